This design comes from an exercise in tuning for small area, a short achievable clock period and few clock cycles per item on the open sky130 flow, not from production work. Where RTL was checked, it was by simulation tests only, not by an equivalence proof against the original. Order is by start time. A run may have started before the one above it ended, and the first run may already hold edits. Some runs may be left out. An edit can pass the tests and still lose a function that they never use. Function not checked in runs 5, 8, 10, 11, 14, 15 and 17: the RTL went through the layout flow alone.

==> flow/design.v <==
module modulo(clk, rst, ld, A, B, O, Done);
input clk, rst, ld;
input [63:0] A;
input [63:0] B;
output reg [63:0] O;	 
output reg Done;
reg busy;
reg [6:0] cnt;
reg [63:0] a;	 
reg [63:0] b;	 
wire [64:0] t   = {O, a[63]};
wire [65:0] sub = {1'b0, t} - {2'b00, b};
always @(posedge clk or posedge rst)
begin
	if (rst)
	begin
		busy <= 1'b0;
		Done <= 1'b0;
		cnt  <= 7'd0;
	end
	else
	begin
		Done <= 1'b0;
		if (ld)
		begin
			a    <= A;
			b    <= B;
			O    <= 64'd0;
			cnt  <= 7'd64;
			busy <= 1'b1;
		end
		else if (busy)
		begin
			if (!sub[65]) O <= sub[63:0];
			else          O <= t[63:0];
			a   <= {a[62:0], 1'b0};
			cnt <= cnt - 7'd1;
			if (cnt == 7'd1)
			begin
				busy <= 1'b0;
				Done <= 1'b1;
			end
		end
	end
end
endmodule
module modmul(clk, rst, ld, X, Y, N, O, Done);
input clk, rst, ld;
input [63:0] X;
input [63:0] Y;
input [63:0] N;
output reg [63:0] O;	 
output reg Done;
reg busy;
reg [6:0] cnt;
reg [63:0] x;
reg [63:0] y;
reg [63:0] n;
wire [65:0] t  = {1'b0, O, 1'b0} + (y[63] ? {2'b00, x} : 66'd0);
wire [65:0] t1 = t - {2'b00, n};
wire [65:0] t2 = t - {1'b0, n, 1'b0};
always @(posedge clk or posedge rst)
begin
	if (rst)
	begin
		busy <= 1'b0;
		Done <= 1'b0;
		cnt  <= 7'd0;
	end
	else
	begin
		Done <= 1'b0;
		if (ld)
		begin
			x    <= X;
			y    <= Y;
			n    <= N;
			O    <= 64'd0;
			cnt  <= 7'd64;
			busy <= 1'b1;
		end
		else if (busy)
		begin
			if (!t2[65])      O <= t2[63:0];
			else if (!t1[65]) O <= t1[63:0];
			else              O <= t[63:0];
			y   <= {y[62:0], 1'b0};
			cnt <= cnt - 7'd1;
			if (cnt == 7'd1)
			begin
				busy <= 1'b0;
				Done <= 1'b1;
			end
		end
	end
end
endmodule
module exponent(clk, rst, ld, A, B, N, O, Done);
input clk, rst, ld;
input [63:0] A;	 
input [63:0] B;	 
input [63:0] N;	 
output reg [63:0] O;	 
output reg Done;
reg [2:0] select;
reg [6:0] C;		 
reg [63:0] a;		 
reg [63:0] b;		 
reg [63:0] n;
reg mm_ld;
reg [63:0] mm_x;
reg [63:0] mm_y;
wire [63:0] mm_o;
wire mm_done;
modmul mult(
	.clk	(clk),
	.rst	(rst),
	.ld		(mm_ld),
	.X		(mm_x),
	.Y		(mm_y),
	.N		(n),
	.O		(mm_o),
	.Done	(mm_done)
);
always @(posedge clk or posedge rst)
begin
if (rst)
 begin
	select <= 3'd0;
	Done   <= 1'b0;
	mm_ld  <= 1'b0;
 end
else
 begin
	Done  <= 1'b0;
	mm_ld <= 1'b0;
	case (select)
	0:begin	 
		if (ld)
		begin
			a      <= A;
			b      <= B;
			n      <= N;
			O      <= (N == 64'd1) ? 64'd0 : 64'd1;
			C      <= 7'd64;
			select <= 3'd1;
		end
	  end
	1:begin	 
		mm_x   <= O;
		mm_y   <= O;
		mm_ld  <= 1'b1;
		select <= 3'd2;
	  end
	2:begin	 
		if (mm_done)
		begin
			O <= mm_o;
			if (b[63]) select <= 3'd3;
			else       select <= 3'd5;
		end
	  end
	3:begin	 
		mm_x   <= a;
		mm_y   <= O;
		mm_ld  <= 1'b1;
		select <= 3'd4;
	  end
	4:begin	 
		if (mm_done)
		begin
			O      <= mm_o;
			select <= 3'd5;
		end
	  end
	5:begin	 
		b <= {b[62:0], 1'b0};
		C <= C - 7'd1;
		if (C == 7'd1)
		begin
			Done   <= 1'b1;
			select <= 3'd0;
		end
		else
			select <= 3'd1;
	  end
	default: select <= 3'd0;
	endcase
 end
end
endmodule
module RSA_Encryptor(private_key, public_key, message_val, clk, start, rst, cal_done, cal_val);
	input 	[63:0] 	private_key;	 
	input 	[63:0] 	public_key;		 
	input 	[63:0] 	message_val;	 
	input 			clk;			 
	input 			start;			 
	input 			rst;			 
	output	reg		cal_done;		 
	output	reg [63:0]	cal_val;	 
	reg 	[1:0] 	state;			 
	reg 	[63:0]	loc_msg_val;	 
	reg		[63:0] 	loc_pri_key;	 
	reg		[63:0]	loc_pub_key;	 
	reg load_exp;
	wire [63:0] exp_output;
	wire exp_done;
	reg load_mod;
	wire [63:0] mod_out;
	wire mod_done;
	modulo my_mod(
	.clk	(clk),
	.rst	(rst),
	.ld		(load_mod),
	.A		(loc_msg_val),
	.B		(loc_pub_key),
	.O		(mod_out),
	.Done	(mod_done)
	);
	exponent my_exp(
	.clk	(clk),
	.rst	(rst),
	.ld		(load_exp),
	.A		(mod_out),
	.B		(loc_pri_key),
	.N		(loc_pub_key),
	.O		(exp_output),
	.Done	(exp_done)
	);
	parameter  Capture_state	= 	2'b00;	 
	parameter  Mod_state		= 	2'b01;	 
	parameter  Exp_state		= 	2'b10;	 
	always @(posedge clk or posedge rst)
	begin
		if(rst)
		begin
			state		<=	Capture_state;
			cal_done	<=	1'b0;
			load_mod	<=	1'b0;
			load_exp	<=	1'b0;
		end
		else
		begin
			cal_done	<=	1'b0;
			load_mod	<=	1'b0;
			load_exp	<=	1'b0;
			case(state)
			Capture_state:begin
				if (start)
				begin
					loc_msg_val	<=	message_val;
					loc_pri_key	<=	private_key;
					loc_pub_key	<=	public_key;
					load_mod	<=	1'b1;
					state		<=	Mod_state;
				end
			end
			Mod_state:begin
				if (mod_done)
				begin
					load_exp	<=	1'b1;
					state		<=	Exp_state;
				end
			end
			Exp_state:begin
				if (exp_done)
				begin
					cal_val		<=	exp_output;
					cal_done	<=	1'b1;
					state		<=	Capture_state;
				end
			end
			default: state <= Capture_state;
			endcase
		end
	end
endmodule
==> flow/run.sh <==
#!/bin/bash
# synth_recipe.tcl (not shown) runs the flow's synth.tcl, then flattens the netlist and writes it again
# the make line also repeats each setting of config.mk as NAME=value (left out here)
make -C /OpenROAD-flow-scripts/flow DESIGN_CONFIG=/design/flow/config.mk WORK_HOME=/design/flow/orfs CLKGATE_MAP_FILE= SYNTH_SCRIPT=/design/flow/synth_recipe.tcl finish
==> flow/config.mk <==
export PLATFORM = sky130hd
export DESIGN_NAME = RSA_Encryptor
export DESIGN_NICKNAME = RSA_Encryptor
export VERILOG_FILES = /design/flow/design.v
export SDC_FILE = /design/flow/constraint.sdc
export NUM_CORES = 4
export LEC_CHECK = 0
export CAP_MARGIN = 20
export CORE_MARGIN = 2
export CORE_UTILIZATION = 40
export SLEW_MARGIN = 20
==> flow/constraint.sdc <==
create_clock -name core_clock -period 10.0 [get_ports {clk}]
set_input_delay 2.0000 -clock core_clock [delete_from_list [all_inputs] [get_ports {clk}]]
set_output_delay 2.0000 -clock core_clock [all_outputs]
set_load 0.01 [all_outputs]
==> run notes, run 1 <==
- Status: complete, no violations
- Top cell type's share of synthesized area: 0.5856
- Die area: 143400 um^2
- CP startpoint kind: register
- Worst-Margin Slew: 1.049 ns
- Final net count: 5102
- Worst-Skew Late Latency: 0.77 ns
- Req. time, crit path: 10.53 ns
- Final Setup Violations: 0
- Ys flop type: edfxtp_1
- Critical path class: reg2reg
- H-tree depth: 3
- Vias in the first global route: 34.96k
- Initial antenna violation count: 33
- Post CTS Setup Buffer Count: 0
- Drt drc: 0
- Root Buffer: clkbuf_16
- Die Ht: 378.7 um
- Fraction of layout cells with a size suffix above 1: 0.1105
- Number of port buffers: 259
- Global-route wire length before repair: 215000 um
- DR iter-0 viols: 2846
- HPWL after detailed placement: 106100 um
- Fill count: 12.50k
- Met3 Use GR: 0.03557
- Post-Synthesis Cell Area: 56150 um^2
- Yosys cell types: 97
- CTS sink count: 1123
- Crit end category: register
- Met1 Usage GRT: 0.3020
- Clk buf depth: 3
- Core area: 139400 um^2
- DR pass1 iterations: 5
- Total grt overflow: 0
- Post-synth EDFFs: 1095
- Post-DRT Antenna Nets: 0
- M2 GR Usage: 0.2834
- Num rows: 137
- Fin. Hold Viols: 0
- Cts repair resizes: 0
- Setup_tns: 0 ns
- Reg clk slew, reported paths: 0.06 ns
- Sequential area share after synthesis: 0.5981
- Die X: 378.7 um
- DR vias: 35.52k
- Layout Area Growth over Synthesis: 15.06%
- RSZ-0062 raised after global routing: no
- Max_cap viols: 0
- Max-slew headroom: 0.2957
- Worst Skew: 0.07170 ns
- GR peak layer: met1
- Most area-consuming cells after synthesis: edfxtp_1 59%, ha_1 5.8%, mux2_2 5.1%
- Post-synth top area cell: edfxtp_1
- CTS tree: built
- Max Clk Rate: 122.4 MHz
- Hold Path Class: reg2reg
- Synthesized instance count: 4412
- CTS buffer count: 117
- Synth cell count leaders: 1095 x edfxtp_1, 315 x nor2_1, 293 x a21oi_1
- Tot GR Track Use: 0.1966
- Routed len/inst: 21.40 um
- Max Slew Vio Count: 0
- Period utilization: 0.8167
- #FFs+latches synth: 1123
- Worst-path fanout max: 53
- Synthesized area per cell: 12.73 um^2
- Synthesis Warnings: 4
- Effective utilization at floorplan: 0.4029
- Crit path time final: 8.167 ns
- Post-synth ARST share: 0.02493
- Hold buffers post-CTS: 0
- IO Count: 260
- Routability cong.: 0.9258
- Routed WL: 141800 um
- Syn Nets: 4872
- Most common cell in the netlist: edfxtp_1
- CP arrival: 8.69 ns
- Largest net degree at the start of global routing: 146
- Drt via density: 5.361
==> critical path: stages (launching register included) <==
cell and delay, ns:
edfxtp_1 0.55, buf_8 0.24, and2_1 0.17, ha_1 0.31, a211oi_2 0.19, nor2_1 0.13
o31ai_1 0.33, a21oi_1 0.18, o41ai_1 0.54, a221oi_1 0.18, buf_4 0.21, a221oi_1 0.26
buf_4 0.19, o21ai_0 0.22, a41oi_1 0.35, xnor2_1 0.27, ha_1 0.39, a21o_1 0.19
a21o_1 0.17, a21oi_1 0.33, nand2_1 0.10, a211oi_1 0.27, o21bai_1 0.25, nor4_4 0.91
nor2_8 0.40, mux2i_1 0.22, a211oi_1 0.32
==> final timing paths <==
kind                                             endpoint  depth (start not counted)                         from  slack [ns]
setup / recovery           my_exp.mult.O[7]$_SDFFCE_PP0P_                         26  my_exp.mult.y[63]$_DFFE_PP_        1.83
min in group asynchronous       my_mod.cnt[6]$_DFFE_PP0N_                          2                          rst        2.31
hold / removal                my_exp.mult.x[36]$_DFFE_PP_                          0    my_exp.mm_x[36]$_DFFE_PP_        0.41
hold reg to reg               my_exp.mult.x[36]$_DFFE_PP_                          0    my_exp.mm_x[36]$_DFFE_PP_        0.41
setup reg to reg           my_exp.mult.O[7]$_SDFFCE_PP0P_                         26  my_exp.mult.y[63]$_DFFE_PP_        1.83
max in group asynchronous          my_exp.mm_ld$_DFF_PP0_                          3                          rst        7.00
==> cell usage in the layout, fill, tap and decap left out, types with 58 or more instances in the layout <==
| master | n |
|---|---|
| nand3_1 | 66 |
| xnor2_1 | 156 |
| mux2i_1 | 87 |
| nand4_1 | 58 |
| a21oi_1 | 293 |
| nor3_1 | 59 |
| mux2_2 | 254 |
| ha_1 | 261 |
| xor2_1 | 95 |
| nor2_1 | 313 |
| clkdlybuf4s50_1 | 259 |
| inv_1 | 195 |
| o21ai_0 | 156 |
| nand2_1 | 230 |
| a211oi_1 | 89 |
| edfxtp_1 | 1095 |
| and2_1 | 143 |
| a21o_1 | 142 |
| clkbuf_16 | 118 |
==> final cells by class <==
type,count,area [um^2],area share
flip-flops and latches,1123,33590,0.5199
multi-input cells,2909,21180,0.3278
clock buffers,137,3024,0.04681
repair buffers,296,2928,0.04532
well taps,1876,2347,0.03633
clock inverters,82,789.5,0.01222
inverters,195,732.0,0.01133
diodes,7,17.52,0.0002711
==> layer usage <==
metal	wire (um)	vias up
met4	3078	32
met1	70350	17230
li1	-	17080
met5	207	-
met2	58790	990
met3	9359	193
==> cell families after synthesis <==
logic type | count (synthesis) | share of synthesized area
AOI/OAI and AO/OA | 990 | 0.1163
muxes | 341 | 0.06645
adders and majority gates | 265 | 0.05958
xor gates and xnor gates | 253 | 0.03980
DFF | 1123 | 0.5981
buffers and inverters | 380 | 0.02681
and+or+nand+nor | 1060 | 0.09299
==> metrics by stage <==
stage	setup slack, ns	hold slack (ns)	util	instances	instance area (um^2)
after floorplan	1.101	0.4003	-	4412	56180
after CTS	1.421	0.4141	0.4634	6617	64570
after global routing	1.323	0.4201	0.4635	6622	64600
after detailed placement	1.493	0.4045	0.4360	6398	60760
after global placement	1.244	0.4002	0.4360	6398	60750
final	1.833	0.4141	0.4636	6625	64610
Testbench counts, summed over its fixed seeds: cycles 208,772, items 32.
Power of run 1 is not shown: the default activity estimate is doubtful for this run.
==> run 2, diff against run 1 <==
==> flow/design.v (replaced) <==
module cpa66(a, b, ci, s);
input  [65:0] a;
input  [65:0] b;
input         ci;
output [65:0] s;
assign s = a + b + {65'd0, ci};
endmodule
module mont_step(S, C, k, a, B, N, So, Co, ko);
input  [65:0] S;
input  [65:0] C;
input         k;
input  [1:0]  a;
input  [64:0] B;
input  [63:0] N;
output [65:0] So;
output [65:0] Co;
output        ko;
wire       q0 = S[0] ^ C[0] ^ k ^ (a[0] & B[0]);
wire [2:0] v  = {1'b0, S[1:0]} + {1'b0, C[1:0]} + {2'b0, k}
              + (a[0] ? {1'b0, B[1:0]} : 3'd0)
              + (q0   ? {1'b0, N[1:0]} : 3'd0)
              + {1'b0, a[1] & B[0], 1'b0};
wire       q1 = v[1];
wire [67:0] p0 = a[0] ? {3'b0, B} : 68'd0;
wire [67:0] p1 = {(a[1] ? {2'b0, B} : 67'd0), k};
wire [67:0] r0 = q0 ? {4'b0, N} : 68'd0;
wire [67:0] r1 = {(q1 ? {3'b0, N} : 67'd0), 1'b0};
wire [67:0] s1 = S ^ C ^ p0;
wire [67:0] c1 = {((S & C) | (S & p0) | (C & p0)), 1'b0};
wire [67:0] s2 = s1 ^ c1 ^ p1;
wire [67:0] c2 = {((s1 & c1) | (s1 & p1) | (c1 & p1)), 1'b0};
wire [67:0] s3 = s2 ^ c2 ^ r0;
wire [67:0] c3 = {((s2 & c2) | (s2 & r0) | (c2 & r0)), 1'b0};
wire [67:0] s4 = s3 ^ c3 ^ r1;
wire [67:0] c4 = {((s3 & c3) | (s3 & r1) | (c3 & r1)), 1'b0};
assign So = s4[67:2];
assign Co = c4[67:2];
assign ko = s4[1] | s4[0] | c4[1];
endmodule
module RSA_Encryptor(private_key, public_key, message_val, clk, start, rst, cal_done, cal_val);
	input 	[63:0] 	private_key;	 
	input 	[63:0] 	public_key;		 
	input 	[63:0] 	message_val;	 
	input 			clk;
	input 			start;
	input 			rst;
	output	reg		cal_done;
	output	[63:0]	cal_val;
	localparam IDLE  = 3'd0;
	localparam SETUP = 3'd1;	 
	localparam DIV   = 3'd2;	 
	localparam MUL   = 3'd3;	 
	localparam CPA   = 3'd4;	 
	localparam FIX   = 3'd5;	 
	localparam M_SQ  = 2'd0;	 
	localparam M_MX  = 2'd1;	 
	localparam M_FIN = 2'd2;	 
	reg [2:0]  state;
	reg [1:0]  mode;
	reg        first;		 
	reg [7:0]  cnt;
	reg [6:0]  ecnt;		 
	reg [63:0] N;
	reg [63:0] E;
	reg [64:0] X;			 
	reg [64:0] A;			 
	reg [65:0] S;			 
	reg [65:0] C;
	reg        k;			 
	reg [1:0]  ad;			 
	assign cal_val = A[63:0];
	wire [65:0] cpa;
	cpa66 u_cpa(.a(S), .b(C), .ci(k), .s(cpa));
	wire [65:0] Sn, Cn;
	wire        kn;
	mont_step u_step(.S(S), .C(C), .k(k), .a(ad), .B(A), .N(N), .So(Sn), .Co(Cn), .ko(kn));
	wire        ok  = ~cpa[65];
	wire [64:0] rem = ok ? cpa[64:0] : S[64:0];
	wire        ez  = ~|E;
	wire        divbit = ez ? (cnt == 8'd63) : X[63];
	wire [67:0] dsrc = (mode == M_MX) ? {3'b0, X} : {3'b0, A};
	wire [1:0]  dnext = (mode == M_FIN) ? 2'b00 : dsrc[2*cnt[5:0]+2 +: 2];
	wire eshift = (state == SETUP || state == DIV) && !E[63] && ecnt != 7'd0;
	always @(posedge clk or posedge rst)
	begin
		if (rst)
		begin
			state    <= IDLE;
			cal_done <= 1'b0;
		end
		else
		begin
			cal_done <= 1'b0;
			case (state)
			IDLE:  if (start) state <= SETUP;
			SETUP: state <= DIV;
			DIV:   if (cnt == 8'd129) state <= CPA;
			MUL:   if (cnt == 8'd32) state <= CPA;
			CPA:   if (mode == M_FIN && !first) state <= FIX;
			       else state <= MUL;
			FIX:   begin
				cal_done <= 1'b1;
				state    <= IDLE;
			end
			default: state <= IDLE;
			endcase
		end
	end
	always @(posedge clk)
	begin
		case (state)
		MUL:     begin S <= Sn; C <= Cn; k <= kn; end
		DIV:     begin
			S <= {rem, divbit};
			if (cnt == 8'd129) begin C <= 66'd0; k <= 1'b0; end
			else begin C <= {2'b11, ~N}; k <= 1'b1; end
		end
		SETUP:   begin S <= 66'd0; C <= {2'b11, ~N}; k <= 1'b1; end
		default: begin S <= 66'd0; C <= 66'd0; k <= 1'b0; end
		endcase
		if (state == IDLE && start)
		begin
			E    <= private_key;
			ecnt <= 7'd64;
		end
		else if (eshift)
		begin
			E    <= {E[62:0], 1'b0};
			ecnt <= ecnt - 7'd1;
		end
		else if (state == CPA && !(mode == M_FIN && !first) &&
		         !(mode == M_SQ && E[63] && !first) && ecnt > 7'd1)
		begin
			E    <= {E[62:0], 1'b0};
			ecnt <= ecnt - 7'd1;
		end
		if (state == IDLE && start) N <= public_key;
		if (state == IDLE && start) X <= {1'b0, message_val};
		else if (state == DIV)      X <= {X[63:0], 1'b0};
		else if (state == CPA && first) X <= cpa[64:0];
		if (state == CPA)      A <= cpa[64:0];
		else if (state == FIX) A <= (A == {1'b0, N}) ? 65'd0 : A;
		case (state)
		SETUP: cnt <= 8'd0;
		DIV:   cnt <= cnt + 8'd1;
		MUL:   cnt <= cnt + 8'd1;
		default: cnt <= 8'd0;
		endcase
		if (state == DIV) first <= 1'b1;
		else if (state == CPA) first <= 1'b0;
		if (state == MUL) ad <= dnext;
		else if (state == CPA)
		begin
			if (mode == M_SQ && E[63] && !first)
			begin
				mode <= M_MX;
				ad   <= X[1:0];
			end
			else if (ecnt <= 7'd1)
			begin
				mode <= M_FIN;
				ad   <= 2'b01;
			end
			else
			begin
				mode <= M_SQ;
				ad   <= cpa[1:0];
			end
		end
	end
endmodule
==> run 2 against run 1 <==
Compared with the run above:
- flip-flop and latch count shrank 708
- critical path type unchanged
- final cell count shrank 36%
- critical endpoint is now S[27]$_DFF_P_
- synthesized cell count shrank 30%
- still clean on timing, DRC and antenna
- first-iteration DRC count shrank 23%
- count of clock-buffer cells in the layout shrank 76
- via count shrank 33%
- critical path depth shrank 14
- synthesized area shrank 46%
- fmax grew 77%
==> run notes, run 2 <==
- IO Count: 260 (unchanged)
- Worst Skew: 0.02519 ns (-0.04651 ns)
- Num rows: 100 (-27%)
- Post-Synthesis Cell Area: 30110 um^2 (-46%)
- Post CTS Setup Buffer Count: 0 (unchanged)
- Max Slew Vio Count: 0 (unchanged)
- Period utilization: 0.4602 (-0.3566)
- Final net count: 3737 (-27%)
- Fill count: 6980 (-44%)
- CTS sink count: 415 (-63%)
- H-tree depth: 2 (-1)
- Final Setup Violations: 0 (unchanged)
- Critical path class: reg2reg
- Syn Nets: 3629 (-26%)
- Status: complete, no violations
- Crit path time final: 4.602 ns (-3.566 ns)
- HPWL after detailed placement: 74270 um (-30%)
- CP startpoint kind: register
- Vias in the first global route: 23.47k (-33%)
- Synthesized instance count: 3096 (-30%)
- Sequential area share after synthesis: 0.3633 (-0.2347)
- Reg clk slew, reported paths: 0.06 ns (about the same)
- DR iter-0 viols: 2187 (-23%)
- Fraction of layout cells with a size suffix above 1: 0.05484 (-0.05567)
- Max Clk Rate: 217.3 MHz (+77%)
- Post-synth top area cell: edfxtp_1
- Crit-path cells: fa_1 > a21oi_1 > nand4b_1 > a21o_1 > a211o_1 > a21oi_1 > o31a_1 > nor2_4 > xor2_4 > buf_4 > mux2_2 > o22ai_1
- Post-synth EDFFs: 261 (-76%)
- DR vias: 23.76k (-33%)
- Cell mode on critical path: a21oi_1
- Most area-consuming cells after synthesis: edfxtp_1 26%, fa_1 17%, dfxtp_1 10%
- Routed len/inst: 23.92 um (+12%)
- DR pass1 iterations: 6 (+1)
- Total grt overflow: 0 (unchanged)
- Number of port buffers: 259 (unchanged)
- Global-route wire length before repair: 151400 um (-30%)
- CTS tree: built
- Hold buffers post-CTS: 0 (unchanged)
- Worst-Skew Late Latency: 0.63 ns (-0.14 ns)
- Routability cong.: 0.9970 (+7.7%)
- Die X: 278.4 um (-26%)
- Area of the multi-input gates: 17180 um^2 (-19%)
- Crit-path slowest cell: buf_4
- Largest regs: C: 66 flops, S: 66 flops
- Area after DPL: 33060 um^2 (-46%)
- DP Cell Count: 4120 (-36%)
- CP arrival: 5.12 ns (-3.57 ns)
- Req. time, crit path: 10.52 ns (about the same)
- CTS buffer count: 50 (-57%)
- Synthesized area per cell: 9.726 um^2 (-24%)
- Largest net degree at the start of global routing: 99 (-32%)
- Die area: 77490 um^2 (-46%)
- Routed WL: 100900 um (-29%)
- Worst-Margin Slew: 1.124 ns (+0.07582 ns)
- Crit end category: register
- Post-DRT Antenna Nets: 0 (unchanged)
- Clk buf depth: 3 (unchanged)
- Initial antenna violation count: 3 (-91%)
- #FFs+latches synth: 415 (-63%)
- Drt drc: 0 (unchanged)
- Most common cell in the netlist: nand2_1
- Synth cell count leaders: 580 x nand2_1, 261 x edfxtp_1, 260 x fa_1
- Effective utilization at floorplan: 0.4045 (+0.001564)
- Hold Path Class: reg2reg
- Final Instance Count excl. Fillers: 4217 (-36%)
- Ys flop type: edfxtp_1
- Synthesis Warnings: 1 (-3)
- Top cell type's share of synthesized area: 0.2603 (-0.3253)
- Final Cell Area: 34840 um^2 (-46%)
- Drt via density: 5.633 (+5.1%)
- Max-slew headroom: 0.2435 (-0.05221)
- RSZ-0062 raised after global routing: no
- Tot GR Track Use: 0.2594 (+0.06282)
- Root Buffer: clkbuf_16
- Fin. Hold Viols: 0 (unchanged)
- FF+latch area: 10940 um^2 (-67%)
- Layout Area Growth over Synthesis: 15.71%
- FF-to-FF setup slack: 5.40 ns (+3.57 ns)
- Buffer and inverter count on the worst path: 1 (-2)
- Yosys cell types: 78 (-20%)
- Core area: 74450 um^2 (-47%)
- Cts repair resizes: 0 (unchanged)
- Setup_tns: 0 ns (unchanged)
- Most common cell after layout, fill and taps aside: nand2_1
- Commonest cells after routing, fill and taps aside: 577 x nand2_1, 261 x edfxtp_1, 260 x fa_1
- Post-synth ARST share: 0.009639 (-0.01529)
- Crit-path leading delay family: compound AO/OA/AOI/OAI gates
- Worst-path fanout max: 36 (-32%)
- Max_cap viols: 0 (unchanged)
- Largest stage delay on the critical path: 0.65 ns (-0.26 ns)
- Die Ht: 278.4 um (-26%)
[run 2: metal layers]
layer,routed length [um],global-route usage,part of all wire
met3,8721,0.05356,0.086
met2,44700,0.3983,0.44
met5,0,0,0
met4,3541,0.08773,0.035
met1,43920,0.3651,0.44
[run 2: final cells by class]
type,count,area share
timing repair buffer,281,0.07972
inverter,259,0.02805
clock buffer,61,0.03767
sequential,415,0.3141
clock inverter,33,0.01253
multi-input combinational,2197,0.4930
tap,969,0.03480
antenna,2,0.0001436
[run 2: logic make-up after synthesis]
family	share of synthesized area
and+or+nand+nor	0.1654
buffers and inverters	0.06918
muxes	0.04695
DFF	0.3633
adders and majority gates	0.2053
AOI/OAI and AO/OA	0.1130
xor gates and xnor gates	0.03690
[run 2: per-stage QoR]
stage	util	hold WS, ns	setup slack [ns]
after floorplan	-	0.4576	3.264
after global placement	0.4441	0.4835	5.070
after detailed placement	0.4441	0.5023	5.001
after CTS	0.4676	0.5127	5.511
after global routing	0.4680	0.5344	5.272
final	0.4680	0.5167	5.398
[run 2: final timing paths]
check                                  endpoint  cells past startpoint                 start
max                               S[27]$_DFF_P_                     12          S[0]$_DFF_P_
min in group asynchronous  state[2]$_DFFE_PP0P_                      2                   rst
min                        ecnt[6]$_SDFFE_PP1P_                      2  ecnt[6]$_SDFFE_PP1P_
max reg2reg                       S[27]$_DFF_P_                     12          S[0]$_DFF_P_
min reg2reg                ecnt[6]$_SDFFE_PP1P_                      2  ecnt[6]$_SDFFE_PP1P_
max in group asynchronous  state[0]$_DFFE_PP0P_                      2                   rst
[run 2: tightest hold or removal path: stages, from the launching register on]
cell	delay [ns]
dfxtp_1	0.33
inv_1	0.07
o21ai_0	0.07
Testbench counts for the RTL of run 2, summed over its fixed seeds: cycles 105,980, items 32.
Power of run 2 is not shown: the default activity estimate is doubtful for this run.
==> run 3, diff against run 2 <==
==> flow/design.v (replaced) <==
module cpa66(a, b, ci, s);
input  [65:0] a;
input  [65:0] b;
input         ci;
output [65:0] s;
wire [65:0] p = a ^ b;
wire [65:0] g = a & b;
wire [65:0] G0 = {g[65:1], g[0] | (p[0] & ci)};
wire [65:0] P0 = p;
wire [65:0] G1 = {G0[65:1] | (P0[65:1] & G0[64:0]), G0[0:0]};
wire [65:0] P1 = {P0[65:1] & P0[64:0], P0[0:0]};
wire [65:0] G2 = {G1[65:2] | (P1[65:2] & G1[63:0]), G1[1:0]};
wire [65:0] P2 = {P1[65:2] & P1[63:0], P1[1:0]};
wire [65:0] G3 = {G2[65:4] | (P2[65:4] & G2[61:0]), G2[3:0]};
wire [65:0] P3 = {P2[65:4] & P2[61:0], P2[3:0]};
wire [65:0] G4 = {G3[65:8] | (P3[65:8] & G3[57:0]), G3[7:0]};
wire [65:0] P4 = {P3[65:8] & P3[57:0], P3[7:0]};
wire [65:0] G5 = {G4[65:16] | (P4[65:16] & G4[49:0]), G4[15:0]};
wire [65:0] P5 = {P4[65:16] & P4[49:0], P4[15:0]};
wire [65:0] G6 = {G5[65:32] | (P5[65:32] & G5[33:0]), G5[31:0]};
wire [65:0] P6 = {P5[65:32] & P5[33:0], P5[31:0]};
wire [65:0] G7 = {G6[65:64] | (P6[65:64] & G6[1:0]), G6[63:0]};
wire [65:0] P7 = {P6[65:64] & P6[1:0], P6[63:0]};
assign s = p ^ {G7[64:0], ci};
endmodule
module mont_step(S, C, k, a, ab, B, N, So, Co, ko);
input  [65:0] S;
input  [65:0] C;
input         k;
input  [2:0]  a;
input  [2:0]  ab;
input  [64:0] B;
input  [63:0] N;
output [65:0] So;
output [65:0] Co;
output        ko;
wire [2:0] u = S[2:0] + C[2:0] + {2'b0, k} + ab;
wire [2:0] q = (3'd0 - u) * N[2:0];
wire [68:0] p0 = a[0] ? {4'b0, B} : 69'd0;
wire [68:0] p1 = {(a[1] ? {3'b0, B} : 68'd0), k};
wire [68:0] p2 = {(a[2] ? {2'b0, B} : 67'd0), 2'b0};
wire [68:0] r0 = q[0] ? {5'b0, N} : 69'd0;
wire [68:0] r1 = {(q[1] ? {4'b0, N} : 68'd0), 1'b0};
wire [68:0] r2 = {(q[2] ? {3'b0, N} : 67'd0), 2'b0};
wire [68:0] s0 = {3'b0, S};
wire [68:0] c0 = {3'b0, C};
wire [68:0] s1 = s0 ^ c0 ^ p0;
wire [68:0] c1 = {((s0 & c0) | (s0 & p0) | (c0 & p0)), 1'b0};
wire [68:0] s2 = s1 ^ c1 ^ p1;
wire [68:0] c2 = {((s1 & c1) | (s1 & p1) | (c1 & p1)), 1'b0};
wire [68:0] s3 = s2 ^ c2 ^ p2;
wire [68:0] c3 = {((s2 & c2) | (s2 & p2) | (c2 & p2)), 1'b0};
wire [68:0] s4 = r0 ^ r1 ^ r2;
wire [68:0] c4 = {((r0 & r1) | (r0 & r2) | (r1 & r2)), 1'b0};
wire [68:0] s5 = s3 ^ c3 ^ s4;
wire [68:0] c5 = {((s3 & c3) | (s3 & s4) | (c3 & s4)), 1'b0};
wire [68:0] s6 = s5 ^ c5 ^ c4;
wire [68:0] c6 = {((s5 & c5) | (s5 & c4) | (c5 & c4)), 1'b0};
assign So = s6[68:3];
assign Co = c6[68:3];
assign ko = |{s6[2:0], c6[2:1]};
endmodule
module RSA_Encryptor(private_key, public_key, message_val, clk, start, rst, cal_done, cal_val);
	input 	[63:0] 	private_key;	 
	input 	[63:0] 	public_key;		 
	input 	[63:0] 	message_val;	 
	input 			clk;
	input 			start;
	input 			rst;
	output	reg		cal_done;
	output	[63:0]	cal_val;
	localparam IDLE  = 3'd0;
	localparam SETUP = 3'd1;	 
	localparam DIV   = 3'd2;	 
	localparam MUL   = 3'd3;	 
	localparam CPA   = 3'd4;	 
	localparam FIX   = 3'd5;	 
	localparam M_SQ  = 2'd0;	 
	localparam M_MX  = 2'd1;	 
	localparam M_FIN = 2'd2;	 
	reg [2:0]  state;
	reg [1:0]  mode;
	reg        first;		 
	reg [7:0]  cnt;
	reg [6:0]  ecnt;		 
	reg [63:0] N;
	reg [63:0] E;
	reg [64:0] X;			 
	reg [64:0] A;			 
	reg [65:0] S;			 
	reg [65:0] C;
	reg        k;			 
	reg [2:0]  ad;			 
	reg [2:0]  abr;			 
	reg        idle;
	assign cal_val = A[63:0];
	wire [65:0] cpa;
	cpa66 u_cpa(.a(S), .b(C), .ci(k), .s(cpa));
	wire [65:0] Sn, Cn;
	wire        kn;
	wire [2:0]  dnext;
	mont_step u_step(.S(S), .C(C), .k(k), .a(ad), .ab(abr), .B(A), .N(N),
	                 .So(Sn), .Co(Cn), .ko(kn));
	wire        ok  = ~cpa[65];
	wire [64:0] rem = ok ? cpa[64:0] : S[64:0];
	wire        ez  = ~|E;
	wire        divbit = ez ? (cnt == 8'd63) : X[63];
	wire [68:0] dsrc = (mode == M_MX) ? {4'b0, X} : {4'b0, A};
	assign      dnext = (mode == M_FIN) ? 3'd0 : dsrc[3*cnt[4:0]+3 +: 3];
	wire        nmx  = mode == M_SQ && E[63] && !first;
	wire        nfin = !nmx && ecnt <= 7'd1;
	wire [2:0]  d0   = nmx ? X[2:0] : (nfin ? 3'd1 : cpa[2:0]);
	wire eshift = (state == SETUP || state == DIV) && !E[63] && ecnt != 7'd0;
	always @(posedge clk or posedge rst)
	begin
		if (rst)
		begin
			state    <= IDLE;
			idle     <= 1'b1;
			cal_done <= 1'b0;
		end
		else
		begin
			cal_done <= 1'b0;
			idle     <= 1'b0;
			case (state)
			IDLE:  if (start) state <= SETUP;
			       else idle <= 1'b1;
			SETUP: state <= DIV;
			DIV:   if (cnt == 8'd129) state <= CPA;
			MUL:   if (cnt == 8'd21) state <= CPA;
			CPA:   if (mode == M_FIN && !first) state <= FIX;
			       else state <= MUL;
			FIX:   begin
				cal_done <= 1'b1;
				idle     <= 1'b1;
				state    <= IDLE;
			end
			default: state <= IDLE;
			endcase
		end
	end
	always @(posedge clk)
	begin
		case (state)
		MUL:     begin S <= Sn; C <= Cn; k <= kn; end
		DIV:     begin
			S <= {rem, divbit};
			if (cnt == 8'd129) begin C <= 66'd0; k <= 1'b0; end
			else begin C <= {2'b11, ~N}; k <= 1'b1; end
		end
		SETUP:   begin S <= 66'd0; C <= {2'b11, ~N}; k <= 1'b1; end
		default: begin S <= 66'd0; C <= 66'd0; k <= 1'b0; end
		endcase
		if (idle)
		begin
			E    <= private_key;
			ecnt <= 7'd64;
		end
		else if (eshift)
		begin
			E    <= {E[62:0], 1'b0};
			ecnt <= ecnt - 7'd1;
		end
		else if (state == CPA && !(mode == M_FIN && !first) && !nmx && !nfin)
		begin
			E    <= {E[62:0], 1'b0};
			ecnt <= ecnt - 7'd1;
		end
		if (idle) N <= public_key;
		if (idle) X <= {1'b0, message_val};
		else if (state == DIV)      X <= {X[63:0], 1'b0};
		else if (state == CPA && first) X <= cpa[64:0];
		if (state == CPA)      A <= cpa[64:0];
		else if (state == FIX) A <= (A == {1'b0, N}) ? 65'd0 : A;
		case (state)
		SETUP: cnt <= 8'd0;
		DIV:   cnt <= cnt + 8'd1;
		MUL:   cnt <= cnt + 8'd1;
		default: cnt <= 8'd0;
		endcase
		if (state == DIV) first <= 1'b1;
		else if (state == CPA) first <= 1'b0;
		if (state == MUL)
		begin
			ad  <= dnext;
			abr <= dnext * A[2:0];
		end
		else if (state == CPA)
		begin
			ad   <= d0;
			abr  <= d0 * cpa[2:0];
			mode <= nmx ? M_MX : (nfin ? M_FIN : M_SQ);
		end
	end
endmodule
==> run 3 against run 2 <==
Compared with the run above:
- synthesized cell count is 9.4% higher
- still clean
- largest cell class unchanged
- global-route usage rose by 1.2 points
- fmax down 16%
==> run notes, run 3 <==
- Routability cong.: 0.9198 (-7.7%)
- Yosys cell types: 85 (+9.0%)
- Tot GR Track Use: 0.2711 (+0.01167)
- Ys flop type: edfxtp_1
- Global-route wire length before repair: 175100 um (+16%)
- Req. time, crit path: 10.52 ns (about the same)
- Fill count: 8125 (+16%)
- CTS buffer count: 54 (+8.0%)
- Critical path class: reg2reg
- Most area-consuming cells after synthesis: edfxtp_1 23%, fa_1 23%, dfxtp_1 8.8%
- Synthesis Warnings: 1 (unchanged)
- Reg-to-Reg Start: C[0]$_DFF_P_
- Setup crit end: S[9]$_DFF_P_
- Worst-path fanout max: 34 (-5.6%)
- Max Slew Vio Count: 0 (unchanged)
- CTS tree: built
- Post-synth EDFFs: 265 (+1.5%)
- Initial antenna violation count: 1 (-2)
- Worst-Skew Late Latency: 0.66 ns (+0.03 ns)
- Max Clk Rate: 183.5 MHz (-16%)
- Die Ht: 295.8 um (+6.3%)
- Synthesized instance count: 3388 (+9.4%)
- Post-DRT Antenna Nets: 0 (unchanged)
- Most common cell after layout, fill and taps aside: nand2_1
- FF-to-FF setup slack: 4.55 ns (-0.85 ns)
- CP arrival: 5.96 ns (+0.84 ns)
- IO Count: 260 (unchanged)
- HPWL after detailed placement: 90220 um (+21%)
- Sequential area share after synthesis: 0.3255 (-0.03783)
- RSZ-0062 raised after global routing: no
- DR iter-0 viols: 2052 (-6.2%)
- Routed len/inst: 25.14 um (+5.1%)
- Setup ws final: 4.552 ns (-0.8464 ns)
- Worst Skew: 0.05292 ns (+0.02773 ns)
- R2R cell count: 15 (+3)
- Max-slew headroom: 0.2671 (+0.02364)
- DR pass1 iterations: 5 (-1)
- Setup_tns: 0 ns (unchanged)
- Reg2reg end: S[9]$_DFF_P_
- Largest net degree at the start of global routing: 94 (-5.1%)
- Worst-Margin Slew: 1.099 ns (-0.02509 ns)
- Final Setup Violations: 0 (unchanged)
- Worst Hold Margin: 0.5223 ns (+0.005668 ns)
- DP Worst Slack: 4.641 ns (-0.3606 ns)
- Post-Synthesis Cell Area: 34060 um^2 (+13%)
- Drt via density: 5.585 (-0.86%)
- Drt drc: 0 (unchanged)
- Final net count: 4159 (+11%)
- Number of port buffers: 259 (unchanged)
- Hold Path Class: reg2reg
- #FFs+latches synth: 420 (+1.2%)
- Effective utilization at floorplan: 0.4019 (-0.002544)
- Synth cell count leaders: 450 x nand2_1, 389 x fa_1, 369 x inv_1
- DR vias: 26.14k (+10%)
- Crit end category: register
- Vias in the first global route: 27.13k (+16%)
- Post CTS Setup Buffer Count: 0 (unchanged)
- Routed WL: 117700 um (+17%)
- Die area: 87510 um^2 (+13%)
- Fraction of layout cells with a size suffix above 1: 0.07270 (+0.01786)
- Period utilization: 0.5448 (+0.08464)
- Cts repair resizes: 0 (unchanged)
- Core area: 84750 um^2 (+14%)
- CTS sink count: 420 (+1.2%)
- Most common cell in the netlist: nand2_1
- Hold Startpoint: ecnt[1]$_SDFFE_PP0P_
- Die X: 295.8 um (+6.3%)
- CP startpoint kind: register
- Fin. Hold Viols: 0 (unchanged)
- Syn Nets: 4056 (+12%)
- Hold buffers post-CTS: 0 (unchanged)
- Crit path time final: 5.448 ns (+0.8464 ns)
- Top cell type's share of synthesized area: 0.2336 (-0.02666)
- Num rows: 107 (+7.0%)
- Post-synth ARST share: 0.01190 (+0.002266)
- Layout Area Growth over Synthesis: 14.51%
- Root Buffer: clkbuf_16
- Largest regs: C: 66 flops, S: 66 flops
- Status: complete, no violations
- Clk buf depth: 3 (unchanged)
- Post-synth top area cell: edfxtp_1
- Max_cap viols: 0 (unchanged)
- Commonest cells after routing, fill and taps aside: 447 x nand2_1, 389 x fa_1, 369 x inv_1
- Total grt overflow: 0 (unchanged)
- Reg clk slew, reported paths: 0.07 ns (about the same)
- Synthesized area per cell: 10.05 um^2 (+3.4%)
- H-tree depth: 2 (unchanged)
- Critical Path Start: C[0]$_DFF_P_
==> run 3: worst min path at each step <==
stage | depth (start not counted) | slack (ns) | to
finish | 2 | 0.52 | ecnt[1]$_SDFFE_PP0P_
global route | 2 | 0.55 | S[30]$_DFF_P_
CTS | 2 | 0.51 | S[65]$_DFF_P_
detailed placement | 2 | 0.50 | S[65]$_DFF_P_
global placement | 2 | 0.49 | S[65]$_DFF_P_
floorplan | 2 | 0.45 | S[65]$_DFF_P_
==> run 3: stage by stage <==
stage,cell area (um^2),instances,utilization
floorplan,34060,3388,-
global placement,37190,4579,0.4388
detailed placement,37190,4579,0.4388
CTS,39000,4679,0.4602
global route,39000,4680,0.4602
finish,39000,4681,0.4603
==> run 3: cell families after synthesis <==
family | after synthesis | share of synthesized area
buffers and inverters | 613 | 0.07615
AOI/OAI and AO/OA | 575 | 0.1076
and+or+nand+nor | 1055 | 0.1449
DFF | 420 | 0.3255
muxes | 134 | 0.05532
adders and majority gates | 473 | 0.2595
xor gates and xnor gates | 118 | 0.03111
==> run 3: area by class of cell <==
class / count / area, um^2 / area share
flip-flops and latches: 420 / 11100 / 0.2845
multi-input cells: 2355 / 20440 / 0.5241
clock inverters: 28 / 364.1 / 0.009335
well taps: 1144 / 1431 / 0.03670
diodes: 2 / 5.005 / 0.0001283
repair buffers: 291 / 2833 / 0.07262
clock buffers: 72 / 1449 / 0.03715
inverters: 369 / 1385 / 0.03551
==> run 3: routing by layer <==
metal / track usage / part of all wire
met1: 0.3310 / 0.38
met2: 0.4720 / 0.51
met3: 0.02938 / 0.051
met4: 0.1432 / 0.060
met5: 0 / 0
==> run 3: worst max-delay path: stages (launching register included) <==
cell and delay (ns):
dfxtp_1 0.36, fa_1 0.43, inv_1 0.09, fa_1 0.43, ha_1 0.30, and2_1 0.15
ha_2 0.80, buf_4 0.52, nand2_1 0.14, fa_1 0.53, inv_1 0.06, fa_1 0.55
inv_1 0.06, fa_1 0.43, or3_1 0.36, o311ai_1 0.08
Testbench counts for the RTL of run 3, summed over its fixed seeds: cycles 73,090, items 32.
Power of run 3 is not shown: the default activity estimate is doubtful for this run.
==> run 4, diff against run 3 <==
--- a/flow/design.v
+++ b/flow/design.v
@@ -24,8 +24,9 @@
 assign s = p ^ {G7[64:0], ci};
 endmodule
-module mont_step(S, C, k, a, ab, B, N, So, Co, ko);
+module mont_step(S, C, k, u, a, ab, B, N, So, Co, ko, uo);
 input  [65:0] S;
 input  [65:0] C;
 input         k;
+input  [2:0]  u;
 input  [2:0]  a;
 input  [2:0]  ab;
@@ -35,6 +36,6 @@
 output [65:0] Co;
 output        ko;
-wire [2:0] u = S[2:0] + C[2:0] + {2'b0, k} + ab;
-wire [2:0] q = (3'd0 - u) * N[2:0];
+output [2:0]  uo;
+wire [2:0] q = (3'd0 - (u + ab)) * N[2:0];
 wire [68:0] p0 = a[0] ? {4'b0, B} : 69'd0;
 wire [68:0] p1 = {(a[1] ? {3'b0, B} : 68'd0), k};
@@ -60,4 +61,5 @@
 assign Co = c6[68:3];
 assign ko = |{s6[2:0], c6[2:1]};
+assign uo = s6[5:3] + c6[5:3] + {2'b0, ko};
 endmodule
 module RSA_Encryptor(private_key, public_key, message_val, clk, start, rst, cal_done, cal_val);
@@ -91,4 +93,5 @@
 	reg [65:0] C;
 	reg        k;			 
+	reg [2:0]  u;			 
 	reg [2:0]  ad;			 
 	reg [2:0]  abr;			 
@@ -99,7 +102,8 @@
 	wire [65:0] Sn, Cn;
 	wire        kn;
+	wire [2:0]  un;
 	wire [2:0]  dnext;
-	mont_step u_step(.S(S), .C(C), .k(k), .a(ad), .ab(abr), .B(A), .N(N),
-	                 .So(Sn), .Co(Cn), .ko(kn));
+	mont_step u_step(.S(S), .C(C), .k(k), .u(u), .a(ad), .ab(abr), .B(A), .N(N),
+	                 .So(Sn), .Co(Cn), .ko(kn), .uo(un));
 	wire        ok  = ~cpa[65];
 	wire [64:0] rem = ok ? cpa[64:0] : S[64:0];
@@ -144,5 +148,5 @@
 	begin
 		case (state)
-		MUL:     begin S <= Sn; C <= Cn; k <= kn; end
+		MUL:     begin S <= Sn; C <= Cn; k <= kn; u <= un; end
 		DIV:     begin
 			S <= {rem, divbit};
@@ -151,5 +155,5 @@
 		end
 		SETUP:   begin S <= 66'd0; C <= {2'b11, ~N}; k <= 1'b1; end
-		default: begin S <= 66'd0; C <= 66'd0; k <= 1'b0; end
+		default: begin S <= 66'd0; C <= 66'd0; k <= 1'b0; u <= 3'd0; end
 		endcase
 		if (idle)
==> run 4 against run 3 <==
Compared with the run above:
- final cell count rose by 6.6%
- critical path depth increased by 1
- die area increased by 5.2%
- global-route usage grew 0.75 points
- design area is 4.4% higher
- flip-flop and latch count up 3
- register-to-register slack got worse by 0.48 ns
- first-iteration DRC count increased by 44%
- count of clock-buffer cells in the layout down 1
- worst setup slack got worse by 0.48 ns
- via count up 11%
- sequential share of layout area decreased by 0.99 points
- largest cell class unchanged
==> run notes, run 4 <==
- Status: complete, no violations
- Die Ht: 303.4 um (+2.6%)
- #FFs+latches synth: 423 (+0.71%)
- Max Slew Vio Count: 0 (unchanged)
- Clk buf depth: 3 (unchanged)
- CTS sink count: 423 (+0.71%)
- Hold buffers post-CTS: 0 (unchanged)
- Most common cell in the netlist: nand2_1
- Final net count: 4446 (+6.9%)
- Post-DRT Antenna Nets: 0 (unchanged)
- Synth cell count leaders: 482 x nand2_1, 410 x inv_1, 389 x fa_1
- Fin. Hold Viols: 0 (unchanged)
- Worst-Margin Slew: 1.256 ns (+0.1565 ns)
- Top cell type's share of synthesized area: 0.2245 (-0.009138)
- CP arrival: 6.31 ns (+0.35 ns)
- DR pass1 iterations: 6 (+1)
- Req. time, crit path: 10.38 ns (-0.14 ns)
- Worst Skew: 0.04579 ns (-0.007131 ns)
- Layout Area Growth over Synthesis: 13.59%
- Post-Synthesis Cell Area: 35850 um^2 (+5.2%)
- FF+latch area: 11180 um^2 (+0.78%)
- Worst-Skew Late Latency: 0.66 ns (about the same)
- IO Count: 260 (unchanged)
- Total grt overflow: 0 (unchanged)
- Setup_tns: 0 ns (unchanged)
- HPWL after detailed placement: 96220 um (+6.7%)
- RSZ-0062 raised after global routing: no
- Post CTS Setup Buffer Count: 0 (unchanged)
- Routed WL: 127700 um (+8.5%)
- Fraction of layout cells with a size suffix above 1: 0.07378 (+0.001082)
- Critical path class: reg2reg
- CTS buffer count: 53 (-1.9%)
- Worst-path fanout max: 64 (+88%)
- Effective utilization at floorplan: 0.4044 (+0.002475)
- Core area: 88650 um^2 (+4.6%)
- Largest net degree at the start of global routing: 89 (-5.3%)
- Vias in the first global route: 28.43k (+4.8%)
- CTS tree: built
- Die X: 303.4 um (+2.6%)
- Syn Nets: 4372 (+7.8%)
- Routability cong.: 0.9754 (+6.0%)
- Initial antenna violation count: 6 (+5)
- Post-synth EDFFs: 268 (+1.1%)
- Post-synth ARST share: 0.01182 (-0.00008443)
- Tot GR Track Use: 0.2786 (+0.007536)
- Routed len/inst: 25.61 um (+1.9%)
- Drt drc: 0 (unchanged)
- Reg-to-Reg Start: abr[1]$_DFFE_PP_
- Fill count: 8460 (+4.1%)
- DR vias: 29.02k (+11%)
- Period utilization: 0.5931 (+0.04830)
- Most common cell after layout, fill and taps aside: nand2_1
- Max-slew headroom: 0.1628 (-0.1043)
- Area of the multi-input gates: 21850 um^2 (+6.9%)
- Reg clk slew, reported paths: 0.06 ns (about the same)
- Drt via density: 5.817 (+4.2%)
- Commonest cells after routing, fill and taps aside: 478 x nand2_1, 410 x inv_1, 389 x fa_1
- Number of port buffers: 259 (unchanged)
- Largest regs: C: 66 flops, S: 66 flops
- Yosys cell types: 95 (+12%)
- Final Setup Violations: 0 (unchanged)
- Max Clk Rate: 168.6 MHz (-8.1%)
- Global-route wire length before repair: 189500 um (+8.2%)
- Crit path time final: 5.931 ns (+0.4830 ns)
- Max_cap viols: 0 (unchanged)
- Root Buffer: clkbuf_16
- Synthesized area per cell: 9.682 um^2 (-3.7%)
- Hold Startpoint: ecnt[1]$_SDFFE_PP0P_
- DR iter-0 viols: 2953 (+44%)
- Num rows: 109 (+1.9%)
- Most area-consuming cells after synthesis: edfxtp_1 22%, fa_1 22%, dfxtp_1 8.4%
- Hold Path Class: reg2reg
- Synthesis Warnings: 1 (unchanged)
- Critical Path Start: abr[1]$_DFFE_PP_
- CP startpoint kind: register
- Die area: 92040 um^2 (+5.2%)
- FF-to-FF setup slack: 4.07 ns (-0.48 ns)
- Sequential area share after synthesis: 0.3118 (-0.01372)
- Ys flop type: edfxtp_1
- Cts repair resizes: 0 (unchanged)
- Crit end category: register
- Synthesized instance count: 3703 (+9.3%)
- Post-synth top area cell: edfxtp_1
- H-tree depth: 2 (unchanged)
[run 4: cell types whose count changed after synthesis, sizes merged, moves of 32 or more]
cell     before  now
nand3        51  119
and3         32   68
nand2       450  483
or3          11   58
and2        170  123
nor3         17  112
nor2        209  170
o31a         38    3
inv         369  411
o2111ai       4   36
[run 4: cell families after synthesis]
group / synth area share
and+or+nand+nor: 0.1685
DFF: 0.3118
buffers and inverters: 0.08146
AOI/OAI and AO/OA: 0.1090
adders and majority gates: 0.2469
muxes: 0.05357
xor gates and xnor gates: 0.02883
[run 4: cell type report]
cell class | instances | share of cell area
antenna | 1 | 0.00006145
clock buffer | 71 | 0.03496
clock inverter | 29 | 0.009064
inverter | 411 | 0.03788
multi-input combinational | 2589 | 0.5366
sequential | 423 | 0.2746
tap | 1165 | 0.03579
timing repair buffer | 299 | 0.07104
[run 4: stage by stage]
stage                     instances  setup slack, ns  instance area, um^2  utilization  hold slack, ns
after floorplan                3703            4.554                35850            -          0.4760
after global placement         4887            4.021                38910       0.4390          0.4945
after detailed placement       4887            4.042                38910       0.4390          0.5029
after CTS                      4987            4.035                40710       0.4592          0.5164
after global routing           4987            3.825                40720       0.4594          0.5480
final                          4988            4.069                40720       0.4594          0.5107
[run 4: worst max-delay path: stages (launching register included)]
cell and delay (ns):
edfxtp_1 0.37, ha_1 0.28, inv_1 0.04, ha_1 0.27, and2_1 0.16, ha_2 0.30
buf_4 0.69, and2_1 0.26, fa_1 0.46, fa_1 0.54, inv_1 0.05, fa_1 0.47
or4b_2 0.63, fa_1 0.47, fa_1 0.44, xnor2_1 0.16, nor2_1 0.05
[run 4: metal layers]
metal  global-route usage  routed length (um)  vias to the layer above  share of wire
met5                    0                  58                        -        0.00045
met4               0.1005                5007                        8          0.039
met3              0.07789               15100                      238           0.12
met2               0.4019               53570                     1517           0.42
met1               0.3993               54000                    14540           0.42
li1                     -                   -                    12710              -
[run 4: path summary, 6_finish.rpt]
kind,to,depth (start not counted)
setup / recovery,u[2]$_SDFFCE_PN0N_,16
max in group asynchronous,idle$_DFF_PP1_,2
hold reg to reg,ecnt[1]$_SDFFE_PP0P_,2
min in group asynchronous,cal_done$_DFF_PP0_,2
hold / removal,ecnt[1]$_SDFFE_PP0P_,2
setup reg to reg,u[2]$_SDFFCE_PN0N_,16
Testbench counts for the RTL of run 4, summed over its fixed seeds: cycles 73,090, items 32.
Power of run 4 is not shown: the default activity estimate is doubtful for this run.
==> run 5, diff against run 4 <==
--- a/flow/design.v
+++ b/flow/design.v
@@ -24,11 +24,12 @@
 assign s = p ^ {G7[64:0], ci};
 endmodule
-module mont_step(S, C, k, u, a, ab, B, N, So, Co, ko, uo);
+module mont_step(S, C, k, a, q, ab, abn, B, N, So, Co, ko, qo);
 input  [65:0] S;
 input  [65:0] C;
 input         k;
-input  [2:0]  u;
 input  [2:0]  a;
-input  [2:0]  ab;
+input  [2:0]  q;
+input  [5:0]  ab;
+input  [2:0]  abn;
 input  [64:0] B;
 input  [63:0] N;
@@ -36,6 +37,5 @@
 output [65:0] Co;
 output        ko;
-output [2:0]  uo;
-wire [2:0] q = (3'd0 - (u + ab)) * N[2:0];
+output [2:0]  qo;
 wire [68:0] p0 = a[0] ? {4'b0, B} : 69'd0;
 wire [68:0] p1 = {(a[1] ? {3'b0, B} : 68'd0), k};
@@ -48,10 +48,10 @@
 wire [68:0] s1 = s0 ^ c0 ^ p0;
 wire [68:0] c1 = {((s0 & c0) | (s0 & p0) | (c0 & p0)), 1'b0};
-wire [68:0] s2 = s1 ^ c1 ^ p1;
-wire [68:0] c2 = {((s1 & c1) | (s1 & p1) | (c1 & p1)), 1'b0};
-wire [68:0] s3 = s2 ^ c2 ^ p2;
-wire [68:0] c3 = {((s2 & c2) | (s2 & p2) | (c2 & p2)), 1'b0};
-wire [68:0] s4 = r0 ^ r1 ^ r2;
-wire [68:0] c4 = {((r0 & r1) | (r0 & r2) | (r1 & r2)), 1'b0};
+wire [68:0] s2 = p1 ^ p2 ^ r0;
+wire [68:0] c2 = {((p1 & p2) | (p1 & r0) | (p2 & r0)), 1'b0};
+wire [68:0] s3 = s1 ^ c1 ^ s2;
+wire [68:0] c3 = {((s1 & c1) | (s1 & s2) | (c1 & s2)), 1'b0};
+wire [68:0] s4 = c2 ^ r1 ^ r2;
+wire [68:0] c4 = {((c2 & r1) | (c2 & r2) | (r1 & r2)), 1'b0};
 wire [68:0] s5 = s3 ^ c3 ^ s4;
 wire [68:0] c5 = {((s3 & c3) | (s3 & s4) | (c3 & s4)), 1'b0};
@@ -61,5 +61,293 @@
 assign Co = c6[68:3];
 assign ko = |{s6[2:0], c6[2:1]};
-assign uo = s6[5:3] + c6[5:3] + {2'b0, ko};
+wire [5:0] x  = S[5:0] ^ C[5:0] ^ ab;
+wire [5:0] y  = {(S[4:0] & C[4:0]) | (S[4:0] & ab[4:0]) | (C[4:0] & ab[4:0]), k};
+wire [5:0] g  = x & y;
+wire [5:0] p  = x ^ y;
+wire [5:0] cy;
+assign cy[0] = 1'b0;
+assign cy[1] = g[0];
+assign cy[2] = g[1] | (p[1] & g[0]);
+assign cy[3] = g[2] | (p[2] & g[1]) | (p[2] & p[1] & g[0]);
+wire       g43 = g[4] | (p[4] & g[3]);
+wire       p43 = p[4] & p[3];
+assign cy[4] = g[3] | (p[3] & cy[3]);
+assign cy[5] = g43 | (p43 & cy[3]);
+wire [5:0] w  = p ^ cy;
+reg  [2:0] h;
+always @(*)
+begin
+	case ({N[5:1], w[2:0]})
+	8'b00000_000: h = 3'd0;
+	8'b00000_001: h = 3'd1;
+	8'b00000_010: h = 3'd1;
+	8'b00000_011: h = 3'd1;
+	8'b00000_100: h = 3'd1;
+	8'b00000_101: h = 3'd1;
+	8'b00000_110: h = 3'd1;
+	8'b00000_111: h = 3'd1;
+	8'b00001_000: h = 3'd0;
+	8'b00001_001: h = 3'd2;
+	8'b00001_010: h = 3'd1;
+	8'b00001_011: h = 3'd3;
+	8'b00001_100: h = 3'd2;
+	8'b00001_101: h = 3'd1;
+	8'b00001_110: h = 3'd3;
+	8'b00001_111: h = 3'd2;
+	8'b00010_000: h = 3'd0;
+	8'b00010_001: h = 3'd2;
+	8'b00010_010: h = 3'd4;
+	8'b00010_011: h = 3'd1;
+	8'b00010_100: h = 3'd3;
+	8'b00010_101: h = 3'd5;
+	8'b00010_110: h = 3'd2;
+	8'b00010_111: h = 3'd4;
+	8'b00011_000: h = 3'd0;
+	8'b00011_001: h = 3'd1;
+	8'b00011_010: h = 3'd2;
+	8'b00011_011: h = 3'd3;
+	8'b00011_100: h = 3'd4;
+	8'b00011_101: h = 3'd5;
+	8'b00011_110: h = 3'd6;
+	8'b00011_111: h = 3'd7;
+	8'b00100_000: h = 3'd0;
+	8'b00100_001: h = 3'd0;
+	8'b00100_010: h = 3'd7;
+	8'b00100_011: h = 3'd6;
+	8'b00100_100: h = 3'd5;
+	8'b00100_101: h = 3'd4;
+	8'b00100_110: h = 3'd3;
+	8'b00100_111: h = 3'd2;
+	8'b00101_000: h = 3'd0;
+	8'b00101_001: h = 3'd7;
+	8'b00101_010: h = 3'd3;
+	8'b00101_011: h = 3'd2;
+	8'b00101_100: h = 3'd6;
+	8'b00101_101: h = 3'd2;
+	8'b00101_110: h = 3'd1;
+	8'b00101_111: h = 3'd5;
+	8'b00110_000: h = 3'd0;
+	8'b00110_001: h = 3'd5;
+	8'b00110_010: h = 3'd2;
+	8'b00110_011: h = 3'd2;
+	8'b00110_100: h = 3'd7;
+	8'b00110_101: h = 3'd4;
+	8'b00110_110: h = 3'd4;
+	8'b00110_111: h = 3'd1;
+	8'b00111_000: h = 3'd0;
+	8'b00111_001: h = 3'd2;
+	8'b00111_010: h = 3'd4;
+	8'b00111_011: h = 3'd6;
+	8'b00111_100: h = 3'd0;
+	8'b00111_101: h = 3'd2;
+	8'b00111_110: h = 3'd4;
+	8'b00111_111: h = 3'd6;
+	8'b01000_000: h = 3'd0;
+	8'b01000_001: h = 3'd7;
+	8'b01000_010: h = 3'd5;
+	8'b01000_011: h = 3'd3;
+	8'b01000_100: h = 3'd1;
+	8'b01000_101: h = 3'd7;
+	8'b01000_110: h = 3'd5;
+	8'b01000_111: h = 3'd3;
+	8'b01001_000: h = 3'd0;
+	8'b01001_001: h = 3'd4;
+	8'b01001_010: h = 3'd5;
+	8'b01001_011: h = 3'd1;
+	8'b01001_100: h = 3'd2;
+	8'b01001_101: h = 3'd3;
+	8'b01001_110: h = 3'd7;
+	8'b01001_111: h = 3'd0;
+	8'b01010_000: h = 3'd0;
+	8'b01010_001: h = 3'd0;
+	8'b01010_010: h = 3'd0;
+	8'b01010_011: h = 3'd3;
+	8'b01010_100: h = 3'd3;
+	8'b01010_101: h = 3'd3;
+	8'b01010_110: h = 3'd6;
+	8'b01010_111: h = 3'd6;
+	8'b01011_000: h = 3'd0;
+	8'b01011_001: h = 3'd3;
+	8'b01011_010: h = 3'd6;
+	8'b01011_011: h = 3'd1;
+	8'b01011_100: h = 3'd4;
+	8'b01011_101: h = 3'd7;
+	8'b01011_110: h = 3'd2;
+	8'b01011_111: h = 3'd5;
+	8'b01100_000: h = 3'd0;
+	8'b01100_001: h = 3'd6;
+	8'b01100_010: h = 3'd3;
+	8'b01100_011: h = 3'd0;
+	8'b01100_100: h = 3'd5;
+	8'b01100_101: h = 3'd2;
+	8'b01100_110: h = 3'd7;
+	8'b01100_111: h = 3'd4;
+	8'b01101_000: h = 3'd0;
+	8'b01101_001: h = 3'd1;
+	8'b01101_010: h = 3'd7;
+	8'b01101_011: h = 3'd0;
+	8'b01101_100: h = 3'd6;
+	8'b01101_101: h = 3'd4;
+	8'b01101_110: h = 3'd5;
+	8'b01101_111: h = 3'd3;
+	8'b01110_000: h = 3'd0;
+	8'b01110_001: h = 3'd3;
+	8'b01110_010: h = 3'd6;
+	8'b01110_011: h = 3'd4;
+	8'b01110_100: h = 3'd7;
+	8'b01110_101: h = 3'd2;
+	8'b01110_110: h = 3'd0;
+	8'b01110_111: h = 3'd3;
+	8'b01111_000: h = 3'd0;
+	8'b01111_001: h = 3'd4;
+	8'b01111_010: h = 3'd0;
+	8'b01111_011: h = 3'd4;
+	8'b01111_100: h = 3'd0;
+	8'b01111_101: h = 3'd4;
+	8'b01111_110: h = 3'd0;
+	8'b01111_111: h = 3'd4;
+	8'b10000_000: h = 3'd0;
+	8'b10000_001: h = 3'd5;
+	8'b10000_010: h = 3'd1;
+	8'b10000_011: h = 3'd5;
+	8'b10000_100: h = 3'd1;
+	8'b10000_101: h = 3'd5;
+	8'b10000_110: h = 3'd1;
+	8'b10000_111: h = 3'd5;
+	8'b10001_000: h = 3'd0;
+	8'b10001_001: h = 3'd6;
+	8'b10001_010: h = 3'd1;
+	8'b10001_011: h = 3'd7;
+	8'b10001_100: h = 3'd2;
+	8'b10001_101: h = 3'd5;
+	8'b10001_110: h = 3'd3;
+	8'b10001_111: h = 3'd6;
+	8'b10010_000: h = 3'd0;
+	8'b10010_001: h = 3'd6;
+	8'b10010_010: h = 3'd4;
+	8'b10010_011: h = 3'd5;
+	8'b10010_100: h = 3'd3;
+	8'b10010_101: h = 3'd1;
+	8'b10010_110: h = 3'd2;
+	8'b10010_111: h = 3'd0;
+	8'b10011_000: h = 3'd0;
+	8'b10011_001: h = 3'd5;
+	8'b10011_010: h = 3'd2;
+	8'b10011_011: h = 3'd7;
+	8'b10011_100: h = 3'd4;
+	8'b10011_101: h = 3'd1;
+	8'b10011_110: h = 3'd6;
+	8'b10011_111: h = 3'd3;
+	8'b10100_000: h = 3'd0;
+	8'b10100_001: h = 3'd4;
+	8'b10100_010: h = 3'd7;
+	8'b10100_011: h = 3'd2;
+	8'b10100_100: h = 3'd5;
+	8'b10100_101: h = 3'd0;
+	8'b10100_110: h = 3'd3;
+	8'b10100_111: h = 3'd6;
+	8'b10101_000: h = 3'd0;
+	8'b10101_001: h = 3'd3;
+	8'b10101_010: h = 3'd3;
+	8'b10101_011: h = 3'd6;
+	8'b10101_100: h = 3'd6;
+	8'b10101_101: h = 3'd6;
+	8'b10101_110: h = 3'd1;
+	8'b10101_111: h = 3'd1;
+	8'b10110_000: h = 3'd0;
+	8'b10110_001: h = 3'd1;
+	8'b10110_010: h = 3'd2;
+	8'b10110_011: h = 3'd6;
+	8'b10110_100: h = 3'd7;
+	8'b10110_101: h = 3'd0;
+	8'b10110_110: h = 3'd4;
+	8'b10110_111: h = 3'd5;
+	8'b10111_000: h = 3'd0;
+	8'b10111_001: h = 3'd6;
+	8'b10111_010: h = 3'd4;
+	8'b10111_011: h = 3'd2;
+	8'b10111_100: h = 3'd0;
+	8'b10111_101: h = 3'd6;
+	8'b10111_110: h = 3'd4;
+	8'b10111_111: h = 3'd2;
+	8'b11000_000: h = 3'd0;
+	8'b11000_001: h = 3'd3;
+	8'b11000_010: h = 3'd5;
+	8'b11000_011: h = 3'd7;
+	8'b11000_100: h = 3'd1;
+	8'b11000_101: h = 3'd3;
+	8'b11000_110: h = 3'd5;
+	8'b11000_111: h = 3'd7;
+	8'b11001_000: h = 3'd0;
+	8'b11001_001: h = 3'd0;
+	8'b11001_010: h = 3'd5;
+	8'b11001_011: h = 3'd5;
+	8'b11001_100: h = 3'd2;
+	8'b11001_101: h = 3'd7;
+	8'b11001_110: h = 3'd7;
+	8'b11001_111: h = 3'd4;
+	8'b11010_000: h = 3'd0;
+	8'b11010_001: h = 3'd4;
+	8'b11010_010: h = 3'd0;
+	8'b11010_011: h = 3'd7;
+	8'b11010_100: h = 3'd3;
+	8'b11010_101: h = 3'd7;
+	8'b11010_110: h = 3'd6;
+	8'b11010_111: h = 3'd2;
+	8'b11011_000: h = 3'd0;
+	8'b11011_001: h = 3'd7;
+	8'b11011_010: h = 3'd6;
+	8'b11011_011: h = 3'd5;
+	8'b11011_100: h = 3'd4;
+	8'b11011_101: h = 3'd3;
+	8'b11011_110: h = 3'd2;
+	8'b11011_111: h = 3'd1;
+	8'b11100_000: h = 3'd0;
+	8'b11100_001: h = 3'd2;
+	8'b11100_010: h = 3'd3;
+	8'b11100_011: h = 3'd4;
+	8'b11100_100: h = 3'd5;
+	8'b11100_101: h = 3'd6;
+	8'b11100_110: h = 3'd7;
+	8'b11100_111: h = 3'd0;
+	8'b11101_000: h = 3'd0;
+	8'b11101_001: h = 3'd5;
+	8'b11101_010: h = 3'd7;
+	8'b11101_011: h = 3'd4;
+	8'b11101_100: h = 3'd6;
+	8'b11101_101: h = 3'd0;
+	8'b11101_110: h = 3'd5;
+	8'b11101_111: h = 3'd7;
+	8'b11110_000: h = 3'd0;
+	8'b11110_001: h = 3'd7;
+	8'b11110_010: h = 3'd6;
+	8'b11110_011: h = 3'd0;
+	8'b11110_100: h = 3'd7;
+	8'b11110_101: h = 3'd6;
+	8'b11110_110: h = 3'd0;
+	8'b11110_111: h = 3'd7;
+	8'b11111_000: h = 3'd0;
+	8'b11111_001: h = 3'd0;
+	8'b11111_010: h = 3'd0;
+	8'b11111_011: h = 3'd0;
+	8'b11111_100: h = 3'd0;
+	8'b11111_101: h = 3'd0;
+	8'b11111_110: h = 3'd0;
+	8'b11111_111: h = 3'd0;
+	default: h = 3'd0;
+	endcase
+end
+wire [2:0] u;
+assign u[0] = w[3] ^ h[0];
+assign u[1] = w[4] ^ h[1] ^ (w[3] & h[0]);
+assign u[2] = w[5] ^ h[2] ^ ((w[4] & h[1]) | ((w[4] ^ h[1]) & w[3] & h[0]));
+wire [2:0] v;
+assign v[0] = u[0] ^ abn[0];
+assign v[1] = u[1] ^ abn[1] ^ (u[0] & abn[0]);
+assign v[2] = u[2] ^ abn[2] ^ ((u[1] & abn[1]) | ((u[1] ^ abn[1]) & u[0] & abn[0]));
+wire [2:0] mn = {~N[2], ~N[1], 1'b1};
+assign qo[0] = v[0];
+assign qo[1] = v[1] ^ (mn[1] & v[0]);
+assign qo[2] = v[2] ^ (mn[1] & v[1]) ^ (mn[2] & v[0]) ^ (v[1] & mn[1] & v[0]);
 endmodule
 module RSA_Encryptor(private_key, public_key, message_val, clk, start, rst, cal_done, cal_val);
@@ -71,5 +359,5 @@
 	input 			rst;
 	output	reg		cal_done;
-	output	[63:0]	cal_val;
+	output	reg [63:0]	cal_val;
 	localparam IDLE  = 3'd0;
 	localparam SETUP = 3'd1;	 
@@ -84,4 +372,6 @@
 	reg [1:0]  mode;
 	reg        first;		 
+	reg        ph;			 
+	reg        sg;			 
 	reg [7:0]  cnt;
 	reg [6:0]  ecnt;		 
@@ -93,19 +383,25 @@
 	reg [65:0] C;
 	reg        k;			 
-	reg [2:0]  u;			 
+	reg [2:0]  q;			 
 	reg [2:0]  ad;			 
-	reg [2:0]  abr;			 
+	reg [5:0]  abr;			 
 	reg        idle;
-	assign cal_val = A[63:0];
 	wire [65:0] cpa;
 	cpa66 u_cpa(.a(S), .b(C), .ci(k), .s(cpa));
 	wire [65:0] Sn, Cn;
 	wire        kn;
-	wire [2:0]  un;
+	wire [2:0]  qn;
 	wire [2:0]  dnext;
-	mont_step u_step(.S(S), .C(C), .k(k), .u(u), .a(ad), .ab(abr), .B(A), .N(N),
-	                 .So(Sn), .Co(Cn), .ko(kn), .uo(un));
-	wire        ok  = ~cpa[65];
-	wire [64:0] rem = ok ? cpa[64:0] : S[64:0];
+	wire [5:0]  abnext = dnext * A[5:0];
+	wire [2:0]  abn;
+	assign abn[0] = dnext[0] & A[0];
+	assign abn[1] = (dnext[0] & A[1]) ^ (dnext[1] & A[0]);
+	assign abn[2] = (dnext[0] & A[2]) ^ (dnext[1] & A[1]) ^ (dnext[2] & A[0])
+	              ^ (dnext[0] & A[1] & dnext[1] & A[0]);
+	mont_step u_step(.S(S), .C(C), .k(k), .a(ad), .q(q), .ab(abr), .abn(abn), .B(A), .N(N),
+	                 .So(Sn), .Co(Cn), .ko(kn), .qo(qn));
+	wire        fast  = N[63] && S[65:63] == 3'd0;
+	wire        dstep = state == DIV && (fast || ph);
+	wire [64:0] rem   = (fast || sg) ? S[64:0] : A[64:0];
 	wire        ez  = ~|E;
 	wire        divbit = ez ? (cnt == 8'd63) : X[63];
@@ -115,4 +411,6 @@
 	wire        nfin = !nmx && ecnt <= 7'd1;
 	wire [2:0]  d0   = nmx ? X[2:0] : (nfin ? 3'd1 : cpa[2:0]);
+	wire [5:0]  ab0  = d0 * cpa[5:0];
+	wire [2:0]  q0   = (3'd0 - ab0[2:0]) * N[2:0];
 	wire eshift = (state == SETUP || state == DIV) && !E[63] && ecnt != 7'd0;
 	always @(posedge clk or posedge rst)
@@ -132,5 +430,5 @@
 			       else idle <= 1'b1;
 			SETUP: state <= DIV;
-			DIV:   if (cnt == 8'd129) state <= CPA;
+			DIV:   if (dstep && cnt == 8'd129) state <= CPA;
 			MUL:   if (cnt == 8'd21) state <= CPA;
 			CPA:   if (mode == M_FIN && !first) state <= FIX;
@@ -148,12 +446,12 @@
 	begin
 		case (state)
-		MUL:     begin S <= Sn; C <= Cn; k <= kn; u <= un; end
-		DIV:     begin
+		MUL:     begin S <= Sn; C <= Cn; k <= kn; end
+		DIV:     if (dstep)
+		begin
 			S <= {rem, divbit};
 			if (cnt == 8'd129) begin C <= 66'd0; k <= 1'b0; end
-			else begin C <= {2'b11, ~N}; k <= 1'b1; end
 		end
 		SETUP:   begin S <= 66'd0; C <= {2'b11, ~N}; k <= 1'b1; end
-		default: begin S <= 66'd0; C <= 66'd0; k <= 1'b0; u <= 3'd0; end
+		default: begin S <= 66'd0; C <= 66'd0; k <= 1'b0; end
 		endcase
 		if (idle)
@@ -174,11 +472,13 @@
 		if (idle) N <= public_key;
 		if (idle) X <= {1'b0, message_val};
-		else if (state == DIV)      X <= {X[63:0], 1'b0};
+		else if (dstep)             X <= {X[63:0], 1'b0};
 		else if (state == CPA && first) X <= cpa[64:0];
-		if (state == CPA)      A <= cpa[64:0];
-		else if (state == FIX) A <= (A == {1'b0, N}) ? 65'd0 : A;
+		if (state == CPA || (state == DIV && !dstep)) A <= cpa[64:0];
+		sg <= cpa[65];
+		ph <= state == DIV && !dstep;
+		cal_val <= (A == {1'b0, N}) ? 64'd0 : A[63:0];
 		case (state)
 		SETUP: cnt <= 8'd0;
-		DIV:   cnt <= cnt + 8'd1;
+		DIV:   if (dstep) cnt <= cnt + 8'd1;
 		MUL:   cnt <= cnt + 8'd1;
 		default: cnt <= 8'd0;
@@ -189,10 +489,12 @@
 		begin
 			ad  <= dnext;
-			abr <= dnext * A[2:0];
+			abr <= abnext;
+			q   <= qn;
 		end
 		else if (state == CPA)
 		begin
 			ad   <= d0;
-			abr  <= d0 * cpa[2:0];
+			abr  <= ab0;
+			q    <= q0;
 			mode <= nmx ? M_MX : (nfin ? M_FIN : M_SQ);
 		end
==> flow/flow/run.sh (new file) <==
#!/bin/bash
# Layout flow: the standard layout (standard.sh, unchanged synthesis),
# with two repair settings changed:
#  - the input and output ports are buffered with buf_2 cells instead of the
#    default pick, a slow delay buffer;
#  - repair_timing aims for SETUP_SLACK_MARGIN ns of extra setup slack.
# The clock period and all constraints are the standard flow's.
set -euo pipefail
MARGIN=6.5
bash standard.sh "BUFFER_PORTS_ARGS=-buffer_cell sky130_fd_sc_hd__buf_2" \
	"SETUP_SLACK_MARGIN=${MARGIN}" finish > standard.log 2>&1
==> flow/standard.sh (new file) <==
#!/bin/bash
# synth_recipe.tcl (not shown) runs the flow's synth.tcl, then flattens the netlist and writes it again
# the make line also repeats each setting of config.mk as NAME=value (left out here)
make -C /OpenROAD-flow-scripts/flow DESIGN_CONFIG=/design/flow/config.mk WORK_HOME=/design/flow/orfs CLKGATE_MAP_FILE= SYNTH_SCRIPT=/design/flow/synth_recipe.tcl "${@:-finish}"
removed: flow/run.sh
==> run 5 against run 4 <==
Compared with the run above:
- critical path type unchanged
- count of clock-buffer cells in the layout up 26
- synthesized cell count up 1.9%
- global-route usage down 1.5 points
- largest cell class unchanged
- flip-flop and latch count up 69
- core utilization up 3.3 points
- sequential share of layout area up 1.5 points
- synthesized area up 10%
- clock skew up 0.0055 ns
==> run notes, run 5 <==
- Status: complete, no violations
- Setup_tns: 0 ns (unchanged)
- R2R cell count: 22 (+6)
- Largest net degree at the start of global routing: 73 (-18%)
- Worst Skew: 0.05133 ns (+0.005543 ns)
- Total grt overflow: 0 (unchanged)
- Max-slew headroom: 0.1992 (+0.03637)
- Post-Synthesis Cell Area: 39540 um^2 (+10%)
- Hold Crit Depth: 2 (unchanged)
- FF-to-FF setup slack: 4.92 ns (+0.85 ns)
- Synthesized instance count: 3774 (+1.9%)
- Fill count: 8956 (+5.9%)
- CP arrival: 5.55 ns (-0.76 ns)
- Num rows: 115 (+5.5%)
- Layout Area Growth over Synthesis: 22.18%
- Critical path class: reg2reg
- Global-route wire length before repair: 200900 um (+6.0%)
- Yosys cell types: 98 (+3.2%)
- CTS buffer count: 68 (+28%)
- Clk buf depth: 3 (unchanged)
- Vias in the first global route: 31.11k (+9.4%)
- Most common cell in the netlist: inv_1
- Max_cap viols: 0 (unchanged)
- Worst-Margin Slew: 1.201 ns (-0.05456 ns)
- Post-synth ARST share: 0.01016 (-0.001658)
- Final Setup Violations: 0 (unchanged)
- Routability cong.: 0.9495 (-2.7%)
- Die X: 318.4 um (+5.0%)
- RSZ-0062 raised after global routing: yes
- Most area-consuming cells after synthesis: edfxtp_1 31%, fa_1 20%, inv_1 5.8%
- Die Ht: 318.4 um (+5.0%)
- Post-DRT Antenna Nets: 0 (unchanged)
- Req. time, crit path: 10.47 ns (+0.09 ns)
- CTS sink count: 492 (+16%)
- Syn Nets: 4478 (+2.4%)
- Crit path time final: 5.084 ns (-0.8476 ns)
- Worst-path fanout max: 3 (-95%)
- Root Buffer: clkbuf_16
- Crit end category: register
- Final net count: 4823 (+8.5%)
- Routed WL: 134700 um (+5.5%)
- Routed len/inst: 24.65 um (-3.7%)
- Drt drc: 0 (unchanged)
- Top cell type's share of synthesized area: 0.3129 (+0.08843)
- Most common cell after layout, fill and taps aside: inv_1
- Die area: 101400 um^2 (+10%)
- DR pass1 iterations: 5 (-1)
- Sequential area share after synthesis: 0.3541 (+0.04232)
- IO Count: 260 (unchanged)
- Worst-Skew Late Latency: 0.66 ns (about the same)
- Synthesis Warnings: 2 (+1)
- DR vias: 30.45k (+4.9%)
- H-tree depth: 3 (+1)
- Hold Path Class: reg2reg
- Fin. Hold Viols: 0 (unchanged)
- #FFs+latches synth: 492 (+16%)
- Area of the multi-input gates: 24310 um^2 (+11%)
- HPWL after detailed placement: 92500 um (-3.9%)
- FF+latch area: 14010 um^2 (+25%)
- Max Slew Vio Count: 0 (unchanged)
- Synth cell count leaders: 613 x inv_1, 412 x edfxtp_1, 402 x fa_1
- Largest regs: C: 66 flops, S: 66 flops
- Effective utilization at floorplan: 0.4029 (-0.001511)
- Synthesized area per cell: 10.48 um^2 (+8.2%)
- Reg clk slew, reported paths: 0.06 ns (about the same)
- Period utilization: 0.5084 (-0.08476)
- Number of port buffers: 259 (unchanged)
- DR iter-0 viols: 2591 (-12%)
- Core area: 98130 um^2 (+11%)
- Tot GR Track Use: 0.2639 (-0.01476)
- Initial antenna violation count: 26 (+20)
- CTS tree: built
- Fraction of layout cells with a size suffix above 1: 0.2679 (+0.1941)
- Commonest cells after routing, fill and taps aside: 521 x inv_1, 412 x edfxtp_1, 350 x fa_1
- Max Clk Rate: 196.7 MHz (+17%)
- Drt via density: 5.572 (-4.2%)
- Ys flop type: edfxtp_1
- Post-synth top area cell: edfxtp_1
- CP startpoint kind: register
- Post-synth EDFFs: 412 (+54%)
-- run 5: changes by cell type after synthesis, moves of 52 or more --
cell / delta
edfxtp_1: +144
nor2b_1: +53
inv_1: +203
and3_1: -52
nand3_1: -95
and2_1: +185
dfxtp_1: -75
a211oi_1: +59
buf_4: -67
nor2_1: -70
mux2i_1: +85
nor3_1: -96
nand2_1: -121
-- run 5: repair_timing --
item | CTS | global route
setup buffers | 102 | 48
endpoints found under the setup margin | 255 | 220
resized for setup | 314 | 266
pin swaps | 255 | 250
hold buffers | 0 | 0
cloned | 15 | 2
-- run 5: path summary, 6_finish.rpt --
path / from / to
setup / recovery: S[1]$_DFFE_PN_ / q[2]$_DFFE_PP_
hold / removal: ecnt[6]$_SDFFE_PP1P_ / ecnt[6]$_SDFFE_PP1P_
setup reg to reg: S[1]$_DFFE_PN_ / q[2]$_DFFE_PP_
hold reg to reg: ecnt[6]$_SDFFE_PP1P_ / ecnt[6]$_SDFFE_PP1P_
max in group asynchronous: rst / idle$_DFF_PP1_
min in group asynchronous: rst / cal_done$_DFF_PP0_
-- run 5: cell families (layout without fill, tap and decap cells) --
family | count (synthesis) | in the layout | synth area share
and+or+nand+nor | 1007 | 1007 | 0.1303
AOI/OAI and AO/OA | 593 | 593 | 0.1024
adders and majority gates | 509 | 509 | 0.2374
xor gates and xnor gates | 152 | 152 | 0.03402
buffers and inverters | 807 | 1206 | 0.07763
DFF | 492 | 492 | 0.3541
muxes | 214 | 214 | 0.06411
other | 0 | 5 | 0
-- run 5: worst max-delay path, stage by stage (launching register included) --
cell	delay, ns
edfxtp_1	0.42
fa_1	0.53
ha_4	0.34
xor2_4	0.23
buf_6	0.14
ha_4	0.19
mux2_4	0.27
a211oi_2	0.19
a31oi_1	0.07
a211oi_2	0.19
a21oi_1	0.07
o31a_1	0.26
a22o_1	0.22
ha_2	0.18
xor2_1	0.14
ha_1	0.34
xor2_2	0.19
a22oi_2	0.08
xnor2_1	0.20
xnor2_1	0.15
xnor2_1	0.16
xnor3_1	0.24
o21ai_1	0.12
-- run 5: area by class of cell --
type / instances / share of cell area
Timing Repair inverter: 1 / 0.0001036
Antenna cell: 5 / 0.0002590
Multi-Input combinational cell: 2475 / 0.5033
Inverter: 616 / 0.04804
Tap cell: 1287 / 0.03333
Timing Repair Buffer: 465 / 0.07685
Clock inverter: 27 / 0.005931
Clock buffer: 97 / 0.04222
Sequential cell: 492 / 0.2900
-- run 5: metal layers --
layer	vias to the layer above	GRT usage	wire length, um
met4	34	0.1032	6105
met5	-	0	219
met2	1375	0.4044	59800
li1	13290	-	-
met1	15450	0.3550	55030
met3	301	0.07301	13560
-- run 5: through the flow --
| stage | setup WS, ns | instances | instance area (um^2) | util | hold slack [ns] |
|---|---|---|---|---|---|
| 2_1_floorplan | 4.835 | 3774 | 39690 | - | 0.4616 |
| 3_3_place_gp | 4.085 | 5168 | 42140 | 0.4294 | 0.4840 |
| 3_5_place_dp | 4.181 | 5168 | 42140 | 0.4294 | 0.4891 |
| 4_1_cts | 4.800 | 5409 | 46800 | 0.4769 | 0.5086 |
| 5_1_grt | 4.701 | 5463 | 48300 | 0.4922 | 0.5526 |
| 6_report | 4.916 | 5465 | 48310 | 0.4923 | 0.5143 |
Power of run 5 is not shown: default switching activity piles up to over one toggle a cycle in this logic, so the estimate is an artifact.
==> run 6, diff against run 5 <==
==> flow/design.v (replaced) <==
module cpa66(a, b, ci, s);
input  [65:0] a;
input  [65:0] b;
input         ci;
output [65:0] s;
wire [65:0] p = a ^ b;
wire [65:0] g = a & b;
wire [65:0] G0 = {g[65:1], g[0] | (p[0] & ci)};
wire [65:0] P0 = p;
wire [65:0] G1 = {G0[65:1] | (P0[65:1] & G0[64:0]), G0[0:0]};
wire [65:0] P1 = {P0[65:1] & P0[64:0], P0[0:0]};
wire [65:0] G2 = {G1[65:2] | (P1[65:2] & G1[63:0]), G1[1:0]};
wire [65:0] P2 = {P1[65:2] & P1[63:0], P1[1:0]};
wire [65:0] G3 = {G2[65:4] | (P2[65:4] & G2[61:0]), G2[3:0]};
wire [65:0] P3 = {P2[65:4] & P2[61:0], P2[3:0]};
wire [65:0] G4 = {G3[65:8] | (P3[65:8] & G3[57:0]), G3[7:0]};
wire [65:0] P4 = {P3[65:8] & P3[57:0], P3[7:0]};
wire [65:0] G5 = {G4[65:16] | (P4[65:16] & G4[49:0]), G4[15:0]};
wire [65:0] P5 = {P4[65:16] & P4[49:0], P4[15:0]};
wire [65:0] G6 = {G5[65:32] | (P5[65:32] & G5[33:0]), G5[31:0]};
wire [65:0] P6 = {P5[65:32] & P5[33:0], P5[31:0]};
wire [65:0] G7 = {G6[65:64] | (P6[65:64] & G6[1:0]), G6[63:0]};
wire [65:0] P7 = {P6[65:64] & P6[1:0], P6[63:0]};
assign s = p ^ {G7[64:0], ci};
endmodule
module mont_step(S, C, v, k, a, abn, B, N, So, Co, ko, vo);
input  [65:0] S;
input  [65:0] C;
input  [2:0]  v;
input         k;
input  [2:0]  a;
input  [2:0]  abn;
input  [64:0] B;
input  [63:0] N;
output [65:0] So;
output [65:0] Co;
output        ko;
output [2:0]  vo;
wire [2:0] fs = S[2:0] ^ C[2:0] ^ v;
wire [2:0] fc = (S[2:0] & C[2:0]) | (S[2:0] & v) | (C[2:0] & v);
wire [2:0] u;
assign u[0] = fs[0];
assign u[1] = fs[1] ^ fc[0];
assign u[2] = fs[2] ^ fc[1] ^ (fs[1] & fc[0]);
wire [2:0] mn = {~N[2], ~N[1], 1'b1};	 
wire [2:0] q;
assign q[0] = u[0];
assign q[1] = u[1] ^ (mn[1] & u[0]);
assign q[2] = u[2] ^ (mn[1] & u[1]) ^ (mn[2] & u[0]) ^ (u[1] & mn[1] & u[0]);
wire [68:0] p0 = a[0] ? {4'b0, B} : 69'd0;
wire [68:0] p1 = {(a[1] ? {3'b0, B} : 68'd0), k};
wire [68:0] p2 = {(a[2] ? {2'b0, B} : 67'd0), 2'b0};
wire [68:0] r0 = q[0] ? {5'b0, N} : 69'd0;
wire [68:0] r1 = {(q[1] ? {4'b0, N} : 68'd0), 1'b0};
wire [68:0] r2 = {(q[2] ? {3'b0, N} : 67'd0), 2'b0};
wire [68:0] s0 = {3'b0, S};
wire [68:0] c0 = {3'b0, C};
wire [68:0] s1 = s0 ^ c0 ^ p0;
wire [68:0] c1 = {((s0 & c0) | (s0 & p0) | (c0 & p0)), 1'b0};
wire [68:0] s2 = s1 ^ c1 ^ p1;
wire [68:0] c2 = {((s1 & c1) | (s1 & p1) | (c1 & p1)), 1'b0};
wire [68:0] s3 = s2 ^ c2 ^ p2;
wire [68:0] c3 = {((s2 & c2) | (s2 & p2) | (c2 & p2)), 1'b0};
wire [68:0] s4 = r0 ^ r1 ^ r2;
wire [68:0] c4 = {((r0 & r1) | (r0 & r2) | (r1 & r2)), 1'b0};
wire [68:0] s5 = s3 ^ c3 ^ s4;
wire [68:0] c5 = {((s3 & c3) | (s3 & s4) | (c3 & s4)), 1'b0};
wire [68:0] s6 = s5 ^ c5 ^ c4;
wire [68:0] c6 = {((s5 & c5) | (s5 & c4) | (c5 & c4)), 1'b0};
assign So = s6[68:3];
assign Co = c6[68:3];
assign ko = |{s6[2:0], c6[2:1]};
assign vo[0] = abn[0] ^ ko;
assign vo[1] = abn[1] ^ (abn[0] & ko);
assign vo[2] = abn[2] ^ (abn[1] & abn[0] & ko);
endmodule
module RSA_Encryptor(private_key, public_key, message_val, clk, start, rst, cal_done, cal_val);
	input 	[63:0] 	private_key;	 
	input 	[63:0] 	public_key;		 
	input 	[63:0] 	message_val;	 
	input 			clk;
	input 			start;
	input 			rst;
	output	reg		cal_done;
	output	reg [63:0]	cal_val;
	localparam IDLE  = 3'd0;
	localparam SETUP = 3'd1;	 
	localparam DIV   = 3'd2;	 
	localparam MUL   = 3'd3;	 
	localparam CPA   = 3'd4;	 
	localparam FIX   = 3'd5;	 
	localparam M_SQ  = 2'd0;	 
	localparam M_MX  = 2'd1;	 
	localparam M_FIN = 2'd2;	 
	reg [2:0]  state;
	reg [1:0]  mode;
	reg        first;		 
	reg        ph;			 
	reg        sg;			 
	reg [7:0]  cnt;
	reg [6:0]  ecnt;		 
	reg [63:0] N;
	reg [63:0] E;
	reg [64:0] X;			 
	reg [64:0] A;			 
	reg [65:0] S;			 
	reg [65:0] C;
	reg        k;			 
	reg [2:0]  v;			 
	reg [2:0]  ad;			 
	reg        idle;
	wire [65:0] cpa;
	cpa66 u_cpa(.a(S), .b(C), .ci(k), .s(cpa));
	wire [65:0] Sn, Cn;
	wire        kn;
	wire [2:0]  vn;
	wire [2:0]  dnext;
	wire [2:0]  abn = dnext * A[2:0];
	mont_step u_step(.S(S), .C(C), .v(v), .k(k), .a(ad), .abn(abn), .B(A), .N(N),
	                 .So(Sn), .Co(Cn), .ko(kn), .vo(vn));
	wire        fast  = N[63] && S[65:63] == 3'd0;
	wire        dstep = state == DIV && (fast || ph);
	wire [64:0] rem   = (fast || sg) ? S[64:0] : A[64:0];
	wire        ez  = ~|E;
	wire        divbit = ez ? (cnt == 8'd63) : X[63];
	wire [68:0] dsrc = (mode == M_MX) ? {4'b0, X} : {4'b0, A};
	assign      dnext = (mode == M_FIN) ? 3'd0 : dsrc[3*cnt[4:0]+3 +: 3];
	wire        nmx  = mode == M_SQ && E[63] && !first;
	wire        nfin = !nmx && ecnt <= 7'd1;
	wire [2:0]  d0   = nmx ? X[2:0] : (nfin ? 3'd1 : cpa[2:0]);
	wire [2:0]  ab0  = d0 * cpa[2:0];
	wire eshift = (state == SETUP || state == DIV) && !E[63] && ecnt != 7'd0;
	always @(posedge clk or posedge rst)
	begin
		if (rst)
		begin
			state    <= IDLE;
			idle     <= 1'b1;
			cal_done <= 1'b0;
		end
		else
		begin
			cal_done <= 1'b0;
			idle     <= 1'b0;
			case (state)
			IDLE:  if (start) state <= SETUP;
			       else idle <= 1'b1;
			SETUP: state <= DIV;
			DIV:   if (dstep && cnt == 8'd129) state <= CPA;
			MUL:   if (cnt == 8'd21) state <= CPA;
			CPA:   if (mode == M_FIN && !first) state <= FIX;
			       else state <= MUL;
			FIX:   begin
				cal_done <= 1'b1;
				idle     <= 1'b1;
				state    <= IDLE;
			end
			default: state <= IDLE;
			endcase
		end
	end
	always @(posedge clk)
	begin
		case (state)
		MUL:     begin S <= Sn; C <= Cn; k <= kn; end
		DIV:     if (dstep)
		begin
			S <= {rem, divbit};
			if (cnt == 8'd129) begin C <= 66'd0; k <= 1'b0; end
		end
		SETUP:   begin S <= 66'd0; C <= {2'b11, ~N}; k <= 1'b1; end
		default: begin S <= 66'd0; C <= 66'd0; k <= 1'b0; end
		endcase
		if (idle)
		begin
			E    <= private_key;
			ecnt <= 7'd64;
		end
		else if (eshift)
		begin
			E    <= {E[62:0], 1'b0};
			ecnt <= ecnt - 7'd1;
		end
		else if (state == CPA && !(mode == M_FIN && !first) && !nmx && !nfin)
		begin
			E    <= {E[62:0], 1'b0};
			ecnt <= ecnt - 7'd1;
		end
		if (idle) N <= public_key;
		if (idle) X <= {1'b0, message_val};
		else if (dstep)             X <= {X[63:0], 1'b0};
		else if (state == CPA && first) X <= cpa[64:0];
		if (state == CPA || (state == DIV && !dstep)) A <= cpa[64:0];
		sg <= cpa[65];
		ph <= state == DIV && !dstep;
		cal_val <= (A == {1'b0, N}) ? 64'd0 : A[63:0];
		case (state)
		SETUP: cnt <= 8'd0;
		DIV:   if (dstep) cnt <= cnt + 8'd1;
		MUL:   cnt <= cnt + 8'd1;
		default: cnt <= 8'd0;
		endcase
		if (state == DIV) first <= 1'b1;
		else if (state == CPA) first <= 1'b0;
		if (state == MUL)
		begin
			ad  <= dnext;
			v   <= vn;
		end
		else if (state == CPA)
		begin
			ad   <= d0;
			v    <= ab0;
			mode <= nmx ? M_MX : (nfin ? M_FIN : M_SQ);
		end
	end
endmodule
==> flow/run.sh (new file) <==
#!/bin/bash
# synth_recipe.tcl (not shown) runs the flow's synth.tcl, then flattens the netlist and writes it again
# the make line also repeats each setting of config.mk as NAME=value (left out here)
make -C /OpenROAD-flow-scripts/flow DESIGN_CONFIG=/design/flow/config.mk WORK_HOME=/design/flow/orfs CLKGATE_MAP_FILE= SYNTH_SCRIPT=/design/flow/synth_recipe.tcl finish
removed: flow/flow/run.sh
removed: flow/standard.sh
==> run 6 against run 5 <==
Compared with the run above:
- still clean
- synthesized cell count shrank 13%
- design area shrank 13%
- core utilization fell by 2.3 points
- routed wire length decreased by 15%
- hold slack gained 0.0033 ns
- final cell count fell by 14%
- count of clock-buffer cells in the layout is 16 lower
- via count shrank 13%
- highest routed layer unchanged
==> run notes, run 6 <==
- CP startpoint kind: register
- Routability cong.: 0.9228 (-2.8%)
- Largest net degree at the start of global routing: 88 (+21%)
- Max-slew headroom: 0.2201 (+0.02088)
- Worst-Skew Late Latency: 0.67 ns (about the same)
- Die Ht: 304.9 um (-4.2%)
- Max Clk Rate: 189.1 MHz (-3.9%)
- Ys flop type: edfxtp_1
- Max_cap viols: 0 (unchanged)
- Most common cell in the netlist: nand2_1
- Largest regs: C: 66 flops, S: 66 flops
- Most area-consuming cells after synthesis: edfxtp_1 34%, fa_1 22%, nand2_1 4.3%
- Crit-path cells: inv_1 > fa_1 > inv_1 > ha_1 > a21oi_1 > xnor2_2 > nand2_1 > fa_1 > inv_1 > fa_1 > inv_1 > fa_1 > nor4b_1 > nor2b_1 > and3_1 > o21ai_0 > nand4_1 > xnor2_1 > a21oi_1
- DR pass1 iterations: 5 (unchanged)
- Buffer and inverter count on the worst path: 4 (+3)
- Tot GR Track Use: 0.2466 (-0.01730)
- Crit path time final: 5.289 ns (+0.2053 ns)
- Cts repair resizes: 0 (-100%)
- Crit end category: register
- Core area: 89870 um^2 (-8.4%)
- DR iter-0 viols: 2289 (-12%)
- Fin. Hold Viols: 0 (unchanged)
- Hold Path Class: reg2reg
- Syn Nets: 3951 (-12%)
- Clk buf depth: 3 (unchanged)
- Global-route wire length before repair: 174000 um (-13%)
- Routed WL: 114500 um (-15%)
- CTS tree: built
- Effective utilization at floorplan: 0.4029 (about the same)
- Period utilization: 0.5289 (+0.02053)
- Post-DRT Antenna Nets: 0 (unchanged)
- Post-synth ARST share: 0.01029 (+0.0001255)
- CP arrival: 5.70 ns (+0.15 ns)
- Status: complete, no violations
- Worst-path fanout max: 4 (+1)
- Critical Path Start: C[1]$_DFFE_PP_
- Synthesis Warnings: 1 (-1)
- DR vias: 26.35k (-13%)
- Total grt overflow: 0 (unchanged)
- Util after Layout: 0.4693 (-0.02301)
- Fraction of layout cells with a size suffix above 1: 0.07330 (-0.1946)
- Synthesized area per cell: 11.03 um^2 (+5.3%)
- Post-synth top area cell: edfxtp_1
- Reg clk slew, reported paths: 0.06 ns (about the same)
- Largest stage delay on the critical path: 0.55 ns (+0.02 ns)
- Crit-path slowest cell: fa_1
- Most common cell after layout, fill and taps aside: nand2_1
- Final Instance Count excl. Fillers: 4697 (-14%)
- Yosys cell types: 75 (-23%)
- Req. time, crit path: 10.41 ns (-0.06 ns)
- H-tree depth: 2 (-1)
- Layout Area Growth over Synthesis: 16.47%
- Initial antenna violation count: 11 (-58%)
- Crit-path leading delay family: adder cells
- Worst-Margin Slew: 1.170 ns (-0.03132 ns)
- #FFs+latches synth: 486 (-1.2%)
- Final Setup Violations: 0 (unchanged)
- Drt drc: 0 (unchanged)
- Hold Startpoint: ecnt[1]$_SDFFE_PP0P_
- RSZ-0062 raised after global routing: no
- Synth cell count leaders: 415 x nand2_1, 406 x edfxtp_1, 389 x fa_1
- Hold buffers post-CTS: 0 (unchanged)
- Post-synth EDFFs: 406 (-1.5%)
- Num rows: 110 (-4.3%)
- Commonest cells after routing, fill and taps aside: 412 x nand2_1, 406 x edfxtp_1, 388 x fa_1
- Final net count: 4134 (-14%)
- Worst Skew: 0.01748 ns (-0.03385 ns)
- Drt via density: 5.610 (+0.69%)
- HPWL after detailed placement: 82790 um (-10%)
- CTS sink count: 486 (-1.2%)
- Synthesized instance count: 3284 (-13%)
- Fill count: 8294 (-7.4%)
- CTS buffer count: 61 (-10%)
- Number of port buffers: 259 (unchanged)
- Post-Synthesis Cell Area: 36210 um^2 (-8.4%)
- Critical path class: reg2reg
- Top cell type's share of synthesized area: 0.3367 (+0.02376)
- Max Slew Vio Count: 0 (unchanged)
- Vias in the first global route: 27.01k (-13%)
- Root Buffer: clkbuf_16
- Post CTS Setup Buffer Count: 0 (-100%)
- Reg-to-Reg Start: C[1]$_DFFE_PP_
- IO Count: 260 (unchanged)
- Setup_tns: 0 ns (unchanged)
- Routed len/inst: 24.38 um (-1.1%)
- DP Cell Count: 4580 (-11%)
- Die X: 304.9 um (-4.2%)
- Die area: 92950 um^2 (-8.3%)
- Sequential area share after synthesis: 0.3816 (+0.02754)
-- run 6: cell count changes after synthesis, sizes merged, moves of 10 or more --
cell,change
mux2i,-40
xnor2,-16
ha,-24
a2bb2oi,-17
a21o,-19
a211oi,+44
and2,-108
nor3,+10
fa,-13
nand2,+54
o21ai,+15
inv,-284
-- run 6: final cells by class --
type                    count  area [um^2]  area share
multi-input cells        2295        20560      0.4876
flip-flops and latches    486        13830      0.3278
repair buffers            293         2848     0.06752
clock buffers              81         1737     0.04118
well taps                1176         1471     0.03489
inverters                 330         1239     0.02937
clock inverters            35        488.0     0.01157
diodes                      1        2.502  0.00005933
-- run 6: path summary, 6_finish.rpt --
check | end | slack (ns) | cells past startpoint
worst min register to register | ecnt[1]$_SDFFE_PP0P_ | 0.52 | 2
min in group asynchronous | cal_done$_DFF_PP0_ | 1.53 | 2
worst max register to register | v[2]$_DFFE_PP_ | 4.71 | 19
worst max-delay path | v[2]$_DFFE_PP_ | 4.71 | 19
worst min-delay path | ecnt[1]$_SDFFE_PP0P_ | 0.52 | 2
max in group asynchronous | idle$_DFF_PP1_ | 8.23 | 2
-- run 6: per-layer routing --
metal  track usage  vias up  part of all wire
li1              -    11630                 -
met1        0.3424    13440              0.43
met2        0.3807     1085              0.45
met3       0.06390      182             0.091
met4       0.07103       16             0.030
met5             0        -           0.00091
-- run 6: cell families (layout without fill, tap and decap cells) --
logic type,count (synthesis),after routing,share of synthesized area
compound gates,543,543,0.09758
xor+xnor,141,141,0.03410
fa+ha+maj,472,472,0.2437
buf+inv,503,739,0.05314
flops,486,486,0.3816
mux,172,172,0.05853
other cells,0,1,0
simple gates,967,967,0.1313
-- run 6: through the flow --
stage / setup slack [ns] / hold slack, ns / instance area (um^2)
detailed placement: 4.735 / 0.5094 / 39940
global route: 4.285 / 0.5423 / 42170
CTS: 4.708 / 0.5235 / 42160
finish: 4.711 / 0.5176 / 42180
global placement: 4.896 / 0.4937 / 39930
floorplan: 2.996 / 0.4760 / 36210
-- run 6: worst min-delay path, delay by kind of cell, from the launching register on --
kind,cells,cell delay (ns)
DFF,1,0.35
AOI/OAI and AO/OA,1,0.07
and+or+nand+nor,1,0.07
Testbench counts for the RTL of run 6, summed over its fixed seeds: cycles 74,483, items 32.
Power of run 6 is left out for the same reason.
==> run 7, diff against run 6 <==
==> flow/flow/run.sh (new file) <==
#!/bin/bash
# Layout flow: the standard layout (standard.sh, unchanged synthesis),
# with two repair settings changed:
#  - the input and output ports are buffered with buf_2 cells instead of the
#    default pick, a slow delay buffer;
#  - repair_timing aims for SETUP_SLACK_MARGIN ns of extra setup slack.
# The clock period and all constraints are the standard flow's.
set -euo pipefail
MARGIN=6.5
bash standard.sh "BUFFER_PORTS_ARGS=-buffer_cell sky130_fd_sc_hd__buf_2" \
	"SETUP_SLACK_MARGIN=${MARGIN}" finish > standard.log 2>&1
==> flow/standard.sh (new file) <==
#!/bin/bash
# synth_recipe.tcl (not shown) runs the flow's synth.tcl, then flattens the netlist and writes it again
# the make line also repeats each setting of config.mk as NAME=value (left out here)
make -C /OpenROAD-flow-scripts/flow DESIGN_CONFIG=/design/flow/config.mk WORK_HOME=/design/flow/orfs CLKGATE_MAP_FILE= SYNTH_SCRIPT=/design/flow/synth_recipe.tcl "${@:-finish}"
removed: flow/run.sh
==> run 7 against run 6 <==
Compared with the run above:
- still clean on timing, DRC and antenna
- register-to-register slack improved by 0.67 ns
- design area grew 6.4%
- via count grew 3.6%
- highest routed layer unchanged
==> run notes, run 7 <==
- Status: complete, no violations
- Fill count: 7955 (-4.1%)
- Synthesized instance count: 3284 (unchanged)
- FF-to-FF setup slack: 5.38 ns (+0.67 ns)
- Max Clk Rate: 216.4 MHz (+14%)
- Largest stage delay on the critical path: 0.55 ns (about the same)
- DR pass1 iterations: 7 (+2)
- Post-DRT Antenna Nets: 0 (unchanged)
- Hold buffers post-CTS: 0 (unchanged)
- Worst-path fanout max: 6 (+2)
- Routed WL: 122200 um (+6.7%)
- Post-synthesis mux area share: 0.05853 (unchanged)
- Syn Nets: 3951 (unchanged)
- Root Buffer: clkbuf_16
- Effective utilization at floorplan: 0.4029 (unchanged)
- Crit path time final: 4.621 ns (-0.6682 ns)
- Yosys cell types: 75 (unchanged)
- Die Ht: 304.9 um (unchanged)
- Worst-Margin Slew: 1.340 ns (+0.1705 ns)
- Most area-consuming cells after synthesis: edfxtp_1 34%, fa_1 22%, nand2_1 4.3%
- Largest net degree at the start of global routing: 170 (+93%)
- H-tree depth: 2 (unchanged)
- Initial antenna violation count: 20 (+9)
- Num rows: 110 (unchanged)
- Period utilization: 0.4621 (-0.06682)
- Max_cap viols: 0 (unchanged)
- Die X: 304.9 um (unchanged)
- Cell mode on critical path: fa_1
- CTS sink count: 486 (unchanged)
- Synth Area in Adders: 0.2437 (unchanged)
- Final net count: 4278 (+3.5%)
- Tot GR Track Use: 0.2591 (+0.01251)
- Reg2reg end: v[2]$_DFFE_PP_
- Number of port buffers: 259 (unchanged)
- Critical path class: reg2reg
- Reg clk slew, reported paths: 0.06 ns (about the same)
- Reg-to-Reg Start: ad[0]$_DFFE_PP_
- CTS tree: built
- HPWL after detailed placement: 81630 um (-1.4%)
- Crit end category: register
- Routability cong.: 0.9171 (-0.62%)
- Hold Path Class: reg2reg
- Post-synth top area cell: edfxtp_1
- Worst-Skew Late Latency: 0.66 ns (about the same)
- Post-synth ARST share: 0.01029 (unchanged)
- Req. time, crit path: 10.39 ns (-0.02 ns)
- Worst Skew: 0.02541 ns (+0.007927 ns)
- Largest regs: C: 66 flops, S: 66 flops
- Setup_tns: 0 ns (unchanged)
- DR vias: 27.31k (+3.6%)
- Die area: 92950 um^2 (unchanged)
- Crit-path cells: and2_1 > fa_1 > inv_1 > fa_1 > inv_1 > fa_1 > fa_1 > inv_1 > fa_1 > nor4b_4 > nor2b_2 > and3_1 > o21ai_1 > nand4_1 > xnor2_1 > a21oi_1
- Post-Synth Simple-Gate Area: 0.1313 (unchanged)
- CP arrival: 5.01 ns (-0.69 ns)
- Final Instance Count excl. Fillers: 4839 (+3.0%)
- DP Cell Count: 4574 (-0.13%)
- Post-synth EDFFs: 406 (unchanged)
- Setup crit end: v[2]$_DFFE_PP_
- Synth cell count leaders: 415 x nand2_1, 406 x edfxtp_1, 389 x fa_1
- CTS buffer count: 59 (-3.3%)
- Crit-path slowest cell: fa_1
- Area of the multi-input gates: 22660 um^2 (+10%)
- Global-route wire length before repair: 180500 um (+3.7%)
- Final Setup Violations: 0 (unchanged)
- Fin. Hold Viols: 0 (unchanged)
- Main combinational cell family by area after synthesis: adder cells
- IO Count: 260 (unchanged)
- Sequential area share after synthesis: 0.3816 (unchanged)
- DR iter-0 viols: 2711 (+18%)
- Fraction of layout cells with a size suffix above 1: 0.2927 (+0.2194)
- Total grt overflow: 0 (unchanged)
- Critical Path Start: ad[0]$_DFFE_PP_
- Layout Area Growth over Synthesis: 23.92%
- Post-Synthesis Cell Area: 36210 um^2 (unchanged)
- R2R cell count: 16 (-3)
- Top cell type's share of synthesized area: 0.3367 (unchanged)
- #FFs+latches synth: 486 (unchanged)
- FF+latch area: 13830 um^2 (unchanged)
- Most common cell after layout, fill and taps aside: edfxtp_1
- Clk buf depth: 3 (unchanged)
- Commonest cells after routing, fill and taps aside: 406 x edfxtp_1, 348 x nand2_1, 306 x fa_1
- Core area: 89870 um^2 (unchanged)
- Synthesized area per cell: 11.03 um^2 (unchanged)
- Vias in the first global route: 27.65k (+2.4%)
- Util after Layout: 0.4993 (+0.03002)
- Max-slew headroom: 0.1064 (-0.1136)
- Routed len/inst: 25.26 um (+3.6%)
- Drt via density: 5.643 (+0.58%)
- Most common cell in the netlist: nand2_1
- Drt drc: 0 (unchanged)
- Max Slew Vio Count: 0 (unchanged)
- Post-Synth XOR/XNOR Area: 0.03410 (unchanged)
- CP startpoint kind: register
- Ys flop type: edfxtp_1
- Synthesis Warnings: 1 (unchanged)
- Post-synthesis compound-gate area fraction: 0.09757 (unchanged)
- Worst Hold Margin: 0.5110 ns (-0.006632 ns)
- RSZ-0062 raised after global routing: yes
run 7: cell counts after synthesis:
Identical to the previous run, type by type.
run 7: area by class of cell:
type / count / share of cell area
clock buffers: 80 / 0.03761
inverters: 330 / 0.02780
well taps: 1176 / 0.03279
flip-flops and latches: 486 / 0.3081
multi-input cells: 2295 / 0.5049
diodes: 1 / 0.00005577
clock inverters: 32 / 0.009648
repair buffers: 439 / 0.07902
run 7: logic make-up after synthesis:
family          count (synthesis)
buf+inv                       503
fa+ha+maj                     472
mux                           172
compound gates                543
simple gates                  967
flops                         486
xor+xnor                      141
run 7: metrics by stage:
stage	setup WS, ns	instance area [um^2]
2_1_floorplan	5.269	36330
3_3_place_gp	4.527	38690
3_5_place_dp	4.487	38700
4_1_cts	5.399	42850
5_1_grt	5.134	44870
6_report	5.379	44870
run 7: critical path: cells and delay by family (launching register included):
kind	cells	cell delay [ns]
buf+inv	3	0.16
simple gates	5	0.85
compound gates	2	0.20
fa+ha+maj	5	2.47
flops	1	0.52
xor+xnor	1	0.15
run 7: how the worst min path moves through the flow:
stage                                    start  cells past startpoint                    to  slack [ns]
after CTS                 ecnt[5]$_SDFFE_PP0P_                      2  ecnt[5]$_SDFFE_PP0P_        0.52
after global placement    ecnt[5]$_SDFFE_PP0P_                      2  ecnt[5]$_SDFFE_PP0P_        0.50
after global routing      ecnt[5]$_SDFFE_PP0P_                      2  ecnt[5]$_SDFFE_PP0P_        0.54
after detailed placement  ecnt[5]$_SDFFE_PP0P_                      2  ecnt[5]$_SDFFE_PP0P_        0.50
final                     ecnt[5]$_SDFFE_PP0P_                      2  ecnt[5]$_SDFFE_PP0P_        0.51
after floorplan           ecnt[5]$_SDFFE_PP0P_                      2  ecnt[5]$_SDFFE_PP0P_        0.48
run 7: routing by layer:
layer  routed length, um  up-vias  GRT usage
met5                 230        -          0
met4                4934       36    0.08934
met3               12510      246    0.07712
met2               54900     1295     0.3986
met1               49670    13820     0.3487
li1                    -    11910          -
run 7: timing repair:
item | 4_1_cts | 5_1_grt
pin swaps | 178 | 237
gates resized for setup | 277 | 364
buffers inserted | 71 | 68
cloned | 12 | 0
setup endpoints to repair | 472 | 246
Power of run 7 is left out for the same reason.
==> run 8, diff against run 7 <==
--- a/flow/design.v
+++ b/flow/design.v
@@ -27,8 +27,8 @@
 input  [65:0] S;
 input  [65:0] C;
-input  [2:0]  v;
+input  [3:0]  v;
 input         k;
-input  [2:0]  a;
-input  [2:0]  abn;
+input  [3:0]  a;
+input  [3:0]  abn;
 input  [64:0] B;
 input  [63:0] N;
@@ -36,42 +36,195 @@
 output [65:0] Co;
 output        ko;
-output [2:0]  vo;
-wire [2:0] fs = S[2:0] ^ C[2:0] ^ v;
-wire [2:0] fc = (S[2:0] & C[2:0]) | (S[2:0] & v) | (C[2:0] & v);
-wire [2:0] u;
+output [3:0]  vo;
+wire [3:0] fs = S[3:0] ^ C[3:0] ^ v;
+wire [3:0] fc = (S[3:0] & C[3:0]) | (S[3:0] & v) | (C[3:0] & v);
+wire [3:0] u;
 assign u[0] = fs[0];
 assign u[1] = fs[1] ^ fc[0];
 assign u[2] = fs[2] ^ fc[1] ^ (fs[1] & fc[0]);
-wire [2:0] mn = {~N[2], ~N[1], 1'b1};	 
-wire [2:0] q;
-assign q[0] = u[0];
-assign q[1] = u[1] ^ (mn[1] & u[0]);
-assign q[2] = u[2] ^ (mn[1] & u[1]) ^ (mn[2] & u[0]) ^ (u[1] & mn[1] & u[0]);
-wire [68:0] p0 = a[0] ? {4'b0, B} : 69'd0;
-wire [68:0] p1 = {(a[1] ? {3'b0, B} : 68'd0), k};
-wire [68:0] p2 = {(a[2] ? {2'b0, B} : 67'd0), 2'b0};
-wire [68:0] r0 = q[0] ? {5'b0, N} : 69'd0;
-wire [68:0] r1 = {(q[1] ? {4'b0, N} : 68'd0), 1'b0};
-wire [68:0] r2 = {(q[2] ? {3'b0, N} : 67'd0), 2'b0};
-wire [68:0] s0 = {3'b0, S};
-wire [68:0] c0 = {3'b0, C};
-wire [68:0] s1 = s0 ^ c0 ^ p0;
-wire [68:0] c1 = {((s0 & c0) | (s0 & p0) | (c0 & p0)), 1'b0};
-wire [68:0] s2 = s1 ^ c1 ^ p1;
-wire [68:0] c2 = {((s1 & c1) | (s1 & p1) | (c1 & p1)), 1'b0};
-wire [68:0] s3 = s2 ^ c2 ^ p2;
-wire [68:0] c3 = {((s2 & c2) | (s2 & p2) | (c2 & p2)), 1'b0};
-wire [68:0] s4 = r0 ^ r1 ^ r2;
-wire [68:0] c4 = {((r0 & r1) | (r0 & r2) | (r1 & r2)), 1'b0};
-wire [68:0] s5 = s3 ^ c3 ^ s4;
-wire [68:0] c5 = {((s3 & c3) | (s3 & s4) | (c3 & s4)), 1'b0};
-wire [68:0] s6 = s5 ^ c5 ^ c4;
-wire [68:0] c6 = {((s5 & c5) | (s5 & c4) | (c5 & c4)), 1'b0};
-assign So = s6[68:3];
-assign Co = c6[68:3];
-assign ko = |{s6[2:0], c6[2:1]};
+assign u[3] = fs[3] ^ fc[2] ^ ((fs[2] & fc[1]) | ((fs[2] ^ fc[1]) & fs[1] & fc[0]));
+reg [3:0] mn;
+always @(*)
+begin
+	case (N[3:1])
+	3'b000: mn = 4'd15;
+	3'b001: mn = 4'd5;
+	3'b010: mn = 4'd3;
+	3'b011: mn = 4'd9;
+	3'b100: mn = 4'd7;
+	3'b101: mn = 4'd13;
+	3'b110: mn = 4'd11;
+	3'b111: mn = 4'd1;
+	default: mn = 4'd0;
+	endcase
+end
+reg [3:0] q;
+always @(*)
+begin
+	case ({mn[3:1], u})
+	7'b000_0000: q = 4'd0;
+	7'b000_0001: q = 4'd1;
+	7'b000_0010: q = 4'd2;
+	7'b000_0011: q = 4'd3;
+	7'b000_0100: q = 4'd4;
+	7'b000_0101: q = 4'd5;
+	7'b000_0110: q = 4'd6;
+	7'b000_0111: q = 4'd7;
+	7'b000_1000: q = 4'd8;
+	7'b000_1001: q = 4'd9;
+	7'b000_1010: q = 4'd10;
+	7'b000_1011: q = 4'd11;
+	7'b000_1100: q = 4'd12;
+	7'b000_1101: q = 4'd13;
+	7'b000_1110: q = 4'd14;
+	7'b000_1111: q = 4'd15;
+	7'b001_0000: q = 4'd0;
+	7'b001_0001: q = 4'd3;
+	7'b001_0010: q = 4'd6;
+	7'b001_0011: q = 4'd9;
+	7'b001_0100: q = 4'd12;
+	7'b001_0101: q = 4'd15;
+	7'b001_0110: q = 4'd2;
+	7'b001_0111: q = 4'd5;
+	7'b001_1000: q = 4'd8;
+	7'b001_1001: q = 4'd11;
+	7'b001_1010: q = 4'd14;
+	7'b001_1011: q = 4'd1;
+	7'b001_1100: q = 4'd4;
+	7'b001_1101: q = 4'd7;
+	7'b001_1110: q = 4'd10;
+	7'b001_1111: q = 4'd13;
+	7'b010_0000: q = 4'd0;
+	7'b010_0001: q = 4'd5;
+	7'b010_0010: q = 4'd10;
+	7'b010_0011: q = 4'd15;
+	7'b010_0100: q = 4'd4;
+	7'b010_0101: q = 4'd9;
+	7'b010_0110: q = 4'd14;
+	7'b010_0111: q = 4'd3;
+	7'b010_1000: q = 4'd8;
+	7'b010_1001: q = 4'd13;
+	7'b010_1010: q = 4'd2;
+	7'b010_1011: q = 4'd7;
+	7'b010_1100: q = 4'd12;
+	7'b010_1101: q = 4'd1;
+	7'b010_1110: q = 4'd6;
+	7'b010_1111: q = 4'd11;
+	7'b011_0000: q = 4'd0;
+	7'b011_0001: q = 4'd7;
+	7'b011_0010: q = 4'd14;
+	7'b011_0011: q = 4'd5;
+	7'b011_0100: q = 4'd12;
+	7'b011_0101: q = 4'd3;
+	7'b011_0110: q = 4'd10;
+	7'b011_0111: q = 4'd1;
+	7'b011_1000: q = 4'd8;
+	7'b011_1001: q = 4'd15;
+	7'b011_1010: q = 4'd6;
+	7'b011_1011: q = 4'd13;
+	7'b011_1100: q = 4'd4;
+	7'b011_1101: q = 4'd11;
+	7'b011_1110: q = 4'd2;
+	7'b011_1111: q = 4'd9;
+	7'b100_0000: q = 4'd0;
+	7'b100_0001: q = 4'd9;
+	7'b100_0010: q = 4'd2;
+	7'b100_0011: q = 4'd11;
+	7'b100_0100: q = 4'd4;
+	7'b100_0101: q = 4'd13;
+	7'b100_0110: q = 4'd6;
+	7'b100_0111: q = 4'd15;
+	7'b100_1000: q = 4'd8;
+	7'b100_1001: q = 4'd1;
+	7'b100_1010: q = 4'd10;
+	7'b100_1011: q = 4'd3;
+	7'b100_1100: q = 4'd12;
+	7'b100_1101: q = 4'd5;
+	7'b100_1110: q = 4'd14;
+	7'b100_1111: q = 4'd7;
+	7'b101_0000: q = 4'd0;
+	7'b101_0001: q = 4'd11;
+	7'b101_0010: q = 4'd6;
+	7'b101_0011: q = 4'd1;
+	7'b101_0100: q = 4'd12;
+	7'b101_0101: q = 4'd7;
+	7'b101_0110: q = 4'd2;
+	7'b101_0111: q = 4'd13;
+	7'b101_1000: q = 4'd8;
+	7'b101_1001: q = 4'd3;
+	7'b101_1010: q = 4'd14;
+	7'b101_1011: q = 4'd9;
+	7'b101_1100: q = 4'd4;
+	7'b101_1101: q = 4'd15;
+	7'b101_1110: q = 4'd10;
+	7'b101_1111: q = 4'd5;
+	7'b110_0000: q = 4'd0;
+	7'b110_0001: q = 4'd13;
+	7'b110_0010: q = 4'd10;
+	7'b110_0011: q = 4'd7;
+	7'b110_0100: q = 4'd4;
+	7'b110_0101: q = 4'd1;
+	7'b110_0110: q = 4'd14;
+	7'b110_0111: q = 4'd11;
+	7'b110_1000: q = 4'd8;
+	7'b110_1001: q = 4'd5;
+	7'b110_1010: q = 4'd2;
+	7'b110_1011: q = 4'd15;
+	7'b110_1100: q = 4'd12;
+	7'b110_1101: q = 4'd9;
+	7'b110_1110: q = 4'd6;
+	7'b110_1111: q = 4'd3;
+	7'b111_0000: q = 4'd0;
+	7'b111_0001: q = 4'd15;
+	7'b111_0010: q = 4'd14;
+	7'b111_0011: q = 4'd13;
+	7'b111_0100: q = 4'd12;
+	7'b111_0101: q = 4'd11;
+	7'b111_0110: q = 4'd10;
+	7'b111_0111: q = 4'd9;
+	7'b111_1000: q = 4'd8;
+	7'b111_1001: q = 4'd7;
+	7'b111_1010: q = 4'd6;
+	7'b111_1011: q = 4'd5;
+	7'b111_1100: q = 4'd4;
+	7'b111_1101: q = 4'd3;
+	7'b111_1110: q = 4'd2;
+	7'b111_1111: q = 4'd1;
+	default: q = 4'd0;
+	endcase
+end
+wire [70:0] p0 = a[0] ? {6'b0, B} : 71'd0;
+wire [70:0] p1 = {(a[1] ? {5'b0, B} : 70'd0), k};
+wire [70:0] p2 = {(a[2] ? {4'b0, B} : 69'd0), 2'b0};
+wire [70:0] p3 = {(a[3] ? {3'b0, B} : 68'd0), 3'b0};
+wire [70:0] r0 = q[0] ? {7'b0, N} : 71'd0;
+wire [70:0] r1 = {(q[1] ? {6'b0, N} : 70'd0), 1'b0};
+wire [70:0] r2 = {(q[2] ? {5'b0, N} : 69'd0), 2'b0};
+wire [70:0] r3 = {(q[3] ? {4'b0, N} : 68'd0), 3'b0};
+wire [70:0] s0 = {5'b0, S};
+wire [70:0] c0 = {5'b0, C};
+wire [70:0] s1 = s0 ^ c0 ^ p0;
+wire [70:0] c1 = {((s0 & c0) | (s0 & p0) | (c0 & p0)), 1'b0};
+wire [70:0] s2 = p1 ^ p2 ^ p3;
+wire [70:0] c2 = {((p1 & p2) | (p1 & p3) | (p2 & p3)), 1'b0};
+wire [70:0] s3 = s1 ^ c1 ^ s2;
+wire [70:0] c3 = {((s1 & c1) | (s1 & s2) | (c1 & s2)), 1'b0};
+wire [70:0] s4 = s3 ^ c3 ^ c2;
+wire [70:0] c4 = {((s3 & c3) | (s3 & c2) | (c3 & c2)), 1'b0};
+wire [70:0] s5 = s4 ^ c4 ^ r0;
+wire [70:0] c5 = {((s4 & c4) | (s4 & r0) | (c4 & r0)), 1'b0};
+wire [70:0] s6 = r1 ^ r2 ^ r3;
+wire [70:0] c6 = {((r1 & r2) | (r1 & r3) | (r2 & r3)), 1'b0};
+wire [70:0] s7 = s5 ^ c5 ^ s6;
+wire [70:0] c7 = {((s5 & c5) | (s5 & s6) | (c5 & s6)), 1'b0};
+wire [70:0] s8 = s7 ^ c7 ^ c6;
+wire [70:0] c8 = {((s7 & c7) | (s7 & c6) | (c7 & c6)), 1'b0};
+assign So = s8[69:4];
+assign Co = c8[69:4];
+assign ko = |{s8[3:0], c8[3:1]};
 assign vo[0] = abn[0] ^ ko;
 assign vo[1] = abn[1] ^ (abn[0] & ko);
 assign vo[2] = abn[2] ^ (abn[1] & abn[0] & ko);
+assign vo[3] = abn[3] ^ (abn[2] & abn[1] & abn[0] & ko);
 endmodule
 module RSA_Encryptor(private_key, public_key, message_val, clk, start, rst, cal_done, cal_val);
@@ -83,5 +236,5 @@
 	input 			rst;
 	output	reg		cal_done;
-	output	reg [63:0]	cal_val;
+	output	[63:0]	cal_val;
 	localparam IDLE  = 3'd0;
 	localparam SETUP = 3'd1;	 
@@ -107,6 +260,7 @@
 	reg [65:0] C;
 	reg        k;			 
-	reg [2:0]  v;			 
-	reg [2:0]  ad;			 
+	reg [3:0]  v;			 
+	assign cal_val = A[63:0];
+	reg [3:0]  ad;			 
 	reg        idle;
 	wire [65:0] cpa;
@@ -114,7 +268,7 @@
 	wire [65:0] Sn, Cn;
 	wire        kn;
-	wire [2:0]  vn;
-	wire [2:0]  dnext;
-	wire [2:0]  abn = dnext * A[2:0];
+	wire [3:0]  vn;
+	wire [3:0]  dnext;
+	wire [3:0]  abn = dnext * A[3:0];
 	mont_step u_step(.S(S), .C(C), .v(v), .k(k), .a(ad), .abn(abn), .B(A), .N(N),
 	                 .So(Sn), .Co(Cn), .ko(kn), .vo(vn));
@@ -124,10 +278,10 @@
 	wire        ez  = ~|E;
 	wire        divbit = ez ? (cnt == 8'd63) : X[63];
-	wire [68:0] dsrc = (mode == M_MX) ? {4'b0, X} : {4'b0, A};
-	assign      dnext = (mode == M_FIN) ? 3'd0 : dsrc[3*cnt[4:0]+3 +: 3];
+	wire [71:0] dsrc = (mode == M_MX) ? {7'b0, X} : {7'b0, A};
+	assign      dnext = (mode == M_FIN) ? 4'd0 : dsrc[4*cnt[4:0]+4 +: 4];
 	wire        nmx  = mode == M_SQ && E[63] && !first;
 	wire        nfin = !nmx && ecnt <= 7'd1;
-	wire [2:0]  d0   = nmx ? X[2:0] : (nfin ? 3'd1 : cpa[2:0]);
-	wire [2:0]  ab0  = d0 * cpa[2:0];
+	wire [3:0]  d0   = nmx ? X[3:0] : (nfin ? 4'd1 : cpa[3:0]);
+	wire [3:0]  ab0  = d0 * cpa[3:0];
 	wire eshift = (state == SETUP || state == DIV) && !E[63] && ecnt != 7'd0;
 	always @(posedge clk or posedge rst)
@@ -147,6 +301,6 @@
 			       else idle <= 1'b1;
 			SETUP: state <= DIV;
-			DIV:   if (dstep && cnt == 8'd129) state <= CPA;
-			MUL:   if (cnt == 8'd21) state <= CPA;
+			DIV:   if (dstep && cnt == 8'd131) state <= CPA;
+			MUL:   if (cnt == 8'd16) state <= CPA;
 			CPA:   if (mode == M_FIN && !first) state <= FIX;
 			       else state <= MUL;
@@ -167,5 +321,5 @@
 		begin
 			S <= {rem, divbit};
-			if (cnt == 8'd129) begin C <= 66'd0; k <= 1'b0; end
+			if (cnt == 8'd131) begin C <= 66'd0; k <= 1'b0; end
 		end
 		SETUP:   begin S <= 66'd0; C <= {2'b11, ~N}; k <= 1'b1; end
@@ -192,7 +346,7 @@
 		else if (state == CPA && first) X <= cpa[64:0];
 		if (state == CPA || (state == DIV && !dstep)) A <= cpa[64:0];
+		else if (state == FIX) A <= (A == {1'b0, N}) ? 65'd0 : A;
 		sg <= cpa[65];
 		ph <= state == DIV && !dstep;
-		cal_val <= (A == {1'b0, N}) ? 64'd0 : A[63:0];
 		case (state)
 		SETUP: cnt <= 8'd0;
==> run 8 against run 7 <==
Compared with the run above:
- first-iteration DRC count is 4.2% higher
- worst setup slack lost 0.87 ns
- register-to-register slack got worse by 0.87 ns
- clock skew up 0.026 ns
- via count is 15% higher
- sequential share of layout area decreased by 4.8 points
- critical path type unchanged
- critical endpoint unchanged
==> run notes, run 8 <==
- Status: complete, no violations
- Crit end category: register
- Most common cell after layout, fill and taps aside: inv_1
- Max Slew Vio Count: 0 (unchanged)
- IO Count: 260 (unchanged)
- DR pass1 iterations: 5 (-2)
- CP startpoint kind: register
- Largest regs: C: 66 flops, S: 66 flops
- Most area-consuming cells after synthesis: edfxtp_1 30%, fa_1 26%, inv_1 5.0%
- Final Setup Violations: 0 (unchanged)
- HPWL after detailed placement: 100400 um (+23%)
- Period utilization: 0.5491 (+0.08705)
- Setup_tns: 0 ns (unchanged)
- Critical path class: reg2reg
- DR iter-0 viols: 2826 (+4.2%)
- Layout Area Growth over Synthesis: 20.74%
- Drt via density: 5.652 (+0.15%)
- Root Buffer: clkbuf_16
- Post-synth ARST share: 0.01171 (+0.001422)
- Routability cong.: 0.9486 (+3.4%)
- CP arrival: 5.83 ns (+0.82 ns)
- Worst-Margin Slew: 1.273 ns (-0.06696 ns)
- Die Ht: 321.8 um (+5.5%)
- H-tree depth: 2 (unchanged)
- Worst Skew: 0.05142 ns (+0.02601 ns)
- Req. time, crit path: 10.34 ns (-0.05 ns)
- #FFs+latches synth: 427 (-12%)
- Effective utilization at floorplan: 0.4033 (about the same)
- Synth cell count leaders: 535 x inv_1, 517 x fa_1, 427 x nand2_1
- Post-synth EDFFs: 408 (+0.49%)
- Top cell type's share of synthesized area: 0.3034 (-0.03331)
- Hold Path Class: reg2reg
- Total grt overflow: 0 (unchanged)
- Fraction of layout cells with a size suffix above 1: 0.2572 (-0.03557)
- Initial antenna violation count: 6 (-70%)
- Most common cell in the netlist: inv_1
- Number of port buffers: 259 (unchanged)
- Max Clk Rate: 182.1 MHz (-16%)
- Drt drc: 0 (unchanged)
- CTS tree: built
- Largest net degree at the start of global routing: 94 (-45%)
- Synthesized area per cell: 10.44 um^2 (-5.3%)
- Vias in the first global route: 32.38k (+17%)
- Worst-Skew Late Latency: 0.67 ns (about the same)
- Max-slew headroom: 0.1511 (+0.04464)
- Global-route wire length before repair: 215800 um (+20%)
- Post-DRT Antenna Nets: 0 (unchanged)
- Clk buf depth: 3 (unchanged)
- Fin. Hold Viols: 0 (unchanged)
- Routed len/inst: 26.57 um (+5.2%)
- Sequential area share after synthesis: 0.3134 (-0.06819)
- DR vias: 31.40k (+15%)
- Worst-path fanout max: 65 (+59)
- Ys flop type: edfxtp_1
- Die X: 321.8 um (+5.5%)
- CTS sink count: 427 (-12%)
- Reg clk slew, reported paths: 0.07 ns (about the same)
- Routed WL: 147600 um (+21%)
- Synthesized instance count: 3868 (+18%)
- Post-Synthesis Cell Area: 40390 um^2 (+12%)
- Crit path time final: 5.491 ns (+0.8705 ns)
- Post-synth top area cell: edfxtp_1
- Yosys cell types: 92 (+23%)
- Final net count: 5028 (+18%)
- Max_cap viols: 0 (unchanged)
- Synthesis Warnings: 2 (+1)
- Commonest cells after routing, fill and taps aside: 529 x inv_1, 433 x fa_1, 408 x edfxtp_1
- Core area: 100100 um^2 (+11%)
- Util after Layout: 0.4869 (-0.01236)
- Num rows: 116 (+5.5%)
- Syn Nets: 4686 (+19%)
- Die area: 103500 um^2 (+11%)
- Tot GR Track Use: 0.2847 (+0.02564)
- CTS buffer count: 52 (-12%)
- RSZ-0062 raised after global routing: yes
-- run 8: changes by cell type in the layout (fill, tap and decap cells not counted), sizes merged, moves of 61 or more --
cell	before	now
inv	331	537
nor2	102	196
buf	437	536
a211oi	117	48
and2	199	279
fa	389	517
dfxtp	75	14
-- run 8: final timing paths --
kind,startpoint,end,slack [ns],cells past startpoint
min in group asynchronous,rst,cal_done$_DFF_PP0_,1.25,2
hold / removal,ecnt[6]$_SDFFE_PP1P_,ecnt[6]$_SDFFE_PP1P_,0.47,2
max in group asynchronous,rst,idle$_DFF_PP1_,8.49,2
hold reg to reg,ecnt[6]$_SDFFE_PP1P_,ecnt[6]$_SDFFE_PP1P_,0.47,2
setup reg to reg,ad[1]$_DFFE_PP_,v[2]$_DFFE_PP_,4.51,21
setup / recovery,ad[1]$_DFFE_PP_,v[2]$_DFFE_PP_,4.51,21
-- run 8: metal layers --
metal  global-route usage  part of all wire  up-vias
met5                    0           0.00029        -
met4               0.1518             0.062        6
met3              0.05420             0.079      387
met2               0.4873              0.50     1451
met1               0.3390              0.36    16090
li1                     -                 -    13460
-- run 8: timing repair --
| item | 4_1_cts | 5_1_grt |
|---|---|---|
| buffers inserted | 186 | 42 |
| gates resized for setup | 391 | 136 |
| setup endpoints to repair | 412 | 388 |
| hold buffers | 0 | 0 |
| gates cloned | 13 | 0 |
| pin swaps | 116 | 76 |
-- run 8: final cells by class --
type,instances,area [um^2]
multi-input cells,2653,26410
clock inverters,32,372.9
diodes,3,7.507
well taps,1298,1624
inverters,538,2026
clock buffers,66,1426
flip-flops and latches,427,12670
fillers,9231,51380
repair buffers,538,4230
-- run 8: through the flow --
step | area [um^2] | setup WS [ns] | hold slack, ns | cells
after floorplan | 40710 | 4.579 | 0.4364 | 3868
after global placement | 42690 | 3.910 | 0.4555 | 5212
after detailed placement | 42690 | 3.730 | 0.4622 | 5212
after CTS | 47850 | 4.454 | 0.4706 | 5509
after global routing | 48760 | 4.223 | 0.5129 | 5555
final | 48760 | 4.509 | 0.4729 | 5555
-- run 8: logic make-up after synthesis --
family,after synthesis,share of synthesized area
DFF,427,0.3134
muxes,197,0.06156
AOI/OAI and AO/OA,554,0.08811
xor gates and xnor gates,132,0.02881
buffers and inverters,790,0.07993
and+or+nand+nor,1145,0.1390
adders and majority gates,623,0.2891
-- run 8: critical path, stage by stage (launching register included) --
cell	delay [ns]
edfxtp_1	0.34
buf_6	0.49
and2_1	0.25
fa_1	0.44
inv_1	0.10
fa_1	0.41
fa_1	0.51
inv_1	0.06
fa_1	0.49
inv_1	0.06
fa_1	0.54
inv_1	0.05
fa_1	0.46
nor2_2	0.13
nand2_2	0.08
buf_4	0.15
buf_6	0.10
buf_4	0.13
nand3_1	0.07
nor2_1	0.05
xnor2_1	0.16
o21ai_1	0.08
Power of run 8 is left out for the same reason.
==> run 9, diff against run 8 <==
==> flow/design.v: back to that of run 3 <==
==> run 9 against run 8 <==
Compared with the run above:
- still clean
- core utilization is essentially flat
- routed wire length shrank 15%
- sequential share of layout area grew 0.99 points
- clock skew shrank 0.028 ns
- first-iteration DRC count shrank 9.9%
- non-clock buffer count shrank 81
- final cell count shrank 13%
- via count shrank 13%
- count of clock-buffer cells in the layout grew 9
==> run notes, run 9 <==
- Hold buffers post-CTS: 0 (unchanged)
- Yosys cell types: 85 (-7.6%)
- Util after Layout: 0.4868 (about the same)
- Setup_tns: 0 ns (unchanged)
- Root Buffer: clkbuf_16
- Clk buf depth: 3 (unchanged)
- Most common cell in the netlist: nand2_1
- Initial antenna violation count: 2 (-4)
- Period utilization: 0.4831 (-0.06599)
- Largest net degree at the start of global routing: 193 (+110%)
- Critical path class: reg2reg
- Core area: 84750 um^2 (-15%)
- Max-slew headroom: 0.1738 (+0.02271)
- Drt drc: 0 (unchanged)
- RSZ-0062 raised after global routing: yes
- Synthesis Warnings: 1 (-1)
- Worst-Skew Late Latency: 0.64 ns (-0.03 ns)
- Crit end category: register
- Max Slew Vio Count: 0 (unchanged)
- Routability cong.: 0.9622 (+1.4%)
- Post-synth top area cell: edfxtp_1
- Effective utilization at floorplan: 0.4019 (-0.001330)
- Crit path time final: 4.831 ns (-0.6599 ns)
- FF+latch area: 11120 um^2 (-12%)
- Hold Path Class: reg2reg
- Commonest cells after routing, fill and taps aside: 399 x nand2_1, 340 x inv_1, 334 x fa_1
- H-tree depth: 2 (unchanged)
- Most area-consuming cells after synthesis: edfxtp_1 23%, fa_1 23%, dfxtp_1 8.8%
- Routed WL: 125800 um (-15%)
- Synthesized area per cell: 10.05 um^2 (-3.7%)
- Post-Synthesis Cell Area: 34060 um^2 (-16%)
- Area after DPL: 36050 um^2 (-16%)
- Final Cell Area: 41250 um^2 (-15%)
- Ys flop type: edfxtp_1
- Global-route wire length before repair: 181900 um (-16%)
- Worst-path fanout max: 6 (-91%)
- Num rows: 107 (-7.8%)
- Layout Area Growth over Synthesis: 21.10%
- Reg clk slew, reported paths: 0.06 ns (about the same)
- IO Count: 260 (unchanged)
- Worst Hold Margin: 0.5145 ns (+0.04163 ns)
- Die X: 295.8 um (-8.1%)
- Fraction of layout cells with a size suffix above 1: 0.2710 (+0.01379)
- Die area: 87510 um^2 (-15%)
- Synth cell count leaders: 450 x nand2_1, 389 x fa_1, 369 x inv_1
- Sequential area share after synthesis: 0.3255 (+0.01205)
- Worst Skew: 0.02316 ns (-0.02827 ns)
- Most common cell after layout, fill and taps aside: nand2_1
- CP startpoint kind: register
- Vias in the first global route: 27.80k (-14%)
- DR iter-0 viols: 2545 (-9.9%)
- Post-synth EDFFs: 265 (-35%)
- Post-synth ARST share: 0.01190 (+0.0001952)
- Worst-Margin Slew: 1.239 ns (-0.03407 ns)
- Max_cap viols: 0 (unchanged)
- CTS buffer count: 51 (-1.9%)
- Synthesized instance count: 3388 (-12%)
- HPWL after detailed placement: 89580 um (-11%)
- CTS sink count: 420 (-1.6%)
- Die Ht: 295.8 um (-8.1%)
- Tot GR Track Use: 0.2829 (-0.001819)
- Area of the multi-input gates: 22220 um^2 (-16%)
- Syn Nets: 4056 (-13%)
- Drt via density: 5.659 (+0.13%)
- Req. time, crit path: 10.51 ns (+0.17 ns)
- Total grt overflow: 0 (unchanged)
- Fin. Hold Viols: 0 (unchanged)
- DR vias: 27.41k (-13%)
- Post-DRT Antenna Nets: 0 (unchanged)
- Max Clk Rate: 207.0 MHz (+14%)
- Largest regs: C: 66 flops, S: 66 flops
- Routed len/inst: 25.97 um (-2.3%)
- Fill count: 7859 (-15%)
- DR pass1 iterations: 6 (+1)
- CP arrival: 5.34 ns (-0.49 ns)
- CTS tree: built
- Number of port buffers: 259 (unchanged)
- #FFs+latches synth: 420 (-1.6%)
- Final Setup Violations: 0 (unchanged)
- Top cell type's share of synthesized area: 0.2336 (-0.06975)
- Final net count: 4323 (-14%)
- Status: complete, no violations
## run 9: cell count changes in the layout (fill, tap and decap cells not counted), moves of 32 or more
cell,change
inv_1,-189
edfxtp_1,-143
and2_1,-136
dfxtp_1,+122
fa_1,-99
mux2i_1,-70
buf_6,-56
nor2b_1,-48
buf_4,-41
nand2_1,+38
o31a_1,+36
a211oi_2,-35
o22ai_2,+32
## run 9: final timing paths
| kind | slack (ns) | startpoint | depth (start not counted) | end |
|---|---|---|---|---|
| min in group asynchronous | 1.31 | rst | 2 | cal_done$_DFF_PP0_ |
| worst max register to register | 5.17 | abr[0]$_DFFE_PP_ | 17 | S[35]$_DFF_P_ |
| worst max-delay path | 5.17 | abr[0]$_DFFE_PP_ | 17 | S[35]$_DFF_P_ |
| worst min-delay path | 0.51 | S[64]$_DFF_P_ | 2 | S[65]$_DFF_P_ |
| worst min register to register | 0.51 | S[64]$_DFF_P_ | 2 | S[65]$_DFF_P_ |
| max in group asynchronous | 8.41 | rst | 2 | idle$_DFF_PP1_ |
## run 9: critical path, stage by stage, from the launching register on
cell       delay, ns
edfxtp_1        0.41
fa_2            0.42
inv_2           0.07
fa_1            0.45
ha_4            0.28
and2_4          0.15
ha_4            0.17
xnor2_4         0.21
xnor2_4         0.15
buf_12          0.17
buf_12          0.15
clkbuf_16       0.19
nand2_4         0.06
fa_1            0.60
fa_2            0.48
fa_1            0.55
a21oi_2         0.06
o31a_1          0.14
## run 9: cells by family (layout without fill, tap and decap cells)
logic type                 after synthesis  after routing  share of synthesized area
and+or+nand+nor                       1055           1055                     0.1449
buffers and inverters                  613            922                    0.07615
AOI/OAI and AO/OA                      575            575                     0.1076
adders and majority gates              473            473                     0.2595
DFF                                    420            420                     0.3255
muxes                                  134            134                    0.05532
xor gates and xnor gates               118            119                    0.03111
other                                    0              2                          0
## run 9: stage by stage
step	cells	worst slack, ns
after global placement	4580	4.347
after CTS	4795	5.278
after global routing	4843	5.110
after floorplan	3388	5.445
final	4844	5.169
after detailed placement	4581	4.173
## run 9: cell type report
class,instances,area share
inverter,369,0.03373
clock inverter,21,0.004792
tap,1144,0.03470
timing repair buffer,457,0.08238
multi-input combinational,2356,0.5386
antenna,2,0.0001213
clock buffer,75,0.03603
sequential,420,0.2696
## run 9: timing repair
item                                    CTS  global route
buffers inserted                        110            45
gates cloned                              8             2
resized for setup                       171           295
pin swaps                                81           196
endpoints found under the setup margin  418           339
## run 9: per-layer routing
layer	vias to the layer above	share of wire	wire [um]	track usage
li1	11880	-	-	-
met1	13980	0.37	46120	0.3396
met2	1201	0.49	61970	0.4828
met3	354	0.073	9157	0.04287
met4	2	0.068	8525	0.1655
met5	-	0.00010	13	0
Testbench counts for the RTL of run 9, summed over its fixed seeds: cycles 73,090, items 32.
Power of run 9 is not shown: the default activity estimate is doubtful for this run.
==> run 10, diff against run 9 <==
--- a/flow/design.v
+++ b/flow/design.v
@@ -24,10 +24,11 @@
 assign s = p ^ {G7[64:0], ci};
 endmodule
-module mont_step(S, C, k, a, ab, B, N, So, Co, ko);
+module mont_step(S, C, u, k, a, abn, B, N, So, Co, ko, uo);
 input  [65:0] S;
 input  [65:0] C;
+input  [3:0]  u;
 input         k;
-input  [2:0]  a;
-input  [2:0]  ab;
+input  [3:0]  a;
+input  [3:0]  abn;
 input  [64:0] B;
 input  [63:0] N;
@@ -35,29 +36,192 @@
 output [65:0] Co;
 output        ko;
-wire [2:0] u = S[2:0] + C[2:0] + {2'b0, k} + ab;
-wire [2:0] q = (3'd0 - u) * N[2:0];
-wire [68:0] p0 = a[0] ? {4'b0, B} : 69'd0;
-wire [68:0] p1 = {(a[1] ? {3'b0, B} : 68'd0), k};
-wire [68:0] p2 = {(a[2] ? {2'b0, B} : 67'd0), 2'b0};
-wire [68:0] r0 = q[0] ? {5'b0, N} : 69'd0;
-wire [68:0] r1 = {(q[1] ? {4'b0, N} : 68'd0), 1'b0};
-wire [68:0] r2 = {(q[2] ? {3'b0, N} : 67'd0), 2'b0};
-wire [68:0] s0 = {3'b0, S};
-wire [68:0] c0 = {3'b0, C};
-wire [68:0] s1 = s0 ^ c0 ^ p0;
-wire [68:0] c1 = {((s0 & c0) | (s0 & p0) | (c0 & p0)), 1'b0};
-wire [68:0] s2 = s1 ^ c1 ^ p1;
-wire [68:0] c2 = {((s1 & c1) | (s1 & p1) | (c1 & p1)), 1'b0};
-wire [68:0] s3 = s2 ^ c2 ^ p2;
-wire [68:0] c3 = {((s2 & c2) | (s2 & p2) | (c2 & p2)), 1'b0};
-wire [68:0] s4 = r0 ^ r1 ^ r2;
-wire [68:0] c4 = {((r0 & r1) | (r0 & r2) | (r1 & r2)), 1'b0};
-wire [68:0] s5 = s3 ^ c3 ^ s4;
-wire [68:0] c5 = {((s3 & c3) | (s3 & s4) | (c3 & s4)), 1'b0};
-wire [68:0] s6 = s5 ^ c5 ^ c4;
-wire [68:0] c6 = {((s5 & c5) | (s5 & c4) | (c5 & c4)), 1'b0};
-assign So = s6[68:3];
-assign Co = c6[68:3];
-assign ko = |{s6[2:0], c6[2:1]};
+output [3:0]  uo;
+reg [3:0] mn;
+always @(*)
+begin
+	case (N[3:1])
+	3'b000: mn = 4'd15;
+	3'b001: mn = 4'd5;
+	3'b010: mn = 4'd3;
+	3'b011: mn = 4'd9;
+	3'b100: mn = 4'd7;
+	3'b101: mn = 4'd13;
+	3'b110: mn = 4'd11;
+	3'b111: mn = 4'd1;
+	default: mn = 4'd0;
+	endcase
+end
+reg [3:0] q;
+always @(*)
+begin
+	case ({mn[3:1], u})
+	7'b000_0000: q = 4'd0;
+	7'b000_0001: q = 4'd1;
+	7'b000_0010: q = 4'd2;
+	7'b000_0011: q = 4'd3;
+	7'b000_0100: q = 4'd4;
+	7'b000_0101: q = 4'd5;
+	7'b000_0110: q = 4'd6;
+	7'b000_0111: q = 4'd7;
+	7'b000_1000: q = 4'd8;
+	7'b000_1001: q = 4'd9;
+	7'b000_1010: q = 4'd10;
+	7'b000_1011: q = 4'd11;
+	7'b000_1100: q = 4'd12;
+	7'b000_1101: q = 4'd13;
+	7'b000_1110: q = 4'd14;
+	7'b000_1111: q = 4'd15;
+	7'b001_0000: q = 4'd0;
+	7'b001_0001: q = 4'd3;
+	7'b001_0010: q = 4'd6;
+	7'b001_0011: q = 4'd9;
+	7'b001_0100: q = 4'd12;
+	7'b001_0101: q = 4'd15;
+	7'b001_0110: q = 4'd2;
+	7'b001_0111: q = 4'd5;
+	7'b001_1000: q = 4'd8;
+	7'b001_1001: q = 4'd11;
+	7'b001_1010: q = 4'd14;
+	7'b001_1011: q = 4'd1;
+	7'b001_1100: q = 4'd4;
+	7'b001_1101: q = 4'd7;
+	7'b001_1110: q = 4'd10;
+	7'b001_1111: q = 4'd13;
+	7'b010_0000: q = 4'd0;
+	7'b010_0001: q = 4'd5;
+	7'b010_0010: q = 4'd10;
+	7'b010_0011: q = 4'd15;
+	7'b010_0100: q = 4'd4;
+	7'b010_0101: q = 4'd9;
+	7'b010_0110: q = 4'd14;
+	7'b010_0111: q = 4'd3;
+	7'b010_1000: q = 4'd8;
+	7'b010_1001: q = 4'd13;
+	7'b010_1010: q = 4'd2;
+	7'b010_1011: q = 4'd7;
+	7'b010_1100: q = 4'd12;
+	7'b010_1101: q = 4'd1;
+	7'b010_1110: q = 4'd6;
+	7'b010_1111: q = 4'd11;
+	7'b011_0000: q = 4'd0;
+	7'b011_0001: q = 4'd7;
+	7'b011_0010: q = 4'd14;
+	7'b011_0011: q = 4'd5;
+	7'b011_0100: q = 4'd12;
+	7'b011_0101: q = 4'd3;
+	7'b011_0110: q = 4'd10;
+	7'b011_0111: q = 4'd1;
+	7'b011_1000: q = 4'd8;
+	7'b011_1001: q = 4'd15;
+	7'b011_1010: q = 4'd6;
+	7'b011_1011: q = 4'd13;
+	7'b011_1100: q = 4'd4;
+	7'b011_1101: q = 4'd11;
+	7'b011_1110: q = 4'd2;
+	7'b011_1111: q = 4'd9;
+	7'b100_0000: q = 4'd0;
+	7'b100_0001: q = 4'd9;
+	7'b100_0010: q = 4'd2;
+	7'b100_0011: q = 4'd11;
+	7'b100_0100: q = 4'd4;
+	7'b100_0101: q = 4'd13;
+	7'b100_0110: q = 4'd6;
+	7'b100_0111: q = 4'd15;
+	7'b100_1000: q = 4'd8;
+	7'b100_1001: q = 4'd1;
+	7'b100_1010: q = 4'd10;
+	7'b100_1011: q = 4'd3;
+	7'b100_1100: q = 4'd12;
+	7'b100_1101: q = 4'd5;
+	7'b100_1110: q = 4'd14;
+	7'b100_1111: q = 4'd7;
+	7'b101_0000: q = 4'd0;
+	7'b101_0001: q = 4'd11;
+	7'b101_0010: q = 4'd6;
+	7'b101_0011: q = 4'd1;
+	7'b101_0100: q = 4'd12;
+	7'b101_0101: q = 4'd7;
+	7'b101_0110: q = 4'd2;
+	7'b101_0111: q = 4'd13;
+	7'b101_1000: q = 4'd8;
+	7'b101_1001: q = 4'd3;
+	7'b101_1010: q = 4'd14;
+	7'b101_1011: q = 4'd9;
+	7'b101_1100: q = 4'd4;
+	7'b101_1101: q = 4'd15;
+	7'b101_1110: q = 4'd10;
+	7'b101_1111: q = 4'd5;
+	7'b110_0000: q = 4'd0;
+	7'b110_0001: q = 4'd13;
+	7'b110_0010: q = 4'd10;
+	7'b110_0011: q = 4'd7;
+	7'b110_0100: q = 4'd4;
+	7'b110_0101: q = 4'd1;
+	7'b110_0110: q = 4'd14;
+	7'b110_0111: q = 4'd11;
+	7'b110_1000: q = 4'd8;
+	7'b110_1001: q = 4'd5;
+	7'b110_1010: q = 4'd2;
+	7'b110_1011: q = 4'd15;
+	7'b110_1100: q = 4'd12;
+	7'b110_1101: q = 4'd9;
+	7'b110_1110: q = 4'd6;
+	7'b110_1111: q = 4'd3;
+	7'b111_0000: q = 4'd0;
+	7'b111_0001: q = 4'd15;
+	7'b111_0010: q = 4'd14;
+	7'b111_0011: q = 4'd13;
+	7'b111_0100: q = 4'd12;
+	7'b111_0101: q = 4'd11;
+	7'b111_0110: q = 4'd10;
+	7'b111_0111: q = 4'd9;
+	7'b111_1000: q = 4'd8;
+	7'b111_1001: q = 4'd7;
+	7'b111_1010: q = 4'd6;
+	7'b111_1011: q = 4'd5;
+	7'b111_1100: q = 4'd4;
+	7'b111_1101: q = 4'd3;
+	7'b111_1110: q = 4'd2;
+	7'b111_1111: q = 4'd1;
+	default: q = 4'd0;
+	endcase
+end
+wire [70:0] p0 = a[0] ? {6'b0, B} : 71'd0;
+wire [70:0] p1 = {(a[1] ? {5'b0, B} : 70'd0), k};
+wire [70:0] p2 = {(a[2] ? {4'b0, B} : 69'd0), 2'b0};
+wire [70:0] p3 = {(a[3] ? {3'b0, B} : 68'd0), 3'b0};
+wire [70:0] r0 = q[0] ? {7'b0, N} : 71'd0;
+wire [70:0] r1 = {(q[1] ? {6'b0, N} : 70'd0), 1'b0};
+wire [70:0] r2 = {(q[2] ? {5'b0, N} : 69'd0), 2'b0};
+wire [70:0] r3 = {(q[3] ? {4'b0, N} : 68'd0), 3'b0};
+wire [70:0] s0 = {5'b0, S};
+wire [70:0] c0 = {5'b0, C};
+wire [70:0] s1 = s0 ^ c0 ^ p0;
+wire [70:0] c1 = {((s0 & c0) | (s0 & p0) | (c0 & p0)), 1'b0};
+wire [70:0] s2 = p1 ^ p2 ^ p3;
+wire [70:0] c2 = {((p1 & p2) | (p1 & p3) | (p2 & p3)), 1'b0};
+wire [70:0] s3 = s1 ^ c1 ^ s2;
+wire [70:0] c3 = {((s1 & c1) | (s1 & s2) | (c1 & s2)), 1'b0};
+wire [70:0] s4 = s3 ^ c3 ^ c2;
+wire [70:0] c4 = {((s3 & c3) | (s3 & c2) | (c3 & c2)), 1'b0};
+wire [70:0] s5 = s4 ^ c4 ^ r0;
+wire [70:0] c5 = {((s4 & c4) | (s4 & r0) | (c4 & r0)), 1'b0};
+wire [70:0] s6 = r1 ^ r2 ^ r3;
+wire [70:0] c6 = {((r1 & r2) | (r1 & r3) | (r2 & r3)), 1'b0};
+wire [70:0] s7 = s5 ^ c5 ^ s6;
+wire [70:0] c7 = {((s5 & c5) | (s5 & s6) | (c5 & s6)), 1'b0};
+wire [70:0] s8 = s7 ^ c7 ^ c6;
+wire [70:0] c8 = {((s7 & c7) | (s7 & c6) | (c7 & c6)), 1'b0};
+assign So = s8[69:4];
+assign Co = c8[69:4];
+assign ko = |{s8[3:0], c8[3:1]};
+wire [3:0] ux = s8[7:4] ^ c8[7:4] ^ abn;
+wire [3:0] uy = (s8[7:4] & c8[7:4]) | (s8[7:4] & abn) | (c8[7:4] & abn);
+wire [3:0] uc;
+assign uc[0] = ko;
+assign uc[1] = ux[0] & ko;
+assign uc[2] = (ux[1] & uy[0]) | ((ux[1] ^ uy[0]) & uc[1]);
+assign uc[3] = (ux[2] & uy[1]) | ((ux[2] ^ uy[1]) & uc[2]);
+assign uo = ux ^ {uy[2:0], 1'b0} ^ uc;
 endmodule
 module RSA_Encryptor(private_key, public_key, message_val, clk, start, rst, cal_done, cal_val);
@@ -91,24 +255,27 @@
 	reg [65:0] C;
 	reg        k;			 
-	reg [2:0]  ad;			 
-	reg [2:0]  abr;			 
+	reg [3:0]  u;			 
+	assign cal_val = A[63:0];
+	reg [3:0]  ad;			 
 	reg        idle;
-	assign cal_val = A[63:0];
 	wire [65:0] cpa;
 	cpa66 u_cpa(.a(S), .b(C), .ci(k), .s(cpa));
 	wire [65:0] Sn, Cn;
 	wire        kn;
-	wire [2:0]  dnext;
-	mont_step u_step(.S(S), .C(C), .k(k), .a(ad), .ab(abr), .B(A), .N(N),
-	                 .So(Sn), .Co(Cn), .ko(kn));
+	wire [3:0]  un;
+	wire [3:0]  dnext;
+	wire [3:0]  abn = dnext * A[3:0];
+	mont_step u_step(.S(S), .C(C), .u(u), .k(k), .a(ad), .abn(abn), .B(A), .N(N),
+	                 .So(Sn), .Co(Cn), .ko(kn), .uo(un));
 	wire        ok  = ~cpa[65];
 	wire [64:0] rem = ok ? cpa[64:0] : S[64:0];
 	wire        ez  = ~|E;
-	wire        divbit = ez ? (cnt == 8'd63) : X[63];
-	wire [68:0] dsrc = (mode == M_MX) ? {4'b0, X} : {4'b0, A};
-	assign      dnext = (mode == M_FIN) ? 3'd0 : dsrc[3*cnt[4:0]+3 +: 3];
+	wire        divbit = ez ? (cnt == 8'd63) : (cnt[7:6] == 2'b00 && X[~cnt[5:0]]);
+	wire [71:0] dsrc = (mode == M_MX) ? {7'b0, X} : {7'b0, A};
+	assign      dnext = (mode == M_FIN) ? 4'd0 : dsrc[4*cnt[4:0]+4 +: 4];
 	wire        nmx  = mode == M_SQ && E[63] && !first;
 	wire        nfin = !nmx && ecnt <= 7'd1;
-	wire [2:0]  d0   = nmx ? X[2:0] : (nfin ? 3'd1 : cpa[2:0]);
+	wire [3:0]  d0   = nmx ? X[3:0] : (nfin ? 4'd1 : cpa[3:0]);
+	wire [3:0]  ab0  = d0 * cpa[3:0];
 	wire eshift = (state == SETUP || state == DIV) && !E[63] && ecnt != 7'd0;
 	always @(posedge clk or posedge rst)
@@ -128,6 +295,6 @@
 			       else idle <= 1'b1;
 			SETUP: state <= DIV;
-			DIV:   if (cnt == 8'd129) state <= CPA;
-			MUL:   if (cnt == 8'd21) state <= CPA;
+			DIV:   if (cnt == 8'd131) state <= CPA;
+			MUL:   if (cnt == 8'd16) state <= CPA;
 			CPA:   if (mode == M_FIN && !first) state <= FIX;
 			       else state <= MUL;
@@ -147,8 +314,8 @@
 		DIV:     begin
 			S <= {rem, divbit};
-			if (cnt == 8'd129) begin C <= 66'd0; k <= 1'b0; end
+			if (cnt == 8'd131) begin C <= 66'd0; k <= 1'b0; end
 			else begin C <= {2'b11, ~N}; k <= 1'b1; end
 		end
-		SETUP:   begin S <= 66'd0; C <= {2'b11, ~N}; k <= 1'b1; end
+		SETUP:   begin S <= (N[63] && !ez) ? {3'b0, X[63:1]} : 66'd0; C <= {2'b11, ~N}; k <= 1'b1; end
 		default: begin S <= 66'd0; C <= 66'd0; k <= 1'b0; end
 		endcase
@@ -170,10 +337,9 @@
 		if (idle) N <= public_key;
 		if (idle) X <= {1'b0, message_val};
-		else if (state == DIV)      X <= {X[63:0], 1'b0};
 		else if (state == CPA && first) X <= cpa[64:0];
-		if (state == CPA)      A <= cpa[64:0];
+		if (state == CPA) A <= cpa[64:0];
 		else if (state == FIX) A <= (A == {1'b0, N}) ? 65'd0 : A;
 		case (state)
-		SETUP: cnt <= 8'd0;
+		SETUP: cnt <= N[63] ? 8'd63 : 8'd0;
 		DIV:   cnt <= cnt + 8'd1;
 		MUL:   cnt <= cnt + 8'd1;
@@ -185,10 +351,10 @@
 		begin
 			ad  <= dnext;
-			abr <= dnext * A[2:0];
+			u   <= un;
 		end
 		else if (state == CPA)
 		begin
 			ad   <= d0;
-			abr  <= d0 * cpa[2:0];
+			u    <= ab0;
 			mode <= nmx ? M_MX : (nfin ? M_FIN : M_SQ);
 		end
--- a/flow/flow/run.sh
+++ b/flow/flow/run.sh
@@ -7,5 +7,5 @@
 # The clock period and all constraints are the standard flow's.
 set -euo pipefail
-MARGIN=6.5
+MARGIN=5.5
 bash standard.sh "BUFFER_PORTS_ARGS=-buffer_cell sky130_fd_sc_hd__buf_2" \
 	"SETUP_SLACK_MARGIN=${MARGIN}" finish > standard.log 2>&1
==> run 10 against run 9 <==
Compared with the run above:
- count of clock-buffer cells in the layout decreased by 13
- synthesized cell count is 14% higher
- clock skew grew 0.013 ns
- critical endpoint is now u[3]$_DFFE_PP_
- synthesized area rose by 15%
- largest cell class unchanged
- register-to-register slack got worse by 1.6 ns
- critical path type unchanged
- die area increased by 15%
- sequential share of layout area fell by 2.0 points
- first-iteration DRC count rose by 16%
==> run notes, run 10 <==
- Post-Synthesis Cell Area: 39170 um^2 (+15%)
- Die area: 100400 um^2 (+15%)
- Max_cap viols: 0 (unchanged)
- Hold EP: first$_SDFFE_PP1N_
- Final Setup Violations: 0 (unchanged)
- Reg2reg end: u[3]$_DFFE_PP_
- Period utilization: 0.6478 (+0.1647)
- Post-synth EDFFs: 267 (+0.75%)
- Syn Nets: 4693 (+16%)
- Fill count: 9052 (+15%)
- DR vias: 30.41k (+11%)
- Tot GR Track Use: 0.2731 (-0.009822)
- Worst Skew: 0.03585 ns (+0.01269 ns)
- H-tree depth: 2 (unchanged)
- Commonest cells after routing, fill and taps aside: 554 x inv_1, 404 x fa_1, 334 x nand2_1
- Worst Hold Margin: 0.5023 ns (-0.01222 ns)
- Synth cell count leaders: 636 x inv_1, 518 x fa_1, 339 x nand2_1
- Number of port buffers: 259 (unchanged)
- Most area-consuming cells after synthesis: fa_1 26%, edfxtp_1 20%, dfxtp_1 7.8%
- Largest net degree at the start of global routing: 89 (-54%)
- #FFs+latches synth: 425 (+1.2%)
- Worst-Skew Late Latency: 0.66 ns (+0.02 ns)
- Die X: 316.9 um (+7.1%)
- Initial antenna violation count: 6 (+4)
- Status: complete, no violations
- Clk buf depth: 3 (unchanged)
- Fraction of layout cells with a size suffix above 1: 0.2242 (-0.04673)
- Final net count: 4876 (+13%)
- RSZ-0062 raised after global routing: yes
- CTS tree: built
- Worst-path fanout max: 4 (-2)
- Core area: 96850 um^2 (+14%)
- Vias in the first global route: 30.96k (+11%)
- Routed WL: 136700 um (+8.7%)
- Ys flop type: edfxtp_1
- Reg clk slew, reported paths: 0.06 ns (about the same)
- DR pass1 iterations: 6 (unchanged)
- Worst-Margin Slew: 1.187 ns (-0.05280 ns)
- Post-synth top area cell: fa_1
- Crit end category: register
- Global-route wire length before repair: 202100 um (+11%)
- Drt via density: 5.651 (-0.14%)
- Hold Crit Depth: 2 (unchanged)
- Fin. Hold Viols: 0 (unchanged)
- Synthesized instance count: 3876 (+14%)
- Most common cell after layout, fill and taps aside: inv_1
- IO Count: 260 (unchanged)
- Max Clk Rate: 154.4 MHz (-25%)
- Most common cell in the netlist: inv_1
- CP arrival: 6.83 ns (+1.49 ns)
- Hold Startpoint: first$_SDFFE_PP1N_
- Num rows: 114 (+6.5%)
- Effective utilization at floorplan: 0.4045 (+0.002509)
- Max-slew headroom: 0.2065 (+0.03275)
- Post-synth ARST share: 0.01176 (-0.0001401)
- Req. time, crit path: 10.35 ns (-0.16 ns)
- CTS sink count: 425 (+1.2%)
- Synthesis Warnings: 2 (+1)
- Top cell type's share of synthesized area: 0.2647 (+0.03112)
- Yosys cell types: 78 (-8.2%)
- Drt drc: 0 (unchanged)
- Die Ht: 316.9 um (+7.1%)
- Synthesized area per cell: 10.11 um^2 (+0.52%)
- Total grt overflow: 0 (unchanged)
- Reg-to-Reg Start: ad[2]$_DFFE_PP_
- Crit path time final: 6.478 ns (+1.647 ns)
- CTS buffer count: 53 (+3.9%)
- Max Slew Vio Count: 0 (unchanged)
- Layout Area Growth over Synthesis: 14.64%
- Routability cong.: 0.9196 (-4.4%)
- Post-DRT Antenna Nets: 0 (unchanged)
- FF-to-FF setup slack: 3.52 ns (-1.65 ns)
- DR iter-0 viols: 2957 (+16%)
- Hold buffers post-CTS: 0 (unchanged)
- R2R cell count: 24 (+7)
- Routed len/inst: 25.41 um (-2.1%)
- Setup_tns: 0 ns (unchanged)
- Largest regs: C: 66 flops, S: 66 flops
- Sequential area share after synthesis: 0.2861 (-0.03938)
- HPWL after detailed placement: 100700 um (+12%)
- Critical path class: reg2reg
- Root Buffer: clkbuf_16
- Hold Path Class: reg2reg
- CP startpoint kind: register
run 10: cells by family after synthesis:
group,share of synthesized area
AND/OR/NAND/NOR,0.1410
buffers and inverters,0.09193
adder cells (fa/ha/maj),0.2982
AO/OA/AOI/OAI,0.09362
flip-flops,0.2861
multiplexers,0.05756
XOR/XNOR,0.03156
run 10: worst max-delay path by stage:
stage | from | endpoint | cells past startpoint
CTS | ad[2]$_DFFE_PP_ | u[3]$_DFFE_PP_ | 22
global placement | ad[2]$_DFFE_PP_ | u[3]$_DFFE_PP_ | 21
floorplan | ad[3]$_DFFE_PP_ | u[3]$_DFFE_PP_ | 25
detailed placement | ad[2]$_DFFE_PP_ | u[3]$_DFFE_PP_ | 21
global route | u[0]$_DFFE_PP_ | u[3]$_DFFE_PP_ | 25
finish | ad[2]$_DFFE_PP_ | u[3]$_DFFE_PP_ | 24
run 10: final cells by class:
type                    count  area [um^2]  share of cell area
diodes                      1        2.502          0.00005573
clock buffers              62         1370             0.03051
clock inverters            37        399.1            0.008888
inverters                 639         2401             0.05347
multi-input cells        2571        25240              0.5621
flip-flops and latches    425        11210              0.2497
well taps                1276         1597             0.03555
repair buffers            369         2680             0.05968
run 10: what timing repair did:
action,CTS,global route
endpoints found under the setup margin,135,136
gates resized for setup,224,171
pin swaps,172,186
gates cloned,13,0
setup buffers,48,16
run 10: per-layer routing:
metal,up-vias,GRT usage,part of all wire
li1,13020,-,-
met3,303,0.05608,0.090
met1,15620,0.3667,0.40
met5,-,0,0.00045
met2,1457,0.4330,0.46
met4,10,0.1101,0.045
run 10: metrics by stage:
stage	instances	cell area, um^2	utilization	setup slack, ns
after detailed placement	5203	41210	0.4255	2.701
after global routing	5379	44900	0.4636	3.283
final	5380	44910	0.4637	3.522
after CTS	5363	44330	0.4577	3.529
after global placement	5203	41210	0.4255	2.857
after floorplan	3876	39230	-	3.734
run 10: critical path, cell delays in order (launching register included):
cell	delay, ns
edfxtp_1	0.44
buf_8	0.16
and2_4	0.13
fa_1	0.49
inv_1	0.05
fa_1	0.47
fa_1	0.50
inv_1	0.05
fa_1	0.48
inv_1	0.05
fa_1	0.49
inv_1	0.05
fa_1	0.50
inv_1	0.06
fa_1	0.47
inv_1	0.05
fa_2	0.33
fa_2	0.34
xnor2_1	0.14
xnor2_1	0.18
xnor2_1	0.16
xnor2_1	0.11
xnor2_1	0.24
xnor2_1	0.15
o21ai_1	0.07
Power of run 10 is not shown: the default activity estimate is doubtful for this run.
==> run 11, diff against run 10 <==
--- a/flow/design.v
+++ b/flow/design.v
@@ -24,8 +24,9 @@
 assign s = p ^ {G7[64:0], ci};
 endmodule
-module mont_step(S, C, u, k, a, abn, B, N, So, Co, ko, uo);
+module mont_step(S, C, ux, uy, k, a, abn, B, N, So, Co, ko, uxo, uyo);
 input  [65:0] S;
 input  [65:0] C;
-input  [3:0]  u;
+input  [3:0]  ux;
+input  [2:0]  uy;
 input         k;
 input  [3:0]  a;
@@ -36,5 +37,14 @@
 output [65:0] Co;
 output        ko;
-output [3:0]  uo;
+output [3:0]  uxo;
+output [2:0]  uyo;
+wire [3:0] u;
+wire       u1c = ux[0] & k;
+wire       u2c = (ux[1] & uy[0]) | ((ux[1] ^ uy[0]) & u1c);
+wire       u3c = (ux[2] & uy[1]) | ((ux[2] ^ uy[1]) & u2c);
+assign u[0] = ux[0] ^ k;
+assign u[1] = ux[1] ^ uy[0] ^ u1c;
+assign u[2] = ux[2] ^ uy[1] ^ u2c;
+assign u[3] = ux[3] ^ uy[2] ^ u3c;
 reg [3:0] mn;
 always @(*)
@@ -197,31 +207,26 @@
 wire [70:0] s0 = {5'b0, S};
 wire [70:0] c0 = {5'b0, C};
-wire [70:0] s1 = s0 ^ c0 ^ p0;
-wire [70:0] c1 = {((s0 & c0) | (s0 & p0) | (c0 & p0)), 1'b0};
-wire [70:0] s2 = p1 ^ p2 ^ p3;
-wire [70:0] c2 = {((p1 & p2) | (p1 & p3) | (p2 & p3)), 1'b0};
-wire [70:0] s3 = s1 ^ c1 ^ s2;
-wire [70:0] c3 = {((s1 & c1) | (s1 & s2) | (c1 & s2)), 1'b0};
-wire [70:0] s4 = s3 ^ c3 ^ c2;
-wire [70:0] c4 = {((s3 & c3) | (s3 & c2) | (c3 & c2)), 1'b0};
-wire [70:0] s5 = s4 ^ c4 ^ r0;
-wire [70:0] c5 = {((s4 & c4) | (s4 & r0) | (c4 & r0)), 1'b0};
-wire [70:0] s6 = r1 ^ r2 ^ r3;
-wire [70:0] c6 = {((r1 & r2) | (r1 & r3) | (r2 & r3)), 1'b0};
-wire [70:0] s7 = s5 ^ c5 ^ s6;
-wire [70:0] c7 = {((s5 & c5) | (s5 & s6) | (c5 & s6)), 1'b0};
-wire [70:0] s8 = s7 ^ c7 ^ c6;
-wire [70:0] c8 = {((s7 & c7) | (s7 & c6) | (c7 & c6)), 1'b0};
+wire [70:0] a1s = s0 ^ c0 ^ p0;
+wire [70:0] a1c = {((s0 & c0) | (s0 & p0) | (c0 & p0)), 1'b0};
+wire [70:0] a2s = p1 ^ p2 ^ p3;
+wire [70:0] a2c = {((p1 & p2) | (p1 & p3) | (p2 & p3)), 1'b0};
+wire [70:0] b1s = a1s ^ a1c ^ a2s;
+wire [70:0] b1c = {((a1s & a1c) | (a1s & a2s) | (a1c & a2s)), 1'b0};
+wire [70:0] b2s = a2c ^ r0 ^ r1;
+wire [70:0] b2c = {((a2c & r0) | (a2c & r1) | (r0 & r1)), 1'b0};
+wire [70:0] c1s = b1s ^ b1c ^ r2;
+wire [70:0] c1c = {((b1s & b1c) | (b1s & r2) | (b1c & r2)), 1'b0};
+wire [70:0] c2s = b2s ^ b2c ^ r3;
+wire [70:0] c2c = {((b2s & b2c) | (b2s & r3) | (b2c & r3)), 1'b0};
+wire [70:0] d1s = c1s ^ c1c ^ c2s;
+wire [70:0] d1c = {((c1s & c1c) | (c1s & c2s) | (c1c & c2s)), 1'b0};
+wire [70:0] s8  = d1s ^ d1c ^ c2c;
+wire [70:0] c8  = {((d1s & d1c) | (d1s & c2c) | (d1c & c2c)), 1'b0};
 assign So = s8[69:4];
 assign Co = c8[69:4];
 assign ko = |{s8[3:0], c8[3:1]};
-wire [3:0] ux = s8[7:4] ^ c8[7:4] ^ abn;
-wire [3:0] uy = (s8[7:4] & c8[7:4]) | (s8[7:4] & abn) | (c8[7:4] & abn);
-wire [3:0] uc;
-assign uc[0] = ko;
-assign uc[1] = ux[0] & ko;
-assign uc[2] = (ux[1] & uy[0]) | ((ux[1] ^ uy[0]) & uc[1]);
-assign uc[3] = (ux[2] & uy[1]) | ((ux[2] ^ uy[1]) & uc[2]);
-assign uo = ux ^ {uy[2:0], 1'b0} ^ uc;
+assign uxo = s8[7:4] ^ c8[7:4] ^ abn;
+wire [3:0] uyw = (s8[7:4] & c8[7:4]) | (s8[7:4] & abn) | (c8[7:4] & abn);
+assign uyo = uyw[2:0];
 endmodule
 module RSA_Encryptor(private_key, public_key, message_val, clk, start, rst, cal_done, cal_val);
@@ -255,5 +260,6 @@
 	reg [65:0] C;
 	reg        k;			 
-	reg [3:0]  u;			 
+	reg [3:0]  ux;			 
+	reg [2:0]  uy;
 	assign cal_val = A[63:0];
 	reg [3:0]  ad;			 
@@ -263,9 +269,10 @@
 	wire [65:0] Sn, Cn;
 	wire        kn;
-	wire [3:0]  un;
+	wire [3:0]  uxn;
+	wire [2:0]  uyn;
 	wire [3:0]  dnext;
 	wire [3:0]  abn = dnext * A[3:0];
-	mont_step u_step(.S(S), .C(C), .u(u), .k(k), .a(ad), .abn(abn), .B(A), .N(N),
-	                 .So(Sn), .Co(Cn), .ko(kn), .uo(un));
+	mont_step u_step(.S(S), .C(C), .ux(ux), .uy(uy), .k(k), .a(ad), .abn(abn), .B(A), .N(N),
+	                 .So(Sn), .Co(Cn), .ko(kn), .uxo(uxn), .uyo(uyn));
 	wire        ok  = ~cpa[65];
 	wire [64:0] rem = ok ? cpa[64:0] : S[64:0];
@@ -351,10 +358,12 @@
 		begin
 			ad  <= dnext;
-			u   <= un;
+			ux  <= uxn;
+			uy  <= uyn;
 		end
 		else if (state == CPA)
 		begin
 			ad   <= d0;
-			u    <= ab0;
+			ux   <= ab0;
+			uy   <= 3'd0;
 			mode <= nmx ? M_MX : (nfin ? M_FIN : M_SQ);
 		end
--- a/flow/flow/run.sh
+++ b/flow/flow/run.sh
@@ -7,5 +7,5 @@
 # The clock period and all constraints are the standard flow's.
 set -euo pipefail
-MARGIN=5.5
+MARGIN=6.5
 bash standard.sh "BUFFER_PORTS_ARGS=-buffer_cell sky130_fd_sc_hd__buf_2" \
 	"SETUP_SLACK_MARGIN=${MARGIN}" finish > standard.log 2>&1
==> run 11 against run 10 <==
Compared with the run above:
- still clean on timing, DRC and antenna
- final cell count is the same
- critical path depth shrank 4
- die area shrank 1.6%
- hold slack gained 0.00052 ns
- worst setup slack gained 0.80 ns
- flip-flop and latch count grew 3
- sequential share of layout area shrank 0.052 points
- first-iteration DRC count grew 9.7%
- core utilization grew 1.3 points
- largest cell class unchanged
==> run notes, run 11 <==
- IO Count: 260 (unchanged)
- Post-synth ARST share: 0.01168 (-0.00008246)
- Commonest cells after routing, fill and taps aside: 533 x inv_1, 521 x nand2_1, 475 x fa_1
- Final Setup Violations: 0 (unchanged)
- Clk buf depth: 3 (unchanged)
- Number of port buffers: 259 (unchanged)
- Largest net degree at the start of global routing: 75 (-16%)
- FF+latch area: 11310 um^2 (+0.86%)
- Total grt overflow: 0 (unchanged)
- Synthesized instance count: 3787 (-2.3%)
- Post-Synthesis Cell Area: 38530 um^2 (-1.6%)
- CTS sink count: 428 (+0.71%)
- Max Slew Vio Count: 0 (unchanged)
- Routed len/inst: 25.61 um (+0.76%)
- Tot GR Track Use: 0.2771 (+0.004029)
- Root Buffer: clkbuf_16
- Vias in the first global route: 30.88k (-0.25%)
- Synthesis Warnings: 2 (unchanged)
- Post-synth EDFFs: 270 (+1.1%)
- Setup_tns: 0 ns (unchanged)
- Area of the multi-input gates: 25260 um^2 (about the same)
- Worst-Skew Late Latency: 0.68 ns (+0.02 ns)
- Die X: 314.4 um (-0.81%)
- Most area-consuming cells after synthesis: fa_1 27%, edfxtp_1 21%, dfxtp_1 7.9%
- Crit-path slowest cell: ha_1
- Drt via density: 5.649 (about the same)
- Drt drc: 0 (unchanged)
- #FFs+latches synth: 428 (+0.71%)
- Num rows: 113 (-0.88%)
- Top cell type's share of synthesized area: 0.2697 (+0.004930)
- Worst Skew: 0.05079 ns (+0.01494 ns)
- Syn Nets: 4604 (-1.9%)
- Fill count: 8980 (-0.80%)
- Fin. Hold Viols: 0 (unchanged)
- Global-route wire length before repair: 202600 um (+0.22%)
- DR vias: 30.39k (-0.046%)
- Reg clk slew, reported paths: 0.07 ns (about the same)
- Crit path time final: 5.677 ns (-0.8009 ns)
- Post-DRT Antenna Nets: 0 (unchanged)
- Max_cap viols: 0 (unchanged)
- Effective utilization at floorplan: 0.4043 (about the same)
- CTS tree: built
- Most common cell after layout, fill and taps aside: inv_1
- Routed WL: 137800 um (+0.76%)
- Most common cell in the netlist: inv_1
- Synth cell count leaders: 544 x inv_1, 541 x nand2_1, 519 x fa_1
- CP arrival: 6.04 ns (-0.79 ns)
- Sequential area share after synthesis: 0.2932 (+0.007104)
- Max-slew headroom: 0.2006 (-0.005875)
- CP startpoint kind: register
- Ys flop type: edfxtp_1
- Cell mode on critical path: xnor2_1
- Die Ht: 314.4 um (-0.81%)
- Period utilization: 0.5677 (-0.08009)
- RSZ-0062 raised after global routing: yes
- CTS buffer count: 54 (+1.9%)
- Core area: 95290 um^2 (-1.6%)
- Status: complete, no violations
- Routability cong.: 0.9813 (+6.7%)
- DR iter-0 viols: 3244 (+9.7%)
- Synthesized area per cell: 10.17 um^2 (+0.67%)
- Hold Path Class: reg2reg
- Die area: 98820 um^2 (-1.6%)
- Req. time, crit path: 10.36 ns (about the same)
- Crit-path cells: ha_2 > fa_2 > ha_1 > mux2i_1 > xnor2_1 > mux4_2 > nand2_2 > o21ai_4 > buf_12 > nand2_4 > fa_1 > fa_1 > fa_1 > xnor2_1 > xnor2_1 > xnor2_1 > xnor2_1 > xnor2_1 > xnor2_1 > mux2i_1
- Yosys cell types: 82 (+5.1%)
- DR pass1 iterations: 8 (+2)
- HPWL after detailed placement: 98680 um (-2.0%)
- Crit end category: register
- Final net count: 4886 (+0.21%)
- Fraction of layout cells with a size suffix above 1: 0.2210 (-0.003273)
- Largest stage delay on the critical path: 0.65 ns (+0.15 ns)
- Worst-Margin Slew: 1.188 ns (+0.001534 ns)
- Buffer and inverter count on the worst path: 1 (-6)
- Initial antenna violation count: 4 (-2)
- Worst-path fanout max: 8 (+4)
- Critical path class: reg2reg
- Largest regs: C: 66 flops, S: 66 flops
- Crit-path leading delay family: adder cells
- Max Clk Rate: 176.2 MHz (+14%)
- Post-synth top area cell: fa_1
- Layout Area Growth over Synthesis: 17.80%
- H-tree depth: 2 (unchanged)
[run 11: cell count changes in the layout (fill, tap and decap cells not counted), moves of 52 or more]
cell and delta:
fa_2 -70, inv_2 -70, buf_4 +52, fa_1 +71, nand2_1 +187, nor2b_1 -101
and2_4 -55
[run 11: final cells by class]
class                      instances  share of cell area
multi-input combinational       2586              0.5565
clock buffer                      64             0.03195
sequential                       428              0.2492
timing repair buffer             453             0.07300
clock inverter                    37            0.009235
antenna                            1          0.00005514
tap                             1265             0.03487
inverter                         546             0.04516
[run 11: repair_timing]
item | 4_1_cts | 5_1_grt
setup buffers | 100 | 48
endpoints found under the setup margin | 406 | 382
hold buffers | 0 | 0
pin swaps | 73 | 74
cloned | 8 | 4
gates resized for setup | 206 | 144
[run 11: metal layers]
| metal | GRT usage | up-vias | wire [um] |
|---|---|---|---|
| met4 | 0.1053 | 0 | 5369 |
| met2 | 0.4335 | 1517 | 62890 |
| li1 | - | 13040 | - |
| met1 | 0.3776 | 15570 | 56070 |
| met5 | 0 | - | 0 |
| met3 | 0.06054 | 264 | 13430 |
[run 11: worst register-to-register path, delay by kind of cell, from the launching register on]
family          cells  cell delay (ns)
xor+xnor            7             1.10
mux                 3             0.73
fa+ha+maj           6             2.85
buf+inv             1             0.13
compound gates      1             0.07
simple gates        2             0.15
flops               1             0.38
[run 11: worst paths after layout]
check | depth (start not counted) | to | startpoint | slack, ns
max | 20 | ux[3]$_DFFE_PP_ | ux[0]$_DFFE_PP_ | 4.32
min reg2reg | 2 | X[64]$_SDFFE_PP0P_ | X[64]$_SDFFE_PP0P_ | 0.50
max in group asynchronous | 2 | idle$_DFF_PP1_ | rst | 8.51
min in group asynchronous | 2 | state[1]$_DFFE_PP0P_ | rst | 1.25
max reg2reg | 20 | ux[3]$_DFFE_PP_ | ux[0]$_DFFE_PP_ | 4.32
min | 2 | X[64]$_SDFFE_PP0P_ | X[64]$_SDFFE_PP0P_ | 0.50
[run 11: stage by stage]
stage | util | hold slack (ns) | instances | cell area (um^2) | setup WS (ns)
detailed placement | 0.4272 | 0.4860 | 5118 | 40710 | 3.899
floorplan | - | 0.4549 | 3787 | 38630 | 4.544
global route | 0.4762 | 0.5375 | 5379 | 45380 | 4.146
CTS | 0.4650 | 0.5022 | 5327 | 44310 | 4.378
finish | 0.4763 | 0.5028 | 5380 | 45390 | 4.323
global placement | 0.4272 | 0.4703 | 5118 | 40710 | 3.924
[run 11: kinds of logic after synthesis]
kind of cell / after synthesis / share of synthesized area
xor+xnor: 133 / 0.03023
compound gates: 549 / 0.09301
fa+ha+maj: 622 / 0.3031
simple gates: 1112 / 0.1345
flops: 428 / 0.2932
mux: 167 / 0.06303
buf+inv: 776 / 0.08287
Power of run 11 is not shown: the default activity estimate is doubtful for this run.
==> run 12, diff against run 11 <==
==> flow/design.v (replaced) <==
module cpa66(a, b, ci, s);
input  [65:0] a;
input  [65:0] b;
input         ci;
output [65:0] s;
wire [65:0] p = a ^ b;
wire [65:0] g = a & b;
wire [65:0] G0 = {g[65:1], g[0] | (p[0] & ci)};
wire [65:0] P0 = p;
wire [65:0] G1 = {G0[65:1] | (P0[65:1] & G0[64:0]), G0[0:0]};
wire [65:0] P1 = {P0[65:1] & P0[64:0], P0[0:0]};
wire [65:0] G2 = {G1[65:2] | (P1[65:2] & G1[63:0]), G1[1:0]};
wire [65:0] P2 = {P1[65:2] & P1[63:0], P1[1:0]};
wire [65:0] G3 = {G2[65:4] | (P2[65:4] & G2[61:0]), G2[3:0]};
wire [65:0] P3 = {P2[65:4] & P2[61:0], P2[3:0]};
wire [65:0] G4 = {G3[65:8] | (P3[65:8] & G3[57:0]), G3[7:0]};
wire [65:0] P4 = {P3[65:8] & P3[57:0], P3[7:0]};
wire [65:0] G5 = {G4[65:16] | (P4[65:16] & G4[49:0]), G4[15:0]};
wire [65:0] P5 = {P4[65:16] & P4[49:0], P4[15:0]};
wire [65:0] G6 = {G5[65:32] | (P5[65:32] & G5[33:0]), G5[31:0]};
wire [65:0] P6 = {P5[65:32] & P5[33:0], P5[31:0]};
wire [65:0] G7 = {G6[65:64] | (P6[65:64] & G6[1:0]), G6[63:0]};
wire [65:0] P7 = {P6[65:64] & P6[1:0], P6[63:0]};
assign s = p ^ {G7[64:0], ci};
endmodule
module mont_step(S, C, v, k, a, abn, B, N, So, Co, ko, vo);
input  [65:0] S;
input  [65:0] C;
input  [2:0]  v;
input         k;
input  [2:0]  a;
input  [2:0]  abn;
input  [64:0] B;
input  [63:0] N;
output [65:0] So;
output [65:0] Co;
output        ko;
output [2:0]  vo;
wire [2:0] fs = S[2:0] ^ C[2:0] ^ v;
wire [2:0] fc = (S[2:0] & C[2:0]) | (S[2:0] & v) | (C[2:0] & v);
wire [2:0] u;
assign u[0] = fs[0];
assign u[1] = fs[1] ^ fc[0];
assign u[2] = fs[2] ^ fc[1] ^ (fs[1] & fc[0]);
wire [2:0] mn = {~N[2], ~N[1], 1'b1};	 
wire [2:0] q;
assign q[0] = u[0];
assign q[1] = u[1] ^ (mn[1] & u[0]);
assign q[2] = u[2] ^ (mn[1] & u[1]) ^ (mn[2] & u[0]) ^ (u[1] & mn[1] & u[0]);
wire [68:0] p0 = a[0] ? {4'b0, B} : 69'd0;
wire [68:0] p1 = {(a[1] ? {3'b0, B} : 68'd0), k};
wire [68:0] p2 = {(a[2] ? {2'b0, B} : 67'd0), 2'b0};
wire [68:0] r0 = q[0] ? {5'b0, N} : 69'd0;
wire [68:0] r1 = {(q[1] ? {4'b0, N} : 68'd0), 1'b0};
wire [68:0] r2 = {(q[2] ? {3'b0, N} : 67'd0), 2'b0};
wire [68:0] s0 = {3'b0, S};
wire [68:0] c0 = {3'b0, C};
wire [68:0] s1 = s0 ^ c0 ^ p0;
wire [68:0] c1 = {((s0 & c0) | (s0 & p0) | (c0 & p0)), 1'b0};
wire [68:0] s2 = s1 ^ c1 ^ p1;
wire [68:0] c2 = {((s1 & c1) | (s1 & p1) | (c1 & p1)), 1'b0};
wire [68:0] s3 = s2 ^ c2 ^ p2;
wire [68:0] c3 = {((s2 & c2) | (s2 & p2) | (c2 & p2)), 1'b0};
wire [68:0] s4 = r0 ^ r1 ^ r2;
wire [68:0] c4 = {((r0 & r1) | (r0 & r2) | (r1 & r2)), 1'b0};
wire [68:0] s5 = s3 ^ c3 ^ s4;
wire [68:0] c5 = {((s3 & c3) | (s3 & s4) | (c3 & s4)), 1'b0};
wire [68:0] s6 = s5 ^ c5 ^ c4;
wire [68:0] c6 = {((s5 & c5) | (s5 & c4) | (c5 & c4)), 1'b0};
assign So = s6[68:3];
assign Co = c6[68:3];
assign ko = |{s6[2:0], c6[2:1]};
assign vo[0] = abn[0] ^ ko;
assign vo[1] = abn[1] ^ (abn[0] & ko);
assign vo[2] = abn[2] ^ (abn[1] & abn[0] & ko);
endmodule
module RSA_Encryptor(private_key, public_key, message_val, clk, start, rst, cal_done, cal_val);
	input 	[63:0] 	private_key;	 
	input 	[63:0] 	public_key;		 
	input 	[63:0] 	message_val;	 
	input 			clk;
	input 			start;
	input 			rst;
	output	reg		cal_done;
	output	[63:0]	cal_val;
	localparam IDLE  = 3'd0;
	localparam SETUP = 3'd1;	 
	localparam DIV   = 3'd2;	 
	localparam MUL   = 3'd3;	 
	localparam CPA   = 3'd4;	 
	localparam FIX   = 3'd5;	 
	localparam M_SQ  = 2'd0;	 
	localparam M_MX  = 2'd1;	 
	localparam M_FIN = 2'd2;	 
	reg [2:0]  state;
	reg [1:0]  mode;
	reg        first;		 
	reg [7:0]  cnt;
	reg [6:0]  ecnt;		 
	reg [63:0] N;
	reg [63:0] E;
	reg [64:0] X;			 
	reg [64:0] A;			 
	reg [65:0] S;			 
	reg [65:0] C;
	reg        k;			 
	reg [2:0]  v;			 
	assign cal_val = A[63:0];
	reg [2:0]  ad;			 
	reg        idle;
	wire [65:0] cpa;
	cpa66 u_cpa(.a(S), .b(C), .ci(k), .s(cpa));
	wire [65:0] Sn, Cn;
	wire        kn;
	wire [2:0]  vn;
	wire [2:0]  dnext;
	wire [2:0]  abn = dnext * A[2:0];
	mont_step u_step(.S(S), .C(C), .v(v), .k(k), .a(ad), .abn(abn), .B(A), .N(N),
	                 .So(Sn), .Co(Cn), .ko(kn), .vo(vn));
	wire        ok  = ~cpa[65];
	wire [64:0] rem = ok ? cpa[64:0] : S[64:0];
	wire        ez  = ~|E;
	wire        divbit = ez ? (cnt == 8'd63) : (cnt[7:6] == 2'b00 && X[~cnt[5:0]]);
	wire [68:0] dsrc = (mode == M_MX) ? {4'b0, X} : {4'b0, A};
	assign      dnext = (mode == M_FIN) ? 3'd0 : dsrc[3*cnt[4:0]+3 +: 3];
	wire        nmx  = mode == M_SQ && E[63] && !first;
	wire        nfin = !nmx && ecnt <= 7'd1;
	wire [2:0]  d0   = nmx ? X[2:0] : (nfin ? 3'd1 : cpa[2:0]);
	wire [2:0]  ab0  = d0 * cpa[2:0];
	wire eshift = (state == SETUP || state == DIV) && !E[63] && ecnt != 7'd0;
	always @(posedge clk or posedge rst)
	begin
		if (rst)
		begin
			state    <= IDLE;
			idle     <= 1'b1;
			cal_done <= 1'b0;
		end
		else
		begin
			cal_done <= 1'b0;
			idle     <= 1'b0;
			case (state)
			IDLE:  if (start) state <= SETUP;
			       else idle <= 1'b1;
			SETUP: state <= DIV;
			DIV:   if (cnt == 8'd129) state <= CPA;
			MUL:   if (cnt == 8'd21) state <= CPA;
			CPA:   if (mode == M_FIN && !first) state <= FIX;
			       else state <= MUL;
			FIX:   begin
				cal_done <= 1'b1;
				idle     <= 1'b1;
				state    <= IDLE;
			end
			default: state <= IDLE;
			endcase
		end
	end
	always @(posedge clk)
	begin
		case (state)
		MUL:     begin S <= Sn; C <= Cn; k <= kn; end
		DIV:     begin
			S <= {rem, divbit};
			if (cnt == 8'd129) begin C <= 66'd0; k <= 1'b0; end
			else begin C <= {2'b11, ~N}; k <= 1'b1; end
		end
		SETUP:   begin S <= (N[63] && !ez) ? {3'b0, X[63:1]} : 66'd0; C <= {2'b11, ~N}; k <= 1'b1; end
		default: begin S <= 66'd0; C <= 66'd0; k <= 1'b0; end
		endcase
		if (idle)
		begin
			E    <= private_key;
			ecnt <= 7'd64;
		end
		else if (eshift)
		begin
			E    <= {E[62:0], 1'b0};
			ecnt <= ecnt - 7'd1;
		end
		else if (state == CPA && !(mode == M_FIN && !first) && !nmx && !nfin)
		begin
			E    <= {E[62:0], 1'b0};
			ecnt <= ecnt - 7'd1;
		end
		if (idle) N <= public_key;
		if (idle) X <= {1'b0, message_val};
		else if (state == CPA && first) X <= cpa[64:0];
		if (state == CPA) A <= cpa[64:0];
		else if (state == FIX) A <= (A == {1'b0, N}) ? 65'd0 : A;
		case (state)
		SETUP: cnt <= N[63] ? 8'd63 : 8'd0;
		DIV:   cnt <= cnt + 8'd1;
		MUL:   cnt <= cnt + 8'd1;
		default: cnt <= 8'd0;
		endcase
		if (state == DIV) first <= 1'b1;
		else if (state == CPA) first <= 1'b0;
		if (state == MUL)
		begin
			ad  <= dnext;
			v   <= vn;
		end
		else if (state == CPA)
		begin
			ad   <= d0;
			v    <= ab0;
			mode <= nmx ? M_MX : (nfin ? M_FIN : M_SQ);
		end
	end
endmodule
==> run 12 against run 11 <==
Compared with the run above:
- synthesized cell count decreased by 13%
- final cell count down 13%
- worst setup slack better by 0.97 ns
- synthesized area decreased by 12%
- critical path depth is 2 higher
- count of clock-buffer cells in the layout grew 1
- sequential share of layout area rose by 2.3 points
- routed wire length decreased by 12%
- via count down 11%
- flip-flop and latch count shrank 8
- hold slack barely moved
- critical endpoint is now v[2]$_DFFE_PP_
- highest routed layer is now met5
==> run notes, run 12 <==
- Number of port buffers: 259 (unchanged)
- #FFs+latches synth: 420 (-1.9%)
- Largest regs: C: 66 flops, S: 66 flops
- Post-synth EDFFs: 265 (-1.9%)
- Max Clk Rate: 212.4 MHz (+21%)
- Reg clk slew, reported paths: 0.07 ns (about the same)
- Syn Nets: 3962 (-14%)
- Tot GR Track Use: 0.2804 (+0.003227)
- Worst-Margin Slew: 0.9603 ns (-0.2278 ns)
- Most common cell after layout, fill and taps aside: nand2_1
- Core area: 83560 um^2 (-12%)
- Routed WL: 121600 um (-12%)
- Worst Skew: 0.03631 ns (-0.01448 ns)
- Final Setup Violations: 0 (unchanged)
- Setup_tns: 0 ns (unchanged)
- Root Buffer: clkbuf_16
- IO Count: 260 (unchanged)
- Initial antenna violation count: 4 (unchanged)
- Post-DRT Antenna Nets: 0 (unchanged)
- Die area: 86660 um^2 (-12%)
- Max_cap viols: 0 (unchanged)
- Die X: 294.4 um (-6.4%)
- Final net count: 4233 (-13%)
- Ys flop type: edfxtp_1
- Sequential area share after synthesis: 0.3287 (+0.03551)
- Most area-consuming cells after synthesis: edfxtp_1 24%, fa_1 23%, dfxtp_1 8.9%
- Yosys cell types: 84 (+2.4%)
- Top cell type's share of synthesized area: 0.2359 (-0.03372)
- CP startpoint kind: register
- Synthesized area per cell: 10.23 um^2 (+0.58%)
- Global-route wire length before repair: 180400 um (-11%)
- CTS tree: built
- Req. time, crit path: 10.34 ns (-0.02 ns)
- DR iter-0 viols: 2816 (-13%)
- Fraction of layout cells with a size suffix above 1: 0.2647 (+0.04372)
- Largest net degree at the start of global routing: 76 (+1.3%)
- Critical path class: reg2reg
- Crit path time final: 4.709 ns (-0.9680 ns)
- Worst-Skew Late Latency: 0.64 ns (-0.04 ns)
- Fin. Hold Viols: 0 (unchanged)
- H-tree depth: 2 (unchanged)
- Layout Area Growth over Synthesis: 21.04%
- Die Ht: 294.4 um (-6.4%)
- Drt drc: 0 (unchanged)
- Max-slew headroom: 0.3539 (+0.1532)
- Hold Path Class: reg2reg
- HPWL after detailed placement: 85330 um (-14%)
- Effective utilization at floorplan: 0.4037 (-0.0006686)
- Routability cong.: 0.9394 (-4.3%)
- Synth cell count leaders: 490 x nand2_1, 435 x inv_1, 389 x fa_1
- Hold buffers post-CTS: 0 (unchanged)
- Commonest cells after routing, fill and taps aside: 437 x nand2_1, 407 x inv_1, 324 x fa_1
- Clk buf depth: 3 (unchanged)
- DR vias: 27.15k (-11%)
- Crit end category: register
- Num rows: 106 (-6.2%)
- DR pass1 iterations: 8 (unchanged)
- CTS sink count: 420 (-1.9%)
- Status: complete, no violations
- CP arrival: 5.05 ns (-0.99 ns)
- Worst-path fanout max: 3 (-5)
- Max Slew Vio Count: 0 (unchanged)
- CTS buffer count: 53 (-1.9%)
- Total grt overflow: 0 (unchanged)
- Post-synth top area cell: edfxtp_1
- Period utilization: 0.4709 (-0.09680)
- Routed len/inst: 25.89 um (+1.1%)
- Setup ws final: 5.291 ns (+0.9680 ns)
- Worst Hold Margin: 0.5025 ns (-0.0002800 ns)
- DP Worst Slack: 4.302 ns (+0.4024 ns)
- RSZ-0062 raised after global routing: yes
- Vias in the first global route: 27.68k (-10%)
- Post-synth ARST share: 0.01190 (+0.0002225)
- Drt via density: 5.782 (+2.4%)
- Most common cell in the netlist: nand2_1
- Synthesized instance count: 3296 (-13%)
- Synthesis Warnings: 1 (-1)
- Post-Synthesis Cell Area: 33730 um^2 (-12%)
-- run 12: final cells by class --
type | instances | area (um^2)
repair buffers | 437 | 3386
clock inverters | 35 | 464.2
multi-input cells | 2219 | 21440
inverters | 436 | 1638
diodes | 4 | 10.01
flip-flops and latches | 420 | 11100
clock buffers | 65 | 1434
fillers | 7687 | 42730
well taps | 1080 | 1351
-- run 12: path summary, 6_finish.rpt --
kind	from	end	slack, ns	cells past startpoint
max	C[1]$_DFF_P_	v[2]$_DFFE_PP_	5.29	22
min	X[64]$_SDFFE_PP0P_	X[64]$_SDFFE_PP0P_	0.50	2
max reg2reg	C[1]$_DFF_P_	v[2]$_DFFE_PP_	5.29	22
min reg2reg	X[64]$_SDFFE_PP0P_	X[64]$_SDFFE_PP0P_	0.50	2
max in group asynchronous	rst	idle$_DFF_PP1_	8.45	2
min in group asynchronous	rst	state[2]$_DFFE_PP0P_	1.29	2
-- run 12: per-layer routing --
layer,vias up,part of all wire,GRT usage
met1,13780,0.41,0.3804
met3,342,0.094,0.05746
met4,4,0.051,0.1251
met5,-,0.00019,0
li1,11590,-,-
met2,1438,0.45,0.4336
-- run 12: kinds of logic after synthesis --
kind of cell / Yosys count / synth area share
fa+ha+maj: 471 / 0.2613
flops: 420 / 0.3287
xor+xnor: 125 / 0.03302
compound gates: 522 / 0.1005
mux: 139 / 0.06351
buf+inv: 660 / 0.08187
simple gates: 959 / 0.1311
-- run 12: what timing repair did --
action	4_1_cts	5_1_grt
buffers inserted	89	43
cloned	16	0
resized for setup	360	88
pin swaps	200	108
setup endpoints to repair	352	388
-- run 12: critical path, cell delays in order (launching register included) --
cell	delay, ns
dfxtp_4	0.35
inv_2	0.04
fa_1	0.54
inv_2	0.05
ha_4	0.17
xnor2_4	0.19
xnor2_4	0.16
buf_12	0.14
xnor2_4	0.11
buf_6	0.13
nand2_4	0.04
fa_1	0.48
inv_1	0.05
fa_1	0.50
inv_2	0.05
fa_1	0.51
nor4b_4	0.28
nor3b_2	0.09
xor2_1	0.17
nand2_1	0.09
xnor2_1	0.14
nor2_1	0.08
a21oi_1	0.05
-- run 12: per-stage QoR --
stage	cell area, um^2	utilization	std cells
CTS	40220	0.4814	4649
global placement	35670	0.4269	4444
floorplan	33840	-	3296
global route	40820	0.4885	4693
detailed placement	35670	0.4269	4444
finish	40820	0.4886	4696
Testbench counts for the RTL of run 12, summed over its fixed seeds: cycles 71,074, items 32.
Power of run 12 is not shown: the default activity estimate is doubtful for this run.
==> run 13, diff against run 12 <==
--- a/flow/design.v
+++ b/flow/design.v
@@ -71,7 +71,6 @@
 assign Co = c6[68:3];
 assign ko = |{s6[2:0], c6[2:1]};
-assign vo[0] = abn[0] ^ ko;
-assign vo[1] = abn[1] ^ (abn[0] & ko);
-assign vo[2] = abn[2] ^ (abn[1] & abn[0] & ko);
+wire [2:0] abn1 = abn + 3'd1;
+assign vo = ko ? abn1 : abn;
 endmodule
 module RSA_Encryptor(private_key, public_key, message_val, clk, start, rst, cal_done, cal_val);
==> run 13 against run 12 <==
Compared with the run above:
- final cell count down 1.4%
- first-iteration DRC count is 20% lower
- still clean on timing, DRC and antenna
- hold slack better by 0.014 ns
- flip-flop and latch count is the same
- clock skew shrank 0.022 ns
- synthesized cell count is 2.0% lower
==> run notes, run 13 <==
- Status: complete, no violations
- Post-DRT Antenna Nets: 0 (unchanged)
- Final net count: 4118 (-2.7%)
- Clk buf depth: 3 (unchanged)
- Reg clk slew, reported paths: 0.06 ns (about the same)
- Max_cap viols: 0 (unchanged)
- Synthesized area per cell: 10.49 um^2 (+2.5%)
- Worst-path fanout max: 6 (+3)
- Core area: 83820 um^2 (+0.32%)
- Sequential area share after synthesis: 0.3272 (-0.001529)
- Post-synth ARST share: 0.01190 (unchanged)
- Routed len/inst: 25.11 um (-3.0%)
- Fill count: 7768 (+1.1%)
- DR pass1 iterations: 6 (-2)
- Commonest cells after routing, fill and taps aside: 416 x nand2_1, 351 x inv_1, 302 x fa_1
- Critical path class: reg2reg
- Area of the multi-input gates: 21910 um^2 (+2.2%)
- Cell mode on critical path: buf_6
- Layout Area Growth over Synthesis: 19.66%
- Largest stage delay on the critical path: 0.54 ns (about the same)
- CP arrival: 5.10 ns (+0.05 ns)
- Worst Hold Margin: 0.5161 ns (+0.01355 ns)
- RSZ-0062 raised after global routing: yes
- Routed WL: 116300 um (-4.3%)
- Die Ht: 295.1 um (+0.23%)
- Vias in the first global route: 26.70k (-3.5%)
- Total grt overflow: 0 (unchanged)
- Max Slew Vio Count: 0 (unchanged)
- Crit-path leading delay family: adder cells
- Synth cell count leaders: 477 x nand2_1, 389 x fa_1, 378 x inv_1
- Largest regs: C: 66 flops, S: 66 flops
- CTS sink count: 420 (unchanged)
- Hold buffers post-CTS: 0 (unchanged)
- Post-synth EDFFs: 265 (unchanged)
- DR iter-0 viols: 2241 (-20%)
- Yosys cell types: 83 (-1.2%)
- Root Buffer: clkbuf_16
- Worst-Margin Slew: 1.197 ns (+0.2370 ns)
- Setup_tns: 0 ns (unchanged)
- #FFs+latches synth: 420 (unchanged)
- Hold Path Class: reg2reg
- Number of port buffers: 259 (unchanged)
- Most area-consuming cells after synthesis: edfxtp_1 23%, fa_1 23%, dfxtp_1 8.9%
- Die area: 87060 um^2 (+0.46%)
- Routability cong.: 0.9507 (+1.2%)
- Crit path time final: 4.591 ns (-0.1182 ns)
- Crit-path cells: inv_2 > fa_1 > inv_2 > ha_4 > nor3b_4 > a21oi_4 > xnor2_4 > buf_6 > buf_6 > buf_6 > buf_12 > buf_6 > buf_12 > buf_16 > buf_6 > nand2_2 > fa_1 > fa_2 > fa_2 > nor2_1 > a21oi_1 > o211ai_2
- H-tree depth: 2 (unchanged)
- Syn Nets: 3896 (-1.7%)
- CTS buffer count: 52 (-1.9%)
- Worst-Skew Late Latency: 0.63 ns (about the same)
- Initial antenna violation count: 4 (unchanged)
- Buffer and inverter count on the worst path: 10 (+4)
- Fraction of layout cells with a size suffix above 1: 0.2840 (+0.01937)
- CTS tree: built
- IO Count: 260 (unchanged)
- Top cell type's share of synthesized area: 0.2348 (-0.001098)
- Final Setup Violations: 0 (unchanged)
- Die X: 295.1 um (+0.23%)
- Synthesized instance count: 3230 (-2.0%)
- Global-route wire length before repair: 171800 um (-4.8%)
- Crit end category: register
- CP startpoint kind: register
- FF+latch area: 11130 um^2 (+0.25%)
- Effective utilization at floorplan: 0.4043 (+0.0006034)
- Crit-path slowest cell: fa_1
- Drt drc: 0 (unchanged)
- Most common cell in the netlist: nand2_1
- Ys flop type: edfxtp_1
- Largest net degree at the start of global routing: 155 (+100%)
- Req. time, crit path: 10.51 ns (+0.17 ns)
- Post-synth top area cell: edfxtp_1
- Max-slew headroom: 0.2018 (-0.1521)
- Drt via density: 5.596 (-3.2%)
- Fin. Hold Viols: 0 (unchanged)
- Tot GR Track Use: 0.2662 (-0.01417)
- HPWL after detailed placement: 81360 um (-4.7%)
- Num rows: 106 (unchanged)
- Synthesis Warnings: 1 (unchanged)
- Worst Skew: 0.01411 ns (-0.02221 ns)
- DR vias: 25.92k (-4.6%)
- Max Clk Rate: 217.8 MHz (+2.6%)
- Most common cell after layout, fill and taps aside: nand2_1
- Period utilization: 0.4591 (-0.01182)
- Post-Synthesis Cell Area: 33880 um^2 (+0.47%)
==> run 13: layout make-up <==
cell class	count	area share
timing repair buffer	388	0.07002
clock inverter	29	0.009689
multi-input combinational	2210	0.5404
tap	1134	0.03499
clock buffer	69	0.03515
sequential	420	0.2745
inverter	380	0.03518
antenna	1	0.00006172
==> run 13: kinds of logic (layout without fill, tap and decap cells) <==
| kind of cell | after synthesis | count (layout) | synth area share |
|---|---|---|---|
| other | 0 | 1 | 0 |
| xor gates and xnor gates | 145 | 145 | 0.03811 |
| buffers and inverters | 600 | 866 | 0.07607 |
| and+or+nand+nor | 914 | 914 | 0.1224 |
| DFF | 420 | 420 | 0.3272 |
| AOI/OAI and AO/OA | 500 | 500 | 0.09933 |
| muxes | 180 | 180 | 0.07684 |
| adders and majority gates | 471 | 471 | 0.2601 |
==> run 13: tightest hold or removal path: cells and delay by family (launching register included) <==
family,cells,cell delay (ns)
compound gates,1,0.05
flops,1,0.32
simple gates,1,0.10
==> run 13: repair_timing <==
item / in CTS / in global routing
pin swaps: 149 / 240
setup buffers: 55 / 38
endpoints found under the setup margin: 253 / 248
resized for setup: 170 / 295
gates cloned: 8 / 1
==> run 13: path summary, 6_finish.rpt <==
kind                                        end                  from  slack, ns  cells past startpoint
min                        ecnt[1]$_SDFFE_PP0P_  ecnt[1]$_SDFFE_PP0P_       0.52                      2
min reg2reg                ecnt[1]$_SDFFE_PP0P_  ecnt[1]$_SDFFE_PP0P_       0.52                      2
max reg2reg                       S[52]$_DFF_P_          C[1]$_DFF_P_       5.41                     22
max                               S[52]$_DFF_P_          C[1]$_DFF_P_       5.41                     22
min in group asynchronous  state[1]$_DFFE_PP0P_                   rst       1.27                      2
max in group asynchronous        idle$_DFF_PP1_                   rst       8.47                      2
==> run 13: routing by layer <==
metal | routed length, um | global-route usage
met5 | 67 | 0
met4 | 5059 | 0.09385
met3 | 10010 | 0.04894
met2 | 54950 | 0.4403
met1 | 46210 | 0.3510
==> run 13: metrics by stage <==
stage / setup WS (ns) / cells / cell area [um^2] / utilization
2_1_floorplan: 5.328 / 3230 / 34000 / -
3_3_place_gp: 5.068 / 4430 / 35850 / 0.4277
3_5_place_dp: 4.963 / 4430 / 35850 / 0.4277
4_1_cts: 5.518 / 4591 / 39120 / 0.4667
5_1_grt: 5.316 / 4631 / 40550 / 0.4837
6_report: 5.409 / 4631 / 40550 / 0.4837
Testbench counts for the RTL of run 13, summed over its fixed seeds: cycles 71,074, items 32.
Power of run 13 is not shown: the default activity estimate is doubtful for this run.
==> run 14, diff against run 13 <==
--- a/flow/design.v
+++ b/flow/design.v
@@ -8,18 +8,32 @@
 wire [65:0] G0 = {g[65:1], g[0] | (p[0] & ci)};
 wire [65:0] P0 = p;
-wire [65:0] G1 = {G0[65:1] | (P0[65:1] & G0[64:0]), G0[0:0]};
-wire [65:0] P1 = {P0[65:1] & P0[64:0], P0[0:0]};
-wire [65:0] G2 = {G1[65:2] | (P1[65:2] & G1[63:0]), G1[1:0]};
-wire [65:0] P2 = {P1[65:2] & P1[63:0], P1[1:0]};
-wire [65:0] G3 = {G2[65:4] | (P2[65:4] & G2[61:0]), G2[3:0]};
-wire [65:0] P3 = {P2[65:4] & P2[61:0], P2[3:0]};
-wire [65:0] G4 = {G3[65:8] | (P3[65:8] & G3[57:0]), G3[7:0]};
-wire [65:0] P4 = {P3[65:8] & P3[57:0], P3[7:0]};
-wire [65:0] G5 = {G4[65:16] | (P4[65:16] & G4[49:0]), G4[15:0]};
-wire [65:0] P5 = {P4[65:16] & P4[49:0], P4[15:0]};
-wire [65:0] G6 = {G5[65:32] | (P5[65:32] & G5[33:0]), G5[31:0]};
-wire [65:0] P6 = {P5[65:32] & P5[33:0], P5[31:0]};
-wire [65:0] G7 = {G6[65:64] | (P6[65:64] & G6[1:0]), G6[63:0]};
-wire [65:0] P7 = {P6[65:64] & P6[1:0], P6[63:0]};
+wire [65:0] G1s = {G0[64], 1'b0, G0[62], 1'b0, G0[60], 1'b0, G0[58], 1'b0, G0[56], 1'b0, G0[54], 1'b0, G0[52], 1'b0, G0[50], 1'b0, G0[48], 1'b0, G0[46], 1'b0, G0[44], 1'b0, G0[42], 1'b0, G0[40], 1'b0, G0[38], 1'b0, G0[36], 1'b0, G0[34], 1'b0, G0[32], 1'b0, G0[30], 1'b0, G0[28], 1'b0, G0[26], 1'b0, G0[24], 1'b0, G0[22], 1'b0, G0[20], 1'b0, G0[18], 1'b0, G0[16], 1'b0, G0[14], 1'b0, G0[12], 1'b0, G0[10], 1'b0, G0[8], 1'b0, G0[6], 1'b0, G0[4], 1'b0, G0[2], 1'b0, G0[0], 1'b0};
+wire [65:0] P1s = {P0[64], 1'b1, P0[62], 1'b1, P0[60], 1'b1, P0[58], 1'b1, P0[56], 1'b1, P0[54], 1'b1, P0[52], 1'b1, P0[50], 1'b1, P0[48], 1'b1, P0[46], 1'b1, P0[44], 1'b1, P0[42], 1'b1, P0[40], 1'b1, P0[38], 1'b1, P0[36], 1'b1, P0[34], 1'b1, P0[32], 1'b1, P0[30], 1'b1, P0[28], 1'b1, P0[26], 1'b1, P0[24], 1'b1, P0[22], 1'b1, P0[20], 1'b1, P0[18], 1'b1, P0[16], 1'b1, P0[14], 1'b1, P0[12], 1'b1, P0[10], 1'b1, P0[8], 1'b1, P0[6], 1'b1, P0[4], 1'b1, P0[2], 1'b1, P0[0], 1'b1};
+wire [65:0] G1 = G0 | (P0 & G1s);
+wire [65:0] P1 = P0 & P1s;
+wire [65:0] G2s = {1'b0, 1'b0, G1[61], G1[61], 1'b0, 1'b0, G1[57], G1[57], 1'b0, 1'b0, G1[53], G1[53], 1'b0, 1'b0, G1[49], G1[49], 1'b0, 1'b0, G1[45], G1[45], 1'b0, 1'b0, G1[41], G1[41], 1'b0, 1'b0, G1[37], G1[37], 1'b0, 1'b0, G1[33], G1[33], 1'b0, 1'b0, G1[29], G1[29], 1'b0, 1'b0, G1[25], G1[25], 1'b0, 1'b0, G1[21], G1[21], 1'b0, 1'b0, G1[17], G1[17], 1'b0, 1'b0, G1[13], G1[13], 1'b0, 1'b0, G1[9], G1[9], 1'b0, 1'b0, G1[5], G1[5], 1'b0, 1'b0, G1[1], G1[1], 1'b0, 1'b0};
+wire [65:0] P2s = {1'b1, 1'b1, P1[61], P1[61], 1'b1, 1'b1, P1[57], P1[57], 1'b1, 1'b1, P1[53], P1[53], 1'b1, 1'b1, P1[49], P1[49], 1'b1, 1'b1, P1[45], P1[45], 1'b1, 1'b1, P1[41], P1[41], 1'b1, 1'b1, P1[37], P1[37], 1'b1, 1'b1, P1[33], P1[33], 1'b1, 1'b1, P1[29], P1[29], 1'b1, 1'b1, P1[25], P1[25], 1'b1, 1'b1, P1[21], P1[21], 1'b1, 1'b1, P1[17], P1[17], 1'b1, 1'b1, P1[13], P1[13], 1'b1, 1'b1, P1[9], P1[9], 1'b1, 1'b1, P1[5], P1[5], 1'b1, 1'b1, P1[1], P1[1], 1'b1, 1'b1};
+wire [65:0] G2 = G1 | (P1 & G2s);
+wire [65:0] P2 = P1 & P2s;
+wire [65:0] G3s = {1'b0, 1'b0, G2[59], G2[59], G2[59], G2[59], 1'b0, 1'b0, 1'b0, 1'b0, G2[51], G2[51], G2[51], G2[51], 1'b0, 1'b0, 1'b0, 1'b0, G2[43], G2[43], G2[43], G2[43], 1'b0, 1'b0, 1'b0, 1'b0, G2[35], G2[35], G2[35], G2[35], 1'b0, 1'b0, 1'b0, 1'b0, G2[27], G2[27], G2[27], G2[27], 1'b0, 1'b0, 1'b0, 1'b0, G2[19], G2[19], G2[19], G2[19], 1'b0, 1'b0, 1'b0, 1'b0, G2[11], G2[11], G2[11], G2[11], 1'b0, 1'b0, 1'b0, 1'b0, G2[3], G2[3], G2[3], G2[3], 1'b0, 1'b0, 1'b0, 1'b0};
+wire [65:0] P3s = {1'b1, 1'b1, P2[59], P2[59], P2[59], P2[59], 1'b1, 1'b1, 1'b1, 1'b1, P2[51], P2[51], P2[51], P2[51], 1'b1, 1'b1, 1'b1, 1'b1, P2[43], P2[43], P2[43], P2[43], 1'b1, 1'b1, 1'b1, 1'b1, P2[35], P2[35], P2[35], P2[35], 1'b1, 1'b1, 1'b1, 1'b1, P2[27], P2[27], P2[27], P2[27], 1'b1, 1'b1, 1'b1, 1'b1, P2[19], P2[19], P2[19], P2[19], 1'b1, 1'b1, 1'b1, 1'b1, P2[11], P2[11], P2[11], P2[11], 1'b1, 1'b1, 1'b1, 1'b1, P2[3], P2[3], P2[3], P2[3], 1'b1, 1'b1, 1'b1, 1'b1};
+wire [65:0] G3 = G2 | (P2 & G3s);
+wire [65:0] P3 = P2 & P3s;
+wire [65:0] G4s = {1'b0, 1'b0, G3[55], G3[55], G3[55], G3[55], G3[55], G3[55], G3[55], G3[55], 1'b0, 1'b0, 1'b0, 1'b0, 1'b0, 1'b0, 1'b0, 1'b0, G3[39], G3[39], G3[39], G3[39], G3[39], G3[39], G3[39], G3[39], 1'b0, 1'b0, 1'b0, 1'b0, 1'b0, 1'b0, 1'b0, 1'b0, G3[23], G3[23], G3[23], G3[23], G3[23], G3[23], G3[23], G3[23], 1'b0, 1'b0, 1'b0, 1'b0, 1'b0, 1'b0, 1'b0, 1'b0, G3[7], G3[7], G3[7], G3[7], G3[7], G3[7], G3[7], G3[7], 1'b0, 1'b0, 1'b0, 1'b0, 1'b0, 1'b0, 1'b0, 1'b0};
+wire [65:0] P4s = {1'b1, 1'b1, P3[55], P3[55], P3[55], P3[55], P3[55], P3[55], P3[55], P3[55], 1'b1, 1'b1, 1'b1, 1'b1, 1'b1, 1'b1, 1'b1, 1'b1, P3[39], P3[39], P3[39], P3[39], P3[39], P3[39], P3[39], P3[39], 1'b1, 1'b1, 1'b1, 1'b1, 1'b1, 1'b1, 1'b1, 1'b1, P3[23], P3[23], P3[23], P3[23], P3[23], P3[23], P3[23], P3[23], 1'b1, 1'b1, 1'b1, 1'b1, 1'b1, 1'b1, 1'b1, 1'b1, P3[7], P3[7], P3[7], P3[7], P3[7], P3[7], P3[7], P3[7], 1'b1, 1'b1, 1'b1, 1'b1, 1'b1, 1'b1, 1'b1, 1'b1};
+wire [65:0] G4 = G3 | (P3 & G4s);
+wire [65:0] P4 = P3 & P4s;
+wire [65:0] G5s = {1'b0, 1'b0, G4[47], G4[47], G4[47], G4[47], G4[47], G4[47], G4[47], G4[47], G4[47], G4[47], G4[47], G4[47], G4[47], G4[47], G4[47], G4[47], 1'b0, 1'b0, 1'b0, 1'b0, 1'b0, 1'b0, 1'b0, 1'b0, 1'b0, 1'b0, 1'b0, 1'b0, 1'b0, 1'b0, 1'b0, 1'b0, G4[15], G4[15], G4[15], G4[15], G4[15], G4[15], G4[15], G4[15], G4[15], G4[15], G4[15], G4[15], G4[15], G4[15], G4[15], G4[15], 1'b0, 1'b0, 1'b0, 1'b0, 1'b0, 1'b0, 1'b0, 1'b0, 1'b0, 1'b0, 1'b0, 1'b0, 1'b0, 1'b0, 1'b0, 1'b0};
+wire [65:0] P5s = {1'b1, 1'b1, P4[47], P4[47], P4[47], P4[47], P4[47], P4[47], P4[47], P4[47], P4[47], P4[47], P4[47], P4[47], P4[47], P4[47], P4[47], P4[47], 1'b1, 1'b1, 1'b1, 1'b1, 1'b1, 1'b1, 1'b1, 1'b1, 1'b1, 1'b1, 1'b1, 1'b1, 1'b1, 1'b1, 1'b1, 1'b1, P4[15], P4[15], P4[15], P4[15], P4[15], P4[15], P4[15], P4[15], P4[15], P4[15], P4[15], P4[15], P4[15], P4[15], P4[15], P4[15], 1'b1, 1'b1, 1'b1, 1'b1, 1'b1, 1'b1, 1'b1, 1'b1, 1'b1, 1'b1, 1'b1, 1'b1, 1'b1, 1'b1, 1'b1, 1'b1};
+wire [65:0] G5 = G4 | (P4 & G5s);
+wire [65:0] P5 = P4 & P5s;
+wire [65:0] G6s = {1'b0, 1'b0, G5[31], G5[31], G5[31], G5[31], G5[31], G5[31], G5[31], G5[31], G5[31], G5[31], G5[31], G5[31], G5[31], G5[31], G5[31], G5[31], G5[31], G5[31], G5[31], G5[31], G5[31], G5[31], G5[31], G5[31], G5[31], G5[31], G5[31], G5[31], G5[31], G5[31], G5[31], G5[31], 1'b0, 1'b0, 1'b0, 1'b0, 1'b0, 1'b0, 1'b0, 1'b0, 1'b0, 1'b0, 1'b0, 1'b0, 1'b0, 1'b0, 1'b0, 1'b0, 1'b0, 1'b0, 1'b0, 1'b0, 1'b0, 1'b0, 1'b0, 1'b0, 1'b0, 1'b0, 1'b0, 1'b0, 1'b0, 1'b0, 1'b0, 1'b0};
+wire [65:0] P6s = {1'b1, 1'b1, P5[31], P5[31], P5[31], P5[31], P5[31], P5[31], P5[31], P5[31], P5[31], P5[31], P5[31], P5[31], P5[31], P5[31], P5[31], P5[31], P5[31], P5[31], P5[31], P5[31], P5[31], P5[31], P5[31], P5[31], P5[31], P5[31], P5[31], P5[31], P5[31], P5[31], P5[31], P5[31], 1'b1, 1'b1, 1'b1, 1'b1, 1'b1, 1'b1, 1'b1, 1'b1, 1'b1, 1'b1, 1'b1, 1'b1, 1'b1, 1'b1, 1'b1, 1'b1, 1'b1, 1'b1, 1'b1, 1'b1, 1'b1, 1'b1, 1'b1, 1'b1, 1'b1, 1'b1, 1'b1, 1'b1, 1'b1, 1'b1, 1'b1, 1'b1};
+wire [65:0] G6 = G5 | (P5 & G6s);
+wire [65:0] P6 = P5 & P6s;
+wire [65:0] G7s = {G6[63], G6[63], 1'b0, 1'b0, 1'b0, 1'b0, 1'b0, 1'b0, 1'b0, 1'b0, 1'b0, 1'b0, 1'b0, 1'b0, 1'b0, 1'b0, 1'b0, 1'b0, 1'b0, 1'b0, 1'b0, 1'b0, 1'b0, 1'b0, 1'b0, 1'b0, 1'b0, 1'b0, 1'b0, 1'b0, 1'b0, 1'b0, 1'b0, 1'b0, 1'b0, 1'b0, 1'b0, 1'b0, 1'b0, 1'b0, 1'b0, 1'b0, 1'b0, 1'b0, 1'b0, 1'b0, 1'b0, 1'b0, 1'b0, 1'b0, 1'b0, 1'b0, 1'b0, 1'b0, 1'b0, 1'b0, 1'b0, 1'b0, 1'b0, 1'b0, 1'b0, 1'b0, 1'b0, 1'b0, 1'b0, 1'b0};
+wire [65:0] P7s = {P6[63], P6[63], 1'b1, 1'b1, 1'b1, 1'b1, 1'b1, 1'b1, 1'b1, 1'b1, 1'b1, 1'b1, 1'b1, 1'b1, 1'b1, 1'b1, 1'b1, 1'b1, 1'b1, 1'b1, 1'b1, 1'b1, 1'b1, 1'b1, 1'b1, 1'b1, 1'b1, 1'b1, 1'b1, 1'b1, 1'b1, 1'b1, 1'b1, 1'b1, 1'b1, 1'b1, 1'b1, 1'b1, 1'b1, 1'b1, 1'b1, 1'b1, 1'b1, 1'b1, 1'b1, 1'b1, 1'b1, 1'b1, 1'b1, 1'b1, 1'b1, 1'b1, 1'b1, 1'b1, 1'b1, 1'b1, 1'b1, 1'b1, 1'b1, 1'b1, 1'b1, 1'b1, 1'b1, 1'b1, 1'b1, 1'b1};
+wire [65:0] G7 = G6 | (P6 & G7s);
+wire [65:0] P7 = P6 & P7s;
 assign s = p ^ {G7[64:0], ci};
 endmodule
==> run 14 against run 13 <==
Compared with the run above:
- still clean on timing, DRC and antenna
- clock skew increased by 0.023 ns
- design area up 1.8%
- hold slack worse by 0.0091 ns
- critical path depth is 4 lower
- count of clock-buffer cells in the layout grew 2
- register-to-register slack improved by 0.07 ns
- final cell count increased by 0.41%
- global-route usage grew 1.2 points
- non-clock buffer count rose by 58
- core utilization grew 1.1 points
- critical path type unchanged
- critical endpoint is now v[2]$_DFFE_PP_
==> run notes, run 14 <==
- Fin. Hold Viols: 0 (unchanged)
- Max Slew Vio Count: 0 (unchanged)
- Layout Area Growth over Synthesis: 22.81%
- Final Setup Violations: 0 (unchanged)
- Setup crit end: v[2]$_DFFE_PP_
- Syn Nets: 3893 (-0.077%)
- Status: complete, no violations
- Number of port buffers: 259 (unchanged)
- Synthesized instance count: 3223 (-0.22%)
- Synthesized area per cell: 10.43 um^2 (-0.55%)
- Routability cong.: 0.9303 (-2.1%)
- Drt via density: 5.662 (+1.2%)
- Core area: 83420 um^2 (-0.47%)
- Global-route wire length before repair: 177200 um (+3.2%)
- Die area: 86400 um^2 (-0.76%)
- Top cell type's share of synthesized area: 0.2367 (+0.001818)
- Clk buf depth: 3 (unchanged)
- Max_cap viols: 0 (unchanged)
- Period utilization: 0.4521 (-0.007015)
- DR iter-0 viols: 2423 (+8.1%)
- Drt drc: 0 (unchanged)
- Largest net degree at the start of global routing: 88 (-43%)
- IO Count: 260 (unchanged)
- Yosys cell types: 70 (-16%)
- Post-synth ARST share: 0.01190 (unchanged)
- R2R cell count: 18 (-18%)
- Max-slew headroom: 0.1593 (-0.04251)
- Met1 Usage GRT: 0.3725 (+0.02149)
- CP arrival: 5.02 ns (-0.08 ns)
- Critical path class: reg2reg
- Commonest cells after routing, fill and taps aside: 465 x inv_1, 326 x fa_1, 265 x edfxtp_1
- GR peak layer: met2
- Ys flop type: edfxtp_1
- Hold Path Class: reg2reg
- Post-synthesis mux area share: 0.06627 (-0.01057)
- Buffer and inverter count on the worst path: 3 (-7)
- Crit-path cells: inv_2 > fa_1 > inv_2 > ha_4 > nor3b_4 > a21oi_4 > xnor2_4 > nor2_2 > fa_1 > fa_1 > inv_2 > fa_1 > nor4b_4 > nand2b_4 > xnor2_2 > xnor2_1 > xnor3_1 > a21oi_2
- Most common cell in the netlist: inv_1
- Synthesis Warnings: 1 (unchanged)
- Crit path time final: 4.521 ns (-0.07015 ns)
- Routed WL: 120500 um (+3.6%)
- Worst-Skew Late Latency: 0.65 ns (+0.02 ns)
- Tot GR Track Use: 0.2784 (+0.01219)
- Post-synth top area cell: edfxtp_1
- Die Ht: 293.9 um (-0.38%)
- Synth Area in Adders: 0.2649 (+0.004841)
- FF+latch area: 11120 um^2 (-0.10%)
- HPWL after detailed placement: 80870 um (-0.60%)
- CTS sink count: 420 (unchanged)
- Root Buffer: clkbuf_16
- Worst path depth: 18 (-18%)
- Post-Synth Simple-Gate Area: 0.1323 (+0.009952)
- Cell mode on critical path: fa_1
- Post-Synth XOR/XNOR Area: 0.02906 (-0.009045)
- Reg2reg end: v[2]$_DFFE_PP_
- Worst-Margin Slew: 1.261 ns (+0.06377 ns)
- DR vias: 26.33k (+1.6%)
- Crit-path slowest cell: fa_1
- Setup_tns: 0 ns (unchanged)
- Req. time, crit path: 10.50 ns (about the same)
- Total grt overflow: 0 (unchanged)
- Reg-to-Reg Start: S[1]$_DFF_P_
- Die X: 293.9 um (-0.38%)
- Sequential area share after synthesis: 0.3297 (+0.002532)
- Most area-consuming cells after synthesis: edfxtp_1 24%, fa_1 24%, dfxtp_1 8.9%
- FF-to-FF setup slack: 5.48 ns (+0.07 ns)
- RSZ-0062 raised after global routing: yes
- Hold buffers post-CTS: 0 (unchanged)
- Crit-path leading delay family: adder cells
- CTS tree: built
- H-tree depth: 2 (unchanged)
- Crit end category: register
- Synth cell count leaders: 488 x inv_1, 395 x fa_1, 265 x edfxtp_1
- DR pass1 iterations: 6 (unchanged)
- Met3 Use GR: 0.06760 (+0.01866)
- M2 GR Usage: 0.4281 (-0.01225)
- Post-DRT Antenna Nets: 0 (unchanged)
- Routed len/inst: 25.91 um (+3.2%)
- Worst Skew: 0.03704 ns (+0.02293 ns)
- Area of the multi-input gates: 21450 um^2 (-2.1%)
- Main combinational cell family by area after synthesis: adder cells
- Initial antenna violation count: 5 (+1)
- Reg clk slew, reported paths: 0.06 ns (about the same)
- Post-Synthesis Cell Area: 33620 um^2 (-0.77%)
- Post-synth EDFFs: 265 (unchanged)
- Num rows: 106 (unchanged)
- Fill count: 7580 (-2.4%)
- Most common cell after layout, fill and taps aside: inv_1
- Largest regs: C: 66 flops, S: 66 flops
- CTS buffer count: 54 (+3.8%)
- Fraction of layout cells with a size suffix above 1: 0.2786 (-0.005451)
- Worst-path fanout max: 2 (-4)
- Effective utilization at floorplan: 0.4031 (-0.001192)
- Post-synthesis compound-gate area fraction: 0.09210 (-0.007232)
- Vias in the first global route: 26.72k (+0.10%)
- Max Clk Rate: 221.2 MHz (+1.6%)
- CP startpoint kind: register
- Largest stage delay on the critical path: 0.55 ns (about the same)
- #FFs+latches synth: 420 (unchanged)
- Critical Path Start: S[1]$_DFF_P_
- Final net count: 4193 (+1.8%)
==> run 14: changes by cell type after synthesis, moves of 16 or more <==
cell,delta
a221oi_1,+34
xnor2_1,-35
nand4_1,-16
nor2_1,+44
a21o_1,-33
o21ai_1,-23
o22ai_1,+19
o221ai_1,-20
inv_1,+110
nand2_1,-248
o21ai_0,+32
and2_1,+76
nor2b_1,+110
mux2_4,-16
==> run 14: final cells by class <==
class,count,share of cell area
antenna,2,0.0001212
inverter,491,0.04472
timing repair buffer,446,0.09180
clock buffer,71,0.03451
clock inverter,30,0.007363
multi-input combinational,2110,0.5195
tap,1080,0.03272
sequential,420,0.2693
==> run 14: layer usage <==
metal	wire [um]	share of wire
met5	36	0.00030
met4	6100	0.051
met3	12550	0.10
met2	54300	0.45
met1	47500	0.39
==> run 14: worst min path at each step <==
stage,endpoint,start,depth (start not counted)
2_1_floorplan,C[12]$_DFF_P_,N[12]$_DFFE_PP_,1
3_3_place_gp,S[18]$_DFF_P_,X[19]$_DFFE_PP_,2
3_5_place_dp,C[11]$_DFF_P_,N[11]$_DFFE_PP_,1
4_1_cts,C[54]$_DFF_P_,N[54]$_DFFE_PP_,1
5_1_grt,C[54]$_DFF_P_,N[54]$_DFFE_PP_,1
6_report,C[54]$_DFF_P_,N[54]$_DFFE_PP_,1
==> run 14: repair_timing <==
item / CTS / global route
gates cloned: 21 / 1
endpoints found under the hold margin: 0 / 0
setup buffers: 99 / 38
setup endpoints to repair: 366 / 233
gates resized for setup: 354 / 180
pin swaps: 192 / 134
==> run 14: cell families after synthesis <==
group,Yosys count
AND/OR/NAND/NOR,885
AO/OA/AOI/OAI,487
buffers and inverters,696
multiplexers,150
flip-flops,420
XOR/XNOR,110
adder cells (fa/ha/maj),475
==> run 14: per-stage QoR <==
step	cell area, um^2	hold WS (ns)	std cells	util	setup WS (ns)
6_report	41300	0.5070	4650	0.4950	5.479
5_1_grt	41300	0.5257	4650	0.4950	5.368
4_1_cts	40210	0.5145	4609	0.4820	5.471
3_5_place_dp	35720	0.5043	4388	0.4281	4.287
3_3_place_gp	35720	0.4977	4388	0.4281	4.433
2_1_floorplan	33880	0.4444	3223	-	5.408
==> run 14: worst register-to-register path, cell delays in order, from the launching register on <==
cell and delay (ns):
dfxtp_2 0.33, inv_2 0.05, fa_1 0.55, inv_2 0.05, ha_4 0.25, nor3b_4 0.22, a21oi_4 0.07, xnor2_4 0.22
nor2_2 0.08, fa_1 0.45, fa_1 0.52, inv_2 0.04, fa_1 0.47, nor4b_4 0.26, nand2b_4 0.20, xnor2_2 0.11
xnor2_1 0.14, xnor3_1 0.24, a21oi_2 0.11
Power of run 14 is not shown: the default activity estimate is doubtful for this run.
==> run 15, diff against run 14 <==
--- a/flow/design.v
+++ b/flow/design.v
@@ -76,10 +76,10 @@
 wire [68:0] s3 = s2 ^ c2 ^ p2;
 wire [68:0] c3 = {((s2 & c2) | (s2 & p2) | (c2 & p2)), 1'b0};
-wire [68:0] s4 = r0 ^ r1 ^ r2;
-wire [68:0] c4 = {((r0 & r1) | (r0 & r2) | (r1 & r2)), 1'b0};
-wire [68:0] s5 = s3 ^ c3 ^ s4;
-wire [68:0] c5 = {((s3 & c3) | (s3 & s4) | (c3 & s4)), 1'b0};
-wire [68:0] s6 = s5 ^ c5 ^ c4;
-wire [68:0] c6 = {((s5 & c5) | (s5 & c4) | (c5 & c4)), 1'b0};
+wire [68:0] s4 = s3 ^ c3 ^ r0;
+wire [68:0] c4 = {((s3 & c3) | (s3 & r0) | (c3 & r0)), 1'b0};
+wire [68:0] s5 = s4 ^ c4 ^ r1;
+wire [68:0] c5 = {((s4 & c4) | (s4 & r1) | (c4 & r1)), 1'b0};
+wire [68:0] s6 = s5 ^ c5 ^ r2;
+wire [68:0] c6 = {((s5 & c5) | (s5 & r2) | (c5 & r2)), 1'b0};
 assign So = s6[68:3];
 assign Co = c6[68:3];
==> flow/flow/run.sh (replaced) <==
#!/bin/bash
# Layout flow: the standard layout (standard.sh, unchanged synthesis),
# with two repair settings changed:
#  - the input and output ports are buffered with buf_2 cells instead of the
#    default pick, a slow delay buffer;
set -euo pipefail
bash standard.sh "BUFFER_PORTS_ARGS=-buffer_cell sky130_fd_sc_hd__buf_2" \
	"SETUP_SLACK_MARGIN=6.5" \
	finish > standard.log 2>&1
--- a/flow/config.mk
+++ b/flow/config.mk
@@ -8,4 +8,5 @@
 export CAP_MARGIN = 20
 export CORE_MARGIN = 2
-export CORE_UTILIZATION = 40
+export CORE_UTILIZATION = 60
 export SLEW_MARGIN = 20
+export TNS_END_PERCENT = 10
==> run 15 against run 14 <==
Compared with the run above:
- still clean
- flip-flop and latch count unchanged
- hold slack gained 0.0029 ns
- routed wire length is 12% lower
- register-to-register slack worse by 0.49 ns
- final cell count down 13%
- clock skew grew 0.0043 ns
==> run notes, run 15 <==
- Status: complete, no violations
- Die Ht: 238.6 um (-19%)
- Met3 Use GR: 0.08291 (+0.01531)
- Crit path time final: 5.007 ns (+0.4867 ns)
- Fin. Hold Viols: 0 (unchanged)
- Req. time, crit path: 10.47 ns (-0.03 ns)
- Effective utilization at floorplan: 0.6102 (+0.2072)
- IO Count: 260 (unchanged)
- Number of port buffers: 259 (unchanged)
- Routed len/inst: 26.13 um (+0.84%)
- Post-synthesis mux area share: 0.06363 (-0.002638)
- Critical path class: reg2reg
- Synthesized area per cell: 10.58 um^2 (+1.4%)
- Met1 Usage GRT: 0.5168 (+0.1443)
- Cell mode on critical path: fa_2
- Synthesized instance count: 3123 (-3.1%)
- Critical Path Start: ad[0]$_DFFE_PP_
- Worst-path fanout max: 8 (+6)
- Core area: 54130 um^2 (-35%)
- GR peak layer: met2
- Max-slew headroom: 0.2349 (+0.07560)
- Worst-Skew Late Latency: 0.64 ns (about the same)
- Largest net degree at the start of global routing: 199 (+130%)
- Crit-path slowest cell: fa_2
- M2 GR Usage: 0.5839 (+0.1558)
- CTS sink count: 420 (unchanged)
- Crit-path cells: buf_4 > buf_6 > buf_6 > buf_12 > buf_12 > buf_4 > buf_16 > and2_1 > fa_2 > inv_1 > fa_2 > fa_2 > fa_1 > inv_1 > fa_2 > inv_1 > fa_1 > o221ai_1
- Root Buffer: clkbuf_16
- H-tree depth: 2 (unchanged)
- Layout Area Growth over Synthesis: 11.63%
- Commonest cells after routing, fill and taps aside: 402 x inv_1, 357 x nand2_1, 344 x fa_1
- DR pass1 iterations: 7 (+1)
- Total grt overflow: 0 (unchanged)
- CP startpoint kind: register
- Post-Synthesis Cell Area: 33030 um^2 (-1.8%)
- Post-synthesis compound-gate area fraction: 0.09216 (about the same)
- Synth cell count leaders: 417 x inv_1, 395 x fa_1, 361 x nand2_1
- Most common cell after layout, fill and taps aside: inv_1
- DR vias: 25.30k (-3.9%)
- Initial antenna violation count: 6 (+1)
- Util after Layout: 0.6812 (+0.1862)
- CTS tree: built
- Max Slew Vio Count: 0 (unchanged)
- Post-Synth Simple-Gate Area: 0.1280 (-0.004334)
- Sequential area share after synthesis: 0.3356 (+0.005907)
- Reg clk slew, reported paths: 0.07 ns (about the same)
- Top cell type's share of synthesized area: 0.2409 (+0.004240)
- Period utilization: 0.5007 (+0.04867)
- Hold Startpoint: X[11]$_DFFE_PP_
- Fill count: 4271 (-44%)
- Syn Nets: 3796 (-2.5%)
- Largest regs: C: 66 flops, S: 66 flops
- Die area: 56950 um^2 (-34%)
- Post-synth top area cell: edfxtp_1
- Hold Crit Depth: 2 (+1)
- Routed WL: 105400 um (-12%)
- Fraction of layout cells with a size suffix above 1: 0.1945 (-0.08411)
- Synth Area in Adders: 0.2708 (+0.005883)
- Most area-consuming cells after synthesis: edfxtp_1 24%, fa_1 24%, dfxtp_1 9.1%
- Crit end category: register
- Routability cong.: 0.9272 (-0.33%)
- Drt drc: 0 (unchanged)
- Reg-to-Reg Start: ad[0]$_DFFE_PP_
- Post-DRT Antenna Nets: 0 (unchanged)
- Synthesis Warnings: 1 (unchanged)
- Final net count: 3964 (-5.5%)
- Area after DPL: 34550 um^2 (-3.3%)
- Worst-Margin Slew: 1.145 ns (-0.1161 ns)
- Die X: 238.6 um (-19%)
- Area of the multi-input gates: 19740 um^2 (-8.0%)
- Max Clk Rate: 199.7 MHz (-9.7%)
- FF-to-FF setup slack: 4.99 ns (-0.49 ns)
- Ys flop type: edfxtp_1
- Clk buf depth: 3 (unchanged)
- DR iter-0 viols: 2351 (-3.0%)
- FF+latch area: 11100 um^2 (-0.21%)
- Max_cap viols: 0 (unchanged)
- Final Cell Area: 36880 um^2 (-11%)
- #FFs+latches synth: 420 (unchanged)
- Hold EP: S[10]$_DFF_P_
- Setup_tns: 0 ns (unchanged)
- Worst Skew: 0.04138 ns (+0.004336 ns)
- CTS buffer count: 50 (-7.4%)
- Drt via density: 6.267 (+11%)
- Post-synth ARST share: 0.01190 (unchanged)
- Main combinational cell family by area after synthesis: adder cells
- Hold Path Class: reg2reg
- HPWL after detailed placement: 75830 um (-6.2%)
- Reg2reg end: S[18]$_DFF_P_
- Tot GR Track Use: 0.3789 (+0.1005)
- Vias in the first global route: 26.18k (-2.0%)
- RSZ-0062 raised after global routing: yes
- Largest stage delay on the critical path: 0.54 ns (about the same)
- Yosys cell types: 82 (+17%)
- R2R cell count: 18 (unchanged)
- CP arrival: 5.48 ns (+0.46 ns)
- Num rows: 85 (-20%)
- Post-Synth XOR/XNOR Area: 0.03129 (+0.002225)
- Post-synth EDFFs: 265 (unchanged)
- Final Setup Violations: 0 (unchanged)
- Global-route wire length before repair: 159700 um (-9.9%)
- Most common cell in the netlist: inv_1
==> run 15: changes by cell type after synthesis, moves of 11 or more <==
cell,delta
nor2_1,-45
nor2b_1,-60
inv_1,-71
a21oi_1,-25
and2_1,-28
a222oi_1,+21
nand2_1,+132
o22ai_1,-42
o21ai_0,+32
a221oi_1,-11
==> run 15: cells by family (layout without fill, tap and decap cells) <==
logic type / after synthesis / count (layout)
and+or+nand+nor: 881 / 882
buffers and inverters: 620 / 828
adders and majority gates: 478 / 478
AOI/OAI and AO/OA: 466 / 466
DFF: 420 / 420
muxes: 140 / 140
xor gates and xnor gates: 118 / 118
other: 0 / 8
==> run 15: worst max path at each step <==
stage / slack [ns] / cells after the start / to
global route: 4.86 / 18 / v[2]$_DFFE_PP_
finish: 4.99 / 18 / S[18]$_DFF_P_
global placement: 4.27 / 19 / S[32]$_DFF_P_
CTS: 5.04 / 18 / v[2]$_DFFE_PP_
floorplan: 5.24 / 18 / v[2]$_DFFE_PP_
detailed placement: 4.16 / 19 / S[32]$_DFF_P_
==> run 15: area by class of cell <==
class | count | share of cell area
multi-input cells | 2084 | 0.5354
inverters | 419 | 0.04265
flip-flops and latches | 420 | 0.3009
repair buffers | 316 | 0.05202
diodes | 8 | 0.0005429
clock buffers | 60 | 0.03746
clock inverters | 33 | 0.007397
well taps | 696 | 0.02362
==> run 15: stage by stage <==
step                      instances  hold slack [ns]  worst slack [ns]
after floorplan                3123           0.4554             5.237
after global placement         3912           0.4989             4.273
after detailed placement       3912           0.4980             4.161
after CTS                      4023           0.5087             5.036
after global routing           4033           0.5492             4.859
final                          4036           0.5099             4.993
==> run 15: per-layer routing <==
metal	up-vias	routed length [um]
met3	303	10700
li1	10780	-
met4	0	5664
met5	-	0
met1	12850	41390
met2	1367	47690
==> run 15: timing repair <==
action / in CTS / in global routing
gates resized for setup: 93 / 66
hold buffers: 0 / 0
buffers inserted: 11 / 5
setup endpoints to repair: 405 / 398
pin swaps: 40 / 41
gates cloned: 7 / 0
==> run 15: worst max-delay path, delay by kind of cell, from the launching register on <==
kind | cells | cell delay [ns]
fa+ha+maj | 6 | 3.01
buf+inv | 10 | 1.12
compound gates | 1 | 0.13
flops | 1 | 0.44
simple gates | 1 | 0.15
Power of run 15 is not shown: the default activity estimate is doubtful for this run.
==> run 16, diff against run 15 <==
==> flow/design.v: back to that of run 13 <==
--- a/flow/config.mk
+++ b/flow/config.mk
@@ -8,5 +8,5 @@
 export CAP_MARGIN = 20
 export CORE_MARGIN = 2
-export CORE_UTILIZATION = 60
+export CORE_UTILIZATION = 55
 export SLEW_MARGIN = 20
 export TNS_END_PERCENT = 10
==> run 16 against run 15 <==
Compared with the run above:
- still clean on timing, DRC and antenna
- synthesized cell count increased by 3.4%
- critical path depth is 1 higher
- die area grew 12%
- worst setup slack improved by 0.40 ns
- core utilization down 4.3 points
- flip-flop and latch count is the same
- design area up 4.8%
- sequential share of layout area down 1.3 points
- count of clock-buffer cells in the layout rose by 14
- final cell count increased by 5.3%
- clock skew is 0.024 ns lower
- non-clock buffer count grew 41
==> run notes, run 16 <==
- Status: complete, no violations
- Fin. Hold Viols: 0 (unchanged)
- CP arrival: 4.94 ns (-0.54 ns)
- CTS sink count: 420 (unchanged)
- R2R cell count: 19 (+1)
- Area after DPL: 35390 um^2 (+2.4%)
- Synth cell count leaders: 477 x nand2_1, 389 x fa_1, 378 x inv_1
- CTS tree: built
- H-tree depth: 2 (unchanged)
- HPWL after detailed placement: 79160 um (+4.4%)
- Worst Skew: 0.01703 ns (-0.02435 ns)
- IO Count: 260 (unchanged)
- Worst-Skew Late Latency: 0.63 ns (about the same)
- Post-synth top area cell: edfxtp_1
- Post-Synthesis Cell Area: 33880 um^2 (+2.6%)
- Hold Path Class: reg2reg
- Hold buffers post-CTS: 0 (unchanged)
- DR pass1 iterations: 6 (-1)
- #FFs+latches synth: 420 (unchanged)
- Post-DRT Antenna Nets: 0 (unchanged)
- Req. time, crit path: 10.34 ns (-0.13 ns)
- Hold EP: S[30]$_DFF_P_
- Largest net degree at the start of global routing: 94 (-53%)
- Final Cell Area: 38630 um^2 (+4.8%)
- Hold Startpoint: X[31]$_DFFE_PP_
- Max_cap viols: 0 (unchanged)
- Period utilization: 0.4604 (-0.04034)
- Die Ht: 252.2 um (+5.7%)
- Num rows: 90 (+5.9%)
- Commonest cells after routing, fill and taps aside: 446 x nand2_1, 372 x fa_1, 364 x inv_1
- Crit-path leading delay family: adder cells
- Largest regs: C: 66 flops, S: 66 flops
- Most area-consuming cells after synthesis: edfxtp_1 23%, fa_1 23%, dfxtp_1 8.9%
- Number of port buffers: 259 (unchanged)
- Root Buffer: clkbuf_16
- Post-synth ARST share: 0.01190 (unchanged)
- RSZ-0062 raised after global routing: yes
- Effective utilization at floorplan: 0.5593 (-0.05090)
- Most common cell after layout, fill and taps aside: nand2_1
- Synthesized instance count: 3230 (+3.4%)
- Max Slew Vio Count: 0 (unchanged)
- Reg clk slew, reported paths: 0.06 ns (about the same)
- Max Clk Rate: 217.2 MHz (+8.8%)
- Util after Layout: 0.6377 (-0.04349)
- Total grt overflow: 0 (unchanged)
- Crit end category: register
- Yosys cell types: 83 (+1.2%)
- Cell mode on critical path: fa_1
- CP startpoint kind: register
- Hold Crit Depth: 2 (unchanged)
- Die area: 63610 um^2 (+12%)
- FF-to-FF setup slack: 5.40 ns (+0.40 ns)
- Most common cell in the netlist: nand2_1
- Drt via density: 6.173 (-1.5%)
- Worst-path fanout max: 2 (-6)
- Routed len/inst: 27.19 um (+4.1%)
- Synthesized area per cell: 10.49 um^2 (-0.82%)
- Syn Nets: 3896 (+2.6%)
- Critical path class: reg2reg
- DR vias: 26.22k (+3.7%)
- Crit-path cells: inv_2 > fa_1 > inv_2 > ha_4 > nor3b_4 > a21oi_4 > xnor2_4 > nand2_4 > fa_1 > inv_1 > fa_1 > inv_2 > fa_1 > nor4b_4 > nand2b_4 > xnor2_2 > xnor3_1 > nor2_1 > a21oi_1
- Clk buf depth: 3 (unchanged)
- Global-route wire length before repair: 172700 um (+8.2%)
- Reg2reg end: v[2]$_DFFE_PP_
- Reg-to-Reg Start: C[1]$_DFF_P_
- Vias in the first global route: 27.13k (+3.6%)
- Core area: 60580 um^2 (+12%)
- Synthesis Warnings: 1 (unchanged)
- Crit path time final: 4.604 ns (-0.4034 ns)
- Worst-Margin Slew: 1.131 ns (-0.01411 ns)
- Crit-path slowest cell: fa_1
- Fraction of layout cells with a size suffix above 1: 0.2108 (+0.01632)
- Layout Area Growth over Synthesis: 14.02%
- DR iter-0 viols: 2632 (+12%)
- Final net count: 4086 (+3.1%)
- Post-synth EDFFs: 265 (unchanged)
- Die X: 252.2 um (+5.7%)
- Sequential area share after synthesis: 0.3272 (-0.008440)
- Setup_tns: 0 ns (unchanged)
- Tot GR Track Use: 0.3682 (-0.01071)
- Routed WL: 115500 um (+9.5%)
- CTS buffer count: 51 (+2.0%)
- Initial antenna violation count: 5 (-1)
- Largest stage delay on the critical path: 0.55 ns (about the same)
- Ys flop type: edfxtp_1
- Final Setup Violations: 0 (unchanged)
- Buffer and inverter count on the worst path: 4 (-6)
- Top cell type's share of synthesized area: 0.2348 (-0.006058)
- Drt drc: 0 (unchanged)
- Routability cong.: 0.9282 (+0.11%)
- Max-slew headroom: 0.2461 (+0.01122)
==> run 16: cell types whose count changed after synthesis, moves of 23 or more <==
| cell | change |
|---|---|
| mux2i_1 | +25 |
| a21o_1 | +29 |
| nand2_1 | +116 |
| inv_1 | -39 |
| nor2b_1 | -50 |
| o21ai_0 | -64 |
| xnor2_1 | +25 |
| a221oi_1 | -23 |
| o22ai_1 | +23 |
| o21ai_1 | +25 |
| and2_1 | -48 |
| a21oi_1 | +32 |
==> run 16: layout make-up <==
| class | count | area (um^2) |
|---|---|---|
| antenna | 3 | 7.507 |
| clock buffer | 74 | 1525 |
| clock inverter | 22 | 225.2 |
| fill | 5045 | 21950 |
| inverter | 380 | 1426 |
| multi-input combinational | 2210 | 20810 |
| sequential | 420 | 11110 |
| tap | 782 | 978.4 |
| timing repair buffer | 357 | 2560 |
==> run 16: how the worst max path moves through the flow <==
stage                         start              to  slack (ns)  cells past startpoint
floorplan              S[1]$_DFF_P_  v[2]$_DFFE_PP_        5.33                     20
global placement    ad[0]$_DFFE_PP_  v[2]$_DFFE_PP_        4.68                     16
detailed placement     C[0]$_DFF_P_  v[2]$_DFFE_PP_        4.54                     15
CTS                    C[1]$_DFF_P_  v[2]$_DFFE_PP_        5.41                     19
global route        ad[0]$_DFFE_PP_  v[2]$_DFFE_PP_        5.25                     16
finish                 C[1]$_DFF_P_  v[2]$_DFFE_PP_        5.40                     19
==> run 16: what timing repair did <==
item                                    CTS  global route
setup buffers                            39            20
pin swaps                               101            82
gates resized for setup                  93            63
endpoints found under the setup margin  252           358
cloned                                   11             0
==> run 16: through the flow <==
stage          hold slack, ns  setup slack [ns]  std cells
4_1_cts                0.5093             5.415       4225
6_report               0.5153             5.396       4248
3_3_place_gp           0.4951             4.677       4079
2_1_floorplan          0.4558             5.328       3230
5_1_grt                0.5287             5.254       4246
3_5_place_dp           0.5037             4.539       4079
==> run 16: routing by layer <==
metal / vias to the layer above / track usage / share of wire
li1: 11230 / - / -
met1: 13260 / 0.4836 / 0.39
met2: 1411 / 0.5815 / 0.46
met3: 317 / 0.08527 / 0.098
met4: 2 / 0.1736 / 0.054
met5: - / 0 / 0.00011
==> run 16: cell families after synthesis <==
family	after synthesis	synth area share
xor gates and xnor gates	145	0.03811
DFF	420	0.3272
muxes	180	0.07684
adders and majority gates	471	0.2601
AOI/OAI and AO/OA	500	0.09933
and+or+nand+nor	914	0.1224
buffers and inverters	600	0.07607
==> run 16: tightest hold or removal path: cells and delay by family (launching register included) <==
family	cells	cell delay (ns)
compound gates	1	0.06
simple gates	1	0.06
flops	1	0.37
Testbench counts for the RTL of run 16, summed over its fixed seeds: cycles 71,074, items 32.
Power of run 16 is not shown: the default activity estimate is doubtful for this run.
==> run 17, diff against run 16 <==
--- a/flow/design.v
+++ b/flow/design.v
@@ -27,8 +27,8 @@
 input  [65:0] S;
 input  [65:0] C;
-input  [2:0]  v;
+input  [3:0]  v;
 input         k;
-input  [2:0]  a;
-input  [2:0]  abn;
+input  [3:0]  a;
+input  [3:0]  abn;
 input  [64:0] B;
 input  [63:0] N;
@@ -36,40 +36,192 @@
 output [65:0] Co;
 output        ko;
-output [2:0]  vo;
-wire [2:0] fs = S[2:0] ^ C[2:0] ^ v;
-wire [2:0] fc = (S[2:0] & C[2:0]) | (S[2:0] & v) | (C[2:0] & v);
-wire [2:0] u;
+output [3:0]  vo;
+wire [3:0] fs = S[3:0] ^ C[3:0] ^ v;
+wire [3:0] fc = (S[3:0] & C[3:0]) | (S[3:0] & v) | (C[3:0] & v);
+wire [3:0] u;
 assign u[0] = fs[0];
 assign u[1] = fs[1] ^ fc[0];
 assign u[2] = fs[2] ^ fc[1] ^ (fs[1] & fc[0]);
-wire [2:0] mn = {~N[2], ~N[1], 1'b1};	 
-wire [2:0] q;
-assign q[0] = u[0];
-assign q[1] = u[1] ^ (mn[1] & u[0]);
-assign q[2] = u[2] ^ (mn[1] & u[1]) ^ (mn[2] & u[0]) ^ (u[1] & mn[1] & u[0]);
-wire [68:0] p0 = a[0] ? {4'b0, B} : 69'd0;
-wire [68:0] p1 = {(a[1] ? {3'b0, B} : 68'd0), k};
-wire [68:0] p2 = {(a[2] ? {2'b0, B} : 67'd0), 2'b0};
-wire [68:0] r0 = q[0] ? {5'b0, N} : 69'd0;
-wire [68:0] r1 = {(q[1] ? {4'b0, N} : 68'd0), 1'b0};
-wire [68:0] r2 = {(q[2] ? {3'b0, N} : 67'd0), 2'b0};
-wire [68:0] s0 = {3'b0, S};
-wire [68:0] c0 = {3'b0, C};
-wire [68:0] s1 = s0 ^ c0 ^ p0;
-wire [68:0] c1 = {((s0 & c0) | (s0 & p0) | (c0 & p0)), 1'b0};
-wire [68:0] s2 = s1 ^ c1 ^ p1;
-wire [68:0] c2 = {((s1 & c1) | (s1 & p1) | (c1 & p1)), 1'b0};
-wire [68:0] s3 = s2 ^ c2 ^ p2;
-wire [68:0] c3 = {((s2 & c2) | (s2 & p2) | (c2 & p2)), 1'b0};
-wire [68:0] s4 = r0 ^ r1 ^ r2;
-wire [68:0] c4 = {((r0 & r1) | (r0 & r2) | (r1 & r2)), 1'b0};
-wire [68:0] s5 = s3 ^ c3 ^ s4;
-wire [68:0] c5 = {((s3 & c3) | (s3 & s4) | (c3 & s4)), 1'b0};
-wire [68:0] s6 = s5 ^ c5 ^ c4;
-wire [68:0] c6 = {((s5 & c5) | (s5 & c4) | (c5 & c4)), 1'b0};
-assign So = s6[68:3];
-assign Co = c6[68:3];
-assign ko = |{s6[2:0], c6[2:1]};
-wire [2:0] abn1 = abn + 3'd1;
+assign u[3] = fs[3] ^ fc[2] ^ ((fs[2] & fc[1]) | ((fs[2] ^ fc[1]) & fs[1] & fc[0]));
+reg [3:0] mn;
+always @(*)
+begin
+	case (N[3:1])
+	3'b000: mn = 4'd15;
+	3'b001: mn = 4'd5;
+	3'b010: mn = 4'd3;
+	3'b011: mn = 4'd9;
+	3'b100: mn = 4'd7;
+	3'b101: mn = 4'd13;
+	3'b110: mn = 4'd11;
+	3'b111: mn = 4'd1;
+	default: mn = 4'd0;
+	endcase
+end
+reg [3:0] q;
+always @(*)
+begin
+	case ({mn[3:1], u})
+	7'b000_0000: q = 4'd0;
+	7'b000_0001: q = 4'd1;
+	7'b000_0010: q = 4'd2;
+	7'b000_0011: q = 4'd3;
+	7'b000_0100: q = 4'd4;
+	7'b000_0101: q = 4'd5;
+	7'b000_0110: q = 4'd6;
+	7'b000_0111: q = 4'd7;
+	7'b000_1000: q = 4'd8;
+	7'b000_1001: q = 4'd9;
+	7'b000_1010: q = 4'd10;
+	7'b000_1011: q = 4'd11;
+	7'b000_1100: q = 4'd12;
+	7'b000_1101: q = 4'd13;
+	7'b000_1110: q = 4'd14;
+	7'b000_1111: q = 4'd15;
+	7'b001_0000: q = 4'd0;
+	7'b001_0001: q = 4'd3;
+	7'b001_0010: q = 4'd6;
+	7'b001_0011: q = 4'd9;
+	7'b001_0100: q = 4'd12;
+	7'b001_0101: q = 4'd15;
+	7'b001_0110: q = 4'd2;
+	7'b001_0111: q = 4'd5;
+	7'b001_1000: q = 4'd8;
+	7'b001_1001: q = 4'd11;
+	7'b001_1010: q = 4'd14;
+	7'b001_1011: q = 4'd1;
+	7'b001_1100: q = 4'd4;
+	7'b001_1101: q = 4'd7;
+	7'b001_1110: q = 4'd10;
+	7'b001_1111: q = 4'd13;
+	7'b010_0000: q = 4'd0;
+	7'b010_0001: q = 4'd5;
+	7'b010_0010: q = 4'd10;
+	7'b010_0011: q = 4'd15;
+	7'b010_0100: q = 4'd4;
+	7'b010_0101: q = 4'd9;
+	7'b010_0110: q = 4'd14;
+	7'b010_0111: q = 4'd3;
+	7'b010_1000: q = 4'd8;
+	7'b010_1001: q = 4'd13;
+	7'b010_1010: q = 4'd2;
+	7'b010_1011: q = 4'd7;
+	7'b010_1100: q = 4'd12;
+	7'b010_1101: q = 4'd1;
+	7'b010_1110: q = 4'd6;
+	7'b010_1111: q = 4'd11;
+	7'b011_0000: q = 4'd0;
+	7'b011_0001: q = 4'd7;
+	7'b011_0010: q = 4'd14;
+	7'b011_0011: q = 4'd5;
+	7'b011_0100: q = 4'd12;
+	7'b011_0101: q = 4'd3;
+	7'b011_0110: q = 4'd10;
+	7'b011_0111: q = 4'd1;
+	7'b011_1000: q = 4'd8;
+	7'b011_1001: q = 4'd15;
+	7'b011_1010: q = 4'd6;
+	7'b011_1011: q = 4'd13;
+	7'b011_1100: q = 4'd4;
+	7'b011_1101: q = 4'd11;
+	7'b011_1110: q = 4'd2;
+	7'b011_1111: q = 4'd9;
+	7'b100_0000: q = 4'd0;
+	7'b100_0001: q = 4'd9;
+	7'b100_0010: q = 4'd2;
+	7'b100_0011: q = 4'd11;
+	7'b100_0100: q = 4'd4;
+	7'b100_0101: q = 4'd13;
+	7'b100_0110: q = 4'd6;
+	7'b100_0111: q = 4'd15;
+	7'b100_1000: q = 4'd8;
+	7'b100_1001: q = 4'd1;
+	7'b100_1010: q = 4'd10;
+	7'b100_1011: q = 4'd3;
+	7'b100_1100: q = 4'd12;
+	7'b100_1101: q = 4'd5;
+	7'b100_1110: q = 4'd14;
+	7'b100_1111: q = 4'd7;
+	7'b101_0000: q = 4'd0;
+	7'b101_0001: q = 4'd11;
+	7'b101_0010: q = 4'd6;
+	7'b101_0011: q = 4'd1;
+	7'b101_0100: q = 4'd12;
+	7'b101_0101: q = 4'd7;
+	7'b101_0110: q = 4'd2;
+	7'b101_0111: q = 4'd13;
+	7'b101_1000: q = 4'd8;
+	7'b101_1001: q = 4'd3;
+	7'b101_1010: q = 4'd14;
+	7'b101_1011: q = 4'd9;
+	7'b101_1100: q = 4'd4;
+	7'b101_1101: q = 4'd15;
+	7'b101_1110: q = 4'd10;
+	7'b101_1111: q = 4'd5;
+	7'b110_0000: q = 4'd0;
+	7'b110_0001: q = 4'd13;
+	7'b110_0010: q = 4'd10;
+	7'b110_0011: q = 4'd7;
+	7'b110_0100: q = 4'd4;
+	7'b110_0101: q = 4'd1;
+	7'b110_0110: q = 4'd14;
+	7'b110_0111: q = 4'd11;
+	7'b110_1000: q = 4'd8;
+	7'b110_1001: q = 4'd5;
+	7'b110_1010: q = 4'd2;
+	7'b110_1011: q = 4'd15;
+	7'b110_1100: q = 4'd12;
+	7'b110_1101: q = 4'd9;
+	7'b110_1110: q = 4'd6;
+	7'b110_1111: q = 4'd3;
+	7'b111_0000: q = 4'd0;
+	7'b111_0001: q = 4'd15;
+	7'b111_0010: q = 4'd14;
+	7'b111_0011: q = 4'd13;
+	7'b111_0100: q = 4'd12;
+	7'b111_0101: q = 4'd11;
+	7'b111_0110: q = 4'd10;
+	7'b111_0111: q = 4'd9;
+	7'b111_1000: q = 4'd8;
+	7'b111_1001: q = 4'd7;
+	7'b111_1010: q = 4'd6;
+	7'b111_1011: q = 4'd5;
+	7'b111_1100: q = 4'd4;
+	7'b111_1101: q = 4'd3;
+	7'b111_1110: q = 4'd2;
+	7'b111_1111: q = 4'd1;
+	default: q = 4'd0;
+	endcase
+end
+wire [70:0] p0 = a[0] ? {6'b0, B} : 71'd0;
+wire [70:0] p1 = {(a[1] ? {5'b0, B} : 70'd0), k};
+wire [70:0] p2 = {(a[2] ? {4'b0, B} : 69'd0), 2'b0};
+wire [70:0] p3 = {(a[3] ? {3'b0, B} : 68'd0), 3'b0};
+wire [70:0] r0 = q[0] ? {7'b0, N} : 71'd0;
+wire [70:0] r1 = {(q[1] ? {6'b0, N} : 70'd0), 1'b0};
+wire [70:0] r2 = {(q[2] ? {5'b0, N} : 69'd0), 2'b0};
+wire [70:0] r3 = {(q[3] ? {4'b0, N} : 68'd0), 3'b0};
+wire [70:0] s0 = {5'b0, S};
+wire [70:0] c0 = {5'b0, C};
+wire [70:0] s1 = s0 ^ c0 ^ p0;
+wire [70:0] c1 = {((s0 & c0) | (s0 & p0) | (c0 & p0)), 1'b0};
+wire [70:0] s2 = p1 ^ p2 ^ p3;
+wire [70:0] c2 = {((p1 & p2) | (p1 & p3) | (p2 & p3)), 1'b0};
+wire [70:0] s3 = s1 ^ c1 ^ s2;
+wire [70:0] c3 = {((s1 & c1) | (s1 & s2) | (c1 & s2)), 1'b0};
+wire [70:0] s4 = s3 ^ c3 ^ c2;
+wire [70:0] c4 = {((s3 & c3) | (s3 & c2) | (c3 & c2)), 1'b0};
+wire [70:0] s5 = s4 ^ c4 ^ r0;
+wire [70:0] c5 = {((s4 & c4) | (s4 & r0) | (c4 & r0)), 1'b0};
+wire [70:0] s6 = r1 ^ r2 ^ r3;
+wire [70:0] c6 = {((r1 & r2) | (r1 & r3) | (r2 & r3)), 1'b0};
+wire [70:0] s7 = s5 ^ c5 ^ s6;
+wire [70:0] c7 = {((s5 & c5) | (s5 & s6) | (c5 & s6)), 1'b0};
+wire [70:0] s8 = s7 ^ c7 ^ c6;
+wire [70:0] c8 = {((s7 & c7) | (s7 & c6) | (c7 & c6)), 1'b0};
+assign So = s8[69:4];
+assign Co = c8[69:4];
+assign ko = |{s8[3:0], c8[3:1]};
+wire [3:0] abn1 = abn + 4'd1;
 assign vo = ko ? abn1 : abn;
 endmodule
@@ -104,7 +256,7 @@
 	reg [65:0] C;
 	reg        k;			 
-	reg [2:0]  v;			 
+	reg [3:0]  v;			 
 	assign cal_val = A[63:0];
-	reg [2:0]  ad;			 
+	reg [3:0]  ad;			 
 	reg        idle;
 	wire [65:0] cpa;
@@ -112,7 +264,7 @@
 	wire [65:0] Sn, Cn;
 	wire        kn;
-	wire [2:0]  vn;
-	wire [2:0]  dnext;
-	wire [2:0]  abn = dnext * A[2:0];
+	wire [3:0]  vn;
+	wire [3:0]  dnext;
+	wire [3:0]  abn = dnext * A[3:0];
 	mont_step u_step(.S(S), .C(C), .v(v), .k(k), .a(ad), .abn(abn), .B(A), .N(N),
 	                 .So(Sn), .Co(Cn), .ko(kn), .vo(vn));
@@ -121,10 +273,10 @@
 	wire        ez  = ~|E;
 	wire        divbit = ez ? (cnt == 8'd63) : (cnt[7:6] == 2'b00 && X[~cnt[5:0]]);
-	wire [68:0] dsrc = (mode == M_MX) ? {4'b0, X} : {4'b0, A};
-	assign      dnext = (mode == M_FIN) ? 3'd0 : dsrc[3*cnt[4:0]+3 +: 3];
+	wire [71:0] dsrc = (mode == M_MX) ? {7'b0, X} : {7'b0, A};
+	assign      dnext = (mode == M_FIN) ? 4'd0 : dsrc[4*cnt[4:0]+4 +: 4];
 	wire        nmx  = mode == M_SQ && E[63] && !first;
 	wire        nfin = !nmx && ecnt <= 7'd1;
-	wire [2:0]  d0   = nmx ? X[2:0] : (nfin ? 3'd1 : cpa[2:0]);
-	wire [2:0]  ab0  = d0 * cpa[2:0];
+	wire [3:0]  d0   = nmx ? X[3:0] : (nfin ? 4'd1 : cpa[3:0]);
+	wire [3:0]  ab0  = d0 * cpa[3:0];
 	wire eshift = (state == SETUP || state == DIV) && !E[63] && ecnt != 7'd0;
 	always @(posedge clk or posedge rst)
@@ -144,6 +296,6 @@
 			       else idle <= 1'b1;
 			SETUP: state <= DIV;
-			DIV:   if (cnt == 8'd129) state <= CPA;
-			MUL:   if (cnt == 8'd21) state <= CPA;
+			DIV:   if (cnt == 8'd131) state <= CPA;
+			MUL:   if (cnt == 8'd16) state <= CPA;
 			CPA:   if (mode == M_FIN && !first) state <= FIX;
 			       else state <= MUL;
@@ -163,5 +315,5 @@
 		DIV:     begin
 			S <= {rem, divbit};
-			if (cnt == 8'd129) begin C <= 66'd0; k <= 1'b0; end
+			if (cnt == 8'd131) begin C <= 66'd0; k <= 1'b0; end
 			else begin C <= {2'b11, ~N}; k <= 1'b1; end
 		end
==> run 17 against run 16 <==
Compared with the run above:
- count of clock-buffer cells in the layout shrank 2
- routed wire length grew 13%
- worst setup slack lost 0.87 ns
- global-route usage grew 0.11 points
- critical path depth grew 1
- fmax shrank 16%
- still clean on timing, DRC and antenna
- design area grew 10%
- final cell count grew 15%
==> run notes, run 17 <==
- Drt via density: 6.097 (-1.2%)
- Yosys cell types: 73 (-12%)
- Routed WL: 130000 um (+13%)
- IO Count: 260 (unchanged)
- Num rows: 96 (+6.7%)
- FF+latch area: 11220 um^2 (+1.0%)
- Most common cell in the netlist: inv_1
- Commonest cells after routing, fill and taps aside: 525 x inv_1, 504 x fa_1, 476 x nand2_1
- Largest net degree at the start of global routing: 84 (-11%)
- Worst-Skew Late Latency: 0.64 ns (about the same)
- Clk buf depth: 3 (unchanged)
- Layout Area Growth over Synthesis: 11.51%
- Fin. Hold Viols: 0 (unchanged)
- Final net count: 4713 (+15%)
- Die Ht: 267.6 um (+6.1%)
- Hold Path Class: reg2reg
- Status: complete, no violations
- Core area: 68710 um^2 (+13%)
- Crit path time final: 5.478 ns (+0.8739 ns)
- Drt drc: 0 (unchanged)
- Post-DRT Antenna Nets: 0 (unchanged)
- Hold buffers post-CTS: 0 (unchanged)
- Die area: 71620 um^2 (+13%)
- Post-synth ARST share: 0.01176 (-0.0001401)
- H-tree depth: 2 (unchanged)
- Largest regs: C: 66 flops, S: 66 flops
- Most common cell after layout, fill and taps aside: inv_1
- RSZ-0062 raised after global routing: yes
- CTS buffer count: 53 (+3.9%)
- Final Setup Violations: 0 (unchanged)
- CTS sink count: 425 (+1.2%)
- Initial antenna violation count: 4 (-1)
- Crit end category: register
- Root Buffer: clkbuf_16
- Ys flop type: edfxtp_1
- Period utilization: 0.5478 (+0.08739)
- Max-slew headroom: 0.2314 (-0.01475)
- Fill count: 5874 (+16%)
- Top cell type's share of synthesized area: 0.2708 (+0.03595)
- Hold Startpoint: ecnt[2]$_SDFFE_PP0P_
- Sequential area share after synthesis: 0.2932 (-0.03397)
- R2R cell count: 20 (+1)
- Total grt overflow: 0 (unchanged)
- Fraction of layout cells with a size suffix above 1: 0.1664 (-0.04439)
- Routed len/inst: 26.64 um (-2.0%)
- DR pass1 iterations: 6 (unchanged)
- CTS tree: built
- Routability cong.: 1.016 (+9.4%)
- Synthesis Warnings: 2 (+1)
- FF-to-FF setup slack: 4.52 ns (-0.87 ns)
- Number of port buffers: 259 (unchanged)
- Most area-consuming cells after synthesis: fa_1 27%, edfxtp_1 21%, dfxtp_1 8.0%
- Global-route wire length before repair: 195600 um (+13%)
- Critical path class: reg2reg
- Synthesized instance count: 3753 (+16%)
- Worst Skew: 0.02266 ns (+0.005635 ns)
- Hold EP: ecnt[2]$_SDFFE_PP0P_
- HPWL after detailed placement: 94940 um (+20%)
- Post-Synthesis Cell Area: 38220 um^2 (+13%)
- Post-synth EDFFs: 267 (+0.75%)
- Reg2reg end: v[3]$_DFFE_PP_
- Synth cell count leaders: 532 x inv_1, 517 x fa_1, 513 x nand2_1
- Setup_tns: 0 ns (unchanged)
- Reg clk slew, reported paths: 0.06 ns (about the same)
- CP startpoint kind: register
- DR iter-0 viols: 3208 (+22%)
- Max Slew Vio Count: 0 (unchanged)
- Vias in the first global route: 31.17k (+15%)
- Synthesized area per cell: 10.18 um^2 (-2.9%)
- #FFs+latches synth: 425 (+1.2%)
- Syn Nets: 4563 (+17%)
- DR vias: 29.75k (+13%)
- Hold Crit Depth: 2 (unchanged)
- Max_cap viols: 0 (unchanged)
- Reg-to-Reg Start: C[2]$_DFF_P_
- Tot GR Track Use: 0.3693 (+0.001100)
- Post-synth top area cell: fa_1
- Area of the multi-input gates: 24330 um^2 (+17%)
- Max Clk Rate: 182.6 MHz (-16%)
- Die X: 267.6 um (+6.1%)
- Effective utilization at floorplan: 0.5563 (-0.003024)
- Worst-Margin Slew: 1.150 ns (+0.01939 ns)
- CP arrival: 5.83 ns (+0.89 ns)
- Worst-path fanout max: 5 (+3)
- Req. time, crit path: 10.35 ns (about the same)
-- run 17: what timing repair did --
action                                  CTS  global route
buffers inserted                         17            11
cloned                                    3             0
pin swaps                                40            34
endpoints found under the setup margin  262           295
resized for setup                        72            61
-- run 17: critical path: stages, from the launching register on --
cell     delay (ns)
dfxtp_1        0.34
fa_1           0.60
ha_4           0.24
xnor2_4        0.18
buf_6          0.15
a31oi_4        0.19
a21oi_2        0.09
a221o_1        0.32
mux4_2         0.53
buf_12         0.16
nand2_4        0.05
fa_1           0.43
fa_1           0.51
fa_1           0.45
nand2_4        0.11
nand4_1        0.12
xnor2_1        0.20
nand2_1        0.11
xnor2_2        0.15
xnor2_1        0.16
o21ai_0        0.09
-- run 17: worst max path at each step --
stage | start | to | slack (ns) | depth (start not counted)
floorplan | S[1]$_DFF_P_ | v[3]$_DFFE_PP_ | 4.74 | 23
CTS | v[2]$_DFFE_PP_ | v[3]$_DFFE_PP_ | 4.63 | 20
global route | v[2]$_DFFE_PP_ | v[3]$_DFFE_PP_ | 4.37 | 21
global placement | C[0]$_DFF_P_ | v[3]$_DFFE_PP_ | 4.14 | 21
finish | C[2]$_DFF_P_ | v[3]$_DFFE_PP_ | 4.52 | 20
detailed placement | C[0]$_DFF_P_ | v[3]$_DFFE_PP_ | 3.97 | 21
-- run 17: layout make-up --
| cell class | instances | share of cell area |
|---|---|---|
| antenna | 1 | 0.00005872 |
| clock buffer | 72 | 0.03517 |
| clock inverter | 28 | 0.008807 |
| inverter | 535 | 0.04712 |
| multi-input combinational | 2565 | 0.5708 |
| sequential | 425 | 0.2633 |
| tap | 931 | 0.02733 |
| timing repair buffer | 323 | 0.04738 |
-- run 17: metrics by stage --
stage	instances	hold WS, ns	utilization	setup WS [ns]	cell area (um^2)
6_report	4880	0.4886	0.6203	4.522	42620
5_1_grt	4880	0.5069	0.6203	4.368	42620
4_1_cts	4868	0.4849	0.6154	4.633	42280
3_5_place_dp	4748	0.4758	0.5813	3.970	39940
3_3_place_gp	4748	0.4576	0.5813	4.144	39940
2_1_floorplan	3753	0.4501	-	4.743	38300
-- run 17: layer usage --
metal / up-vias / wire [um] / part of all wire / track usage
li1: 12640 / - / - / -
met1: 15210 / 52930 / 0.41 / 0.5107
met2: 1601 / 59890 / 0.46 / 0.5867
met3: 305 / 11880 / 0.091 / 0.06592
met4: 4 / 5302 / 0.041 / 0.1347
met5: - / 26 / 0.00020 / 0
-- run 17: cells by family after synthesis --
logic type,count (synthesis),synth area share
buffers and inverters,763,0.08276
muxes,174,0.06678
AOI/OAI and AO/OA,537,0.08986
adders and majority gates,615,0.3029
DFF,425,0.2932
xor gates and xnor gates,142,0.03254
and+or+nand+nor,1097,0.1320
Power of run 17 is not shown: the default activity estimate is doubtful for this run.
==> run 18, diff against run 17 <==
==> flow/design.v: back to that of run 13 <==
--- a/flow/config.mk
+++ b/flow/config.mk
@@ -8,5 +8,5 @@
 export CAP_MARGIN = 20
 export CORE_MARGIN = 2
-export CORE_UTILIZATION = 55
+export CORE_UTILIZATION = 78
 export SLEW_MARGIN = 20
-export TNS_END_PERCENT = 10
+export TNS_END_PERCENT = 2
==> run 18 against run 17 <==
Compared with the run above:
- still clean on timing, DRC and antenna
- sequential share of layout area is 3.3 points higher
- fmax is 17% higher
- worst setup slack better by 0.80 ns
- die area is 37% lower
- core utilization is 25 points higher
- synthesized cell count is 14% lower
- non-clock buffer count is 7 lower
- hold slack better by 0.027 ns
- critical path depth is 9 lower
- first-iteration DRC count is 31% higher
- clock skew is 0.011 ns higher
- largest cell class unchanged
- highest routed layer unchanged
==> run notes, run 18 <==
- Reg clk slew, reported paths: 0.06 ns (about the same)
- Area of the multi-input gates: 20530 um^2 (-16%)
- Met3 Use GR: 0.1721 (+0.1062)
- Post-Synthesis Cell Area: 33880 um^2 (-11%)
- Ys flop type: edfxtp_1
- CP startpoint kind: register
- FF+latch area: 11110 um^2 (-1.0%)
- Drt drc: 0 (unchanged)
- Max-slew headroom: 0.1399 (-0.09151)
- Root Buffer: clkbuf_16
- Die Ht: 212.4 um (-21%)
- H-tree depth: 2 (unchanged)
- Most area-consuming cells after synthesis: edfxtp_1 23%, fa_1 23%, dfxtp_1 8.9%
- Largest net degree at the start of global routing: 114 (+36%)
- Post-synth EDFFs: 265 (-0.75%)
- Synthesis Warnings: 1 (-1)
- Synthesized instance count: 3230 (-14%)
- Total grt overflow: 0 (unchanged)
- CTS sink count: 420 (-1.2%)
- DR iter-0 viols: 4188 (+31%)
- Largest stage delay on the critical path: 0.96 ns (+0.36 ns)
- Routed WL: 113100 um (-13%)
- Largest regs: C: 66 flops, S: 66 flops
- Yosys cell types: 83 (+14%)
- Vias in the first global route: 28.96k (-7.1%)
- Layout Area Growth over Synthesis: 10.68%
- Post-DRT Antenna Nets: 0 (unchanged)
- Crit path time final: 4.680 ns (-0.7977 ns)
- Worst-Margin Slew: 1.278 ns (+0.1282 ns)
- Drt via density: 7.009 (+15%)
- Crit end category: register
- Top cell type's share of synthesized area: 0.2348 (-0.03595)
- Setup_tns: 0 ns (unchanged)
- DR vias: 28.07k (-5.7%)
- M2 GR Usage: 0.7495 (+0.1628)
- Effective utilization at floorplan: 0.7884 (+0.2321)
- Critical path class: reg2reg
- Crit-path cells: ha_1 > nand3_1 > o21bai_1 > nor2_1 > o31a_1 > o31ai_2 > a21o_1 > a21oi_1 > nor4b_1 > nor4_1 > nor2_1
- Met1 Usage GRT: 0.6105 (+0.09981)
- Fraction of layout cells with a size suffix above 1: 0.1816 (+0.01519)
- Post-synth ARST share: 0.01190 (+0.0001401)
- Sequential area share after synthesis: 0.3272 (+0.03397)
- Die area: 45130 um^2 (-37%)
- Crit-path slowest cell: nor4_1
- RSZ-0062 raised after global routing: yes
- Global-route wire length before repair: 167400 um (-14%)
- CP arrival: 5.00 ns (-0.83 ns)
- Hold Crit Depth: 2 (unchanged)
- R2R cell count: 11 (-45%)
- Worst Skew: 0.03348 ns (+0.01081 ns)
- Syn Nets: 3896 (-15%)
- Status: complete, no violations
- Commonest cells after routing, fill and taps aside: 473 x nand2_1, 386 x fa_1, 374 x inv_1
- Max Slew Vio Count: 0 (unchanged)
- Max Clk Rate: 213.7 MHz (+17%)
- Number of port buffers: 259 (unchanged)
- Period utilization: 0.4680 (-0.07977)
- Cell mode on critical path: nor2_1
- Post-synth top area cell: edfxtp_1
- Worst-Skew Late Latency: 0.64 ns (about the same)
- Fin. Hold Viols: 0 (unchanged)
- Crit-path leading delay family: compound AO/OA/AOI/OAI gates
- Synth cell count leaders: 477 x nand2_1, 389 x fa_1, 378 x inv_1
- Synthesized area per cell: 10.49 um^2 (+3.0%)
- Initial antenna violation count: 8 (+4)
- HPWL after detailed placement: 73000 um (-23%)
- Worst path depth: 11 (-45%)
- Final net count: 4041 (-14%)
- Routability cong.: 1.016 (about the same)
- Most common cell in the netlist: nand2_1
- Final Setup Violations: 0 (unchanged)
- Fill count: 2094 (-64%)
- Core area: 42980 um^2 (-37%)
- Num rows: 76 (-21%)
- CTS buffer count: 47 (-11%)
- Hold Path Class: reg2reg
- IO Count: 260 (unchanged)
- Clk buf depth: 3 (unchanged)
- DR pass1 iterations: 6 (unchanged)
- Buffer and inverter count on the worst path: 0 (-2)
- Tot GR Track Use: 0.5027 (+0.1335)
- Most common cell after layout, fill and taps aside: nand2_1
- Worst-path fanout max: 6 (+1)
- Routed len/inst: 28.25 um (+6.0%)
- Max_cap viols: 0 (unchanged)
- CTS tree: built
- Req. time, crit path: 10.32 ns (-0.03 ns)
- Hold buffers post-CTS: 0 (unchanged)
- GR peak layer: met2
- #FFs+latches synth: 420 (-1.2%)
- Die X: 212.4 um (-21%)
==> run 18: cell types whose count changed after synthesis, moves of 17 or more <==
cell	previous run	this run
inv_1	532	378
fa_1	517	389
and2_1	212	107
nor2_1	202	157
o21ai_0	145	107
nand2_1	513	477
a21o_1	17	41
nor2b_1	31	12
o221ai_1	9	28
a221o_1	20	3
a221oi_1	21	4
==> run 18: kinds of logic after synthesis <==
group	share of synthesized area
multiplexers	0.07684
adder cells (fa/ha/maj)	0.2601
buffers and inverters	0.07607
XOR/XNOR	0.03811
AND/OR/NAND/NOR	0.1224
flip-flops	0.3272
AO/OA/AOI/OAI	0.09933
==> run 18: routing by layer <==
layer | routed length (um) | vias to the layer above
met5 | 38 | -
met4 | 10230 | 6
met3 | 17400 | 739
met2 | 49570 | 2723
met1 | 35900 | 13470
li1 | - | 11130
==> run 18: final cells by class <==
class | instances | area share
Timing Repair Buffer | 316 | 0.05348
Clock inverter | 24 | 0.009475
Multi-Input combinational cell | 2210 | 0.5474
Antenna cell | 6 | 0.0004003
Clock buffer | 64 | 0.03553
Inverter | 380 | 0.03803
Sequential cell | 420 | 0.2961
Tap cell | 585 | 0.01952
==> run 18: final timing paths <==
path / end / slack [ns] / startpoint
worst max-delay path: A[63]$_SDFFCE_PP0P_ / 5.32 / S[2]$_DFF_P_
worst min-delay path: ecnt[1]$_SDFFE_PP0P_ / 0.52 / ecnt[1]$_SDFFE_PP0P_
worst max register to register: A[63]$_SDFFCE_PP0P_ / 5.32 / S[2]$_DFF_P_
worst min register to register: ecnt[1]$_SDFFE_PP0P_ / 0.52 / ecnt[1]$_SDFFE_PP0P_
max in group asynchronous: idle$_DFF_PP1_ / 8.48 / rst
min in group asynchronous: state[0]$_DFFE_PP0P_ / 1.26 / rst
==> run 18: worst register-to-register path: cells and delay by family, from the launching register on <==
kind	cells	cell delay [ns]
and+or+nand+nor	5	1.60
adders and majority gates	1	0.62
DFF	1	0.36
AOI/OAI and AO/OA	5	1.79
==> run 18: repair_timing <==
| action | 4_1_cts | 5_1_grt |
|---|---|---|
| cloned | 4 | 2 |
| gates resized for setup | 18 | 36 |
| setup endpoints to repair | 291 | 307 |
| pin swaps | 8 | 15 |
| buffers inserted | 9 | 14 |
==> run 18: per-stage QoR <==
step / setup slack (ns) / hold slack [ns] / util / cells / instance area, um^2
3_3_place_gp: 5.132 / 0.4943 / 0.8171 / 3880 / 35120
4_1_cts: 5.348 / 0.5258 / 0.8634 / 3981 / 37110
6_report: 5.320 / 0.5160 / 0.8726 / 4005 / 37500
5_1_grt: 5.237 / 0.5408 / 0.8724 / 4003 / 37500
3_5_place_dp: 4.984 / 0.5085 / 0.8171 / 3880 / 35120
2_1_floorplan: 5.328 / 0.4558 / - / 3230 / 33980
Testbench counts for the RTL of run 18, summed over its fixed seeds: cycles 71,074, items 32.
Power of run 18 is not shown: the default activity estimate is doubtful for this run.
==> run 19, diff against run 18 <==
--- a/flow/config.mk
+++ b/flow/config.mk
@@ -8,5 +8,5 @@
 export CAP_MARGIN = 20
 export CORE_MARGIN = 2
-export CORE_UTILIZATION = 78
+export CORE_UTILIZATION = 70
 export SLEW_MARGIN = 20
-export TNS_END_PERCENT = 2
+export TNS_END_PERCENT = 5
==> run 19 against run 18 <==
Compared with the run above:
- hold slack got worse by 0.0029 ns
- synthesized cell count did not move
- core utilization fell by 8.8 points
- sequential share of layout area barely moved
- largest cell class unchanged
- final cell count rose by 0.97%
- still clean on timing, DRC and antenna
- non-clock buffer count rose by 10
- design area barely moved
- synthesized area did not move
- critical path type unchanged
- die area rose by 11%
- global-route usage fell by 7.2 points
==> run notes, run 19 <==
- Status: complete, no violations
- Post-synthesis compound-gate area fraction: 0.09933 (unchanged)
- DR iter-0 viols: 2990 (-29%)
- Synthesized instance count: 3230 (unchanged)
- Hold Path Class: reg2reg
- Most common cell in the netlist: nand2_1
- Root Buffer: clkbuf_16
- Met2 wire length: 47580 um (-4.0%)
- Critical path class: reg2reg
- Sequential area share after synthesis: 0.3272 (unchanged)
- Worst-path fanout max: 8 (+2)
- FF-to-FF setup slack: 5.44 ns (+0.12 ns)
- CTS sink count: 420 (unchanged)
- Commonest cells after routing, fill and taps aside: 473 x nand2_1, 386 x fa_1, 375 x inv_1
- Reg clk slew, reported paths: 0.07 ns (about the same)
- Routed len/inst: 26.30 um (-6.9%)
- Hold EP: S[65]$_DFF_P_
- Reg-to-Reg Start: C[1]$_DFF_P_
- Largest regs: C: 66 flops, S: 66 flops
- Routability cong.: 1.029 (+1.4%)
- Die Ht: 224.0 um (+5.5%)
- Largest stage delay on the critical path: 0.56 ns (-0.40 ns)
- Crit-path leading delay family: adder cells
- Crit end category: register
- Die X: 224.0 um (+5.5%)
- Synthesized area per cell: 10.49 um^2 (unchanged)
- R2R cell count: 20 (+9)
- Final Cell Area: 37480 um^2 (about the same)
- Hold Startpoint: S[64]$_DFF_P_
- Synth Area in Adders: 0.2601 (unchanged)
- Hold buffers post-CTS: 0 (unchanged)
- Initial antenna violation count: 7 (-1)
- Synth cell count leaders: 477 x nand2_1, 389 x fa_1, 378 x inv_1
- Worst-Skew Late Latency: 0.62 ns (-0.02 ns)
- Post-synth EDFFs: 265 (unchanged)
- CP startpoint kind: register
- Routed WL: 106400 um (-6.0%)
- Area after DPL: 35160 um^2 (+0.10%)
- Die area: 50180 um^2 (+11%)
- Reg2reg end: S[57]$_DFF_P_
- Drt drc: 0 (unchanged)
- Vias in the first global route: 27.72k (-4.3%)
- Main combinational cell family by area after synthesis: adder cells
- DP Cell Count: 3907 (+0.70%)
- M1 wire length: 38300 um (+6.7%)
- Max_cap viols: 0 (unchanged)
- Ys flop type: edfxtp_1
- Layout Area Growth over Synthesis: 10.60% (about the same)
- DR pass1 iterations: 6 (unchanged)
- Cell mode on critical path: fa_1
- Post-Synth Simple-Gate Area: 0.1224 (unchanged)
- Syn Nets: 3896 (unchanged)
- Crit path time final: 4.563 ns (-0.1169 ns)
- Clk buf depth: 3 (unchanged)
- CTS tree: built
- Num rows: 80 (+5.3%)
- Post-synth top area cell: edfxtp_1
- HPWL after detailed placement: 74210 um (+1.7%)
- Final Setup Violations: 0 (unchanged)
- Post-DRT Antenna Nets: 0 (unchanged)
- Core area: 47750 um^2 (+11%)
- Number of port buffers: 259 (unchanged)
- RSZ-0062 raised after global routing: yes
- Post-Synthesis Cell Area: 33880 um^2 (unchanged)
- Crit-path cells: inv_2 > fa_1 > inv_2 > ha_4 > xnor2_4 > xnor2_2 > xnor2_4 > buf_4 > buf_8 > buf_16 > buf_12 > nand2_1 > fa_1 > inv_1 > fa_1 > inv_1 > fa_1 > nor2_1 > a21oi_1 > o211ai_1
- IO Count: 260 (unchanged)
- Setup_tns: 0 ns (unchanged)
- Global-route wire length before repair: 161400 um (-3.6%)
- Worst Hold Margin: 0.5132 ns (-0.002867 ns)
- Hold Crit Depth: 2 (unchanged)
- H-tree depth: 2 (unchanged)
- Largest net degree at the start of global routing: 187 (+64%)
- Worst-Margin Slew: 1.123 ns (-0.1559 ns)
- Effective utilization at floorplan: 0.7097 (-0.07867)
- Drt via density: 6.600 (-5.8%)
- Final Instance Count excl. Fillers: 4044 (+0.97%)
- Fill count: 3077 (+47%)
- Req. time, crit path: 10.47 ns (+0.15 ns)
- Max Slew Vio Count: 0 (unchanged)
- Metal3 WL: 13630 um (-22%)
- CTS buffer count: 48 (+2.1%)
- Crit-path slowest cell: fa_1
- Post-synthesis mux area share: 0.07684 (unchanged)
- Buffer and inverter count on the worst path: 8 (+8)
- Final net count: 4052 (+0.27%)
- Most common cell after layout, fill and taps aside: nand2_1
- Most area-consuming cells after synthesis: edfxtp_1 23%, fa_1 23%, dfxtp_1 8.9%
- Total grt overflow: 0 (unchanged)
- Fin. Hold Viols: 0 (unchanged)
- Max Clk Rate: 219.1 MHz (+2.6%)
- Yosys cell types: 83 (unchanged)
- Max-slew headroom: 0.2448 (+0.1049)
- Top cell type's share of synthesized area: 0.2348 (unchanged)
- CP arrival: 5.03 ns (+0.03 ns)
- Tot GR Track Use: 0.4304 (-0.07232)
- Post-synth ARST share: 0.01190 (unchanged)
- Synthesis Warnings: 1 (unchanged)
- #FFs+latches synth: 420 (unchanged)
- Period utilization: 0.4563 (-0.01169)
- Fraction of layout cells with a size suffix above 1: 0.1856 (+0.004034)
- Post-Synth XOR/XNOR Area: 0.03811 (unchanged)
- DR vias: 26.69k (-4.9%)
- DR top layer: met5
- Worst Skew: 0.01842 ns (-0.01506 ns)
[run 19: cell counts after synthesis]
No cell type changed its count.
[run 19: kinds of logic after synthesis]
kind of cell	count (synthesis)
AND/OR/NAND/NOR	914
buffers and inverters	600
AO/OA/AOI/OAI	500
adder cells (fa/ha/maj)	471
flip-flops	420
multiplexers	180
XOR/XNOR	145
[run 19: worst max-delay path by stage]
stage | start | to | slack [ns] | depth (start not counted)
5_1_grt | C[1]$_DFF_P_ | S[57]$_DFF_P_ | 5.31 | 20
2_1_floorplan | S[1]$_DFF_P_ | v[2]$_DFFE_PP_ | 5.33 | 20
6_report | C[1]$_DFF_P_ | S[57]$_DFF_P_ | 5.44 | 20
3_5_place_dp | S[1]$_DFF_P_ | S[59]$_DFF_P_ | 4.94 | 17
3_3_place_gp | S[1]$_DFF_P_ | S[60]$_DFF_P_ | 5.05 | 17
4_1_cts | C[1]$_DFF_P_ | v[2]$_DFFE_PP_ | 5.43 | 19
[run 19: tightest hold or removal path, stage by stage, from the launching register on]
cell	delay, ns
dfxtp_1	0.35
nand3_1	0.08
o21ai_1	0.06
[run 19: per-layer routing]
metal	vias to the layer above	track usage
met3	432	0.1163
met4	6	0.2363
met2	1925	0.6548
li1	11140	-
met1	13190	0.5670
met5	-	0
[run 19: what timing repair did]
item,in CTS,in global routing
setup endpoints to repair,247,325
cloned,2,0
setup buffers,9,32
pin swaps,8,24
resized for setup,18,58
[run 19: per-stage QoR]
stage | utilization | setup slack, ns
after floorplan | - | 5.328
after global placement | 0.7362 | 5.053
after detailed placement | 0.7363 | 4.939
after CTS | 0.7726 | 5.432
after global routing | 0.7848 | 5.311
final | 0.7849 | 5.437
[run 19: layout make-up]
class | instances | area [um^2] | share of cell area
inverter | 380 | 1426 | 0.03806
sequential | 420 | 11110 | 0.2963
timing repair buffer | 326 | 1988 | 0.05305
multi-input combinational | 2210 | 20660 | 0.5512
antenna | 3 | 7.507 | 0.0002003
clock buffer | 66 | 1289 | 0.03439
tap | 615 | 769.5 | 0.02053
clock inverter | 24 | 232.7 | 0.006210
Power of run 19 is not shown: the default activity estimate is doubtful for this run.
==> run 20, diff against run 19 <==
--- a/flow/flow/run.sh
+++ b/flow/flow/run.sh
@@ -6,4 +6,4 @@
 set -euo pipefail
 bash standard.sh "BUFFER_PORTS_ARGS=-buffer_cell sky130_fd_sc_hd__buf_2" \
-	"SETUP_SLACK_MARGIN=6.5" \
+	"SETUP_SLACK_MARGIN=7" \
 	finish > standard.log 2>&1
==> run 20 against run 19 <==
Compared with the run above:
- still clean on timing, DRC and antenna
- first-iteration DRC count rose by 4.2%
- non-clock buffer count increased by 18
- critical path depth down 9
- count of clock-buffer cells in the layout unchanged
- hold slack got worse by 0.0083 ns
- core utilization up 0.79 points
- critical endpoint is now X[63]$_DFFE_PP_
==> run notes, run 20 <==
- Ys flop type: edfxtp_1
- Crit-path slowest cell: nor4_1
- Commonest cells after routing, fill and taps aside: 468 x nand2_1, 385 x fa_1, 371 x inv_1
- Top cell type's share of synthesized area: 0.2348 (unchanged)
- Post-synth ARST share: 0.01190 (unchanged)
- Hold Path Class: reg2reg
- Core area: 47750 um^2 (unchanged)
- Worst-path fanout max: 6 (-2)
- Setup_tns: 0 ns (unchanged)
- Synth cell count leaders: 477 x nand2_1, 389 x fa_1, 378 x inv_1
- Num rows: 80 (unchanged)
- Synthesized instance count: 3230 (unchanged)
- Die Ht: 224.0 um (unchanged)
- Final Setup Violations: 0 (unchanged)
- Most common cell in the netlist: nand2_1
- Req. time, crit path: 10.33 ns (-0.14 ns)
- Crit-path cells: ha_1 > nand3_1 > o21bai_1 > nor2_1 > o31a_1 > o31ai_2 > a21o_1 > a21oi_1 > nor4b_1 > nor4_1 > o21ai_1
- Post-synth top area cell: edfxtp_1
- Global-route wire length before repair: 161400 um (about the same)
- Fraction of layout cells with a size suffix above 1: 0.1986 (+0.01297)
- Drt via density: 6.627 (+0.40%)
- Final net count: 4070 (+0.44%)
- Fin. Hold Viols: 0 (unchanged)
- CP startpoint kind: register
- Buffer and inverter count on the worst path: 0 (-8)
- Post-Synthesis Cell Area: 33880 um^2 (unchanged)
- IO Count: 260 (unchanged)
- Vias in the first global route: 27.71k (-0.051%)
- Die area: 50180 um^2 (unchanged)
- Routed len/inst: 26.76 um (+1.8%)
- Number of port buffers: 259 (unchanged)
- CTS sink count: 420 (unchanged)
- #FFs+latches synth: 420 (unchanged)
- DR iter-0 viols: 3115 (+4.2%)
- DP Worst Slack: 4.939 ns (unchanged)
- CTS tree: built
- Hold buffers post-CTS: 0 (unchanged)
- Synthesis Warnings: 1 (unchanged)
- Crit path time final: 4.580 ns (+0.01652 ns)
- Post-DRT Antenna Nets: 0 (unchanged)
- Max-slew headroom: 0.1027 (-0.1420)
- Root Buffer: clkbuf_16
- Crit-path leading delay family: compound AO/OA/AOI/OAI gates
- DR vias: 26.92k (+0.85%)
- Clk buf depth: 3 (unchanged)
- Post-synth EDFFs: 265 (unchanged)
- Largest regs: C: 66 flops, S: 66 flops
- CP arrival: 4.91 ns (-0.12 ns)
- H-tree depth: 2 (unchanged)
- Routed WL: 108700 um (+2.2%)
- Largest net degree at the start of global routing: 187 (unchanged)
- Crit end category: register
- Effective utilization at floorplan: 0.7097 (unchanged)
- Layout Area Growth over Synthesis: 11.72%
- Die X: 224.0 um (unchanged)
- Most common cell after layout, fill and taps aside: nand2_1
- Max_cap viols: 0 (unchanged)
- Initial antenna violation count: 8 (+1)
- HPWL after detailed placement: 74210 um (unchanged)
- Period utilization: 0.4580 (+0.001652)
- DR pass1 iterations: 6 (unchanged)
- Yosys cell types: 83 (unchanged)
- Reg clk slew, reported paths: 0.07 ns (about the same)
- Syn Nets: 3896 (unchanged)
- Worst Skew: 0.02090 ns (+0.002487 ns)
- Total grt overflow: 0 (unchanged)
- Setup ws final: 5.420 ns (-0.01652 ns)
- Drt drc: 0 (unchanged)
- Max Slew Vio Count: 0 (unchanged)
- Tot GR Track Use: 0.4302 (about the same)
- CTS buffer count: 48 (unchanged)
- Worst-Skew Late Latency: 0.62 ns (about the same)
- Most area-consuming cells after synthesis: edfxtp_1 23%, fa_1 23%, dfxtp_1 8.9%
- Status: complete, no violations
- Routability cong.: 1.029 (unchanged)
- Synthesized area per cell: 10.49 um^2 (unchanged)
- Sequential area share after synthesis: 0.3272 (unchanged)
- Largest stage delay on the critical path: 0.87 ns (+0.31 ns)
- Max Clk Rate: 218.4 MHz (-0.36%)
- RSZ-0062 raised after global routing: yes
- Worst-Margin Slew: 1.334 ns (+0.2111 ns)
- Util after Layout: 0.7928 (+0.007914)
- Critical path class: reg2reg
run 20: cell counts after synthesis:
No cell type changed its count.
run 20: per-stage QoR:
| stage | cells | hold WS [ns] | cell area (um^2) |
|---|---|---|---|
| CTS | 4008 | 0.5143 | 36890 |
| global placement | 3907 | 0.4924 | 35150 |
| finish | 4062 | 0.5049 | 37860 |
| floorplan | 3230 | 0.4558 | 33980 |
| detailed placement | 3907 | 0.5093 | 35160 |
| global route | 4060 | 0.5306 | 37850 |
run 20: cells by family after synthesis:
group                    synth area share
AO/OA/AOI/OAI                     0.09933
XOR/XNOR                          0.03811
adder cells (fa/ha/maj)            0.2601
buffers and inverters             0.07607
flip-flops                         0.3272
multiplexers                      0.07684
AND/OR/NAND/NOR                    0.1224
run 20: final timing paths:
| kind | start | end | slack, ns | depth (start not counted) |
|---|---|---|---|---|
| max in group asynchronous | rst | idle$_DFF_PP1_ | 8.48 | 2 |
| worst max-delay path | S[2]$_DFF_P_ | X[63]$_DFFE_PP_ | 5.42 | 11 |
| worst max register to register | S[2]$_DFF_P_ | X[63]$_DFFE_PP_ | 5.42 | 11 |
| worst min register to register | S[64]$_DFF_P_ | S[65]$_DFF_P_ | 0.50 | 2 |
| min in group asynchronous | rst | cal_done$_DFF_PP0_ | 1.28 | 2 |
| worst min-delay path | S[64]$_DFF_P_ | S[65]$_DFF_P_ | 0.50 | 2 |
run 20: per-layer routing:
layer	wire (um)	GRT usage	vias to the layer above
met5	50	0	-
met3	14650	0.1175	472
met1	38560	0.5650	13220
met4	6667	0.2282	8
met2	48770	0.6592	2042
li1	-	-	11170
run 20: worst reg2reg max path: stages (launching register included):
cell and delay, ns:
dfxtp_1 0.34, ha_1 0.48, nand3_1 0.13, o21bai_1 0.36, nor2_1 0.16, o31a_1 0.40
o31ai_2 0.71, a21o_1 0.31, a21oi_1 0.23, nor4b_1 0.22, nor4_1 0.87, o21ai_1 0.10
run 20: layout make-up:
| type | count | area, um^2 |
|---|---|---|
| Sequential cell | 420 | 11100 |
| Fill cell | 3023 | 9891 |
| Antenna cell | 3 | 7.507 |
| Clock inverter | 24 | 232.7 |
| Clock buffer | 66 | 1289 |
| Timing Repair Buffer | 344 | 2211 |
| Multi-Input combinational cell | 2210 | 20820 |
| Tap cell | 615 | 769.5 |
| Inverter | 380 | 1426 |
run 20: repair_timing:
item	CTS	global route
gates resized for setup	19	108
endpoints found under the setup margin	407	433
hold endpoints to repair	0	0
cloned	2	5
pin swaps	8	48
setup buffers	9	45
Power of run 20 is not shown: the default activity estimate is doubtful for this run.
==> run 21, diff against run 20 <==
--- a/flow/flow/run.sh
+++ b/flow/flow/run.sh
@@ -6,4 +6,4 @@
 set -euo pipefail
 bash standard.sh "BUFFER_PORTS_ARGS=-buffer_cell sky130_fd_sc_hd__buf_2" \
-	"SETUP_SLACK_MARGIN=7" \
+	"SETUP_SLACK_MARGIN=6" \
 	finish > standard.log 2>&1
==> run 21 against run 20 <==
Compared with the run above:
- die area did not move
- largest cell class unchanged
- flip-flop and latch count unchanged
- critical endpoint is now v[2]$_DFFE_PP_
- highest routed layer unchanged
- first-iteration DRC count grew 20%
- critical path type unchanged
- still clean
- clock skew up 0.0059 ns
- global-route usage is 1.6 points higher
- sequential share of layout area rose by 0.31 points
==> run notes, run 21 <==
- Status: complete, no violations
- Max Slew Vio Count: 0 (unchanged)
- Hold Path Class: reg2reg
- Routed WL: 110400 um (+1.6%)
- Die X: 224.0 um (unchanged)
- Num rows: 80 (unchanged)
- Most common cell in the netlist: nand2_1
- FF-to-FF setup slack: 5.43 ns (about the same)
- Post-synth top area cell: edfxtp_1
- Worst Skew: 0.02682 ns (+0.005912 ns)
- Ys flop type: edfxtp_1
- DR vias: 26.84k (-0.28%)
- Syn Nets: 3896 (unchanged)
- Fill count: 3070 (+1.6%)
- Vias in the first global route: 27.68k (-0.087%)
- Post-DRT Antenna Nets: 0 (unchanged)
- Yosys cell types: 83 (unchanged)
- Routed len/inst: 27.37 um (+2.3%)
- HPWL after detailed placement: 75360 um (+1.5%)
- Initial antenna violation count: 6 (-2)
- Drt via density: 6.654 (+0.41%)
- Hold Startpoint: ecnt[1]$_SDFFE_PP0P_
- Synthesis Warnings: 1 (unchanged)
- CTS buffer count: 47 (-2.1%)
- Worst-path fanout max: 33 (+27)
- Setup_tns: 0 ns (unchanged)
- Tot GR Track Use: 0.4461 (+0.01589)
- H-tree depth: 2 (unchanged)
- Hold EP: ecnt[1]$_SDFFE_PP0P_
- Post-synth ARST share: 0.01190 (unchanged)
- Total grt overflow: 0 (unchanged)
- Die area: 50180 um^2 (unchanged)
- Worst-Margin Slew: 1.126 ns (-0.2071 ns)
- Post-Synthesis Cell Area: 33880 um^2 (unchanged)
- Period utilization: 0.4574 (-0.0005780)
- Synthesized area per cell: 10.49 um^2 (unchanged)
- Sequential area share after synthesis: 0.3272 (unchanged)
- DR pass1 iterations: 6 (unchanged)
- RSZ-0062 raised after global routing: yes
- Global-route wire length before repair: 166000 um (+2.9%)
- Effective utilization at floorplan: 0.7097 (unchanged)
- Routability cong.: 0.9722 (-5.6%)
- Final Setup Violations: 0 (unchanged)
- Clk buf depth: 3 (unchanged)
- Final net count: 4044 (-0.64%)
- Die Ht: 224.0 um (unchanged)
- Fraction of layout cells with a size suffix above 1: 0.1806 (-0.01804)
- Top cell type's share of synthesized area: 0.2348 (unchanged)
- Number of port buffers: 259 (unchanged)
- Reg clk slew, reported paths: 0.06 ns (about the same)
- CTS tree: built
- Reg2reg end: v[2]$_DFFE_PP_
- CP arrival: 4.91 ns (about the same)
- Largest regs: C: 66 flops, S: 66 flops
- Drt drc: 0 (unchanged)
- Largest net degree at the start of global routing: 88 (-53%)
- Crit end category: register
- CTS sink count: 420 (unchanged)
- Req. time, crit path: 10.34 ns (about the same)
- Critical path class: reg2reg
- Root Buffer: clkbuf_16
- #FFs+latches synth: 420 (unchanged)
- Core area: 47750 um^2 (unchanged)
- Fin. Hold Viols: 0 (unchanged)
- Max_cap viols: 0 (unchanged)
- Most common cell after layout, fill and taps aside: nand2_1
- Worst-Skew Late Latency: 0.63 ns (about the same)
- Synthesized instance count: 3230 (unchanged)
- CP startpoint kind: register
- Layout Area Growth over Synthesis: 10.55%
- Hold Crit Depth: 2 (unchanged)
- Post-synth EDFFs: 265 (unchanged)
- Util after Layout: 0.7846 (-0.008281)
- Max-slew headroom: 0.2490 (+0.1463)
- Most area-consuming cells after synthesis: edfxtp_1 23%, fa_1 23%, dfxtp_1 8.9%
- R2R cell count: 14 (+3)
- Max Clk Rate: 218.6 MHz (+0.13%)
- Reg-to-Reg Start: mode[1]$_SDFFCE_PP0P_
- Crit path time final: 4.574 ns (-0.005780 ns)
- Commonest cells after routing, fill and taps aside: 473 x nand2_1, 387 x fa_1, 374 x inv_1
- Synth cell count leaders: 477 x nand2_1, 389 x fa_1, 378 x inv_1
- DR iter-0 viols: 3727 (+20%)
- IO Count: 260 (unchanged)
==> run 21: critical path, cell delays in order (launching register included) <==
cell	delay, ns
edfxtp_1	0.50
nor2b_4	0.14
buf_4	0.59
mux4_2	0.58
mux4_2	0.49
o22ai_1	0.46
a211oi_1	0.19
and2_1	0.21
ha_1	0.29
ha_1	0.22
nand2b_4	0.08
xnor2_2	0.11
xnor3_1	0.24
nor2_1	0.10
a21oi_1	0.06
==> run 21: how the worst max path moves through the flow <==
stage | start | end | slack [ns] | cells after the start
after floorplan | S[1]$_DFF_P_ | v[2]$_DFFE_PP_ | 5.26 | 20
after global placement | C[0]$_DFF_P_ | v[2]$_DFFE_PP_ | 4.91 | 16
after detailed placement | C[0]$_DFF_P_ | v[2]$_DFFE_PP_ | 4.68 | 16
after CTS | S[1]$_DFF_P_ | v[2]$_DFFE_PP_ | 5.36 | 19
after global routing | C[1]$_DFF_P_ | v[2]$_DFFE_PP_ | 5.31 | 19
final | mode[1]$_SDFFCE_PP0P_ | v[2]$_DFFE_PP_ | 5.43 | 14
==> run 21: cells by family (layout without fill, tap and decap cells) <==
kind of cell,count (synthesis),after routing,synth area share
other,0,2,0
buffers and inverters,600,787,0.07607
multiplexers,180,180,0.07684
flip-flops,420,420,0.3272
XOR/XNOR,145,145,0.03811
AO/OA/AOI/OAI,500,500,0.09933
adder cells (fa/ha/maj),471,471,0.2601
AND/OR/NAND/NOR,914,914,0.1224
==> run 21: per-stage QoR <==
stage,hold WS (ns),std cells,setup WS [ns],cell area (um^2)
4_1_cts,0.5169,4021,5.356,37280
3_3_place_gp,0.4944,3912,4.909,35180
2_1_floorplan,0.4558,3230,5.264,33970
5_1_grt,0.5440,4033,5.313,37460
6_report,0.5122,4034,5.426,37460
3_5_place_dp,0.5087,3913,4.678,35200
==> run 21: what timing repair did <==
| item | in CTS | in global routing |
|---|---|---|
| hold buffers | 0 | 0 |
| buffers inserted | 13 | 10 |
| endpoints found under the setup margin | 157 | 168 |
| pin swaps | 13 | 10 |
| gates resized for setup | 27 | 20 |
| gates cloned | 7 | 0 |
==> run 21: final cells by class <==
| cell class | instances | area [um^2] | share of cell area |
|---|---|---|---|
| clock inverter | 28 | 354.1 | 0.009453 |
| tap | 615 | 769.5 | 0.02054 |
| multi-input combinational | 2210 | 20520 | 0.5477 |
| inverter | 380 | 1426 | 0.03808 |
| clock buffer | 60 | 1265 | 0.03377 |
| sequential | 420 | 11100 | 0.2964 |
| timing repair buffer | 319 | 2018 | 0.05388 |
| antenna | 2 | 5.005 | 0.0001336 |
==> run 21: per-layer routing <==
| metal | GRT usage | share of wire |
|---|---|---|
| met1 | 0.5769 | 0.35 |
| met2 | 0.6708 | 0.44 |
| met3 | 0.1338 | 0.13 |
| met4 | 0.2656 | 0.069 |
| met5 | 0 | 0.00034 |
Power of run 21 is not shown: the default activity estimate is doubtful for this run.
==> run 22, diff against run 21 <==
--- a/flow/design.v
+++ b/flow/design.v
@@ -24,8 +24,9 @@
 assign s = p ^ {G7[64:0], ci};
 endmodule
-module mont_step(S, C, v, k, a, abn, B, N, So, Co, ko, vo);
+module mont_step(S, C, fs, fc, k, a, abn, B, N, So, Co, ko, fso, fco);
 input  [65:0] S;
 input  [65:0] C;
-input  [2:0]  v;
+input  [2:0]  fs;
+input  [1:0]  fc;
 input         k;
 input  [2:0]  a;
@@ -36,11 +37,12 @@
 output [65:0] Co;
 output        ko;
-output [2:0]  vo;
-wire [2:0] fs = S[2:0] ^ C[2:0] ^ v;
-wire [2:0] fc = (S[2:0] & C[2:0]) | (S[2:0] & v) | (C[2:0] & v);
+output [2:0]  fso;
+output [1:0]  fco;
+wire       uc1 = fs[0] & k;
+wire       uc2 = (fs[1] & fc[0]) | (fs[1] & uc1) | (fc[0] & uc1);
 wire [2:0] u;
-assign u[0] = fs[0];
-assign u[1] = fs[1] ^ fc[0];
-assign u[2] = fs[2] ^ fc[1] ^ (fs[1] & fc[0]);
+assign u[0] = fs[0] ^ k;
+assign u[1] = fs[1] ^ fc[0] ^ uc1;
+assign u[2] = fs[2] ^ fc[1] ^ uc2;
 wire [2:0] mn = {~N[2], ~N[1], 1'b1};	 
 wire [2:0] q;
@@ -71,6 +73,7 @@
 assign Co = c6[68:3];
 assign ko = |{s6[2:0], c6[2:1]};
-wire [2:0] abn1 = abn + 3'd1;
-assign vo = ko ? abn1 : abn;
+assign fso = s6[5:3] ^ c6[5:3] ^ abn;
+wire [2:0] fcw = (s6[5:3] & c6[5:3]) | (s6[5:3] & abn) | (c6[5:3] & abn);
+assign fco = fcw[1:0];
 endmodule
 module RSA_Encryptor(private_key, public_key, message_val, clk, start, rst, cal_done, cal_val);
@@ -104,5 +107,6 @@
 	reg [65:0] C;
 	reg        k;			 
-	reg [2:0]  v;			 
+	reg [2:0]  fs;			 
+	reg [1:0]  fc;
 	assign cal_val = A[63:0];
 	reg [2:0]  ad;			 
@@ -112,9 +116,10 @@
 	wire [65:0] Sn, Cn;
 	wire        kn;
-	wire [2:0]  vn;
+	wire [2:0]  fsn;
+	wire [1:0]  fcn;
 	wire [2:0]  dnext;
 	wire [2:0]  abn = dnext * A[2:0];
-	mont_step u_step(.S(S), .C(C), .v(v), .k(k), .a(ad), .abn(abn), .B(A), .N(N),
-	                 .So(Sn), .Co(Cn), .ko(kn), .vo(vn));
+	mont_step u_step(.S(S), .C(C), .fs(fs), .fc(fc), .k(k), .a(ad), .abn(abn), .B(A), .N(N),
+	                 .So(Sn), .Co(Cn), .ko(kn), .fso(fsn), .fco(fcn));
 	wire        ok  = ~cpa[65];
 	wire [64:0] rem = ok ? cpa[64:0] : S[64:0];
@@ -200,10 +205,12 @@
 		begin
 			ad  <= dnext;
-			v   <= vn;
+			fs  <= fsn;
+			fc  <= fcn;
 		end
 		else if (state == CPA)
 		begin
 			ad   <= d0;
-			v    <= ab0;
+			fs   <= ab0;
+			fc   <= 2'd0;
 			mode <= nmx ? M_MX : (nfin ? M_FIN : M_SQ);
 		end
--- a/flow/flow/run.sh
+++ b/flow/flow/run.sh
@@ -6,4 +6,4 @@
 set -euo pipefail
 bash standard.sh "BUFFER_PORTS_ARGS=-buffer_cell sky130_fd_sc_hd__buf_2" \
-	"SETUP_SLACK_MARGIN=6" \
+	"SETUP_SLACK_MARGIN=6.5" \
 	finish > standard.log 2>&1
==> run 22 against run 21 <==
Compared with the run above:
- still clean on timing, DRC and antenna
- flip-flop and latch count grew 2
- clock skew shrank 0.0052 ns
- design area grew 0.92%
- hold slack gained 0.019 ns
- final cell count grew 3.4%
- count of clock-buffer cells in the layout shrank 2
- core utilization grew 0.39 points
- sequential share of layout area shrank 0.13 points
- non-clock buffer count shrank 3
- die area grew 0.69%
- routed wire length grew 6.1%
- critical path depth grew 5
==> run notes, run 22 <==
- Status: complete, no violations
- Post-synth top area cell: edfxtp_1
- Num rows: 80 (unchanged)
- CTS sink count: 422 (+0.48%)
- Tot GR Track Use: 0.4671 (+0.02102)
- Reg clk slew, reported paths: 0.07 ns (about the same)
- Most area-consuming cells after synthesis: edfxtp_1 23%, fa_1 23%, dfxtp_1 8.8%
- Post-synth ARST share: 0.01185 (-0.00005642)
- HPWL after detailed placement: 78250 um (+3.8%)
- FF+latch area: 11150 um^2 (+0.46%)
- Hold Startpoint: state[1]$_DFFE_PP0P_
- Commonest cells after routing, fill and taps aside: 467 x nand2_1, 431 x inv_1, 377 x fa_1
- Core area: 47950 um^2 (+0.42%)
- Critical Path Start: fs[0]$_DFFE_PP_
- CTS tree: built
- CP arrival: 4.81 ns (-0.10 ns)
- Hold Crit Depth: 1 (-1)
- Drt drc: 0 (unchanged)
- Number of port buffers: 259 (unchanged)
- Total grt overflow: 0 (unchanged)
- Root Buffer: clkbuf_16
- Top cell type's share of synthesized area: 0.2350 (about the same)
- Sequential area share after synthesis: 0.3267 (-0.0005314)
- Reg2reg end: fs[2]$_DFFE_PP_
- Syn Nets: 4043 (+3.8%)
- Crit path time final: 4.495 ns (-0.07927 ns)
- Fin. Hold Viols: 0 (unchanged)
- Die X: 224.8 um (+0.35%)
- Routability cong.: 0.9970 (+2.6%)
- DR iter-0 viols: 4172 (+12%)
- Routed len/inst: 28.08 um (+2.6%)
- Setup crit end: fs[2]$_DFFE_PP_
- Crit-path leading delay family: adder cells
- Crit-path slowest cell: fa_2
- Largest stage delay on the critical path: 0.59 ns (about the same)
- IO Count: 260 (unchanged)
- Hold buffers post-CTS: 0 (unchanged)
- Buffer and inverter count on the worst path: 5 (+4)
- Post-DRT Antenna Nets: 0 (unchanged)
- CP startpoint kind: register
- H-tree depth: 2 (unchanged)
- Fraction of layout cells with a size suffix above 1: 0.1660 (-0.01456)
- Effective utilization at floorplan: 0.7117 (+0.002021)
- Initial antenna violation count: 9 (+3)
- Fill count: 3118 (+1.6%)
- Max_cap viols: 0 (unchanged)
- Max-slew headroom: 0.1882 (-0.06076)
- Area of the multi-input gates: 20450 um^2 (-0.31%)
- Yosys cell types: 81 (-2.4%)
- RSZ-0062 raised after global routing: yes
- Most common cell in the netlist: nand2_1
- Die Ht: 224.8 um (+0.35%)
- Reg-to-Reg Start: fs[0]$_DFFE_PP_
- Synthesized area per cell: 10.10 um^2 (-3.7%)
- DR pass1 iterations: 8 (+2)
- Worst-Skew Late Latency: 0.63 ns (about the same)
- Global-route wire length before repair: 173700 um (+4.7%)
- FF-to-FF setup slack: 5.51 ns (+0.08 ns)
- Final net count: 4176 (+3.3%)
- Hold Path Class: reg2reg
- Max Clk Rate: 222.5 MHz (+1.8%)
- Setup_tns: 0 ns (unchanged)
- Synthesis Warnings: 1 (unchanged)
- Drt via density: 6.820 (+2.5%)
- Synth cell count leaders: 481 x nand2_1, 437 x inv_1, 390 x fa_1
- Layout Area Growth over Synthesis: 10.78%
- Post-Synthesis Cell Area: 34120 um^2 (+0.71%)
- Crit end category: register
- Synthesized instance count: 3377 (+4.6%)
- Die area: 50530 um^2 (+0.69%)
- Max Slew Vio Count: 0 (unchanged)
- Ys flop type: edfxtp_1
- Vias in the first global route: 29.12k (+5.2%)
- #FFs+latches synth: 422 (+0.48%)
- Routed WL: 117100 um (+6.1%)
- Worst-path fanout max: 4 (-88%)
- Req. time, crit path: 10.31 ns (-0.03 ns)
- Critical path class: reg2reg
- Crit-path cells: ha_4 > inv_2 > fa_2 > nor2_4 > o21ai_4 > xnor2_4 > buf_6 > buf_12 > buf_12 > nand2_4 > fa_1 > inv_2 > fa_1 > fa_2 > xnor2_2 > xnor2_2 > xnor2_1 > nor2_1 > a21oi_1
- Worst Skew: 0.02163 ns (-0.005183 ns)
- Period utilization: 0.4495 (-0.007927)
- DR vias: 28.45k (+6.0%)
- Largest net degree at the start of global routing: 93 (+5.7%)
- CTS buffer count: 48 (+2.1%)
- Worst-Margin Slew: 1.218 ns (+0.09113 ns)
- Post-synth EDFFs: 267 (+0.75%)
- R2R cell count: 19 (+5)
- Largest regs: C: 66 flops, S: 66 flops
- Final Setup Violations: 0 (unchanged)
- Most common cell after layout, fill and taps aside: nand2_1
- Worst path depth: 19 (+5)
- Clk buf depth: 3 (unchanged)
[run 22: layout make-up]
type                            instances  share of cell area
Sequential cell                       422              0.2951
Inverter                              437             0.04339
Clock buffer                           58             0.03303
Tap cell                              615             0.02036
Antenna cell                            9           0.0005958
Timing Repair Buffer                  316             0.05736
Clock inverter                         30            0.009102
Multi-Input combinational cell       2285              0.5411
[run 22: stage by stage]
step | setup WS [ns] | util | hold slack, ns | area (um^2) | instances
after global placement | 4.611 | 0.7363 | 0.4932 | 35300 | 4042
after CTS | 5.623 | 0.7821 | 0.5256 | 37500 | 4153
after detailed placement | 4.484 | 0.7363 | 0.5161 | 35300 | 4042
final | 5.505 | 0.7884 | 0.5309 | 37800 | 4172
after floorplan | 5.858 | - | 0.4506 | 34200 | 3377
after global routing | 5.460 | 0.7881 | 0.5567 | 37790 | 4165
[run 22: cells by family after synthesis]
kind of cell	synth area share
AO/OA/AOI/OAI	0.1016
XOR/XNOR	0.03230
adder cells (fa/ha/maj)	0.2585
buffers and inverters	0.08316
flip-flops	0.3267
multiplexers	0.06131
AND/OR/NAND/NOR	0.1365
[run 22: how the worst min path moves through the flow]
| stage | end |
|---|---|
| after detailed placement | ecnt[3]$_SDFFE_PP0P_ |
| after CTS | ecnt[3]$_SDFFE_PP0P_ |
| final | idle$_DFF_PP1_ |
| after global routing | X[64]$_SDFFE_PP0P_ |
| after floorplan | idle$_DFF_PP1_ |
| after global placement | ecnt[3]$_SDFFE_PP0P_ |
[run 22: repair_timing]
action	CTS	global route
cloned	9	4
buffers inserted	14	5
setup endpoints to repair	338	421
pin swaps	28	30
resized for setup	48	42
[run 22: layer usage]
| metal | up-vias | part of all wire | track usage |
|---|---|---|---|
| li1 | 11580 | - | - |
| met5 | - | 0.00028 | 0 |
| met1 | 13780 | 0.33 | 0.5733 |
| met4 | 6 | 0.087 | 0.3615 |
| met3 | 698 | 0.15 | 0.1445 |
| met2 | 2395 | 0.44 | 0.6932 |
Testbench counts for the RTL of run 22, summed over its fixed seeds: cycles 71,074, items 32.
Power of run 22 is left out: the tool's default activity adds up to more than one toggle a clock period on the data nets, which glitch-free logic cannot reach.

## re-timing with driven ports
Ports are ideal in the flow. The routed layouts listed here were re-timed in OpenROAD.
Step 1 (the two cells are an assumption about what drives the block):
set clk [get_ports {clk}]
set_driving_cell -lib_cell sky130_fd_sc_hd__clkbuf_16 $clk
set_driving_cell -lib_cell sky130_fd_sc_hd__buf_2 [delete_from_list [all_inputs] $clk]
Step 2 adds t to the input delays and takes it off the output delays; t is the mean of the earliest and latest rising clock arrival at the registers after step 1. Input paths then give back, and output paths get back, about the clock's delay inside the block.
Slacks: ideal ports / drivers / drivers and shift; pairs: ideal ports / drivers.
| run | t (ns) | setup slack, ns | latest minus earliest clock arrival (ns) | worst data-port slew with drivers (ns) |
|---|---|---|---|---|
| run 1 | 0.817 | 1.833 / 1.833 / 1.833 | 0.075 / 0.074 | 0.09 |
| run 2 | 0.680 | 5.398 / 5.398 / 4.970 | 0.028 / 0.028 | 0.08 |
| run 3 | 0.696 | 4.552 / 4.552 / 4.552 | 0.056 / 0.056 | 0.08 |
| run 4 | 0.714 | 4.069 / 4.069 / 4.069 | 0.047 / 0.047 | 0.09 |
| run 5 | 0.701 | 4.916 / 4.916 / 4.916 | 0.052 / 0.052 | 0.10 |
| run 6 | 0.728 | 4.711 / 4.711 / 4.711 | 0.019 / 0.019 | 0.08 |
| run 7 | 0.711 | 5.379 / 5.379 / 5.379 | 0.026 / 0.026 | 0.08 |
| run 8 | 0.723 | 4.509 / 4.509 / 4.509 | 0.052 / 0.052 | 0.08 |
| run 9 | 0.694 | 5.169 / 5.169 / 5.169 | 0.024 / 0.024 | 0.09 |
| run 10 | 0.705 | 3.522 / 3.522 / 3.522 | 0.036 / 0.036 | 0.09 |
| run 11 | 0.724 | 4.323 / 4.323 / 4.323 | 0.051 / 0.051 | 0.10 |
| run 12 | 0.688 | 5.291 / 5.291 / 5.291 | 0.037 / 0.037 | 0.08 |
| run 13 | 0.693 | 5.409 / 5.409 / 5.409 | 0.014 / 0.014 | 0.07 |
| run 14 | 0.701 | 5.479 / 5.479 / 5.479 | 0.037 / 0.037 | 0.07 |
| run 15 | 0.690 | 4.993 / 4.993 / 4.993 | 0.042 / 0.041 | 0.08 |
| run 16 | 0.693 | 5.396 / 5.396 / 5.396 | 0.017 / 0.017 | 0.06 |
| run 17 | 0.698 | 4.522 / 4.522 / 4.522 | 0.023 / 0.023 | 0.07 |
| run 18 | 0.688 | 5.320 / 5.320 / 5.320 | 0.035 / 0.035 | 0.07 |
| run 19 | 0.667 | 5.437 / 5.437 / 5.437 | 0.018 / 0.019 | 0.06 |
| run 20 | 0.673 | 5.420 / 5.420 / 5.420 | 0.021 / 0.022 | 0.06 |
| run 21 | 0.678 | 5.426 / 5.426 / 5.426 | 0.027 / 0.027 | 0.06 |
| run 22 | 0.678 | 5.505 / 5.505 / 5.505 | 0.022 / 0.021 | 0.08 |
After both steps every run listed still meets setup and hold. The setup slack of run 2, which loses most, moves by 0.000 ns with the drivers and by -0.428 ns with both steps.
